Background: an optimization exercise with open tools, aiming at small area. Do not read the settings as production practice.
Only simulation tests tie the RTL to the original design; equivalence was not proved.
Order is by start time. A run may have started before the one above it ended, and the first run may already hold edits.
Some runs may be left out. An edit can pass the tests and still lose a function that they never use.

$ cat design/flow/run.sh
#!/bin/bash
# synth_recipe.tcl (not shown) runs the flow's synth.tcl, then flattens the netlist and writes it again
# the make line also repeats each setting of config.mk as NAME=value (left out here)
make -C /OpenROAD-flow-scripts/flow DESIGN_CONFIG=/design/flow/config.mk WORK_HOME=/design/flow/orfs CLKGATE_MAP_FILE= SYNTH_SCRIPT=/design/flow/synth_recipe.tcl finish
$ cat design/flow/config.mk
export PLATFORM = sky130hd
export DESIGN_NAME = game_core
export DESIGN_NICKNAME = game_core
export VERILOG_FILES = /design/flow/design.v
export SDC_FILE = /design/flow/constraint.sdc
export NUM_CORES = 4
export LEC_CHECK = 0
export CAP_MARGIN = 20
export CORE_MARGIN = 2
export CORE_UTILIZATION = 40
export SLEW_MARGIN = 20
$ cat design/flow/constraint.sdc
create_clock -name core_clock -period 12.0 [get_ports {clk}]
set_input_delay 2.4000 -clock core_clock [delete_from_list [all_inputs] [get_ports {clk}]]
set_output_delay 2.4000 -clock core_clock [all_outputs]
set_load 0.01 [all_outputs]
$ cat design/flow/design.v
module counter  (input RESET,
					input CLK,
					input enable,
					input [31:0] max,
					input [31:0] multi,
					output logic [31:0] sec
);
logic [31:0] count;
always_ff @(posedge CLK)
begin
	if (RESET)
		begin
			sec <= 0;
			count <= 0;
		end
	else if ((!enable) && (count < (1 * multi)))
		begin
			count <= 0;
		end
	else if ((enable == 1) && (count < (1 * multi)))
		begin
			count <= count + 1;
		end
	else if ((count >= (1 * multi)) && (sec < max+1))
		begin
			sec <= sec + 1;
			count <= 0;
		end
end
endmodule
module char_controller(input [7:0] keycode0, keycode1,
							  input CLK,
							  input [31:0] j_count, space_count, arc_count, fall_count,
							  input left_collide, right_collide, bottom_collide, side_collide, ts_collide, bs_collide,
							  input reset,
							  input Char_Size,
							  output logic count_reset,
							  output logic [9:0] Char_X_Motion, Char_Y_Motion, Char_X_Pos, Char_Y_Pos,
							  output logic space_en, jump_en, arc_en, fall_en,
							  output logic [3:0] HEXstate
);
enum logic [3:0] {A,  
						B,  
						C,  
						D,  
						E,  
						F,  
						G,  
						H,  
						I,  
						J,  
						K,  
						L,  
						M,  
						N,  
						O, 
						P 
						}	state, next_state;	
always_ff @ (posedge CLK)
	begin
		if (reset)
			state <= A;  
		else
			state <= next_state;
	end
always_ff @ (posedge CLK)
	begin
		if (state == A)
			begin
				Char_X_Pos <= 320;
				Char_Y_Pos <= 410;				
			end
		else if (ts_collide)
			begin
				Char_X_Pos <= Char_X_Pos;
				Char_Y_Pos <= 436;
			end
		else if (bs_collide)
			begin
				Char_X_Pos <= Char_X_Pos;
				Char_Y_Pos <= 40;
			end
		else
			begin
				Char_X_Pos <= (Char_X_Pos + Char_X_Motion);
				Char_Y_Pos <= (Char_Y_Pos + Char_Y_Motion);				
			end
	end
always_comb
begin
next_state = state;
Char_X_Motion = 0;
Char_Y_Motion = 0;
space_en = 0;
jump_en = 0;
count_reset = 0;
arc_en = 0;
fall_en = 0;
HEXstate = 4'b0000;
	case (state)
		A:  
			next_state = B;  
		B:  
			begin
				if (reset)
					next_state = A;  
				else if ((keycode0 == 8'h2C) || 
							((keycode0 == 8'h07) && (keycode1 == 8'h2C)) || 
							((keycode0 == 8'h2C) && (keycode1 == 8'h07)) || 
							((keycode0 == 8'h04) && (keycode1 == 8'h2C)) || 
							((keycode0 == 8'h2C) && (keycode1 == 8'h04))) 
					next_state = E;  
				else if ((keycode0 == 8'h07) && (!left_collide) && (!bottom_collide))  
					next_state = M;  
				else if ((keycode0 == 8'h04) && (!left_collide) && (!bottom_collide))  
					next_state = N;  
				else if ((keycode0 == 8'h04) && (!left_collide) && (bottom_collide)) 
					next_state = D;  
				else if ((keycode0 == 8'h07) && (!right_collide) && (bottom_collide)) 
					next_state = C;  
				else
					next_state = B;  
			end
		C:  
			begin
				if ((keycode0 == 8'h07) & (!right_collide) && (bottom_collide))
					next_state = C;  
				else if (((keycode0 == 8'h07) && (keycode1 == 8'h2C))||((keycode0 == 8'h2C) && (keycode1 == 8'h07))) 
					next_state = E;  
				else if ((keycode0 == 8'h00) || (right_collide))
					next_state = B;  
				else if ((keycode0 == 8'h07) && (!left_collide) && (!bottom_collide))  
					next_state = M;  
			end
		D:  
			begin
				if ((keycode0 == 8'h04) && (!left_collide) && (bottom_collide))
					next_state = D;  
				else if (((keycode0 == 8'h04) && (keycode1 == 8'h2C))||((keycode0 == 8'h2C) && (keycode1 == 8'h04))) 
					next_state = E;  
				else if ((keycode0 == 8'h00) || (left_collide))
					next_state = B;  
				else if ((keycode0 == 8'h04) && (!left_collide) && (!bottom_collide))  
					next_state = N;  
			end
		E:  
			begin
				if (reset)
					next_state = A;  
				else if (keycode0 == 8'h2C) 
					next_state = E;
				else if ((keycode0 == 8'h00) && (keycode1 == 8'h00))  
					next_state = F;
				else if (keycode0 == 8'h04) 
					next_state = H;  
				else if (keycode0 == 8'h07)  
					next_state = J;
				else	
					next_state = E;
			end
		F:  
			begin
				if (reset)
					next_state = A;  
				else if (j_count >= space_count)
					next_state = G;  
			end
		G:  
			begin
				if (reset)
					next_state = A;  
				else if (bottom_collide)  
					next_state = B;  
			end
		H:  
			begin
				if (reset)
					next_state = A;  
				else if (left_collide) 
					next_state = J;
				else if (j_count >= space_count)
					next_state = I;  
			end
		I:  
			begin
				if (reset)
					next_state = A;  
				else if (left_collide)  
					next_state = K;
				else if (bottom_collide)  
					next_state = B;  
			end
		J:  
			begin
				if (reset)
					next_state = A;  
				else if (right_collide) 
					next_state = H;
				else if (j_count >= space_count)
					next_state = K;  
			end
		K:  
			begin
				if (reset)
					next_state = A;  
				else if (right_collide) 
					next_state = I;
				else if (bottom_collide)  
					next_state = B;  
			end
		M:  
			begin
				if (reset)
					next_state = A;  
				else if (bottom_collide)  
					next_state = B;  
			end
		N:  
			begin
				if (reset)
					next_state = A;  
				else if (bottom_collide)  
					next_state = B;  
			end
	endcase
	case (state)
		A:  
			begin
				Char_X_Motion = 0;
				Char_Y_Motion = 0;
				space_en = 0;
				jump_en = 0;
				arc_en = 0;
				fall_en = 0;
				count_reset = 1;
				HEXstate = 4'b0000;  
			end
		B:  
			begin
				Char_X_Motion = 0;
				Char_Y_Motion = 0;
				space_en = 0;
				jump_en = 0;
				arc_en = 0;
				fall_en = 0;
				count_reset = 1;
				HEXstate = 4'b0001;  
			end
		C:  
			begin
				Char_X_Motion = 2;
				Char_Y_Motion = 0;
				space_en = 0;
				jump_en = 0;
				arc_en = 0;
				fall_en = 0;
				count_reset = 1;
				HEXstate = 4'b0010;  
			end
		D:  
			begin
				Char_X_Motion = -2;
				Char_Y_Motion = 0;
				space_en = 0;
				jump_en = 0;
				arc_en = 0;
				fall_en = 0;
				count_reset = 1;
				HEXstate = 4'b0011;  
			end
		E:  
			begin
				Char_X_Motion = 0;
				Char_Y_Motion = 0;
				space_en = 1;
				jump_en = 0;
				arc_en = 0;
				fall_en = 0;
				count_reset = 0;
				HEXstate = 4'b0100;  
			end
		F:  
			begin
				Char_X_Motion = 0;
				Char_Y_Motion = -3;
				space_en = 0;
				jump_en = 1;
				arc_en = 0;
				fall_en = 0;
				count_reset = 0;
				HEXstate = 4'b0101;  
			end
		G:  
			begin
				Char_X_Motion = 0;
				Char_Y_Motion = -3 + arc_count;
				space_en = 0;
				jump_en = 0;
				arc_en = 1;
				fall_en = 0;
				count_reset = 0;
				HEXstate = 4'b0110;  
			end			
		H:  
			begin
				Char_X_Motion = -1;
				Char_Y_Motion = -3;
				space_en = 0;
				jump_en = 1;
				arc_en = 0;
				fall_en = 0;
				count_reset = 0;
				HEXstate = 4'b0111;  
			end
		I:  
			begin
				Char_X_Motion = -1;
				Char_Y_Motion = -3 + arc_count;
				space_en = 0;
				jump_en = 0;
				arc_en = 1;
				fall_en = 0;
				count_reset = 0;
				HEXstate = 4'b1000;  
			end	
		J:  
			begin
				Char_X_Motion = 1;
				Char_Y_Motion = -3;
				space_en = 0;
				jump_en = 1;
				arc_en = 0;
				fall_en = 0;
				count_reset = 0;
				HEXstate = 4'b1001;  
			end
		K:  
			begin
				Char_X_Motion = 1;
				Char_Y_Motion = -3 + arc_count;
				space_en = 0;
				jump_en = 0;
				arc_en = 1;
				fall_en = 0;
				count_reset = 0;
				HEXstate = 4'b1010;  
			end	
		L:  
			begin
				Char_X_Motion = 0;
				Char_Y_Motion = 1 + fall_count;
				space_en = 0;
				jump_en = 0;
				arc_en = 1;
				fall_en = 1;
				count_reset = 0;
				HEXstate = 4'b1011;  
			end
		M:  
			begin
				Char_X_Motion = 1;
				Char_Y_Motion = 1 + fall_count;
				space_en = 0;
				jump_en = 0;
				arc_en = 1;
				fall_en = 1;
				count_reset = 0;
				HEXstate = 4'b1011;  
			end
		N:  
			begin
				Char_X_Motion = -1;
				Char_Y_Motion = 1 + fall_count;
				space_en = 0;
				jump_en = 0;
				arc_en = 1;
				fall_en = 1;
				count_reset = 0;
				HEXstate = 4'b1100;  
			end
	endcase
end
endmodule
module touch_tb(input logic [9:0] Char_X_Pos, Char_Y_Pos, Char_Size, Char_X_Motion, Char_Y_Motion,
					 output logic ts_collide, bs_collide
);
always_comb
	begin
		if ((Char_Y_Pos - Char_Size - 5) <= 3)  
			begin
				ts_collide = 1;
			end
		else
			begin
				ts_collide = 0;
			end
	end
always_comb
	begin
		if ((Char_Y_Pos + Char_Size + 5) >= 476)  
			begin
				bs_collide = 1;
			end
		else
			begin
				bs_collide = 0;
			end
	end
endmodule
module first_screen(input logic [9:0] Char_X_Pos, Char_Y_Pos, Char_Size, Char_X_Motion, Char_Y_Motion,
						  output logic top_collide, bottom_collide, right_collide, left_collide
);
always_comb 
	begin
		if (((Char_Y_Pos + Char_Size + 5) >= 407) ||  
			(((Char_Y_Pos + Char_Size + 5) >= 240) &&  
			((Char_X_Pos + Char_Size) > 110) &&
			((Char_X_Pos - Char_Size) < 210)) ||
			(((Char_Y_Pos + Char_Size + 5) >= 240) &&  
			((Char_X_Pos + Char_Size) > 432) && 
			((Char_X_Pos - Char_Size) < 532)) ||
			(((Char_Y_Pos + Char_Size + 5) >= 80) &&  
			((Char_Y_Pos - Char_Size - 5) <= 105) &&
			((Char_X_Pos + Char_Size) > 265) && 
			((Char_X_Pos - Char_Size) < 378)))
			begin
				bottom_collide = 1;
			end
		else
			begin
				bottom_collide = 0;
			end
	end
always_comb  
	begin
		if (((Char_Y_Pos - Char_Size - 5) <= 130) &&  
			((Char_Y_Pos + Char_Size + 5) > 106) &&
			((Char_X_Pos + Char_Size) > 265) &&
			((Char_X_Pos - Char_Size) < 378))
			begin
				top_collide = 1;
			end
		else
			begin
				top_collide = 0;
			end
	end
always_comb
	begin
		if (((Char_X_Pos - Char_Size -2) <= 210) && 
			((Char_Y_Pos + Char_Size) > 240) && 
			((Char_Y_Pos - Char_Size) < 407) ||
			((Char_X_Pos - Char_Size ) <= 110) ||
			((Char_X_Pos - Char_Size - 2) <= 378) && 
			((Char_X_Pos + Char_Size - 2) >= 321) &&
			((Char_Y_Pos + Char_Size) > 80) && 
			((Char_Y_Pos - Char_Size) < 130))
			 begin
				left_collide = 1;
			 end
		else
			begin
				left_collide = 0;
			end
	end
always_comb 
	begin
		if (((Char_X_Pos + Char_Size + 2) >= 432) && 
			((Char_Y_Pos + Char_Size) > 240) && 
			((Char_Y_Pos - Char_Size) < 407)||
			((Char_X_Pos + Char_Size) >= 533) ||
			((Char_X_Pos + Char_Size + 2) >= 265) && 
			((Char_X_Pos - Char_Size + 2) <=320) &&
			((Char_Y_Pos + Char_Size) > 80) && 
			((Char_Y_Pos - Char_Size) < 130))
			 begin
				right_collide = 1;
			 end
		else
			begin
				right_collide = 0;
			end
	end
endmodule
module second_screen(input logic [9:0] Char_X_Pos, Char_Y_Pos, Char_Size, Char_X_Motion, Char_Y_Motion,
						  output logic top_collide, bottom_collide, right_collide, left_collide
);
always_comb 
	begin
		if ((((Char_Y_Pos + Char_Size + 5) >= 370) &&  
			((Char_Y_Pos - Char_Size - 5) <= 398) &&
			((Char_X_Pos + Char_Size) > 375) &&
			((Char_X_Pos - Char_Size) < 473)) ||
			(((Char_Y_Pos + Char_Size + 5) >= 260) &&  
			((Char_Y_Pos - Char_Size - 5) <= 280) &&
			((Char_X_Pos + Char_Size) > 490) && 
			((Char_X_Pos - Char_Size) < 533)) ||
			(((Char_Y_Pos + Char_Size + 5) >= 260) &&  
			((Char_Y_Pos - Char_Size - 5) <= 280) &&
			((Char_X_Pos + Char_Size) > 338) && 
			((Char_X_Pos - Char_Size) < 410)) ||
			(((Char_Y_Pos + Char_Size + 5) >= 152) &&  
			((Char_Y_Pos - Char_Size - 5) <= 190) &&
			((Char_X_Pos + Char_Size) > 200) && 
			((Char_X_Pos - Char_Size) < 275)) ||
			(((Char_Y_Pos + Char_Size + 5) >= 128) &&  
			((Char_Y_Pos - Char_Size - 5) <= 175) &&
			((Char_X_Pos + Char_Size) > 110) && 
			((Char_X_Pos - Char_Size) < 170)))
			begin
				bottom_collide = 1;
			end
		else
			begin
				bottom_collide = 0;
			end
	end
always_comb  
	begin
		if ((((Char_Y_Pos - Char_Size - 5) <= 406) &&  
			((Char_Y_Pos + Char_Size + 5) > 399) &&
			((Char_X_Pos + Char_Size) > 375) &&
			((Char_X_Pos - Char_Size) < 473)) ||
			(((Char_Y_Pos - Char_Size - 5) <= 303) &&  
			((Char_Y_Pos + Char_Size + 5) > 281) &&
			((Char_X_Pos + Char_Size) > 490) &&
			((Char_X_Pos - Char_Size) < 533)) ||
			(((Char_Y_Pos - Char_Size - 5) <= 300) &&  
			((Char_Y_Pos + Char_Size + 5) > 281) &&
			((Char_X_Pos + Char_Size) > 336) &&
			((Char_X_Pos - Char_Size) < 410)) ||
			(((Char_Y_Pos - Char_Size - 5) <= 227) &&  
			((Char_Y_Pos + Char_Size + 5) > 191) &&
			((Char_X_Pos + Char_Size) > 200) &&
			((Char_X_Pos - Char_Size) < 275)) ||
			(((Char_Y_Pos - Char_Size - 5) <= 224) &&  
			((Char_Y_Pos + Char_Size + 5) > 176) &&
			((Char_X_Pos + Char_Size) > 110) &&
			((Char_X_Pos - Char_Size) < 170)))
			begin
				top_collide = 1;
			end
		else
			begin
				top_collide = 0;
			end
	end
always_comb
	begin
		if (((Char_X_Pos - Char_Size ) <= 110) ||  
			(((Char_X_Pos - Char_Size - 2) <= 406) &&  
			((Char_X_Pos + Char_Size - 2) >= 398) &&
			((Char_Y_Pos + Char_Size) > 375) && 
			((Char_Y_Pos - Char_Size) < 473)) ||
			(((Char_X_Pos - Char_Size - 2) <= 533) &&  
			((Char_X_Pos + Char_Size - 2) >= 508) &&
			((Char_Y_Pos + Char_Size) > 260) && 
			((Char_Y_Pos - Char_Size) < 303)) ||
			(((Char_X_Pos - Char_Size - 2) <= 410) &&  
			((Char_X_Pos + Char_Size - 2) >= 377) &&
			((Char_Y_Pos + Char_Size) > 260) && 
			((Char_Y_Pos - Char_Size) < 300)) ||
			(((Char_X_Pos - Char_Size - 2) <= 275) &&  
			((Char_X_Pos + Char_Size - 2) >= 240) &&
			((Char_Y_Pos + Char_Size) > 152) && 
			((Char_Y_Pos - Char_Size) < 227)) ||
			(((Char_X_Pos - Char_Size - 2) <= 170) &&  
			((Char_X_Pos + Char_Size - 2) >= 142) &&
			((Char_Y_Pos + Char_Size) > 128) && 
			((Char_Y_Pos - Char_Size) < 224)))
			 begin
				left_collide = 1;
			 end
		else
			begin
				left_collide = 0;
			end
	end
always_comb 
	begin
		if (((Char_X_Pos + Char_Size) >= 533) ||  
			(((Char_X_Pos + Char_Size + 2) >= 375) &&  
			((Char_X_Pos - Char_Size + 2) <=423) &&
			((Char_Y_Pos + Char_Size) > 370) && 
			((Char_Y_Pos - Char_Size) < 406)) ||
			(((Char_X_Pos + Char_Size + 2) >= 490) &&  
			((Char_X_Pos - Char_Size + 2) <=508) &&
			((Char_Y_Pos + Char_Size) > 260) && 
			((Char_Y_Pos - Char_Size) < 303)) ||
			(((Char_X_Pos + Char_Size + 2) >= 338) &&  
			((Char_X_Pos - Char_Size + 2) <=377) &&
			((Char_Y_Pos + Char_Size) > 260) && 
			((Char_Y_Pos - Char_Size) < 300)) ||
			(((Char_X_Pos + Char_Size + 2) >= 200) &&  
			((Char_X_Pos - Char_Size + 2) <=240) &&
			((Char_Y_Pos + Char_Size) > 152) && 
			((Char_Y_Pos - Char_Size) < 227)))
			 begin
				right_collide = 1;
			 end
		else
			begin
				right_collide = 0;
			end
	end
endmodule
module third_screen(input logic [9:0] Char_X_Pos, Char_Y_Pos, Char_Size, Char_X_Motion, Char_Y_Motion,
						  output logic top_collide, bottom_collide, right_collide, left_collide
);
always_comb 
	begin
		if ((((Char_Y_Pos + Char_Size + 5) >= 380) &&  
			((Char_Y_Pos - Char_Size - 5) <= 390) &&
			((Char_X_Pos + Char_Size) > 290) &&
			((Char_X_Pos - Char_Size) < 335)) ||
			(((Char_Y_Pos + Char_Size + 5) >= 380) &&  
			((Char_Y_Pos - Char_Size - 5) <= 390) &&
			((Char_X_Pos + Char_Size) > 403) && 
			((Char_X_Pos - Char_Size) < 457)) ||
			(((Char_Y_Pos + Char_Size + 5) >= 330) &&  
			((Char_Y_Pos - Char_Size - 5) <= 335) &&
			((Char_X_Pos + Char_Size) > 504) && 
			((Char_X_Pos - Char_Size) < 533)) ||
			(((Char_Y_Pos + Char_Size + 5) >= 266) &&  
			((Char_Y_Pos - Char_Size - 5) <= 295) &&
			((Char_X_Pos + Char_Size) > 370) && 
			((Char_X_Pos - Char_Size) < 415)) ||
			(((Char_Y_Pos + Char_Size + 5) >= 289) &&  
			((Char_Y_Pos - Char_Size - 5) <= 306) &&
			((Char_X_Pos + Char_Size) > 270) && 
			((Char_X_Pos - Char_Size) < 370)) ||
			(((Char_Y_Pos + Char_Size + 5) >= 170) &&  
			((Char_Y_Pos - Char_Size - 5) <= 197) &&
			((Char_X_Pos + Char_Size) > 240) && 
			((Char_X_Pos - Char_Size) < 298)) ||
			(((Char_Y_Pos + Char_Size + 5) >= 148) &&  
			((Char_Y_Pos - Char_Size - 5) <= 168) &&
			((Char_X_Pos + Char_Size) > 110) && 
			((Char_X_Pos - Char_Size) < 148)))
			begin
				bottom_collide = 1;
			end
		else
			begin
				bottom_collide = 0;
			end
	end
always_comb  
	begin
		if ((((Char_Y_Pos - Char_Size - 5) <= 398) &&  
			((Char_Y_Pos + Char_Size + 5) > 290) &&
			((Char_X_Pos + Char_Size) > 290) &&
			((Char_X_Pos - Char_Size) < 225)) ||
			(((Char_Y_Pos - Char_Size - 5) <= 398) &&  
			((Char_Y_Pos + Char_Size + 5) > 290) &&
			((Char_X_Pos + Char_Size) > 403) &&
			((Char_X_Pos - Char_Size) < 457)) ||
			(((Char_Y_Pos - Char_Size - 5) <= 342) &&  
			((Char_Y_Pos + Char_Size + 5) > 336) &&
			((Char_X_Pos + Char_Size) > 504) &&
			((Char_X_Pos - Char_Size) < 533)) ||
			(((Char_Y_Pos - Char_Size - 5) <= 324) &&  
			((Char_Y_Pos + Char_Size + 5) > 306) &&
			((Char_X_Pos + Char_Size) > 270) &&
			((Char_X_Pos - Char_Size) < 324)) ||
			(((Char_Y_Pos - Char_Size - 5) <= 225) &&  
			((Char_Y_Pos + Char_Size + 5) > 198) &&
			((Char_X_Pos + Char_Size) > 240) &&
			((Char_X_Pos - Char_Size) < 298)) ||
			(((Char_Y_Pos - Char_Size - 5) <= 168) &&  
			((Char_Y_Pos + Char_Size + 5) > 158) &&
			((Char_X_Pos + Char_Size) > 110) &&
			((Char_X_Pos - Char_Size) < 151)) ||
			(((Char_Y_Pos - Char_Size - 5) <= 56) &&  
			((Char_Y_Pos + Char_Size + 5) > 0) &&
			((Char_X_Pos + Char_Size) > 210) &&
			((Char_X_Pos - Char_Size) < 288)))
			begin
				top_collide = 1;
			end
		else
			begin
				top_collide = 0;
			end
	end
always_comb
	begin
		if (((Char_X_Pos - Char_Size ) <= 110) ||  
			(((Char_X_Pos - Char_Size - 2) <= 335) &&  
			((Char_X_Pos + Char_Size - 2) >= 312) &&
			((Char_Y_Pos + Char_Size) > 380) && 
			((Char_Y_Pos - Char_Size) < 398)) ||
			(((Char_X_Pos - Char_Size - 2) <= 457) &&  
			((Char_X_Pos + Char_Size - 2) >= 430) &&
			((Char_Y_Pos + Char_Size) > 380) && 
			((Char_Y_Pos - Char_Size) < 398)) ||
			(((Char_X_Pos - Char_Size - 2) <= 415) &&  
			((Char_X_Pos + Char_Size - 2) >= 390) &&
			((Char_Y_Pos + Char_Size) > 266) && 
			((Char_Y_Pos - Char_Size) < 324)) ||
			(((Char_X_Pos - Char_Size - 2) <= 298) &&  
			((Char_X_Pos + Char_Size - 2) >= 269) &&
			((Char_Y_Pos + Char_Size) > 170) && 
			((Char_Y_Pos - Char_Size) < 225)) ||
			(((Char_X_Pos - Char_Size - 2) <= 151) &&  
			((Char_X_Pos + Char_Size - 2) >= 110) &&
			((Char_Y_Pos + Char_Size) > 148) && 
			((Char_Y_Pos - Char_Size) < 168)) ||
			(((Char_X_Pos - Char_Size - 2) <= 288) &&  
			((Char_X_Pos + Char_Size - 2) >= 253) &&
			((Char_Y_Pos + Char_Size) > 32) && 
			((Char_Y_Pos - Char_Size) < 56)))
			 begin
				left_collide = 1;
			 end
		else
			begin
				left_collide = 0;
			end
	end
always_comb 
	begin
		if (((Char_X_Pos + Char_Size) >= 533) ||  
			(((Char_X_Pos + Char_Size + 2) >= 290) &&  
			((Char_X_Pos - Char_Size + 2) <= 312) &&
			((Char_Y_Pos + Char_Size) > 380) && 
			((Char_Y_Pos - Char_Size) < 398)) ||
			(((Char_X_Pos + Char_Size + 2) >= 403) &&  
			((Char_X_Pos - Char_Size + 2) <= 430) &&
			((Char_Y_Pos + Char_Size) > 380) && 
			((Char_Y_Pos - Char_Size) < 398)) ||
			(((Char_X_Pos + Char_Size + 2) >= 504) &&  
			((Char_X_Pos - Char_Size + 2) <= 533) &&
			((Char_Y_Pos + Char_Size) > 330) && 
			((Char_Y_Pos - Char_Size) < 342)) ||
			(((Char_X_Pos + Char_Size + 2) >= 365) &&  
			((Char_X_Pos - Char_Size + 2) <= 390) &&
			((Char_Y_Pos + Char_Size) > 266) && 
			((Char_Y_Pos - Char_Size) < 289)) ||
			(((Char_X_Pos + Char_Size + 2) >= 270) &&  
			((Char_X_Pos - Char_Size + 2) <= 320) &&
			((Char_Y_Pos + Char_Size) > 289) && 
			((Char_Y_Pos - Char_Size) < 324)) ||
			(((Char_X_Pos + Char_Size + 2) >= 240) &&  
			((Char_X_Pos - Char_Size + 2) <= 269) &&
			((Char_Y_Pos + Char_Size) > 170) && 
			((Char_Y_Pos - Char_Size) < 225)) ||
			(((Char_X_Pos + Char_Size + 2) >= 218) &&  
			((Char_X_Pos - Char_Size + 2) <= 253) &&
			((Char_Y_Pos + Char_Size) > 32) && 
			((Char_Y_Pos - Char_Size) < 56)))
			 begin
				right_collide = 1;
			 end
		else
			begin
				right_collide = 0;
			end
	end
endmodule
module fourth_screen(input logic [9:0] Char_X_Pos, Char_Y_Pos, Char_Size, Char_X_Motion, Char_Y_Motion,
						  output logic top_collide, bottom_collide, right_collide, left_collide
);
always_comb 
	begin
		if ((((Char_Y_Pos + Char_Size + 5) >= 400) &&  
			((Char_Y_Pos - Char_Size - 5) <= 480) &&
			((Char_X_Pos + Char_Size) > 215) &&
			((Char_X_Pos - Char_Size) < 288)) ||
			(((Char_Y_Pos + Char_Size + 5) >= 280) &&  
			((Char_Y_Pos - Char_Size - 5) <= 295) &&
			((Char_X_Pos + Char_Size) > 110) && 
			((Char_X_Pos - Char_Size) < 170)) ||
			(((Char_Y_Pos + Char_Size + 5) >= 280) &&  
			((Char_Y_Pos - Char_Size - 5) <= 295) &&
			((Char_X_Pos + Char_Size) > 220) && 
			((Char_X_Pos - Char_Size) < 300)) ||
			(((Char_Y_Pos + Char_Size + 5) >= 200) &&  
			((Char_Y_Pos - Char_Size - 5) <= 245) &&
			((Char_X_Pos + Char_Size) > 380) && 
			((Char_X_Pos - Char_Size) < 410)) ||
			(((Char_Y_Pos + Char_Size + 5) >= 150) &&  
			((Char_Y_Pos - Char_Size - 5) <= 220) &&
			((Char_X_Pos + Char_Size) > 410) && 
			((Char_X_Pos - Char_Size) < 430)) ||
			(((Char_Y_Pos + Char_Size + 5) >= 130) &&  
			((Char_Y_Pos - Char_Size - 5) <= 178) &&
			((Char_X_Pos + Char_Size) > 240) && 
			((Char_X_Pos - Char_Size) < 270)) ||
			(((Char_Y_Pos + Char_Size + 5) >= 180) &&  
			((Char_Y_Pos - Char_Size - 5) <= 190) &&
			((Char_X_Pos + Char_Size) > 500) && 
			((Char_X_Pos - Char_Size) < 533)))
			begin
				bottom_collide = 1;
			end
		else
			begin
				bottom_collide = 0;
			end
	end
always_comb  
	begin
		if ((((Char_Y_Pos - Char_Size - 5) <= 310) &&  
			((Char_Y_Pos + Char_Size + 5) > 245) &&
			((Char_X_Pos + Char_Size) > 110) &&
			((Char_X_Pos - Char_Size) < 170)) ||
			(((Char_Y_Pos - Char_Size - 5) <= 310) &&  
			((Char_Y_Pos + Char_Size + 5) > 245) &&
			((Char_X_Pos + Char_Size) > 220) &&
			((Char_X_Pos - Char_Size) < 300)) ||
			(((Char_Y_Pos - Char_Size - 5) <= 290) &&  
			((Char_Y_Pos + Char_Size + 5) > 245) &&
			((Char_X_Pos + Char_Size) > 380) &&
			((Char_X_Pos - Char_Size) < 290)) ||
			(((Char_Y_Pos - Char_Size - 5) <= 227) &&  
			((Char_Y_Pos + Char_Size + 5) > 178) &&
			((Char_X_Pos + Char_Size) > 220) &&
			((Char_X_Pos - Char_Size) < 240)) ||
			(((Char_Y_Pos - Char_Size - 5) <= 200) &&  
			((Char_Y_Pos + Char_Size + 5) > 190) &&
			((Char_X_Pos + Char_Size) > 500) &&
			((Char_X_Pos - Char_Size) < 533)) ||
			(((Char_Y_Pos - Char_Size - 5) <= 80) &&  
			((Char_Y_Pos + Char_Size + 5) > 32) &&
			((Char_X_Pos + Char_Size) > 410) &&
			((Char_X_Pos - Char_Size) < 430)))
			begin
				top_collide = 1;
			end
		else
			begin
				top_collide = 0;
			end
	end
always_comb
	begin
		if (((Char_X_Pos - Char_Size ) <= 110) ||  
			(((Char_X_Pos - Char_Size - 2) <= 288) &&  
			((Char_X_Pos + Char_Size - 2) >= 251) &&
			((Char_Y_Pos + Char_Size) > 400) && 
			((Char_Y_Pos - Char_Size) < 480)) ||
			(((Char_X_Pos - Char_Size - 2) <= 170) &&  
			((Char_X_Pos + Char_Size - 2) >= 110) &&
			((Char_Y_Pos + Char_Size) > 280) && 
			((Char_Y_Pos - Char_Size) < 310)) ||
			(((Char_X_Pos - Char_Size - 2) <= 300) &&  
			((Char_X_Pos + Char_Size - 2) >= 260) &&
			((Char_Y_Pos + Char_Size) > 280) && 
			((Char_Y_Pos - Char_Size) < 310)) ||
			(((Char_X_Pos - Char_Size - 2) <= 430) &&  
			((Char_X_Pos + Char_Size - 2) >= 420) &&
			((Char_Y_Pos + Char_Size) > 150) && 
			((Char_Y_Pos - Char_Size) < 298)) ||
			(((Char_X_Pos - Char_Size - 2) <= 270) &&  
			((Char_X_Pos + Char_Size - 2) >= 255) &&
			((Char_Y_Pos + Char_Size) > 130) && 
			((Char_Y_Pos - Char_Size) < 227)) ||
			(((Char_X_Pos - Char_Size - 2) <= 240) &&  
			((Char_X_Pos + Char_Size - 2) >= 230) &&
			((Char_Y_Pos + Char_Size) > 32) && 
			((Char_Y_Pos - Char_Size) < 227)) ||
			(((Char_X_Pos - Char_Size - 2) <= 430) &&  
			((Char_X_Pos + Char_Size - 2) >= 420) &&
			((Char_Y_Pos + Char_Size) > 32) && 
			((Char_Y_Pos - Char_Size) < 80)))
			 begin
				left_collide = 1;
			 end
		else
			begin
				left_collide = 0;
			end
	end
always_comb 
	begin
		if (((Char_X_Pos + Char_Size) >= 533) ||  
			(((Char_X_Pos + Char_Size + 2) >= 215) &&  
			((Char_X_Pos - Char_Size + 2) <=503) &&
			((Char_Y_Pos + Char_Size) > 400) && 
			((Char_Y_Pos - Char_Size) < 480)) ||
			(((Char_X_Pos + Char_Size + 2) >= 220) &&  
			((Char_X_Pos - Char_Size + 2) <=260) &&
			((Char_Y_Pos + Char_Size) > 280) && 
			((Char_Y_Pos - Char_Size) < 310)) ||
			(((Char_X_Pos + Char_Size + 2) >= 380) &&  
			((Char_X_Pos - Char_Size + 2) <=395) &&
			((Char_Y_Pos + Char_Size) > 200) && 
			((Char_Y_Pos - Char_Size) < 290)) ||
			(((Char_X_Pos + Char_Size + 2) >= 410) &&  
			((Char_X_Pos - Char_Size + 2) <=420) &&
			((Char_Y_Pos + Char_Size) > 150) && 
			((Char_Y_Pos - Char_Size) < 290)) ||
			(((Char_X_Pos + Char_Size + 2) >= 220) &&  
			((Char_X_Pos - Char_Size + 2) <=230) &&
			((Char_Y_Pos + Char_Size) > 32) && 
			((Char_Y_Pos - Char_Size) < 227)) ||
			(((Char_X_Pos + Char_Size + 2) >= 410) &&  
			((Char_X_Pos - Char_Size + 2) <=420) &&
			((Char_Y_Pos + Char_Size) > 32) && 
			((Char_Y_Pos - Char_Size) < 80)) ||
			(((Char_X_Pos + Char_Size + 2) >= 500) &&  
			((Char_X_Pos - Char_Size + 2) <=533) &&
			((Char_Y_Pos + Char_Size) > 180) && 
			((Char_Y_Pos - Char_Size) < 200)))
			 begin
				right_collide = 1;
			 end
		else
			begin
				right_collide = 0;
			end
	end
endmodule
module fifth_screen(input logic [9:0] Char_X_Pos, Char_Y_Pos, Char_Size, Char_X_Motion, Char_Y_Motion,
						  output logic top_collide, bottom_collide, right_collide, left_collide
);
always_comb 
	begin
		if ((((Char_Y_Pos + Char_Size + 5) >= 390) &&  
			((Char_Y_Pos - Char_Size - 5) <= 480) &&
			((Char_X_Pos + Char_Size) > 200) &&
			((Char_X_Pos - Char_Size) < 240)) ||
			(((Char_Y_Pos + Char_Size + 5) >= 390) &&  
			((Char_Y_Pos - Char_Size - 5) <= 480) &&
			((Char_X_Pos + Char_Size) > 410) && 
			((Char_X_Pos - Char_Size) < 450)) ||
			(((Char_Y_Pos + Char_Size + 5) >= 310) &&  
			((Char_Y_Pos - Char_Size - 5) <= 320) &&
			((Char_X_Pos + Char_Size) > 410) && 
			((Char_X_Pos - Char_Size) < 450)) ||
			(((Char_Y_Pos + Char_Size + 5) >= 330) &&  
			((Char_Y_Pos - Char_Size - 5) <= 345) &&
			((Char_X_Pos + Char_Size) > 110) && 
			((Char_X_Pos - Char_Size) < 140)) ||
			(((Char_Y_Pos + Char_Size + 5) >= 220) &&  
			((Char_Y_Pos - Char_Size - 5) <= 235) &&
			((Char_X_Pos + Char_Size) > 513) && 
			((Char_X_Pos - Char_Size) < 533)) ||
			(((Char_Y_Pos + Char_Size + 5) >= 133) &&  
			((Char_Y_Pos - Char_Size - 5) <= 148) &&
			((Char_X_Pos + Char_Size) > 373) && 
			((Char_X_Pos - Char_Size) < 406)) ||
			(((Char_Y_Pos + Char_Size + 5) >= 112) &&  
			((Char_Y_Pos - Char_Size - 5) <= 127) &&
			((Char_X_Pos + Char_Size) > 303) && 
			((Char_X_Pos - Char_Size) < 336)) ||
			(((Char_Y_Pos + Char_Size + 5) >= 100) &&  
			((Char_Y_Pos - Char_Size - 5) <= 115) &&
			((Char_X_Pos + Char_Size) > 242) && 
			((Char_X_Pos - Char_Size) < 275)) ||
			(((Char_Y_Pos + Char_Size + 5) >= 130) &&  
			((Char_Y_Pos - Char_Size - 5) <= 145) &&
			((Char_X_Pos + Char_Size) > 120) && 
			((Char_X_Pos - Char_Size) < 160)))
			begin
				bottom_collide = 1;
			end
		else
			begin
				bottom_collide = 0;
			end
	end
always_comb  
	begin
		if ((((Char_Y_Pos - Char_Size - 5) <= 330) &&  
			((Char_Y_Pos + Char_Size + 5) > 320) &&
			((Char_X_Pos + Char_Size) > 410) &&
			((Char_X_Pos - Char_Size) < 450)) ||
			(((Char_Y_Pos - Char_Size - 5) <= 360) &&  
			((Char_Y_Pos + Char_Size + 5) > 345) &&
			((Char_X_Pos + Char_Size) > 110) &&
			((Char_X_Pos - Char_Size) < 140)) ||
			(((Char_Y_Pos - Char_Size - 5) <= 250) &&  
			((Char_Y_Pos + Char_Size + 5) > 235) &&
			((Char_X_Pos + Char_Size) > 513) &&
			((Char_X_Pos - Char_Size) < 533)) ||
			(((Char_Y_Pos - Char_Size - 5) <= 163) &&  
			((Char_Y_Pos + Char_Size + 5) > 148) &&
			((Char_X_Pos + Char_Size) > 373) &&
			((Char_X_Pos - Char_Size) < 406)) ||
			(((Char_Y_Pos - Char_Size - 5) <= 142) &&  
			((Char_Y_Pos + Char_Size + 5) > 127) &&
			((Char_X_Pos + Char_Size) > 303) &&
			((Char_X_Pos - Char_Size) < 336)) ||
			(((Char_Y_Pos - Char_Size - 5) <= 130) &&  
			((Char_Y_Pos + Char_Size + 5) > 115) &&
			((Char_X_Pos + Char_Size) > 242) &&
			((Char_X_Pos - Char_Size) < 275)) ||
			(((Char_Y_Pos - Char_Size - 5) <= 160) &&  
			((Char_Y_Pos + Char_Size + 5) > 145) &&
			((Char_X_Pos + Char_Size) > 120) &&
			((Char_X_Pos - Char_Size) < 160)) ||
			(((Char_Y_Pos - Char_Size - 5) <= 56) &&  
			((Char_Y_Pos + Char_Size + 5) > 32) &&
			((Char_X_Pos + Char_Size) > 230) &&
			((Char_X_Pos - Char_Size) < 440)))
			begin
				top_collide = 1;
			end
		else
			begin
				top_collide = 0;
			end
	end
always_comb
	begin
		if (((Char_X_Pos - Char_Size ) <= 110) ||  
			(((Char_X_Pos - Char_Size - 2) <= 240) &&  
			((Char_X_Pos + Char_Size - 2) >= 220) &&
			((Char_Y_Pos + Char_Size) > 390) && 
			((Char_Y_Pos - Char_Size) < 480)) ||
			(((Char_X_Pos - Char_Size - 2) <= 450) &&  
			((Char_X_Pos + Char_Size - 2) >= 430) &&
			((Char_Y_Pos + Char_Size) > 390) && 
			((Char_Y_Pos - Char_Size) < 480)) ||
			(((Char_X_Pos - Char_Size - 2) <= 310) &&  
			((Char_X_Pos + Char_Size - 2) >= 430) &&
			((Char_Y_Pos + Char_Size) > 310) && 
			((Char_Y_Pos - Char_Size) < 330)) ||
			(((Char_X_Pos - Char_Size - 2) <= 406) &&  
			((Char_X_Pos + Char_Size - 2) >= 390) &&
			((Char_Y_Pos + Char_Size) > 133) && 
			((Char_Y_Pos - Char_Size) < 163)) ||
			(((Char_X_Pos - Char_Size - 2) <= 336) &&  
			((Char_X_Pos + Char_Size - 2) >= 320) &&
			((Char_Y_Pos + Char_Size) > 112) && 
			((Char_Y_Pos - Char_Size) < 142)) ||
			(((Char_X_Pos - Char_Size - 2) <= 275) &&  
			((Char_X_Pos + Char_Size - 2) >= 259) &&
			((Char_Y_Pos + Char_Size) > 100) && 
			((Char_Y_Pos - Char_Size) < 130)) ||
			(((Char_X_Pos - Char_Size - 2) <= 160) &&  
			((Char_X_Pos + Char_Size - 2) >= 140) &&
			((Char_Y_Pos + Char_Size) > 130) && 
			((Char_Y_Pos - Char_Size) < 160)) ||
			(((Char_X_Pos - Char_Size - 2) <= 140) &&  
			((Char_X_Pos + Char_Size - 2) >= 125) &&
			((Char_Y_Pos + Char_Size) > 330) && 
			((Char_Y_Pos - Char_Size) < 360)) ||
			(((Char_X_Pos - Char_Size - 2) <= 440) &&  
			((Char_X_Pos + Char_Size - 2) >= 335) &&
			((Char_Y_Pos + Char_Size) > 32) && 
			((Char_Y_Pos - Char_Size) < 56)))
			 begin
				left_collide = 1;
			 end
		else
			begin
				left_collide = 0;
			end
	end
always_comb 
	begin
		if (((Char_X_Pos + Char_Size) >= 533) ||  
			(((Char_X_Pos + Char_Size + 2) >= 200) &&  
			((Char_X_Pos - Char_Size + 2) <=220) &&
			((Char_Y_Pos + Char_Size) > 390) && 
			((Char_Y_Pos - Char_Size) < 480)) ||
			(((Char_X_Pos + Char_Size + 2) >= 410) &&  
			((Char_X_Pos - Char_Size + 2) <=430) &&
			((Char_Y_Pos + Char_Size) > 390) && 
			((Char_Y_Pos - Char_Size) < 480)) ||
			(((Char_X_Pos + Char_Size + 2) >= 410) &&  
			((Char_X_Pos - Char_Size + 2) <=430) &&
			((Char_Y_Pos + Char_Size) > 310) && 
			((Char_Y_Pos - Char_Size) < 330)) ||
			(((Char_X_Pos + Char_Size + 2) >= 513) &&  
			((Char_X_Pos - Char_Size + 2) <=533) &&
			((Char_Y_Pos + Char_Size) > 220) && 
			((Char_Y_Pos - Char_Size) < 250)) ||
			(((Char_X_Pos + Char_Size + 2) >= 373) &&  
			((Char_X_Pos - Char_Size + 2) <=389) &&
			((Char_Y_Pos + Char_Size) > 133) && 
			((Char_Y_Pos - Char_Size) < 163)) ||
			(((Char_X_Pos + Char_Size + 2) >= 303) &&  
			((Char_X_Pos - Char_Size + 2) <=319) &&
			((Char_Y_Pos + Char_Size) > 112) && 
			((Char_Y_Pos - Char_Size) < 142)) ||
			(((Char_X_Pos + Char_Size + 2) >= 242) &&  
			((Char_X_Pos - Char_Size + 2) <=258) &&
			((Char_Y_Pos + Char_Size) > 100) && 
			((Char_Y_Pos - Char_Size) < 130)) ||
			(((Char_X_Pos + Char_Size + 2) >= 120) &&  
			((Char_X_Pos - Char_Size + 2) <=140) &&
			((Char_Y_Pos + Char_Size) > 130) && 
			((Char_Y_Pos - Char_Size) < 160)) || 
			(((Char_X_Pos + Char_Size + 2) >= 230) &&  
			((Char_X_Pos - Char_Size + 2) <=335) &&
			((Char_Y_Pos + Char_Size) > 32) && 
			((Char_Y_Pos - Char_Size) < 56)))
			 begin
				right_collide = 1;
			 end
		else
			begin
				right_collide = 0;
			end
	end
endmodule 
module sixth_screen(input logic [9:0] Char_X_Pos, Char_Y_Pos, Char_Size, Char_X_Motion, Char_Y_Motion,
						  output logic top_collide, bottom_collide, right_collide, left_collide
);
always_comb 
	begin
		if ((((Char_Y_Pos + Char_Size + 5) >= 420) &&  
			((Char_Y_Pos - Char_Size - 5) <= 480) &&
			((Char_X_Pos + Char_Size) > 230) &&
			((Char_X_Pos - Char_Size) < 400)))
			begin
				bottom_collide = 1;
			end
		else
			begin
				bottom_collide = 0;
			end
	end
always_comb
	begin
		if (((Char_X_Pos - Char_Size ) <= 110) ||  
			(((Char_X_Pos - Char_Size - 2) <= 400) &&  
			((Char_X_Pos + Char_Size - 2) >= 315) &&
			((Char_Y_Pos + Char_Size) > 420) && 
			((Char_Y_Pos - Char_Size) < 480)))
			 begin
				left_collide = 1;
			 end
		else
			begin
				left_collide = 0;
			end
	end
always_comb 
	begin
		if (((Char_X_Pos + Char_Size) >= 533) ||  
			(((Char_X_Pos + Char_Size + 2) >= 230) &&  
			((Char_X_Pos - Char_Size + 2) <=315) &&
			((Char_Y_Pos + Char_Size) > 420) && 
			((Char_Y_Pos - Char_Size) < 480)))
			 begin
				right_collide = 1;
			 end
		else
			begin
				right_collide = 0;
			end
	end
endmodule 
module  character ( input Reset, frame_clk, CLK,
					input [3:0] tracker,
					input [7:0] keycode0, keycode1,
					output ts_collide, bs_collide,
               output [9:0]  CharX, CharY, CharS,
					output logic [3:0] test0, test1, test2, test3);
	 logic [31:0] space_count,j_count, arc_count, fall_count;
    logic [9:0] Char_X_Pos, Char_X_Motion, Char_Y_Pos, Char_Y_Motion, Char_Size;
	 logic space_reset,space_en,jump_reset,jump_en, arc_reset, arc_en, fall_en;
	 logic right_collide , left_collide, top_collide, bottom_collide, diagonal_collide;
	 logic right_collide1 , left_collide1, top_collide1, bottom_collide1, diagonal_collide1;
	 logic right_collide2 , left_collide2, top_collide2, bottom_collide2, diagonal_collide2;
	 logic right_collide3 , left_collide3, top_collide3, bottom_collide3, diagonal_collide3;
	 logic right_collide4 , left_collide4, top_collide4, bottom_collide4, diagonal_collide4;
	 logic right_collide5 , left_collide5, top_collide5, bottom_collide5, diagonal_collide5;
	 logic right_collide6 , left_collide6, top_collide6, bottom_collide6, diagonal_collide6;
	 logic [3:0] screen_tracker, HEXstate;
	 logic count_reset;
    parameter [9:0] Char_X_Start=320;   
    parameter [9:0] Char_Y_Start=410;   
	 assign Char_Size = 7;   
    parameter [9:0] Char_X_Min=110;        
    parameter [9:0] Char_X_Max=432;      
    parameter [9:0] Char_Y_Min=0;        
    parameter [9:0] Char_Y_Max=479;      
    parameter [9:0] Char_X_Step=1;       
    parameter [9:0] Char_Y_Step=1;       
	counter space_counter(.RESET(count_reset), .CLK(frame_clk), .enable (space_en), .max(15), .multi(3), .sec(space_count));
	counter jump_counter(.RESET(count_reset), .CLK(frame_clk), .enable(jump_en), .max(15), .multi(1), .sec(j_count));	 
	counter arc(.RESET(count_reset), .CLK(frame_clk), .enable(arc_en), .max(6), .multi(15), .sec(arc_count));
	counter fall_arc(.RESET(count_reset), .CLK(frame_clk), .enable(fall_en), .max(3), .multi(15), .sec(fall_count));
	always_comb
		begin
			if (tracker == 1)
				begin
					left_collide <= left_collide1;
					right_collide <= right_collide1;
					top_collide <= top_collide1;
					bottom_collide <= bottom_collide1;
				end
			else if(tracker == 2)
				begin
					left_collide <= left_collide2;
					right_collide <= right_collide2;
					top_collide <= top_collide2;
					bottom_collide <= bottom_collide2;
				end
			else if(tracker == 3)
				begin
					left_collide <= left_collide3;
					right_collide <= right_collide3;
					top_collide <= top_collide3;
					bottom_collide <= bottom_collide3;
				end
			else if(tracker == 4)
				begin
					left_collide <= left_collide4;
					right_collide <= right_collide4;
					top_collide <= top_collide4;
					bottom_collide <= bottom_collide4;
				end
			else if(tracker == 5)
				begin
					left_collide <= left_collide5;
					right_collide <= right_collide5;
					top_collide <= top_collide5;
					bottom_collide <= bottom_collide5;
				end
			else if(tracker == 6)
				begin
					left_collide <= left_collide6;
					right_collide <= right_collide6;
					top_collide <= top_collide6;
					bottom_collide <= bottom_collide6;
				end
			else
				begin
					left_collide <= 0;
					right_collide <= 0;
					top_collide <= 0;
					bottom_collide <= 1;
				end
		end
	first_screen screen1(.Char_X_Pos(Char_X_Pos),
								.Char_Y_Pos(Char_Y_Pos),
								.Char_Size(Char_Size),
								.Char_X_Motion(Char_X_Motion), 
								.Char_Y_Motion(Char_Y_Motion),
								.left_collide(left_collide1),
								.right_collide(right_collide1),
								.bottom_collide(bottom_collide1),
								.top_collide(top_collide1));
	second_screen screen2(.Char_X_Pos(Char_X_Pos),
								.Char_Y_Pos(Char_Y_Pos),
								.Char_Size(Char_Size),
								.Char_X_Motion(Char_X_Motion), 
								.Char_Y_Motion(Char_Y_Motion),
								.left_collide(left_collide2),
								.right_collide(right_collide2),
								.bottom_collide(bottom_collide2),
								.top_collide(top_collide2));
	third_screen screen3(.Char_X_Pos(Char_X_Pos),
								.Char_Y_Pos(Char_Y_Pos),
								.Char_Size(Char_Size),
								.Char_X_Motion(Char_X_Motion), 
								.Char_Y_Motion(Char_Y_Motion),
								.left_collide(left_collide3),
								.right_collide(right_collide3),
								.bottom_collide(bottom_collide3),
								.top_collide(top_collide3));
	fourth_screen screen4(.Char_X_Pos(Char_X_Pos),
								.Char_Y_Pos(Char_Y_Pos),
								.Char_Size(Char_Size),
								.Char_X_Motion(Char_X_Motion), 
								.Char_Y_Motion(Char_Y_Motion),
								.left_collide(left_collide4),
								.right_collide(right_collide4),
								.bottom_collide(bottom_collide4),
								.top_collide(top_collide4));
	fifth_screen screen5(.Char_X_Pos(Char_X_Pos),
								.Char_Y_Pos(Char_Y_Pos),
								.Char_Size(Char_Size),
								.Char_X_Motion(Char_X_Motion), 
								.Char_Y_Motion(Char_Y_Motion),
								.left_collide(left_collide5),
								.right_collide(right_collide5),
								.bottom_collide(bottom_collide5),
								.top_collide(top_collide5));
	sixth_screen screen6(.Char_X_Pos(Char_X_Pos),
								.Char_Y_Pos(Char_Y_Pos),
								.Char_Size(Char_Size),
								.Char_X_Motion(Char_X_Motion), 
								.Char_Y_Motion(Char_Y_Motion),
								.left_collide(left_collide6),
								.right_collide(right_collide6),
								.bottom_collide(bottom_collide6),
								.top_collide(top_collide6));
	touch_tb edges(.Char_X_Pos(Char_X_Pos),
						.Char_Y_Pos(Char_Y_Pos),
						.Char_Size(Char_Size),
						.Char_X_Motion(Char_X_Motion), 
						.Char_Y_Motion(Char_Y_Motion),
						.ts_collide(ts_collide),
						.bs_collide(bs_collide)
						);
	always_comb
	begin
		test0 <= left_collide;
		test1 <= right_collide;
		test2 <= bottom_collide;
		test3 <= HEXstate;
	end
	char_controller state_machine(.keycode0(keycode0),
											.keycode1(keycode1),
											.CLK(frame_clk),
											.space_count(space_count),
											.j_count(j_count),
											.arc_count(arc_count),
											.fall_count(fall_count),
											.left_collide(left_collide),
											.right_collide(right_collide),
											.bottom_collide(bottom_collide),
											.ts_collide(ts_collide),
											.bs_collide(bs_collide),
											.reset(Reset),
											.Char_Size(Char_Size),
											.count_reset(count_reset),
											.Char_X_Motion(Char_X_Motion), 
											.Char_Y_Motion(Char_Y_Motion),
											.Char_X_Pos(Char_X_Pos),
											.Char_Y_Pos(Char_Y_Pos),
											.space_en(space_en), 
											.jump_en(jump_en),
											.arc_en(arc_en),
											.fall_en(fall_en),
											.HEXstate(HEXstate)
											);  
	assign CharX = Char_X_Pos;
	assign CharY = Char_Y_Pos;
	assign CharS = Char_Size;
endmodule
module back_controller(input [7:0] keycode0, keycode1,
							  input CLK,
							  input reset, ts_colide, bs_collide,
							  output logic [3:0] tracker, tracker2,
							  output logic [10:0] background_number,  
							  output logic [3:0] HEXstate
);
		enum logic [5:0] {StartScreen,
							Green1,
							Green2,
							Green3,
							Leaf1,
							Leaf2, 
							Leaf3,
							EndScreen
							}	state, next_state;
		always_ff @ (posedge CLK)
		begin
				if (reset)
					tracker <= 0;
				else if(background_number == 10'b00_0000_0000)
						tracker <= 0; 
				else if (ts_colide)
					tracker <= tracker + 1; 
				else if(bs_collide)
					tracker <= tracker -1;
				else 
					tracker <= tracker;
		end
		always_ff @ (posedge CLK)
		begin
				if (reset)
					state <= StartScreen;  
				else
					state <= next_state;
		end
			always_comb
		begin 
				next_state = state;
				background_number = 10'h0;
			case(state)
			StartScreen:	
				if((keycode0 == 8'h2C))  
					next_state = Green1;		
				else
					next_state = StartScreen;	
			Green1:
				if((tracker == 1) || (keycode0 == 8'h1e))	 
					next_state = Green2;					
				else					
					next_state = Green1;
			Green2:
				if((tracker == 2) || (keycode0 == 8'h1f))  
					next_state = Green3;
				else if((tracker == 1))
					next_state = Green1;
				else
					next_state = Green2;
			Green3:
				if((tracker == 3) || (keycode0 == 8'h20))  
					next_state = Leaf1;
				else if((tracker == 2))
					next_state = Green2;
				else
					next_state = Green3;		
			Leaf1:
				if((tracker == 4) || (keycode0 == 8'h21))   
					next_state = Leaf2;
				else if((tracker == 3))
					next_state = Green3;
				else
					next_state = Leaf1;
			Leaf2:
				if((tracker == 5) || (keycode0 == 8'h22))  
					next_state = Leaf3;
				else if((tracker == 4))
					next_state = Leaf1;
				else
					next_state = Leaf2;
			Leaf3:
				if((tracker == 6) || (keycode0 == 8'h23))   
					next_state = EndScreen;
				else if((tracker == 5))
					next_state = Leaf2;
				else
					next_state = Leaf3;					
			EndScreen:	
				if((keycode0 == 8'h15))  
						next_state = StartScreen;			
				else
					next_state = EndScreen;
			endcase
			case(state)
			StartScreen:
				begin
					background_number[0] = 1'b1;  
					HEXstate = 4'b0000;  
					tracker2 = 0;
				end
			Green1:
				begin
					background_number[1] = 1'b1;  
					HEXstate = 4'b0001;  
					tracker2 = 1;
				end
			Green2:
				begin
					background_number[2] = 1'b1;  
					HEXstate = 4'b0010;  
					tracker2 = 2;
				end
			Green3:
				begin
					background_number[3] = 1'b1;  
					HEXstate = 4'b0011;  
					tracker2 = 3;
				end	
			Leaf1:		
				begin
					background_number[4] = 1'b1;  
					HEXstate = 4'b0010;  
					tracker2 = 4;
				end
			Leaf2:		
				begin
					background_number[5] = 1'h1;  
					HEXstate = 4'b0101;  
					tracker2 = 5;
				end
			Leaf3:		
				begin
					background_number[6] = 1'h1;  
					HEXstate = 4'b0110;  
					tracker2 = 6;
				end
			EndScreen:		
				begin
					background_number[7] = 1'h1;  
					HEXstate = 4'b0111;  
					tracker2 = 7;
				end
			default :
				begin
					background_number = 10'h0; 
					HEXstate = 4'b1010;  
					tracker2 = 0;
				end	
			endcase		
		end
	endmodule
module game_core (
    input  logic        clk,
    input  logic        reset,
    input  logic [7:0]  keycode0,
    input  logic [7:0]  keycode1,
    output logic [9:0]  char_x,
    output logic [9:0]  char_y,
    output logic        ts_collide,
    output logic        bs_collide,
    output logic        left_collide,
    output logic        right_collide,
    output logic        bottom_collide,
    output logic [3:0]  char_state,
    output logic [3:0]  screen,
    output logic [10:0] background_number,
    output logic [3:0]  screen_state
);
    logic [9:0] char_s;
    logic [3:0] test0, test1, test2, test3;
    logic [3:0] tracker_unused;
    character char (
        .CLK        (1'b0),
        .Reset      (reset),
        .frame_clk  (clk),
        .keycode0   (keycode0),
        .keycode1   (keycode1),
        .CharX      (char_x),
        .CharY      (char_y),
        .CharS      (char_s),
        .test0      (test0),
        .test1      (test1),
        .test2      (test2),
        .test3      (test3),
        .ts_collide (ts_collide),
        .bs_collide (bs_collide),
        .tracker    (screen)
    );
    back_controller bak (
        .keycode0          (keycode0),
        .keycode1          (keycode1),
        .CLK               (clk),
        .reset             (reset),
        .background_number (background_number),
        .HEXstate          (screen_state),
        .tracker           (tracker_unused),
        .tracker2          (screen),
        .ts_colide         (ts_collide),
        .bs_collide        (bs_collide)
    );
    assign left_collide   = test0[0];
    assign right_collide  = test1[0];
    assign bottom_collide = test2[0];
    assign char_state     = test3;
endmodule
==> metrics.md, run 1 <==
| Metric | Value |
|---|---|
| Status | finished clean |
| Port buffer count | 60 |
| Hold_buf cts | 0 |
| Clock transition at path regs | 0.06 ns |
| Initial antenna violation count | 0 |
| Post-CTS sizing | 0 |
| N_diodes | 0 |
| YS warnings | 12 |
| Final WS setup | 0.759 ns |
| Dominant cell type by area after synthesis | dfxtp_1 |
| Die Footprint | 63300 sq um |
| Post-synthesis sequential area ratio | 24.5% |
| RSZ-0062 raised after global routing | no |
| Met2 Resource Use GR | 49.9% |
| Setup crit start kind | flip-flop |
| WHS Path Cells | 2 |
| Reg2reg end | char.state_machine.state[2]$_SDFFE_PP0P_ |
| Critical Path AT | 8.84 ns |
| Max-cap violations | 0 |
| Layout cells sized above 1 | 7.28% |
| Via/cell ratio | 6.66 |
| Vias in the first global route | 24.8k |
| Final setup fails | 0 |
| Worst Path Required | 9.60 ns |
| # IOs | 66 |
| Final Core Density | 44.3% |
| Initial Util | 40.5% |
| TNS Setup | 0 ns |
| Antenna viol nets, final | 0 |
| Slew at the pin with the worst max-slew slack | 1.19 ns |
| Final nets | 3373 |
| DP Worst Slack | 1.47 ns |
| P&R area growth vs syn | 9.36% |
| Fin. max-slew vios | 0 |
| Tmin final | 11.24 ns |
| Hold endpoint | char.fall_arc.count[4]$_SDFFE_PP0P_ |
| Num CTS Buffers | 30 |
| CP endpoint kind | primary output |
| Pre-antenna DRT Iters | 8 |
| Final wirelength | 106 mm |
| M3 GR Usage | 5.56% |
| Vias | 27.0k |
| Hold_sp | char.fall_arc.count[4]$_SDFFE_PP0P_ |
| Slew headroom | 19.8% |
| Number of flops mapped to enable cells by yosys | 0 |
| Synth Cell Area | 24500 sq um |
| Final-report hold violation count | 0 |
| Worst Setup Path Type | reg -> out |
| Setup Buffers After CTS | 0 |
| Fmax | 89.0 MHz |
| Crit Path Max Fanout | 28 |
| Post-DP HPWL | 80.3 mm |
| Die X-Extent | 252 um |
| Min-Delay Path Class | reg -> reg |
| Fill cell total of the finished layout | 6148 |
| Avg Cell Area, Syn | 7.44 sq um |
| Cell count after synthesis | 3296 |
| H-tree Lvls | 1 |
| 1st-iter DRT viols | 3898 |
| Clock root cell | clkbuf_16 |
| Most Crowded Layer GR | met2 |
| Clk Latency, worst-skew pair | 0.61 ns |
| Netlist cell types | 112 |
| Total GRT Usage | 32.3% |
| Die height | 252 um |
| Predominant post-synthesis flop cell | dfxtp_1 |
| GR Util met1 | 43.2% |
| Avg WL per Cell | 26.2 um |
| R2R depth | 22 |
| TritonCTS clock tree | yes |
| Async SR Flop Fraction | 0% |
| Fin Clk Skew | 0.0616 ns |
| Critical R2R Launch | char.state_machine.Char_X_Pos[1]$_SDFFE_PP0P_ |
| Routability congestion estimate | 1.08 |
| Site Rows | 90 |
| Synth top area share | 24.5% |
| CP Launch Point | char.state_machine.Char_X_Pos[1]$_SDFFE_PP0P_ |
| First-pass GRT wire length | 159 mm |
| Residual DRC | 0 |
| Core ar. | 60500 sq um |
| Clock Tree Buf Depth | 3 |
| Yosys reg bits | 300 |
| Largest net degree at the start of global routing | 86 |
| Crit share post-route | 93.7% |
| Main area contributors after synthesis | dfxtp_1 (24%), and2_1 (5.5%), ha_1 (5.5%) |
| Sink Count | 300 |
| R2r setup slk | 2.80 ns |
| Total gr overflow | 0 |
[through the flow]
step	instances	instance area, sq um	hold slack [ns]
after global placement	3995	25800	0.428
after CTS	4049	26800	0.445
final	4049	26800	0.450
after detailed placement	3995	25800	0.434
after global routing	4049	26800	0.470
after floorplan	3300	24500	0.414
[synth_stat cells (29+ instances only)]
cell       instances
dfxtp_1          300
nor2_1           274
nand2_1          258
and2_1           216
a21oi_1          212
o21ai_0          177
clkbuf_1         165
nor3_1           141
nand3_1          128
nor4_1           113
ha_1             108
xnor2_1           83
inv_1             82
nand4_1           74
o211ai_1          55
a31oi_1           54
a211oi_1          43
buf_2             36
a21o_1            34
o31ai_1           32
or3_1             31
a2111oi_0         29
[metal layers]
layer / routed length [um] / vias to the layer above / part of all wire (%)
li1: - / 12300 / -
met1: 43900 / 12600 / 41
met2: 45300 / 1720 / 43
met3: 10100 / 370 / 9.5
met4: 6740 / 0 / 6.4
met5: 0 / - / 0
[kinds of logic (layout without fill, tap and decap cells)]
kind of cell               count (synthesis)  after routing  share of synthesized area [%]
other                                      1              5                         0.0153
muxes                                     23             23                          0.954
adders and majority gates                110            110                           5.67
buffers and inverters                    323            290                           5.43
xor gates and xnor gates                 116            116                           4.35
and+or+nand+nor                         1434           1434                           30.8
AOI/OAI and AO/OA                        989            989                           28.2
DFF                                      300            300                           24.5
[layout by cell type, fill, tap and decap left out, types with 53 or more instances in the layout]
cell	netlist	routed
nand2_1	258	258
a31oi_1	54	53
xnor2_1	83	80
inv_1	82	82
and2_1	216	216
nor4_1	113	111
o21ai_0	177	177
o211ai_1	55	55
nand4_1	74	74
nor3_1	141	141
nand3_1	128	128
ha_1	108	108
dfxtp_1	300	296
a21oi_1	212	212
nor2_1	274	273
clkdlybuf4s50_1	0	60
buf_4	14	85
[flip-flops by register name, indices dropped and copies added (netlist names)]
name                           cells
char.arc.count                    32
char.arc.sec                      32
char.fall_arc.count               32
char.fall_arc.sec                 32
char.jump_counter.count           32
char.jump_counter.sec             32
char.space_counter.count          32
char.space_counter.sec            32
char.state_machine.Char_X_Pos     10
char.state_machine.Char_Y_Pos     10
bak.background_number              8
bak.tracker                        4
char.state_machine.state           4
bak.state                          3
char.tracker                       3
screen_state                       2
[critical path, cell delays in order, from the launching register on]
cell             delay (ns)
dfxtp_1                0.99
inv_1                  0.31
ha_1                   0.97
nor4bb_1               0.52
a31o_2                 0.39
nand3_1                0.22
nor3_1                 0.49
nand2_1                0.12
ha_1                   0.21
or4_1                  0.53
nor4_1                 0.76
nand3_1                0.21
inv_1                  0.13
o311ai_1               0.17
or4_1                  0.46
a311oi_1               0.30
a211o_1                0.14
or3_1                  0.10
a41o_1                 0.40
nand2_2                0.16
inv_2                  0.14
clkdlybuf4s50_1        0.57
[cell type report]
cell class / count / area [sq um] / area share (%)
multi-input cells: 2677 / 17300 / 64.4
clock buffers: 40 / 848 / 3.16
inverters: 91 / 342 / 1.27
well taps: 782 / 978 / 3.65
clock inverters: 14 / 134 / 0.499
repair buffers: 145 / 1240 / 4.62
flip-flops and latches: 300 / 6010 / 22.4
[how the worst max path moves through the flow]
stage / to / slack (ns) / cells past startpoint
6_report: right_collide / 0.76 / 21
5_1_grt: right_collide / 0.11 / 20
4_1_cts: right_collide / 0.88 / 20
3_5_place_dp: right_collide / 1.47 / 20
3_3_place_gp: right_collide / 1.67 / 20
2_1_floorplan: right_collide / 3.46 / 23
Power of run 1 is not shown: the default activity estimate is doubtful for this run.
==> run 2, diff against run 1 <==
==> design/flow/design.v (replaced) <==
module char_controller (
    input  logic       clk,
    input  logic       reset,
    input  logic [7:0] keycode0,
    input  logic [7:0] keycode1,
    input  logic       lc,
    input  logic       rc,
    input  logic       bc,
    input  logic       ts,
    input  logic       bs,
    output logic [3:0] state,
    output logic [9:0] xpos,
    output logic [9:0] ypos
);
    localparam logic [3:0] A = 4'd0,   
                           B = 4'd1,   
                           C = 4'd2,   
                           D = 4'd3,   
                           E = 4'd4,   
                           F = 4'd5,   
                           G = 4'd6,   
                           H = 4'd7,   
                           I = 4'd8,   
                           J = 4'd9,   
                           K = 4'd10,  
                           M = 4'd11,  
                           N = 4'd12;  
    logic [3:0] next_state;
    logic [6:0] cnt, cnt_inc, cnt_sat;
    logic       k0_sp, k0_d, k0_a, k0_0, k1_sp, k1_d, k1_a, k1_0;
    logic       jump_done, to_jump, to_arc;
    logic [9:0] xm, ym;
    assign k0_sp = (keycode0 == 8'h2C);
    assign k0_d  = (keycode0 == 8'h07);
    assign k0_a  = (keycode0 == 8'h04);
    assign k0_0  = (keycode0 == 8'h00);
    assign k1_sp = (keycode1 == 8'h2C);
    assign k1_d  = (keycode1 == 8'h07);
    assign k1_a  = (keycode1 == 8'h04);
    assign k1_0  = (keycode1 == 8'h00);
    assign jump_done = (cnt[6:1] == 6'd0);
    always_comb begin
        next_state = state;
        case (state)
            A: next_state = B;
            B: if (k0_sp || ((k0_d || k0_a) && k1_sp))  next_state = E;
               else if (k0_d && !lc && !bc)              next_state = M;
               else if (k0_a && !lc && !bc)              next_state = N;
               else if (k0_a && !lc && bc)               next_state = D;
               else if (k0_d && !rc && bc)               next_state = C;
            C: if (k0_d && !rc && bc)                    next_state = C;
               else if ((k0_d && k1_sp) || (k0_sp && k1_d)) next_state = E;
               else if (k0_0 || rc)                      next_state = B;
               else if (k0_d && !lc && !bc)              next_state = M;
            D: if (k0_a && !lc && bc)                    next_state = D;
               else if ((k0_a && k1_sp) || (k0_sp && k1_a)) next_state = E;
               else if (k0_0 || lc)                      next_state = B;
               else if (k0_a && !lc && !bc)              next_state = N;
            E: if (k0_sp)                                next_state = E;
               else if (k0_0 && k1_0)                    next_state = F;
               else if (k0_a)                            next_state = H;
               else if (k0_d)                            next_state = J;
            F: if (jump_done)                            next_state = G;
            G: if (bc)                                   next_state = B;
            H: if (lc)                                   next_state = J;
               else if (jump_done)                       next_state = I;
            I: if (lc)                                   next_state = K;
               else if (bc)                              next_state = B;
            J: if (rc)                                   next_state = H;
               else if (jump_done)                       next_state = K;
            K: if (rc)                                   next_state = I;
               else if (bc)                              next_state = B;
            M: if (bc)                                   next_state = B;
            N: if (bc)                                   next_state = B;
            default: next_state = A;
        endcase
    end
    always_ff @(posedge clk) begin
        if (reset)
            state <= A;
        else
            state <= next_state;
    end
    assign to_jump = (next_state == F) || (next_state == H) || (next_state == J);
    assign to_arc  = (next_state == G) || (next_state == I) || (next_state == K);
    assign cnt_inc = cnt + 7'd1;
    assign cnt_sat = (cnt == 7'd67) ? cnt : cnt_inc;
    always_ff @(posedge clk) begin
        case (state)
            E: begin
                if (to_jump)
                    cnt <= {cnt_sat[6:2], 1'b0, cnt_sat[1] & cnt_sat[0] & ~cnt_sat[6]};
                else
                    cnt <= cnt_sat;
            end
            F, H, J: begin
                if (to_arc)
                    cnt <= 7'd0;
                else if (cnt[0])
                    cnt <= {cnt[6:2], 2'b10};
                else if (!jump_done)
                    cnt <= {cnt[6:1] - 6'd1, 1'b0};
            end
            G, I, K: if (cnt != 7'd127) cnt <= cnt_inc;
            M, N:    if (cnt != 7'd79)  cnt <= cnt_inc;
            default: cnt <= 7'd0;
        endcase
    end
    always_comb begin
        xm = 10'd0;
        ym = 10'd0;
        case (state)
            C:       xm = 10'd2;
            D:       xm = -10'd2;
            H, I, N: xm = -10'd1;
            J, K, M: xm = 10'd1;
            default: xm = 10'd0;
        endcase
        case (state)
            F, H, J: ym = -10'd3;
            G, I, K: ym = {7'd0, cnt[6:4]} - 10'd3;
            M, N:    ym = {7'd0, cnt[6:4]} + 10'd1;
            default: ym = 10'd0;
        endcase
    end
    always_ff @(posedge clk) begin
        if (state == A) begin
            xpos <= 10'd320;
            ypos <= 10'd410;
        end else if (ts) begin
            ypos <= 10'd436;
        end else if (bs) begin
            ypos <= 10'd40;
        end else begin
            xpos <= xpos + xm;
            ypos <= ypos + ym;
        end
    end
endmodule
module collide (
    input  logic [9:0] x,
    input  logic [9:0] y,
    input  logic [2:0] scr,
    output logic       l,
    output logic       r,
    output logic       b,
    output logic       ts,
    output logic       bs
);
    logic [8:0] yy;
    assign yy = y[8:0];
    assign ts = ~|yy[8:4];
    assign bs = yy[8] & yy[7] & yy[6] & yy[4];
    logic b1;
    assign b1 = ((yy >= 9'd395))
        | ((x >= 10'd104) & (x < 10'd217) & (yy >= 9'd228))
        | ((x >= 10'd426) & (x < 10'd539) & (yy >= 9'd228))
        | ((x >= 10'd259) & (x < 10'd385) & (yy >= 9'd68) & (yy < 9'd118));
    logic l1;
    assign l1 = ((x >= 10'd7) & (x < 10'd118))
        | ((x >= 10'd7) & (x < 10'd220) & (yy >= 9'd234) & (yy < 9'd414))
        | ((x >= 10'd316) & (x < 10'd388) & (yy >= 9'd74) & (yy < 9'd137));
    logic r1;
    assign r1 = ((x >= 10'd526))
        | ((x >= 10'd423) & (yy >= 9'd234) & (yy < 9'd414))
        | ((x >= 10'd256) & (x < 10'd326) & (yy >= 9'd74) & (yy < 9'd137));
    logic b2;
    assign b2 = ((x >= 10'd104) & (x < 10'd177) & (yy >= 9'd116) & (yy < 9'd188))
        | ((x >= 10'd194) & (x < 10'd282) & (yy >= 9'd140) & (yy < 9'd203))
        | ((x >= 10'd332) & (x < 10'd417) & (yy >= 9'd248) & (yy < 9'd293))
        | ((x >= 10'd369) & (x < 10'd480) & (yy >= 9'd358) & (yy < 9'd411))
        | ((x >= 10'd484) & (x < 10'd540) & (yy >= 9'd248) & (yy < 9'd293));
    logic l2;
    assign l2 = ((x >= 10'd7) & (x < 10'd118))
        | ((x >= 10'd372) & (x < 10'd420) & (yy >= 9'd254) & (yy < 9'd307))
        | ((x >= 10'd137) & (x < 10'd180) & (yy >= 9'd122) & (yy < 9'd231))
        | ((x >= 10'd235) & (x < 10'd285) & (yy >= 9'd146) & (yy < 9'd234))
        | ((x >= 10'd503) & (x < 10'd543) & (yy >= 9'd254) & (yy < 9'd310))
        | ((x >= 10'd393) & (x < 10'd416) & (yy >= 9'd369));
    logic r2;
    assign r2 = ((x >= 10'd526))
        | ((x >= 10'd329) & (x < 10'd383) & (yy >= 9'd254) & (yy < 9'd307))
        | ((x >= 10'd366) & (x < 10'd429) & (yy >= 9'd364) & (yy < 9'd413))
        | ((x >= 10'd481) & (x < 10'd514) & (yy >= 9'd254) & (yy < 9'd310))
        | ((x >= 10'd191) & (x < 10'd246) & (yy >= 9'd146) & (yy < 9'd234));
    logic b3;
    assign b3 = ((x >= 10'd264) & (x < 10'd377) & (yy >= 9'd277) & (yy < 9'd319))
        | ((x >= 10'd234) & (x < 10'd305) & (yy >= 9'd158) & (yy < 9'd210))
        | ((x >= 10'd364) & (x < 10'd422) & (yy >= 9'd254) & (yy < 9'd308))
        | ((x >= 10'd104) & (x < 10'd155) & (yy >= 9'd136) & (yy < 9'd181))
        | ((x >= 10'd284) & (x < 10'd342) & (yy >= 9'd368) & (yy < 9'd403))
        | ((x >= 10'd397) & (x < 10'd464) & (yy >= 9'd368) & (yy < 9'd403))
        | ((x >= 10'd498) & (x < 10'd540) & (yy >= 9'd318) & (yy < 9'd348));
    logic l3;
    assign l3 = ((x >= 10'd7) & (x < 10'd118))
        | ((x >= 10'd264) & (x < 10'd308) & (yy >= 9'd164) & (yy < 9'd232))
        | ((x >= 10'd7) & (x < 10'd161) & (yy >= 9'd142) & (yy < 9'd175))
        | ((x >= 10'd248) & (x < 10'd298) & (yy >= 9'd26) & (yy < 9'd63))
        | ((x >= 10'd307) & (x < 10'd345) & (yy >= 9'd374) & (yy < 9'd405))
        | ((x >= 10'd385) & (x < 10'd425) & (yy >= 9'd260) & (yy < 9'd331))
        | ((x >= 10'd425) & (x < 10'd467) & (yy >= 9'd374) & (yy < 9'd405));
    logic r3;
    assign r3 = ((x >= 10'd526))
        | ((x >= 10'd261) & (x < 10'd326) & (yy >= 9'd283) & (yy < 9'd331))
        | ((x >= 10'd356) & (x < 10'd396) & (yy >= 9'd260) & (yy < 9'd296))
        | ((x >= 10'd231) & (x < 10'd275) & (yy >= 9'd164) & (yy < 9'd232))
        | ((x >= 10'd495) & (yy >= 9'd324) & (yy < 9'd349))
        | ((x >= 10'd209) & (x < 10'd259) & (yy >= 9'd26) & (yy < 9'd63))
        | ((x >= 10'd394) & (x < 10'd436) & (yy >= 9'd374) & (yy < 9'd405))
        | ((x >= 10'd281) & (x < 10'd318) & (yy >= 9'd374) & (yy < 9'd405));
    logic b4;
    assign b4 = ((x >= 10'd404) & (x < 10'd437) & (yy >= 9'd138) & (yy < 9'd233))
        | ((x >= 10'd209) & (x < 10'd295) & (yy >= 9'd388))
        | ((x >= 10'd374) & (x < 10'd417) & (yy >= 9'd188) & (yy < 9'd258))
        | ((x >= 10'd214) & (x < 10'd307) & (yy >= 9'd268) & (yy < 9'd308))
        | ((x >= 10'd234) & (x < 10'd277) & (yy >= 9'd118) & (yy < 9'd191))
        | ((x >= 10'd494) & (x < 10'd540) & (yy >= 9'd168) & (yy < 9'd203))
        | ((x >= 10'd104) & (x < 10'd177) & (yy >= 9'd268) & (yy < 9'd308));
    logic l4;
    assign l4 = ((x >= 10'd7) & (x < 10'd118))
        | ((x >= 10'd225) & (x < 10'd250) & (yy >= 9'd26) & (yy < 9'd234))
        | ((x >= 10'd255) & (x < 10'd310) & (yy >= 9'd274) & (yy < 9'd317))
        | ((x >= 10'd246) & (x < 10'd298) & (yy >= 9'd394))
        | ((x >= 10'd225) & (x < 10'd280) & (yy >= 9'd124) & (yy < 9'd234))
        | ((x >= 10'd415) & (x < 10'd440) & (yy >= 9'd144) & (yy < 9'd305))
        | ((x >= 10'd7) & (x < 10'd180) & (yy >= 9'd274) & (yy < 9'd317))
        | ((x >= 10'd415) & (x < 10'd440) & (yy >= 9'd26) & (yy < 9'd87));
    logic r4;
    assign r4 = ((x >= 10'd526))
        | ((x >= 10'd206) & (x < 10'd509) & (yy >= 9'd394))
        | ((x >= 10'd371) & (x < 10'd426) & (yy >= 9'd194) & (yy < 9'd297))
        | ((x >= 10'd211) & (x < 10'd236) & (yy >= 9'd26) & (yy < 9'd234))
        | ((x >= 10'd491) & (yy >= 9'd174) & (yy < 9'd207))
        | ((x >= 10'd211) & (x < 10'd266) & (yy >= 9'd274) & (yy < 9'd317))
        | ((x >= 10'd401) & (x < 10'd426) & (yy >= 9'd144) & (yy < 9'd297))
        | ((x >= 10'd401) & (x < 10'd426) & (yy >= 9'd26) & (yy < 9'd87));
    logic b5;
    assign b5 = ((x >= 10'd114) & (x < 10'd167) & (yy >= 9'd118) & (yy < 9'd158))
        | ((x >= 10'd236) & (x < 10'd282) & (yy >= 9'd88) & (yy < 9'd128))
        | ((x >= 10'd367) & (x < 10'd413) & (yy >= 9'd121) & (yy < 9'd161))
        | ((x >= 10'd104) & (x < 10'd147) & (yy >= 9'd318) & (yy < 9'd358))
        | ((x >= 10'd297) & (x < 10'd343) & (yy >= 9'd100) & (yy < 9'd140))
        | ((x >= 10'd404) & (x < 10'd457) & (yy >= 9'd298) & (yy < 9'd333))
        | ((x >= 10'd194) & (x < 10'd247) & (yy >= 9'd378))
        | ((x >= 10'd404) & (x < 10'd457) & (yy >= 9'd378))
        | ((x >= 10'd507) & (x < 10'd540) & (yy >= 9'd208) & (yy < 9'd248));
    logic l5;
    assign l5 = ((x >= 10'd7) & (x < 10'd118))
        | ((x >= 10'd135) & (x < 10'd170) & (yy >= 9'd124) & (yy < 9'd167))
        | ((x >= 10'd315) & (x < 10'd346) & (yy >= 9'd106) & (yy < 9'd149))
        | ((x >= 10'd330) & (x < 10'd450) & (yy >= 9'd26) & (yy < 9'd63))
        | ((x >= 10'd254) & (x < 10'd285) & (yy >= 9'd94) & (yy < 9'd137))
        | ((x >= 10'd385) & (x < 10'd416) & (yy >= 9'd127) & (yy < 9'd170))
        | ((x >= 10'd425) & (x < 10'd460) & (yy >= 9'd384))
        | ((x >= 10'd120) & (x < 10'd150) & (yy >= 9'd324) & (yy < 9'd367))
        | ((x >= 10'd215) & (x < 10'd250) & (yy >= 9'd384));
    logic r5;
    assign r5 = ((x >= 10'd526))
        | ((x >= 10'd221) & (x < 10'd341) & (yy >= 9'd26) & (yy < 9'd63))
        | ((x >= 10'd111) & (x < 10'd146) & (yy >= 9'd124) & (yy < 9'd167))
        | ((x >= 10'd233) & (x < 10'd264) & (yy >= 9'd94) & (yy < 9'd137))
        | ((x >= 10'd294) & (x < 10'd325) & (yy >= 9'd106) & (yy < 9'd149))
        | ((x >= 10'd364) & (x < 10'd395) & (yy >= 9'd127) & (yy < 9'd170))
        | ((x >= 10'd191) & (x < 10'd226) & (yy >= 9'd384))
        | ((x >= 10'd401) & (x < 10'd436) & (yy >= 9'd384))
        | ((x >= 10'd504) & (yy >= 9'd214) & (yy < 9'd257))
        | ((x >= 10'd401) & (x < 10'd436) & (yy >= 9'd304) & (yy < 9'd337));
    logic b6;
    assign b6 = ((x >= 10'd224) & (x < 10'd407) & (yy >= 9'd408));
    logic l6;
    assign l6 = ((x >= 10'd7) & (x < 10'd118))
        | ((x >= 10'd310) & (x < 10'd410) & (yy >= 9'd414));
    logic r6;
    assign r6 = ((x >= 10'd526))
        | ((x >= 10'd221) & (x < 10'd321) & (yy >= 9'd414));
    always_comb begin
        case (scr)
            3'd1: begin l = l1; r = r1; b = b1; end
            3'd2: begin l = l2; r = r2; b = b2; end
            3'd3: begin l = l3; r = r3; b = b3; end
            3'd4: begin l = l4; r = r4; b = b4; end
            3'd5: begin l = l5; r = r5; b = b5; end
            3'd6: begin l = l6; r = r6; b = b6; end
            default: begin l = 1'b0; r = 1'b0; b = 1'b1; end
        endcase
    end
endmodule
module character (
    input  logic       clk,
    input  logic       reset,
    input  logic [7:0] keycode0,
    input  logic [7:0] keycode1,
    input  logic [2:0] scr,
    output logic [9:0] char_x,
    output logic [9:0] char_y,
    output logic       ts_collide,
    output logic       bs_collide,
    output logic       left_collide,
    output logic       right_collide,
    output logic       bottom_collide,
    output logic [3:0] char_state
);
    collide coll (
        .x   (char_x),
        .y   (char_y),
        .scr (scr),
        .l   (left_collide),
        .r   (right_collide),
        .b   (bottom_collide),
        .ts  (ts_collide),
        .bs  (bs_collide)
    );
    char_controller ctl (
        .clk      (clk),
        .reset    (reset),
        .keycode0 (keycode0),
        .keycode1 (keycode1),
        .lc       (left_collide),
        .rc       (right_collide),
        .bc       (bottom_collide),
        .ts       (ts_collide),
        .bs       (bs_collide),
        .state    (char_state),
        .xpos     (char_x),
        .ypos     (char_y)
    );
endmodule
module back_controller (
    input  logic        clk,
    input  logic        reset,
    input  logic [7:0]  keycode0,
    input  logic        ts_collide,
    input  logic        bs_collide,
    output logic [2:0]  scr,
    output logic [3:0]  screen,
    output logic [10:0] background_number,
    output logic [3:0]  screen_state
);
    logic [2:0] st, nst;
    logic [3:0] tracker;
    always_ff @(posedge clk) begin
        if (reset) begin
            st      <= 3'd0;
            tracker <= 4'd0;
        end else begin
            st <= nst;
            if (ts_collide)
                tracker <= tracker + 4'd1;
            else if (bs_collide)
                tracker <= tracker - 4'd1;
        end
    end
    always_comb begin
        nst = st;
        case (st)
            3'd0: if (keycode0 == 8'h2C) nst = 3'd1;
            3'd1: if ((tracker == 4'd1) || (keycode0 == 8'h1E)) nst = 3'd2;
            3'd2: if ((tracker == 4'd2) || (keycode0 == 8'h1F)) nst = 3'd3;
                  else if (tracker == 4'd1) nst = 3'd1;
            3'd3: if ((tracker == 4'd3) || (keycode0 == 8'h20)) nst = 3'd4;
                  else if (tracker == 4'd2) nst = 3'd2;
            3'd4: if ((tracker == 4'd4) || (keycode0 == 8'h21)) nst = 3'd5;
                  else if (tracker == 4'd3) nst = 3'd3;
            3'd5: if ((tracker == 4'd5) || (keycode0 == 8'h22)) nst = 3'd6;
                  else if (tracker == 4'd4) nst = 3'd4;
            3'd6: if ((tracker == 4'd6) || (keycode0 == 8'h23)) nst = 3'd7;
                  else if (tracker == 4'd5) nst = 3'd5;
            3'd7: if (keycode0 == 8'h15) nst = 3'd0;
        endcase
    end
    assign scr               = st;
    assign screen            = {1'b0, st};
    assign background_number = {3'b000, 8'b0000_0001 << st};
    assign screen_state      = {1'b0, st[2] & (st[1] | st[0]), st[1] | (st[2] & ~st[0]), st[0]};
endmodule
module game_core (
    input  logic        clk,
    input  logic        reset,
    input  logic [7:0]  keycode0,
    input  logic [7:0]  keycode1,
    output logic [9:0]  char_x,
    output logic [9:0]  char_y,
    output logic        ts_collide,
    output logic        bs_collide,
    output logic        left_collide,
    output logic        right_collide,
    output logic        bottom_collide,
    output logic [3:0]  char_state,
    output logic [3:0]  screen,
    output logic [10:0] background_number,
    output logic [3:0]  screen_state
);
    logic [2:0] scr;
    character char (
        .clk        (clk),
        .reset      (reset),
        .keycode0   (keycode0),
        .keycode1   (keycode1),
        .scr        (scr),
        .char_x     (char_x),
        .char_y     (char_y),
        .ts_collide (ts_collide),
        .bs_collide (bs_collide),
        .left_collide  (left_collide),
        .right_collide (right_collide),
        .bottom_collide(bottom_collide),
        .char_state (char_state)
    );
    back_controller bak (
        .clk               (clk),
        .reset             (reset),
        .keycode0          (keycode0),
        .ts_collide        (ts_collide),
        .bs_collide        (bs_collide),
        .scr               (scr),
        .screen            (screen),
        .background_number (background_number),
        .screen_state      (screen_state)
    );
endmodule
==> metrics.md, run 2 <==
| Metric | Value |
|---|---|
| Status | finished clean |
| TNS Setup | 0 ns (unchanged) |
| Synth top area share | 8.26% (-16 points) |
| Die Footprint | 21800 sq um (-66%) |
| Fmax | 143 MHz (+61%) |
| First-pass GRT wire length | 62.5 mm (-61%) |
| # IOs | 66 (unchanged) |
| Crit share post-route | 58.2% (-35 points) |
| Slew headroom | 8.83% (-11 points) |
| Avg Cell Area, Syn | 6.80 sq um (-8.6%) |
| Worst Setup Path Type | reg -> out |
| Async SR Flop Fraction | 0% (unchanged) |
| R2r setup slk | 6.12 ns (+3.32 ns) |
| Fin. max-slew vios | 0 (unchanged) |
| Avg WL per Cell | 28.5 um (+8.9%) |
| Top cell family by delay on the critical path | simple AND/OR/NAND/NOR gates |
| Placed Instances | 1465 (-63%) |
| Hold_ws | 0.499 ns (+0.0483 ns) |
| Critical Path AT | 4.59 ns (-4.25 ns) |
| Total gr overflow | 0 (unchanged) |
| Hold_buf cts | 0 (unchanged) |
| Main area contributors after synthesis | dfxtp_1 (8.3%), a21oi_1 (6.3%), nand2_1 (5.7%) |
| Post-DP HPWL | 31.7 mm (-61%) |
| Final nets | 1253 (-63%) |
| Die X-Extent | 147 um (-41%) |
| Initial Util | 40.7% (+0.15 points) |
| Largest net degree at the start of global routing | 46 (-47%) |
| Clk Latency, worst-skew pair | 0.30 ns (-0.31 ns) |
| Total GRT Usage | 37.4% (+5.1 points) |
| Final wirelength | 42.0 mm (-60%) |
| 1st-iter DRT viols | 1843 (-53%) |
| Final-report hold violation count | 0 (unchanged) |
| Worst Path Required | 9.60 ns (about the same) |
| Clock root cell | clkbuf_16 |
| CP Buf/Inv Count | 3 (-1) |
| Post-synthesis sequential area ratio | 10.8% (-14 points) |
| Die height | 147 um (-41%) |
| CP endpoint kind | primary output |
| Setup crit start kind | flip-flop |
| WHS Path Cells | 2 (unchanged) |
| Vias | 10.7k (-60%) |
| Final setup fails | 0 (unchanged) |
| YS warnings | 3 (-9) |
| Critical R2R Launch | char.ctl.xpos[6]$_SDFFE_PP1P_ |
| Most frequent cells after synthesis | nand2_1 (125), nor2_1 (108), a21oi_1 (103) |
| Most frequent cells in the layout | nand2_1 (125), nor2_1 (108), a21oi_1 (103) |
| Min-Delay Path Class | reg -> reg |
| Layout cells sized above 1 | 6.73% (-0.55 points) |
| Slew at the pin with the worst max-slew slack | 1.36 ns (+0.170 ns) |
| Number of flops mapped to enable cells by yosys | 7 (+7) |
| Antenna viol nets, final | 0 (unchanged) |
| Via/cell ratio | 7.24 (+8.7%) |
| Site Rows | 52 (-42%) |
| Worst path max stage delay | 1.09 ns (+0.10 ns) |
| Clock transition at path regs | 0.07 ns (about the same) |
| Cell count after synthesis | 1211 (-63%) |
| Reg2reg end | char.ctl.cnt[2]$_DFFE_PP_ |
| Most common cell after layout, fill and taps aside | nand2_1 |
| Cell at the slowest stage of the critical path | nor3_1 |
| N_diodes | 0 (unchanged) |
| Setup Buffers After CTS | 0 (unchanged) |
| Dominant cell type by area after synthesis | dfxtp_1 |
| Final Core Density | 43.8% (-0.58 points) |
| Cell Chain, Critical Path | buf_4, nor3_1, a21boi_1, a31oi_1, o31a_1, nand4_1, a22oi_1, and3_1, inv_2, clkdlybuf4s50_1 |
| P&R area growth vs syn | 7.54% |
| Synth Cell Area | 8240 sq um (-66%) |
| Max-cap violations | 0 (unchanged) |
| Clock Tree Buf Depth | 2 (-1) |
| Top flop regs | char.ctl.xpos: 10 flops, char.ctl.ypos: 10 flops, char.ctl.cnt: 7 flops |
| H-tree Lvls | 2 (+1) |
| Residual DRC | 0 (unchanged) |
| Sink Count | 41 (-86%) |
| Pre-antenna DRT Iters | 9 (+1) |
| Routability congestion estimate | 1.11 (+2.3%) |
| R2R depth | 14 (-36%) |
| Post-CTS sizing | 0 (unchanged) |
| Predominant post-synthesis flop cell | dfxtp_1 |
| Netlist cell types | 114 (+1.8%) |
| Yosys reg bits | 41 (-86%) |
| Tmin final | 6.99 ns (-4.25 ns) |
| Initial antenna violation count | 1 (+1) |
| Port buffer count | 60 (unchanged) |
| Crit Path Max Fanout | 20 (-29%) |
| Core ar. | 20200 sq um (-67%) |
| Fin cells | 1473 (-64%) |
| Fin Clk Skew | 0.0118 ns (-0.0498 ns) |
| TritonCTS clock tree | yes |
| Cell with the most instances after synthesis | nand2_1 |
| Hold endpoint | char.ctl.xpos[7]$_SDFFE_PP0P_ |
| Vias in the first global route | 9798 (-60%) |
| Hold_sp | char.ctl.xpos[7]$_SDFFE_PP0P_ |
| RSZ-0062 raised after global routing | no |
| Num CTS Buffers | 5 (-83%) |
run 2: cell types whose count changed after synthesis, sizes merged, moves of 110 or more:
cell and delta:
dfxtp -266, and2 -208, nor2 -164, clkbuf -135
nand2 -133, a21oi -110
run 2: layer usage:
metal / GRT usage, % / routed length [um] / vias to the layer above
met2: 53.2 / 16900 / 851
li1: - / - / 4616
met4: 18.3 / 2450 / 2
met3: 12.4 / 5760 / 186
met5: 0 / 41 / -
met1: 50.6 / 16800 / 5010
run 2: cells by family after synthesis:
family / share of synthesized area [%]
other cells: 0.0455
fa+ha+maj: 5.20
flops: 10.8
xor+xnor: 2.98
compound gates: 37.8
buf+inv: 10.5
mux: 0.258
simple gates: 32.4
run 2: worst max path at each step:
stage | start | endpoint | slack, ns | depth (start not counted)
4_1_cts | char.ctl.ypos[1]$_SDFF_PP1_ | left_collide | 5.29 | 10
2_1_floorplan | keycode0[7] | char.ctl.cnt[2]$_DFFE_PP_ | 6.46 | 10
6_report | char.ctl.xpos[6]$_SDFFE_PP1P_ | right_collide | 5.01 | 10
3_3_place_gp | keycode0[2] | char.ctl.cnt[2]$_DFFE_PP_ | 5.36 | 13
3_5_place_dp | keycode0[2] | char.ctl.cnt[3]$_DFFE_PP_ | 5.34 | 13
5_1_grt | char.ctl.xpos[6]$_SDFFE_PP1P_ | right_collide | 5.00 | 10
run 2: metrics by stage:
step	cell area, sq um	setup WS (ns)
2_1_floorplan	8250	6.46
3_3_place_gp	8690	5.36
3_5_place_dp	8690	5.34
4_1_cts	8860	5.29
5_1_grt	8860	5.00
6_report	8860	5.01
run 2: layout make-up:
type | count | area [sq um]
clock buffers | 6 | 129
clock inverters | 2 | 38.8
fillers | 2149 | 11400
inverters | 47 | 179
multi-input cells | 1023 | 6500
flip-flops and latches | 41 | 891
well taps | 270 | 338
repair buffers | 84 | 781
run 2: worst register-to-register path: stages (launching register included):
cell and delay (ns):
dfxtp_1 0.51, buf_4 0.34, nor3_1 1.10, a21boi_1 0.52
a31oi_1 0.29, o31a_1 0.16, nand4_1 0.10, a22oi_1 0.30
and3_1 0.35, inv_2 0.13, or4_4 0.55, a21oi_2 0.14
o2111ai_2 0.39, a21oi_1 0.33, nor2b_1 0.34
Power of run 2 is not shown: the default activity estimate is doubtful for this run.
==> run 3, diff against run 2 <==
==> design/flow/design.v (replaced) <==
module char_controller (
    input  logic       clk,
    input  logic       reset,
    input  logic [7:0] keycode0,
    input  logic [7:0] keycode1,
    input  logic       lc,
    input  logic       rc,
    input  logic       bc,
    input  logic       ts,
    input  logic       bs,
    output logic [3:0] state,
    output logic [9:0] xpos,
    output logic [9:0] ypos
);
    localparam logic [3:0] A = 4'd0,   
                           B = 4'd1,   
                           C = 4'd2,   
                           D = 4'd3,   
                           E = 4'd4,   
                           F = 4'd5,   
                           G = 4'd6,   
                           H = 4'd7,   
                           I = 4'd8,   
                           J = 4'd9,   
                           K = 4'd10,  
                           M = 4'd11,  
                           N = 4'd12;  
    logic [3:0] next_state;
    logic [6:0] cnt, cnt_inc, cnt_sat;
    logic       k0_sp, k0_d, k0_a, k0_0, k1_sp, k1_d, k1_a, k1_0;
    logic       jump_done, to_jump, to_arc;
    assign k0_sp = (keycode0 == 8'h2C);
    assign k0_d  = (keycode0 == 8'h07);
    assign k0_a  = (keycode0 == 8'h04);
    assign k0_0  = (keycode0 == 8'h00);
    assign k1_sp = (keycode1 == 8'h2C);
    assign k1_d  = (keycode1 == 8'h07);
    assign k1_a  = (keycode1 == 8'h04);
    assign k1_0  = (keycode1 == 8'h00);
    assign jump_done = (cnt[6:1] == 6'd0);
    always_comb begin
        next_state = state;
        case (state)
            A: next_state = B;
            B: if (k0_sp || ((k0_d || k0_a) && k1_sp))  next_state = E;
               else if (k0_d && !lc && !bc)              next_state = M;
               else if (k0_a && !lc && !bc)              next_state = N;
               else if (k0_a && !lc && bc)               next_state = D;
               else if (k0_d && !rc && bc)               next_state = C;
            C: if (k0_d && !rc && bc)                    next_state = C;
               else if ((k0_d && k1_sp) || (k0_sp && k1_d)) next_state = E;
               else if (k0_0 || rc)                      next_state = B;
               else if (k0_d && !lc && !bc)              next_state = M;
            D: if (k0_a && !lc && bc)                    next_state = D;
               else if ((k0_a && k1_sp) || (k0_sp && k1_a)) next_state = E;
               else if (k0_0 || lc)                      next_state = B;
               else if (k0_a && !lc && !bc)              next_state = N;
            E: if (k0_sp)                                next_state = E;
               else if (k0_0 && k1_0)                    next_state = F;
               else if (k0_a)                            next_state = H;
               else if (k0_d)                            next_state = J;
            F: if (jump_done)                            next_state = G;
            G: if (bc)                                   next_state = B;
            H: if (lc)                                   next_state = J;
               else if (jump_done)                       next_state = I;
            I: if (lc)                                   next_state = K;
               else if (bc)                              next_state = B;
            J: if (rc)                                   next_state = H;
               else if (jump_done)                       next_state = K;
            K: if (rc)                                   next_state = I;
               else if (bc)                              next_state = B;
            M: if (bc)                                   next_state = B;
            N: if (bc)                                   next_state = B;
            default: next_state = A;
        endcase
    end
    always_ff @(posedge clk) begin
        if (reset)
            state <= A;
        else
            state <= next_state;
    end
    assign to_jump = (next_state == F) || (next_state == H) || (next_state == J);
    assign to_arc  = (next_state == G) || (next_state == I) || (next_state == K);
    logic [5:0] cnt_dec;
    always_comb begin
        logic c;
        c = 1'b1;
        for (int i = 0; i < 7; i++) begin
            cnt_inc[i] = cnt[i] ^ c;
            c = c & cnt[i];
        end
        c = 1'b1;
        for (int i = 0; i < 6; i++) begin
            cnt_dec[i] = cnt[i+1] ^ c;
            c = c & ~cnt[i+1];
        end
    end
    assign cnt_sat = (cnt == 7'd67) ? cnt : cnt_inc;
    always_ff @(posedge clk) begin
        case (state)
            E: begin
                if (to_jump)
                    cnt <= {cnt_sat[6:2], 1'b0, cnt_sat[1] & cnt_sat[0] & ~cnt_sat[6]};
                else
                    cnt <= cnt_sat;
            end
            F, H, J: begin
                if (to_arc)
                    cnt <= 7'd0;
                else if (cnt[0])
                    cnt <= {cnt[6:2], 2'b10};
                else if (!jump_done)
                    cnt <= {cnt_dec, 1'b0};
            end
            G, I, K: if (cnt != 7'd127) cnt <= cnt_inc;
            M, N:    if (cnt != 7'd79)  cnt <= cnt_inc;
            default: cnt <= 7'd0;
        endcase
    end
    logic xodd, xup, xdn;        
    logic [3:0] dy;              
    logic [9:0] xs;
    logic [8:0] ys;
    always_comb begin
        logic p1, n1, p2, n2;
        p1 = (state == J) || (state == K) || (state == M);
        n1 = (state == H) || (state == I) || (state == N);
        p2 = (state == C);
        n2 = (state == D);
        xodd = p1 | n1;
        xup  = p2 | (p1 & xpos[0]);
        xdn  = n2 | (n1 & ~xpos[0]);
        case (state)
            F, H, J: dy = 4'b1101;
            G, I, K: dy = {~cnt[6] & ~(cnt[5] & cnt[4]), ~(cnt[6] ^ (cnt[5] & cnt[4])),
                           cnt[5] ^ cnt[4], ~cnt[4]};
            M, N:    dy = {1'b0, cnt[6] ^ (cnt[5] & cnt[4]), cnt[5] ^ cnt[4], ~cnt[4]};
            default: dy = 4'd0;
        endcase
    end
    always_comb begin
        logic a, b, c, up, dn;
        xs[0] = xpos[0] ^ xodd;
        a = 1'b1;
        b = 1'b1;
        for (int i = 1; i < 10; i++) begin
            xs[i] = xpos[i] ^ ((xup & a) | (xdn & b));
            a = a & xpos[i];
            b = b & ~xpos[i];
        end
        c = 1'b0;
        for (int i = 0; i < 4; i++) begin
            ys[i] = ypos[i] ^ dy[i] ^ c;
            c = (ypos[i] & dy[i]) | (c & (ypos[i] ^ dy[i]));
        end
        up = c & ~dy[3];
        dn = ~c & dy[3];
        a = 1'b1;
        b = 1'b1;
        for (int i = 4; i < 9; i++) begin
            ys[i] = ypos[i] ^ ((up & a) | (dn & b));
            a = a & ypos[i];
            b = b & ~ypos[i];
        end
    end
    logic [8:0] yreg;
    assign ypos = {1'b0, yreg};
    always_ff @(posedge clk) begin
        if (state == A) begin
            xpos <= 10'd320;
            yreg <= 9'd410;
        end else if (ts) begin
            yreg <= 9'd436;
        end else if (bs) begin
            yreg <= 9'd40;
        end else begin
            xpos <= xs;
            yreg <= ys;
        end
    end
endmodule
module collide (
    input  logic [9:0] x,
    input  logic [9:0] y,
    input  logic [2:0] scr,
    output logic       l,
    output logic       r,
    output logic       b,
    output logic       ts,
    output logic       bs
);
wire new_n29, new_n30, new_n31, new_n32, new_n33, new_n34, new_n35,
    new_n36, new_n37, new_n38, new_n39, new_n40, new_n41, new_n42, new_n43,
    new_n44, new_n45, new_n46, new_n47, new_n48, new_n49, new_n50, new_n51,
    new_n52, new_n53, new_n54, new_n55, new_n56, new_n57, new_n58, new_n59,
    new_n60, new_n61, new_n62, new_n63, new_n64, new_n65, new_n66, new_n67,
    new_n68, new_n69, new_n70, new_n71, new_n72, new_n73, new_n74, new_n75,
    new_n76, new_n77, new_n78, new_n79, new_n80, new_n81, new_n82, new_n83,
    new_n84, new_n85, new_n86, new_n87, new_n88, new_n89, new_n90, new_n91,
    new_n92, new_n93, new_n94, new_n95, new_n96, new_n97, new_n98, new_n99,
    new_n100, new_n101, new_n102, new_n103, new_n104, new_n105, new_n106,
    new_n107, new_n108, new_n109, new_n110, new_n111, new_n112, new_n113,
    new_n114, new_n115, new_n116, new_n117, new_n118, new_n119, new_n120,
    new_n121, new_n122, new_n123, new_n124, new_n125, new_n126, new_n127,
    new_n128, new_n129, new_n130, new_n131, new_n132, new_n133, new_n134,
    new_n135, new_n136, new_n137, new_n138, new_n139, new_n140, new_n141,
    new_n142, new_n143, new_n144, new_n145, new_n146, new_n147, new_n148,
    new_n149, new_n150, new_n151, new_n152, new_n153, new_n154, new_n155,
    new_n156, new_n157, new_n158, new_n159, new_n160, new_n161, new_n162,
    new_n163, new_n164, new_n165, new_n166, new_n167, new_n168, new_n169,
    new_n170, new_n171, new_n172, new_n173, new_n174, new_n175, new_n176,
    new_n177, new_n178, new_n179, new_n180, new_n181, new_n182, new_n183,
    new_n184, new_n185, new_n186, new_n187, new_n188, new_n189, new_n190,
    new_n191, new_n192, new_n193, new_n194, new_n195, new_n196, new_n197,
    new_n198, new_n199, new_n200, new_n201, new_n202, new_n203, new_n204,
    new_n205, new_n206, new_n207, new_n208, new_n209, new_n210, new_n211,
    new_n212, new_n213, new_n214, new_n215, new_n216, new_n217, new_n218,
    new_n219, new_n220, new_n221, new_n222, new_n223, new_n224, new_n225,
    new_n226, new_n227, new_n228, new_n229, new_n230, new_n231, new_n232,
    new_n233, new_n234, new_n235, new_n236, new_n237, new_n238, new_n239,
    new_n240, new_n241, new_n242, new_n243, new_n244, new_n245, new_n246,
    new_n247, new_n248, new_n249, new_n250, new_n251, new_n252, new_n253,
    new_n254, new_n255, new_n256, new_n257, new_n258, new_n259, new_n260,
    new_n261, new_n262, new_n263, new_n264, new_n265, new_n266, new_n267,
    new_n268, new_n269, new_n270, new_n271, new_n272, new_n273, new_n274,
    new_n275, new_n276, new_n277, new_n278, new_n279, new_n280, new_n281,
    new_n282, new_n283, new_n284, new_n285, new_n286, new_n287, new_n288,
    new_n289, new_n290, new_n291, new_n292, new_n293, new_n294, new_n295,
    new_n296, new_n297, new_n298, new_n299, new_n300, new_n301, new_n302,
    new_n303, new_n304, new_n305, new_n306, new_n307, new_n308, new_n309,
    new_n310, new_n311, new_n312, new_n313, new_n314, new_n315, new_n316,
    new_n317, new_n318, new_n319, new_n320, new_n321, new_n322, new_n323,
    new_n324, new_n325, new_n326, new_n327, new_n328, new_n329, new_n330,
    new_n331, new_n332, new_n333, new_n334, new_n335, new_n336, new_n337,
    new_n338, new_n339, new_n340, new_n341, new_n342, new_n343, new_n344,
    new_n345, new_n346, new_n347, new_n348, new_n349, new_n350, new_n351,
    new_n352, new_n353, new_n354, new_n355, new_n356, new_n357, new_n358,
    new_n359, new_n360, new_n361, new_n362, new_n363, new_n364, new_n365,
    new_n366, new_n367, new_n368, new_n369, new_n370, new_n371, new_n372,
    new_n373, new_n374, new_n375, new_n376, new_n377, new_n378, new_n379,
    new_n380, new_n381, new_n382, new_n383, new_n384, new_n385, new_n386,
    new_n387, new_n388, new_n389, new_n390, new_n391, new_n392, new_n393,
    new_n394, new_n395, new_n396, new_n397, new_n398, new_n399, new_n400,
    new_n401, new_n402, new_n403, new_n404, new_n405, new_n406, new_n407,
    new_n408, new_n409, new_n410, new_n411, new_n412, new_n413, new_n414,
    new_n415, new_n416, new_n417, new_n418, new_n419, new_n420, new_n421,
    new_n422, new_n423, new_n425, new_n426, new_n427, new_n428, new_n429,
    new_n430, new_n431, new_n432, new_n433, new_n434, new_n435, new_n436,
    new_n437, new_n438, new_n439, new_n440, new_n441, new_n442, new_n443,
    new_n444, new_n445, new_n446, new_n447, new_n448, new_n449, new_n450,
    new_n451, new_n452, new_n453, new_n454, new_n455, new_n456, new_n457,
    new_n458, new_n459, new_n460, new_n461, new_n462, new_n463, new_n464,
    new_n465, new_n466, new_n467, new_n468, new_n469, new_n470, new_n471,
    new_n472, new_n473, new_n474, new_n475, new_n476, new_n477, new_n478,
    new_n479, new_n480, new_n481, new_n482, new_n483, new_n484, new_n485,
    new_n486, new_n487, new_n488, new_n489, new_n490, new_n491, new_n492,
    new_n493, new_n494, new_n495, new_n496, new_n497, new_n498, new_n499,
    new_n500, new_n501, new_n502, new_n503, new_n504, new_n505, new_n506,
    new_n507, new_n508, new_n509, new_n510, new_n511, new_n512, new_n513,
    new_n514, new_n515, new_n516, new_n517, new_n518, new_n519, new_n520,
    new_n521, new_n522, new_n523, new_n524, new_n525, new_n526, new_n527,
    new_n528, new_n529, new_n530, new_n531, new_n532, new_n533, new_n534,
    new_n535, new_n536, new_n537, new_n538, new_n539, new_n540, new_n541,
    new_n542, new_n543, new_n544, new_n545, new_n546, new_n547, new_n548,
    new_n549, new_n550, new_n551, new_n552, new_n553, new_n554, new_n555,
    new_n556, new_n557, new_n558, new_n559, new_n560, new_n561, new_n562,
    new_n563, new_n564, new_n565, new_n566, new_n567, new_n568, new_n569,
    new_n570, new_n571, new_n572, new_n573, new_n574, new_n575, new_n576,
    new_n577, new_n578, new_n579, new_n580, new_n581, new_n582, new_n583,
    new_n584, new_n585, new_n586, new_n587, new_n588, new_n589, new_n590,
    new_n591, new_n592, new_n593, new_n594, new_n595, new_n596, new_n597,
    new_n598, new_n599, new_n600, new_n601, new_n602, new_n603, new_n604,
    new_n605, new_n606, new_n607, new_n608, new_n609, new_n610, new_n611,
    new_n612, new_n613, new_n614, new_n615, new_n616, new_n617, new_n618,
    new_n619, new_n620, new_n621, new_n622, new_n623, new_n624, new_n625,
    new_n626, new_n627, new_n628, new_n629, new_n630, new_n631, new_n632,
    new_n633, new_n634, new_n635, new_n636, new_n637, new_n638, new_n639,
    new_n640, new_n641, new_n642, new_n643, new_n644, new_n646, new_n647,
    new_n648, new_n649, new_n650, new_n651, new_n652, new_n653, new_n654,
    new_n655, new_n656, new_n657, new_n658, new_n659, new_n660, new_n661,
    new_n662, new_n663, new_n664, new_n665, new_n666, new_n667, new_n668,
    new_n669, new_n670, new_n671, new_n672, new_n673, new_n674, new_n675,
    new_n676, new_n677, new_n678, new_n679, new_n680, new_n681, new_n682,
    new_n683, new_n684, new_n685, new_n686, new_n687, new_n688, new_n689,
    new_n690, new_n691, new_n692, new_n693, new_n694, new_n695, new_n696,
    new_n697, new_n698, new_n699, new_n700, new_n701, new_n702, new_n703,
    new_n704, new_n705, new_n706, new_n707, new_n708, new_n709, new_n710,
    new_n711, new_n712, new_n713, new_n714, new_n715, new_n716, new_n717,
    new_n718, new_n719, new_n720, new_n721, new_n722, new_n723, new_n724,
    new_n725, new_n726, new_n727, new_n728, new_n729, new_n730, new_n731,
    new_n732, new_n733, new_n734, new_n735, new_n736, new_n737, new_n738,
    new_n739, new_n740, new_n741, new_n742, new_n743, new_n744, new_n745,
    new_n746, new_n747, new_n748, new_n749, new_n750, new_n751, new_n752,
    new_n753, new_n754, new_n755, new_n756, new_n757, new_n758, new_n759,
    new_n760, new_n761, new_n762, new_n763, new_n764, new_n765, new_n766,
    new_n767, new_n768, new_n769, new_n770, new_n771, new_n772, new_n773,
    new_n774, new_n775, new_n776, new_n777, new_n778, new_n779, new_n780,
    new_n781, new_n782, new_n783, new_n784, new_n785, new_n786, new_n787,
    new_n788, new_n789, new_n790, new_n791, new_n792, new_n793, new_n794,
    new_n795, new_n796, new_n797, new_n798, new_n799, new_n800, new_n801,
    new_n802, new_n803, new_n804, new_n805, new_n806, new_n807, new_n808,
    new_n809, new_n810, new_n811, new_n812, new_n813, new_n814, new_n815,
    new_n816, new_n817, new_n818, new_n819, new_n820, new_n821, new_n822,
    new_n823, new_n824, new_n825, new_n826, new_n827, new_n828, new_n829,
    new_n830, new_n831, new_n832, new_n833, new_n834, new_n835, new_n836,
    new_n837, new_n838, new_n839, new_n840, new_n841, new_n842, new_n843,
    new_n844, new_n845, new_n846, new_n847, new_n848, new_n849, new_n850,
    new_n851, new_n852, new_n853, new_n854, new_n855, new_n856, new_n857,
    new_n858, new_n859, new_n860;
  assign new_n29 = ~x[8] & ~x[9];
  assign new_n30 = ~x[3] & ~x[4];
  assign new_n31 = ~x[5] & ~x[6];
  assign new_n32 = new_n30 & new_n31;
  assign new_n33 = ~x[7] & new_n32;
  assign new_n34 = x[0] & x[1];
  assign new_n35 = x[2] & new_n34;
  assign new_n36 = new_n33 & ~new_n35;
  assign new_n37 = new_n29 & ~new_n36;
  assign new_n38 = x[1] & x[2];
  assign new_n39 = ~x[3] & ~new_n38;
  assign new_n40 = x[4] & ~new_n39;
  assign new_n41 = x[5] & x[6];
  assign new_n42 = new_n40 & new_n41;
  assign new_n43 = ~x[7] & ~new_n42;
  assign new_n44 = new_n37 & new_n43;
  assign new_n45 = ~scr[1] & scr[2];
  assign new_n46 = y[6] & y[7];
  assign new_n47 = ~y[2] & ~y[3];
  assign new_n48 = ~y[4] & new_n47;
  assign new_n49 = y[5] & ~new_n48;
  assign new_n50 = ~y[6] & new_n49;
  assign new_n51 = ~y[3] & ~y[4];
  assign new_n52 = y[5] & ~new_n51;
  assign new_n53 = y[6] & ~new_n52;
  assign new_n54 = ~new_n50 & ~new_n53;
  assign new_n55 = ~y[1] & ~y[2];
  assign new_n56 = y[3] & ~new_n55;
  assign new_n57 = ~y[4] & ~new_n56;
  assign new_n58 = y[5] & ~new_n57;
  assign new_n59 = y[3] & y[4];
  assign new_n60 = ~y[5] & ~new_n59;
  assign new_n61 = y[4] & ~new_n55;
  assign new_n62 = new_n60 & ~new_n61;
  assign new_n63 = ~new_n58 & ~new_n62;
  assign new_n64 = new_n54 & ~new_n63;
  assign new_n65 = new_n46 & new_n64;
  assign new_n66 = ~y[8] & ~new_n65;
  assign new_n67 = ~y[5] & ~y[6];
  assign new_n68 = ~new_n55 & new_n59;
  assign new_n69 = new_n67 & ~new_n68;
  assign new_n70 = ~y[7] & new_n69;
  assign new_n71 = new_n66 & ~new_n70;
  assign new_n72 = y[4] & y[5];
  assign new_n73 = y[2] & y[3];
  assign new_n74 = y[0] & y[1];
  assign new_n75 = new_n73 & new_n74;
  assign new_n76 = new_n72 & new_n75;
  assign new_n77 = ~y[6] & ~y[7];
  assign new_n78 = ~new_n76 & new_n77;
  assign new_n79 = new_n71 & new_n78;
  assign new_n80 = ~x[1] & ~x[2];
  assign new_n81 = x[3] & ~new_n80;
  assign new_n82 = ~x[4] & ~new_n81;
  assign new_n83 = ~x[5] & new_n82;
  assign new_n84 = x[6] & ~new_n83;
  assign new_n85 = ~x[7] & ~new_n84;
  assign new_n86 = x[8] & ~x[9];
  assign new_n87 = x[6] & x[7];
  assign new_n88 = ~x[4] & ~x[5];
  assign new_n89 = ~x[3] & new_n80;
  assign new_n90 = new_n88 & new_n89;
  assign new_n91 = new_n87 & ~new_n90;
  assign new_n92 = new_n86 & ~new_n91;
  assign new_n93 = ~new_n85 & new_n92;
  assign new_n94 = new_n79 & new_n93;
  assign new_n95 = y[7] & y[8];
  assign new_n96 = x[2] & x[3];
  assign new_n97 = ~x[4] & ~new_n96;
  assign new_n98 = ~x[0] & ~x[1];
  assign new_n99 = x[3] & ~new_n98;
  assign new_n100 = new_n97 & ~new_n99;
  assign new_n101 = ~x[6] & ~new_n100;
  assign new_n102 = ~x[5] & new_n97;
  assign new_n103 = ~new_n101 & ~new_n102;
  assign new_n104 = x[7] & new_n86;
  assign new_n105 = ~new_n31 & new_n104;
  assign new_n106 = ~new_n103 & new_n105;
  assign new_n107 = x[3] & x[4];
  assign new_n108 = x[2] & new_n107;
  assign new_n109 = new_n34 & new_n108;
  assign new_n110 = x[5] & new_n109;
  assign new_n111 = ~x[6] & ~new_n110;
  assign new_n112 = x[7] & new_n29;
  assign new_n113 = ~new_n111 & new_n112;
  assign new_n114 = ~x[3] & ~new_n35;
  assign new_n115 = x[4] & ~new_n114;
  assign new_n116 = ~x[5] & ~new_n115;
  assign new_n117 = ~new_n80 & new_n107;
  assign new_n118 = x[5] & new_n117;
  assign new_n119 = ~new_n116 & ~new_n118;
  assign new_n120 = new_n113 & new_n119;
  assign new_n121 = ~new_n106 & ~new_n120;
  assign new_n122 = new_n95 & ~new_n121;
  assign new_n123 = y[7] & ~y[8];
  assign new_n124 = ~y[6] & new_n123;
  assign new_n125 = ~y[0] & ~y[1];
  assign new_n126 = y[2] & ~new_n125;
  assign new_n127 = ~y[3] & ~new_n126;
  assign new_n128 = y[4] & ~new_n127;
  assign new_n129 = ~y[5] & ~new_n128;
  assign new_n130 = new_n124 & new_n129;
  assign new_n131 = ~y[7] & ~y[8];
  assign new_n132 = y[6] & new_n131;
  assign new_n133 = new_n58 & new_n132;
  assign new_n134 = ~new_n130 & ~new_n133;
  assign new_n135 = x[6] & ~x[7];
  assign new_n136 = new_n86 & new_n135;
  assign new_n137 = ~x[5] & new_n136;
  assign new_n138 = ~new_n117 & new_n137;
  assign new_n139 = ~x[6] & ~x[7];
  assign new_n140 = new_n86 & new_n139;
  assign new_n141 = x[5] & new_n140;
  assign new_n142 = ~x[2] & ~new_n34;
  assign new_n143 = x[3] & ~new_n142;
  assign new_n144 = x[4] & new_n143;
  assign new_n145 = new_n141 & new_n144;
  assign new_n146 = ~new_n138 & ~new_n145;
  assign new_n147 = ~new_n134 & ~new_n146;
  assign new_n148 = ~new_n47 & new_n72;
  assign new_n149 = new_n132 & new_n148;
  assign new_n150 = y[4] & new_n73;
  assign new_n151 = y[5] & new_n150;
  assign new_n152 = new_n124 & ~new_n151;
  assign new_n153 = ~new_n149 & ~new_n152;
  assign new_n154 = new_n58 & ~new_n76;
  assign new_n155 = ~new_n153 & ~new_n154;
  assign new_n156 = ~x[2] & new_n98;
  assign new_n157 = new_n30 & new_n156;
  assign new_n158 = new_n31 & new_n104;
  assign new_n159 = ~new_n157 & new_n158;
  assign new_n160 = new_n155 & new_n159;
  assign new_n161 = x[3] & ~x[7];
  assign new_n162 = ~x[6] & x[7];
  assign new_n163 = ~x[5] & new_n162;
  assign new_n164 = ~new_n40 & new_n163;
  assign new_n165 = ~new_n161 & ~new_n164;
  assign new_n166 = ~y[4] & ~new_n75;
  assign new_n167 = y[5] & ~new_n166;
  assign new_n168 = ~y[7] & y[8];
  assign new_n169 = ~y[4] & ~y[5];
  assign new_n170 = new_n47 & new_n169;
  assign new_n171 = new_n168 & ~new_n170;
  assign new_n172 = new_n29 & ~new_n77;
  assign new_n173 = new_n171 & new_n172;
  assign new_n174 = ~new_n167 & new_n173;
  assign new_n175 = ~new_n165 & new_n174;
  assign new_n176 = scr[0] & ~new_n175;
  assign new_n177 = ~new_n160 & new_n176;
  assign new_n178 = y[1] & y[2];
  assign new_n179 = ~y[3] & ~new_n178;
  assign new_n180 = new_n72 & ~new_n179;
  assign new_n181 = new_n132 & new_n180;
  assign new_n182 = ~new_n124 & ~new_n181;
  assign new_n183 = y[2] & new_n74;
  assign new_n184 = ~y[3] & ~new_n183;
  assign new_n185 = y[5] & y[7];
  assign new_n186 = ~new_n184 & new_n185;
  assign new_n187 = new_n72 & ~new_n73;
  assign new_n188 = new_n29 & ~new_n187;
  assign new_n189 = ~new_n186 & new_n188;
  assign new_n190 = ~new_n182 & new_n189;
  assign new_n191 = new_n88 & new_n114;
  assign new_n192 = x[5] & ~new_n82;
  assign new_n193 = ~x[6] & ~new_n192;
  assign new_n194 = ~new_n191 & new_n193;
  assign new_n195 = new_n190 & new_n194;
  assign new_n196 = ~new_n73 & new_n169;
  assign new_n197 = new_n124 & new_n196;
  assign new_n198 = y[3] & ~new_n125;
  assign new_n199 = new_n197 & ~new_n198;
  assign new_n200 = ~new_n132 & ~new_n199;
  assign new_n201 = x[5] & new_n87;
  assign new_n202 = ~x[8] & ~new_n201;
  assign new_n203 = ~y[5] & ~y[7];
  assign new_n204 = new_n59 & new_n178;
  assign new_n205 = new_n203 & ~new_n204;
  assign new_n206 = ~new_n202 & ~new_n205;
  assign new_n207 = ~new_n200 & new_n206;
  assign new_n208 = new_n38 & new_n107;
  assign new_n209 = x[5] & ~new_n208;
  assign new_n210 = x[8] & ~new_n139;
  assign new_n211 = ~x[9] & ~new_n210;
  assign new_n212 = x[5] & x[8];
  assign new_n213 = new_n211 & ~new_n212;
  assign new_n214 = x[2] & ~new_n98;
  assign new_n215 = new_n107 & new_n214;
  assign new_n216 = new_n86 & new_n215;
  assign new_n217 = new_n213 & ~new_n216;
  assign new_n218 = ~new_n209 & new_n217;
  assign new_n219 = new_n207 & new_n218;
  assign new_n220 = ~new_n195 & ~new_n219;
  assign new_n221 = new_n177 & new_n220;
  assign new_n222 = ~new_n147 & new_n221;
  assign new_n223 = ~new_n122 & new_n222;
  assign new_n224 = ~new_n94 & new_n223;
  assign new_n225 = y[4] & y[6];
  assign new_n226 = ~new_n184 & new_n225;
  assign new_n227 = y[5] & y[6];
  assign new_n228 = ~y[6] & new_n169;
  assign new_n229 = ~new_n227 & ~new_n228;
  assign new_n230 = ~new_n226 & new_n229;
  assign new_n231 = new_n71 & new_n230;
  assign new_n232 = ~y[6] & new_n168;
  assign new_n233 = new_n47 & new_n125;
  assign new_n234 = new_n72 & ~new_n233;
  assign new_n235 = new_n232 & ~new_n234;
  assign new_n236 = y[6] & new_n123;
  assign new_n237 = ~new_n235 & ~new_n236;
  assign new_n238 = ~new_n231 & new_n237;
  assign new_n239 = ~x[5] & ~new_n109;
  assign new_n240 = x[5] & new_n107;
  assign new_n241 = new_n86 & new_n162;
  assign new_n242 = ~new_n240 & new_n241;
  assign new_n243 = ~new_n239 & new_n242;
  assign new_n244 = ~new_n238 & new_n243;
  assign new_n245 = ~new_n157 & new_n201;
  assign new_n246 = ~new_n29 & ~new_n107;
  assign new_n247 = ~new_n245 & ~new_n246;
  assign new_n248 = new_n150 & new_n227;
  assign new_n249 = ~y[7] & ~new_n248;
  assign new_n250 = new_n213 & ~new_n249;
  assign new_n251 = new_n29 & ~new_n117;
  assign new_n252 = ~new_n69 & new_n251;
  assign new_n253 = ~new_n250 & ~new_n252;
  assign new_n254 = ~new_n247 & ~new_n253;
  assign new_n255 = new_n66 & new_n254;
  assign new_n256 = ~x[2] & ~x[3];
  assign new_n257 = x[4] & ~new_n256;
  assign new_n258 = x[5] & new_n257;
  assign new_n259 = new_n162 & ~new_n258;
  assign new_n260 = x[7] & ~new_n259;
  assign new_n261 = new_n37 & ~new_n260;
  assign new_n262 = new_n40 & new_n212;
  assign new_n263 = new_n211 & ~new_n262;
  assign new_n264 = ~x[8] & ~new_n41;
  assign new_n265 = new_n41 & ~new_n109;
  assign new_n266 = ~new_n264 & ~new_n265;
  assign new_n267 = new_n263 & new_n266;
  assign new_n268 = ~new_n261 & ~new_n267;
  assign new_n269 = ~new_n125 & new_n151;
  assign new_n270 = ~new_n62 & new_n232;
  assign new_n271 = ~new_n269 & new_n270;
  assign new_n272 = ~new_n268 & new_n271;
  assign new_n273 = ~x[9] & new_n95;
  assign new_n274 = new_n57 & new_n67;
  assign new_n275 = new_n273 & ~new_n274;
  assign new_n276 = new_n140 & ~new_n192;
  assign new_n277 = new_n40 & new_n87;
  assign new_n278 = x[5] & ~x[8];
  assign new_n279 = new_n277 & new_n278;
  assign new_n280 = ~new_n276 & ~new_n279;
  assign new_n281 = new_n275 & ~new_n280;
  assign new_n282 = ~scr[0] & ~new_n281;
  assign new_n283 = ~new_n272 & new_n282;
  assign new_n284 = ~new_n255 & new_n283;
  assign new_n285 = ~new_n244 & new_n284;
  assign new_n286 = ~new_n224 & ~new_n285;
  assign new_n287 = new_n45 & ~new_n286;
  assign new_n288 = new_n107 & new_n201;
  assign new_n289 = new_n213 & new_n288;
  assign new_n290 = ~new_n276 & ~new_n289;
  assign new_n291 = new_n79 & ~new_n290;
  assign new_n292 = ~x[3] & new_n142;
  assign new_n293 = x[4] & ~new_n292;
  assign new_n294 = x[7] & new_n293;
  assign new_n295 = new_n107 & ~new_n156;
  assign new_n296 = ~x[5] & ~new_n295;
  assign new_n297 = x[6] & new_n86;
  assign new_n298 = new_n296 & new_n297;
  assign new_n299 = ~new_n294 & new_n298;
  assign new_n300 = new_n141 & new_n293;
  assign new_n301 = ~new_n106 & ~new_n300;
  assign new_n302 = ~new_n299 & new_n301;
  assign new_n303 = ~y[2] & ~new_n74;
  assign new_n304 = y[3] & ~new_n303;
  assign new_n305 = new_n169 & ~new_n304;
  assign new_n306 = y[6] & ~new_n305;
  assign new_n307 = new_n168 & ~new_n306;
  assign new_n308 = ~x[0] & new_n90;
  assign new_n309 = new_n241 & ~new_n308;
  assign new_n310 = ~y[6] & new_n170;
  assign new_n311 = new_n309 & ~new_n310;
  assign new_n312 = new_n307 & new_n311;
  assign new_n313 = new_n302 & new_n312;
  assign new_n314 = y[7] & new_n67;
  assign new_n315 = ~new_n128 & new_n314;
  assign new_n316 = ~y[7] & new_n227;
  assign new_n317 = y[4] & new_n316;
  assign new_n318 = ~new_n179 & new_n317;
  assign new_n319 = ~new_n315 & ~new_n318;
  assign new_n320 = y[8] & ~new_n319;
  assign new_n321 = ~new_n302 & new_n320;
  assign new_n322 = x[5] & ~x[6];
  assign new_n323 = ~new_n157 & new_n322;
  assign new_n324 = ~new_n87 & ~new_n323;
  assign new_n325 = new_n169 & ~new_n178;
  assign new_n326 = ~y[3] & new_n169;
  assign new_n327 = new_n124 & ~new_n326;
  assign new_n328 = ~new_n325 & new_n327;
  assign new_n329 = ~new_n167 & new_n328;
  assign new_n330 = new_n37 & new_n329;
  assign new_n331 = new_n324 & new_n330;
  assign new_n332 = ~new_n54 & new_n123;
  assign new_n333 = ~new_n32 & new_n140;
  assign new_n334 = ~new_n258 & new_n333;
  assign new_n335 = new_n332 & new_n334;
  assign new_n336 = scr[0] & scr[1];
  assign new_n337 = ~new_n335 & new_n336;
  assign new_n338 = ~new_n331 & new_n337;
  assign new_n339 = ~new_n321 & new_n338;
  assign new_n340 = ~new_n313 & new_n339;
  assign new_n341 = ~new_n291 & new_n340;
  assign new_n342 = y[6] & ~new_n68;
  assign new_n343 = new_n58 & ~new_n342;
  assign new_n344 = ~y[7] & ~new_n343;
  assign new_n345 = new_n172 & ~new_n344;
  assign new_n346 = y[6] & new_n186;
  assign new_n347 = ~x[5] & new_n100;
  assign new_n348 = ~new_n346 & ~new_n347;
  assign new_n349 = new_n345 & new_n348;
  assign new_n350 = new_n66 & new_n349;
  assign new_n351 = y[6] & new_n234;
  assign new_n352 = ~y[7] & ~new_n351;
  assign new_n353 = y[8] & new_n86;
  assign new_n354 = ~x[5] & new_n353;
  assign new_n355 = ~new_n100 & new_n354;
  assign new_n356 = ~new_n352 & new_n355;
  assign new_n357 = ~new_n350 & ~new_n356;
  assign new_n358 = new_n259 & ~new_n357;
  assign new_n359 = ~new_n180 & new_n232;
  assign new_n360 = y[5] & new_n204;
  assign new_n361 = new_n236 & new_n360;
  assign new_n362 = ~new_n359 & ~new_n361;
  assign new_n363 = ~x[2] & new_n30;
  assign new_n364 = x[5] & ~new_n363;
  assign new_n365 = new_n162 & ~new_n364;
  assign new_n366 = ~x[7] & new_n41;
  assign new_n367 = new_n257 & new_n366;
  assign new_n368 = ~new_n365 & ~new_n367;
  assign new_n369 = new_n72 & ~new_n178;
  assign new_n370 = ~new_n303 & new_n369;
  assign new_n371 = ~new_n368 & ~new_n370;
  assign new_n372 = new_n115 & new_n201;
  assign new_n373 = ~new_n371 & ~new_n372;
  assign new_n374 = new_n86 & ~new_n373;
  assign new_n375 = ~x[7] & ~x[8];
  assign new_n376 = new_n31 & new_n375;
  assign new_n377 = x[9] & new_n376;
  assign new_n378 = ~new_n109 & new_n377;
  assign new_n379 = ~new_n374 & ~new_n378;
  assign new_n380 = ~new_n362 & ~new_n379;
  assign new_n381 = ~new_n64 & new_n123;
  assign new_n382 = ~x[4] & ~new_n143;
  assign new_n383 = new_n201 & ~new_n382;
  assign new_n384 = ~x[8] & ~new_n383;
  assign new_n385 = new_n217 & ~new_n384;
  assign new_n386 = new_n381 & new_n385;
  assign new_n387 = ~scr[0] & ~scr[2];
  assign new_n388 = ~new_n386 & new_n387;
  assign new_n389 = ~new_n380 & new_n388;
  assign new_n390 = ~new_n358 & new_n389;
  assign new_n391 = ~new_n341 & ~new_n390;
  assign new_n392 = ~new_n287 & new_n391;
  assign new_n393 = ~new_n44 & ~new_n392;
  assign new_n394 = new_n67 & ~new_n204;
  assign new_n395 = y[7] & ~new_n394;
  assign new_n396 = y[8] & new_n395;
  assign new_n397 = ~new_n66 & ~new_n396;
  assign new_n398 = ~x[5] & ~new_n108;
  assign new_n399 = new_n87 & ~new_n398;
  assign new_n400 = new_n37 & ~new_n399;
  assign new_n401 = new_n397 & new_n400;
  assign new_n402 = new_n57 & new_n203;
  assign new_n403 = ~new_n200 & ~new_n402;
  assign new_n404 = new_n108 & new_n141;
  assign new_n405 = new_n158 & new_n363;
  assign new_n406 = ~new_n136 & ~new_n405;
  assign new_n407 = ~new_n404 & new_n406;
  assign new_n408 = new_n403 & ~new_n407;
  assign new_n409 = ~scr[1] & ~new_n44;
  assign new_n410 = ~new_n408 & new_n409;
  assign new_n411 = ~new_n401 & new_n410;
  assign new_n412 = new_n273 & ~new_n394;
  assign new_n413 = new_n31 & ~new_n117;
  assign new_n414 = x[7] & ~new_n413;
  assign new_n415 = new_n412 & ~new_n414;
  assign new_n416 = ~new_n263 & new_n415;
  assign new_n417 = ~new_n44 & ~new_n416;
  assign new_n418 = ~scr[0] & ~new_n417;
  assign new_n419 = scr[2] & ~new_n418;
  assign new_n420 = ~scr[0] & ~scr[1];
  assign new_n421 = ~new_n419 & ~new_n420;
  assign new_n422 = ~new_n411 & new_n421;
  assign new_n423 = ~new_n45 & ~new_n422;
  assign l = ~new_n393 & ~new_n423;
  assign new_n425 = x[8] & new_n293;
  assign new_n426 = new_n366 & new_n425;
  assign new_n427 = x[7] & x[8];
  assign new_n428 = new_n193 & new_n427;
  assign new_n429 = ~new_n426 & ~new_n428;
  assign new_n430 = ~x[3] & new_n156;
  assign new_n431 = x[4] & ~new_n430;
  assign new_n432 = new_n31 & ~new_n431;
  assign new_n433 = ~new_n31 & new_n431;
  assign new_n434 = ~new_n432 & ~new_n433;
  assign new_n435 = new_n231 & new_n434;
  assign new_n436 = ~y[1] & new_n170;
  assign new_n437 = new_n46 & ~new_n436;
  assign new_n438 = new_n57 & ~new_n198;
  assign new_n439 = y[5] & ~new_n438;
  assign new_n440 = new_n232 & ~new_n439;
  assign new_n441 = ~new_n437 & ~new_n440;
  assign new_n442 = ~new_n435 & new_n441;
  assign new_n443 = ~new_n429 & ~new_n442;
  assign new_n444 = ~new_n97 & new_n201;
  assign new_n445 = new_n29 & ~new_n444;
  assign new_n446 = new_n71 & new_n445;
  assign new_n447 = x[8] & ~new_n83;
  assign new_n448 = new_n211 & new_n271;
  assign new_n449 = ~new_n447 & new_n448;
  assign new_n450 = ~new_n446 & ~new_n449;
  assign new_n451 = new_n87 & new_n293;
  assign new_n452 = new_n202 & ~new_n451;
  assign new_n453 = ~new_n450 & ~new_n452;
  assign new_n454 = x[3] & new_n38;
  assign new_n455 = ~x[4] & ~new_n454;
  assign new_n456 = new_n87 & ~new_n455;
  assign new_n457 = new_n202 & ~new_n456;
  assign new_n458 = new_n86 & new_n201;
  assign new_n459 = new_n215 & new_n458;
  assign new_n460 = new_n275 & ~new_n459;
  assign new_n461 = ~new_n457 & new_n460;
  assign new_n462 = ~x[9] & ~new_n383;
  assign new_n463 = ~y[5] & y[6];
  assign new_n464 = new_n166 & new_n463;
  assign new_n465 = ~y[4] & ~new_n178;
  assign new_n466 = ~y[6] & new_n52;
  assign new_n467 = ~new_n465 & new_n466;
  assign new_n468 = ~new_n464 & ~new_n467;
  assign new_n469 = ~new_n29 & new_n123;
  assign new_n470 = ~new_n468 & new_n469;
  assign new_n471 = ~new_n462 & new_n470;
  assign new_n472 = ~new_n461 & ~new_n471;
  assign new_n473 = ~new_n453 & new_n472;
  assign new_n474 = ~new_n443 & new_n473;
  assign new_n475 = ~scr[1] & ~new_n474;
  assign new_n476 = x[9] & new_n89;
  assign new_n477 = new_n135 & ~new_n370;
  assign new_n478 = ~new_n110 & new_n477;
  assign new_n479 = ~new_n347 & new_n478;
  assign new_n480 = ~new_n245 & ~new_n479;
  assign new_n481 = x[8] & ~new_n480;
  assign new_n482 = ~new_n476 & ~new_n481;
  assign new_n483 = ~new_n362 & ~new_n482;
  assign new_n484 = x[3] & new_n214;
  assign new_n485 = ~x[4] & ~new_n484;
  assign new_n486 = x[5] & ~new_n485;
  assign new_n487 = new_n162 & ~new_n486;
  assign new_n488 = new_n366 & ~new_n455;
  assign new_n489 = ~new_n487 & ~new_n488;
  assign new_n490 = y[5] & ~new_n73;
  assign new_n491 = ~new_n125 & new_n150;
  assign new_n492 = ~new_n490 & ~new_n491;
  assign new_n493 = ~new_n72 & ~new_n492;
  assign new_n494 = ~new_n314 & ~new_n316;
  assign new_n495 = new_n353 & ~new_n494;
  assign new_n496 = ~new_n493 & new_n495;
  assign new_n497 = ~new_n489 & new_n496;
  assign new_n498 = ~new_n42 & new_n113;
  assign new_n499 = new_n381 & new_n498;
  assign new_n500 = ~new_n497 & ~new_n499;
  assign new_n501 = ~new_n483 & new_n500;
  assign new_n502 = ~scr[2] & ~new_n501;
  assign new_n503 = ~x[5] & ~new_n431;
  assign new_n504 = new_n87 & ~new_n503;
  assign new_n505 = new_n29 & ~new_n504;
  assign new_n506 = new_n202 & ~new_n484;
  assign new_n507 = ~new_n505 & ~new_n506;
  assign new_n508 = ~x[7] & new_n308;
  assign new_n509 = new_n210 & ~new_n508;
  assign new_n510 = scr[2] & new_n412;
  assign new_n511 = ~new_n509 & new_n510;
  assign new_n512 = new_n507 & new_n511;
  assign new_n513 = new_n376 & new_n455;
  assign new_n514 = x[9] & ~new_n513;
  assign new_n515 = ~scr[0] & ~new_n514;
  assign new_n516 = ~new_n512 & new_n515;
  assign new_n517 = ~new_n502 & new_n516;
  assign new_n518 = ~new_n475 & new_n517;
  assign new_n519 = ~new_n34 & new_n363;
  assign new_n520 = x[8] & ~new_n519;
  assign new_n521 = new_n213 & ~new_n520;
  assign new_n522 = ~new_n505 & new_n521;
  assign new_n523 = new_n79 & new_n522;
  assign new_n524 = ~x[7] & new_n364;
  assign new_n525 = new_n102 & new_n162;
  assign new_n526 = ~new_n524 & ~new_n525;
  assign new_n527 = ~y[6] & ~new_n52;
  assign new_n528 = new_n210 & new_n527;
  assign new_n529 = ~new_n526 & new_n528;
  assign new_n530 = x[3] & new_n35;
  assign new_n531 = ~x[4] & ~new_n530;
  assign new_n532 = new_n41 & ~new_n531;
  assign new_n533 = new_n427 & new_n532;
  assign new_n534 = ~x[9] & ~new_n533;
  assign new_n535 = new_n463 & ~new_n491;
  assign new_n536 = ~new_n534 & new_n535;
  assign new_n537 = ~new_n529 & ~new_n536;
  assign new_n538 = new_n171 & ~new_n537;
  assign new_n539 = new_n63 & new_n304;
  assign new_n540 = new_n67 & ~new_n539;
  assign new_n541 = new_n30 & ~new_n38;
  assign new_n542 = x[6] & ~new_n541;
  assign new_n543 = x[8] & ~new_n542;
  assign new_n544 = new_n85 & new_n543;
  assign new_n545 = new_n32 & ~new_n214;
  assign new_n546 = new_n307 & ~new_n545;
  assign new_n547 = new_n544 & new_n546;
  assign new_n548 = ~new_n540 & new_n547;
  assign new_n549 = new_n259 & new_n447;
  assign new_n550 = x[5] & new_n208;
  assign new_n551 = new_n140 & ~new_n550;
  assign new_n552 = ~new_n296 & new_n551;
  assign new_n553 = ~new_n549 & ~new_n552;
  assign new_n554 = new_n320 & ~new_n553;
  assign new_n555 = ~new_n202 & new_n213;
  assign new_n556 = new_n30 & ~new_n35;
  assign new_n557 = ~x[8] & new_n556;
  assign new_n558 = ~new_n425 & ~new_n557;
  assign new_n559 = new_n555 & new_n558;
  assign new_n560 = new_n332 & new_n559;
  assign new_n561 = scr[1] & ~new_n514;
  assign new_n562 = ~new_n560 & new_n561;
  assign new_n563 = ~new_n554 & new_n562;
  assign new_n564 = ~new_n548 & new_n563;
  assign new_n565 = ~new_n538 & new_n564;
  assign new_n566 = ~new_n523 & new_n565;
  assign new_n567 = x[5] & ~new_n556;
  assign new_n568 = ~x[6] & ~new_n567;
  assign new_n569 = x[7] & ~new_n568;
  assign new_n570 = ~x[9] & ~new_n569;
  assign new_n571 = new_n397 & ~new_n570;
  assign new_n572 = new_n403 & new_n544;
  assign new_n573 = ~new_n571 & ~new_n572;
  assign new_n574 = ~new_n29 & ~new_n573;
  assign new_n575 = ~scr[1] & ~new_n514;
  assign new_n576 = ~new_n574 & new_n575;
  assign new_n577 = scr[0] & ~scr[2];
  assign new_n578 = ~new_n576 & new_n577;
  assign new_n579 = ~new_n566 & new_n578;
  assign new_n580 = ~x[8] & ~new_n100;
  assign new_n581 = ~new_n33 & ~new_n580;
  assign new_n582 = new_n207 & ~new_n581;
  assign new_n583 = ~x[3] & ~new_n214;
  assign new_n584 = new_n425 & ~new_n583;
  assign new_n585 = ~new_n212 & ~new_n584;
  assign new_n586 = x[6] & ~new_n585;
  assign new_n587 = ~new_n104 & new_n507;
  assign new_n588 = ~new_n586 & new_n587;
  assign new_n589 = new_n79 & new_n588;
  assign new_n590 = ~new_n582 & ~new_n589;
  assign new_n591 = ~x[9] & ~new_n590;
  assign new_n592 = x[5] & ~new_n541;
  assign new_n593 = new_n140 & new_n592;
  assign new_n594 = ~new_n140 & ~new_n214;
  assign new_n595 = new_n544 & new_n594;
  assign new_n596 = ~new_n593 & ~new_n595;
  assign new_n597 = ~new_n134 & ~new_n596;
  assign new_n598 = ~x[7] & ~new_n532;
  assign new_n599 = x[4] & ~new_n89;
  assign new_n600 = new_n31 & ~new_n599;
  assign new_n601 = x[7] & ~new_n600;
  assign new_n602 = new_n190 & ~new_n601;
  assign new_n603 = new_n30 & new_n80;
  assign new_n604 = new_n41 & ~new_n603;
  assign new_n605 = new_n95 & ~new_n604;
  assign new_n606 = new_n113 & new_n605;
  assign new_n607 = ~new_n602 & ~new_n606;
  assign new_n608 = ~new_n598 & ~new_n607;
  assign new_n609 = new_n31 & new_n382;
  assign new_n610 = new_n104 & ~new_n609;
  assign new_n611 = ~new_n97 & new_n366;
  assign new_n612 = new_n162 & ~new_n592;
  assign new_n613 = ~new_n611 & ~new_n612;
  assign new_n614 = x[8] & ~new_n613;
  assign new_n615 = new_n155 & new_n614;
  assign new_n616 = ~new_n514 & ~new_n615;
  assign new_n617 = ~new_n610 & ~new_n616;
  assign new_n618 = y[4] & ~new_n233;
  assign new_n619 = new_n463 & ~new_n618;
  assign new_n620 = ~y[6] & new_n72;
  assign new_n621 = ~y[7] & ~new_n620;
  assign new_n622 = ~new_n619 & new_n621;
  assign new_n623 = new_n259 & new_n353;
  assign new_n624 = ~new_n503 & new_n623;
  assign new_n625 = ~new_n622 & new_n624;
  assign new_n626 = x[8] & new_n288;
  assign new_n627 = ~x[9] & ~new_n626;
  assign new_n628 = ~y[5] & new_n179;
  assign new_n629 = ~new_n169 & new_n236;
  assign new_n630 = ~new_n628 & new_n629;
  assign new_n631 = new_n232 & new_n436;
  assign new_n632 = ~y[0] & new_n631;
  assign new_n633 = ~new_n630 & ~new_n632;
  assign new_n634 = ~new_n627 & ~new_n633;
  assign new_n635 = scr[0] & ~new_n634;
  assign new_n636 = ~new_n625 & new_n635;
  assign new_n637 = ~new_n617 & new_n636;
  assign new_n638 = ~new_n608 & new_n637;
  assign new_n639 = ~new_n597 & new_n638;
  assign new_n640 = ~new_n591 & new_n639;
  assign new_n641 = ~scr[1] & ~scr[2];
  assign new_n642 = ~new_n336 & ~new_n641;
  assign new_n643 = ~new_n640 & new_n642;
  assign new_n644 = ~new_n579 & ~new_n643;
  assign r = ~new_n518 & ~new_n644;
  assign new_n646 = x[7] & ~new_n485;
  assign new_n647 = new_n398 & ~new_n646;
  assign new_n648 = x[6] & ~new_n88;
  assign new_n649 = ~new_n647 & ~new_n648;
  assign new_n650 = x[6] & ~new_n40;
  assign new_n651 = new_n647 & new_n650;
  assign new_n652 = ~new_n649 & ~new_n651;
  assign new_n653 = new_n47 & ~new_n74;
  assign new_n654 = y[4] & ~new_n653;
  assign new_n655 = new_n314 & ~new_n654;
  assign new_n656 = ~new_n317 & ~new_n655;
  assign new_n657 = y[8] & ~new_n656;
  assign new_n658 = ~new_n652 & new_n657;
  assign new_n659 = ~new_n148 & new_n232;
  assign new_n660 = ~new_n361 & ~new_n659;
  assign new_n661 = ~new_n613 & ~new_n660;
  assign new_n662 = new_n41 & new_n295;
  assign new_n663 = ~x[7] & ~new_n32;
  assign new_n664 = new_n232 & new_n663;
  assign new_n665 = ~new_n76 & new_n664;
  assign new_n666 = ~new_n662 & new_n665;
  assign new_n667 = ~new_n129 & new_n666;
  assign new_n668 = ~new_n661 & ~new_n667;
  assign new_n669 = ~new_n658 & new_n668;
  assign new_n670 = new_n86 & ~new_n669;
  assign new_n671 = ~x[8] & new_n82;
  assign new_n672 = new_n555 & ~new_n671;
  assign new_n673 = ~new_n140 & ~new_n672;
  assign new_n674 = new_n212 & new_n431;
  assign new_n675 = y[6] & ~new_n62;
  assign new_n676 = ~y[8] & new_n395;
  assign new_n677 = ~new_n675 & new_n676;
  assign new_n678 = ~new_n674 & new_n677;
  assign new_n679 = ~new_n673 & new_n678;
  assign new_n680 = ~new_n30 & new_n366;
  assign new_n681 = ~new_n163 & ~new_n680;
  assign new_n682 = new_n29 & ~new_n681;
  assign new_n683 = new_n327 & new_n682;
  assign new_n684 = y[5] & new_n128;
  assign new_n685 = ~x[6] & new_n144;
  assign new_n686 = ~new_n684 & ~new_n685;
  assign new_n687 = new_n683 & new_n686;
  assign new_n688 = ~new_n108 & new_n377;
  assign new_n689 = new_n458 & new_n599;
  assign new_n690 = ~new_n688 & ~new_n689;
  assign new_n691 = y[6] & ~new_n150;
  assign new_n692 = ~new_n360 & ~new_n691;
  assign new_n693 = new_n168 & ~new_n227;
  assign new_n694 = ~new_n692 & new_n693;
  assign new_n695 = ~new_n690 & new_n694;
  assign new_n696 = ~scr[2] & new_n336;
  assign new_n697 = ~new_n695 & new_n696;
  assign new_n698 = ~new_n687 & new_n697;
  assign new_n699 = ~new_n679 & new_n698;
  assign new_n700 = ~new_n670 & new_n699;
  assign new_n701 = new_n104 & new_n364;
  assign new_n702 = ~new_n136 & ~new_n701;
  assign new_n703 = ~new_n102 & ~new_n702;
  assign new_n704 = ~new_n241 & ~new_n688;
  assign new_n705 = ~new_n703 & new_n704;
  assign new_n706 = y[5] & new_n59;
  assign new_n707 = new_n236 & new_n706;
  assign new_n708 = ~y[4] & new_n127;
  assign new_n709 = y[5] & ~new_n708;
  assign new_n710 = new_n232 & ~new_n709;
  assign new_n711 = ~new_n707 & ~new_n710;
  assign new_n712 = ~new_n323 & ~new_n711;
  assign new_n713 = ~new_n705 & new_n712;
  assign new_n714 = new_n123 & ~new_n306;
  assign new_n715 = ~x[8] & ~new_n91;
  assign new_n716 = x[8] & ~new_n413;
  assign new_n717 = new_n211 & ~new_n716;
  assign new_n718 = ~new_n197 & new_n717;
  assign new_n719 = ~new_n715 & new_n718;
  assign new_n720 = new_n714 & new_n719;
  assign new_n721 = x[7] & ~new_n41;
  assign new_n722 = new_n366 & new_n431;
  assign new_n723 = ~new_n721 & ~new_n722;
  assign new_n724 = ~new_n53 & ~new_n360;
  assign new_n725 = new_n178 & new_n227;
  assign new_n726 = ~new_n724 & ~new_n725;
  assign new_n727 = new_n495 & ~new_n726;
  assign new_n728 = ~new_n539 & new_n727;
  assign new_n729 = ~new_n723 & new_n728;
  assign new_n730 = ~new_n162 & ~new_n680;
  assign new_n731 = new_n29 & ~new_n730;
  assign new_n732 = new_n431 & new_n681;
  assign new_n733 = new_n731 & ~new_n732;
  assign new_n734 = ~new_n153 & new_n733;
  assign new_n735 = scr[1] & ~new_n734;
  assign new_n736 = ~new_n729 & new_n735;
  assign new_n737 = ~new_n720 & new_n736;
  assign new_n738 = ~new_n713 & new_n737;
  assign new_n739 = new_n46 & new_n49;
  assign new_n740 = ~y[8] & ~new_n739;
  assign new_n741 = new_n104 & ~new_n193;
  assign new_n742 = new_n112 & new_n296;
  assign new_n743 = ~new_n144 & new_n377;
  assign new_n744 = ~new_n731 & ~new_n743;
  assign new_n745 = ~new_n742 & new_n744;
  assign new_n746 = ~new_n741 & new_n745;
  assign new_n747 = ~new_n740 & ~new_n746;
  assign new_n748 = ~x[9] & ~new_n87;
  assign new_n749 = new_n132 & new_n748;
  assign new_n750 = ~new_n170 & new_n749;
  assign new_n751 = ~new_n180 & new_n750;
  assign new_n752 = ~new_n309 & new_n751;
  assign new_n753 = ~new_n521 & new_n752;
  assign new_n754 = new_n228 & ~new_n304;
  assign new_n755 = new_n95 & ~new_n754;
  assign new_n756 = scr[0] & ~new_n755;
  assign new_n757 = ~new_n753 & new_n756;
  assign new_n758 = ~new_n747 & new_n757;
  assign new_n759 = ~scr[2] & ~new_n758;
  assign new_n760 = ~new_n738 & new_n759;
  assign new_n761 = ~new_n336 & ~new_n760;
  assign new_n762 = ~new_n700 & ~new_n761;
  assign new_n763 = ~new_n59 & new_n67;
  assign new_n764 = scr[1] & scr[2];
  assign new_n765 = ~new_n763 & new_n764;
  assign new_n766 = ~new_n202 & new_n765;
  assign new_n767 = new_n31 & ~new_n115;
  assign new_n768 = new_n766 & new_n767;
  assign new_n769 = new_n427 & ~new_n768;
  assign new_n770 = new_n273 & ~new_n769;
  assign new_n771 = new_n227 & ~new_n438;
  assign new_n772 = ~x[5] & ~new_n257;
  assign new_n773 = new_n241 & ~new_n772;
  assign new_n774 = new_n123 & new_n420;
  assign new_n775 = ~new_n274 & new_n774;
  assign new_n776 = new_n773 & new_n775;
  assign new_n777 = ~new_n771 & new_n776;
  assign new_n778 = ~new_n770 & ~new_n777;
  assign new_n779 = x[8] & ~new_n568;
  assign new_n780 = ~new_n310 & new_n420;
  assign new_n781 = ~new_n779 & new_n780;
  assign new_n782 = ~new_n505 & new_n781;
  assign new_n783 = ~new_n584 & new_n773;
  assign new_n784 = ~new_n766 & ~new_n783;
  assign new_n785 = ~new_n782 & new_n784;
  assign new_n786 = ~new_n778 & ~new_n785;
  assign new_n787 = ~new_n99 & new_n106;
  assign new_n788 = ~new_n773 & ~new_n787;
  assign new_n789 = y[3] & new_n126;
  assign new_n790 = ~y[4] & new_n463;
  assign new_n791 = ~new_n789 & new_n790;
  assign new_n792 = new_n344 & ~new_n791;
  assign new_n793 = ~new_n788 & ~new_n792;
  assign new_n794 = new_n91 & ~new_n372;
  assign new_n795 = new_n345 & new_n794;
  assign new_n796 = ~new_n793 & ~new_n795;
  assign new_n797 = y[8] & ~new_n796;
  assign new_n798 = new_n163 & ~new_n215;
  assign new_n799 = ~new_n532 & ~new_n798;
  assign new_n800 = ~new_n198 & new_n490;
  assign new_n801 = ~new_n185 & ~new_n800;
  assign new_n802 = ~y[4] & new_n233;
  assign new_n803 = ~new_n801 & ~new_n802;
  assign new_n804 = ~new_n799 & ~new_n803;
  assign new_n805 = x[8] & ~new_n804;
  assign new_n806 = new_n41 & new_n599;
  assign new_n807 = ~x[7] & ~new_n806;
  assign new_n808 = ~new_n395 & ~new_n807;
  assign new_n809 = ~x[8] & ~new_n808;
  assign new_n810 = ~new_n182 & new_n570;
  assign new_n811 = ~new_n809 & new_n810;
  assign new_n812 = ~new_n805 & new_n811;
  assign new_n813 = new_n49 & new_n132;
  assign new_n814 = ~new_n197 & ~new_n813;
  assign new_n815 = ~new_n100 & new_n141;
  assign new_n816 = ~new_n115 & new_n137;
  assign new_n817 = ~new_n815 & ~new_n816;
  assign new_n818 = ~new_n814 & ~new_n817;
  assign new_n819 = ~new_n60 & new_n132;
  assign new_n820 = ~new_n445 & new_n819;
  assign new_n821 = new_n717 & new_n820;
  assign new_n822 = scr[0] & ~new_n821;
  assign new_n823 = ~new_n818 & new_n822;
  assign new_n824 = new_n144 & new_n458;
  assign new_n825 = ~new_n688 & ~new_n824;
  assign new_n826 = new_n629 & ~new_n706;
  assign new_n827 = ~new_n825 & new_n826;
  assign new_n828 = new_n168 & ~new_n294;
  assign new_n829 = new_n682 & new_n726;
  assign new_n830 = new_n828 & new_n829;
  assign new_n831 = ~new_n827 & ~new_n830;
  assign new_n832 = new_n823 & new_n831;
  assign new_n833 = ~new_n812 & new_n832;
  assign new_n834 = ~new_n797 & new_n833;
  assign new_n835 = new_n202 & ~new_n277;
  assign new_n836 = new_n211 & ~new_n300;
  assign new_n837 = ~new_n835 & new_n836;
  assign new_n838 = ~new_n733 & ~new_n837;
  assign new_n839 = ~new_n196 & new_n659;
  assign new_n840 = ~new_n838 & new_n839;
  assign new_n841 = new_n123 & new_n153;
  assign new_n842 = ~new_n631 & ~new_n841;
  assign new_n843 = ~new_n43 & new_n86;
  assign new_n844 = new_n324 & new_n843;
  assign new_n845 = ~new_n842 & new_n844;
  assign new_n846 = new_n76 & ~new_n132;
  assign new_n847 = ~new_n182 & ~new_n846;
  assign new_n848 = ~new_n584 & new_n847;
  assign new_n849 = new_n672 & new_n848;
  assign new_n850 = ~new_n455 & new_n458;
  assign new_n851 = ~new_n688 & ~new_n850;
  assign new_n852 = ~new_n527 & ~new_n851;
  assign new_n853 = new_n714 & new_n852;
  assign new_n854 = ~scr[0] & ~new_n853;
  assign new_n855 = ~new_n849 & new_n854;
  assign new_n856 = ~new_n845 & new_n855;
  assign new_n857 = ~new_n840 & new_n856;
  assign new_n858 = new_n45 & ~new_n857;
  assign new_n859 = ~new_n834 & new_n858;
  assign new_n860 = ~new_n786 & ~new_n859;
  assign b = new_n762 | ~new_n860;
  assign ts = new_n131 & new_n228;
  assign bs = new_n95 & new_n225;
endmodule
module character (
    input  logic       clk,
    input  logic       reset,
    input  logic [7:0] keycode0,
    input  logic [7:0] keycode1,
    input  logic [2:0] scr,
    output logic [9:0] char_x,
    output logic [9:0] char_y,
    output logic       ts_collide,
    output logic       bs_collide,
    output logic       left_collide,
    output logic       right_collide,
    output logic       bottom_collide,
    output logic [3:0] char_state
);
    collide coll (
        .x   (char_x),
        .y   (char_y),
        .scr (scr),
        .l   (left_collide),
        .r   (right_collide),
        .b   (bottom_collide),
        .ts  (ts_collide),
        .bs  (bs_collide)
    );
    char_controller ctl (
        .clk      (clk),
        .reset    (reset),
        .keycode0 (keycode0),
        .keycode1 (keycode1),
        .lc       (left_collide),
        .rc       (right_collide),
        .bc       (bottom_collide),
        .ts       (ts_collide),
        .bs       (bs_collide),
        .state    (char_state),
        .xpos     (char_x),
        .ypos     (char_y)
    );
endmodule
module back_controller (
    input  logic        clk,
    input  logic        reset,
    input  logic [7:0]  keycode0,
    input  logic        ts_collide,
    input  logic        bs_collide,
    output logic [2:0]  scr,
    output logic [3:0]  screen,
    output logic [10:0] background_number,
    output logic [3:0]  screen_state
);
    logic [2:0] st, nst;
    logic [3:0] tracker;
    always_ff @(posedge clk) begin
        if (reset) begin
            st      <= 3'd0;
            tracker <= 4'd0;
        end else begin
            st <= nst;
            tracker <= tr_next;
        end
    end
    logic [3:0] tr_next;
    always_comb begin
        logic a, b;
        a = 1'b1;
        b = 1'b1;
        for (int i = 0; i < 4; i++) begin
            tr_next[i] = tracker[i] ^ ((ts_collide & a) | (~ts_collide & bs_collide & b));
            a = a & tracker[i];
            b = b & ~tracker[i];
        end
    end
    always_comb begin
        nst = st;
        case (st)
            3'd0: if (keycode0 == 8'h2C) nst = 3'd1;
            3'd1: if ((tracker == 4'd1) || (keycode0 == 8'h1E)) nst = 3'd2;
            3'd2: if ((tracker == 4'd2) || (keycode0 == 8'h1F)) nst = 3'd3;
                  else if (tracker == 4'd1) nst = 3'd1;
            3'd3: if ((tracker == 4'd3) || (keycode0 == 8'h20)) nst = 3'd4;
                  else if (tracker == 4'd2) nst = 3'd2;
            3'd4: if ((tracker == 4'd4) || (keycode0 == 8'h21)) nst = 3'd5;
                  else if (tracker == 4'd3) nst = 3'd3;
            3'd5: if ((tracker == 4'd5) || (keycode0 == 8'h22)) nst = 3'd6;
                  else if (tracker == 4'd4) nst = 3'd4;
            3'd6: if ((tracker == 4'd6) || (keycode0 == 8'h23)) nst = 3'd7;
                  else if (tracker == 4'd5) nst = 3'd5;
            3'd7: if (keycode0 == 8'h15) nst = 3'd0;
        endcase
    end
    assign scr               = st;
    assign screen            = {1'b0, st};
    assign background_number = {3'b000, 8'b0000_0001 << st};
    assign screen_state      = {1'b0, st[2] & (st[1] | st[0]), st[1] | (st[2] & ~st[0]), st[0]};
endmodule
module game_core (
    input  logic        clk,
    input  logic        reset,
    input  logic [7:0]  keycode0,
    input  logic [7:0]  keycode1,
    output logic [9:0]  char_x,
    output logic [9:0]  char_y,
    output logic        ts_collide,
    output logic        bs_collide,
    output logic        left_collide,
    output logic        right_collide,
    output logic        bottom_collide,
    output logic [3:0]  char_state,
    output logic [3:0]  screen,
    output logic [10:0] background_number,
    output logic [3:0]  screen_state
);
    logic [2:0] scr;
    character char (
        .clk        (clk),
        .reset      (reset),
        .keycode0   (keycode0),
        .keycode1   (keycode1),
        .scr        (scr),
        .char_x     (char_x),
        .char_y     (char_y),
        .ts_collide (ts_collide),
        .bs_collide (bs_collide),
        .left_collide  (left_collide),
        .right_collide (right_collide),
        .bottom_collide(bottom_collide),
        .char_state (char_state)
    );
    back_controller bak (
        .clk               (clk),
        .reset             (reset),
        .keycode0          (keycode0),
        .ts_collide        (ts_collide),
        .bs_collide        (bs_collide),
        .scr               (scr),
        .screen            (screen),
        .background_number (background_number),
        .screen_state      (screen_state)
    );
endmodule
==> metrics.md, run 3 <==
| Metric | Value |
|---|---|
| Final setup fails | 0 (unchanged) |
| Predominant post-synthesis flop cell | dfxtp_1 |
| Cell with the most instances after synthesis | nand2_1 |
| Initial antenna violation count | 0 (-1) |
| R2r setup slk | 6.26 ns (+0.14 ns) |
| Residual DRC | 0 (unchanged) |
| Via/cell ratio | 7.16 (-1.1%) |
| Antenna viol nets, final | 0 (unchanged) |
| Sink Count | 37 (-9.8%) |
| Final nets | 1117 (-11%) |
| Setup crit start kind | flip-flop |
| Critical R2R Launch | char.ctl.xpos[0]$_SDFFE_PP0P_ |
| Num CTS Buffers | 5 (unchanged) |
| Final wirelength | 36.2 mm (-14%) |
| Yosys reg bits | 37 (-9.8%) |
| Fmax | 143 MHz (-0.14%) |
| Clock transition at path regs | 0.06 ns (about the same) |
| Clk Latency, worst-skew pair | 0.29 ns (about the same) |
| Die height | 137 um (-6.9%) |
| Vias | 9343 (-12%) |
| Synth top area share | 8.46% (+0.19 points) |
| Post-DP HPWL | 26.9 mm (-15%) |
| 1st-iter DRT viols | 1501 (-19%) |
| Main area contributors after synthesis | dfxtp_1 (8.5%), o21ai_0 (6.1%), nand2_1 (5.6%) |
| P&R area growth vs syn | 9.97% |
| Worst Path Required | 9.60 ns (about the same) |
| Avg WL per Cell | 27.8 um (-2.6%) |
| Site Rows | 48 (-7.7%) |
| YS warnings | 2 (-1) |
| Status | finished clean |
| Clock root cell | clkbuf_16 |
| Hold endpoint | char.ctl.xpos[6]$_SDFFE_PP1P_ |
| Initial Util | 40.9% (+0.22 points) |
| Number of flops mapped to enable cells by yosys | 7 (unchanged) |
| TritonCTS clock tree | yes |
| RSZ-0062 raised after global routing | no |
| Port buffer count | 59 (-1.7%) |
| Top reg by flops | char.ctl.xpos |
| Fin. max-slew vios | 0 (unchanged) |
| Cell count after synthesis | 1083 (-11%) |
| Slew at the pin with the worst max-slew slack | 1.08 ns (-0.276 ns) |
| Final-report hold violation count | 0 (unchanged) |
| Die X-Extent | 137 um (-6.9%) |
| Top flop regs | char.ctl.xpos: 10 flops, char.ctl.yreg: 9 flops, char.ctl.cnt: 7 flops |
| Core ar. | 17400 sq um (-14%) |
| Hold_sp | char.ctl.xpos[6]$_SDFFE_PP1P_ |
| Clock Tree Buf Depth | 2 (unchanged) |
| Synth Cell Area | 7100 sq um (-14%) |
| Tmin final | 7.00 ns (+0.00975 ns) |
| Layout cells sized above 1 | 6.48% (-0.25 points) |
| Routability congestion estimate | 1.11 (about the same) |
| Worst Setup Path Type | reg -> out |
| Critical Path AT | 4.60 ns (about the same) |
| Async SR Flop Fraction | 0% (unchanged) |
| Max FFs per register | 10 |
| Total gr overflow | 0 (unchanged) |
| Netlist cell types | 99 (-13%) |
| Hold_buf cts | 0 (unchanged) |
| Post-CTS sizing | 0 (unchanged) |
| Largest net degree at the start of global routing | 46 (unchanged) |
| Final Core Density | 45.0% (+1.2 points) |
| Setup Buffers After CTS | 0 (unchanged) |
| # IOs | 66 (unchanged) |
| Avg Cell Area, Syn | 6.56 sq um (-3.6%) |
| Crit Path Max Fanout | 25 (+25%) |
| Min-Delay Path Class | reg -> reg |
| Post-synthesis sequential area ratio | 11.4% (+0.60 points) |
| Dominant cell type by area after synthesis | dfxtp_1 |
| TNS Setup | 0 ns (unchanged) |
| Crit share post-route | 58.3% (+0.081 points) |
| N_diodes | 0 (unchanged) |
| CP endpoint kind | primary output |
| Pre-antenna DRT Iters | 9 (unchanged) |
| Slew headroom | 27.1% (+18 points) |
| Total GRT Usage | 38.4% (+0.96 points) |
| WHS Path Cells | 2 (unchanged) |
| Most common cell after layout, fill and taps aside | nand2_1 |
| Most frequent cells in the layout | nand2_1 (106), nor2_1 (105), o21ai_0 (86) |
| H-tree Lvls | 2 (unchanged) |
| Most frequent cells after synthesis | nand2_1 (106), nor2_1 (105), o21ai_0 (86) |
| Die Footprint | 18800 sq um (-13%) |
| Fin Clk Skew | 0.00672 ns (-0.00504 ns) |
| Max-cap violations | 0 (unchanged) |
| Reg2reg end | char.ctl.cnt[5]$_DFFE_PP_ |
| R2R depth | 14 (unchanged) |
| First-pass GRT wire length | 53.8 mm (-14%) |
| Vias in the first global route | 8470 (-14%) |
-- run 3: changes by cell type in the layout (fill, tap and decap cells not counted), moves of 10 or more --
| cell | before | now |
|---|---|---|
| o22ai_1 | 6 | 17 |
| a21o_1 | 17 | 3 |
| ha_1 | 31 | 17 |
| or3_1 | 20 | 7 |
| nand2_1 | 125 | 106 |
| a21oi_1 | 103 | 79 |
| o21bai_1 | 13 | 3 |
-- run 3: layer usage --
| metal | track usage [%] | vias up | share of wire [%] |
|---|---|---|---|
| li1 | - | 4075 | - |
| met1 | 47.4 | 4323 | 37 |
| met2 | 59.6 | 750 | 44 |
| met3 | 10.1 | 195 | 11 |
| met4 | 23.2 | 0 | 7.4 |
| met5 | 0 | - | 0 |
-- run 3: metrics by stage --
stage          std cells  cell area (sq um)  worst slack (ns)  hold slack (ns)
2_1_floorplan       1088               7120              6.88            0.534
3_3_place_gp        1297               7670              5.84            0.555
3_5_place_dp        1297               7670              5.87            0.565
4_1_cts             1305               7810              5.58            0.572
5_1_grt             1305               7810              4.93            0.598
6_report            1305               7810              5.00            0.567
-- run 3: critical path, stage by stage, from the launching register on --
cell and delay (ns):
dfxtp_1 1.00, nor4_4 0.22, o21a_1 0.25, o21ai_0 0.83
o21ai_0 0.20, or4_1 0.63, o311ai_1 0.18, nand3_1 0.39
clkdlybuf4s50_1 0.60
-- run 3: layout make-up --
type                    instances  area [sq um]
flip-flops and latches         37           811
clock buffers                   6           129
repair buffers                 84           778
multi-input cells             911          5650
clock inverters                 2          10.0
well taps                     225           282
inverters                      40           150
fillers                      1861          9550
-- run 3: cell families after synthesis --
group / count (synthesis) / synth area share (%)
buffers and inverters: 140 / 9.37
other: 1 / 0.0528
DFF: 37 / 11.4
and+or+nand+nor: 475 / 35.0
AOI/OAI and AO/OA: 388 / 37.5
muxes: 5 / 0.705
xor gates and xnor gates: 17 / 2.10
adders and majority gates: 20 / 3.84
-- run 3: how the worst max path moves through the flow --
stage | start | endpoint | cells after the start
final | char.ctl.xpos[0]$_SDFFE_PP0P_ | bottom_collide | 8
after global routing | char.ctl.xpos[0]$_SDFFE_PP0P_ | bottom_collide | 8
after floorplan | keycode0[0] | char.ctl.cnt[2]$_DFFE_PP_ | 13
after global placement | char.ctl.xpos[0]$_SDFFE_PP0P_ | bottom_collide | 8
after CTS | char.ctl.xpos[0]$_SDFFE_PP0P_ | left_collide | 8
after detailed placement | keycode0[5] | char.ctl.cnt[3]$_DFFE_PP_ | 12
Power of run 3 is not shown: the default activity estimate is doubtful for this run.
==> run 4, diff against run 3 <==
==> design/flow/flow/run.sh (new file) <==
#!/bin/bash
# Own layout flow: the standard synthesis, then the combinational logic
# re-mapped for area by yosys/ABC (every flip-flop instance kept exactly as the
# standard synthesis made it), then the standard layout steps.
set -euo pipefail
W=$(pwd)
R=$W/orfs/results/${FLOW_PLATFORM}/game_core/base
LIB=$FLOW_HOME/platforms/${FLOW_PLATFORM}/lib/sky130_fd_sc_hd__tt_025C_1v80.lib
YOSYS=$(command -v yosys || true)
[[ -n "$YOSYS" ]] || YOSYS=$FLOW_HOME/../tools/install/yosys/bin/yosys

# 1. standard synthesis
bash standard.sh synth > "$W/flow_synth.log" 2>&1
cp "$R/1_2_yosys.v" "$W/std_1_2_yosys.v"

# 2. re-map the combinational logic for area
IN="$W/std_1_2_yosys.v" OUT="$W/remap.v" LIB="$LIB" TOP="$FLOW_TOP" \
  ABC_SCRIPT="$W/flow/remap.abc" "$YOSYS" -c "$W/flow/remap.tcl" > "$W/flow_remap.log" 2>&1

# 3. the rest of the standard layout, from the re-mapped netlist
cp "$W/remap.v" "$R/1_2_yosys.v"
rm -f "$R/1_synth.odb" "$R/1_synth.sdc"
bash standard.sh finish > "$W/flow_layout.log" 2>&1
==> design/flow/flow/remap.abc (new file) <==
strash
&get -n
&deepsyn -T 30
&put
dch -f
amap
topo
==> design/flow/flow/remap.tcl (new file) <==
# remap.tcl: re-map the combinational logic of a mapped netlist for area,
# keeping every flip-flop instance (name, cell type, connections) as it is.
# env: LIB, IN, OUT, ABC_SCRIPT
yosys read_liberty -ignore_miss_func $::env(LIB)
yosys blackbox {sky130_fd_sc_hd__*df*} {sky130_fd_sc_hd__*dl*} {sky130_fd_sc_hd__*sdf*}
yosys read_verilog $::env(IN)
yosys hierarchy -top $::env(TOP)
yosys flatten
yosys rename -hide {w:_*}
yosys hierarchy -top $::env(TOP)
yosys opt_clean -purge
yosys abc -liberty $::env(LIB) -dont_use {*probe*} -dont_use {*lpflow*} -script $::env(ABC_SCRIPT)
yosys opt_clean -purge
yosys hilomap -hicell sky130_fd_sc_hd__conb_1 HI -locell sky130_fd_sc_hd__conb_1 LO
yosys opt_clean -purge
yosys insbuf -buf sky130_fd_sc_hd__buf_1 A X
yosys splitnets
yosys opt_clean -purge
yosys tee -o $::env(OUT).stat stat -liberty $::env(LIB)
yosys write_verilog -noattr -nohex -nodec $::env(OUT)
==> design/flow/standard.sh (new file) <==
#!/bin/bash
# synth_recipe.tcl (not shown) runs the flow's synth.tcl, then flattens the netlist and writes it again
# the make line also repeats each setting of config.mk as NAME=value (left out here)
make -C /OpenROAD-flow-scripts/flow DESIGN_CONFIG=/design/flow/config.mk WORK_HOME=/design/flow/orfs CLKGATE_MAP_FILE= SYNTH_SCRIPT=/design/flow/synth_recipe.tcl "${@:-finish}"
removed: design/flow/run.sh
==> metrics.md, run 4 <==
| Metric | Value |
|---|---|
| Status | finished clean |
| Sink Count | 37 (unchanged) |
| Routability congestion estimate | 1.14 (+2.8%) |
| Synth Cell Area | 5390 sq um (-24%) |
| Total GRT Usage | 40.8% (+2.4 points) |
| Port buffer count | 59 (unchanged) |
| Antenna viol nets, final | 0 (unchanged) |
| Worst path max stage delay | 0.67 ns (-0.33 ns) |
| Tmin final | 8.02 ns (+1.02 ns) |
| Setup crit start kind | flip-flop |
| Crit share post-route | 66.8% (+8.5 points) |
| P&R area growth vs syn | 19.6% |
| First-pass GRT wire length | 44.5 mm (-17%) |
| Final wirelength | 29.7 mm (-18%) |
| Setup Buffers After CTS | 0 (unchanged) |
| Most common cell after layout, fill and taps aside | nor2_1 |
| Critical Path AT | 5.62 ns (+1.02 ns) |
| Via/cell ratio | 6.81 (-4.8%) |
| Most frequent cells in the layout | nor2_1 (270), clkinv_1 (140), o21ai_0 (87) |
| Crit Path Max Fanout | 16 (-36%) |
| Cell Chain, Critical Path | clkinv_1, nor2_1, clkinv_1, nor2_1, nor2_1, a211oi_1, o21ai_0, o32ai_1, nor4_1, a31oi_1, o221ai_1, a211oi_1, a21oi_1, nor2_1, clkdlybuf4s50_1 |
| Vias | 8333 (-11%) |
| Hold endpoint | bak.tracker[2]$_SDFF_PP0_ |
| CP Buf/Inv Count | 3 (+2) |
| Largest net degree at the start of global routing | 24 (-48%) |
| Clock root cell | clkbuf_16 |
| Cell at the slowest stage of the critical path | dfxtp_1 |
| Min-Delay Path Class | reg -> reg |
| TritonCTS clock tree | yes |
| N_diodes | 0 (unchanged) |
| Avg Cell Area, Syn | 5.56 sq um (-15%) |
| Avg WL per Cell | 24.3 um (-12%) |
| R2R depth | 23 (+9) |
| Cell count after synthesis | 971 (-10%) |
| Fill cell total of the finished layout | 1419 (-24%) |
| Fin Clk Skew | 0.00670 ns (-0.0000177 ns) |
| Post-CTS sizing | 0 (unchanged) |
| 1st-iter DRT viols | 1386 (-7.7%) |
| Worst Path Required | 9.60 ns (about the same) |
| CP most frequent cell | nor2_1 |
| YS warnings | 2 (unchanged) |
| Initial antenna violation count | 0 (unchanged) |
| Clock transition at path regs | 0.07 ns (about the same) |
| CP endpoint kind | primary output |
| TNS Setup | 0 ns (unchanged) |
| Die X-Extent | 120 um (-12%) |
| Top cell family by delay on the critical path | simple AND/OR/NAND/NOR gates |
| Final nets | 1064 (-4.7%) |
| Slew headroom | 30.0% (+2.9 points) |
| Vias in the first global route | 7494 (-12%) |
| Slew at the pin with the worst max-slew slack | 1.04 ns (-0.0429 ns) |
| Max FFs per register | 10 (unchanged) |
| R2r setup slk | 5.07 ns (-1.19 ns) |
| Pre-antenna DRT Iters | 14 (+5) |
| Fmax | 125 MHz (-13%) |
| # IOs | 66 (unchanged) |
| Post-route cell area | 6450 sq um (-17%) |
| Clock Tree Buf Depth | 2 (unchanged) |
| Fin. max-slew vios | 0 (unchanged) |
| Die height | 120 um (-12%) |
| Hold_buf cts | 0 (unchanged) |
| Critical R2R Launch | char.ctl.xpos[7]$_SDFFE_PP0P_ |
| Num CTS Buffers | 5 (unchanged) |
| Reg2reg end | char.ctl.cnt[5]$_DFFE_PP_ |
| Post-DP HPWL | 22.7 mm (-15%) |
| Site Rows | 42 (-13%) |
| Layout cells sized above 1 | 1.72% (-4.8 points) |
| Top reg by flops | char.ctl.xpos |
| RSZ-0062 raised after global routing | no |
| Total gr overflow | 0 (unchanged) |
| Placement Cell Area | 6280 sq um (-18%) |
| Top flop regs | char.ctl.xpos: 10 flops, char.ctl.yreg: 9 flops, char.ctl.cnt: 7 flops |
| Initial Util | 40.9% (about the same) |
| Max-cap violations | 0 (unchanged) |
| Clk Latency, worst-skew pair | 0.30 ns (about the same) |
| WHS Path Cells | 1 (-1) |
| Core ar. | 13200 sq um (-24%) |
| Worst Setup Path Type | reg -> out |
| H-tree Lvls | 2 (unchanged) |
| Residual DRC | 0 (unchanged) |
| Final-report hold violation count | 0 (unchanged) |
| Hold_sp | bak.tracker[2]$_SDFF_PP0_ |
| Die Footprint | 14400 sq um (-23%) |
| Final setup fails | 0 (unchanged) |
[run 4: how the worst max path moves through the flow]
| stage | to | slack (ns) | depth (start not counted) | from |
|---|---|---|---|---|
| 3_3_place_gp | left_collide | 4.57 | 15 | char.ctl.xpos[7]$_SDFFE_PP0P_ |
| 3_5_place_dp | left_collide | 4.63 | 15 | char.ctl.xpos[7]$_SDFFE_PP0P_ |
| 2_1_floorplan | left_collide | 6.28 | 14 | char.ctl.xpos[5]$_SDFFE_PP0P_ |
| 5_1_grt | left_collide | 3.80 | 14 | char.ctl.xpos[7]$_SDFFE_PP0P_ |
| 4_1_cts | left_collide | 4.27 | 15 | char.ctl.xpos[7]$_SDFFE_PP0P_ |
| 6_report | left_collide | 3.98 | 15 | char.ctl.xpos[7]$_SDFFE_PP0P_ |
[run 4: stage by stage]
stage                     setup slack, ns  std cells  utilization [%]  hold slack [ns]
after floorplan                      6.28        971                -            0.463
after global placement               4.57       1215             47.6            0.488
after detailed placement             4.63       1215             47.6            0.509
after CTS                            4.27       1223             48.9            0.518
after global routing                 3.80       1223             48.9            0.549
final                                3.98       1223             48.9            0.513
[run 4: final cells by class]
class	instances	area, sq um	area share (%)
flip-flops and latches	37	811	12.6
clock buffers	6	129	2.00
clock inverters	2	38.8	0.601
inverters	140	526	8.15
multi-input cells	793	4060	62.9
repair buffers	69	666	10.3
well taps	176	220	3.41
[run 4: per-layer routing]
| layer | global-route usage [%] | up-vias | share of wire (%) |
|---|---|---|---|
| met5 | 0 | - | 0 |
| met4 | 27.1 | 0 | 8.4 |
| met3 | 14.4 | 220 | 15 |
| met2 | 60.7 | 818 | 41 |
| met1 | 49.4 | 3651 | 35 |
| li1 | - | 3644 | - |
Power of run 4 is not shown: the default activity estimate is doubtful for this run.
==> run 5, diff against run 4 <==
--- a/design/flow/design.v
+++ b/design/flow/design.v
@@ -26,7 +26,7 @@
                            M = 4'd11,  
                            N = 4'd12;  
     logic [3:0] next_state;
-    logic [6:0] cnt, cnt_inc, cnt_sat;
+    logic [6:0] cnt, cnt_inc, cnt_jmp;
     logic       k0_sp, k0_d, k0_a, k0_0, k1_sp, k1_d, k1_a, k1_0;
     logic       jump_done, to_jump, to_arc;
     assign k0_sp = (keycode0 == 8'h2C);
@@ -80,44 +80,47 @@
         else
             state <= next_state;
     end
+    logic cls_clr, cls_e, cls_jump, cls_arc, cls_fall;
+    assign cls_clr  = (state[3:2] == 2'b00) || (state[3:2] == 2'b11 && state[1:0] != 2'b00);
+    assign cls_e    = (state == E);
+    assign cls_jump = (state == F) || (state == H) || (state == J);
+    assign cls_arc  = (state == G) || (state == I) || (state == K);
+    assign cls_fall = (state == M) || (state == N);
     assign to_jump = (next_state == F) || (next_state == H) || (next_state == J);
     assign to_arc  = (next_state == G) || (next_state == I) || (next_state == K);
-    logic [5:0] cnt_dec;
+    logic       inc_en, dec_en, p;
+    logic [6:0] cnt_next;
     always_comb begin
         logic c;
-        c = 1'b1;
+        inc_en = (cls_e    & ~(cnt[6] & cnt[1] & cnt[0]))
+               | (cls_arc  & ~(&cnt))
+               | (cls_fall & ~(cnt[6] & (&cnt[3:0])));
+        c = inc_en;
         for (int i = 0; i < 7; i++) begin
             cnt_inc[i] = cnt[i] ^ c;
             c = c & cnt[i];
         end
-        c = 1'b1;
-        for (int i = 0; i < 6; i++) begin
-            cnt_dec[i] = cnt[i+1] ^ c;
-            c = c & ~cnt[i+1];
+        dec_en = ~cnt[0] & ~jump_done;
+        c = dec_en;
+        cnt_jmp[0] = cnt[0] ^ cnt[0];
+        cnt_jmp[1] = cnt[1] ^ (cnt[0] | c);
+        c = c & ~cnt[1];
+        for (int i = 2; i < 7; i++) begin
+            cnt_jmp[i] = cnt[i] ^ c;
+            c = c & ~cnt[i];
         end
+        p = cnt_inc[1] & cnt_inc[0] & ~cnt_inc[6];
+        if (cls_clr || (cls_jump && to_arc))
+            cnt_next = 7'd0;
+        else if (cls_jump)
+            cnt_next = cnt_jmp;
+        else if (cls_e && to_jump)
+            cnt_next = {cnt_inc[6:2], 1'b0, p};
+        else
+            cnt_next = cnt_inc;
     end
-    assign cnt_sat = (cnt == 7'd67) ? cnt : cnt_inc;
-    always_ff @(posedge clk) begin
-        case (state)
-            E: begin
-                if (to_jump)
-                    cnt <= {cnt_sat[6:2], 1'b0, cnt_sat[1] & cnt_sat[0] & ~cnt_sat[6]};
-                else
-                    cnt <= cnt_sat;
-            end
-            F, H, J: begin
-                if (to_arc)
-                    cnt <= 7'd0;
-                else if (cnt[0])
-                    cnt <= {cnt[6:2], 2'b10};
-                else if (!jump_done)
-                    cnt <= {cnt_dec, 1'b0};
-            end
-            G, I, K: if (cnt != 7'd127) cnt <= cnt_inc;
-            M, N:    if (cnt != 7'd79)  cnt <= cnt_inc;
-            default: cnt <= 7'd0;
-        endcase
-    end
+    always_ff @(posedge clk)
+        cnt <= cnt_next;
     logic xodd, xup, xdn;        
     logic [3:0] dy;              
     logic [9:0] xs;
@@ -128,9 +131,9 @@
         n1 = (state == H) || (state == I) || (state == N);
         p2 = (state == C);
         n2 = (state == D);
-        xodd = p1 | n1;
-        xup  = p2 | (p1 & xpos[0]);
-        xdn  = n2 | (n1 & ~xpos[0]);
+        xodd = (p1 | n1) & ~ts & ~bs;
+        xup  = (p2 | (p1 & xpos[0])) & ~ts & ~bs;
+        xdn  = (n2 | (n1 & ~xpos[0])) & ~ts & ~bs;
         case (state)
             F, H, J: dy = 4'b1101;
             G, I, K: dy = {~cnt[6] & ~(cnt[5] & cnt[4]), ~(cnt[6] ^ (cnt[5] & cnt[4])),
@@ -170,13 +173,14 @@
         if (state == A) begin
             xpos <= 10'd320;
             yreg <= 9'd410;
-        end else if (ts) begin
-            yreg <= 9'd436;
-        end else if (bs) begin
-            yreg <= 9'd40;
         end else begin
             xpos <= xs;
-            yreg <= ys;
+            if (ts)
+                yreg <= 9'd436;
+            else if (bs)
+                yreg <= 9'd40;
+            else
+                yreg <= ys;
         end
     end
 endmodule
@@ -1195,45 +1199,55 @@
     output logic [10:0] background_number,
     output logic [3:0]  screen_state
 );
-    logic [2:0] st, nst;
-    logic [3:0] tracker;
-    always_ff @(posedge clk) begin
-        if (reset) begin
-            st      <= 3'd0;
-            tracker <= 4'd0;
-        end else begin
-            st <= nst;
-            tracker <= tr_next;
-        end
-    end
-    logic [3:0] tr_next;
+    logic [2:0] st, st_next;
+    logic [3:0] tracker, tr_next, tr_inc;
+    logic [7:0] k3;
+    logic       lvl, kmatch, adv, ret;
     always_comb begin
         logic a, b;
         a = 1'b1;
         b = 1'b1;
         for (int i = 0; i < 4; i++) begin
             tr_next[i] = tracker[i] ^ ((ts_collide & a) | (~ts_collide & bs_collide & b));
+            tr_inc[i]  = tracker[i] ^ a;
             a = a & tracker[i];
             b = b & ~tracker[i];
         end
     end
     always_comb begin
-        nst = st;
-        case (st)
-            3'd0: if (keycode0 == 8'h2C) nst = 3'd1;
-            3'd1: if ((tracker == 4'd1) || (keycode0 == 8'h1E)) nst = 3'd2;
-            3'd2: if ((tracker == 4'd2) || (keycode0 == 8'h1F)) nst = 3'd3;
-                  else if (tracker == 4'd1) nst = 3'd1;
-            3'd3: if ((tracker == 4'd3) || (keycode0 == 8'h20)) nst = 3'd4;
-                  else if (tracker == 4'd2) nst = 3'd2;
-            3'd4: if ((tracker == 4'd4) || (keycode0 == 8'h21)) nst = 3'd5;
-                  else if (tracker == 4'd3) nst = 3'd3;
-            3'd5: if ((tracker == 4'd5) || (keycode0 == 8'h22)) nst = 3'd6;
-                  else if (tracker == 4'd4) nst = 3'd4;
-            3'd6: if ((tracker == 4'd6) || (keycode0 == 8'h23)) nst = 3'd7;
-                  else if (tracker == 4'd5) nst = 3'd5;
-            3'd7: if (keycode0 == 8'h15) nst = 3'd0;
-        endcase
+        logic c;
+        k3[0] = ~keycode0[0];
+        k3[1] = ~(keycode0[1] ^ keycode0[0]);
+        c = keycode0[1] | keycode0[0];
+        for (int i = 2; i < 8; i++) begin
+            k3[i] = keycode0[i] ^ c;
+            c = keycode0[i] & c;
+        end
+    end
+    assign lvl    = (st != 3'd0) && (st != 3'd7);
+    assign kmatch = (k3[7:3] == 5'b00100) && (k3[2:0] == st);
+    assign adv = (lvl && ((tracker == {1'b0, st}) || kmatch))
+               || (st == 3'd0 && keycode0 == 8'h2C)
+               || (st == 3'd7 && keycode0 == 8'h15);
+    assign ret = lvl && (st != 3'd1) && (tr_inc == {1'b0, st});
+    always_comb begin
+        logic a, b;
+        a = 1'b1;
+        b = 1'b1;
+        for (int i = 0; i < 3; i++) begin
+            st_next[i] = st[i] ^ ((adv & a) | (~adv & ret & b));
+            a = a & st[i];
+            b = b & ~st[i];
+        end
+    end
+    always_ff @(posedge clk) begin
+        if (reset) begin
+            st      <= 3'd0;
+            tracker <= 4'd0;
+        end else begin
+            st      <= st_next;
+            tracker <= tr_next;
+        end
     end
     assign scr               = st;
     assign screen            = {1'b0, st};
--- a/design/flow/flow/run.sh
+++ b/design/flow/flow/run.sh
@@ -20,4 +20,7 @@
 # 3. the rest of the standard layout, from the re-mapped netlist
 cp "$W/remap.v" "$R/1_2_yosys.v"
 rm -f "$R/1_synth.odb" "$R/1_synth.sdc"
-bash standard.sh finish > "$W/flow_layout.log" 2>&1
+# port buffers: the smallest buffer; clock tree: clkbuf_8, no dummy loads
+bash standard.sh BUFFER_PORTS_ARGS="-buffer_cell sky130_fd_sc_hd__buf_1" \
+  CTS_ARGS="-sink_clustering_enable -repair_clock_nets -buf_list sky130_fd_sc_hd__clkbuf_8 -dont_use_dummy_load" \
+  finish > "$W/flow_layout.log" 2>&1
--- a/design/flow/config.mk
+++ b/design/flow/config.mk
@@ -7,5 +7,6 @@
 export LEC_CHECK = 0
 export CAP_MARGIN = 20
 export CORE_MARGIN = 2
-export CORE_UTILIZATION = 40
+export CORE_UTILIZATION = 25
+export GPL_TIMING_DRIVEN = 0
 export SLEW_MARGIN = 20
==> metrics.md, run 5 <==
| Metric | Value |
|---|---|
| H-tree Lvls | 2 (unchanged) |
| 1st-iter DRT viols | 1007 (-27%) |
| TritonCTS clock tree | yes |
| Avg Cell Area, Syn | 5.51 sq um (-0.88%) |
| Status | finished clean |
| Synth Cell Area | 5140 sq um (-4.8%) |
| Min-Delay Path Class | reg -> reg |
| Worst Setup Path Type | reg -> out |
| R2r setup slk | 4.63 ns (-0.44 ns) |
| Final wirelength | 32.0 mm (+7.7%) |
| Vias in the first global route | 7334 (-2.1%) |
| Total GRT Usage | 28.7% (-12 points) |
| Top flop regs | char.ctl.xpos: 10 flops, char.ctl.yreg: 9 flops, char.ctl.cnt: 7 flops |
| Initial antenna violation count | 1 (+1) |
| Fmax | 115 MHz (-7.5%) |
| Register area | 741 sq um (-8.6%) |
| Core ar. | 20200 sq um (+53%) |
| P&R area growth vs syn | 12.7% |
| Fill cell total of the finished layout | 2432 (+71%) |
| First-pass GRT wire length | 46.9 mm (+5.5%) |
| Clock Tree Buf Depth | 2 (unchanged) |
| Die height | 147 um (+23%) |
| Top cell family by delay on the critical path | simple AND/OR/NAND/NOR gates |
| Routability congestion estimate | 1.05 (-7.9%) |
| Worst path max stage delay | 0.91 ns (+0.24 ns) |
| Sink Count | 37 (unchanged) |
| Setup crit start kind | flip-flop |
| YS warnings | 2 (unchanged) |
| Post-CTS sizing | 0 (unchanged) |
| Total gr overflow | 0 (unchanged) |
| Clock transition at path regs | 0.07 ns (about the same) |
| Most frequent cells in the layout | nor2_1 (255), clkinv_1 (126), nand2_1 (77) |
| Max-cap violations | 0 (unchanged) |
| Crit share post-route | 72.2% (+5.4 points) |
| RSZ-0062 raised after global routing | no |
| Final Core Density | 28.7% (-20 points) |
| Cell at the slowest stage of the critical path | dfxtp_1 |
| Site Rows | 52 (+24%) |
| Top reg by flops | char.ctl.xpos |
| Worst Path Required | 9.60 ns (about the same) |
| Setup Buffers After CTS | 0 (unchanged) |
| Pre-antenna DRT Iters | 6 (-8) |
| Layout cells sized above 1 | 0.801% (-0.92 points) |
| TNS Setup | 0 ns (unchanged) |
| Port buffer count | 59 (unchanged) |
| # IOs | 66 (unchanged) |
| Multi-input gate area | 3930 sq um (-3.2%) |
| Initial Util | 25.5% (-15 points) |
| Hold_buf cts | 0 (unchanged) |
| Final setup fails | 0 (unchanged) |
| CP endpoint kind | primary output |
| Most common cell after layout, fill and taps aside | nor2_1 |
| Max FFs per register | 10 (unchanged) |
| Final-report hold violation count | 0 (unchanged) |
| Avg WL per Cell | 25.2 um (+3.8%) |
| Slew at the pin with the worst max-slew slack | 1.09 ns (+0.0471 ns) |
| Via/cell ratio | 6.15 (-9.7%) |
| Final nets | 1019 (-4.2%) |
| Clk Latency, worst-skew pair | 0.30 ns (about the same) |
| Fin. max-slew vios | 0 (unchanged) |
| Tmin final | 8.67 ns (+0.649 ns) |
| Critical Path AT | 6.27 ns (+0.65 ns) |
| Crit Path Max Fanout | 16 (unchanged) |
| Residual DRC | 0 (unchanged) |
| Antenna viol nets, final | 0 (unchanged) |
| Num CTS Buffers | 5 (unchanged) |
| Die Footprint | 21700 sq um (+50%) |
| Cell Chain, Critical Path | clkinv_1, nor2_1, clkinv_1, nor2_1, o21ai_0, nand4_1, nor2_1, or4_1, o21ai_0, nor3_1, nor3_1, clkinv_1, buf_1 |
| CP Buf/Inv Count | 4 (+1) |
| Fin Clk Skew | 0.0238 ns (+0.0171 ns) |
| Largest net degree at the start of global routing | 26 (+8.3%) |
| Die X-Extent | 147 um (+23%) |
| Vias | 7809 (-6.3%) |
| Post-DP HPWL | 25.6 mm (+13%) |
| Cell count after synthesis | 933 (-3.9%) |
| Clock root cell | clkbuf_8 |
| N_diodes | 0 (unchanged) |
| Slew headroom | 26.8% (-3.2 points) |
==> run 5: cell types whose count changed in the layout (fill, tap and decap cells not counted), moves of 8 or more <==
cell | previous run | this run
buf_1 | 0 | 60
clkdlybuf4s50_1 | 59 | 0
nand3_1 | 11 | 34
nor2_1 | 270 | 255
clkinv_1 | 140 | 126
o21ai_0 | 87 | 76
a2111oi_0 | 15 | 5
buf_4 | 10 | 1
o211ai_1 | 5 | 14
a21oi_1 | 58 | 50
==> run 5: worst register-to-register path, cell delays in order, from the launching register on <==
cell	delay (ns)
dfxtp_1	0.87
clkinv_1	0.76
nor2_1	0.49
clkinv_1	0.32
nor2_1	0.59
clkinv_1	0.50
nor4_1	0.38
nor2_1	0.12
a211oi_1	0.26
o21ai_0	0.30
a31oi_1	0.23
nor2_1	0.05
nor3_1	0.16
a31oi_1	0.07
a31oi_1	0.59
clkinv_1	0.33
o21ai_0	0.27
nor3_1	0.14
or4_1	0.43
nor4_1	0.29
a31oi_1	0.12
==> run 5: through the flow <==
stage	hold WS, ns	worst slack, ns	area (sq um)	cells
3_3_place_gp	0.463	3.69	5700	1262
3_5_place_dp	0.467	4.05	5720	1264
4_1_cts	0.479	3.70	5790	1269
6_report	0.477	3.33	5790	1269
5_1_grt	0.490	3.14	5790	1269
2_1_floorplan	0.443	6.34	5140	933
==> run 5: worst paths after layout <==
kind              cells after the start                            to                        start
setup / recovery                     13                bottom_collide  char.ctl.xpos[8]$_SDFF_PP1_
hold / removal                        2     bak.tracker[3]$_SDFF_PP0_    bak.tracker[3]$_SDFF_PP0_
setup reg to reg                     20  char.ctl.state[1]$_SDFF_PP0_  char.ctl.xpos[6]$_SDFF_PP1_
hold reg to reg                       2     bak.tracker[3]$_SDFF_PP0_    bak.tracker[3]$_SDFF_PP0_
==> run 5: layer usage <==
metal | wire length, um | track usage [%] | share of wire (%)
met5 | 13 | 0 | 0.041
met2 | 13900 | 45.3 | 44
met3 | 3460 | 7.17 | 11
met1 | 12800 | 36.3 | 40
met4 | 1840 | 14.5 | 5.8
==> run 5: cell type report <==
cell class	count	share of cell area (%)
Buffer	1	0.0648
Clock buffer	5	1.19
Inverter	126	8.17
Multi-Input combinational cell	769	67.8
Sequential cell	37	12.8
Tap cell	270	5.83
Timing Repair Buffer	61	4.13
Power of run 5 is not shown: the default activity estimate is doubtful for this run.
==> run 6, diff against run 5 <==
==> design/flow/flow/run.sh (replaced) <==
#!/bin/bash
# Own layout flow: the standard synthesis, then the combinational logic
# re-mapped for area by yosys/ABC (every flip-flop instance kept exactly as the
# standard synthesis made it), then the standard layout steps with the
# smallest port buffers and a clock tree without dummy loads.
set -euo pipefail
W=$(pwd)
R=$W/orfs/results/${FLOW_PLATFORM}/game_core/base
LIB=$FLOW_HOME/platforms/${FLOW_PLATFORM}/lib/sky130_fd_sc_hd__tt_025C_1v80.lib
YOSYS=$(command -v yosys || true)
[[ -n "$YOSYS" ]] || YOSYS=$FLOW_HOME/../tools/install/yosys/bin/yosys

# 1. standard synthesis
bash standard.sh synth > "$W/flow_synth.log" 2>&1
cp "$R/1_2_yosys.v" "$W/std_1_2_yosys.v"

# 2. re-map the combinational logic for area: four ABC runs with different
#    seeds, keep the smallest
for s in 1 2 3 4; do
  printf 'strash\ndc2\n&get -n\n&deepsyn -T 60 -S %s\n&put\ndch -f\namap\ntopo\n' "$s" > "$W/remap_$s.abc"
  IN="$W/std_1_2_yosys.v" OUT="$W/remap_$s.v" LIB="$LIB" TOP="$FLOW_TOP" \
    ABC_SCRIPT="$W/remap_$s.abc" "$YOSYS" -c "$W/flow/remap.tcl" > "$W/flow_remap_$s.log" 2>&1 &
done
wait
best=""
best_area=""
for s in 1 2 3 4; do
  a=$(awk '/Chip area/ {print $NF}' "$W/remap_$s.v.stat")
  echo "remap $s: $a" >> "$W/flow_remap.log"
  if [[ -z "$best" ]] || awk -v a="$a" -v b="$best_area" 'BEGIN {exit !(a < b)}'; then
    best=$s
    best_area=$a
  fi
done
echo "kept remap $best ($best_area)" >> "$W/flow_remap.log"

# 3. the rest of the standard layout, from the re-mapped netlist
cp "$W/remap_$best.v" "$R/1_2_yosys.v"
rm -f "$R/1_synth.odb" "$R/1_synth.sdc"
bash standard.sh BUFFER_PORTS_ARGS="-buffer_cell sky130_fd_sc_hd__buf_1" \
  CTS_ARGS="-sink_clustering_enable -sink_clustering_size 40 -sink_clustering_max_diameter 300 -repair_clock_nets -buf_list sky130_fd_sc_hd__clkbuf_8 -dont_use_dummy_load" \
  finish > "$W/flow_layout.log" 2>&1
removed: design/flow/flow/remap.abc
==> metrics.md, run 6 <==
| Metric | Value |
|---|---|
| Fin. max-slew vios | 0 (unchanged) |
| TNS Setup | 0 ns (unchanged) |
| Avg Cell Area, Syn | 5.62 sq um (+2.1%) |
| Slew headroom | 24.9% (-2.0 points) |
| Fin cells | 1236 (-2.6%) |
| Site Rows | 52 (unchanged) |
| P&R area growth vs syn | 12.6% |
| Post-DP HPWL | 23.8 mm (-7.2%) |
| Final wirelength | 30.0 mm (-6.3%) |
| Cell Chain, Critical Path | clkinv_1, nor2_1, clkinv_1, nor2_1, or3_1, o32a_1, nor3_1, a2111oi_0, nor3_1, a22oi_1, clkinv_1, buf_1 |
| Sink Count | 37 (unchanged) |
| Routability congestion estimate | 1.10 (+4.6%) |
| Final nets | 986 (-3.2%) |
| Clock Tree Buf Depth | 2 (unchanged) |
| Residual DRC | 0 (unchanged) |
| Clock transition at path regs | 0.08 ns (about the same) |
| Setup crit start kind | flip-flop |
| CP most frequent cell | clkinv_1 |
| Initial antenna violation count | 1 (unchanged) |
| Crit share post-route | 66.7% (-5.6 points) |
| Total GRT Usage | 27.0% (-1.7 points) |
| Max FFs per register | 10 (unchanged) |
| Largest net degree at the start of global routing | 27 (+3.8%) |
| Worst Path Required | 9.60 ns (about the same) |
| Port buffer count | 59 (unchanged) |
| Critical Path AT | 5.60 ns (-0.67 ns) |
| Top reg by flops | char.ctl.xpos |
| Die height | 146 um (-0.68%) |
| Via/cell ratio | 6.30 (+2.4%) |
| Placed Instances | 1231 (-2.6%) |
| Num CTS Buffers | 5 (unchanged) |
| Slew at the pin with the worst max-slew slack | 1.11 ns (+0.0291 ns) |
| Die Footprint | 21400 sq um (-1.3%) |
| Worst Setup Path Type | reg -> out |
| Antenna viol nets, final | 0 (unchanged) |
| # IOs | 66 (unchanged) |
| Most frequent cells in the layout | nor2_1 (252), clkinv_1 (120), o21ai_0 (84) |
| Post-CTS sizing | 0 (unchanged) |
| Core ar. | 20000 sq um (-0.65%) |
| Clock root cell | clkbuf_8 |
| H-tree Lvls | 2 (unchanged) |
| Final-report hold violation count | 0 (unchanged) |
| CP Buf/Inv Count | 4 (unchanged) |
| Min-Delay Path Class | reg -> reg |
| RSZ-0062 raised after global routing | no |
| Pre-antenna DRT Iters | 10 (+4) |
| Top cell family by delay on the critical path | simple AND/OR/NAND/NOR gates |
| YS warnings | 2 (unchanged) |
| Setup Buffers After CTS | 0 (unchanged) |
| Most common cell after layout, fill and taps aside | nor2_1 |
| Vias in the first global route | 7052 (-3.8%) |
| CP endpoint kind | primary output |
| Avg WL per Cell | 24.3 um (-3.8%) |
| Die X-Extent | 146 um (-0.68%) |
| Clk Latency, worst-skew pair | 0.30 ns (about the same) |
| Fill cell total of the finished layout | 2392 (-1.6%) |
| Vias | 7792 (-0.22%) |
| Final setup fails | 0 (unchanged) |
| Cell at the slowest stage of the critical path | a2111oi_0 |
| Final Core Density | 28.5% (-0.26 points) |
| Cell count after synthesis | 901 (-3.4%) |
| Status | finished clean |
| Tmin final | 8.00 ns (-0.668 ns) |
| N_diodes | 0 (unchanged) |
| Layout cells sized above 1 | 0.725% (-0.076 points) |
| Top flop regs | char.ctl.xpos: 10 flops, char.ctl.yreg: 9 flops, char.ctl.cnt: 7 flops |
| Initial Util | 25.3% (-0.19 points) |
| Fmax | 125 MHz (+8.3%) |
| Max-cap violations | 0 (unchanged) |
| Hold_buf cts | 0 (unchanged) |
| Synth Cell Area | 5070 sq um (-1.4%) |
| First-pass GRT wire length | 44.2 mm (-5.7%) |
| TritonCTS clock tree | yes |
| Crit Path Max Fanout | 19 (+3) |
| Fin Clk Skew | 0.0160 ns (-0.00774 ns) |
| 1st-iter DRT viols | 1267 (+26%) |
| Worst path max stage delay | 0.74 ns (-0.17 ns) |
| Total gr overflow | 0 (unchanged) |
run 6: final cells by class:
class	count	area (sq um)	share of cell area, %
multi-input combinational	743	3870	67.9
buffer	1	3.75	0.0658
clock buffer	5	68.8	1.21
tap	270	338	5.92
timing repair buffer	60	226	3.97
inverter	120	450	7.90
sequential	37	741	13.0
run 6: routing by layer:
metal	share of wire (%)	up-vias	global-route usage, %	wire length [um]
met5	0	-	0	0
met4	7.0	0	15.3	2110
met3	11	152	4.59	3210
met2	43	669	42.5	13100
met1	39	3565	35.1	11600
li1	-	3406	-	-
run 6: worst paths after layout:
| kind | startpoint | to | slack, ns | depth (start not counted) |
|---|---|---|---|---|
| hold / removal | bak.tracker[3]$_SDFF_PP0_ | bak.tracker[3]$_SDFF_PP0_ | 0.48 | 2 |
| setup / recovery | char.ctl.yreg[5]$_SDFF_PP0_ | left_collide | 4.00 | 12 |
| setup reg to reg | char.ctl.yreg[5]$_SDFF_PP0_ | char.ctl.state[3]$_SDFF_PP0_ | 5.49 | 19 |
| hold reg to reg | bak.tracker[3]$_SDFF_PP0_ | bak.tracker[3]$_SDFF_PP0_ | 0.48 | 2 |
run 6: worst reg2reg max path, stage by stage, from the launching register on:
cell       delay [ns]
dfxtp_1          0.69
clkinv_1         0.65
nor2_1           0.63
clkinv_1         0.36
nor2_1           0.30
or3_1            0.34
o32a_1           0.21
nor3_1           0.10
a2111oi_0        0.74
nor3_1           0.18
a22oi_1          0.57
clkinv_1         0.32
nor2_1           0.20
clkinv_1         0.09
nor2_1           0.18
nor2_1           0.06
o21ai_0          0.10
nor2_1           0.10
a2111oi_0        0.47
nor2_1           0.07
run 6: stage by stage:
stage	worst slack, ns	instance area [sq um]	hold slack [ns]
after detailed placement	4.66	5630	0.470
final	4.00	5700	0.477
after floorplan	6.45	5070	0.441
after CTS	4.29	5700	0.480
after global placement	4.09	5630	0.463
after global routing	3.83	5700	0.513
Power of run 6 is not shown: the default activity estimate is doubtful for this run.
==> run 7, diff against run 6 <==
--- a/design/flow/flow/run.sh
+++ b/design/flow/flow/run.sh
@@ -14,17 +14,23 @@
 bash standard.sh synth > "$W/flow_synth.log" 2>&1
 cp "$R/1_2_yosys.v" "$W/std_1_2_yosys.v"
 
-# 2. re-map the combinational logic for area: four ABC runs with different
-#    seeds, keep the smallest
-for s in 1 2 3 4; do
-  printf 'strash\ndc2\n&get -n\n&deepsyn -T 60 -S %s\n&put\ndch -f\namap\ntopo\n' "$s" > "$W/remap_$s.abc"
-  IN="$W/std_1_2_yosys.v" OUT="$W/remap_$s.v" LIB="$LIB" TOP="$FLOW_TOP" \
-    ABC_SCRIPT="$W/remap_$s.abc" "$YOSYS" -c "$W/flow/remap.tcl" > "$W/flow_remap_$s.log" 2>&1 &
+# 2. re-map the combinational logic for area: eight ABC runs (different
+#    seeds, with and without dc2 first), four at a time; keep the smallest
+remap() {
+  IN="$W/std_1_2_yosys.v" OUT="$W/remap_$1.v" LIB="$LIB" TOP="$FLOW_TOP" \
+    ABC_SCRIPT="$W/remap_$1.abc" "$YOSYS" -c "$W/flow/remap.tcl" > "$W/flow_remap_$1.log" 2>&1
+}
+for s in 1 2 3 4 5 6 7 8; do
+  if (( s % 2 )); then pre='dc2\n'; else pre=''; fi
+  printf "strash\n${pre}&get -n\n&deepsyn -T 60 -S %s\n&put\ndch -f\namap\ntopo\n" "$s" > "$W/remap_$s.abc"
 done
+for s in 1 2 3 4; do remap $s & done
+wait
+for s in 5 6 7 8; do remap $s & done
 wait
 best=""
 best_area=""
-for s in 1 2 3 4; do
+for s in 1 2 3 4 5 6 7 8; do
   a=$(awk '/Chip area/ {print $NF}' "$W/remap_$s.v.stat")
   echo "remap $s: $a" >> "$W/flow_remap.log"
   if [[ -z "$best" ]] || awk -v a="$a" -v b="$best_area" 'BEGIN {exit !(a < b)}'; then
@@ -38,5 +44,5 @@
 cp "$W/remap_$best.v" "$R/1_2_yosys.v"
 rm -f "$R/1_synth.odb" "$R/1_synth.sdc"
 bash standard.sh BUFFER_PORTS_ARGS="-buffer_cell sky130_fd_sc_hd__buf_1" \
-  CTS_ARGS="-sink_clustering_enable -sink_clustering_size 40 -sink_clustering_max_diameter 300 -repair_clock_nets -buf_list sky130_fd_sc_hd__clkbuf_8 -dont_use_dummy_load" \
+  CTS_ARGS="-sink_clustering_enable -sink_clustering_size 40 -sink_clustering_max_diameter 300 -repair_clock_nets -buf_list sky130_fd_sc_hd__clkbuf_16 -dont_use_dummy_load" \
   finish > "$W/flow_layout.log" 2>&1
==> metrics.md, run 7 <==
| Metric | Value |
|---|---|
| TNS Setup | 0 ns (unchanged) |
| Synth Cell Area | 5040 sq um (-0.47%) |
| First-pass GRT wire length | 46.9 mm (+6.1%) |
| Layout cells sized above 1 | 0.712% (-0.013 points) |
| Residual DRC | 0 (unchanged) |
| Vias | 7705 (-1.1%) |
| Top flop regs | char.ctl.xpos: 10 flops, char.ctl.yreg: 9 flops, char.ctl.cnt: 7 flops |
| WHS Path Cells | 2 (unchanged) |
| Worst Setup Path Type | reg -> out |
| Most common cell after layout, fill and taps aside | nor2_1 |
| H-tree Lvls | 2 (unchanged) |
| Worst Path Required | 9.60 ns (about the same) |
| Slew headroom | 23.8% (-1.1 points) |
| Reg2reg end | char.ctl.cnt[1]$_SDFF_PP0_ |
| Setup crit start kind | flip-flop |
| 1st-iter DRT viols | 1019 (-20%) |
| Tmin final | 8.19 ns (+0.187 ns) |
| Clock root cell | clkbuf_16 |
| Final nets | 1003 (+1.7%) |
| Core ar. | 19700 sq um (-1.9%) |
| WL met1 | 13.9 mm (+20%) |
| Max-cap violations | 0 (unchanged) |
| Top reg by flops | char.ctl.xpos |
| Routability congestion estimate | 1.07 (-2.7%) |
| Critical R2R Launch | char.ctl.xpos[6]$_SDFF_PP1_ |
| Setup Buffers After CTS | 0 (unchanged) |
| Crit Path Max Fanout | 18 (-1) |
| CP endpoint kind | primary output |
| Die height | 146 um (-0.23%) |
| Largest net degree at the start of global routing | 26 (-3.7%) |
| Antenna viol nets, final | 0 (unchanged) |
| Crit share post-route | 68.2% (+1.6 points) |
| Min-Delay Path Class | reg -> reg |
| Post-DP HPWL | 25.9 mm (+8.8%) |
| Fill cell total of the finished layout | 2343 (-2.0%) |
| TritonCTS clock tree | yes |
| Initial Util | 25.7% (+0.37 points) |
| R2R depth | 16 (-3) |
| Fin. max-slew vios | 0 (unchanged) |
| RSZ-0062 raised after global routing | no |
| Post-CTS sizing | 0 (unchanged) |
| R2r setup slk | 5.35 ns (-0.14 ns) |
| Final setup fails | 0 (unchanged) |
| Avg WL per Cell | 25.6 um (+5.4%) |
| Total gr overflow | 0 (unchanged) |
| # IOs | 66 (unchanged) |
| Final wirelength | 32.0 mm (+6.5%) |
| Clock Tree Buf Depth | 2 (unchanged) |
| Hold_sp | bak.tracker[3]$_SDFF_PP0_ |
| Clk Latency, worst-skew pair | 0.30 ns (about the same) |
| Site Rows | 51 (-1.9%) |
| Cell count after synthesis | 919 (+2.0%) |
| Initial antenna violation count | 0 (-1) |
| Met3 wire len | 3.61 mm (+13%) |
| Pre-antenna DRT Iters | 6 (-4) |
| WL met2 | 12.7 mm (-2.8%) |
| Max FFs per register | 10 (unchanged) |
| Die X-Extent | 146 um (-0.23%) |
| Vias in the first global route | 7081 (+0.41%) |
| Fmax | 122 MHz (-2.3%) |
| Num CTS Buffers | 5 (unchanged) |
| Via/cell ratio | 6.17 (-2.1%) |
| Hold_buf cts | 0 (unchanged) |
| Top sig layer | met4 |
| Most frequent cells in the layout | nor2_1 (259), clkinv_1 (121), o21ai_0 (89) |
| Die Footprint | 21300 sq um (-0.46%) |
| Status | finished clean |
| P&R area growth vs syn | 13.6% |
| YS warnings | 2 (unchanged) |
| Avg Cell Area, Syn | 5.49 sq um (-2.4%) |
| Slew at the pin with the worst max-slew slack | 1.14 ns (+0.0253 ns) |
| Critical Path AT | 5.79 ns (+0.19 ns) |
| Hold endpoint | bak.tracker[3]$_SDFF_PP0_ |
| Clock transition at path regs | 0.06 ns (-0.02 ns) |
| Fin Clk Skew | 0.0116 ns (-0.00442 ns) |
| Total GRT Usage | 29.2% (+2.1 points) |
| Port buffer count | 59 (unchanged) |
| Sink Count | 37 (unchanged) |
| CP Launch Point | char.ctl.xpos[6]$_SDFF_PP1_ |
| Final-report hold violation count | 0 (unchanged) |
## run 7: cell count changes in the layout (fill, tap and decap cells not counted), sizes merged, moves of 5 or more
| cell | previous run | this run |
|---|---|---|
| a311oi | 10 | 4 |
| o32a | 5 | 0 |
| nand2 | 74 | 86 |
| o22ai | 14 | 23 |
| o221ai | 14 | 4 |
| o21a | 22 | 11 |
| o21ai | 84 | 89 |
| nand3 | 15 | 20 |
| nor2 | 253 | 260 |
## run 7: metal layers
metal  vias to the layer above  global-route usage, %
met5                         -                      0
met4                         0                   13.4
met3                        93                   6.72
met2                       561                   41.0
met1                      3599                   41.9
li1                       3452                      -
## run 7: worst max-delay path by stage
| stage | end | depth (start not counted) |
|---|---|---|
| global placement | bottom_collide | 11 |
| detailed placement | bottom_collide | 13 |
| finish | bottom_collide | 13 |
| CTS | bottom_collide | 13 |
| global route | bottom_collide | 13 |
| floorplan | bottom_collide | 10 |
## run 7: cell type report
class	count	area [sq um]	share of cell area, %
Clock buffer	5	125	2.18
Sequential cell	37	742	13.0
Timing Repair Buffer	59	221	3.87
Buffer	1	3.75	0.0655
Multi-Input combinational cell	760	3850	67.2
Tap cell	265	332	5.79
Inverter	121	454	7.93
Antenna cell	1	2.50	0.0437
## run 7: per-stage QoR
step	instances	utilization, %	instance area (sq um)	setup WS [ns]	hold slack, ns
after global routing	1248	29.1	5730	3.58	0.520
after CTS	1248	29.1	5730	4.05	0.496
final	1249	29.2	5730	3.81	0.497
after floorplan	919	-	5040	6.60	0.449
after detailed placement	1243	28.5	5600	4.34	0.485
after global placement	1243	28.5	5600	4.01	0.464
## run 7: worst max-delay path, cell delays in order (launching register included)
cell      delay (ns)
dfxtp_1         0.88
clkinv_1        0.63
nor2_1          0.36
clkinv_1        0.32
nor2_1          0.55
clkinv_1        0.43
o21ai_0         0.54
o21ai_0         0.18
o2111a_1        0.15
nor3_1          0.24
nor3_1          0.08
nor3_1          0.60
clkinv_1        0.31
buf_1           0.20
Power of run 7 is not shown: the default activity estimate is doubtful for this run.
==> run 8, diff against run 7 <==
--- a/design/flow/flow/run.sh
+++ b/design/flow/flow/run.sh
@@ -44,5 +44,5 @@
 cp "$W/remap_$best.v" "$R/1_2_yosys.v"
 rm -f "$R/1_synth.odb" "$R/1_synth.sdc"
 bash standard.sh BUFFER_PORTS_ARGS="-buffer_cell sky130_fd_sc_hd__buf_1" \
-  CTS_ARGS="-sink_clustering_enable -sink_clustering_size 40 -sink_clustering_max_diameter 300 -repair_clock_nets -buf_list sky130_fd_sc_hd__clkbuf_16 -dont_use_dummy_load" \
+  CTS_ARGS="-sink_clustering_enable -sink_clustering_size 40 -sink_clustering_max_diameter 300 -repair_clock_nets -buf_list sky130_fd_sc_hd__clkbuf_8 -dont_use_dummy_load" \
   finish > "$W/flow_layout.log" 2>&1
==> metrics.md, run 8 <==
| Metric | Value |
|---|---|
| Status | finished clean |
| Fin Clk Skew | 0.0148 ns (+0.00320 ns) |
| Avg Cell Area, Syn | 5.49 sq um (unchanged) |
| Largest net degree at the start of global routing | 26 (unchanged) |
| Antenna viol nets, final | 0 (unchanged) |
| Clock transition at path regs | 0.09 ns (+0.03 ns) |
| Fmax | 120 MHz (-1.9%) |
| Hold endpoint | bak.tracker[3]$_SDFF_PP0_ |
| Cell count after synthesis | 919 (unchanged) |
| Initial Util | 25.7% (unchanged) |
| R2R depth | 16 (unchanged) |
| Final setup fails | 0 (unchanged) |
| Critical Path AT | 5.94 ns (+0.15 ns) |
| Fin. max-slew vios | 0 (unchanged) |
| DP Worst Slack | 4.34 ns (unchanged) |
| First-pass GRT wire length | 46.9 mm (about the same) |
| Die Footprint | 21300 sq um (unchanged) |
| Clock root cell | clkbuf_8 |
| CP most frequent cell | clkinv_1 |
| Top reg by flops | char.ctl.xpos |
| Site Rows | 51 (unchanged) |
| Slew at the pin with the worst max-slew slack | 1.11 ns (-0.0352 ns) |
| Hold_buf cts | 0 (unchanged) |
| Reg2reg end | char.ctl.cnt[1]$_SDFF_PP0_ |
| Post-DP HPWL | 25.9 mm (unchanged) |
| Most common cell after layout, fill and taps aside | nor2_1 |
| Crit share post-route | 69.5% (+1.3 points) |
| Clock Tree Buf Depth | 2 (unchanged) |
| Die height | 146 um (unchanged) |
| Cell at the slowest stage of the critical path | dfxtp_1 |
| Setup Buffers After CTS | 0 (unchanged) |
| Crit Path Max Fanout | 18 (unchanged) |
| Final-report hold violation count | 0 (unchanged) |
| Setup crit start kind | flip-flop |
| Die X-Extent | 146 um (unchanged) |
| Worst path max stage delay | 0.91 ns (+0.03 ns) |
| H-tree Lvls | 2 (unchanged) |
| Top flop regs | char.ctl.xpos: 10 flops, char.ctl.yreg: 9 flops, char.ctl.cnt: 7 flops |
| Total gr overflow | 0 (unchanged) |
| Critical R2R Launch | char.ctl.xpos[6]$_SDFF_PP1_ |
| Most frequent cells in the layout | nor2_1 (259), clkinv_1 (121), o21ai_0 (89) |
| Final wirelength | 32.1 mm (+0.38%) |
| 1st-iter DRT viols | 942 (-7.6%) |
| Sink Count | 37 (unchanged) |
| Max FFs per register | 10 (unchanged) |
| Port buffer count | 59 (unchanged) |
| Residual DRC | 0 (unchanged) |
| P&R area growth vs syn | 12.5% |
| Pre-antenna DRT Iters | 6 (unchanged) |
| YS warnings | 2 (unchanged) |
| Routability congestion estimate | 1.07 (unchanged) |
| Cell Chain, Critical Path | clkinv_1, nor2_1, clkinv_1, nor2_1, clkinv_1, o21ai_0, o21ai_0, o2111a_1, nor3_1, nor3_1, nor3_1, clkinv_1, buf_1 |
| Tmin final | 8.34 ns (+0.156 ns) |
| Synth Cell Area | 5040 sq um (unchanged) |
| RSZ-0062 raised after global routing | no |
| CP endpoint kind | primary output |
| Worst Setup Path Type | reg -> out |
| Core ar. | 19700 sq um (unchanged) |
| Final Core Density | 28.9% (-0.30 points) |
| TritonCTS clock tree | yes |
| Clk Latency, worst-skew pair | 0.33 ns (+0.03 ns) |
| Avg WL per Cell | 25.7 um (+0.46%) |
| TNS Setup | 0 ns (unchanged) |
| Post-CTS sizing | 0 (unchanged) |
| Vias in the first global route | 7089 (+0.11%) |
| WHS Path Cells | 2 (unchanged) |
| Slew headroom | 26.1% (+2.4 points) |
| Via/cell ratio | 6.20 (+0.50%) |
| Total GRT Usage | 29.2% (about the same) |
| # IOs | 66 (unchanged) |
| Final WS setup | 3.66 ns (-0.156 ns) |
| Hold_sp | bak.tracker[3]$_SDFF_PP0_ |
| Max-cap violations | 0 (unchanged) |
| Initial antenna violation count | 0 (unchanged) |
| Vias | 7737 (+0.42%) |
| Num CTS Buffers | 5 (unchanged) |
| Final nets | 1003 (unchanged) |
| N_diodes | 0 (-1) |
| R2r setup slk | 5.21 ns (-0.14 ns) |
| Min-Delay Path Class | reg -> reg |
| Worst Path Required | 9.60 ns (about the same) |
| Layout cells sized above 1 | 0.712% (unchanged) |
==> run 8: worst max-delay path by stage <==
stage	end	slack [ns]	from
6_report	bottom_collide	3.66	char.ctl.xpos[6]$_SDFF_PP1_
4_1_cts	bottom_collide	4.01	char.ctl.xpos[6]$_SDFF_PP1_
3_5_place_dp	bottom_collide	4.34	char.ctl.xpos[6]$_SDFF_PP1_
5_1_grt	bottom_collide	3.54	char.ctl.xpos[6]$_SDFF_PP1_
3_3_place_gp	bottom_collide	4.01	char.ctl.xpos[5]$_SDFF_PP0_
2_1_floorplan	bottom_collide	6.60	char.ctl.xpos[5]$_SDFF_PP0_
==> run 8: metrics by stage <==
step,hold slack [ns],cell area [sq um],std cells
final,0.500,5670,1248
after global routing,0.524,5670,1248
after CTS,0.500,5670,1248
after detailed placement,0.485,5600,1243
after global placement,0.464,5600,1243
after floorplan,0.449,5040,919
==> run 8: layer usage <==
layer  up-vias  track usage, %  share of wire (%)
met1      3623            42.2                 44
met5         -               0                  0
li1       3441               -                  -
met2       577            40.4                 39
met4         0            13.8                5.3
met3        96            6.94                 12
==> run 8: cell type report <==
type	count	area, sq um
timing repair buffer	59	221
inverter	121	454
sequential	37	742
tap	265	332
multi-input combinational	760	3850
fill	2344	14000
buffer	1	3.75
clock buffer	5	68.8
==> run 8: worst max-delay path: cells and delay by family (launching register included) <==
kind                   cells  cell delay, ns
flip-flops                 1            0.91
AO/OA/AOI/OAI              3            0.85
buffers and inverters      5            1.91
AND/OR/NAND/NOR            5            1.91
Power of run 8 is not shown: the default activity estimate is doubtful for this run.
==> run 9, diff against run 8 <==
--- a/design/flow/flow/run.sh
+++ b/design/flow/flow/run.sh
@@ -44,5 +44,5 @@
 cp "$W/remap_$best.v" "$R/1_2_yosys.v"
 rm -f "$R/1_synth.odb" "$R/1_synth.sdc"
 bash standard.sh BUFFER_PORTS_ARGS="-buffer_cell sky130_fd_sc_hd__buf_1" \
-  CTS_ARGS="-sink_clustering_enable -sink_clustering_size 40 -sink_clustering_max_diameter 300 -repair_clock_nets -buf_list sky130_fd_sc_hd__clkbuf_8 -dont_use_dummy_load" \
+  CTS_ARGS="-sink_clustering_enable -sink_clustering_size 40 -sink_clustering_max_diameter 300 -repair_clock_nets -root_buf sky130_fd_sc_hd__clkbuf_8 -buf_list sky130_fd_sc_hd__clkbuf_4 -dont_use_dummy_load" \
   finish > "$W/flow_layout.log" 2>&1
==> metrics.md, run 9 <==
| Metric | Value |
|---|---|
| Status | finished clean |
| H-tree Lvls | 2 (unchanged) |
| Crit Path Max Fanout | 18 (unchanged) |
| First-pass GRT wire length | 46.9 mm (unchanged) |
| Cell count after synthesis | 919 (unchanged) |
| 1st-iter DRT viols | 942 (unchanged) |
| Avg Cell Area, Syn | 5.49 sq um (unchanged) |
| YS warnings | 2 (unchanged) |
| # IOs | 66 (unchanged) |
| Total gr overflow | 0 (unchanged) |
| Num CTS Buffers | 5 (unchanged) |
| Placed Instances | 1243 (unchanged) |
| Setup Buffers After CTS | 0 (unchanged) |
| Fin cells | 1248 (unchanged) |
| P&R area growth vs syn | 12.5% (unchanged) |
| Max-cap violations | 0 (unchanged) |
| Tmin final | 8.34 ns (unchanged) |
| TritonCTS clock tree | yes |
| Die X-Extent | 146 um (unchanged) |
| Avg WL per Cell | 25.7 um (unchanged) |
| Crit share post-route | 69.5% (unchanged) |
| Site Rows | 51 (unchanged) |
| Final setup fails | 0 (unchanged) |
| Most frequent cells in the layout | nor2_1 (259), clkinv_1 (121), o21ai_0 (89) |
| Critical Path AT | 5.94 ns (about the same) |
| Max FFs per register | 10 (unchanged) |
| Routability congestion estimate | 1.07 (unchanged) |
| Initial Util | 25.7% (unchanged) |
| TNS Setup | 0 ns (unchanged) |
| Met3 wire len | 3.77 mm (unchanged) |
| Fin Clk Skew | 0.0148 ns (unchanged) |
| Setup crit start kind | flip-flop |
| Vias in the first global route | 7089 (unchanged) |
| WL met1 | 14.0 mm (unchanged) |
| WL met2 | 12.6 mm (unchanged) |
| Min-Delay Path Class | reg -> reg |
| Top reg by flops | char.ctl.xpos |
| Hold_buf cts | 0 (unchanged) |
| Slew at the pin with the worst max-slew slack | 1.11 ns (unchanged) |
| Final nets | 1003 (unchanged) |
| Port buffer count | 59 (unchanged) |
| Total GRT Usage | 29.2% (unchanged) |
| CP endpoint kind | primary output |
| Post-DP HPWL | 25.9 mm (unchanged) |
| Synth Cell Area | 5040 sq um (unchanged) |
| Worst Setup Path Type | reg -> out |
| N_diodes | 0 (unchanged) |
| Worst Path Required | 9.60 ns (about the same) |
| Fmax | 120 MHz (unchanged) |
| Slew headroom | 26.1% (unchanged) |
| Fill cell total of the finished layout | 2344 (unchanged) |
| Final Core Density | 28.9% (unchanged) |
| Register area | 742 sq um (unchanged) |
| Fin. max-slew vios | 0 (unchanged) |
| Antenna viol nets, final | 0 (unchanged) |
| Die height | 146 um (unchanged) |
| RSZ-0062 raised after global routing | no |
| Largest net degree at the start of global routing | 26 (unchanged) |
| Final wirelength | 32.1 mm (unchanged) |
| Most common cell after layout, fill and taps aside | nor2_1 |
| Top sig layer | met4 |
| Clock Tree Buf Depth | 2 (unchanged) |
| Core ar. | 19700 sq um (unchanged) |
| Layout cells sized above 1 | 0.712% (unchanged) |
| Clk Latency, worst-skew pair | 0.33 ns (about the same) |
| Top flop regs | char.ctl.xpos: 10 flops, char.ctl.yreg: 9 flops, char.ctl.cnt: 7 flops |
| Clock transition at path regs | 0.09 ns (about the same) |
| Via/cell ratio | 6.20 (unchanged) |
| Final-report hold violation count | 0 (unchanged) |
| Initial antenna violation count | 0 (unchanged) |
| Die Footprint | 21300 sq um (unchanged) |
| Vias | 7737 (unchanged) |
| Pre-antenna DRT Iters | 6 (unchanged) |
| Residual DRC | 0 (unchanged) |
| Multi-input gate area | 3850 sq um (unchanged) |
| Sink Count | 37 (unchanged) |
| Clock root cell | clkbuf_8 |
| Post-CTS sizing | 0 (unchanged) |
run 9: cell counts in the layout (fill, tap and decap cells not counted):
No cell type changed its count.
run 9: final cells by class:
class	count	share of cell area, %
flip-flops and latches	37	13.1
well taps	265	5.85
plain buffers	1	0.0662
clock buffers	5	1.21
inverters	121	8.01
repair buffers	59	3.91
multi-input cells	760	67.9
run 9: worst max-delay path: stages (launching register included):
cell and delay [ns]:
dfxtp_1 0.91, clkinv_1 0.65, nor2_1 0.36, clkinv_1 0.34, nor2_1 0.60, clkinv_1 0.44
o21ai_0 0.54, o21ai_0 0.17, o2111a_1 0.14, nor3_1 0.28, nor3_1 0.09, nor3_1 0.58
clkinv_1 0.29, buf_1 0.19
run 9: stage by stage:
step                      setup slack, ns  cell area [sq um]  hold WS [ns]
after floorplan                      6.60               5040         0.449
after global placement               4.01               5600         0.464
after detailed placement             4.34               5600         0.485
after CTS                            4.01               5670         0.500
after global routing                 3.54               5670         0.524
final                                3.66               5670         0.500
run 9: worst paths after layout:
path	from	endpoint	slack [ns]	cells after the start
setup reg to reg	char.ctl.xpos[6]$_SDFF_PP1_	char.ctl.cnt[1]$_SDFF_PP0_	5.21	16
hold / removal	bak.tracker[3]$_SDFF_PP0_	bak.tracker[3]$_SDFF_PP0_	0.50	2
hold reg to reg	bak.tracker[3]$_SDFF_PP0_	bak.tracker[3]$_SDFF_PP0_	0.50	2
setup / recovery	char.ctl.xpos[6]$_SDFF_PP1_	bottom_collide	3.66	13
run 9: per-layer routing:
layer | vias to the layer above | track usage, %
met5 | - | 0
met4 | 0 | 13.8
met3 | 96 | 6.94
met2 | 577 | 40.4
met1 | 3623 | 42.2
li1 | 3441 | -
Power of run 9 is not shown: the default activity estimate is doubtful for this run.
==> run 10, diff against run 9 <==
--- a/design/flow/design.v
+++ b/design/flow/design.v
@@ -81,11 +81,11 @@
             state <= next_state;
     end
     logic cls_clr, cls_e, cls_jump, cls_arc, cls_fall;
-    assign cls_clr  = (state[3:2] == 2'b00) || (state[3:2] == 2'b11 && state[1:0] != 2'b00);
+    assign cls_clr  = (state[3:2] == 2'b00);
     assign cls_e    = (state == E);
     assign cls_jump = (state == F) || (state == H) || (state == J);
     assign cls_arc  = (state == G) || (state == I) || (state == K);
-    assign cls_fall = (state == M) || (state == N);
+    assign cls_fall = state[3] & (state[2] | (state[1] & state[0]));
     assign to_jump = (next_state == F) || (next_state == H) || (next_state == J);
     assign to_arc  = (next_state == G) || (next_state == I) || (next_state == K);
     logic       inc_en, dec_en, p;
--- a/design/flow/flow/run.sh
+++ b/design/flow/flow/run.sh
@@ -44,5 +44,5 @@
 cp "$W/remap_$best.v" "$R/1_2_yosys.v"
 rm -f "$R/1_synth.odb" "$R/1_synth.sdc"
 bash standard.sh BUFFER_PORTS_ARGS="-buffer_cell sky130_fd_sc_hd__buf_1" \
-  CTS_ARGS="-sink_clustering_enable -sink_clustering_size 40 -sink_clustering_max_diameter 300 -repair_clock_nets -root_buf sky130_fd_sc_hd__clkbuf_8 -buf_list sky130_fd_sc_hd__clkbuf_4 -dont_use_dummy_load" \
+  CTS_ARGS="-sink_clustering_enable -sink_clustering_size 40 -sink_clustering_max_diameter 300 -repair_clock_nets -buf_list sky130_fd_sc_hd__clkbuf_8 -dont_use_dummy_load" \
   finish > "$W/flow_layout.log" 2>&1
==> metrics.md, run 10 <==
| Metric | Value |
|---|---|
| Status | finished clean |
| Pre-antenna DRT Iters | 12 (+6) |
| Hold_buf cts | 0 (unchanged) |
| Clock transition at path regs | 0.08 ns (about the same) |
| Routability congestion estimate | 1.02 (-4.8%) |
| Core ar. | 20000 sq um (+2.0%) |
| Setup crit start kind | flip-flop |
| YS warnings | 2 (unchanged) |
| Avg Cell Area, Syn | 5.65 sq um (+2.9%) |
| Final setup fails | 0 (unchanged) |
| Crit share post-route | 67.2% (-2.3 points) |
| TNS Setup | 0 ns (unchanged) |
| CP endpoint kind | primary output |
| # IOs | 66 (unchanged) |
| RSZ-0062 raised after global routing | no |
| H-tree Lvls | 2 (unchanged) |
| Cell count after synthesis | 896 (-2.5%) |
| Initial Util | 25.3% (-0.40 points) |
| R2r setup slk | 5.00 ns (-0.21 ns) |
| Synth Cell Area | 5060 sq um (+0.37%) |
| Final wirelength | 28.3 mm (-12%) |
| Fill cell total of the finished layout | 2417 (+3.1%) |
| Top flop regs | char.ctl.xpos: 10 flops, char.ctl.yreg: 9 flops, char.ctl.cnt: 7 flops |
| Top reg by flops | char.ctl.xpos |
| Setup Buffers After CTS | 0 (unchanged) |
| Final nets | 980 (-2.3%) |
| Worst Setup Path Type | reg -> out |
| Total GRT Usage | 25.6% (-3.6 points) |
| Vias in the first global route | 7088 (-0.014%) |
| Most common cell after layout, fill and taps aside | nor2_1 |
| Fmax | 124 MHz (+3.5%) |
| N_diodes | 0 (unchanged) |
| Port buffer count | 59 (unchanged) |
| Die X-Extent | 146 um (+0.18%) |
| Critical R2R Launch | char.ctl.xpos[7]$_SDFF_PP0_ |
| Layout cells sized above 1 | 0.521% (-0.19 points) |
| Post-DP HPWL | 22.5 mm (-13%) |
| P&R area growth vs syn | 12.4% (about the same) |
| TritonCTS clock tree | yes |
| Fin. max-slew vios | 0 (unchanged) |
| Final-report hold violation count | 0 (unchanged) |
| Tmin final | 8.06 ns (-0.280 ns) |
| Residual DRC | 0 (unchanged) |
| Max FFs per register | 10 (unchanged) |
| Clk Latency, worst-skew pair | 0.32 ns (about the same) |
| R2R depth | 15 (-1) |
| 1st-iter DRT viols | 1306 (+39%) |
| Via/cell ratio | 6.22 (+0.36%) |
| Antenna viol nets, final | 0 (unchanged) |
| Sink Count | 37 (unchanged) |
| Total gr overflow | 0 (unchanged) |
| WHS Path Cells | 2 (unchanged) |
| Hold_sp | bak.tracker[3]$_SDFF_PP0_ |
| Crit Path Max Fanout | 22 (+4) |
| Most frequent cells in the layout | nor2_1 (243), clkinv_1 (116), o21ai_0 (82), nand2_1 (82), buf_1 (60) |
| Min-Delay Path Class | reg -> reg |
| Fin Clk Skew | 0.0190 ns (+0.00419 ns) |
| Clock root cell | clkbuf_8 |
| Num CTS Buffers | 5 (unchanged) |
| Largest net degree at the start of global routing | 25 (-3.8%) |
| Site Rows | 52 (+2.0%) |
| Die height | 146 um (+0.18%) |
| Clock Tree Buf Depth | 2 (unchanged) |
| Worst Path Required | 9.60 ns (about the same) |
| Critical Path AT | 5.66 ns (-0.28 ns) |
| Post-CTS sizing | 0 (unchanged) |
| Initial antenna violation count | 0 (unchanged) |
| Max-cap violations | 0 (unchanged) |
| Avg WL per Cell | 23.0 um (-11%) |
| Die Footprint | 21400 sq um (+0.36%) |
| Hold endpoint | bak.tracker[3]$_SDFF_PP0_ |
| Slew at the pin with the worst max-slew slack | 1.12 ns (+0.0191 ns) |
| Reg2reg end | char.ctl.cnt[1]$_SDFF_PP0_ |
| Slew headroom | 24.3% (-1.9 points) |
| Vias | 7653 (-1.1%) |
| First-pass GRT wire length | 42.3 mm (-9.8%) |
run 10: critical path, cell delays in order (launching register included):
cell and delay (ns):
dfxtp_1 0.81, clkinv_1 0.87, nor2_1 0.88, clkinv_1 0.35, o21ai_0 0.66, nor4b_1 0.48
a2111oi_0 0.21, o21a_1 0.18, o21ai_1 0.67, buf_1 0.22
run 10: layout make-up:
| cell class | instances | area [sq um] | area share [%] |
|---|---|---|---|
| inverter | 116 | 435 | 7.65 |
| sequential | 37 | 741 | 13.0 |
| buffer | 1 | 3.75 | 0.0660 |
| tap | 270 | 338 | 5.94 |
| timing repair buffer | 59 | 221 | 3.89 |
| multi-input combinational | 742 | 3880 | 68.2 |
| clock buffer | 5 | 68.8 | 1.21 |
run 10: worst max path at each step:
stage	start	endpoint	slack (ns)	cells after the start
after detailed placement	char.ctl.xpos[7]$_SDFF_PP0_	left_collide	4.61	12
final	char.ctl.xpos[7]$_SDFF_PP0_	bottom_collide	3.94	9
after global placement	char.ctl.xpos[7]$_SDFF_PP0_	bottom_collide	4.03	9
after CTS	char.ctl.xpos[7]$_SDFF_PP0_	left_collide	4.25	12
after global routing	char.ctl.yreg[7]$_SDFF_PP1_	left_collide	3.85	16
after floorplan	char.ctl.yreg[7]$_SDFF_PP1_	left_collide	6.60	15
run 10: routing by layer:
metal / global-route usage (%) / vias to the layer above / routed length [um]
met5: 0 / - / 0
met4: 15.8 / 0 / 2180
met3: 5.56 / 167 / 3360
met2: 38.8 / 645 / 11800
met1: 33.2 / 3447 / 11000
li1: - / 3394 / -
run 10: through the flow:
| step | instances | area (sq um) | utilization (%) | setup slack [ns] | hold slack, ns |
|---|---|---|---|---|---|
| global placement | 1225 | 5620 | 28.0 | 4.03 | 0.462 |
| floorplan | 896 | 5060 | - | 6.60 | 0.447 |
| detailed placement | 1225 | 5620 | 28.0 | 4.61 | 0.473 |
| global route | 1230 | 5690 | 28.4 | 3.85 | 0.513 |
| CTS | 1230 | 5690 | 28.4 | 4.25 | 0.489 |
| finish | 1230 | 5690 | 28.4 | 3.94 | 0.485 |
Power of run 10 is not shown: the default activity estimate is doubtful for this run.
==> run 11, diff against run 10 <==
--- a/design/flow/design.v
+++ b/design/flow/design.v
@@ -81,11 +81,11 @@
             state <= next_state;
     end
     logic cls_clr, cls_e, cls_jump, cls_arc, cls_fall;
-    assign cls_clr  = (state[3:2] == 2'b00);
+    assign cls_clr  = (state[3:2] == 2'b00) || (state[3:2] == 2'b11 && state[1:0] != 2'b00);
     assign cls_e    = (state == E);
     assign cls_jump = (state == F) || (state == H) || (state == J);
     assign cls_arc  = (state == G) || (state == I) || (state == K);
-    assign cls_fall = state[3] & (state[2] | (state[1] & state[0]));
+    assign cls_fall = (state == M) || (state == N);
     assign to_jump = (next_state == F) || (next_state == H) || (next_state == J);
     assign to_arc  = (next_state == G) || (next_state == I) || (next_state == K);
     logic       inc_en, dec_en, p;
--- a/design/flow/flow/run.sh
+++ b/design/flow/flow/run.sh
@@ -44,5 +44,5 @@
 cp "$W/remap_$best.v" "$R/1_2_yosys.v"
 rm -f "$R/1_synth.odb" "$R/1_synth.sdc"
 bash standard.sh BUFFER_PORTS_ARGS="-buffer_cell sky130_fd_sc_hd__buf_1" \
-  CTS_ARGS="-sink_clustering_enable -sink_clustering_size 40 -sink_clustering_max_diameter 300 -repair_clock_nets -buf_list sky130_fd_sc_hd__clkbuf_8 -dont_use_dummy_load" \
+  CTS_ARGS="-repair_clock_nets -buf_list sky130_fd_sc_hd__clkbuf_8 -dont_use_dummy_load" \
   finish > "$W/flow_layout.log" 2>&1
==> metrics.md, run 11 <==
| Metric | Value |
|---|---|
| R2r setup slk | 5.21 ns (+0.21 ns) |
| Max FFs per register | 10 (unchanged) |
| CP endpoint kind | primary output |
| # IOs | 66 (unchanged) |
| Min-Delay Path Class | reg -> reg |
| YS warnings | 2 (unchanged) |
| Most common cell after layout, fill and taps aside | nor2_1 |
| Port buffer count | 59 (unchanged) |
| Fin. max-slew vios | 0 (unchanged) |
| Post-CTS sizing | 0 (unchanged) |
| H-tree Lvls | 2 (unchanged) |
| Total GRT Usage | 29.2% (+3.6 points) |
| Core ar. | 19700 sq um (-1.9%) |
| Die height | 146 um (-0.18%) |
| Sink Count | 37 (unchanged) |
| Fill cell total of the finished layout | 2344 (-3.0%) |
| Layout cells sized above 1 | 0.712% (+0.19 points) |
| Post-DP HPWL | 25.9 mm (+15%) |
| Top reg by flops | char.ctl.xpos |
| Vias | 7737 (+1.1%) |
| Routability congestion estimate | 1.07 (+5.0%) |
| Pre-antenna DRT Iters | 6 (-6) |
| Worst Setup Path Type | reg -> out |
| Worst Path Required | 9.60 ns (about the same) |
| Die X-Extent | 146 um (-0.18%) |
| Clock Tree Buf Depth | 2 (unchanged) |
| TNS Setup | 0 ns (unchanged) |
| Crit Path Max Fanout | 18 (-18%) |
| Top sig layer | met4 |
| 1st-iter DRT viols | 942 (-28%) |
| Clock transition at path regs | 0.09 ns (about the same) |
| Critical R2R Launch | char.ctl.xpos[6]$_SDFF_PP1_ |
| Avg WL per Cell | 25.7 um (+12%) |
| Met3 wire len | 3.77 mm (+12%) |
| Crit share post-route | 69.5% (+2.3 points) |
| Final wirelength | 32.1 mm (+13%) |
| Final setup fails | 0 (unchanged) |
| R2R depth | 16 (+1) |
| Hold_buf cts | 0 (unchanged) |
| WL met1 | 14.0 mm (+27%) |
| Setup Buffers After CTS | 0 (unchanged) |
| Setup crit start kind | flip-flop |
| N_diodes | 0 (unchanged) |
| Reg2reg end | char.ctl.cnt[1]$_SDFF_PP0_ |
| Clock root cell | clkbuf_8 |
| Die Footprint | 21300 sq um (-0.36%) |
| Status | finished clean |
| Site Rows | 51 (-1.9%) |
| WL met2 | 12.6 mm (+7.2%) |
| Antenna viol nets, final | 0 (unchanged) |
| Num CTS Buffers | 5 (unchanged) |
| Avg Cell Area, Syn | 5.49 sq um (-2.9%) |
| Slew at the pin with the worst max-slew slack | 1.11 ns (-0.0191 ns) |
| First-pass GRT wire length | 46.9 mm (+11%) |
| RSZ-0062 raised after global routing | no |
| Fmax | 120 MHz (-3.4%) |
| Critical path endpoint | bottom_collide |
| TritonCTS clock tree | yes |
| Slew headroom | 26.1% (+1.9 points) |
| Residual DRC | 0 (unchanged) |
| Synth Cell Area | 5040 sq um (-0.37%) |
| Final-report hold violation count | 0 (unchanged) |
| Top flop regs | char.ctl.xpos: 10 flops, char.ctl.yreg: 9 flops, char.ctl.cnt: 7 flops |
| Initial Util | 25.7% (+0.40 points) |
| Tmin final | 8.34 ns (+0.280 ns) |
| Final nets | 1003 (+2.3%) |
| Initial antenna violation count | 0 (unchanged) |
| Via/cell ratio | 6.20 (-0.36%) |
| Final Core Density | 28.9% (+0.45 points) |
| Most frequent cells in the layout | nor2_1 (259), clkinv_1 (121), o21ai_0 (89) |
| Critical Path AT | 5.94 ns (+0.28 ns) |
| P&R area growth vs syn | 12.5% (about the same) |
| Vias in the first global route | 7089 (+0.014%) |
| Clk Latency, worst-skew pair | 0.33 ns (about the same) |
| Largest net degree at the start of global routing | 26 (+4.0%) |
| Fin Clk Skew | 0.0148 ns (-0.00419 ns) |
| Cell count after synthesis | 919 (+2.6%) |
| CP Launch Point | char.ctl.xpos[6]$_SDFF_PP1_ |
| Max-cap violations | 0 (unchanged) |
| Total gr overflow | 0 (unchanged) |
run 11: changes by cell type in the layout (fill, tap and decap cells not counted), sizes merged, moves of 5 or more:
cell	delta
nor4	+9
o41ai	-5
a221oi	-5
nor3	+9
o21ai	+6
o21a	-5
o31ai	+6
o22ai	+10
a211oi	-6
clkinv	+5
nor2	+17
run 11: layout make-up:
type	count	area (sq um)	area share, %
Sequential cell	37	742	13.1
Tap cell	265	332	5.85
Multi-Input combinational cell	760	3850	67.9
Inverter	121	454	8.01
Clock buffer	5	68.8	1.21
Buffer	1	3.75	0.0662
Timing Repair Buffer	59	221	3.91
run 11: worst min path at each step:
stage	from	to	slack, ns	cells after the start
floorplan	bak.tracker[3]$_SDFF_PP0_	bak.tracker[3]$_SDFF_PP0_	0.45	2
global placement	bak.tracker[3]$_SDFF_PP0_	bak.tracker[3]$_SDFF_PP0_	0.46	2
detailed placement	bak.tracker[3]$_SDFF_PP0_	bak.tracker[3]$_SDFF_PP0_	0.49	2
CTS	bak.tracker[3]$_SDFF_PP0_	bak.tracker[3]$_SDFF_PP0_	0.50	2
global route	bak.tracker[3]$_SDFF_PP0_	bak.tracker[3]$_SDFF_PP0_	0.52	2
finish	bak.tracker[3]$_SDFF_PP0_	bak.tracker[3]$_SDFF_PP0_	0.50	2
run 11: metrics by stage:
stage               hold WS [ns]  instance area (sq um)  std cells  setup slack [ns]
floorplan                  0.449                   5040        919              6.60
CTS                        0.500                   5670       1248              4.01
global route               0.524                   5670       1248              3.54
global placement           0.464                   5600       1243              4.01
detailed placement         0.485                   5600       1243              4.34
finish                     0.500                   5670       1248              3.66
run 11: routing by layer:
layer	up-vias	track usage [%]
li1	3441	-
met1	3623	42.2
met2	577	40.4
met3	96	6.94
met4	0	13.8
met5	-	0
run 11: critical path: stages (launching register included):
cell,delay [ns]
dfxtp_1,0.91
clkinv_1,0.65
nor2_1,0.36
clkinv_1,0.34
nor2_1,0.60
clkinv_1,0.44
o21ai_0,0.54
o21ai_0,0.17
o2111a_1,0.14
nor3_1,0.28
nor3_1,0.09
nor3_1,0.58
clkinv_1,0.29
buf_1,0.19
Power of run 11 is not shown: the default activity estimate is doubtful for this run.
==> run 12, diff against run 11 <==
==> design/flow/design.v (replaced) <==
module char_controller (
    input  logic       clk,
    input  logic       reset,
    input  logic [7:0] keycode0,
    input  logic [7:0] keycode1,
    input  logic       lc,
    input  logic       rc,
    input  logic       bc,
    input  logic       ts,
    input  logic       bs,
    output logic [3:0] state,
    output logic [9:0] xpos,
    output logic [9:0] ypos
);
    localparam logic [3:0] A = 4'd0,   
                           B = 4'd1,   
                           C = 4'd2,   
                           D = 4'd3,   
                           E = 4'd4,   
                           F = 4'd5,   
                           G = 4'd6,   
                           H = 4'd7,   
                           I = 4'd8,   
                           J = 4'd9,   
                           K = 4'd10,  
                           M = 4'd11,  
                           N = 4'd12;  
    logic [3:0] next_state;
    logic [6:0] cnt, cnt_inc, cnt_jmp;
    logic       k0_sp, k0_d, k0_a, k0_0, k1_sp, k1_d, k1_a, k1_0;
    logic       jump_done, to_jump, to_arc;
    assign k0_sp = (keycode0 == 8'h2C);
    assign k0_d  = (keycode0 == 8'h07);
    assign k0_a  = (keycode0 == 8'h04);
    assign k0_0  = (keycode0 == 8'h00);
    assign k1_sp = (keycode1 == 8'h2C);
    assign k1_d  = (keycode1 == 8'h07);
    assign k1_a  = (keycode1 == 8'h04);
    assign k1_0  = (keycode1 == 8'h00);
    assign jump_done = (cnt[6:1] == 6'd0);
    always_comb begin
        next_state = state;
        case (state)
            A: next_state = B;
            B: if (k0_sp || ((k0_d || k0_a) && k1_sp))  next_state = E;
               else if (k0_d && !lc && !bc)              next_state = M;
               else if (k0_a && !lc && !bc)              next_state = N;
               else if (k0_a && !lc && bc)               next_state = D;
               else if (k0_d && !rc && bc)               next_state = C;
            C: if (k0_d && !rc && bc)                    next_state = C;
               else if ((k0_d && k1_sp) || (k0_sp && k1_d)) next_state = E;
               else if (k0_0 || rc)                      next_state = B;
               else if (k0_d && !lc && !bc)              next_state = M;
            D: if (k0_a && !lc && bc)                    next_state = D;
               else if ((k0_a && k1_sp) || (k0_sp && k1_a)) next_state = E;
               else if (k0_0 || lc)                      next_state = B;
               else if (k0_a && !lc && !bc)              next_state = N;
            E: if (k0_sp)                                next_state = E;
               else if (k0_0 && k1_0)                    next_state = F;
               else if (k0_a)                            next_state = H;
               else if (k0_d)                            next_state = J;
            F: if (jump_done)                            next_state = G;
            G: if (bc)                                   next_state = B;
            H: if (lc)                                   next_state = J;
               else if (jump_done)                       next_state = I;
            I: if (lc)                                   next_state = K;
               else if (bc)                              next_state = B;
            J: if (rc)                                   next_state = H;
               else if (jump_done)                       next_state = K;
            K: if (rc)                                   next_state = I;
               else if (bc)                              next_state = B;
            M: if (bc)                                   next_state = B;
            N: if (bc)                                   next_state = B;
            default: next_state = A;
        endcase
    end
    always_ff @(posedge clk) begin
        if (reset)
            state <= A;
        else
            state <= next_state;
    end
    logic cls_clr, cls_e, cls_jump, cls_arc, cls_fall;
    assign cls_clr  = (state[3:2] == 2'b00);
    assign cls_e    = (state == E);
    assign cls_jump = (state == F) || (state == H) || (state == J);
    assign cls_arc  = (state == G) || (state == I) || (state == K);
    assign cls_fall = state[3] & (state[2] | (state[1] & state[0]));
    assign to_jump = (next_state == F) || (next_state == H) || (next_state == J);
    assign to_arc  = (next_state == G) || (next_state == I) || (next_state == K);
    logic       inc_en, dec_en, p;
    logic [6:0] cnt_next;
    always_comb begin
        logic c;
        inc_en = (cls_e    & ~(cnt[6] & cnt[1] & cnt[0]))
               | (cls_arc  & ~(&cnt))
               | (cls_fall & ~(cnt[6] & (&cnt[3:0])));
        c = inc_en;
        for (int i = 0; i < 7; i++) begin
            cnt_inc[i] = cnt[i] ^ c;
            c = c & cnt[i];
        end
        dec_en = ~cnt[0] & ~jump_done;
        c = dec_en;
        cnt_jmp[0] = cnt[0] ^ cnt[0];
        cnt_jmp[1] = cnt[1] ^ (cnt[0] | c);
        c = c & ~cnt[1];
        for (int i = 2; i < 7; i++) begin
            cnt_jmp[i] = cnt[i] ^ c;
            c = c & ~cnt[i];
        end
        p = cnt_inc[1] & cnt_inc[0] & ~cnt_inc[6];
        if (cls_clr || (cls_jump && to_arc))
            cnt_next = 7'd0;
        else if (cls_jump)
            cnt_next = cnt_jmp;
        else if (cls_e && to_jump)
            cnt_next = {cnt_inc[6:2], 1'b0, p};
        else
            cnt_next = cnt_inc;
    end
    always_ff @(posedge clk)
        cnt <= cnt_next;
    logic xodd, xup, xdn;        
    logic [3:0] dy;              
    logic [9:0] xs;
    logic [8:0] ys;
    always_comb begin
        logic p1, n1, p2, n2;
        p1 = (state == J) || (state == K) || (state == M);
        n1 = (state == H) || (state == I) || (state == N);
        p2 = (state == C);
        n2 = (state == D);
        xodd = (p1 | n1) & ~ts & ~bs;
        xup  = (p2 | (p1 & xpos[0])) & ~ts & ~bs;
        xdn  = (n2 | (n1 & ~xpos[0])) & ~ts & ~bs;
        case (state)
            F, H, J: dy = 4'b1101;
            G, I, K: dy = {~cnt[6] & ~(cnt[5] & cnt[4]), ~(cnt[6] ^ (cnt[5] & cnt[4])),
                           cnt[5] ^ cnt[4], ~cnt[4]};
            M, N:    dy = {1'b0, cnt[6] ^ (cnt[5] & cnt[4]), cnt[5] ^ cnt[4], ~cnt[4]};
            default: dy = 4'd0;
        endcase
    end
    always_comb begin
        logic a, b, c, up, dn;
        xs[0] = xpos[0] ^ xodd;
        a = 1'b1;
        b = 1'b1;
        for (int i = 1; i < 10; i++) begin
            xs[i] = xpos[i] ^ ((xup & a) | (xdn & b));
            a = a & xpos[i];
            b = b & ~xpos[i];
        end
        c = 1'b0;
        for (int i = 0; i < 4; i++) begin
            ys[i] = ypos[i] ^ dy[i] ^ c;
            c = (ypos[i] & dy[i]) | (c & (ypos[i] ^ dy[i]));
        end
        up = c & ~dy[3];
        dn = ~c & dy[3];
        a = 1'b1;
        b = 1'b1;
        for (int i = 4; i < 9; i++) begin
            ys[i] = ypos[i] ^ ((up & a) | (dn & b));
            a = a & ypos[i];
            b = b & ~ypos[i];
        end
    end
    logic [8:0] yreg;
    assign ypos = {1'b0, yreg};
    always_ff @(posedge clk) begin
        if (state == A) begin
            xpos <= 10'd320;
            yreg <= 9'd410;
        end else begin
            xpos <= xs;
            if (ts)
                yreg <= 9'd436;
            else if (bs)
                yreg <= 9'd40;
            else
                yreg <= ys;
        end
    end
endmodule
module collide (
    input  logic [9:0] x,
    input  logic [9:0] y,
    input  logic [2:0] scr,
    output logic       l,
    output logic       r,
    output logic       b,
    output logic       ts,
    output logic       bs
);
wire new_n29, new_n30, new_n31, new_n32, new_n33, new_n34, new_n35,
    new_n36, new_n37, new_n38, new_n39, new_n40, new_n41, new_n42, new_n43,
    new_n44, new_n45, new_n46, new_n47, new_n48, new_n49, new_n50, new_n51,
    new_n52, new_n53, new_n54, new_n55, new_n56, new_n57, new_n58, new_n59,
    new_n60, new_n61, new_n62, new_n63, new_n64, new_n65, new_n66, new_n67,
    new_n68, new_n69, new_n70, new_n71, new_n72, new_n73, new_n74, new_n75,
    new_n76, new_n77, new_n78, new_n79, new_n80, new_n81, new_n82, new_n83,
    new_n84, new_n85, new_n86, new_n87, new_n88, new_n89, new_n90, new_n91,
    new_n92, new_n93, new_n94, new_n95, new_n96, new_n97, new_n98, new_n99,
    new_n100, new_n101, new_n102, new_n103, new_n104, new_n105, new_n106,
    new_n107, new_n108, new_n109, new_n110, new_n111, new_n112, new_n113,
    new_n114, new_n115, new_n116, new_n117, new_n118, new_n119, new_n120,
    new_n121, new_n122, new_n123, new_n124, new_n125, new_n126, new_n127,
    new_n128, new_n129, new_n130, new_n131, new_n132, new_n133, new_n134,
    new_n135, new_n136, new_n137, new_n138, new_n139, new_n140, new_n141,
    new_n142, new_n143, new_n144, new_n145, new_n146, new_n147, new_n148,
    new_n149, new_n150, new_n151, new_n152, new_n153, new_n154, new_n155,
    new_n156, new_n157, new_n158, new_n159, new_n160, new_n161, new_n162,
    new_n163, new_n164, new_n165, new_n166, new_n167, new_n168, new_n169,
    new_n170, new_n171, new_n172, new_n173, new_n174, new_n175, new_n176,
    new_n177, new_n178, new_n179, new_n180, new_n181, new_n182, new_n183,
    new_n184, new_n185, new_n186, new_n187, new_n188, new_n189, new_n190,
    new_n191, new_n192, new_n193, new_n194, new_n195, new_n196, new_n197,
    new_n198, new_n199, new_n200, new_n201, new_n202, new_n203, new_n204,
    new_n205, new_n206, new_n207, new_n208, new_n209, new_n210, new_n211,
    new_n212, new_n213, new_n214, new_n215, new_n216, new_n217, new_n218,
    new_n219, new_n220, new_n221, new_n222, new_n223, new_n224, new_n225,
    new_n226, new_n227, new_n228, new_n229, new_n230, new_n231, new_n232,
    new_n233, new_n234, new_n235, new_n236, new_n237, new_n238, new_n239,
    new_n240, new_n241, new_n242, new_n243, new_n244, new_n245, new_n246,
    new_n247, new_n248, new_n249, new_n250, new_n251, new_n252, new_n253,
    new_n254, new_n255, new_n256, new_n257, new_n258, new_n259, new_n260,
    new_n261, new_n262, new_n263, new_n264, new_n265, new_n266, new_n267,
    new_n268, new_n269, new_n270, new_n271, new_n272, new_n273, new_n274,
    new_n275, new_n276, new_n277, new_n278, new_n279, new_n280, new_n281,
    new_n282, new_n283, new_n284, new_n285, new_n286, new_n287, new_n288,
    new_n289, new_n290, new_n291, new_n292, new_n293, new_n294, new_n295,
    new_n296, new_n297, new_n298, new_n299, new_n300, new_n301, new_n302,
    new_n303, new_n304, new_n305, new_n306, new_n307, new_n308, new_n309,
    new_n310, new_n311, new_n312, new_n313, new_n314, new_n315, new_n316,
    new_n317, new_n318, new_n319, new_n320, new_n321, new_n322, new_n323,
    new_n324, new_n325, new_n326, new_n327, new_n328, new_n329, new_n330,
    new_n331, new_n332, new_n333, new_n334, new_n335, new_n336, new_n337,
    new_n338, new_n339, new_n340, new_n341, new_n342, new_n343, new_n344,
    new_n345, new_n346, new_n347, new_n348, new_n349, new_n350, new_n351,
    new_n352, new_n353, new_n354, new_n355, new_n356, new_n357, new_n358,
    new_n359, new_n360, new_n361, new_n362, new_n363, new_n364, new_n365,
    new_n366, new_n367, new_n368, new_n369, new_n370, new_n371, new_n372,
    new_n373, new_n374, new_n375, new_n376, new_n377, new_n378, new_n379,
    new_n380, new_n381, new_n382, new_n383, new_n384, new_n385, new_n386,
    new_n387, new_n388, new_n389, new_n390, new_n391, new_n392, new_n393,
    new_n394, new_n395, new_n396, new_n397, new_n398, new_n399, new_n400,
    new_n401, new_n402, new_n403, new_n404, new_n405, new_n406, new_n407,
    new_n409, new_n410, new_n411, new_n412, new_n413, new_n414, new_n415,
    new_n416, new_n417, new_n418, new_n419, new_n420, new_n421, new_n422,
    new_n423, new_n424, new_n425, new_n426, new_n427, new_n428, new_n429,
    new_n430, new_n431, new_n432, new_n433, new_n434, new_n435, new_n436,
    new_n437, new_n438, new_n439, new_n440, new_n441, new_n442, new_n443,
    new_n444, new_n445, new_n446, new_n447, new_n448, new_n449, new_n450,
    new_n451, new_n452, new_n453, new_n454, new_n455, new_n456, new_n457,
    new_n458, new_n459, new_n460, new_n461, new_n462, new_n463, new_n464,
    new_n465, new_n466, new_n467, new_n468, new_n469, new_n470, new_n471,
    new_n472, new_n473, new_n474, new_n475, new_n476, new_n477, new_n478,
    new_n479, new_n480, new_n481, new_n482, new_n483, new_n484, new_n485,
    new_n486, new_n487, new_n488, new_n489, new_n490, new_n491, new_n492,
    new_n493, new_n494, new_n495, new_n496, new_n497, new_n498, new_n499,
    new_n500, new_n501, new_n502, new_n503, new_n504, new_n505, new_n506,
    new_n507, new_n508, new_n509, new_n510, new_n511, new_n512, new_n513,
    new_n514, new_n515, new_n516, new_n517, new_n518, new_n519, new_n520,
    new_n521, new_n522, new_n523, new_n524, new_n525, new_n526, new_n527,
    new_n528, new_n529, new_n530, new_n531, new_n532, new_n533, new_n534,
    new_n535, new_n536, new_n537, new_n538, new_n539, new_n540, new_n541,
    new_n542, new_n543, new_n544, new_n545, new_n546, new_n547, new_n548,
    new_n549, new_n550, new_n551, new_n552, new_n553, new_n554, new_n555,
    new_n556, new_n557, new_n558, new_n559, new_n560, new_n561, new_n562,
    new_n563, new_n564, new_n565, new_n566, new_n567, new_n568, new_n569,
    new_n570, new_n571, new_n572, new_n573, new_n574, new_n575, new_n576,
    new_n577, new_n578, new_n579, new_n580, new_n581, new_n582, new_n583,
    new_n584, new_n585, new_n586, new_n587, new_n588, new_n589, new_n590,
    new_n591, new_n592, new_n593, new_n594, new_n595, new_n596, new_n597,
    new_n598, new_n599, new_n600, new_n601, new_n602, new_n603, new_n604,
    new_n605, new_n606, new_n607, new_n608, new_n609, new_n610, new_n612,
    new_n613, new_n614, new_n615, new_n616, new_n617, new_n618, new_n619,
    new_n620, new_n621, new_n622, new_n623, new_n624, new_n625, new_n626,
    new_n627, new_n628, new_n629, new_n630, new_n631, new_n632, new_n633,
    new_n634, new_n635, new_n636, new_n637, new_n638, new_n639, new_n640,
    new_n641, new_n642, new_n643, new_n644, new_n645, new_n646, new_n647,
    new_n648, new_n649, new_n650, new_n651, new_n652, new_n653, new_n654,
    new_n655, new_n656, new_n657, new_n658, new_n659, new_n660, new_n661,
    new_n662, new_n663, new_n664, new_n665, new_n666, new_n667, new_n668,
    new_n669, new_n670, new_n671, new_n672, new_n673, new_n674, new_n675,
    new_n676, new_n677, new_n678, new_n679, new_n680, new_n681, new_n682,
    new_n683, new_n684, new_n685, new_n686, new_n687, new_n688, new_n689,
    new_n690, new_n691, new_n692, new_n693, new_n694, new_n695, new_n696,
    new_n697, new_n698, new_n699, new_n700, new_n701, new_n702, new_n703,
    new_n704, new_n705, new_n706, new_n707, new_n708, new_n709, new_n710,
    new_n711, new_n712, new_n713, new_n714, new_n715, new_n716, new_n717,
    new_n718, new_n719, new_n720, new_n721, new_n722, new_n723, new_n724,
    new_n725, new_n726, new_n727, new_n728, new_n729, new_n730, new_n731,
    new_n732, new_n733, new_n734, new_n735, new_n736, new_n737, new_n738,
    new_n739, new_n740, new_n741, new_n742, new_n743, new_n744, new_n745,
    new_n746, new_n747, new_n748, new_n749, new_n750, new_n751, new_n752,
    new_n753, new_n754, new_n755, new_n756, new_n757, new_n758, new_n759,
    new_n760, new_n761, new_n762, new_n763, new_n764, new_n765, new_n766,
    new_n767, new_n768, new_n769, new_n770, new_n771, new_n772, new_n773,
    new_n774, new_n775, new_n776, new_n777, new_n778, new_n779, new_n780,
    new_n781, new_n782, new_n783, new_n784, new_n785, new_n786, new_n787,
    new_n788, new_n789, new_n790, new_n791, new_n792, new_n793, new_n794,
    new_n795, new_n796, new_n797, new_n798, new_n799, new_n800, new_n801,
    new_n802, new_n803, new_n804, new_n805, new_n806, new_n807, new_n808,
    new_n809, new_n810, new_n811, new_n812;
  assign new_n29 = ~scr[0] & scr[2];
  assign new_n30 = ~scr[0] & ~scr[1];
  assign new_n31 = scr[1] & scr[2];
  assign new_n32 = ~new_n30 & ~new_n31;
  assign new_n33 = ~new_n29 & ~new_n32;
  assign new_n34 = y[1] & y[2];
  assign new_n35 = y[3] & new_n34;
  assign new_n36 = y[4] & new_n35;
  assign new_n37 = ~y[5] & ~new_n36;
  assign new_n38 = ~y[7] & ~y[8];
  assign new_n39 = y[6] & new_n38;
  assign new_n40 = ~new_n37 & new_n39;
  assign new_n41 = ~y[1] & ~y[2];
  assign new_n42 = y[3] & ~new_n41;
  assign new_n43 = ~y[4] & ~new_n42;
  assign new_n44 = y[0] & y[3];
  assign new_n45 = new_n43 & ~new_n44;
  assign new_n46 = y[7] & ~y[8];
  assign new_n47 = y[3] & y[4];
  assign new_n48 = ~y[5] & ~new_n47;
  assign new_n49 = y[4] & ~new_n41;
  assign new_n50 = new_n48 & ~new_n49;
  assign new_n51 = ~y[6] & ~new_n50;
  assign new_n52 = y[5] & ~new_n43;
  assign new_n53 = y[6] & ~new_n52;
  assign new_n54 = ~new_n51 & ~new_n53;
  assign new_n55 = new_n46 & ~new_n54;
  assign new_n56 = y[6] & ~y[7];
  assign new_n57 = y[4] & y[5];
  assign new_n58 = ~y[2] & ~y[3];
  assign new_n59 = new_n57 & ~new_n58;
  assign new_n60 = new_n56 & new_n59;
  assign new_n61 = ~y[6] & y[7];
  assign new_n62 = y[2] & y[3];
  assign new_n63 = new_n57 & new_n62;
  assign new_n64 = new_n61 & ~new_n63;
  assign new_n65 = ~new_n60 & ~new_n64;
  assign new_n66 = ~y[8] & ~new_n65;
  assign new_n67 = y[5] & ~new_n62;
  assign new_n68 = new_n66 & ~new_n67;
  assign new_n69 = ~new_n55 & ~new_n68;
  assign new_n70 = ~y[5] & ~y[6];
  assign new_n71 = ~new_n42 & new_n70;
  assign new_n72 = new_n38 & ~new_n71;
  assign new_n73 = ~y[4] & ~y[5];
  assign new_n74 = ~y[6] & new_n73;
  assign new_n75 = new_n72 & ~new_n74;
  assign new_n76 = new_n69 & ~new_n75;
  assign new_n77 = ~y[0] & ~y[1];
  assign new_n78 = y[2] & ~new_n77;
  assign new_n79 = new_n48 & ~new_n78;
  assign new_n80 = new_n51 & ~new_n79;
  assign new_n81 = ~new_n53 & ~new_n80;
  assign new_n82 = ~new_n76 & new_n81;
  assign new_n83 = new_n45 & new_n82;
  assign new_n84 = ~new_n40 & ~new_n83;
  assign new_n85 = new_n39 & ~new_n43;
  assign new_n86 = new_n84 & ~new_n85;
  assign new_n87 = x[8] & ~x[9];
  assign new_n88 = ~x[5] & ~x[6];
  assign new_n89 = x[7] & new_n88;
  assign new_n90 = x[2] & x[3];
  assign new_n91 = ~x[4] & ~new_n90;
  assign new_n92 = x[5] & x[6];
  assign new_n93 = ~x[7] & new_n92;
  assign new_n94 = ~new_n91 & new_n93;
  assign new_n95 = ~new_n89 & ~new_n94;
  assign new_n96 = new_n87 & ~new_n95;
  assign new_n97 = ~x[3] & ~x[4];
  assign new_n98 = ~x[2] & new_n97;
  assign new_n99 = new_n96 & new_n98;
  assign new_n100 = ~x[7] & new_n87;
  assign new_n101 = x[6] & new_n100;
  assign new_n102 = x[5] & new_n100;
  assign new_n103 = x[3] & x[4];
  assign new_n104 = x[2] & new_n103;
  assign new_n105 = new_n102 & new_n104;
  assign new_n106 = ~new_n101 & ~new_n105;
  assign new_n107 = ~new_n99 & new_n106;
  assign new_n108 = ~new_n86 & ~new_n107;
  assign new_n109 = ~x[8] & ~x[9];
  assign new_n110 = ~x[6] & x[7];
  assign new_n111 = new_n93 & ~new_n97;
  assign new_n112 = ~new_n110 & ~new_n111;
  assign new_n113 = new_n109 & ~new_n112;
  assign new_n114 = ~x[5] & x[6];
  assign new_n115 = new_n109 & new_n114;
  assign new_n116 = ~new_n104 & new_n115;
  assign new_n117 = ~new_n113 & ~new_n116;
  assign new_n118 = y[7] & y[8];
  assign new_n119 = ~y[6] & new_n37;
  assign new_n120 = new_n118 & ~new_n119;
  assign new_n121 = ~new_n38 & ~new_n120;
  assign new_n122 = new_n69 & new_n121;
  assign new_n123 = ~new_n117 & new_n122;
  assign new_n124 = ~scr[1] & ~scr[2];
  assign new_n125 = ~new_n123 & new_n124;
  assign new_n126 = ~new_n108 & new_n125;
  assign new_n127 = ~x[0] & ~x[1];
  assign new_n128 = x[3] & ~new_n127;
  assign new_n129 = ~new_n90 & ~new_n128;
  assign new_n130 = ~x[7] & new_n129;
  assign new_n131 = ~x[2] & ~x[3];
  assign new_n132 = x[4] & ~new_n131;
  assign new_n133 = x[0] & x[1];
  assign new_n134 = x[4] & new_n133;
  assign new_n135 = ~new_n132 & ~new_n134;
  assign new_n136 = ~new_n130 & ~new_n135;
  assign new_n137 = new_n114 & ~new_n136;
  assign new_n138 = new_n91 & new_n114;
  assign new_n139 = x[5] & ~x[6];
  assign new_n140 = x[5] & new_n91;
  assign new_n141 = ~new_n128 & new_n140;
  assign new_n142 = new_n139 & ~new_n141;
  assign new_n143 = ~new_n138 & ~new_n142;
  assign new_n144 = ~x[7] & new_n135;
  assign new_n145 = ~new_n143 & ~new_n144;
  assign new_n146 = ~new_n137 & ~new_n145;
  assign new_n147 = y[3] & new_n57;
  assign new_n148 = y[0] & new_n34;
  assign new_n149 = new_n147 & new_n148;
  assign new_n150 = new_n80 & ~new_n149;
  assign new_n151 = y[7] & new_n70;
  assign new_n152 = new_n47 & new_n78;
  assign new_n153 = new_n151 & ~new_n152;
  assign new_n154 = ~y[4] & new_n58;
  assign new_n155 = y[5] & ~new_n154;
  assign new_n156 = new_n56 & new_n155;
  assign new_n157 = ~y[4] & ~new_n62;
  assign new_n158 = new_n156 & ~new_n157;
  assign new_n159 = ~new_n153 & ~new_n158;
  assign new_n160 = ~new_n150 & new_n159;
  assign new_n161 = y[5] & ~new_n34;
  assign new_n162 = ~new_n47 & new_n161;
  assign new_n163 = new_n57 & ~new_n162;
  assign new_n164 = ~y[7] & ~new_n163;
  assign new_n165 = ~new_n160 & ~new_n164;
  assign new_n166 = y[8] & ~new_n80;
  assign new_n167 = new_n165 & new_n166;
  assign new_n168 = ~new_n146 & new_n167;
  assign new_n169 = new_n98 & new_n127;
  assign new_n170 = ~x[5] & ~new_n169;
  assign new_n171 = ~new_n141 & ~new_n170;
  assign new_n172 = ~y[7] & y[8];
  assign new_n173 = ~y[5] & new_n154;
  assign new_n174 = ~y[6] & new_n173;
  assign new_n175 = new_n172 & ~new_n174;
  assign new_n176 = ~new_n171 & new_n175;
  assign new_n177 = x[5] & new_n132;
  assign new_n178 = ~x[7] & new_n177;
  assign new_n179 = new_n110 & ~new_n177;
  assign new_n180 = ~new_n178 & ~new_n179;
  assign new_n181 = y[0] & y[1];
  assign new_n182 = ~y[2] & ~new_n181;
  assign new_n183 = y[3] & ~new_n182;
  assign new_n184 = new_n73 & ~new_n183;
  assign new_n185 = y[6] & ~new_n184;
  assign new_n186 = ~new_n180 & ~new_n185;
  assign new_n187 = new_n176 & new_n186;
  assign new_n188 = ~new_n168 & ~new_n187;
  assign new_n189 = new_n87 & ~new_n188;
  assign new_n190 = new_n72 & new_n150;
  assign new_n191 = x[7] & new_n92;
  assign new_n192 = new_n109 & new_n191;
  assign new_n193 = new_n103 & new_n192;
  assign new_n194 = ~x[1] & ~x[2];
  assign new_n195 = x[3] & ~new_n194;
  assign new_n196 = ~x[4] & ~new_n195;
  assign new_n197 = x[5] & ~new_n196;
  assign new_n198 = ~x[6] & ~new_n197;
  assign new_n199 = new_n100 & new_n198;
  assign new_n200 = ~new_n193 & ~new_n199;
  assign new_n201 = new_n190 & ~new_n200;
  assign new_n202 = y[3] & new_n148;
  assign new_n203 = ~y[4] & ~new_n202;
  assign new_n204 = y[5] & ~new_n203;
  assign new_n205 = new_n113 & ~new_n204;
  assign new_n206 = x[5] & x[7];
  assign new_n207 = ~new_n169 & new_n206;
  assign new_n208 = ~y[6] & new_n46;
  assign new_n209 = ~new_n35 & new_n73;
  assign new_n210 = new_n208 & ~new_n209;
  assign new_n211 = ~new_n207 & new_n210;
  assign new_n212 = new_n205 & new_n211;
  assign new_n213 = ~x[6] & ~x[7];
  assign new_n214 = x[8] & ~new_n213;
  assign new_n215 = new_n46 & ~new_n214;
  assign new_n216 = ~y[3] & ~y[4];
  assign new_n217 = y[5] & ~new_n216;
  assign new_n218 = y[6] & ~new_n217;
  assign new_n219 = y[5] & ~y[6];
  assign new_n220 = ~new_n154 & new_n219;
  assign new_n221 = ~new_n218 & ~new_n220;
  assign new_n222 = new_n215 & ~new_n221;
  assign new_n223 = new_n88 & new_n97;
  assign new_n224 = new_n100 & ~new_n223;
  assign new_n225 = ~new_n177 & new_n224;
  assign new_n226 = new_n222 & new_n225;
  assign new_n227 = scr[1] & ~new_n226;
  assign new_n228 = ~new_n212 & new_n227;
  assign new_n229 = ~new_n201 & new_n228;
  assign new_n230 = ~new_n189 & new_n229;
  assign new_n231 = new_n88 & new_n100;
  assign new_n232 = x[2] & ~new_n127;
  assign new_n233 = new_n103 & new_n232;
  assign new_n234 = new_n231 & ~new_n233;
  assign new_n235 = x[1] & x[2];
  assign new_n236 = new_n193 & new_n235;
  assign new_n237 = ~new_n234 & ~new_n236;
  assign new_n238 = ~new_n84 & ~new_n237;
  assign new_n239 = ~x[3] & ~new_n235;
  assign new_n240 = x[4] & ~new_n239;
  assign new_n241 = new_n102 & new_n240;
  assign new_n242 = ~new_n101 & ~new_n241;
  assign new_n243 = x[6] & x[7];
  assign new_n244 = new_n97 & new_n194;
  assign new_n245 = ~x[5] & new_n244;
  assign new_n246 = new_n243 & ~new_n245;
  assign new_n247 = new_n103 & ~new_n194;
  assign new_n248 = ~x[5] & x[8];
  assign new_n249 = ~new_n247 & new_n248;
  assign new_n250 = ~new_n246 & ~new_n249;
  assign new_n251 = ~x[2] & ~new_n133;
  assign new_n252 = new_n103 & ~new_n251;
  assign new_n253 = ~x[6] & new_n252;
  assign new_n254 = new_n250 & ~new_n253;
  assign new_n255 = ~new_n242 & ~new_n254;
  assign new_n256 = new_n82 & new_n255;
  assign new_n257 = ~x[5] & new_n196;
  assign new_n258 = ~x[7] & new_n257;
  assign new_n259 = ~new_n246 & ~new_n258;
  assign new_n260 = new_n190 & new_n259;
  assign new_n261 = new_n52 & ~new_n149;
  assign new_n262 = new_n66 & ~new_n261;
  assign new_n263 = new_n88 & ~new_n169;
  assign new_n264 = new_n262 & new_n263;
  assign new_n265 = ~new_n260 & ~new_n264;
  assign new_n266 = new_n87 & ~new_n213;
  assign new_n267 = ~new_n265 & new_n266;
  assign new_n268 = x[7] & new_n87;
  assign new_n269 = ~new_n143 & new_n268;
  assign new_n270 = new_n192 & ~new_n247;
  assign new_n271 = x[2] & new_n133;
  assign new_n272 = ~x[3] & ~new_n271;
  assign new_n273 = x[4] & ~new_n272;
  assign new_n274 = new_n115 & new_n273;
  assign new_n275 = ~new_n270 & ~new_n274;
  assign new_n276 = ~new_n269 & new_n275;
  assign new_n277 = new_n118 & ~new_n276;
  assign new_n278 = ~new_n148 & new_n216;
  assign new_n279 = y[5] & ~new_n278;
  assign new_n280 = ~new_n63 & new_n279;
  assign new_n281 = new_n66 & ~new_n280;
  assign new_n282 = new_n97 & ~new_n271;
  assign new_n283 = new_n88 & new_n282;
  assign new_n284 = new_n109 & ~new_n283;
  assign new_n285 = new_n198 & new_n284;
  assign new_n286 = new_n281 & new_n285;
  assign new_n287 = ~x[7] & new_n103;
  assign new_n288 = ~x[5] & ~new_n240;
  assign new_n289 = ~new_n287 & ~new_n288;
  assign new_n290 = y[6] & new_n172;
  assign new_n291 = ~new_n173 & new_n290;
  assign new_n292 = ~new_n289 & new_n291;
  assign new_n293 = new_n205 & new_n292;
  assign new_n294 = scr[2] & ~new_n293;
  assign new_n295 = ~new_n286 & new_n294;
  assign new_n296 = ~new_n277 & new_n295;
  assign new_n297 = ~new_n267 & new_n296;
  assign new_n298 = ~new_n256 & new_n297;
  assign new_n299 = ~new_n238 & new_n298;
  assign new_n300 = ~new_n230 & ~new_n299;
  assign new_n301 = ~new_n126 & new_n300;
  assign new_n302 = scr[0] & ~new_n301;
  assign new_n303 = new_n48 & ~new_n148;
  assign new_n304 = y[6] & ~new_n50;
  assign new_n305 = ~new_n303 & new_n304;
  assign new_n306 = ~new_n76 & ~new_n305;
  assign new_n307 = ~new_n46 & ~new_n306;
  assign new_n308 = ~new_n74 & ~new_n307;
  assign new_n309 = ~y[6] & new_n172;
  assign new_n310 = new_n58 & new_n77;
  assign new_n311 = new_n57 & ~new_n310;
  assign new_n312 = new_n309 & ~new_n311;
  assign new_n313 = ~new_n308 & ~new_n312;
  assign new_n314 = ~new_n103 & new_n139;
  assign new_n315 = new_n103 & new_n271;
  assign new_n316 = new_n88 & new_n315;
  assign new_n317 = ~new_n314 & ~new_n316;
  assign new_n318 = new_n268 & ~new_n317;
  assign new_n319 = ~new_n313 & new_n318;
  assign new_n320 = ~new_n169 & new_n270;
  assign new_n321 = ~new_n76 & new_n320;
  assign new_n322 = new_n96 & ~new_n247;
  assign new_n323 = new_n242 & ~new_n322;
  assign new_n324 = ~x[8] & new_n180;
  assign new_n325 = new_n323 & ~new_n324;
  assign new_n326 = ~new_n200 & new_n271;
  assign new_n327 = ~new_n325 & ~new_n326;
  assign new_n328 = new_n63 & ~new_n77;
  assign new_n329 = ~x[9] & ~new_n268;
  assign new_n330 = new_n172 & new_n329;
  assign new_n331 = ~new_n328 & new_n330;
  assign new_n332 = new_n51 & new_n331;
  assign new_n333 = ~new_n327 & new_n332;
  assign new_n334 = ~new_n91 & new_n192;
  assign new_n335 = ~new_n231 & ~new_n334;
  assign new_n336 = ~new_n287 & ~new_n335;
  assign new_n337 = ~new_n69 & new_n336;
  assign new_n338 = new_n192 & new_n240;
  assign new_n339 = ~new_n199 & ~new_n338;
  assign new_n340 = ~new_n42 & new_n74;
  assign new_n341 = new_n118 & ~new_n340;
  assign new_n342 = ~new_n339 & new_n341;
  assign new_n343 = new_n30 & ~new_n342;
  assign new_n344 = ~new_n337 & new_n343;
  assign new_n345 = ~new_n333 & new_n344;
  assign new_n346 = ~new_n321 & new_n345;
  assign new_n347 = ~new_n319 & new_n346;
  assign new_n348 = new_n120 & ~new_n323;
  assign new_n349 = new_n31 & ~new_n348;
  assign new_n350 = y[6] & y[7];
  assign new_n351 = ~new_n73 & new_n350;
  assign new_n352 = ~y[8] & new_n351;
  assign new_n353 = new_n147 & new_n352;
  assign new_n354 = new_n34 & new_n353;
  assign new_n355 = ~new_n163 & new_n309;
  assign new_n356 = ~new_n354 & ~new_n355;
  assign new_n357 = ~x[5] & ~x[8];
  assign new_n358 = new_n213 & new_n357;
  assign new_n359 = x[9] & new_n358;
  assign new_n360 = ~new_n315 & new_n359;
  assign new_n361 = ~new_n98 & new_n139;
  assign new_n362 = ~new_n104 & new_n359;
  assign new_n363 = new_n87 & new_n191;
  assign new_n364 = ~new_n362 & ~new_n363;
  assign new_n365 = new_n273 & ~new_n364;
  assign new_n366 = y[4] & ~new_n182;
  assign new_n367 = new_n161 & new_n366;
  assign new_n368 = new_n87 & ~new_n367;
  assign new_n369 = ~new_n180 & new_n368;
  assign new_n370 = ~new_n365 & ~new_n369;
  assign new_n371 = ~new_n361 & ~new_n370;
  assign new_n372 = ~new_n360 & ~new_n371;
  assign new_n373 = ~new_n356 & ~new_n372;
  assign new_n374 = y[8] & new_n96;
  assign new_n375 = new_n279 & new_n350;
  assign new_n376 = ~y[8] & new_n109;
  assign new_n377 = ~new_n375 & new_n376;
  assign new_n378 = ~new_n374 & ~new_n377;
  assign new_n379 = new_n42 & ~new_n65;
  assign new_n380 = ~y[7] & ~new_n379;
  assign new_n381 = new_n57 & new_n290;
  assign new_n382 = ~new_n310 & new_n381;
  assign new_n383 = new_n380 & ~new_n382;
  assign new_n384 = ~new_n128 & new_n257;
  assign new_n385 = x[3] & new_n235;
  assign new_n386 = ~x[7] & ~new_n385;
  assign new_n387 = new_n177 & ~new_n386;
  assign new_n388 = ~x[6] & ~new_n387;
  assign new_n389 = ~new_n384 & new_n388;
  assign new_n390 = ~new_n383 & new_n389;
  assign new_n391 = ~new_n378 & new_n390;
  assign new_n392 = x[3] & ~new_n251;
  assign new_n393 = ~x[4] & ~new_n392;
  assign new_n394 = new_n192 & ~new_n393;
  assign new_n395 = ~new_n234 & ~new_n394;
  assign new_n396 = new_n55 & ~new_n395;
  assign new_n397 = ~scr[0] & ~scr[2];
  assign new_n398 = ~new_n396 & new_n397;
  assign new_n399 = ~new_n391 & new_n398;
  assign new_n400 = ~new_n373 & new_n399;
  assign new_n401 = ~new_n349 & ~new_n400;
  assign new_n402 = ~new_n347 & new_n401;
  assign new_n403 = ~new_n302 & new_n402;
  assign new_n404 = new_n92 & new_n240;
  assign new_n405 = ~x[7] & ~new_n404;
  assign new_n406 = new_n284 & new_n405;
  assign new_n407 = ~new_n403 & ~new_n406;
  assign l = ~new_n33 & ~new_n407;
  assign new_n409 = ~x[4] & ~new_n385;
  assign new_n410 = new_n358 & new_n409;
  assign new_n411 = x[9] & ~new_n410;
  assign new_n412 = y[5] & ~new_n45;
  assign new_n413 = new_n309 & ~new_n412;
  assign new_n414 = ~new_n308 & ~new_n413;
  assign new_n415 = x[7] & ~x[8];
  assign new_n416 = x[5] & new_n315;
  assign new_n417 = ~x[6] & ~new_n416;
  assign new_n418 = new_n415 & ~new_n417;
  assign new_n419 = new_n92 & ~new_n244;
  assign new_n420 = y[7] & ~new_n419;
  assign new_n421 = new_n418 & new_n420;
  assign new_n422 = new_n127 & new_n131;
  assign new_n423 = x[4] & ~new_n422;
  assign new_n424 = ~x[5] & ~new_n423;
  assign new_n425 = x[8] & new_n179;
  assign new_n426 = ~new_n424 & new_n425;
  assign new_n427 = ~new_n421 & ~new_n426;
  assign new_n428 = ~y[3] & new_n73;
  assign new_n429 = new_n41 & new_n428;
  assign new_n430 = new_n350 & ~new_n429;
  assign new_n431 = ~new_n309 & ~new_n430;
  assign new_n432 = new_n427 & new_n431;
  assign new_n433 = ~new_n252 & new_n358;
  assign new_n434 = ~new_n198 & new_n268;
  assign new_n435 = ~new_n433 & ~new_n434;
  assign new_n436 = x[4] & new_n243;
  assign new_n437 = new_n128 & new_n436;
  assign new_n438 = ~new_n117 & ~new_n437;
  assign new_n439 = new_n435 & ~new_n438;
  assign new_n440 = ~new_n112 & ~new_n144;
  assign new_n441 = new_n439 & new_n440;
  assign new_n442 = ~new_n432 & new_n441;
  assign new_n443 = ~new_n414 & new_n442;
  assign new_n444 = ~x[8] & ~new_n243;
  assign new_n445 = ~new_n259 & new_n332;
  assign new_n446 = ~x[8] & ~new_n334;
  assign new_n447 = ~new_n76 & new_n446;
  assign new_n448 = ~new_n445 & ~new_n447;
  assign new_n449 = new_n146 & ~new_n448;
  assign new_n450 = x[8] & ~new_n393;
  assign new_n451 = new_n191 & new_n450;
  assign new_n452 = ~x[9] & ~new_n451;
  assign new_n453 = new_n233 & ~new_n452;
  assign new_n454 = new_n357 & new_n409;
  assign new_n455 = new_n341 & ~new_n454;
  assign new_n456 = ~new_n453 & new_n455;
  assign new_n457 = ~new_n449 & ~new_n456;
  assign new_n458 = ~new_n444 & ~new_n457;
  assign new_n459 = ~y[4] & ~new_n35;
  assign new_n460 = new_n219 & ~new_n459;
  assign new_n461 = ~y[5] & y[6];
  assign new_n462 = new_n203 & new_n461;
  assign new_n463 = ~new_n460 & ~new_n462;
  assign new_n464 = new_n46 & ~new_n463;
  assign new_n465 = ~new_n452 & new_n464;
  assign new_n466 = ~new_n458 & ~new_n465;
  assign new_n467 = ~new_n443 & new_n466;
  assign new_n468 = new_n30 & ~new_n467;
  assign new_n469 = ~x[7] & new_n248;
  assign new_n470 = ~x[3] & ~new_n232;
  assign new_n471 = x[4] & ~new_n470;
  assign new_n472 = new_n469 & ~new_n471;
  assign new_n473 = x[8] & new_n213;
  assign new_n474 = ~x[8] & new_n243;
  assign new_n475 = ~x[5] & ~new_n233;
  assign new_n476 = new_n474 & ~new_n475;
  assign new_n477 = ~new_n473 & ~new_n476;
  assign new_n478 = ~new_n472 & new_n477;
  assign new_n479 = new_n97 & ~new_n235;
  assign new_n480 = ~new_n139 & ~new_n479;
  assign new_n481 = new_n114 & ~new_n232;
  assign new_n482 = new_n479 & ~new_n481;
  assign new_n483 = ~new_n480 & ~new_n482;
  assign new_n484 = new_n82 & new_n483;
  assign new_n485 = ~new_n190 & ~new_n484;
  assign new_n486 = ~new_n478 & ~new_n485;
  assign new_n487 = new_n223 & new_n473;
  assign new_n488 = new_n171 & new_n476;
  assign new_n489 = ~new_n487 & ~new_n488;
  assign new_n490 = ~new_n84 & ~new_n489;
  assign new_n491 = y[4] & ~new_n310;
  assign new_n492 = new_n461 & ~new_n491;
  assign new_n493 = ~y[6] & new_n57;
  assign new_n494 = ~y[7] & ~new_n493;
  assign new_n495 = ~new_n492 & new_n494;
  assign new_n496 = y[8] & ~new_n495;
  assign new_n497 = ~new_n427 & new_n496;
  assign new_n498 = ~x[1] & new_n131;
  assign new_n499 = x[4] & ~new_n498;
  assign new_n500 = new_n89 & ~new_n499;
  assign new_n501 = ~new_n450 & new_n500;
  assign new_n502 = ~new_n94 & ~new_n501;
  assign new_n503 = x[8] & new_n262;
  assign new_n504 = ~x[4] & ~x[7];
  assign new_n505 = ~new_n133 & new_n504;
  assign new_n506 = ~x[8] & ~new_n505;
  assign new_n507 = new_n281 & new_n506;
  assign new_n508 = ~new_n503 & ~new_n507;
  assign new_n509 = ~new_n502 & ~new_n508;
  assign new_n510 = ~new_n34 & new_n48;
  assign new_n511 = new_n352 & ~new_n510;
  assign new_n512 = new_n309 & new_n429;
  assign new_n513 = ~y[0] & new_n512;
  assign new_n514 = ~new_n511 & ~new_n513;
  assign new_n515 = new_n103 & new_n363;
  assign new_n516 = ~x[9] & ~new_n515;
  assign new_n517 = ~new_n514 & ~new_n516;
  assign new_n518 = scr[2] & ~new_n517;
  assign new_n519 = ~new_n509 & new_n518;
  assign new_n520 = ~new_n497 & new_n519;
  assign new_n521 = ~new_n490 & new_n520;
  assign new_n522 = ~new_n486 & new_n521;
  assign new_n523 = x[3] & new_n232;
  assign new_n524 = ~x[4] & ~new_n523;
  assign new_n525 = x[7] & ~new_n524;
  assign new_n526 = new_n88 & ~new_n104;
  assign new_n527 = ~new_n525 & new_n526;
  assign new_n528 = x[7] & ~new_n194;
  assign new_n529 = x[4] & ~new_n129;
  assign new_n530 = ~new_n528 & ~new_n529;
  assign new_n531 = new_n527 & new_n530;
  assign new_n532 = new_n389 & ~new_n531;
  assign new_n533 = new_n167 & new_n532;
  assign new_n534 = new_n93 & ~new_n98;
  assign new_n535 = new_n89 & new_n91;
  assign new_n536 = ~new_n534 & ~new_n535;
  assign new_n537 = ~new_n217 & new_n309;
  assign new_n538 = ~new_n173 & new_n537;
  assign new_n539 = ~new_n536 & new_n538;
  assign new_n540 = ~new_n533 & ~new_n539;
  assign new_n541 = x[8] & ~new_n540;
  assign new_n542 = new_n150 & new_n183;
  assign new_n543 = ~new_n70 & ~new_n185;
  assign new_n544 = ~new_n542 & ~new_n543;
  assign new_n545 = new_n223 & ~new_n232;
  assign new_n546 = new_n469 & new_n479;
  assign new_n547 = ~new_n473 & ~new_n546;
  assign new_n548 = ~new_n545 & ~new_n547;
  assign new_n549 = ~new_n544 & new_n548;
  assign new_n550 = ~x[4] & ~x[9];
  assign new_n551 = ~new_n271 & new_n550;
  assign new_n552 = ~new_n154 & new_n461;
  assign new_n553 = ~new_n152 & new_n552;
  assign new_n554 = ~new_n551 & new_n553;
  assign new_n555 = ~new_n452 & new_n554;
  assign new_n556 = ~new_n549 & ~new_n555;
  assign new_n557 = new_n172 & ~new_n556;
  assign new_n558 = ~new_n424 & new_n474;
  assign new_n559 = new_n251 & new_n487;
  assign new_n560 = ~new_n558 & ~new_n559;
  assign new_n561 = new_n190 & ~new_n560;
  assign new_n562 = new_n135 & new_n248;
  assign new_n563 = new_n191 & ~new_n282;
  assign new_n564 = ~new_n562 & ~new_n563;
  assign new_n565 = new_n222 & ~new_n564;
  assign new_n566 = scr[1] & ~new_n565;
  assign new_n567 = ~new_n561 & new_n566;
  assign new_n568 = ~new_n557 & new_n567;
  assign new_n569 = ~new_n541 & new_n568;
  assign new_n570 = scr[0] & ~new_n569;
  assign new_n571 = ~new_n522 & new_n570;
  assign new_n572 = x[9] & new_n498;
  assign new_n573 = x[6] & x[8];
  assign new_n574 = ~x[7] & ~new_n367;
  assign new_n575 = ~new_n416 & new_n574;
  assign new_n576 = ~new_n384 & new_n575;
  assign new_n577 = ~new_n207 & ~new_n576;
  assign new_n578 = new_n573 & ~new_n577;
  assign new_n579 = ~new_n572 & ~new_n578;
  assign new_n580 = ~new_n356 & ~new_n579;
  assign new_n581 = x[5] & ~new_n524;
  assign new_n582 = new_n110 & ~new_n581;
  assign new_n583 = new_n93 & ~new_n409;
  assign new_n584 = ~new_n582 & ~new_n583;
  assign new_n585 = x[8] & y[8];
  assign new_n586 = ~new_n159 & new_n585;
  assign new_n587 = ~new_n584 & new_n586;
  assign new_n588 = ~new_n404 & new_n418;
  assign new_n589 = new_n55 & new_n588;
  assign new_n590 = ~new_n587 & ~new_n589;
  assign new_n591 = ~new_n580 & new_n590;
  assign new_n592 = new_n397 & ~new_n591;
  assign new_n593 = ~new_n169 & new_n573;
  assign new_n594 = new_n29 & ~new_n593;
  assign new_n595 = new_n120 & new_n594;
  assign new_n596 = ~new_n478 & new_n595;
  assign new_n597 = ~new_n592 & ~new_n596;
  assign new_n598 = ~new_n571 & new_n597;
  assign new_n599 = ~new_n468 & new_n598;
  assign new_n600 = x[5] & ~new_n499;
  assign new_n601 = ~new_n282 & new_n600;
  assign new_n602 = new_n435 & ~new_n601;
  assign new_n603 = new_n122 & ~new_n602;
  assign new_n604 = new_n124 & new_n547;
  assign new_n605 = ~new_n603 & new_n604;
  assign new_n606 = ~new_n599 & ~new_n605;
  assign new_n607 = ~new_n411 & ~new_n606;
  assign new_n608 = new_n124 & new_n329;
  assign new_n609 = new_n86 & new_n608;
  assign new_n610 = ~new_n33 & ~new_n609;
  assign r = ~new_n607 & new_n610;
  assign new_n612 = ~x[5] & ~new_n132;
  assign new_n613 = new_n87 & new_n110;
  assign new_n614 = ~new_n612 & new_n613;
  assign new_n615 = ~new_n128 & new_n269;
  assign new_n616 = ~new_n614 & ~new_n615;
  assign new_n617 = new_n62 & ~new_n77;
  assign new_n618 = ~new_n463 & ~new_n617;
  assign new_n619 = new_n42 & new_n219;
  assign new_n620 = new_n380 & ~new_n619;
  assign new_n621 = ~new_n618 & new_n620;
  assign new_n622 = ~new_n616 & ~new_n621;
  assign new_n623 = y[5] & new_n34;
  assign new_n624 = new_n218 & ~new_n623;
  assign new_n625 = new_n36 & new_n219;
  assign new_n626 = ~new_n624 & ~new_n625;
  assign new_n627 = new_n89 & new_n135;
  assign new_n628 = ~new_n111 & ~new_n627;
  assign new_n629 = ~new_n626 & ~new_n628;
  assign new_n630 = new_n380 & new_n629;
  assign new_n631 = new_n273 & ~new_n335;
  assign new_n632 = ~new_n250 & ~new_n380;
  assign new_n633 = ~new_n631 & new_n632;
  assign new_n634 = ~new_n630 & ~new_n633;
  assign new_n635 = new_n109 & ~new_n634;
  assign new_n636 = y[8] & ~new_n635;
  assign new_n637 = ~new_n622 & new_n636;
  assign new_n638 = x[7] & new_n233;
  assign new_n639 = ~new_n44 & new_n57;
  assign new_n640 = ~new_n42 & new_n639;
  assign new_n641 = ~new_n505 & ~new_n640;
  assign new_n642 = ~new_n638 & new_n641;
  assign new_n643 = new_n96 & new_n642;
  assign new_n644 = ~new_n146 & new_n423;
  assign new_n645 = new_n113 & ~new_n644;
  assign new_n646 = new_n36 & ~new_n59;
  assign new_n647 = ~new_n162 & ~new_n646;
  assign new_n648 = ~new_n601 & new_n647;
  assign new_n649 = new_n645 & new_n648;
  assign new_n650 = ~new_n643 & ~new_n649;
  assign new_n651 = y[5] & y[7];
  assign new_n652 = ~new_n310 & new_n651;
  assign new_n653 = ~new_n65 & ~new_n652;
  assign new_n654 = ~new_n650 & new_n653;
  assign new_n655 = new_n114 & ~new_n273;
  assign new_n656 = new_n143 & ~new_n655;
  assign new_n657 = new_n151 & new_n157;
  assign new_n658 = ~new_n156 & ~new_n657;
  assign new_n659 = new_n100 & ~new_n658;
  assign new_n660 = ~new_n656 & new_n659;
  assign new_n661 = ~x[9] & ~new_n252;
  assign new_n662 = ~new_n147 & new_n351;
  assign new_n663 = ~new_n661 & new_n662;
  assign new_n664 = ~new_n364 & new_n663;
  assign new_n665 = ~y[8] & ~new_n664;
  assign new_n666 = ~new_n660 & new_n665;
  assign new_n667 = ~new_n654 & new_n666;
  assign new_n668 = ~new_n637 & ~new_n667;
  assign new_n669 = new_n39 & ~new_n48;
  assign new_n670 = ~new_n250 & new_n669;
  assign new_n671 = ~new_n335 & new_n670;
  assign new_n672 = ~scr[1] & ~new_n671;
  assign new_n673 = ~new_n668 & new_n672;
  assign new_n674 = new_n192 & ~new_n196;
  assign new_n675 = ~new_n87 & ~new_n674;
  assign new_n676 = new_n167 & ~new_n366;
  assign new_n677 = ~new_n381 & ~new_n676;
  assign new_n678 = x[6] & ~new_n288;
  assign new_n679 = ~new_n436 & ~new_n678;
  assign new_n680 = ~new_n527 & new_n679;
  assign new_n681 = ~new_n677 & new_n680;
  assign new_n682 = new_n110 & new_n479;
  assign new_n683 = new_n95 & ~new_n682;
  assign new_n684 = ~new_n59 & new_n309;
  assign new_n685 = ~new_n354 & ~new_n684;
  assign new_n686 = ~new_n683 & ~new_n685;
  assign new_n687 = x[5] & x[8];
  assign new_n688 = new_n423 & new_n687;
  assign new_n689 = new_n215 & ~new_n304;
  assign new_n690 = ~new_n688 & new_n689;
  assign new_n691 = ~new_n119 & new_n690;
  assign new_n692 = ~new_n686 & ~new_n691;
  assign new_n693 = ~new_n681 & new_n692;
  assign new_n694 = ~new_n675 & ~new_n693;
  assign new_n695 = ~new_n129 & new_n404;
  assign new_n696 = new_n224 & ~new_n695;
  assign new_n697 = new_n150 & new_n696;
  assign new_n698 = y[4] & y[6];
  assign new_n699 = new_n62 & new_n698;
  assign new_n700 = ~new_n600 & ~new_n699;
  assign new_n701 = ~new_n364 & new_n700;
  assign new_n702 = ~new_n626 & new_n701;
  assign new_n703 = ~new_n697 & ~new_n702;
  assign new_n704 = y[5] & y[6];
  assign new_n705 = new_n172 & ~new_n704;
  assign new_n706 = ~new_n703 & new_n705;
  assign new_n707 = ~y[3] & ~new_n78;
  assign new_n708 = new_n57 & ~new_n707;
  assign new_n709 = ~new_n139 & new_n208;
  assign new_n710 = ~new_n428 & new_n709;
  assign new_n711 = ~new_n253 & new_n710;
  assign new_n712 = ~new_n708 & new_n711;
  assign new_n713 = new_n113 & new_n712;
  assign new_n714 = ~scr[2] & ~new_n713;
  assign new_n715 = ~new_n706 & new_n714;
  assign new_n716 = ~new_n694 & new_n715;
  assign new_n717 = scr[0] & ~new_n124;
  assign new_n718 = ~new_n716 & new_n717;
  assign new_n719 = ~new_n673 & new_n718;
  assign new_n720 = ~x[6] & new_n472;
  assign new_n721 = x[8] & ~new_n720;
  assign new_n722 = new_n165 & ~new_n721;
  assign new_n723 = ~new_n110 & ~new_n404;
  assign new_n724 = new_n65 & ~new_n207;
  assign new_n725 = ~new_n723 & new_n724;
  assign new_n726 = ~new_n722 & ~new_n725;
  assign new_n727 = ~new_n675 & ~new_n726;
  assign new_n728 = x[5] & new_n409;
  assign new_n729 = ~y[6] & ~new_n217;
  assign new_n730 = ~new_n728 & ~new_n729;
  assign new_n731 = ~new_n185 & new_n730;
  assign new_n732 = ~new_n364 & new_n731;
  assign new_n733 = x[5] & new_n471;
  assign new_n734 = ~new_n45 & new_n704;
  assign new_n735 = ~new_n340 & new_n614;
  assign new_n736 = ~new_n734 & new_n735;
  assign new_n737 = ~new_n733 & new_n736;
  assign new_n738 = ~new_n732 & ~new_n737;
  assign new_n739 = ~new_n727 & new_n738;
  assign new_n740 = ~new_n46 & ~new_n512;
  assign new_n741 = ~new_n66 & new_n740;
  assign new_n742 = ~new_n739 & ~new_n741;
  assign new_n743 = ~new_n288 & new_n415;
  assign new_n744 = new_n547 & ~new_n743;
  assign new_n745 = ~x[9] & ~new_n744;
  assign new_n746 = new_n146 & new_n745;
  assign new_n747 = ~new_n645 & ~new_n746;
  assign new_n748 = ~new_n62 & new_n73;
  assign new_n749 = new_n684 & ~new_n748;
  assign new_n750 = ~new_n747 & new_n749;
  assign new_n751 = ~new_n200 & ~new_n601;
  assign new_n752 = ~new_n558 & ~new_n751;
  assign new_n753 = ~x[9] & new_n118;
  assign new_n754 = ~new_n174 & new_n753;
  assign new_n755 = ~new_n752 & new_n754;
  assign new_n756 = ~new_n750 & ~new_n755;
  assign new_n757 = ~new_n742 & new_n756;
  assign new_n758 = new_n30 & ~new_n757;
  assign new_n759 = y[5] & new_n78;
  assign new_n760 = new_n537 & ~new_n759;
  assign new_n761 = ~new_n353 & ~new_n760;
  assign new_n762 = x[7] & new_n98;
  assign new_n763 = ~new_n364 & ~new_n762;
  assign new_n764 = new_n101 & ~new_n138;
  assign new_n765 = ~new_n763 & ~new_n764;
  assign new_n766 = ~new_n727 & new_n765;
  assign new_n767 = ~new_n761 & ~new_n766;
  assign new_n768 = new_n66 & new_n645;
  assign new_n769 = new_n92 & new_n423;
  assign new_n770 = ~x[7] & ~new_n769;
  assign new_n771 = ~new_n56 & ~new_n61;
  assign new_n772 = ~new_n191 & new_n585;
  assign new_n773 = ~new_n771 & new_n772;
  assign new_n774 = ~new_n770 & new_n773;
  assign new_n775 = new_n626 & new_n774;
  assign new_n776 = new_n544 & new_n775;
  assign new_n777 = ~new_n185 & new_n215;
  assign new_n778 = ~new_n250 & new_n658;
  assign new_n779 = new_n777 & new_n778;
  assign new_n780 = ~new_n776 & ~new_n779;
  assign new_n781 = ~x[9] & ~new_n780;
  assign new_n782 = ~new_n768 & ~new_n781;
  assign new_n783 = ~new_n767 & new_n782;
  assign new_n784 = new_n397 & ~new_n783;
  assign new_n785 = ~x[7] & ~x[9];
  assign new_n786 = ~new_n113 & new_n785;
  assign new_n787 = new_n155 & new_n350;
  assign new_n788 = ~y[8] & ~new_n787;
  assign new_n789 = ~new_n786 & ~new_n788;
  assign new_n790 = ~new_n439 & new_n789;
  assign new_n791 = new_n96 & new_n171;
  assign new_n792 = ~new_n100 & ~new_n791;
  assign new_n793 = new_n39 & ~new_n173;
  assign new_n794 = ~new_n163 & new_n793;
  assign new_n795 = ~new_n559 & new_n794;
  assign new_n796 = ~new_n792 & new_n795;
  assign new_n797 = new_n74 & ~new_n183;
  assign new_n798 = new_n118 & ~new_n797;
  assign new_n799 = scr[0] & ~new_n798;
  assign new_n800 = ~new_n796 & new_n799;
  assign new_n801 = ~new_n790 & new_n800;
  assign new_n802 = new_n124 & ~new_n801;
  assign new_n803 = new_n96 & ~new_n273;
  assign new_n804 = ~new_n100 & ~new_n192;
  assign new_n805 = ~new_n803 & new_n804;
  assign new_n806 = ~new_n47 & new_n70;
  assign new_n807 = new_n31 & new_n118;
  assign new_n808 = ~new_n806 & new_n807;
  assign new_n809 = ~new_n805 & new_n808;
  assign new_n810 = ~new_n802 & ~new_n809;
  assign new_n811 = ~new_n784 & new_n810;
  assign new_n812 = ~new_n758 & new_n811;
  assign b = new_n719 | ~new_n812;
  assign ts = new_n38 & new_n74;
  assign bs = new_n118 & new_n698;
endmodule
module character (
    input  logic       clk,
    input  logic       reset,
    input  logic [7:0] keycode0,
    input  logic [7:0] keycode1,
    input  logic [2:0] scr,
    output logic [9:0] char_x,
    output logic [9:0] char_y,
    output logic       ts_collide,
    output logic       bs_collide,
    output logic       left_collide,
    output logic       right_collide,
    output logic       bottom_collide,
    output logic [3:0] char_state
);
    collide coll (
        .x   (char_x),
        .y   (char_y),
        .scr (scr),
        .l   (left_collide),
        .r   (right_collide),
        .b   (bottom_collide),
        .ts  (ts_collide),
        .bs  (bs_collide)
    );
    char_controller ctl (
        .clk      (clk),
        .reset    (reset),
        .keycode0 (keycode0),
        .keycode1 (keycode1),
        .lc       (left_collide),
        .rc       (right_collide),
        .bc       (bottom_collide),
        .ts       (ts_collide),
        .bs       (bs_collide),
        .state    (char_state),
        .xpos     (char_x),
        .ypos     (char_y)
    );
endmodule
module back_controller (
    input  logic        clk,
    input  logic        reset,
    input  logic [7:0]  keycode0,
    input  logic        ts_collide,
    input  logic        bs_collide,
    output logic [2:0]  scr,
    output logic [3:0]  screen,
    output logic [10:0] background_number,
    output logic [3:0]  screen_state
);
    logic [2:0] st, st_next;
    logic [3:0] tracker, tr_next, tr_inc;
    logic [7:0] k3;
    logic       lvl, kmatch, adv, ret;
    always_comb begin
        logic a, b;
        a = 1'b1;
        b = 1'b1;
        for (int i = 0; i < 4; i++) begin
            tr_next[i] = tracker[i] ^ ((ts_collide & a) | (~ts_collide & bs_collide & b));
            tr_inc[i]  = tracker[i] ^ a;
            a = a & tracker[i];
            b = b & ~tracker[i];
        end
    end
    always_comb begin
        logic c;
        k3[0] = ~keycode0[0];
        k3[1] = ~(keycode0[1] ^ keycode0[0]);
        c = keycode0[1] | keycode0[0];
        for (int i = 2; i < 8; i++) begin
            k3[i] = keycode0[i] ^ c;
            c = keycode0[i] & c;
        end
    end
    assign lvl    = (st != 3'd0) && (st != 3'd7);
    assign kmatch = (k3[7:3] == 5'b00100) && (k3[2:0] == st);
    assign adv = (lvl && ((tracker == {1'b0, st}) || kmatch))
               || (st == 3'd0 && keycode0 == 8'h2C)
               || (st == 3'd7 && keycode0 == 8'h15);
    assign ret = lvl && (st != 3'd1) && (tr_inc == {1'b0, st});
    always_comb begin
        logic a, b;
        a = 1'b1;
        b = 1'b1;
        for (int i = 0; i < 3; i++) begin
            st_next[i] = st[i] ^ ((adv & a) | (~adv & ret & b));
            a = a & st[i];
            b = b & ~st[i];
        end
    end
    always_ff @(posedge clk) begin
        if (reset) begin
            st      <= 3'd0;
            tracker <= 4'd0;
        end else begin
            st      <= st_next;
            tracker <= tr_next;
        end
    end
    assign scr               = st;
    assign screen            = {1'b0, st};
    assign background_number = {3'b000, 8'b0000_0001 << st};
    assign screen_state      = {1'b0, st[2] & (st[1] | st[0]), st[1] | (st[2] & ~st[0]), st[0]};
endmodule
module game_core (
    input  logic        clk,
    input  logic        reset,
    input  logic [7:0]  keycode0,
    input  logic [7:0]  keycode1,
    output logic [9:0]  char_x,
    output logic [9:0]  char_y,
    output logic        ts_collide,
    output logic        bs_collide,
    output logic        left_collide,
    output logic        right_collide,
    output logic        bottom_collide,
    output logic [3:0]  char_state,
    output logic [3:0]  screen,
    output logic [10:0] background_number,
    output logic [3:0]  screen_state
);
    logic [2:0] scr;
    character char (
        .clk        (clk),
        .reset      (reset),
        .keycode0   (keycode0),
        .keycode1   (keycode1),
        .scr        (scr),
        .char_x     (char_x),
        .char_y     (char_y),
        .ts_collide (ts_collide),
        .bs_collide (bs_collide),
        .left_collide  (left_collide),
        .right_collide (right_collide),
        .bottom_collide(bottom_collide),
        .char_state (char_state)
    );
    back_controller bak (
        .clk               (clk),
        .reset             (reset),
        .keycode0          (keycode0),
        .ts_collide        (ts_collide),
        .bs_collide        (bs_collide),
        .scr               (scr),
        .screen            (screen),
        .background_number (background_number),
        .screen_state      (screen_state)
    );
endmodule
==> design/flow/flow/run.sh (replaced) <==
#!/bin/bash
# Own layout flow: the standard synthesis, then the combinational logic
# re-mapped for area by yosys/ABC (every flip-flop instance kept exactly as the
# standard synthesis made it), then the standard layout steps with the
# smallest port buffers and a clock tree without dummy loads.
set -euo pipefail
W=$(pwd)
R=$W/orfs/results/${FLOW_PLATFORM}/game_core/base
LIB=$FLOW_HOME/platforms/${FLOW_PLATFORM}/lib/sky130_fd_sc_hd__tt_025C_1v80.lib
YOSYS=$(command -v yosys || true)
[[ -n "$YOSYS" ]] || YOSYS=$FLOW_HOME/../tools/install/yosys/bin/yosys

# 1. standard synthesis
bash standard.sh synth > "$W/flow_synth.log" 2>&1
cp "$R/1_2_yosys.v" "$W/std_1_2_yosys.v"

# 2. re-map the combinational logic for area: three rounds of four ABC runs
#    (different seeds) in parallel; each round starts from the smallest
#    netlist so far
remap() {  # remap IN TAG
  IN="$1" OUT="$W/remap_$2.v" LIB="$LIB" TOP="$FLOW_TOP" \
    ABC_SCRIPT="$W/remap_$2.abc" "$YOSYS" -c "$W/flow/remap.tcl" > "$W/flow_remap_$2.log" 2>&1
}
area() { awk '/Chip area/ {print $NF}' "$W/remap_$1.v.stat"; }
best_in="$W/std_1_2_yosys.v"
best_area=""
seed=0
for round in 1 2 3; do
  tags=""
  for k in 1 2 3 4; do
    seed=$((seed + 1))
    tag="${round}_${k}"
    if (( round == 1 && k % 2 )); then pre='dc2\n'; else pre=''; fi
    printf "strash\n${pre}&get -n\n&deepsyn -T 60 -S %s\n&put\ndch -f\namap\ntopo\n" "$seed" > "$W/remap_$tag.abc"
    remap "$best_in" "$tag" &
    tags="$tags $tag"
  done
  wait
  for tag in $tags; do
    a=$(area "$tag")
    echo "remap $tag: $a" >> "$W/flow_remap.log"
    if [[ -z "$best_area" ]] || awk -v a="$a" -v b="$best_area" 'BEGIN {exit !(a < b)}'; then
      best_in="$W/remap_$tag.v"
      best_area=$a
    fi
  done
done
echo "kept $best_in ($best_area)" >> "$W/flow_remap.log"

# 3. the rest of the standard layout, from the re-mapped netlist
cp "$best_in" "$R/1_2_yosys.v"
rm -f "$R/1_synth.odb" "$R/1_synth.sdc"
bash standard.sh BUFFER_PORTS_ARGS="-buffer_cell sky130_fd_sc_hd__buf_1" \
  CTS_ARGS="-sink_clustering_enable -sink_clustering_size 40 -sink_clustering_max_diameter 300 -repair_clock_nets -buf_list sky130_fd_sc_hd__clkbuf_8 -dont_use_dummy_load" \
  finish > "$W/flow_layout.log" 2>&1
==> metrics.md, run 12 <==
| Metric | Value |
|---|---|
| Status | finished clean |
| Setup crit start kind | flip-flop |
| Clock root cell | clkbuf_8 |
| Crit Path Max Fanout | 23 (+5) |
| Avg Cell Area, Syn | 5.55 sq um (+1.2%) |
| Synth Cell Area | 5020 sq um (-0.37%) |
| Die X-Extent | 146 um (-0.18%) |
| Pre-antenna DRT Iters | 6 (unchanged) |
| Most common cell after layout, fill and taps aside | nor2_1 |
| CP endpoint kind | primary output |
| Max-cap violations | 0 (unchanged) |
| Slew headroom | 28.9% (+2.7 points) |
| Slew at the pin with the worst max-slew slack | 1.06 ns (-0.0492 ns) |
| Port buffer count | 59 (unchanged) |
| Clock Tree Buf Depth | 2 (unchanged) |
| 1st-iter DRT viols | 1038 (+10%) |
| # IOs | 66 (unchanged) |
| Final-report hold violation count | 0 (unchanged) |
| Final wirelength | 28.4 mm (-11%) |
| Worst path max stage delay | 0.92 ns (about the same) |
| RSZ-0062 raised after global routing | no |
| Clk Latency, worst-skew pair | 0.30 ns (-0.03 ns) |
| TritonCTS clock tree | yes |
| Fmax | 124 MHz (+3.0%) |
| Vias in the first global route | 6920 (-2.4%) |
| Antenna viol nets, final | 0 (unchanged) |
| TNS Setup | 0 ns (unchanged) |
| Core ar. | 19600 sq um (-0.32%) |
| Worst Path Required | 9.60 ns (about the same) |
| Min-Delay Path Class | reg -> reg |
| Cell Chain, Critical Path | clkinv_1, nor2_1, clkinv_1, nor2_1, nor2_1, o21ai_0, nor3_1, o21ai_0, a31oi_1, a311o_1, nor3_1, clkinv_1, buf_1 |
| R2r setup slk | 5.75 ns (+0.54 ns) |
| Fin. max-slew vios | 0 (unchanged) |
| Total GRT Usage | 25.7% (-3.5 points) |
| Residual DRC | 0 (unchanged) |
| Most frequent cells in the layout | nor2_1 (239), clkinv_1 (129), nand2_1 (84) |
| WHS Path Cells | 2 (unchanged) |
| Final setup fails | 0 (unchanged) |
| Clock transition at path regs | 0.07 ns (-0.02 ns) |
| First-pass GRT wire length | 42.0 mm (-10%) |
| Post-DP HPWL | 22.7 mm (-12%) |
| H-tree Lvls | 2 (unchanged) |
| Cell count after synthesis | 905 (-1.5%) |
| R2R depth | 20 (+4) |
| Initial Util | 25.6% (about the same) |
| Post-CTS sizing | 0 (unchanged) |
| Layout cells sized above 1 | 0.619% (-0.093 points) |
| Fill cell total of the finished layout | 2295 (-2.1%) |
| P&R area growth vs syn | 12.4% (about the same) |
| Vias | 7507 (-3.0%) |
| Total gr overflow | 0 (unchanged) |
| Top flop regs | char.ctl.xpos: 10 flops, char.ctl.yreg: 9 flops, char.ctl.cnt: 7 flops |
| Via/cell ratio | 6.08 (-1.9%) |
| Num CTS Buffers | 5 (unchanged) |
| Die height | 146 um (-0.18%) |
| Sink Count | 37 (unchanged) |
| Largest net degree at the start of global routing | 24 (-7.7%) |
| Final nets | 989 (-1.4%) |
| Max FFs per register | 10 (unchanged) |
| N_diodes | 0 (unchanged) |
| Routability congestion estimate | 1.03 (-3.1%) |
| Die Footprint | 21200 sq um (-0.36%) |
| Setup Buffers After CTS | 0 (unchanged) |
| Hold_buf cts | 0 (unchanged) |
| Initial antenna violation count | 0 (unchanged) |
| Avg WL per Cell | 23.0 um (-10%) |
| Critical Path AT | 5.70 ns (-0.24 ns) |
| Crit share post-route | 67.5% (-2.0 points) |
| Site Rows | 51 (unchanged) |
| Worst Setup Path Type | reg -> out |
| YS warnings | 2 (unchanged) |
| Top reg by flops | char.ctl.xpos |
| Cell at the slowest stage of the critical path | clkinv_1 |
| Fin Clk Skew | 0.0117 ns (-0.00309 ns) |
| Tmin final | 8.10 ns (-0.246 ns) |
## run 12: cell types whose count changed in the layout (fill, tap and decap cells not counted), moves of 7 or more
cell	change
a211oi_1	-9
or3_1	+8
nand3_1	-7
a31oi_1	+16
o22ai_1	-12
clkinv_1	+8
nor2_1	-20
## run 12: worst paths after layout
path,startpoint,endpoint
setup / recovery,char.ctl.xpos[5]$_SDFF_PP0_,bottom_collide
hold / removal,bak.tracker[3]$_SDFF_PP0_,bak.tracker[3]$_SDFF_PP0_
setup reg to reg,char.ctl.xpos[5]$_SDFF_PP0_,char.ctl.cnt[1]$_SDFF_PP0_
hold reg to reg,bak.tracker[3]$_SDFF_PP0_,bak.tracker[3]$_SDFF_PP0_
## run 12: critical path: cells and delay by family, from the launching register on
| family | cells | cell delay, ns |
|---|---|---|
| buf+inv | 4 | 1.69 |
| flops | 1 | 0.87 |
| simple gates | 5 | 1.54 |
| compound gates | 4 | 1.28 |
## run 12: stage by stage
stage	setup slack [ns]	hold WS (ns)	util [%]	std cells	instance area (sq um)
6_report	3.90	0.466	28.8	1234	5650
5_1_grt	3.73	0.497	28.8	1234	5650
4_1_cts	4.17	0.469	28.8	1234	5650
3_5_place_dp	4.49	0.456	28.5	1229	5580
3_3_place_gp	4.20	0.454	28.5	1229	5580
2_1_floorplan	6.43	0.432	-	905	5020
## run 12: cell type report
cell class | instances | area [sq um] | area share, %
buffer | 1 | 3.75 | 0.0665
tap | 265 | 332 | 5.87
timing repair buffer | 59 | 221 | 3.92
clock buffer | 5 | 68.8 | 1.22
sequential | 37 | 741 | 13.1
inverter | 129 | 484 | 8.57
multi-input combinational | 738 | 3800 | 67.2
## run 12: metal layers
| layer | track usage, % | vias up | share of wire (%) |
|---|---|---|---|
| met5 | 0 | - | 0 |
| met3 | 3.54 | 132 | 10 |
| met2 | 40.1 | 526 | 43 |
| met1 | 33.2 | 3451 | 39 |
| met4 | 16.7 | 0 | 7.3 |
| li1 | - | 3398 | - |
Power of run 12 is not shown: the default activity estimate is doubtful for this run.
==> run 13, diff against run 12 <==
--- a/design/flow/flow/run.sh
+++ b/design/flow/flow/run.sh
@@ -14,9 +14,9 @@
 bash standard.sh synth > "$W/flow_synth.log" 2>&1
 cp "$R/1_2_yosys.v" "$W/std_1_2_yosys.v"
 
-# 2. re-map the combinational logic for area: three rounds of four ABC runs
-#    (different seeds) in parallel; each round starts from the smallest
-#    netlist so far
+# 2. re-map the combinational logic for area: five rounds of four ABC runs
+#    (different seeds and mappers) in parallel; each round starts from the
+#    smallest netlist so far
 remap() {  # remap IN TAG
   IN="$1" OUT="$W/remap_$2.v" LIB="$LIB" TOP="$FLOW_TOP" \
     ABC_SCRIPT="$W/remap_$2.abc" "$YOSYS" -c "$W/flow/remap.tcl" > "$W/flow_remap_$2.log" 2>&1
@@ -25,13 +25,14 @@
 best_in="$W/std_1_2_yosys.v"
 best_area=""
 seed=0
-for round in 1 2 3; do
+for round in 1 2 3 4 5; do
   tags=""
   for k in 1 2 3 4; do
     seed=$((seed + 1))
     tag="${round}_${k}"
     if (( round == 1 && k % 2 )); then pre='dc2\n'; else pre=''; fi
-    printf "strash\n${pre}&get -n\n&deepsyn -T 60 -S %s\n&put\ndch -f\namap\ntopo\n" "$seed" > "$W/remap_$tag.abc"
+    if (( round > 1 && k > 2 )); then map='map -a'; else map='amap'; fi
+    printf "strash\n${pre}&get -n\n&deepsyn -T 60 -S %s\n&put\ndch -f\n${map}\ntopo\n" "$seed" > "$W/remap_$tag.abc"
     remap "$best_in" "$tag" &
     tags="$tags $tag"
   done
==> metrics.md, run 13 <==
| Metric | Value |
|---|---|
| Cell count after synthesis | 884 (-2.3%) |
| Post-DP HPWL | 22.6 mm (-0.53%) |
| Clock transition at path regs | 0.09 ns (+0.02 ns) |
| YS warnings | 2 (unchanged) |
| Top flop regs | char.ctl.xpos: 10 flops, char.ctl.yreg: 9 flops, char.ctl.cnt: 7 flops |
| Site Rows | 51 (unchanged) |
| Final-report hold violation count | 0 (unchanged) |
| TritonCTS clock tree | yes |
| P&R area growth vs syn | 12.6% |
| Avg WL per Cell | 23.3 um (+0.99%) |
| Fmax | 122 MHz (-1.2%) |
| Clock root cell | clkbuf_8 |
| Min-Delay Path Class | reg -> reg |
| Largest net degree at the start of global routing | 21 (-13%) |
| Routability congestion estimate | 1.07 (+3.3%) |
| Crit Path Max Fanout | 18 (-22%) |
| Status | finished clean |
| Top cell family by delay on the critical path | compound AO/OA/AOI/OAI gates |
| Max-cap violations | 0 (unchanged) |
| Vias | 7575 (+0.91%) |
| Core ar. | 19500 sq um (-0.33%) |
| Setup Buffers After CTS | 0 (unchanged) |
| Worst Path Required | 9.60 ns (about the same) |
| Critical Path AT | 5.79 ns (+0.09 ns) |
| Synth Cell Area | 4990 sq um (-0.65%) |
| R2r setup slk | 5.30 ns (-0.45 ns) |
| Most common cell after layout, fill and taps aside | nor2_1 |
| Via/cell ratio | 6.24 (+2.7%) |
| Residual DRC | 0 (unchanged) |
| CP Launch Point | char.ctl.xpos[5]$_SDFF_PP0_ |
| Reg2reg end | char.ctl.state[1]$_SDFF_PP0_ |
| Cell at the slowest stage of the critical path | dfxtp_1 |
| Hold_buf cts | 0 (unchanged) |
| Setup crit start kind | flip-flop |
| Sink Count | 37 (unchanged) |
| Antenna viol nets, final | 0 (unchanged) |
| Initial antenna violation count | 0 (unchanged) |
| TNS Setup | 0 ns (unchanged) |
| N_diodes | 0 (unchanged) |
| Layout cells sized above 1 | 0.738% (+0.12 points) |
| Post-CTS sizing | 0 (unchanged) |
| Cell Chain, Critical Path | clkinv_1, nor2_1, a22oi_1, o21ai_0, nor4_1, a311oi_1, nor4_1, a31oi_1, clkinv_1, buf_1 |
| Final nets | 968 (-2.1%) |
| CP Buf/Inv Count | 3 (-1) |
| Final wirelength | 28.2 mm (-0.73%) |
| Register area | 741 sq um (unchanged) |
| Clock Tree Buf Depth | 2 (unchanged) |
| Hold endpoint | char.ctl.cnt[3]$_SDFF_PP0_ |
| Fin. max-slew vios | 0 (unchanged) |
| First-pass GRT wire length | 42.2 mm (+0.46%) |
| WHS Path Cells | 1 (-1) |
| Total gr overflow | 0 (unchanged) |
| Pre-antenna DRT Iters | 5 (-1) |
| Hold_sp | char.ctl.cnt[3]$_SDFF_PP0_ |
| Avg Cell Area, Syn | 5.65 sq um (+1.7%) |
| Initial Util | 25.6% (-0.083 points) |
| Die Footprint | 21100 sq um (-0.63%) |
| Final setup fails | 0 (unchanged) |
| Fill cell total of the finished layout | 2335 (+1.7%) |
| Worst Setup Path Type | reg -> out |
| Total GRT Usage | 25.8% (+0.063 points) |
| Vias in the first global route | 6939 (+0.27%) |
| RSZ-0062 raised after global routing | no |
| Die X-Extent | 145 um (-0.32%) |
| Clk Latency, worst-skew pair | 0.30 ns (about the same) |
| Max FFs per register | 10 (unchanged) |
| CP endpoint kind | primary output |
| H-tree Lvls | 2 (unchanged) |
| Tmin final | 8.19 ns (+0.0969 ns) |
| Fin Clk Skew | 0.0216 ns (+0.00989 ns) |
| Die height | 145 um (-0.32%) |
| 1st-iter DRT viols | 1048 (+0.96%) |
| Slew headroom | 29.9% (+1.1 points) |
| R2R depth | 15 (-25%) |
| Multi-input gate area | 3790 sq um (about the same) |
| Port buffer count | 59 (unchanged) |
| Slew at the pin with the worst max-slew slack | 1.04 ns (-0.0160 ns) |
| Num CTS Buffers | 5 (unchanged) |
| Most frequent cells in the layout | nor2_1 (235), clkinv_1 (123), nand2_1 (74) |
| Critical R2R Launch | char.ctl.xpos[5]$_SDFF_PP0_ |
| Top reg by flops | char.ctl.xpos |
| Crit share post-route | 68.3% (+0.81 points) |
| # IOs | 66 (unchanged) |
| Worst path max stage delay | 0.89 ns (-0.03 ns) |
run 13: final cells by class:
class / count / area share [%]
tap: 265 / 5.90
sequential: 37 / 13.2
clock buffer: 5 / 1.22
multi-input combinational: 723 / 67.5
inverter: 123 / 8.21
timing repair buffer: 59 / 3.94
buffer: 1 / 0.0668
run 13: worst max-delay path by stage:
stage | to | slack [ns] | cells after the start
3_5_place_dp | left_collide | 4.46 | 10
3_3_place_gp | left_collide | 4.17 | 10
6_report | left_collide | 3.81 | 10
4_1_cts | left_collide | 4.13 | 10
2_1_floorplan | right_collide | 6.51 | 13
5_1_grt | left_collide | 3.76 | 10
run 13: worst register-to-register path, stage by stage, from the launching register on:
cell and delay [ns]:
dfxtp_1 0.89, clkinv_1 0.84, nor2_1 0.68, a22oi_1 0.33
o21ai_0 0.88, nor4_1 0.12, a311oi_1 0.63, nor4_1 0.12
a31oi_1 0.49, nand2_1 0.09, nor4_1 0.43, a311oi_1 0.18
a21oi_1 0.27, clkinv_1 0.12, or4_1 0.41, a31oi_1 0.17
run 13: per-layer routing:
layer  GRT usage, %  share of wire, %  wire, um
met1           33.4                40     11200
met2           40.7                44     12400
met3           4.91                10      2880
met4           13.2               6.2      1740
met5              0                 0         0
run 13: through the flow:
stage	utilization, %	hold WS [ns]	setup WS (ns)	instance area [sq um]	cells
after floorplan	-	0.439	6.51	4990	884
after global placement	28.4	0.460	4.17	5540	1208
after detailed placement	28.4	0.464	4.46	5550	1208
after CTS	28.8	0.479	4.13	5620	1213
after global routing	28.8	0.518	3.76	5620	1213
final	28.8	0.476	3.81	5620	1213
Power of run 13 is not shown: the default activity estimate is doubtful for this run.
==> run 14, diff against run 13 <==
--- a/design/flow/flow/run.sh
+++ b/design/flow/flow/run.sh
@@ -14,9 +14,10 @@
 bash standard.sh synth > "$W/flow_synth.log" 2>&1
 cp "$R/1_2_yosys.v" "$W/std_1_2_yosys.v"
 
-# 2. re-map the combinational logic for area: five rounds of four ABC runs
-#    (different seeds and mappers) in parallel; each round starts from the
-#    smallest netlist so far
+# 2. re-map the combinational logic for area: twelve rounds of four ABC runs
+#    (different seeds) in parallel; each round starts from the smallest
+#    netlist so far. deepsyn stops after 30 steps without improvement (no
+#    time limit), so the result does not depend on the machine's load.
 remap() {  # remap IN TAG
   IN="$1" OUT="$W/remap_$2.v" LIB="$LIB" TOP="$FLOW_TOP" \
     ABC_SCRIPT="$W/remap_$2.abc" "$YOSYS" -c "$W/flow/remap.tcl" > "$W/flow_remap_$2.log" 2>&1
@@ -25,14 +26,13 @@
 best_in="$W/std_1_2_yosys.v"
 best_area=""
 seed=0
-for round in 1 2 3 4 5; do
+for round in 1 2 3 4 5 6 7 8 9 10 11 12; do
   tags=""
   for k in 1 2 3 4; do
     seed=$((seed + 1))
     tag="${round}_${k}"
     if (( round == 1 && k % 2 )); then pre='dc2\n'; else pre=''; fi
-    if (( round > 1 && k > 2 )); then map='map -a'; else map='amap'; fi
-    printf "strash\n${pre}&get -n\n&deepsyn -T 60 -S %s\n&put\ndch -f\n${map}\ntopo\n" "$seed" > "$W/remap_$tag.abc"
+    printf "strash\n${pre}&get -n\n&deepsyn -J 30 -S %s\n&put\ndch -f\namap\ntopo\n" "$seed" > "$W/remap_$tag.abc"
     remap "$best_in" "$tag" &
     tags="$tags $tag"
   done
==> metrics.md, run 14 <==
| Metric | Value |
|---|---|
| Cell Chain, Critical Path | clkinv_1, nor2_1, clkinv_1, nor2_1, clkinv_1, nor2_1, o21ai_0, o21ai_0, o22ai_1, a2111oi_0, a21oi_1, a31oi_1, clkinv_1, buf_1 |
| Cell count after synthesis | 880 (-0.45%) |
| DP Worst Slack | 4.14 ns (-0.323 ns) |
| Slew at the pin with the worst max-slew slack | 1.08 ns (+0.0438 ns) |
| Pre-antenna DRT Iters | 6 (+1) |
| Final setup fails | 0 (unchanged) |
| Hold_ws | 0.470 ns (-0.00690 ns) |
| Reg2reg end | char.ctl.state[2]$_SDFF_PP0_ |
| Top cell family by delay on the critical path | buffers and inverters |
| Initial Util | 25.4% (-0.18 points) |
| TritonCTS clock tree | yes |
| Post-CTS sizing | 0 (unchanged) |
| Tmin final | 8.50 ns (+0.305 ns) |
| Crit share post-route | 70.8% (+2.5 points) |
| Max-cap violations | 0 (unchanged) |
| CP endpoint kind | primary output |
| Clk Latency, worst-skew pair | 0.33 ns (+0.03 ns) |
| Largest net degree at the start of global routing | 24 (+14%) |
| H-tree Lvls | 2 (unchanged) |
| Die Footprint | 20800 sq um (-1.3%) |
| Synth Cell Area | 4920 sq um (-1.4%) |
| Max FFs per register | 10 (unchanged) |
| Initial antenna violation count | 0 (unchanged) |
| Num CTS Buffers | 5 (unchanged) |
| Fmax | 118 MHz (-3.6%) |
| Cell at the slowest stage of the critical path | dfxtp_1 |
| TNS Setup | 0 ns (unchanged) |
| Final wirelength | 30.6 mm (+8.3%) |
| Layout cells sized above 1 | 0.636% (-0.10 points) |
| R2R depth | 19 (+4) |
| Residual DRC | 0 (unchanged) |
| Fin Clk Skew | 0.0227 ns (+0.00105 ns) |
| Min-Delay Path Class | reg -> reg |
| Final nets | 964 (-0.41%) |
| Post-DP HPWL | 24.6 mm (+9.0%) |
| YS warnings | 2 (unchanged) |
| Fin. max-slew vios | 0 (unchanged) |
| Total GRT Usage | 29.2% (+3.4 points) |
| Total gr overflow | 0 (unchanged) |
| Antenna viol nets, final | 0 (unchanged) |
| Die X-Extent | 144 um (-0.66%) |
| Core ar. | 19400 sq um (-0.65%) |
| Crit Path Max Fanout | 17 (-1) |
| Clock Tree Buf Depth | 2 (unchanged) |
| # IOs | 66 (unchanged) |
| Slew headroom | 27.6% (-2.4 points) |
| Worst path max stage delay | 0.80 ns (-0.09 ns) |
| Most frequent cells in the layout | nor2_1 (232), clkinv_1 (119), o21ai_0 (87) |
| Sink Count | 37 (unchanged) |
| Clock transition at path regs | 0.09 ns (about the same) |
| Top reg by flops | char.ctl.xpos |
| Final WS setup | 3.50 ns (-0.305 ns) |
| CP Buf/Inv Count | 5 (+2) |
| Worst Setup Path Type | reg -> out |
| CP most frequent cell | clkinv_1 |
| Critical path endpoint | left_collide |
| Final-report hold violation count | 0 (unchanged) |
| First-pass GRT wire length | 44.4 mm (+5.2%) |
| P&R area growth vs syn | 12.7% (about the same) |
| Most common cell after layout, fill and taps aside | nor2_1 |
| Status | finished clean |
| 1st-iter DRT viols | 985 (-6.0%) |
| Top flop regs | char.ctl.xpos: 10 flops, char.ctl.yreg: 9 flops, char.ctl.cnt: 7 flops |
| Via/cell ratio | 6.06 (-2.9%) |
| Port buffer count | 59 (unchanged) |
| Critical R2R Launch | char.ctl.xpos[8]$_SDFF_PP1_ |
| Die height | 144 um (-0.66%) |
| Site Rows | 51 (unchanged) |
| Routability congestion estimate | 1.07 (-0.11%) |
| Setup crit start kind | flip-flop |
| CP Launch Point | char.ctl.xpos[8]$_SDFF_PP1_ |
| RSZ-0062 raised after global routing | no |
| Critical Path AT | 6.10 ns (+0.31 ns) |
| Clock root cell | clkbuf_8 |
| Setup Buffers After CTS | 0 (unchanged) |
| Hold_buf cts | 0 (unchanged) |
| Final Core Density | 28.6% (-0.18 points) |
| N_diodes | 0 (unchanged) |
| Vias in the first global route | 6773 (-2.4%) |
| R2r setup slk | 5.07 ns (-0.23 ns) |
| Critical path depth | 14 (+4) |
| Vias | 7331 (-3.2%) |
| Worst Path Required | 9.60 ns (about the same) |
| Avg WL per Cell | 25.3 um (+8.7%) |
| Avg Cell Area, Syn | 5.59 sq um (-0.91%) |
[run 14: layout make-up]
cell class	count	area [sq um]
multi-input cells	723	3740
well taps	265	332
repair buffers	59	221
flip-flops and latches	37	741
plain buffers	1	3.75
inverters	119	447
fillers	2322	13800
clock buffers	5	68.8
[run 14: worst min-delay path: cells and delay by family, from the launching register on]
family / cells / cell delay, ns
simple gates: 1 / 0.05
compound gates: 1 / 0.06
flops: 1 / 0.32
[run 14: how the worst min path moves through the flow]
stage,start,endpoint,slack (ns),cells after the start
after global placement,char.ctl.cnt[2]$_SDFF_PP0_,char.ctl.cnt[6]$_SDFF_PP0_,0.46,2
after global routing,char.ctl.cnt[2]$_SDFF_PP0_,char.ctl.cnt[6]$_SDFF_PP0_,0.52,2
after detailed placement,char.ctl.cnt[2]$_SDFF_PP0_,char.ctl.cnt[6]$_SDFF_PP0_,0.45,2
after floorplan,char.ctl.cnt[2]$_SDFF_PP0_,char.ctl.cnt[6]$_SDFF_PP0_,0.44,2
final,char.ctl.cnt[2]$_SDFF_PP0_,char.ctl.cnt[6]$_SDFF_PP0_,0.47,2
after CTS,char.ctl.cnt[2]$_SDFF_PP0_,char.ctl.cnt[6]$_SDFF_PP0_,0.47,2
[run 14: routing by layer]
metal	track usage, %	up-vias	routed length [um]
met5	0	-	0
met3	5.17	146	2550
li1	-	3315	-
met1	37.0	3362	12400
met2	45.6	508	13200
met4	18.9	0	2500
[run 14: through the flow]
step / cell area, sq um / cells
after floorplan: 4920 / 880
after global placement: 5480 / 1204
after detailed placement: 5480 / 1204
after CTS: 5550 / 1209
after global routing: 5550 / 1209
final: 5550 / 1209
Power of run 14 is not shown: the default activity estimate is doubtful for this run.
==> run 15, diff against run 14 <==
--- a/design/flow/flow/run.sh
+++ b/design/flow/flow/run.sh
@@ -14,7 +14,7 @@
 bash standard.sh synth > "$W/flow_synth.log" 2>&1
 cp "$R/1_2_yosys.v" "$W/std_1_2_yosys.v"
 
-# 2. re-map the combinational logic for area: twelve rounds of four ABC runs
+# 2. re-map the combinational logic for area: five rounds of four ABC runs
 #    (different seeds) in parallel; each round starts from the smallest
 #    netlist so far. deepsyn stops after 30 steps without improvement (no
 #    time limit), so the result does not depend on the machine's load.
@@ -26,7 +26,7 @@
 best_in="$W/std_1_2_yosys.v"
 best_area=""
 seed=0
-for round in 1 2 3 4 5 6 7 8 9 10 11 12; do
+for round in 1 2 3 4 5; do
   tags=""
   for k in 1 2 3 4; do
     seed=$((seed + 1))
==> metrics.md, run 15 <==
| Metric | Value |
|---|---|
| Synth Cell Area | 4920 sq um (unchanged) |
| Residual DRC | 0 (unchanged) |
| Fin cells | 1209 (unchanged) |
| Vias in the first global route | 6773 (unchanged) |
| Avg WL per Cell | 25.3 um (unchanged) |
| Antenna viol nets, final | 0 (unchanged) |
| Critical Path AT | 6.10 ns (about the same) |
| Via/cell ratio | 6.06 (unchanged) |
| N_diodes | 0 (unchanged) |
| Final nets | 964 (unchanged) |
| Most common cell after layout, fill and taps aside | nor2_1 |
| Vias | 7331 (unchanged) |
| Sink Count | 37 (unchanged) |
| Total gr overflow | 0 (unchanged) |
| Fill cell total of the finished layout | 2322 (unchanged) |
| Cell at the slowest stage of the critical path | dfxtp_1 |
| Crit Path Max Fanout | 17 (unchanged) |
| TritonCTS clock tree | yes |
| Final wirelength | 30.6 mm (unchanged) |
| Placed Instances | 1204 (unchanged) |
| Clk Latency, worst-skew pair | 0.33 ns (about the same) |
| Top cell family by delay on the critical path | buffers and inverters |
| Cell count after synthesis | 880 (unchanged) |
| R2R depth | 19 (unchanged) |
| Tmin final | 8.50 ns (unchanged) |
| Cell Chain, Critical Path | clkinv_1, nor2_1, clkinv_1, nor2_1, clkinv_1, nor2_1, o21ai_0, o21ai_0, o22ai_1, a2111oi_0, a21oi_1, a31oi_1, clkinv_1, buf_1 |
| WHS Path Cells | 2 (unchanged) |
| Fin Clk Skew | 0.0227 ns (unchanged) |
| Clock Tree Buf Depth | 2 (unchanged) |
| Worst Setup Path Type | reg -> out |
| YS warnings | 2 (unchanged) |
| Fin. max-slew vios | 0 (unchanged) |
| Post-DP HPWL | 24.6 mm (unchanged) |
| Final Core Density | 28.6% (unchanged) |
| Post-CTS sizing | 0 (unchanged) |
| Critical path depth | 14 (unchanged) |
| H-tree Lvls | 2 (unchanged) |
| CP most frequent cell | clkinv_1 |
| Pre-antenna DRT Iters | 6 (unchanged) |
| Die X-Extent | 144 um (unchanged) |
| RSZ-0062 raised after global routing | no |
| Clock transition at path regs | 0.09 ns (about the same) |
| Routability congestion estimate | 1.07 (unchanged) |
| Status | finished clean |
| Avg Cell Area, Syn | 5.59 sq um (unchanged) |
| Final-report hold violation count | 0 (unchanged) |
| Fmax | 118 MHz (unchanged) |
| Crit share post-route | 70.8% (unchanged) |
| Max FFs per register | 10 (unchanged) |
| Top reg by flops | char.ctl.xpos |
| Clock root cell | clkbuf_8 |
| Die height | 144 um (unchanged) |
| Largest net degree at the start of global routing | 24 (unchanged) |
| Site Rows | 51 (unchanged) |
| # IOs | 66 (unchanged) |
| CP Buf/Inv Count | 5 (unchanged) |
| Worst Path Required | 9.60 ns (about the same) |
| Min-Delay Path Class | reg -> reg |
| Setup Buffers After CTS | 0 (unchanged) |
| Max-cap violations | 0 (unchanged) |
| First-pass GRT wire length | 44.4 mm (unchanged) |
| Most frequent cells in the layout | nor2_1 (232), clkinv_1 (119), o21ai_0 (87) |
| CP endpoint kind | primary output |
| Total GRT Usage | 29.2% (unchanged) |
| P&R area growth vs syn | 12.7% (unchanged) |
| Layout cells sized above 1 | 0.636% (unchanged) |
| Worst path max stage delay | 0.80 ns (about the same) |
| TNS Setup | 0 ns (unchanged) |
| Setup crit start kind | flip-flop |
| Slew headroom | 27.6% (unchanged) |
| Core ar. | 19400 sq um (unchanged) |
| Num CTS Buffers | 5 (unchanged) |
| Port buffer count | 59 (unchanged) |
| Initial Util | 25.4% (unchanged) |
| Final setup fails | 0 (unchanged) |
| 1st-iter DRT viols | 985 (unchanged) |
| Slew at the pin with the worst max-slew slack | 1.08 ns (unchanged) |
| Initial antenna violation count | 0 (unchanged) |
| Top flop regs | char.ctl.xpos: 10 flops, char.ctl.yreg: 9 flops, char.ctl.cnt: 7 flops |
| Hold_buf cts | 0 (unchanged) |
| Die Footprint | 20800 sq um (unchanged) |
==> run 15: layer usage <==
layer,vias to the layer above,global-route usage [%],share of wire [%]
li1,3315,-,-
met1,3362,37.0,40
met2,508,45.6,43
met3,146,5.17,8.3
met4,0,18.9,8.2
met5,-,0,0
==> run 15: final cells by class <==
cell class                 count  area (sq um)  area share (%)
multi-input combinational    723          3740            67.3
sequential                    37           741            13.3
inverter                     119           447            8.05
tap                          265           332            5.98
timing repair buffer          59           221            3.99
clock buffer                   5          68.8            1.24
buffer                         1          3.75          0.0676
==> run 15: worst min-delay path, stage by stage (launching register included) <==
cell and delay, ns:
dfxtp_1 0.32, nand2_1 0.05, a21oi_1 0.06
==> run 15: worst paths after layout <==
path | from | slack (ns) | end
max | char.ctl.xpos[8]$_SDFF_PP1_ | 3.50 | left_collide
min | char.ctl.cnt[2]$_SDFF_PP0_ | 0.47 | char.ctl.cnt[6]$_SDFF_PP0_
max reg2reg | char.ctl.xpos[8]$_SDFF_PP1_ | 5.07 | char.ctl.state[2]$_SDFF_PP0_
min reg2reg | char.ctl.cnt[2]$_SDFF_PP0_ | 0.47 | char.ctl.cnt[6]$_SDFF_PP0_
==> run 15: stage by stage <==
step	hold WS (ns)	worst slack, ns	instance area (sq um)
after floorplan	0.440	6.42	4920
after global placement	0.456	3.85	5480
after detailed placement	0.449	4.14	5480
after CTS	0.466	3.76	5550
after global routing	0.518	3.33	5550
final	0.470	3.50	5550
Power of run 15 is not shown: the default activity estimate is doubtful for this run.
==> run 16, diff against run 15 <==
--- a/design/flow/flow/run.sh
+++ b/design/flow/flow/run.sh
@@ -14,10 +14,11 @@
 bash standard.sh synth > "$W/flow_synth.log" 2>&1
 cp "$R/1_2_yosys.v" "$W/std_1_2_yosys.v"
 
-# 2. re-map the combinational logic for area: five rounds of four ABC runs
+# 2. re-map the combinational logic for area: nine rounds of four ABC runs
 #    (different seeds) in parallel; each round starts from the smallest
-#    netlist so far. deepsyn stops after 30 steps without improvement (no
-#    time limit), so the result does not depend on the machine's load.
+#    netlist so far. deepsyn stops after 30 (from round 6 on, 100) steps
+#    without improvement (no time limit), so the result does not depend on
+#    the machine's load.
 remap() {  # remap IN TAG
   IN="$1" OUT="$W/remap_$2.v" LIB="$LIB" TOP="$FLOW_TOP" \
     ABC_SCRIPT="$W/remap_$2.abc" "$YOSYS" -c "$W/flow/remap.tcl" > "$W/flow_remap_$2.log" 2>&1
@@ -26,13 +27,14 @@
 best_in="$W/std_1_2_yosys.v"
 best_area=""
 seed=0
-for round in 1 2 3 4 5; do
+for round in 1 2 3 4 5 6 7 8 9; do
   tags=""
   for k in 1 2 3 4; do
     seed=$((seed + 1))
     tag="${round}_${k}"
-    if (( round == 1 && k % 2 )); then pre='dc2\n'; else pre=''; fi
-    printf "strash\n${pre}&get -n\n&deepsyn -J 30 -S %s\n&put\ndch -f\namap\ntopo\n" "$seed" > "$W/remap_$tag.abc"
+    if (( (round == 1 || round > 5) && k % 2 )); then pre='dc2\n'; else pre=''; fi
+    if (( round > 5 )); then steps=100; else steps=30; fi
+    printf "strash\n${pre}&get -n\n&deepsyn -J ${steps} -S %s\n&put\ndch -f\namap\ntopo\n" "$seed" > "$W/remap_$tag.abc"
     remap "$best_in" "$tag" &
     tags="$tags $tag"
   done
==> metrics.md, run 16 <==
| Metric | Value |
|---|---|
| Die X-Extent | 144 um (unchanged) |
| Post-CTS sizing | 0 (unchanged) |
| Core ar. | 19400 sq um (unchanged) |
| Synth Cell Area | 4920 sq um (unchanged) |
| Slew at the pin with the worst max-slew slack | 1.08 ns (unchanged) |
| Final nets | 964 (unchanged) |
| Post-DP HPWL | 24.6 mm (unchanged) |
| Top reg by flops | char.ctl.xpos |
| Fin Clk Skew | 0.0227 ns (unchanged) |
| Final wirelength | 30.6 mm (unchanged) |
| Initial Util | 25.4% (unchanged) |
| Most frequent cells in the layout | nor2_1 (232), clkinv_1 (119), o21ai_0 (87) |
| Clk Latency, worst-skew pair | 0.33 ns (about the same) |
| Fin. max-slew vios | 0 (unchanged) |
| Critical Path AT | 6.10 ns (about the same) |
| 1st-iter DRT viols | 985 (unchanged) |
| Largest net degree at the start of global routing | 24 (unchanged) |
| Hold_buf cts | 0 (unchanged) |
| Min-Delay Path Class | reg -> reg |
| Multi-input gate area | 3740 sq um (unchanged) |
| RSZ-0062 raised after global routing | no |
| Die height | 144 um (unchanged) |
| Site Rows | 51 (unchanged) |
| Most Crowded Layer GR | met2 |
| CP endpoint kind | primary output |
| Total gr overflow | 0 (unchanged) |
| Met2 Resource Use GR | 45.6% (unchanged) |
| Setup Buffers After CTS | 0 (unchanged) |
| Num CTS Buffers | 5 (unchanged) |
| Final setup fails | 0 (unchanged) |
| Crit share post-route | 70.8% (unchanged) |
| Max-cap violations | 0 (unchanged) |
| Total GRT Usage | 29.2% (unchanged) |
| Residual DRC | 0 (unchanged) |
| P&R area growth vs syn | 12.7% (unchanged) |
| GR Util met1 | 37.0% (unchanged) |
| Vias in the first global route | 6773 (unchanged) |
| Clock root cell | clkbuf_8 |
| Vias | 7331 (unchanged) |
| Fmax | 118 MHz (unchanged) |
| Via/cell ratio | 6.06 (unchanged) |
| TritonCTS clock tree | yes |
| TNS Setup | 0 ns (unchanged) |
| Crit Path Max Fanout | 17 (unchanged) |
| Pre-antenna DRT Iters | 6 (unchanged) |
| Worst Path Required | 9.60 ns (about the same) |
| M3 GR Usage | 5.17% (unchanged) |
| Final-report hold violation count | 0 (unchanged) |
| Initial antenna violation count | 0 (unchanged) |
| Routability congestion estimate | 1.07 (unchanged) |
| Max FFs per register | 10 (unchanged) |
| Clock Tree Buf Depth | 2 (unchanged) |
| Clock transition at path regs | 0.09 ns (about the same) |
| N_diodes | 0 (unchanged) |
| Top flop regs | char.ctl.xpos: 10 flops, char.ctl.yreg: 9 flops, char.ctl.cnt: 7 flops |
| Avg WL per Cell | 25.3 um (unchanged) |
| Sink Count | 37 (unchanged) |
| Most common cell after layout, fill and taps aside | nor2_1 |
| YS warnings | 2 (unchanged) |
| First-pass GRT wire length | 44.4 mm (unchanged) |
| H-tree Lvls | 2 (unchanged) |
| Antenna viol nets, final | 0 (unchanged) |
| Tmin final | 8.50 ns (unchanged) |
| Register area | 741 sq um (unchanged) |
| Port buffer count | 59 (unchanged) |
| Layout cells sized above 1 | 0.636% (unchanged) |
| # IOs | 66 (unchanged) |
| Avg Cell Area, Syn | 5.59 sq um (unchanged) |
| Die Footprint | 20800 sq um (unchanged) |
| Slew headroom | 27.6% (unchanged) |
| Fill cell total of the finished layout | 2322 (unchanged) |
| Cell count after synthesis | 880 (unchanged) |
| Worst Setup Path Type | reg -> out |
| Setup crit start kind | flip-flop |
| Status | finished clean |
[run 16: final cells by class]
cell class / count / share of cell area, %
Buffer: 1 / 0.0676
Clock buffer: 5 / 1.24
Inverter: 119 / 8.05
Multi-Input combinational cell: 723 / 67.3
Sequential cell: 37 / 13.3
Tap cell: 265 / 5.98
Timing Repair Buffer: 59 / 3.99
[run 16: worst max-delay path, cell delays in order, from the launching register on]
cell and delay (ns):
dfxtp_1 0.80, clkinv_1 0.78, nor2_1 0.78, clkinv_1 0.51
nor2_1 0.25, clkinv_1 0.25, nor2_1 0.20, o21ai_0 0.15
o21ai_0 0.29, o22ai_1 0.22, a2111oi_0 0.43, a21oi_1 0.07
a31oi_1 0.52, clkinv_1 0.31, buf_1 0.20
[run 16: per-stage QoR]
step	cell area, sq um	hold slack (ns)	std cells	worst slack, ns	util [%]
3_3_place_gp	5480	0.456	1204	3.85	28.2
4_1_cts	5550	0.466	1209	3.76	28.6
6_report	5550	0.470	1209	3.50	28.6
2_1_floorplan	4920	0.440	880	6.42	-
3_5_place_dp	5480	0.449	1204	4.14	28.3
5_1_grt	5550	0.518	1209	3.33	28.6
[run 16: worst paths after layout]
kind                                             startpoint                      endpoint  slack (ns)  cells past startpoint
worst max register to register  char.ctl.xpos[8]$_SDFF_PP1_  char.ctl.state[2]$_SDFF_PP0_        5.07                     19
worst min register to register   char.ctl.cnt[2]$_SDFF_PP0_    char.ctl.cnt[6]$_SDFF_PP0_        0.47                      2
worst min-delay path             char.ctl.cnt[2]$_SDFF_PP0_    char.ctl.cnt[6]$_SDFF_PP0_        0.47                      2
worst max-delay path            char.ctl.xpos[8]$_SDFF_PP1_                  left_collide        3.50                     14
[run 16: routing by layer]
metal  share of wire [%]  vias to the layer above
li1                    -                     3315
met1                  40                     3362
met2                  43                      508
met3                 8.3                      146
met4                 8.2                        0
met5                   0                        -
Power of run 16 is not shown: the default activity estimate is doubtful for this run.
==> run 17, diff against run 16 <==
--- a/design/flow/flow/run.sh
+++ b/design/flow/flow/run.sh
@@ -14,11 +14,10 @@
 bash standard.sh synth > "$W/flow_synth.log" 2>&1
 cp "$R/1_2_yosys.v" "$W/std_1_2_yosys.v"
 
-# 2. re-map the combinational logic for area: nine rounds of four ABC runs
-#    (different seeds) in parallel; each round starts from the smallest
-#    netlist so far. deepsyn stops after 30 (from round 6 on, 100) steps
-#    without improvement (no time limit), so the result does not depend on
-#    the machine's load.
+# 2. re-map the combinational logic for area: six rounds of eight ABC runs
+#    (different seeds, with and without dc2 first), four at a time; each round starts from the smallest
+#    netlist so far. deepsyn stops after 30 steps without improvement (no
+#    time limit), so the result does not depend on the machine's load.
 remap() {  # remap IN TAG
   IN="$1" OUT="$W/remap_$2.v" LIB="$LIB" TOP="$FLOW_TOP" \
     ABC_SCRIPT="$W/remap_$2.abc" "$YOSYS" -c "$W/flow/remap.tcl" > "$W/flow_remap_$2.log" 2>&1
@@ -27,17 +26,19 @@
 best_in="$W/std_1_2_yosys.v"
 best_area=""
 seed=0
-for round in 1 2 3 4 5 6 7 8 9; do
+for round in 1 2 3 4 5 6; do
   tags=""
-  for k in 1 2 3 4; do
-    seed=$((seed + 1))
+  for k in 1 2 3 4 5 6 7 8; do
+    seed=$(( (seed % 100) + 1 ))
     tag="${round}_${k}"
-    if (( (round == 1 || round > 5) && k % 2 )); then pre='dc2\n'; else pre=''; fi
-    if (( round > 5 )); then steps=100; else steps=30; fi
-    printf "strash\n${pre}&get -n\n&deepsyn -J ${steps} -S %s\n&put\ndch -f\namap\ntopo\n" "$seed" > "$W/remap_$tag.abc"
-    remap "$best_in" "$tag" &
+    if (( k % 2 )); then pre='dc2\n'; else pre=''; fi
+    printf "strash\n${pre}&get -n\n&deepsyn -J 30 -S %s\n&put\ndch -f\namap\ntopo\n" "$seed" > "$W/remap_$tag.abc"
     tags="$tags $tag"
   done
+  set -- $tags
+  for tag in $1 $2 $3 $4; do remap "$best_in" "$tag" & done
+  wait
+  for tag in $5 $6 $7 $8; do remap "$best_in" "$tag" & done
   wait
   for tag in $tags; do
     a=$(area "$tag")
==> metrics.md, run 17 <==
| Metric | Value |
|---|---|
| Most Crowded Layer GR | met2 |
| Final nets | 972 (+0.83%) |
| Via/cell ratio | 6.06 (about the same) |
| Hold_buf cts | 0 (unchanged) |
| Pre-antenna DRT Iters | 5 (-1) |
| Sink Count | 37 (unchanged) |
| Vias | 7380 (+0.67%) |
| Slew headroom | 29.2% (+1.6 points) |
| Die height | 146 um (+0.96%) |
| Final wirelength | 30.5 mm (-0.21%) |
| Critical Path AT | 5.81 ns (-0.29 ns) |
| Vias in the first global route | 6974 (+3.0%) |
| Tmin final | 8.21 ns (-0.291 ns) |
| Worst Setup Path Type | reg -> out |
| Slew at the pin with the worst max-slew slack | 1.04 ns (-0.0485 ns) |
| N_diodes | 0 (unchanged) |
| Max-cap violations | 0 (unchanged) |
| First-pass GRT wire length | 45.3 mm (+2.0%) |
| Crit Path Max Fanout | 16 (-1) |
| Clock transition at path regs | 0.08 ns (about the same) |
| Post-DP HPWL | 24.8 mm (+0.84%) |
| Fin. max-slew vios | 0 (unchanged) |
| Clock Tree Buf Depth | 2 (unchanged) |
| Most frequent cells in the layout | nor2_1 (239), clkinv_1 (115), o21ai_0 (81) |
| Total gr overflow | 0 (unchanged) |
| M3 GR Usage | 4.67% (-0.49 points) |
| TNS Setup | 0 ns (unchanged) |
| Residual DRC | 0 (unchanged) |
| Avg WL per Cell | 25.1 um (-0.87%) |
| # IOs | 66 (unchanged) |
| Final-report hold violation count | 0 (unchanged) |
| Final WS setup | 3.79 ns (+0.291 ns) |
| Fin Clk Skew | 0.0266 ns (+0.00391 ns) |
| Status | finished clean |
| Top reg by flops | char.ctl.xpos |
| P&R area growth vs syn | 12.6% |
| Die Footprint | 21200 sq um (+1.9%) |
| Antenna viol nets, final | 0 (unchanged) |
| Setup crit start kind | flip-flop |
| Fmax | 122 MHz (+3.5%) |
| YS warnings | 2 (unchanged) |
| Worst Path Required | 9.60 ns (about the same) |
| Num CTS Buffers | 5 (unchanged) |
| Routability congestion estimate | 1.03 (-3.2%) |
| Top flop regs | char.ctl.xpos: 10 flops, char.ctl.yreg: 9 flops, char.ctl.cnt: 7 flops |
| Avg Cell Area, Syn | 5.65 sq um (+1.1%) |
| Min-Delay Path Class | reg -> reg |
| Cell count after synthesis | 888 (+0.91%) |
| CP endpoint kind | primary output |
| Site Rows | 51 (unchanged) |
| GR Util met1 | 35.6% (-1.4 points) |
| TritonCTS clock tree | yes |
| Initial antenna violation count | 0 (unchanged) |
| Setup Buffers After CTS | 0 (unchanged) |
| DP Worst Slack | 4.32 ns (+0.189 ns) |
| Clk Latency, worst-skew pair | 0.33 ns (about the same) |
| Final Core Density | 28.9% (+0.25 points) |
| Core ar. | 19600 sq um (+0.99%) |
| Cell at the slowest stage of the critical path | dfxtp_1 |
| R2r setup slk | 5.18 ns (+0.11 ns) |
| H-tree Lvls | 2 (unchanged) |
| Met2 Resource Use GR | 45.3% (-0.27 points) |
| Post-CTS sizing | 0 (unchanged) |
| Initial Util | 25.6% (+0.25 points) |
| Layout cells sized above 1 | 0.735% (+0.10 points) |
| Final setup fails | 0 (unchanged) |
| Die X-Extent | 146 um (+0.96%) |
| RSZ-0062 raised after global routing | no |
| Clock root cell | clkbuf_8 |
| Most common cell after layout, fill and taps aside | nor2_1 |
| Crit share post-route | 68.4% (-2.4 points) |
| 1st-iter DRT viols | 975 (-1.0%) |
| Max FFs per register | 10 (unchanged) |
| Worst path max stage delay | 0.77 ns (-0.03 ns) |
| Total GRT Usage | 28.0% (-1.2 points) |
| Port buffer count | 59 (unchanged) |
| Cell Chain, Critical Path | clkinv_1, nor2_1, clkinv_1, nor2_1, nand2_1, a211oi_1, o21ai_0, o2111a_1, or4_1, o221ai_1, buf_1 |
| Synth Cell Area | 5020 sq um (+2.0%) |
| Largest net degree at the start of global routing | 24 (unchanged) |
run 17: critical path: cells and delay by family (launching register included):
family	cells	cell delay, ns
AOI/OAI and AO/OA	4	1.53
buffers and inverters	3	1.29
DFF	1	0.77
and+or+nand+nor	4	1.89
run 17: cell type report:
type | instances | area, sq um
Buffer | 1 | 3.75
Clock buffer | 5 | 68.8
Fill cell | 2318 | 13900
Inverter | 115 | 432
Multi-Input combinational cell | 735 | 3850
Sequential cell | 37 | 741
Tap cell | 265 | 332
Timing Repair Buffer | 59 | 221
run 17: routing by layer:
metal | vias to the layer above | share of wire (%) | wire, um
met1 | 3471 | 40 | 12300
met4 | 0 | 6.4 | 1960
met2 | 430 | 46 | 13900
met5 | - | 0 | 0
li1 | 3375 | - | -
met3 | 104 | 7.7 | 2360
run 17: worst paths after layout:
| kind | start | end | cells after the start |
|---|---|---|---|
| setup / recovery | char.ctl.xpos[8]$_SDFF_PP1_ | bottom_collide | 11 |
| hold / removal | bak.tracker[3]$_SDFF_PP0_ | bak.tracker[3]$_SDFF_PP0_ | 1 |
| setup reg to reg | char.ctl.xpos[8]$_SDFF_PP1_ | char.ctl.cnt[1]$_SDFF_PP0_ | 17 |
| hold reg to reg | bak.tracker[3]$_SDFF_PP0_ | bak.tracker[3]$_SDFF_PP0_ | 1 |
run 17: per-stage QoR:
stage / area (sq um) / cells / hold slack [ns]
2_1_floorplan: 5020 / 888 / 0.442
3_3_place_gp: 5570 / 1212 / 0.459
3_5_place_dp: 5580 / 1212 / 0.467
4_1_cts: 5650 / 1217 / 0.482
5_1_grt: 5650 / 1217 / 0.511
6_report: 5650 / 1217 / 0.476
Power of run 17 is not shown: the default activity estimate is doubtful for this run.

==> separate check: timing with driven ports <==
The results above use ideal ports. As a check the final layouts listed here were re-extracted and re-timed, cells and wires unchanged.
Step 1 assumes that a clkbuf_16 drives the clock port and a buf_2 every other input.
Step 2 adds t to the input delays and takes it off the output delays; t is the mean of the earliest and latest rising clock arrival at the registers after step 1. Input paths then give back, and output paths get back, about the clock's delay inside the block.
Three values: no drivers, after step 1, after step 2; two values: the first two.
run	shift t [ns]	setup slack, ns	hold slack, ns
run 1	0.626	0.759 / 0.707 / 1.333	0.450 / 0.450 / 0.450
run 2	0.341	5.011 / 4.968 / 5.255	0.499 / 0.499 / 0.499
run 3	0.326	5.001 / 4.961 / 5.286	0.567 / 0.567 / 0.567
run 4	0.337	3.981 / 3.941 / 4.278	0.513 / 0.513 / 0.513
run 5	0.325	3.332 / 3.300 / 3.625	0.477 / 0.477 / 0.477
run 6	0.328	4.000 / 3.966 / 4.294	0.477 / 0.477 / 0.477
run 7	0.340	3.813 / 3.769 / 4.109	0.497 / 0.497 / 0.497
run 8	0.362	3.657 / 3.620 / 3.983	0.500 / 0.500 / 0.500
run 9	0.362	3.657 / 3.620 / 3.983	0.500 / 0.500 / 0.500
run 10	0.341	3.937 / 3.902 / 4.243	0.485 / 0.485 / 0.485
run 11	0.362	3.657 / 3.620 / 3.983	0.500 / 0.500 / 0.500
run 12	0.326	3.903 / 3.873 / 4.198	0.466 / 0.466 / 0.466
run 13	0.324	3.806 / 3.773 / 4.097	0.476 / 0.476 / 0.476
run 14	0.359	3.501 / 3.465 / 3.824	0.470 / 0.470 / 0.470
run 15	0.359	3.501 / 3.465 / 3.824	0.470 / 0.470 / 0.470
run 16	0.359	3.501 / 3.465 / 3.824	0.470 / 0.470 / 0.470
run 17	0.352	3.793 / 3.757 / 4.109	0.476 / 0.476 / 0.476
After both steps setup and hold are still met in every run listed.
